Background: an optimization exercise with open tools, aiming at small area. Do not read the settings as production practice. RTL that was checked went through simulation tests only; none was proved equivalent to the original. Runs are listed by start time; runs that overlapped did not see each other's results, and the first one shown may already differ from the original design. Some runs may be left out. An edit can pass the tests and still lose a function that they never use. For runs 2, 5 to 11, 17, 19 and 22, only the layout was checked, not whether the RTL still works. Power figures rest on the tool's default switching activity, not on a simulated workload.

==> flow/design.v <==
module lif_neuron #(
    parameter NEURON_WIDTH = 16,       
    parameter WEIGHT_WIDTH = 8,        
    parameter THRESHOLD_WIDTH = 16,    
    parameter LEAK_WIDTH = 16          
)(
    input  wire                      clk,
    input  wire                      rst,
    input  wire [THRESHOLD_WIDTH-1:0] threshold,       
    input  wire [LEAK_WIDTH-1:0]      leak_rate,       
    input  wire [7:0]                 refractory,      
    input  wire                       leaky_enable,    
    input  wire                       reset_on_spike,  
    input  wire [15:0]                input_neuron_id,  
    input  wire [WEIGHT_WIDTH-1:0]    synapse_weight,   
    input  wire                       spike_in_valid,
    output wire                       spike_in_ready,
    output reg  [15:0]                output_neuron_id,  
    output reg                        spike_out_valid,
    input  wire                       spike_out_ready,
    input  wire [15:0]                neuron_id,
    output wire [NEURON_WIDTH-1:0]    membrane_potential,
    output wire                       in_refractory,
    output wire [7:0]                 refract_counter
);
    reg signed [NEURON_WIDTH-1:0] membrane;         
    reg [7:0] refractory_counter;                    
    reg spike_pending;                               
    wire is_refractory = (refractory_counter > 0);
    wire can_integrate = spike_in_valid && spike_in_ready && !is_refractory;
    wire signed [NEURON_WIDTH-1:0] weight_extended = {
        {(NEURON_WIDTH-WEIGHT_WIDTH){synapse_weight[WEIGHT_WIDTH-1]}}, 
        synapse_weight
    };
    wire signed [NEURON_WIDTH+LEAK_WIDTH-1:0] leak_product = membrane * $signed({1'b0, leak_rate});
    wire signed [NEURON_WIDTH-1:0] leak_value = leak_product[NEURON_WIDTH+LEAK_WIDTH-1:LEAK_WIDTH];
    wire spike_condition = (membrane >= $signed(threshold)) && !is_refractory;
    assign spike_in_ready = !is_refractory && !spike_pending;
    localparam STATE_IDLE = 2'b00;
    localparam STATE_INTEGRATE = 2'b01;
    localparam STATE_SPIKE = 2'b10;
    localparam STATE_REFRACT = 2'b11;
    reg [1:0] state, next_state;
    always @(posedge clk) begin
        if (rst) begin
            state <= STATE_IDLE;
        end else begin
            state <= next_state;
        end
    end
    always @(*) begin
        next_state = state;
        case (state)
            STATE_IDLE: begin
                if (can_integrate)
                    next_state = STATE_INTEGRATE;
                else if (spike_pending)
                    next_state = STATE_SPIKE;
            end
            STATE_INTEGRATE: begin
                if (spike_condition)
                    next_state = STATE_SPIKE;
                else
                    next_state = STATE_IDLE;
            end
            STATE_SPIKE: begin
                if (spike_out_ready)
                    next_state = STATE_REFRACT;
            end
            STATE_REFRACT: begin
                if (refractory_counter == 0)
                    next_state = STATE_IDLE;
            end
        endcase
    end
    always @(posedge clk) begin
        if (rst) begin
            membrane <= 0;
            refractory_counter <= 0;
            spike_pending <= 0;
            spike_out_valid <= 0;
            output_neuron_id <= 0;
        end else begin
            case (state)
                STATE_IDLE: begin
                    if (leaky_enable && !is_refractory) begin
                        membrane <= membrane - leak_value;
                        if (membrane < leak_value)
                            membrane <= 0;
                    end
                end
                STATE_INTEGRATE: begin
                    membrane <= membrane + weight_extended;
                    if (spike_condition) begin
                        spike_pending <= 1;
                        output_neuron_id <= neuron_id;
                    end
                end
                STATE_SPIKE: begin
                    spike_out_valid <= 1;
                    if (spike_out_ready) begin
                        spike_out_valid <= 0;
                        spike_pending <= 0;
                        refractory_counter <= refractory;
                        if (reset_on_spike)
                            membrane <= 0;
                        else
                            membrane <= membrane - $signed(threshold);
                    end
                end
                STATE_REFRACT: begin
                    if (refractory_counter > 0)
                        refractory_counter <= refractory_counter - 1;
                end
            endcase
        end
    end
    assign membrane_potential = membrane;
    assign in_refractory = is_refractory;
    assign refract_counter = refractory_counter;
endmodule
==> flow/run.sh <==
#!/bin/bash
# synth_recipe.tcl (not shown) runs the flow's synth.tcl, then flattens the netlist and writes it again
# the make line also repeats each setting of config.mk as NAME=value (left out here)
make -C /OpenROAD-flow-scripts/flow DESIGN_CONFIG=/design/flow/config.mk WORK_HOME=/design/flow/orfs CLKGATE_MAP_FILE= SYNTH_SCRIPT=/design/flow/synth_recipe.tcl finish
==> flow/config.mk <==
export PLATFORM = sky130hd
export DESIGN_NAME = lif_neuron
export DESIGN_NICKNAME = lif_neuron
export VERILOG_FILES = /design/flow/design.v
export SDC_FILE = /design/flow/constraint.sdc
export NUM_CORES = 4
export LEC_CHECK = 0
export CAP_MARGIN = 20
export CORE_MARGIN = 2
export CORE_UTILIZATION = 40
export SLEW_MARGIN = 20
==> flow/constraint.sdc <==
create_clock -name core_clock -period 14.0 [get_ports {clk}]
set_input_delay 2.8000 -clock core_clock [delete_from_list [all_inputs] [get_ports {clk}]]
set_output_delay 2.8000 -clock core_clock [all_outputs]
set_load 0.01 [all_outputs]
==> results by group, run 1 <==
Worst setup path
  – Crit Path Category: in2reg
  – Critical Path End Type: register
  – Largest stage delay, worst path: 0.88 ns
  – CP most frequent cell: fa_1
  – Number of buffers and inverters on the critical path: 5
  – CP top delay family: adder cells
  – CP arrival: roughly 12 ns
  – Critical Path Source Type: input port
  – Critical Path RT: roughly 14 ns
  – Worst-path maximum fanout: 16
  – Slowest-stage cell, CP: clkdlybuf4s50_1

Routing
  – Avg WL per Cell: around 16 um
  – Residual DRC: 0
  – Via count: 10000
  – DRT Pass-1 Iters: 4
  – DR iter-0 viols: between 400 and 500
  – Final wirelength: 31.0 mm
  – Post-route ant nets: 0
  – Vias per cell: between 5 and 6

Synthesis
  – Post-synthesis cell type count: 64
  – Mean post-synth cell area: 8.50 sq um
  – Primary FF master, synth: dfxtp_1
  – YS warnings: 1
  – Mapped Area: about 12000 sq um
  – Flops & latches, synth: between 40 and 50
  – Register area share after synthesis: approximately 7.1%
  – Fraction of registers with async set/reset: 0%
  – EDFF count, synth: 0
  – Synth Instances: ~1500

GRT
  – GR Overflow Total: 0
  – Largest net degree at the start of global routing: 33
  – Vias in the first global route: between 10000 and 15000
  – Global-route wire length before repair: 51.8 mm
  – Initial antenna violation count: 1
  – Total Routing Usage GR: approximately a fifth

Floorplan
  – Num rows: 64
  – Initial core utilization: 40.6%
  – Die area: 32500 sq um
  – Core area: approximately 31000 sq um
  – Die width: about 180 um
  – Die H: between 150 and 200 um
  – IO Pins: around 130

Outcome
  – Status: finished clean

Clocking
  – Clk slew on worst S/H paths: about 0.06 ns
  – Total CTS buffers: 5
  – Skew-Pair Late Insertion Delay: between 0.2 and 0.3 ns
  – Post-CTS Resized: 0
  – H-tree depth: 2
  – # clock sinks: 44
  – Postcts setup bufs: 0
  – Clock root cell: clkbuf_16
  – CTS tree: built
  – Hold buffer count at cts: 0
  – Largest buffer count on any clock path: 2

Layout
  – Layout cells sized above 1: approximately 3.2%
  – Area grow syn2layout: 13.4%
  – Nets: roughly 2000

Run
  – Max-Cap Viols: 0

Timing
  – Setup_tns: 0 ns
  – Hold slack: between 0.4 and 0.5 ns
  – Final setup fails: 0
  – Fmax: ~0.09 GHz
  – Tcrit/Tclk final: approximately four fifths
  – Relative slew slack: roughly 31%
  – RSZ-0062 raised after global routing: false
  – Slew @ Worst Pin: between 1 and 1.5 ns
  – Fin Clk Skew: approximately 0.0086 ns
  – Max Slew Vio Count: 0
  – Minimum clock period after layout: between 10 and 15 ns
  – Hold Vio Cnt, Final: 0

Hold path
  – Hold WC Path Type: reg2reg

Placed design
  – Post-DP HPWL: between 20 and 25 mm
  – Routability cong.: 0.826
  – Port bufs: 112
-- layout make-up --
type / count / area [sq um]
timing repair buffer: 132 / 1270
inverter: 286 / 1070
tap: 396 / 495
clock buffer: 5 / 125
sequential: 44 / 881
multi-input combinational: 1078 / 10200
fill: 3048 / 16500
antenna: 1 / 2.50
clock inverter: 2 / 12.5
-- cells in the mapped netlist, types with 4 or more instances --
master    instances  area (sq um)
inv_1           284          1070
fa_1            196          3920
ha_1            166          2080
nand2_1         164           616
and2_1          113           707
nor2_1           78           293
clkbuf_1         46           173
dfxtp_1          44           881
a21oi_1          40           200
xnor2_1          38           333
o21ai_0          31           155
a211oi_1         23           173
mux2i_1          19           190
a21o_1           17           128
xor2_1           17           149
nand2b_1         16           100
nand3_1          15          75.1
o22ai_1          14          87.6
nor2b_1          12          75.1
a31oi_1          11          68.8
nor3_1           10          50.1
o21a_1            9          67.6
nand4_1           8          50.1
a22oi_1           7          52.6
o31ai_1           6          45.0
or3_1             6          37.5
o21ai_1           5          25.0
a221oi_1          4          35.0
-- worst min-delay path, stage by stage (launching register included) --
cell	delay [ns]
dfxtp_1	0.32
mux2i_1	0.06
nor2_1	0.07
-- registers in the layout (all words and copies together), names as in the netlist --
| name | cells |
|---|---|
| membrane | 16 |
| spike_out_valid | 1 |
| refractory_counter | 8 |
| output_neuron_id | 16 |
| spike_pending | 1 |
| state | 2 |
-- stage by stage --
stage	cells	util [%]	cell area [sq um]	worst slack, ns
6_report	1944	46.1	14100	2.59
5_1_grt	1943	46.1	14100	2.00
4_1_cts	1943	46.1	14100	2.56
3_5_place_dp	1936	45.6	14000	2.32
3_3_place_gp	1936	45.6	14000	2.31
2_1_floorplan	1462	-	12400	4.21
-- routing by layer --
metal / track usage, % / wire length (um)
met5: 0 / 0
met4: 3.32 / 358
met3: 3.07 / 1440
met2: 35.2 / 15900
met1: 24.6 / 13300
-- cell families (layout without fill, tap and decap cells) --
group	Yosys count	count (layout)	share of synthesized area, %
buffers and inverters	340	425	10.5
and+or+nand+nor	444	444	17.5
adders and majority gates	362	362	48.3
DFF	44	44	7.09
AOI/OAI and AO/OA	197	197	11.1
muxes	20	20	1.62
xor gates and xnor gates	55	55	3.88
other	0	1	0
-- cells in the final DEF (no fill, tap or decap), drive strengths merged, types with 5 or more instances in the layout --
master         Yosys  final
a21o              17     17
a221oi             5      5
dfxtp             44     44
clkdlybuf4s50      0    112
a31oi             11     11
mux2i             19     19
o21ai             37     37
nand2b            16     16
nor2b             12     12
nor3              12     12
o21a               9      9
nand4              8      8
inv              284    284
a22oi              7      7
or3                7      7
buf                8     20
clkbuf            46      5
o31ai              9      9
a211oi            23     23
nor2              79     79
ha               166    166
xor2              17     17
o22ai             14     14
fa               196    196
and2             113    113
a21oi             43     43
xnor2             38     38
nand2            164    164
nand3             16     16
a2111oi            5      5
-- final timing paths --
check	from	to	slack (ns)	cells past startpoint
setup reg to reg	membrane[1]	membrane[7]	5.41	30
hold / removal	output_neuron_id[6]	output_neuron_id[6]	0.49	2
setup / recovery	leak_rate[7]	membrane[7]	2.59	31
hold reg to reg	output_neuron_id[6]	output_neuron_id[6]	0.49	2
Power of run 1 is not shown: the default activity estimate is doubtful for this run.
==> inputs of run 2 (changes only) <==
==> flow/design.v (replaced) <==
module lif_neuron (
    input  wire        clk,
    input  wire        rst,
    input  wire [15:0] threshold,
    input  wire [15:0] leak_rate,
    input  wire [7:0]  refractory,
    input  wire        leaky_enable,
    input  wire        reset_on_spike,
    input  wire [15:0] input_neuron_id,
    input  wire [7:0]  synapse_weight,
    input  wire        spike_in_valid,
    output wire        spike_in_ready,
    output reg  [15:0] output_neuron_id,
    output reg         spike_out_valid,
    input  wire        spike_out_ready,
    input  wire [15:0] neuron_id,
    output wire [15:0] membrane_potential,
    output wire        in_refractory,
    output wire [7:0]  refract_counter
);
    localparam S_IDLE = 2'd0, S_INT = 2'd1, S_SPK = 2'd2, S_REF = 2'd3;
    reg  [15:0] membrane;
    reg  [7:0]  cnt;
    reg  [1:0]  state;
    wire is_ref  = |cnt;
    wire st_idle = (state == S_IDLE);
    wire st_int  = (state == S_INT);
    wire st_spk  = (state == S_SPK);
    wire st_ref  = (state == S_REF);
    wire fire = st_spk & spike_out_ready;           
    wire leak = st_idle & leaky_enable;
    wire [14:0] leak_res;
    lif_leak u_leak (.m(membrane[14:0]), .l(leak_rate), .y(leak_res));
    wire [15:0] addend = ({16{st_int}} & {{8{synapse_weight[7]}}, synapse_weight})
                       | ({16{fire}} & ~threshold);
    wire [15:0] sum = membrane + addend + {15'd0, fire};
    wire clr = rst | (leak & membrane[15]) | (fire & reset_on_spike);
    wire [15:0] m_next = clr ? 16'd0 : leak ? {1'b0, leak_res} : sum;
    wire ge = $signed(membrane) >= $signed(threshold);
    assign spike_in_ready = !is_ref && !st_spk;
    always @(posedge clk) begin
        membrane <= m_next;
        if (rst) begin
            state <= S_IDLE;
            cnt <= 8'd0;
            spike_out_valid <= 1'b0;
            output_neuron_id <= 16'd0;
        end else begin
            spike_out_valid <= st_spk & !spike_out_ready;
            if (fire)
                cnt <= refractory;
            else if (is_ref)
                cnt <= cnt - 8'd1;
            if (st_int & ge)
                output_neuron_id <= neuron_id;
            case (state)
                S_IDLE: if (spike_in_valid) state <= S_INT;
                S_INT:  state <= ge ? S_SPK : S_IDLE;
                S_SPK:  if (spike_out_ready) state <= S_REF;
                S_REF:  if (!is_ref) state <= S_IDLE;
            endcase
        end
    end
    assign membrane_potential = membrane;
    assign in_refractory = is_ref;
    assign refract_counter = cnt;
endmodule
module lif_leak (
    input  wire [14:0] m,
    input  wire [15:0] l,
    output wire [14:0] y
);
    wire pp_0_0 = ~(m[0] & l[0]);
    wire pp_0_1 = ~(m[0] & l[1]);
    wire pp_0_2 = ~(m[0] & l[2]);
    wire pp_0_3 = ~(m[0] & l[3]);
    wire pp_0_4 = ~(m[0] & l[4]);
    wire pp_0_5 = ~(m[0] & l[5]);
    wire pp_0_6 = ~(m[0] & l[6]);
    wire pp_0_7 = ~(m[0] & l[7]);
    wire pp_0_8 = ~(m[0] & l[8]);
    wire pp_0_9 = ~(m[0] & l[9]);
    wire pp_0_10 = ~(m[0] & l[10]);
    wire pp_0_11 = ~(m[0] & l[11]);
    wire pp_0_12 = ~(m[0] & l[12]);
    wire pp_0_13 = ~(m[0] & l[13]);
    wire pp_0_14 = ~(m[0] & l[14]);
    wire pp_0_15 = ~(m[0] & l[15]);
    wire pp_1_0 = ~(m[1] & l[0]);
    wire pp_1_1 = ~(m[1] & l[1]);
    wire pp_1_2 = ~(m[1] & l[2]);
    wire pp_1_3 = ~(m[1] & l[3]);
    wire pp_1_4 = ~(m[1] & l[4]);
    wire pp_1_5 = ~(m[1] & l[5]);
    wire pp_1_6 = ~(m[1] & l[6]);
    wire pp_1_7 = ~(m[1] & l[7]);
    wire pp_1_8 = ~(m[1] & l[8]);
    wire pp_1_9 = ~(m[1] & l[9]);
    wire pp_1_10 = ~(m[1] & l[10]);
    wire pp_1_11 = ~(m[1] & l[11]);
    wire pp_1_12 = ~(m[1] & l[12]);
    wire pp_1_13 = ~(m[1] & l[13]);
    wire pp_1_14 = ~(m[1] & l[14]);
    wire pp_1_15 = ~(m[1] & l[15]);
    wire pp_2_0 = ~(m[2] & l[0]);
    wire pp_2_1 = ~(m[2] & l[1]);
    wire pp_2_2 = ~(m[2] & l[2]);
    wire pp_2_3 = ~(m[2] & l[3]);
    wire pp_2_4 = ~(m[2] & l[4]);
    wire pp_2_5 = ~(m[2] & l[5]);
    wire pp_2_6 = ~(m[2] & l[6]);
    wire pp_2_7 = ~(m[2] & l[7]);
    wire pp_2_8 = ~(m[2] & l[8]);
    wire pp_2_9 = ~(m[2] & l[9]);
    wire pp_2_10 = ~(m[2] & l[10]);
    wire pp_2_11 = ~(m[2] & l[11]);
    wire pp_2_12 = ~(m[2] & l[12]);
    wire pp_2_13 = ~(m[2] & l[13]);
    wire pp_2_14 = ~(m[2] & l[14]);
    wire pp_2_15 = ~(m[2] & l[15]);
    wire pp_3_0 = ~(m[3] & l[0]);
    wire pp_3_1 = ~(m[3] & l[1]);
    wire pp_3_2 = ~(m[3] & l[2]);
    wire pp_3_3 = ~(m[3] & l[3]);
    wire pp_3_4 = ~(m[3] & l[4]);
    wire pp_3_5 = ~(m[3] & l[5]);
    wire pp_3_6 = ~(m[3] & l[6]);
    wire pp_3_7 = ~(m[3] & l[7]);
    wire pp_3_8 = ~(m[3] & l[8]);
    wire pp_3_9 = ~(m[3] & l[9]);
    wire pp_3_10 = ~(m[3] & l[10]);
    wire pp_3_11 = ~(m[3] & l[11]);
    wire pp_3_12 = ~(m[3] & l[12]);
    wire pp_3_13 = ~(m[3] & l[13]);
    wire pp_3_14 = ~(m[3] & l[14]);
    wire pp_3_15 = ~(m[3] & l[15]);
    wire pp_4_0 = ~(m[4] & l[0]);
    wire pp_4_1 = ~(m[4] & l[1]);
    wire pp_4_2 = ~(m[4] & l[2]);
    wire pp_4_3 = ~(m[4] & l[3]);
    wire pp_4_4 = ~(m[4] & l[4]);
    wire pp_4_5 = ~(m[4] & l[5]);
    wire pp_4_6 = ~(m[4] & l[6]);
    wire pp_4_7 = ~(m[4] & l[7]);
    wire pp_4_8 = ~(m[4] & l[8]);
    wire pp_4_9 = ~(m[4] & l[9]);
    wire pp_4_10 = ~(m[4] & l[10]);
    wire pp_4_11 = ~(m[4] & l[11]);
    wire pp_4_12 = ~(m[4] & l[12]);
    wire pp_4_13 = ~(m[4] & l[13]);
    wire pp_4_14 = ~(m[4] & l[14]);
    wire pp_4_15 = ~(m[4] & l[15]);
    wire pp_5_0 = ~(m[5] & l[0]);
    wire pp_5_1 = ~(m[5] & l[1]);
    wire pp_5_2 = ~(m[5] & l[2]);
    wire pp_5_3 = ~(m[5] & l[3]);
    wire pp_5_4 = ~(m[5] & l[4]);
    wire pp_5_5 = ~(m[5] & l[5]);
    wire pp_5_6 = ~(m[5] & l[6]);
    wire pp_5_7 = ~(m[5] & l[7]);
    wire pp_5_8 = ~(m[5] & l[8]);
    wire pp_5_9 = ~(m[5] & l[9]);
    wire pp_5_10 = ~(m[5] & l[10]);
    wire pp_5_11 = ~(m[5] & l[11]);
    wire pp_5_12 = ~(m[5] & l[12]);
    wire pp_5_13 = ~(m[5] & l[13]);
    wire pp_5_14 = ~(m[5] & l[14]);
    wire pp_5_15 = ~(m[5] & l[15]);
    wire pp_6_0 = ~(m[6] & l[0]);
    wire pp_6_1 = ~(m[6] & l[1]);
    wire pp_6_2 = ~(m[6] & l[2]);
    wire pp_6_3 = ~(m[6] & l[3]);
    wire pp_6_4 = ~(m[6] & l[4]);
    wire pp_6_5 = ~(m[6] & l[5]);
    wire pp_6_6 = ~(m[6] & l[6]);
    wire pp_6_7 = ~(m[6] & l[7]);
    wire pp_6_8 = ~(m[6] & l[8]);
    wire pp_6_9 = ~(m[6] & l[9]);
    wire pp_6_10 = ~(m[6] & l[10]);
    wire pp_6_11 = ~(m[6] & l[11]);
    wire pp_6_12 = ~(m[6] & l[12]);
    wire pp_6_13 = ~(m[6] & l[13]);
    wire pp_6_14 = ~(m[6] & l[14]);
    wire pp_6_15 = ~(m[6] & l[15]);
    wire pp_7_0 = ~(m[7] & l[0]);
    wire pp_7_1 = ~(m[7] & l[1]);
    wire pp_7_2 = ~(m[7] & l[2]);
    wire pp_7_3 = ~(m[7] & l[3]);
    wire pp_7_4 = ~(m[7] & l[4]);
    wire pp_7_5 = ~(m[7] & l[5]);
    wire pp_7_6 = ~(m[7] & l[6]);
    wire pp_7_7 = ~(m[7] & l[7]);
    wire pp_7_8 = ~(m[7] & l[8]);
    wire pp_7_9 = ~(m[7] & l[9]);
    wire pp_7_10 = ~(m[7] & l[10]);
    wire pp_7_11 = ~(m[7] & l[11]);
    wire pp_7_12 = ~(m[7] & l[12]);
    wire pp_7_13 = ~(m[7] & l[13]);
    wire pp_7_14 = ~(m[7] & l[14]);
    wire pp_7_15 = ~(m[7] & l[15]);
    wire pp_8_0 = ~(m[8] & l[0]);
    wire pp_8_1 = ~(m[8] & l[1]);
    wire pp_8_2 = ~(m[8] & l[2]);
    wire pp_8_3 = ~(m[8] & l[3]);
    wire pp_8_4 = ~(m[8] & l[4]);
    wire pp_8_5 = ~(m[8] & l[5]);
    wire pp_8_6 = ~(m[8] & l[6]);
    wire pp_8_7 = ~(m[8] & l[7]);
    wire pp_8_8 = ~(m[8] & l[8]);
    wire pp_8_9 = ~(m[8] & l[9]);
    wire pp_8_10 = ~(m[8] & l[10]);
    wire pp_8_11 = ~(m[8] & l[11]);
    wire pp_8_12 = ~(m[8] & l[12]);
    wire pp_8_13 = ~(m[8] & l[13]);
    wire pp_8_14 = ~(m[8] & l[14]);
    wire pp_8_15 = ~(m[8] & l[15]);
    wire pp_9_0 = ~(m[9] & l[0]);
    wire pp_9_1 = ~(m[9] & l[1]);
    wire pp_9_2 = ~(m[9] & l[2]);
    wire pp_9_3 = ~(m[9] & l[3]);
    wire pp_9_4 = ~(m[9] & l[4]);
    wire pp_9_5 = ~(m[9] & l[5]);
    wire pp_9_6 = ~(m[9] & l[6]);
    wire pp_9_7 = ~(m[9] & l[7]);
    wire pp_9_8 = ~(m[9] & l[8]);
    wire pp_9_9 = ~(m[9] & l[9]);
    wire pp_9_10 = ~(m[9] & l[10]);
    wire pp_9_11 = ~(m[9] & l[11]);
    wire pp_9_12 = ~(m[9] & l[12]);
    wire pp_9_13 = ~(m[9] & l[13]);
    wire pp_9_14 = ~(m[9] & l[14]);
    wire pp_9_15 = ~(m[9] & l[15]);
    wire pp_10_0 = ~(m[10] & l[0]);
    wire pp_10_1 = ~(m[10] & l[1]);
    wire pp_10_2 = ~(m[10] & l[2]);
    wire pp_10_3 = ~(m[10] & l[3]);
    wire pp_10_4 = ~(m[10] & l[4]);
    wire pp_10_5 = ~(m[10] & l[5]);
    wire pp_10_6 = ~(m[10] & l[6]);
    wire pp_10_7 = ~(m[10] & l[7]);
    wire pp_10_8 = ~(m[10] & l[8]);
    wire pp_10_9 = ~(m[10] & l[9]);
    wire pp_10_10 = ~(m[10] & l[10]);
    wire pp_10_11 = ~(m[10] & l[11]);
    wire pp_10_12 = ~(m[10] & l[12]);
    wire pp_10_13 = ~(m[10] & l[13]);
    wire pp_10_14 = ~(m[10] & l[14]);
    wire pp_10_15 = ~(m[10] & l[15]);
    wire pp_11_0 = ~(m[11] & l[0]);
    wire pp_11_1 = ~(m[11] & l[1]);
    wire pp_11_2 = ~(m[11] & l[2]);
    wire pp_11_3 = ~(m[11] & l[3]);
    wire pp_11_4 = ~(m[11] & l[4]);
    wire pp_11_5 = ~(m[11] & l[5]);
    wire pp_11_6 = ~(m[11] & l[6]);
    wire pp_11_7 = ~(m[11] & l[7]);
    wire pp_11_8 = ~(m[11] & l[8]);
    wire pp_11_9 = ~(m[11] & l[9]);
    wire pp_11_10 = ~(m[11] & l[10]);
    wire pp_11_11 = ~(m[11] & l[11]);
    wire pp_11_12 = ~(m[11] & l[12]);
    wire pp_11_13 = ~(m[11] & l[13]);
    wire pp_11_14 = ~(m[11] & l[14]);
    wire pp_11_15 = ~(m[11] & l[15]);
    wire pp_12_0 = ~(m[12] & l[0]);
    wire pp_12_1 = ~(m[12] & l[1]);
    wire pp_12_2 = ~(m[12] & l[2]);
    wire pp_12_3 = ~(m[12] & l[3]);
    wire pp_12_4 = ~(m[12] & l[4]);
    wire pp_12_5 = ~(m[12] & l[5]);
    wire pp_12_6 = ~(m[12] & l[6]);
    wire pp_12_7 = ~(m[12] & l[7]);
    wire pp_12_8 = ~(m[12] & l[8]);
    wire pp_12_9 = ~(m[12] & l[9]);
    wire pp_12_10 = ~(m[12] & l[10]);
    wire pp_12_11 = ~(m[12] & l[11]);
    wire pp_12_12 = ~(m[12] & l[12]);
    wire pp_12_13 = ~(m[12] & l[13]);
    wire pp_12_14 = ~(m[12] & l[14]);
    wire pp_12_15 = ~(m[12] & l[15]);
    wire pp_13_0 = ~(m[13] & l[0]);
    wire pp_13_1 = ~(m[13] & l[1]);
    wire pp_13_2 = ~(m[13] & l[2]);
    wire pp_13_3 = ~(m[13] & l[3]);
    wire pp_13_4 = ~(m[13] & l[4]);
    wire pp_13_5 = ~(m[13] & l[5]);
    wire pp_13_6 = ~(m[13] & l[6]);
    wire pp_13_7 = ~(m[13] & l[7]);
    wire pp_13_8 = ~(m[13] & l[8]);
    wire pp_13_9 = ~(m[13] & l[9]);
    wire pp_13_10 = ~(m[13] & l[10]);
    wire pp_13_11 = ~(m[13] & l[11]);
    wire pp_13_12 = ~(m[13] & l[12]);
    wire pp_13_13 = ~(m[13] & l[13]);
    wire pp_13_14 = ~(m[13] & l[14]);
    wire pp_13_15 = ~(m[13] & l[15]);
    wire pp_14_0 = ~(m[14] & l[0]);
    wire pp_14_1 = ~(m[14] & l[1]);
    wire pp_14_2 = ~(m[14] & l[2]);
    wire pp_14_3 = ~(m[14] & l[3]);
    wire pp_14_4 = ~(m[14] & l[4]);
    wire pp_14_5 = ~(m[14] & l[5]);
    wire pp_14_6 = ~(m[14] & l[6]);
    wire pp_14_7 = ~(m[14] & l[7]);
    wire pp_14_8 = ~(m[14] & l[8]);
    wire pp_14_9 = ~(m[14] & l[9]);
    wire pp_14_10 = ~(m[14] & l[10]);
    wire pp_14_11 = ~(m[14] & l[11]);
    wire pp_14_12 = ~(m[14] & l[12]);
    wire pp_14_13 = ~(m[14] & l[13]);
    wire pp_14_14 = ~(m[14] & l[14]);
    wire pp_14_15 = ~(m[14] & l[15]);
    wire hs1 = ~(pp_0_13 ^ pp_1_12);
    wire hc2 = pp_0_13 | pp_1_12;
    wire fs3, fc4;
    lif_fa u_fs3 (.a(pp_0_14), .b(pp_1_13), .c(pp_2_12), .s(fs3), .co(fc4));
    wire hs5 = ~(pp_3_11 ^ pp_4_10);
    wire hc6 = pp_3_11 | pp_4_10;
    wire fs7, fc8;
    lif_fa u_fs7 (.a(pp_0_15), .b(pp_1_14), .c(pp_2_13), .s(fs7), .co(fc8));
    wire fs9, fc10;
    lif_fa u_fs9 (.a(pp_3_12), .b(pp_4_11), .c(pp_5_10), .s(fs9), .co(fc10));
    wire fs11, fc12;
    lif_fa u_fs11 (.a(m[0]), .b(pp_1_15), .c(pp_2_14), .s(fs11), .co(fc12));
    wire fs13, fc14;
    lif_fa u_fs13 (.a(pp_3_13), .b(pp_4_12), .c(pp_5_11), .s(fs13), .co(fc14));
    wire fs15, fc16;
    lif_fa u_fs15 (.a(m[1]), .b(pp_2_15), .c(pp_3_14), .s(fs15), .co(fc16));
    wire hs17 = ~(pp_4_13 ^ pp_5_12);
    wire hc18 = pp_4_13 | pp_5_12;
    wire fs19, fc20;
    lif_fa u_fs19 (.a(m[2]), .b(pp_3_15), .c(pp_4_14), .s(fs19), .co(fc20));
    wire hs21 = ~(pp_0_9 ^ pp_1_8);
    wire hc22 = pp_0_9 | pp_1_8;
    wire fs23, fc24;
    lif_fa u_fs23 (.a(pp_0_10), .b(pp_1_9), .c(pp_2_8), .s(fs23), .co(fc24));
    wire hs25 = ~(pp_3_7 ^ pp_4_6);
    wire hc26 = pp_3_7 | pp_4_6;
    wire fs27, fc28;
    lif_fa u_fs27 (.a(pp_0_11), .b(pp_1_10), .c(pp_2_9), .s(fs27), .co(fc28));
    wire fs29, fc30;
    lif_fa u_fs29 (.a(pp_3_8), .b(pp_4_7), .c(pp_5_6), .s(fs29), .co(fc30));
    wire hs31 = ~(pp_6_5 ^ pp_7_4);
    wire hc32 = pp_6_5 | pp_7_4;
    wire fs33, fc34;
    lif_fa u_fs33 (.a(pp_0_12), .b(pp_1_11), .c(pp_2_10), .s(fs33), .co(fc34));
    wire fs35, fc36;
    lif_fa u_fs35 (.a(pp_3_9), .b(pp_4_8), .c(pp_5_7), .s(fs35), .co(fc36));
    wire fs37, fc38;
    lif_fa u_fs37 (.a(pp_6_6), .b(pp_7_5), .c(pp_8_4), .s(fs37), .co(fc38));
    wire hs39 = ~(pp_9_3 ^ pp_10_2);
    wire hc40 = pp_9_3 | pp_10_2;
    wire fs41, fc42;
    lif_fa u_fs41 (.a(pp_2_11), .b(pp_3_10), .c(pp_4_9), .s(fs41), .co(fc42));
    wire fs43, fc44;
    lif_fa u_fs43 (.a(pp_5_8), .b(pp_6_7), .c(pp_7_6), .s(fs43), .co(fc44));
    wire fs45, fc46;
    lif_fa u_fs45 (.a(pp_8_5), .b(pp_9_4), .c(pp_10_3), .s(fs45), .co(fc46));
    wire fs47, fc48;
    lif_fa u_fs47 (.a(pp_11_2), .b(pp_12_1), .c(pp_13_0), .s(fs47), .co(fc48));
    wire fs49, fc50;
    lif_fa u_fs49 (.a(pp_5_9), .b(pp_6_8), .c(pp_7_7), .s(fs49), .co(fc50));
    wire fs51, fc52;
    lif_fa u_fs51 (.a(pp_8_6), .b(pp_9_5), .c(pp_10_4), .s(fs51), .co(fc52));
    wire fs53, fc54;
    lif_fa u_fs53 (.a(pp_11_3), .b(pp_12_2), .c(pp_13_1), .s(fs53), .co(fc54));
    wire fs55, fc56;
    lif_fa u_fs55 (.a(pp_14_0), .b(hs5), .c(hc2), .s(fs55), .co(fc56));
    wire fs57, fc58;
    lif_fa u_fs57 (.a(pp_6_9), .b(pp_7_8), .c(pp_8_7), .s(fs57), .co(fc58));
    wire fs59, fc60;
    lif_fa u_fs59 (.a(pp_9_6), .b(pp_10_5), .c(pp_11_4), .s(fs59), .co(fc60));
    wire fs61, fc62;
    lif_fa u_fs61 (.a(pp_12_3), .b(pp_13_2), .c(pp_14_1), .s(fs61), .co(fc62));
    wire fs63, fc64;
    lif_fa u_fs63 (.a(hc6), .b(fs7), .c(fs9), .s(fs63), .co(fc64));
    wire fs65, fc66;
    lif_fa u_fs65 (.a(pp_6_10), .b(pp_7_9), .c(pp_8_8), .s(fs65), .co(fc66));
    wire fs67, fc68;
    lif_fa u_fs67 (.a(pp_9_7), .b(pp_10_6), .c(pp_11_5), .s(fs67), .co(fc68));
    wire fs69, fc70;
    lif_fa u_fs69 (.a(pp_12_4), .b(pp_13_3), .c(pp_14_2), .s(fs69), .co(fc70));
    wire fs71, fc72;
    lif_fa u_fs71 (.a(fs11), .b(fs13), .c(fc8), .s(fs71), .co(fc72));
    wire fs73, fc74;
    lif_fa u_fs73 (.a(pp_6_11), .b(pp_7_10), .c(pp_8_9), .s(fs73), .co(fc74));
    wire fs75, fc76;
    lif_fa u_fs75 (.a(pp_9_8), .b(pp_10_7), .c(pp_11_6), .s(fs75), .co(fc76));
    wire fs77, fc78;
    lif_fa u_fs77 (.a(pp_12_5), .b(pp_13_4), .c(pp_14_3), .s(fs77), .co(fc78));
    wire fs79, fc80;
    lif_fa u_fs79 (.a(hs17), .b(fs15), .c(fc12), .s(fs79), .co(fc80));
    wire fs81, fc82;
    lif_fa u_fs81 (.a(pp_5_13), .b(pp_6_12), .c(pp_7_11), .s(fs81), .co(fc82));
    wire fs83, fc84;
    lif_fa u_fs83 (.a(pp_8_10), .b(pp_9_9), .c(pp_10_8), .s(fs83), .co(fc84));
    wire fs85, fc86;
    lif_fa u_fs85 (.a(pp_11_7), .b(pp_12_6), .c(pp_13_5), .s(fs85), .co(fc86));
    wire fs87, fc88;
    lif_fa u_fs87 (.a(pp_14_4), .b(hc18), .c(fs19), .s(fs87), .co(fc88));
    wire fs89, fc90;
    lif_fa u_fs89 (.a(m[3]), .b(pp_4_15), .c(pp_5_14), .s(fs89), .co(fc90));
    wire fs91, fc92;
    lif_fa u_fs91 (.a(pp_6_13), .b(pp_7_12), .c(pp_8_11), .s(fs91), .co(fc92));
    wire fs93, fc94;
    lif_fa u_fs93 (.a(pp_9_10), .b(pp_10_9), .c(pp_11_8), .s(fs93), .co(fc94));
    wire fs95, fc96;
    lif_fa u_fs95 (.a(pp_12_7), .b(pp_13_6), .c(pp_14_5), .s(fs95), .co(fc96));
    wire fs97, fc98;
    lif_fa u_fs97 (.a(m[4]), .b(pp_5_15), .c(pp_6_14), .s(fs97), .co(fc98));
    wire fs99, fc100;
    lif_fa u_fs99 (.a(pp_7_13), .b(pp_8_12), .c(pp_9_11), .s(fs99), .co(fc100));
    wire fs101, fc102;
    lif_fa u_fs101 (.a(pp_10_10), .b(pp_11_9), .c(pp_12_8), .s(fs101), .co(fc102));
    wire fs103, fc104;
    lif_fa u_fs103 (.a(m[5]), .b(pp_6_15), .c(pp_7_14), .s(fs103), .co(fc104));
    wire fs105, fc106;
    lif_fa u_fs105 (.a(pp_8_13), .b(pp_9_12), .c(pp_10_11), .s(fs105), .co(fc106));
    wire fs107, fc108;
    lif_fa u_fs107 (.a(m[6]), .b(pp_7_15), .c(pp_8_14), .s(fs107), .co(fc108));
    wire hs109 = ~(pp_0_6 ^ pp_1_5);
    wire hc110 = pp_0_6 | pp_1_5;
    wire fs111, fc112;
    lif_fa u_fs111 (.a(pp_0_7), .b(pp_1_6), .c(pp_2_5), .s(fs111), .co(fc112));
    wire hs113 = ~(pp_3_4 ^ pp_4_3);
    wire hc114 = pp_3_4 | pp_4_3;
    wire fs115, fc116;
    lif_fa u_fs115 (.a(pp_0_8), .b(pp_1_7), .c(pp_2_6), .s(fs115), .co(fc116));
    wire fs117, fc118;
    lif_fa u_fs117 (.a(pp_3_5), .b(pp_4_4), .c(pp_5_3), .s(fs117), .co(fc118));
    wire hs119 = ~(pp_6_2 ^ pp_7_1);
    wire hc120 = pp_6_2 | pp_7_1;
    wire fs121, fc122;
    lif_fa u_fs121 (.a(pp_2_7), .b(pp_3_6), .c(pp_4_5), .s(fs121), .co(fc122));
    wire fs123, fc124;
    lif_fa u_fs123 (.a(pp_5_4), .b(pp_6_3), .c(pp_7_2), .s(fs123), .co(fc124));
    wire fs125, fc126;
    lif_fa u_fs125 (.a(pp_8_1), .b(pp_9_0), .c(hs21), .s(fs125), .co(fc126));
    wire fs127, fc128;
    lif_fa u_fs127 (.a(pp_5_5), .b(pp_6_4), .c(pp_7_3), .s(fs127), .co(fc128));
    wire fs129, fc130;
    lif_fa u_fs129 (.a(pp_8_2), .b(pp_9_1), .c(pp_10_0), .s(fs129), .co(fc130));
    wire fs131, fc132;
    lif_fa u_fs131 (.a(hs25), .b(hc22), .c(fs23), .s(fs131), .co(fc132));
    wire fs133, fc134;
    lif_fa u_fs133 (.a(pp_8_3), .b(pp_9_2), .c(pp_10_1), .s(fs133), .co(fc134));
    wire fs135, fc136;
    lif_fa u_fs135 (.a(pp_11_0), .b(hs31), .c(hc26), .s(fs135), .co(fc136));
    wire fs137, fc138;
    lif_fa u_fs137 (.a(fs27), .b(fs29), .c(fc24), .s(fs137), .co(fc138));
    wire fs139, fc140;
    lif_fa u_fs139 (.a(pp_11_1), .b(pp_12_0), .c(hs39), .s(fs139), .co(fc140));
    wire fs141, fc142;
    lif_fa u_fs141 (.a(hc32), .b(fs33), .c(fs35), .s(fs141), .co(fc142));
    wire fs143, fc144;
    lif_fa u_fs143 (.a(fs37), .b(fc28), .c(fc30), .s(fs143), .co(fc144));
    wire fs145, fc146;
    lif_fa u_fs145 (.a(hs1), .b(hc40), .c(fs41), .s(fs145), .co(fc146));
    wire fs147, fc148;
    lif_fa u_fs147 (.a(fs43), .b(fs45), .c(fs47), .s(fs147), .co(fc148));
    wire fs149, fc150;
    lif_fa u_fs149 (.a(fc34), .b(fc36), .c(fc38), .s(fs149), .co(fc150));
    wire fs151, fc152;
    lif_fa u_fs151 (.a(fs3), .b(fs49), .c(fs51), .s(fs151), .co(fc152));
    wire fs153, fc154;
    lif_fa u_fs153 (.a(fs53), .b(fc42), .c(fc44), .s(fs153), .co(fc154));
    wire fs155, fc156;
    lif_fa u_fs155 (.a(fc46), .b(fc48), .c(fs55), .s(fs155), .co(fc156));
    wire fs157, fc158;
    lif_fa u_fs157 (.a(fc4), .b(fs57), .c(fs59), .s(fs157), .co(fc158));
    wire fs159, fc160;
    lif_fa u_fs159 (.a(fs61), .b(fc50), .c(fc52), .s(fs159), .co(fc160));
    wire fs161, fc162;
    lif_fa u_fs161 (.a(fc54), .b(fc56), .c(fs63), .s(fs161), .co(fc162));
    wire fs163, fc164;
    lif_fa u_fs163 (.a(fc10), .b(fs65), .c(fs67), .s(fs163), .co(fc164));
    wire fs165, fc166;
    lif_fa u_fs165 (.a(fs69), .b(fc58), .c(fc60), .s(fs165), .co(fc166));
    wire fs167, fc168;
    lif_fa u_fs167 (.a(fc62), .b(fs71), .c(fc64), .s(fs167), .co(fc168));
    wire fs169, fc170;
    lif_fa u_fs169 (.a(fc14), .b(fs73), .c(fs75), .s(fs169), .co(fc170));
    wire fs171, fc172;
    lif_fa u_fs171 (.a(fs77), .b(fc66), .c(fc68), .s(fs171), .co(fc172));
    wire fs173, fc174;
    lif_fa u_fs173 (.a(fc70), .b(fs79), .c(fc72), .s(fs173), .co(fc174));
    wire fs175, fc176;
    lif_fa u_fs175 (.a(fc16), .b(fs81), .c(fs83), .s(fs175), .co(fc176));
    wire fs177, fc178;
    lif_fa u_fs177 (.a(fs85), .b(fc74), .c(fc76), .s(fs177), .co(fc178));
    wire fs179, fc180;
    lif_fa u_fs179 (.a(fc78), .b(fs87), .c(fc80), .s(fs179), .co(fc180));
    wire fs181, fc182;
    lif_fa u_fs181 (.a(fc20), .b(fs89), .c(fs91), .s(fs181), .co(fc182));
    wire fs183, fc184;
    lif_fa u_fs183 (.a(fs93), .b(fs95), .c(fc82), .s(fs183), .co(fc184));
    wire fs185, fc186;
    lif_fa u_fs185 (.a(fc84), .b(fc86), .c(fc88), .s(fs185), .co(fc186));
    wire fs187, fc188;
    lif_fa u_fs187 (.a(pp_13_7), .b(pp_14_6), .c(fs97), .s(fs187), .co(fc188));
    wire fs189, fc190;
    lif_fa u_fs189 (.a(fs99), .b(fs101), .c(fc90), .s(fs189), .co(fc190));
    wire fs191, fc192;
    lif_fa u_fs191 (.a(fc92), .b(fc94), .c(fc96), .s(fs191), .co(fc192));
    wire fs193, fc194;
    lif_fa u_fs193 (.a(pp_11_10), .b(pp_12_9), .c(pp_13_8), .s(fs193), .co(fc194));
    wire fs195, fc196;
    lif_fa u_fs195 (.a(pp_14_7), .b(fs103), .c(fs105), .s(fs195), .co(fc196));
    wire fs197, fc198;
    lif_fa u_fs197 (.a(fc98), .b(fc100), .c(fc102), .s(fs197), .co(fc198));
    wire fs199, fc200;
    lif_fa u_fs199 (.a(pp_9_13), .b(pp_10_12), .c(pp_11_11), .s(fs199), .co(fc200));
    wire fs201, fc202;
    lif_fa u_fs201 (.a(pp_12_10), .b(pp_13_9), .c(pp_14_8), .s(fs201), .co(fc202));
    wire fs203, fc204;
    lif_fa u_fs203 (.a(fs107), .b(fc104), .c(fc106), .s(fs203), .co(fc204));
    wire fs205, fc206;
    lif_fa u_fs205 (.a(m[7]), .b(pp_8_15), .c(pp_9_14), .s(fs205), .co(fc206));
    wire fs207, fc208;
    lif_fa u_fs207 (.a(pp_10_13), .b(pp_11_12), .c(pp_12_11), .s(fs207), .co(fc208));
    wire fs209, fc210;
    lif_fa u_fs209 (.a(pp_13_10), .b(pp_14_9), .c(fc108), .s(fs209), .co(fc210));
    wire fs211, fc212;
    lif_fa u_fs211 (.a(m[8]), .b(pp_9_15), .c(pp_10_14), .s(fs211), .co(fc212));
    wire fs213, fc214;
    lif_fa u_fs213 (.a(pp_11_13), .b(pp_12_12), .c(pp_13_11), .s(fs213), .co(fc214));
    wire fs215, fc216;
    lif_fa u_fs215 (.a(m[9]), .b(pp_10_15), .c(pp_11_14), .s(fs215), .co(fc216));
    wire hs217 = ~(pp_0_4 ^ pp_1_3);
    wire hc218 = pp_0_4 | pp_1_3;
    wire fs219, fc220;
    lif_fa u_fs219 (.a(pp_0_5), .b(pp_1_4), .c(pp_2_3), .s(fs219), .co(fc220));
    wire hs221 = ~(pp_3_2 ^ pp_4_1);
    wire hc222 = pp_3_2 | pp_4_1;
    wire fs223, fc224;
    lif_fa u_fs223 (.a(pp_2_4), .b(pp_3_3), .c(pp_4_2), .s(fs223), .co(fc224));
    wire fs225, fc226;
    lif_fa u_fs225 (.a(pp_5_1), .b(pp_6_0), .c(hs109), .s(fs225), .co(fc226));
    wire fs227, fc228;
    lif_fa u_fs227 (.a(pp_5_2), .b(pp_6_1), .c(pp_7_0), .s(fs227), .co(fc228));
    wire fs229, fc230;
    lif_fa u_fs229 (.a(hs113), .b(hc110), .c(fs111), .s(fs229), .co(fc230));
    wire fs231, fc232;
    lif_fa u_fs231 (.a(pp_8_0), .b(hs119), .c(hc114), .s(fs231), .co(fc232));
    wire fs233, fc234;
    lif_fa u_fs233 (.a(fs115), .b(fs117), .c(fc112), .s(fs233), .co(fc234));
    wire fs235, fc236;
    lif_fa u_fs235 (.a(hc120), .b(fs121), .c(fs123), .s(fs235), .co(fc236));
    wire fs237, fc238;
    lif_fa u_fs237 (.a(fc116), .b(fc118), .c(fs125), .s(fs237), .co(fc238));
    wire fs239, fc240;
    lif_fa u_fs239 (.a(fs127), .b(fs129), .c(fc122), .s(fs239), .co(fc240));
    wire fs241, fc242;
    lif_fa u_fs241 (.a(fc124), .b(fc126), .c(fs131), .s(fs241), .co(fc242));
    wire fs243, fc244;
    lif_fa u_fs243 (.a(fs133), .b(fc128), .c(fc130), .s(fs243), .co(fc244));
    wire fs245, fc246;
    lif_fa u_fs245 (.a(fs135), .b(fs137), .c(fc132), .s(fs245), .co(fc246));
    wire fs247, fc248;
    lif_fa u_fs247 (.a(fc134), .b(fs139), .c(fc136), .s(fs247), .co(fc248));
    wire fs249, fc250;
    lif_fa u_fs249 (.a(fs141), .b(fs143), .c(fc138), .s(fs249), .co(fc250));
    wire fs251, fc252;
    lif_fa u_fs251 (.a(fc140), .b(fs145), .c(fs147), .s(fs251), .co(fc252));
    wire fs253, fc254;
    lif_fa u_fs253 (.a(fs149), .b(fc142), .c(fc144), .s(fs253), .co(fc254));
    wire fs255, fc256;
    lif_fa u_fs255 (.a(fs151), .b(fs153), .c(fc146), .s(fs255), .co(fc256));
    wire fs257, fc258;
    lif_fa u_fs257 (.a(fc148), .b(fc150), .c(fs155), .s(fs257), .co(fc258));
    wire fs259, fc260;
    lif_fa u_fs259 (.a(fs157), .b(fs159), .c(fc152), .s(fs259), .co(fc260));
    wire fs261, fc262;
    lif_fa u_fs261 (.a(fc154), .b(fc156), .c(fs161), .s(fs261), .co(fc262));
    wire fs263, fc264;
    lif_fa u_fs263 (.a(fs163), .b(fs165), .c(fc158), .s(fs263), .co(fc264));
    wire fs265, fc266;
    lif_fa u_fs265 (.a(fc160), .b(fs167), .c(fc162), .s(fs265), .co(fc266));
    wire fs267, fc268;
    lif_fa u_fs267 (.a(fs169), .b(fs171), .c(fc164), .s(fs267), .co(fc268));
    wire fs269, fc270;
    lif_fa u_fs269 (.a(fc166), .b(fs173), .c(fc168), .s(fs269), .co(fc270));
    wire fs271, fc272;
    lif_fa u_fs271 (.a(fs175), .b(fs177), .c(fc170), .s(fs271), .co(fc272));
    wire fs273, fc274;
    lif_fa u_fs273 (.a(fc172), .b(fs179), .c(fc174), .s(fs273), .co(fc274));
    wire fs275, fc276;
    lif_fa u_fs275 (.a(fs181), .b(fs183), .c(fc176), .s(fs275), .co(fc276));
    wire fs277, fc278;
    lif_fa u_fs277 (.a(fc178), .b(fs185), .c(fc180), .s(fs277), .co(fc278));
    wire fs279, fc280;
    lif_fa u_fs279 (.a(fs187), .b(fs189), .c(fs191), .s(fs279), .co(fc280));
    wire fs281, fc282;
    lif_fa u_fs281 (.a(fc182), .b(fc184), .c(fc186), .s(fs281), .co(fc282));
    wire fs283, fc284;
    lif_fa u_fs283 (.a(fs193), .b(fs195), .c(fs197), .s(fs283), .co(fc284));
    wire fs285, fc286;
    lif_fa u_fs285 (.a(fc188), .b(fc190), .c(fc192), .s(fs285), .co(fc286));
    wire fs287, fc288;
    lif_fa u_fs287 (.a(fs199), .b(fs201), .c(fc194), .s(fs287), .co(fc288));
    wire fs289, fc290;
    lif_fa u_fs289 (.a(fs203), .b(fc196), .c(fc198), .s(fs289), .co(fc290));
    wire fs291, fc292;
    lif_fa u_fs291 (.a(fs205), .b(fs207), .c(fc200), .s(fs291), .co(fc292));
    wire fs293, fc294;
    lif_fa u_fs293 (.a(fc202), .b(fs209), .c(fc204), .s(fs293), .co(fc294));
    wire fs295, fc296;
    lif_fa u_fs295 (.a(pp_14_10), .b(fs211), .c(fs213), .s(fs295), .co(fc296));
    wire fs297, fc298;
    lif_fa u_fs297 (.a(fc206), .b(fc208), .c(fc210), .s(fs297), .co(fc298));
    wire fs299, fc300;
    lif_fa u_fs299 (.a(pp_12_13), .b(pp_13_12), .c(pp_14_11), .s(fs299), .co(fc300));
    wire fs301, fc302;
    lif_fa u_fs301 (.a(fs215), .b(fc212), .c(fc214), .s(fs301), .co(fc302));
    wire fs303, fc304;
    lif_fa u_fs303 (.a(m[10]), .b(pp_11_15), .c(pp_12_14), .s(fs303), .co(fc304));
    wire fs305, fc306;
    lif_fa u_fs305 (.a(pp_13_13), .b(pp_14_12), .c(fc216), .s(fs305), .co(fc306));
    wire fs307, fc308;
    lif_fa u_fs307 (.a(m[11]), .b(pp_12_15), .c(pp_13_14), .s(fs307), .co(fc308));
    wire hs309 = ~(pp_0_3 ^ pp_1_2);
    wire hc310 = pp_0_3 | pp_1_2;
    wire fs311, fc312;
    lif_fa u_fs311 (.a(pp_2_2), .b(pp_3_1), .c(pp_4_0), .s(fs311), .co(fc312));
    wire fs313, fc314;
    lif_fa u_fs313 (.a(pp_5_0), .b(hs221), .c(hc218), .s(fs313), .co(fc314));
    wire fs315, fc316;
    lif_fa u_fs315 (.a(hc222), .b(fs223), .c(fc220), .s(fs315), .co(fc316));
    wire fs317, fc318;
    lif_fa u_fs317 (.a(fs227), .b(fc224), .c(fc226), .s(fs317), .co(fc318));
    wire fs319, fc320;
    lif_fa u_fs319 (.a(fc228), .b(fs231), .c(fs233), .s(fs319), .co(fc320));
    wire fs321, fc322;
    lif_fa u_fs321 (.a(fc232), .b(fs235), .c(fc234), .s(fs321), .co(fc322));
    wire fs323, fc324;
    lif_fa u_fs323 (.a(fs239), .b(fc236), .c(fc238), .s(fs323), .co(fc324));
    wire fs325, fc326;
    lif_fa u_fs325 (.a(fs243), .b(fc240), .c(fs245), .s(fs325), .co(fc326));
    wire fs327, fc328;
    lif_fa u_fs327 (.a(fc244), .b(fs247), .c(fs249), .s(fs327), .co(fc328));
    wire fs329, fc330;
    lif_fa u_fs329 (.a(fc248), .b(fs251), .c(fs253), .s(fs329), .co(fc330));
    wire fs331, fc332;
    lif_fa u_fs331 (.a(fs255), .b(fc252), .c(fc254), .s(fs331), .co(fc332));
    wire fs333, fc334;
    lif_fa u_fs333 (.a(fs259), .b(fc256), .c(fc258), .s(fs333), .co(fc334));
    wire fs335, fc336;
    lif_fa u_fs335 (.a(fs263), .b(fc260), .c(fs265), .s(fs335), .co(fc336));
    wire fs337, fc338;
    lif_fa u_fs337 (.a(fs267), .b(fc264), .c(fs269), .s(fs337), .co(fc338));
    wire fs339, fc340;
    lif_fa u_fs339 (.a(fs271), .b(fc268), .c(fs273), .s(fs339), .co(fc340));
    wire fs341, fc342;
    lif_fa u_fs341 (.a(fs275), .b(fc272), .c(fs277), .s(fs341), .co(fc342));
    wire fs343, fc344;
    lif_fa u_fs343 (.a(fs279), .b(fc276), .c(fs281), .s(fs343), .co(fc344));
    wire fs345, fc346;
    lif_fa u_fs345 (.a(fs283), .b(fs285), .c(fc280), .s(fs345), .co(fc346));
    wire fs347, fc348;
    lif_fa u_fs347 (.a(fs287), .b(fs289), .c(fc284), .s(fs347), .co(fc348));
    wire fs349, fc350;
    lif_fa u_fs349 (.a(fs291), .b(fc288), .c(fs293), .s(fs349), .co(fc350));
    wire fs351, fc352;
    lif_fa u_fs351 (.a(fs295), .b(fc292), .c(fs297), .s(fs351), .co(fc352));
    wire fs353, fc354;
    lif_fa u_fs353 (.a(fs299), .b(fs301), .c(fc296), .s(fs353), .co(fc354));
    wire fs355, fc356;
    lif_fa u_fs355 (.a(fs303), .b(fc300), .c(fs305), .s(fs355), .co(fc356));
    wire fs357, fc358;
    lif_fa u_fs357 (.a(pp_14_13), .b(fs307), .c(fc304), .s(fs357), .co(fc358));
    wire fs359, fc360;
    lif_fa u_fs359 (.a(m[12]), .b(pp_13_15), .c(pp_14_14), .s(fs359), .co(fc360));
    wire hs361 = ~(pp_0_2 ^ pp_1_1);
    wire hc362 = pp_0_2 | pp_1_1;
    wire fs363, fc364;
    lif_fa u_fs363 (.a(pp_2_1), .b(pp_3_0), .c(hs309), .s(fs363), .co(fc364));
    wire fs365, fc366;
    lif_fa u_fs365 (.a(hs217), .b(hc310), .c(fs311), .s(fs365), .co(fc366));
    wire fs367, fc368;
    lif_fa u_fs367 (.a(fs219), .b(fc312), .c(fs313), .s(fs367), .co(fc368));
    wire fs369, fc370;
    lif_fa u_fs369 (.a(fs225), .b(fc314), .c(fs315), .s(fs369), .co(fc370));
    wire fs371, fc372;
    lif_fa u_fs371 (.a(fs229), .b(fc316), .c(fs317), .s(fs371), .co(fc372));
    wire fs373, fc374;
    lif_fa u_fs373 (.a(fc230), .b(fc318), .c(fs319), .s(fs373), .co(fc374));
    wire fs375, fc376;
    lif_fa u_fs375 (.a(fs237), .b(fs321), .c(fc320), .s(fs375), .co(fc376));
    wire fs377, fc378;
    lif_fa u_fs377 (.a(fs241), .b(fc322), .c(fs323), .s(fs377), .co(fc378));
    wire fs379, fc380;
    lif_fa u_fs379 (.a(fc242), .b(fc324), .c(fs325), .s(fs379), .co(fc380));
    wire fs381, fc382;
    lif_fa u_fs381 (.a(fc246), .b(fs327), .c(fc326), .s(fs381), .co(fc382));
    wire fs383, fc384;
    lif_fa u_fs383 (.a(fc250), .b(fs329), .c(fc328), .s(fs383), .co(fc384));
    wire fs385, fc386;
    lif_fa u_fs385 (.a(fs257), .b(fs331), .c(fc330), .s(fs385), .co(fc386));
    wire fs387, fc388;
    lif_fa u_fs387 (.a(fs261), .b(fc332), .c(fs333), .s(fs387), .co(fc388));
    wire fs389, fc390;
    lif_fa u_fs389 (.a(fc262), .b(fc334), .c(fs335), .s(fs389), .co(fc390));
    wire fs391, fc392;
    lif_fa u_fs391 (.a(fc266), .b(fs337), .c(fc336), .s(fs391), .co(fc392));
    wire fs393, fc394;
    lif_fa u_fs393 (.a(fc270), .b(fs339), .c(fc338), .s(fs393), .co(fc394));
    wire fs395, fc396;
    lif_fa u_fs395 (.a(fc274), .b(fs341), .c(fc340), .s(fs395), .co(fc396));
    wire fs397, fc398;
    lif_fa u_fs397 (.a(fc278), .b(fs343), .c(fc342), .s(fs397), .co(fc398));
    wire fs399, fc400;
    lif_fa u_fs399 (.a(fc282), .b(fs345), .c(fc344), .s(fs399), .co(fc400));
    wire fs401, fc402;
    lif_fa u_fs401 (.a(fc286), .b(fs347), .c(fc346), .s(fs401), .co(fc402));
    wire fs403, fc404;
    lif_fa u_fs403 (.a(fc290), .b(fs349), .c(fc348), .s(fs403), .co(fc404));
    wire fs405, fc406;
    lif_fa u_fs405 (.a(fc294), .b(fs351), .c(fc350), .s(fs405), .co(fc406));
    wire fs407, fc408;
    lif_fa u_fs407 (.a(fc298), .b(fs353), .c(fc352), .s(fs407), .co(fc408));
    wire fs409, fc410;
    lif_fa u_fs409 (.a(fc302), .b(fs355), .c(fc354), .s(fs409), .co(fc410));
    wire fs411, fc412;
    lif_fa u_fs411 (.a(fc306), .b(fs357), .c(fc356), .s(fs411), .co(fc412));
    wire fs413, fc414;
    lif_fa u_fs413 (.a(fc308), .b(fs359), .c(fc358), .s(fs413), .co(fc414));
    wire fs415, fc416;
    lif_fa u_fs415 (.a(m[13]), .b(pp_14_15), .c(fc360), .s(fs415), .co(fc416));
    wire lc417 = (pp_0_0 & 1'b1) | (pp_0_0 & 1'b1) | (1'b1 & 1'b1);
    wire lc418 = (pp_0_1 & pp_1_0) | (pp_0_1 & lc417) | (pp_1_0 & lc417);
    wire lc419 = (pp_2_0 & hs361) | (pp_2_0 & lc418) | (hs361 & lc418);
    wire lc420 = (fs363 & hc362) | (fs363 & lc419) | (hc362 & lc419);
    wire lc421 = (fs365 & fc364) | (fs365 & lc420) | (fc364 & lc420);
    wire lc422 = (fs367 & fc366) | (fs367 & lc421) | (fc366 & lc421);
    wire lc423 = (fs369 & fc368) | (fs369 & lc422) | (fc368 & lc422);
    wire lc424 = (fs371 & fc370) | (fs371 & lc423) | (fc370 & lc423);
    wire lc425 = (fs373 & fc372) | (fs373 & lc424) | (fc372 & lc424);
    wire lc426 = (fs375 & fc374) | (fs375 & lc425) | (fc374 & lc425);
    wire lc427 = (fs377 & fc376) | (fs377 & lc426) | (fc376 & lc426);
    wire lc428 = (fs379 & fc378) | (fs379 & lc427) | (fc378 & lc427);
    wire lc429 = (fs381 & fc380) | (fs381 & lc428) | (fc380 & lc428);
    wire lc430 = (fs383 & fc382) | (fs383 & lc429) | (fc382 & lc429);
    wire lc431 = (fs385 & fc384) | (fs385 & lc430) | (fc384 & lc430);
    wire lc432 = (fs387 & fc386) | (fs387 & lc431) | (fc386 & lc431);
    wire hc433, hc433s;
    lif_fa u_hc433 (.a(fs389), .b(fc388), .c(lc432), .s(hc433s), .co(hc433));
    assign y[0] = hc433s;
    wire hc434, hc434s;
    lif_fa u_hc434 (.a(fs391), .b(fc390), .c(hc433), .s(hc434s), .co(hc434));
    assign y[1] = hc434s;
    wire hc435, hc435s;
    lif_fa u_hc435 (.a(fs393), .b(fc392), .c(hc434), .s(hc435s), .co(hc435));
    assign y[2] = hc435s;
    wire hc436, hc436s;
    lif_fa u_hc436 (.a(fs395), .b(fc394), .c(hc435), .s(hc436s), .co(hc436));
    assign y[3] = hc436s;
    wire hc437, hc437s;
    lif_fa u_hc437 (.a(fs397), .b(fc396), .c(hc436), .s(hc437s), .co(hc437));
    assign y[4] = hc437s;
    wire hc438, hc438s;
    lif_fa u_hc438 (.a(fs399), .b(fc398), .c(hc437), .s(hc438s), .co(hc438));
    assign y[5] = hc438s;
    wire hc439, hc439s;
    lif_fa u_hc439 (.a(fs401), .b(fc400), .c(hc438), .s(hc439s), .co(hc439));
    assign y[6] = hc439s;
    wire hc440, hc440s;
    lif_fa u_hc440 (.a(fs403), .b(fc402), .c(hc439), .s(hc440s), .co(hc440));
    assign y[7] = hc440s;
    wire hc441, hc441s;
    lif_fa u_hc441 (.a(fs405), .b(fc404), .c(hc440), .s(hc441s), .co(hc441));
    assign y[8] = hc441s;
    wire hc442, hc442s;
    lif_fa u_hc442 (.a(fs407), .b(fc406), .c(hc441), .s(hc442s), .co(hc442));
    assign y[9] = hc442s;
    wire hc443, hc443s;
    lif_fa u_hc443 (.a(fs409), .b(fc408), .c(hc442), .s(hc443s), .co(hc443));
    assign y[10] = hc443s;
    wire hc444, hc444s;
    lif_fa u_hc444 (.a(fs411), .b(fc410), .c(hc443), .s(hc444s), .co(hc444));
    assign y[11] = hc444s;
    wire hc445, hc445s;
    lif_fa u_hc445 (.a(fs413), .b(fc412), .c(hc444), .s(hc445s), .co(hc445));
    assign y[12] = hc445s;
    wire hc446, hc446s;
    lif_fa u_hc446 (.a(fs415), .b(fc414), .c(hc445), .s(hc446s), .co(hc446));
    assign y[13] = hc446s;
    assign y[14] = (m[14] ^ fc416 ^ hc446);
endmodule
module lif_fa (
    input  wire a,
    input  wire b,
    input  wire c,
    output wire s,
    output wire co
);
    assign s = a ^ b ^ c;
    assign co = (a & b) | (a & c) | (b & c);
endmodule
--- a/flow/config.mk
+++ b/flow/config.mk
@@ -9,3 +9,5 @@
 export CORE_MARGIN = 2
 export CORE_UTILIZATION = 40
 export SLEW_MARGIN = 20
+export SYNTH_HIERARCHICAL = 1
+export SYNTH_MINIMUM_KEEP_SIZE = 0
==> run 2 against run 1 <==
  * Setup slack worse by 1.8 ns
  * Maximum frequency down 14%
  * Worst hold slack better by 0.0020 ns
  * Still clean on timing, DRC and antenna
  * Cell count down 33%
  * Synthesized cell count down 36%
  * Clock skew down 0.0013 ns
  * Utilization up 1.8 points
  * Via count down 32%
  * Sequential share of layout area up 2.0 points
  * Register-to-register slack worse by 2.3 ns
==> results by group, run 2 <==
Outcome
  – Status: finished clean

GRT
  – Largest net degree at the start of global routing: 31 (-6.1%)
  – Initial antenna violation count: 0 (-1)
  – Total Routing Usage GR: 21.8% (+2.4 points)
  – Vias in the first global route: 7670 (-27%)
  – Global-route wire length before repair: 40.3 mm (-22%)
  – GR Overflow Total: 0 (unchanged)

Worst setup path
  – Crit Path Category: in2reg
  – Slowest-stage cell, CP: clkdlybuf4s50_1
  – CP arrival: 13.44 ns (+1.84 ns)
  – CP most frequent cell: fa_1
  – Largest stage delay, worst path: 0.74 ns (-0.14 ns)
  – Worst-path maximum fanout: 7 (-9)
  – Critical Path RT: 14.22 ns (+0.03 ns)
  – Critical Path End Type: register
  – Critical Path Source Type: input port

Pwr
  – Pwr Density: 247 nW/um^2
  – Tot Pwr: roughly 2600 uW
  – VDD IR max: approximately 0.13 mV
  – Leakage power: 0.00342 uW

Routing
  – Final wirelength: 24.0 mm (-23%)
  – Avg WL per Cell: 18.4 um (+15%)
  – Via count: 6853 (-32%)
  – DR iter-0 viols: 319 (-32%)
  – Post-route ant nets: 0 (unchanged)
  – DRT Pass-1 Iters: 5 (+1)
  – Vias per cell: 5.26 (+1.9%)
  – Residual DRC: 0 (unchanged)

Layout
  – Ant. Diodes: 0 (-1)
  – Commonest non-fill, non-tap cell in the layout: nand2_1
  – Layout cells sized above 1: 5.18% (+2.0 points)
  – Fin cells: 1304 (-33%)
  – Nets: 1364 (-32%)
  – Largest regs: membrane x16, output_neuron_id x16, cnt x8
  – Most frequent cells in the layout: nand2_1 (245), fa_1 (210), clkdlybuf4s50_1 (112), inv_1 (53)
  – Area grow syn2layout: 18.4%

Floorplan
  – Core area: 21700 sq um (-29%)
  – Die H: 152 um (-16%)
  – IO Pins: 129 (unchanged)
  – Die area: 23100 sq um (-29%)
  – Num rows: 54 (-16%)
  – Initial core utilization: 40.4% (-0.20 points)
  – Die width: 152 um (-16%)

Synthesis
  – EDFF count, synth: 0 (unchanged)
  – Most frequent cell after synthesis: nand2_1
  – Synth Instances: 931 (-36%)
  – Primary FF master, synth: dfxtp_1
  – Mean post-synth cell area: 9.42 sq um (+11%)
  – Top cells by area, synth: fa_1 (48%), nand2_1 (10%), dfxtp_1 (9.8%), ha_1 (6.4%), inv_1 (2.3%)
  – Yosys top cell by area: fa_1
  – Post-synthesis cell type count: 55 (-14%)
  – Top cell type's share of synthesized area: 47.9% (+16 points)
  – Post-synth top cells: nand2_1 (245), fa_1 (210), inv_1 (53)
  – Mapped Area: 8770 sq um (-29%)
  – Fraction of registers with async set/reset: 0% (unchanged)
  – Flops & latches, synth: 43 (-2.3%)
  – Register area share after synthesis: 9.82% (+2.7 points)
  – YS warnings: 7 (+6)

Timing
  – Max Slew Vio Count: 0 (unchanged)
  – Minimum clock period after layout: 13.22 ns (+1.82 ns)
  – Setup_tns: 0 ns (unchanged)
  – Fin Clk Skew: 0.00734 ns (-0.00130 ns)
  – Setup ws final: 0.778 ns (-1.82 ns)
  – Relative slew slack: 40.7% (+9.5 points)
  – Fmax: 0.0756 GHz (-14%)
  – Slew @ Worst Pin: 0.889 ns (-0.144 ns)
  – RSZ-0062 raised after global routing: false
  – Tcrit/Tclk final: 94.4% (+13 points)
  – Final setup fails: 0 (unchanged)
  – Hold slack: 0.495 ns (+0.00205 ns)
  – Hold Vio Cnt, Final: 0 (unchanged)

Clocking
  – CTS tree: built
  – # clock sinks: 43 (-2.3%)
  – Clk slew on worst S/H paths: 0.07 ns (about the same)
  – Post-CTS Resized: 0 (unchanged)
  – Postcts setup bufs: 0 (unchanged)
  – Skew-Pair Late Insertion Delay: 0.29 ns (about the same)
  – Largest buffer count on any clock path: 2 (unchanged)
  – Clock root cell: clkbuf_16
  – Hold buffer count at cts: 0 (unchanged)
  – H-tree depth: 2 (unchanged)
  – Total CTS buffers: 5 (unchanged)

Placed design
  – Dpl ws: 0.413 ns (-1.91 ns)
  – Routability cong.: 0.889 (+7.6%)
  – Post-DP HPWL: 19.2 mm (-21%)
  – Placed Cells: 1296 (-33%)
  – Port bufs: 112 (unchanged)

Hold path
  – Hold WC Path Type: reg2reg

Run
  – Max-Cap Viols: 0 (unchanged)
-- run 2: changes by cell type after synthesis, sizes merged, moves of 12 or more --
| cell | before | now |
|---|---|---|
| nand3 | 16 | 4 |
| xor2 | 17 | 5 |
| fa | 196 | 210 |
| nor2 | 79 | 45 |
| ha | 166 | 45 |
| inv | 284 | 53 |
| and2 | 113 | 31 |
| nand2 | 164 | 245 |
| a21o | 17 | 3 |
| xnor2 | 38 | 11 |
-- run 2: per-layer routing --
metal | up-vias | global-route usage, % | part of all wire, %
met4 | 0 | 5.25 | 2.0
met5 | - | 0 | 0
met3 | 33 | 4.08 | 6.9
met1 | 3428 | 29.8 | 44
li1 | 3164 | - | -
met2 | 228 | 36.2 | 48
-- run 2: cell type report --
| type | count | area [sq um] |
|---|---|---|
| sequential | 43 | 861 |
| fill | 2058 | 11300 |
| inverter | 53 | 199 |
| tap | 280 | 350 |
| multi-input combinational | 769 | 7390 |
| clock buffer | 5 | 125 |
| timing repair buffer | 151 | 1410 |
| clock inverter | 3 | 46.3 |
-- run 2: power by group --
group | switching, uW | total [uW] | internal, uW | leakage (uW)
clock network | 54.0 | 139 | 84.9 | 0.0000804
logic | 1170 | 2210 | 1040 | 0.00299
registers | 51.9 | 206 | 154 | 0.000352
total | 1280 | 2560 | 1280 | 0.00342
-- run 2: path summary, 6_finish.rpt --
path	from	endpoint	slack [ns]	cells past startpoint
worst max-delay path	leak_rate[9]	membrane[14]	0.78	30
worst max register to register	membrane[0]	membrane[14]	3.07	29
worst min register to register	output_neuron_id[5]	output_neuron_id[5]	0.49	2
worst min-delay path	output_neuron_id[5]	output_neuron_id[5]	0.49	2
-- run 2: stage by stage --
step	area [sq um]	util, %
2_1_floorplan	8770	-
3_3_place_gp	10200	47.1
3_5_place_dp	10200	47.1
4_1_cts	10400	47.9
5_1_grt	10400	47.9
6_report	10400	47.9
-- run 2: logic make-up after synthesis --
| family | synth area share [%] |
|---|---|
| AOI/OAI and AO/OA | 8.68 |
| xor gates and xnor gates | 1.60 |
| adders and majority gates | 54.4 |
| buffers and inverters | 6.02 |
| DFF | 9.82 |
| muxes | 2.18 |
| and+or+nand+nor | 17.3 |
-- run 2: critical path, delay by kind of cell --
family,cells,cell delay [ns]
adders and majority gates,19,8.15
AOI/OAI and AO/OA,5,1.04
buffers and inverters,1,0.74
xor gates and xnor gates,2,0.32
and+or+nand+nor,3,0.37
-- run 2: modules after synthesis (local to each module, per instance) --
module,flip-flops and latches,times used
lif_fa,0,208
lif_leak,0,1
lif_neuron,43,1
==> inputs of run 3 (changes only) <==
--- a/flow/design.v
+++ b/flow/design.v
@@ -33,10 +33,27 @@
     lif_leak u_leak (.m(membrane[14:0]), .l(leak_rate), .y(leak_res));
     wire [15:0] addend = ({16{st_int}} & {{8{synapse_weight[7]}}, synapse_weight})
                        | ({16{fire}} & ~threshold);
-    wire [15:0] sum = membrane + addend + {15'd0, fire};
+    wire [15:0] sum;
+    wire [16:0] ac;
+    assign ac[0] = fire;
+    genvar gi;
+    generate
+        for (gi = 0; gi < 16; gi = gi + 1) begin : g_add
+            lif_fa u_fa (.a(membrane[gi]), .b(addend[gi]), .c(ac[gi]), .s(sum[gi]), .co(ac[gi + 1]));
+        end
+    endgenerate
     wire clr = rst | (leak & membrane[15]) | (fire & reset_on_spike);
     wire [15:0] m_next = clr ? 16'd0 : leak ? {1'b0, leak_res} : sum;
-    wire ge = $signed(membrane) >= $signed(threshold);
+    wire [16:0] gc;
+    assign gc[0] = 1'b1;
+    generate
+        for (gi = 0; gi < 16; gi = gi + 1) begin : g_cmp
+            wire ma = (gi == 15) ? ~membrane[gi] : membrane[gi];
+            wire tb = (gi == 15) ? threshold[gi] : ~threshold[gi];
+            assign gc[gi + 1] = (ma & tb) | (ma & gc[gi]) | (tb & gc[gi]);
+        end
+    endgenerate
+    wire ge = gc[16];
     assign spike_in_ready = !is_ref && !st_spk;
     always @(posedge clk) begin
         membrane <= m_next;
@@ -49,8 +66,8 @@
             spike_out_valid <= st_spk & !spike_out_ready;
             if (fire)
                 cnt <= refractory;
-            else if (is_ref)
-                cnt <= cnt - 8'd1;
+            else
+                cnt <= cnt - {7'd0, is_ref};
             if (st_int & ge)
                 output_neuron_id <= neuron_id;
             case (state)
==> run 3 against run 2 <==
  * Still clean
  * Sequential cell count did not move
  * Non-clock buffer count fell by 5
  * Via count fell by 6.9%
  * Global-route usage fell by 0.44 points
  * Sequential share of layout area rose by 0.33 points
  * Clock-buffer cell count rose by 1
  * Utilization fell by 0.39 points
  * Largest power group unchanged
==> results by group, run 3 <==
Outcome
  – Status: finished clean

Synthesis
  – Fraction of registers with async set/reset: 0% (unchanged)
  – Yosys top cell by area: fa_1
  – Post-synthesis cell type count: 54 (-1.8%)
  – YS warnings: 7 (unchanged)
  – Register area share after synthesis: 10.1% (+0.24 points)
  – Most frequent cell after synthesis: nand2_1
  – Primary FF master, synth: dfxtp_1
  – Synth Instances: 875 (-6.0%)
  – Mapped Area: 8560 sq um (-2.4%)
  – Top cell type's share of synthesized area: 52.4% (+4.4 points)
  – Flops & latches, synth: 43 (unchanged)
  – Top cells by area, synth: fa_1 (52%), nand2_1 (11%), dfxtp_1 (10%), nand2b_1 (2.9%), buf_4 (2.5%)
  – EDFF count, synth: 0 (unchanged)
  – Post-synth top cells: nand2_1 (254), fa_1 (224), clkbuf_1 (47)
  – Mean post-synth cell area: 9.78 sq um (+3.9%)

Clocking
  – Largest buffer count on any clock path: 2 (unchanged)
  – Skew-Pair Late Insertion Delay: 0.29 ns (about the same)
  – Postcts setup bufs: 0 (unchanged)
  – CTS tree: built
  – Clk slew on worst S/H paths: 0.06 ns (about the same)
  – # clock sinks: 43 (unchanged)
  – H-tree depth: 2 (unchanged)
  – Hold buffer count at cts: 0 (unchanged)
  – Post-CTS Resized: 0 (unchanged)
  – Clock root cell: clkbuf_16
  – Total CTS buffers: 5 (unchanged)

Worst setup path
  – Worst-path maximum fanout: 10 (+3)
  – Critical Path Source Type: input port
  – Crit Path Category: in2reg
  – CP most frequent cell: fa_1
  – Critical Path End Type: register
  – Setup slack, reg-to-reg: 3.07 ns (about the same)
  – Critical Path RT: 14.17 ns (-0.05 ns)
  – FF-to-FF Start: membrane[6]
  – Slowest-stage cell, CP: clkdlybuf4s50_1
  – R2R depth: 29 (unchanged)
  – FF-to-FF End: membrane[14]
  – CP arrival: 13.54 ns (+0.10 ns)
  – Largest stage delay, worst path: 0.82 ns (+0.08 ns)

Floorplan
  – Die H: 150 um (-1.2%)
  – Core area: 21000 sq um (-3.1%)
  – Initial core utilization: 40.7% (+0.29 points)
  – Die width: 150 um (-1.2%)
  – Die area: 22600 sq um (-2.3%)
  – Num rows: 53 (-1.9%)
  – IO Pins: 129 (unchanged)

Placed design
  – Post-DP HPWL: 18.0 mm (-6.2%)
  – Routability cong.: 0.837 (-5.8%)
  – Port bufs: 112 (unchanged)

Timing
  – RSZ-0062 raised after global routing: false
  – Tcrit/Tclk final: 95.5% (+1.0 points)
  – Fin Clk Skew: 0.0102 ns (+0.00285 ns)
  – Relative slew slack: 32.0% (-8.7 points)
  – Max Slew Vio Count: 0 (unchanged)
  – Setup_tns: 0 ns (unchanged)
  – Fmax: 0.0748 GHz (-1.1%)
  – Minimum clock period after layout: 13.37 ns (+0.144 ns)
  – Hold Vio Cnt, Final: 0 (unchanged)
  – Slew @ Worst Pin: 1.02 ns (+0.132 ns)
  – Final setup fails: 0 (unchanged)

GRT
  – Total Routing Usage GR: 21.4% (-0.44 points)
  – Largest net degree at the start of global routing: 45 (+45%)
  – Global-route wire length before repair: 37.4 mm (-7.1%)
  – Vias in the first global route: 6987 (-8.9%)
  – GR Overflow Total: 0 (unchanged)
  – Initial antenna violation count: 0 (unchanged)

Hold path
  – WHS Endpoint: output_neuron_id[14]
  – HP Start: output_neuron_id[14]
  – Hold WC Path Type: reg2reg
  – Hold Path Depth: 2 (unchanged)

Pwr
  – Combinational power share: 85.7% (-0.8 points)
  – Clock power share: 5.1% (-0.3 points)
  – Leakage power: 0.00296 uW (-13%)
  – Sw Share: 49.9% (about the same)
  – NetSw: 1130 uW (-12%)
  – Pint: 1130 uW (-12%)
  – Pwr Density: 226 nW/um^2 (-8.2%)
  – VDD IR max: 0.158 mV (+24%)
  – Flop pwr share: 9.2% (+1.2 points)

Run
  – Max-Cap Viols: 0 (unchanged)

Layout
  – Ant. Diodes: 0 (unchanged)
  – Layout cells sized above 1: 5.16% (-0.012 points)
  – Commonest non-fill, non-tap cell in the layout: nand2_1
  – Largest regs: membrane x16, output_neuron_id x16, cnt x8
  – Most frequent cells in the layout: nand2_1 (254), fa_1 (224), clkdlybuf4s50_1 (112), inv_1 (45), dfxtp_1 (43)
  – Fillers: 2002 (-2.7%)
  – Area grow syn2layout: 16.6%
  – Final Util: 47.5% (-0.39 points)
  – Nets: 1274 (-6.6%)

Routing
  – Avg WL per Cell: 18.8 um (+2.1%)
  – DR iter-0 viols: 330 (+3.4%)
  – Vias per cell: 5.21 (-0.83%)
  – Post-route ant nets: 0 (unchanged)
  – Residual DRC: 0 (unchanged)
  – Final wirelength: 23.0 mm (-4.2%)
  – Via count: 6379 (-6.9%)
  – DRT Pass-1 Iters: 5 (unchanged)
[run 3: routing by layer]
layer / share of wire (%) / vias to the layer above / wire length, um / GRT usage (%)
li1: - / 2854 / - / -
met1: 43 / 3325 / 9990 / 29.4
met2: 50 / 175 / 11600 / 36.9
met3: 4.2 / 25 / 967 / 2.18
met4: 1.9 / 0 / 432 / 4.29
met5: 0 / - / 0 / 0
[run 3: stage by stage]
stage | hold slack (ns) | area (sq um) | setup slack (ns) | total power [uW] | std cells
floorplan | 0.493 | 8560 | 1.64 | 2020 | 875
global placement | 0.458 | 9840 | 0.473 | 2150 | 1216
detailed placement | 0.467 | 9840 | 0.340 | 2180 | 1216
CTS | 0.480 | 9980 | 0.631 | 2300 | 1224
global route | 0.492 | 9980 | 0.0787 | 2580 | 1224
finish | 0.475 | 9980 | 0.634 | 2260 | 1224
[run 3: Yosys stat by module (local to each module, per instance)]
module / cell area [sq um] / copies in the design / flops+latches
lif_neuron: 2370 / 1 / 43
lif_leak: 1710 / 1 / 0
lif_fa: 20.0 / 224 / 0
[run 3: critical path, delay by kind of cell]
family          cells  cell delay (ns)
xor+xnor            2             0.33
simple gates        3             0.34
buf+inv             1             0.82
fa+ha+maj          19             8.18
compound gates      4             1.06
[run 3: logic make-up after synthesis]
group,synth area share (%)
adder cells (fa/ha/maj),55.1
multiplexers,1.87
AO/OA/AOI/OAI,6.39
AND/OR/NAND/NOR,18.7
buffers and inverters,7.13
flip-flops,10.1
XOR/XNOR,0.716
[run 3: how the worst max path moves through the flow]
stage	slack [ns]	end	cells after the start	from
CTS	0.63	membrane[14]	29	leak_rate[8]
detailed placement	0.34	membrane[14]	29	leak_rate[8]
floorplan	1.64	membrane[14]	29	leak_rate[8]
finish	0.63	membrane[14]	29	leak_rate[8]
global placement	0.47	membrane[14]	29	leak_rate[8]
global route	0.08	membrane[14]	29	leak_rate[8]
[run 3: area by class of cell]
type                    instances  area (sq um)  share of cell area [%]
clock inverters                 2          12.5                   0.125
well taps                     275           344                    3.45
repair buffers                146          1380                    13.8
clock buffers                   6           129                    1.29
inverters                      45           169                    1.69
flip-flops and latches         43           861                    8.63
multi-input cells             707          7090                    71.0
[run 3: power by group through the flow]
stage               clock (uW)  combinational [uW]  sequential, uW
detailed placement           0                1970             208
finish                     115                1940             207
CTS                        117                1980             206
floorplan                    0                1820             198
global placement             0                1940             208
global route               123                2250             211
==> inputs of run 4 (changes only) <==
==> flow/flow/run.sh (new file) <==
#!/bin/bash
# Standard ORFS layout (standard.sh: standard synthesis, floorplan,
# placement, CTS, routing), with one change: the buffers that buffer_ports
# puts on every input and output port are the smallest plain buffer
# (sky130_fd_sc_hd__buf_1) instead of the cell the resizer picks by default.
set -euo pipefail
cd "$(dirname "$0")/.."
bash standard.sh "BUFFER_PORTS_ARGS=-buffer_cell sky130_fd_sc_hd__buf_1" finish > make_finish.log 2>&1
==> flow/standard.sh (new file) <==
#!/bin/bash
# synth_recipe.tcl (not shown) runs the flow's synth.tcl, then flattens the netlist and writes it again
# the make line also repeats each setting of config.mk as NAME=value (left out here)
make -C /OpenROAD-flow-scripts/flow DESIGN_CONFIG=/design/flow/config.mk WORK_HOME=/design/flow/orfs CLKGATE_MAP_FILE= SYNTH_SCRIPT=/design/flow/synth_recipe.tcl "${@:-finish}"
removed: flow/run.sh
==> run 4 against run 3 <==
  * Still clean on timing, DRC and antenna
  * Area after synthesis stayed put
  * Register-to-register slack better by 0.05 ns
  * Sequential share of layout area is 0.63 points higher
  * Sequential power is 2% lower
  * Combinational power is 3% lower
  * Sequential cell count stayed put
  * Worst hold slack worse by 0.0020 ns
  * Wire length is 1.6% higher
  * Clock power is 3% higher
  * First-iteration DRC count is 12% lower
==> results by group, run 4 <==
Outcome
  – Status: finished clean

Clocking
  – H-tree depth: 2 (unchanged)
  – Skew-Pair Late Insertion Delay: 0.29 ns (about the same)
  – Hold buffer count at cts: 0 (unchanged)
  – Post-CTS Resized: 0 (unchanged)
  – Total CTS buffers: 5 (unchanged)
  – CTS tree: built
  – Clock root cell: clkbuf_16
  – # clock sinks: 43 (unchanged)
  – Postcts setup bufs: 0 (unchanged)
  – Largest buffer count on any clock path: 2 (unchanged)
  – Clk slew on worst S/H paths: 0.07 ns (about the same)

Placed design
  – Post-DP HPWL: 18.3 mm (+1.3%)
  – Dpl ws: 0.691 ns (+0.352 ns)
  – Port bufs: 112 (unchanged)
  – Placed Cells: 1218 (+0.16%)
  – Routability cong.: 0.833 (-0.48%)

Worst setup path
  – Slowest-stage cell, CP: fa_1
  – Worst-path maximum fanout: 11 (+1)
  – R2R depth: 29 (unchanged)
  – Critical Path Source Type: input port
  – CP top delay family: adder cells
  – WP depth: 29 (unchanged)
  – Crit Path Category: in2reg
  – Number of buffers and inverters on the critical path: 1 (unchanged)
  – Critical Path End Type: register
  – CP most frequent cell: fa_1
  – Largest stage delay, worst path: 0.58 ns (-0.24 ns)
  – CP arrival: 13.20 ns (-0.34 ns)
  – Setup slack, reg-to-reg: 3.12 ns (+0.05 ns)
  – FF-to-FF End: membrane[14]
  – Critical Path RT: 14.21 ns (+0.04 ns)
  – FF-to-FF Start: membrane[7]

Floorplan
  – Die width: 150 um (unchanged)
  – Core area: 21000 sq um (unchanged)
  – Num rows: 53 (unchanged)
  – IO Pins: 129 (unchanged)
  – Die H: 150 um (unchanged)
  – Initial core utilization: 40.7% (unchanged)
  – Die area: 22600 sq um (unchanged)

Pwr
  – Flop pwr share: 9.1% (about the same)
  – VDD IR max: 0.232 mV (+47%)
  – Pint: 1080 uW (-4.3%)
  – Tot Pwr: 2210 uW (-2.2%)
  – Sw Share: 51.0% (+1.1 points)
  – Combinational power share: 85.5% (-0.2 points)
  – Clock power share: 5.4% (+0.3 points)
  – Pwr Density: 238 nW/um^2 (+5.0%)
  – Leakage power: 0.00268 uW (-9.4%)
  – NetSw: 1130 uW (about the same)

Synthesis
  – Mux contribution to synthesized area: 1.87% (unchanged)
  – Post-synthesis cell type count: 54 (unchanged)
  – Post-Synth XOR/XNOR Area: 0.716% (unchanged)
  – YS warnings: 7 (unchanged)
  – Largest family of logic cells by synthesized area: adder cells
  – Post-Synth Simple-Gate Area: 18.7% (unchanged)
  – Mapped Area: 8560 sq um (unchanged)
  – Primary FF master, synth: dfxtp_1
  – Mean post-synth cell area: 9.78 sq um (unchanged)
  – Synth Area in Adders: 55.1% (unchanged)
  – Fraction of registers with async set/reset: 0% (unchanged)
  – Top cells by area, synth: fa_1 (52%), nand2_1 (11%), dfxtp_1 (10%), nand2b_1 (2.9%), buf_4 (2.5%)
  – Synth Area in Compound Gates: 6.39% (unchanged)
  – Post-synth top cells: nand2_1 (254), fa_1 (224), clkbuf_1 (47)
  – EDFF count, synth: 0 (unchanged)
  – Synth Instances: 875 (unchanged)
  – Flops & latches, synth: 43 (unchanged)
  – Yosys top cell by area: fa_1
  – Most frequent cell after synthesis: nand2_1
  – Register area share after synthesis: 10.1% (unchanged)
  – Top cell type's share of synthesized area: 52.4% (unchanged)

Routing
  – Final wirelength: 23.3 mm (+1.6%)
  – DRT Pass-1 Iters: 7 (+2)
  – Vias per cell: 5.23 (+0.29%)
  – Residual DRC: 0 (unchanged)
  – Avg WL per Cell: 19.0 um (+1.4%)
  – Via count: 6408 (+0.45%)
  – DR iter-0 viols: 291 (-12%)
  – Post-route ant nets: 0 (unchanged)

GRT
  – Largest net degree at the start of global routing: 45 (unchanged)
  – Met2 Track Usage GR: 37.9% (+1.0 points)
  – GR Util met1: 29.8% (+0.42 points)
  – GR Overflow Total: 0 (unchanged)
  – M3 GR Usage: 1.94% (-0.24 points)
  – Global-route wire length before repair: 37.4 mm (about the same)
  – Total Routing Usage GR: 21.7% (+0.34 points)
  – Gr busiest metal: met2
  – Vias in the first global route: 6942 (-0.64%)
  – Initial antenna violation count: 0 (unchanged)

Timing
  – Relative slew slack: 34.1% (+2.1 points)
  – Fin Clk Skew: 0.00762 ns (-0.00257 ns)
  – Hold Vio Cnt, Final: 0 (unchanged)
  – Slew @ Worst Pin: 0.989 ns (-0.0316 ns)
  – Setup ws final: 1.01 ns (+0.377 ns)
  – RSZ-0062 raised after global routing: false
  – Minimum clock period after layout: 12.99 ns (-0.377 ns)
  – Setup_tns: 0 ns (unchanged)
  – Max Slew Vio Count: 0 (unchanged)
  – Final setup fails: 0 (unchanged)
  – Fmax: 0.0770 GHz (+2.9%)
  – Tcrit/Tclk final: 92.8% (-2.7 points)

Hold path
  – Hold WC Path Type: reg2reg
  – Hold Path Depth: 2 (unchanged)
  – HP Start: output_neuron_id[7]
  – WHS Endpoint: output_neuron_id[7]

Layout
  – Most frequent cells in the layout: nand2_1 (254), fa_1 (224), buf_1 (112), inv_1 (45), dfxtp_1 (43)
  – Final Util: 44.2% (-3.2 points)
  – Area grow syn2layout: 8.67%
  – Fin cells: 1226 (+0.16%)
  – Layout cells sized above 1: 5.47% (+0.30 points)
  – Fillers: 2026 (+1.2%)
  – Largest regs: membrane x16, output_neuron_id x16, cnt x8
  – Nets: 1276 (+0.16%)
  – Commonest non-fill, non-tap cell in the layout: nand2_1
  – Ant. Diodes: 0 (unchanged)

Run
  – Max-Cap Viols: 0 (unchanged)
==> run 4: cell families after synthesis <==
logic type	count (synthesis)
compound gates	80
fa+ha+maj	243
mux	16
flops	43
xor+xnor	7
buf+inv	125
simple gates	361
==> run 4: power groups by stage <==
| stage | Clock [uW] | Combinational [uW] | Sequential [uW] |
|---|---|---|---|
| detailed placement | 0 | 1910 | 205 |
| finish | 119 | 1890 | 202 |
| global placement | 0 | 1860 | 204 |
| CTS | 123 | 1920 | 202 |
| floorplan | 0 | 1820 | 198 |
| global route | 127 | 2170 | 206 |
==> run 4: how the worst max path moves through the flow <==
stage	startpoint	end	slack, ns
after floorplan	leak_rate[8]	membrane[14]	1.64
after global placement	leak_rate[9]	membrane[14]	0.86
after detailed placement	leak_rate[9]	membrane[14]	0.69
after CTS	leak_rate[9]	membrane[14]	0.99
after global routing	leak_rate[9]	membrane[14]	0.58
final	leak_rate[9]	membrane[14]	1.01
==> run 4: worst register-to-register path, delay by kind of cell (launching register included) <==
family / cells / cell delay, ns
AO/OA/AOI/OAI: 4 / 1.01
XOR/XNOR: 2 / 0.36
adder cells (fa/ha/maj): 19 / 8.11
buffers and inverters: 1 / 0.32
flip-flops: 1 / 0.64
AND/OR/NAND/NOR: 3 / 0.34
==> run 4: routing by layer <==
layer  up-vias  wire length, um  share of wire, %
met1      3326            10100                43
li1       2857                -                 -
met3        24             1110               4.7
met5         -                0                 0
met4         0              337               1.4
met2       201            11800                51
==> run 4: cell type report <==
cell class / instances / area, sq um / area share, %
Clock buffer: 5 / 125 / 1.35
Clock inverter: 3 / 23.8 / 0.256
Inverter: 45 / 169 / 1.82
Multi-Input combinational cell: 707 / 7090 / 76.2
Sequential cell: 43 / 861 / 9.25
Tap cell: 275 / 344 / 3.70
Timing Repair Buffer: 148 / 691 / 7.43
==> run 4: per-module statistics from Yosys (local to each module, per instance) <==
module      cells inside  copies in the design  flip-flops and latches  cell area, sq um
lif_fa                 1                   224                       0              20.0
lif_leak             358                     1                       0              1710
lif_neuron           293                     1                      43              2370
==> run 4: metrics by stage <==
step / hold slack [ns] / area [sq um]
3_3_place_gp: 0.458 / 9150
3_5_place_dp: 0.464 / 9150
5_1_grt: 0.490 / 9300
4_1_cts: 0.478 / 9300
6_report: 0.473 / 9300
2_1_floorplan: 0.493 / 8560
==> inputs of run 5 (changes only) <==
--- a/flow/design.v
+++ b/flow/design.v
@@ -14,13 +14,13 @@
     output reg         spike_out_valid,
     input  wire        spike_out_ready,
     input  wire [15:0] neuron_id,
-    output wire [15:0] membrane_potential,
+    output reg  [15:0] membrane_potential,
     output wire        in_refractory,
-    output wire [7:0]  refract_counter
+    output reg  [7:0]  refract_counter
 );
     localparam S_IDLE = 2'd0, S_INT = 2'd1, S_SPK = 2'd2, S_REF = 2'd3;
-    reg  [15:0] membrane;
-    reg  [7:0]  cnt;
+    wire [15:0] membrane = membrane_potential;
+    wire [7:0]  cnt = refract_counter;
     reg  [1:0]  state;
     wire is_ref  = |cnt;
     wire st_idle = (state == S_IDLE);
@@ -48,26 +48,28 @@
     assign gc[0] = 1'b1;
     generate
         for (gi = 0; gi < 16; gi = gi + 1) begin : g_cmp
-            wire ma = (gi == 15) ? ~membrane[gi] : membrane[gi];
-            wire tb = (gi == 15) ? threshold[gi] : ~threshold[gi];
-            assign gc[gi + 1] = (ma & tb) | (ma & gc[gi]) | (tb & gc[gi]);
+            if (gi == 15) begin : g_top
+                assign gc[gi + 1] = (~membrane[gi] & threshold[gi]) | (~membrane[gi] & gc[gi]) | (threshold[gi] & gc[gi]);
+            end else begin : g_low
+                assign gc[gi + 1] = (membrane[gi] & ~threshold[gi]) | (membrane[gi] & gc[gi]) | (~threshold[gi] & gc[gi]);
+            end
         end
     endgenerate
     wire ge = gc[16];
     assign spike_in_ready = !is_ref && !st_spk;
     always @(posedge clk) begin
-        membrane <= m_next;
+        membrane_potential <= m_next;
         if (rst) begin
             state <= S_IDLE;
-            cnt <= 8'd0;
+            refract_counter <= 8'd0;
             spike_out_valid <= 1'b0;
             output_neuron_id <= 16'd0;
         end else begin
             spike_out_valid <= st_spk & !spike_out_ready;
             if (fire)
-                cnt <= refractory;
+                refract_counter <= refractory;
             else
-                cnt <= cnt - {7'd0, is_ref};
+                refract_counter <= cnt - {7'd0, is_ref};
             if (st_int & ge)
                 output_neuron_id <= neuron_id;
             case (state)
@@ -78,9 +80,7 @@
             endcase
         end
     end
-    assign membrane_potential = membrane;
     assign in_refractory = is_ref;
-    assign refract_counter = cnt;
 endmodule
 module lif_leak (
     input  wire [14:0] m,
@@ -759,48 +759,34 @@
     wire lc430 = (fs383 & fc382) | (fs383 & lc429) | (fc382 & lc429);
     wire lc431 = (fs385 & fc384) | (fs385 & lc430) | (fc384 & lc430);
     wire lc432 = (fs387 & fc386) | (fs387 & lc431) | (fc386 & lc431);
-    wire hc433, hc433s;
-    lif_fa u_hc433 (.a(fs389), .b(fc388), .c(lc432), .s(hc433s), .co(hc433));
-    assign y[0] = hc433s;
-    wire hc434, hc434s;
-    lif_fa u_hc434 (.a(fs391), .b(fc390), .c(hc433), .s(hc434s), .co(hc434));
-    assign y[1] = hc434s;
-    wire hc435, hc435s;
-    lif_fa u_hc435 (.a(fs393), .b(fc392), .c(hc434), .s(hc435s), .co(hc435));
-    assign y[2] = hc435s;
-    wire hc436, hc436s;
-    lif_fa u_hc436 (.a(fs395), .b(fc394), .c(hc435), .s(hc436s), .co(hc436));
-    assign y[3] = hc436s;
-    wire hc437, hc437s;
-    lif_fa u_hc437 (.a(fs397), .b(fc396), .c(hc436), .s(hc437s), .co(hc437));
-    assign y[4] = hc437s;
-    wire hc438, hc438s;
-    lif_fa u_hc438 (.a(fs399), .b(fc398), .c(hc437), .s(hc438s), .co(hc438));
-    assign y[5] = hc438s;
-    wire hc439, hc439s;
-    lif_fa u_hc439 (.a(fs401), .b(fc400), .c(hc438), .s(hc439s), .co(hc439));
-    assign y[6] = hc439s;
-    wire hc440, hc440s;
-    lif_fa u_hc440 (.a(fs403), .b(fc402), .c(hc439), .s(hc440s), .co(hc440));
-    assign y[7] = hc440s;
-    wire hc441, hc441s;
-    lif_fa u_hc441 (.a(fs405), .b(fc404), .c(hc440), .s(hc441s), .co(hc441));
-    assign y[8] = hc441s;
-    wire hc442, hc442s;
-    lif_fa u_hc442 (.a(fs407), .b(fc406), .c(hc441), .s(hc442s), .co(hc442));
-    assign y[9] = hc442s;
-    wire hc443, hc443s;
-    lif_fa u_hc443 (.a(fs409), .b(fc408), .c(hc442), .s(hc443s), .co(hc443));
-    assign y[10] = hc443s;
-    wire hc444, hc444s;
-    lif_fa u_hc444 (.a(fs411), .b(fc410), .c(hc443), .s(hc444s), .co(hc444));
-    assign y[11] = hc444s;
-    wire hc445, hc445s;
-    lif_fa u_hc445 (.a(fs413), .b(fc412), .c(hc444), .s(hc445s), .co(hc445));
-    assign y[12] = hc445s;
-    wire hc446, hc446s;
-    lif_fa u_hc446 (.a(fs415), .b(fc414), .c(hc445), .s(hc446s), .co(hc446));
-    assign y[13] = hc446s;
+    wire hc433;
+    lif_fa u_hc433 (.a(fs389), .b(fc388), .c(lc432), .s(y[0]), .co(hc433));
+    wire hc434;
+    lif_fa u_hc434 (.a(fs391), .b(fc390), .c(hc433), .s(y[1]), .co(hc434));
+    wire hc435;
+    lif_fa u_hc435 (.a(fs393), .b(fc392), .c(hc434), .s(y[2]), .co(hc435));
+    wire hc436;
+    lif_fa u_hc436 (.a(fs395), .b(fc394), .c(hc435), .s(y[3]), .co(hc436));
+    wire hc437;
+    lif_fa u_hc437 (.a(fs397), .b(fc396), .c(hc436), .s(y[4]), .co(hc437));
+    wire hc438;
+    lif_fa u_hc438 (.a(fs399), .b(fc398), .c(hc437), .s(y[5]), .co(hc438));
+    wire hc439;
+    lif_fa u_hc439 (.a(fs401), .b(fc400), .c(hc438), .s(y[6]), .co(hc439));
+    wire hc440;
+    lif_fa u_hc440 (.a(fs403), .b(fc402), .c(hc439), .s(y[7]), .co(hc440));
+    wire hc441;
+    lif_fa u_hc441 (.a(fs405), .b(fc404), .c(hc440), .s(y[8]), .co(hc441));
+    wire hc442;
+    lif_fa u_hc442 (.a(fs407), .b(fc406), .c(hc441), .s(y[9]), .co(hc442));
+    wire hc443;
+    lif_fa u_hc443 (.a(fs409), .b(fc408), .c(hc442), .s(y[10]), .co(hc443));
+    wire hc444;
+    lif_fa u_hc444 (.a(fs411), .b(fc410), .c(hc443), .s(y[11]), .co(hc444));
+    wire hc445;
+    lif_fa u_hc445 (.a(fs413), .b(fc412), .c(hc444), .s(y[12]), .co(hc445));
+    wire hc446;
+    lif_fa u_hc446 (.a(fs415), .b(fc414), .c(hc445), .s(y[13]), .co(hc446));
     assign y[14] = (m[14] ^ fc416 ^ hc446);
 endmodule
 module lif_fa (
==> run 5 against run 4 <==
  * Worst hold slack worse by 0.00079 ns
  * Area after synthesis is 2.5% lower
  * Sequential power is 2% lower
  * Largest cell class unchanged
  * Wire length is 2.7% lower
  * Still clean on timing, DRC and antenna
  * Total power is 0.23% higher
  * Cell count is 0.41% lower
  * Register-to-register slack better by 0.24 ns
  * Sequential share of layout area hardly changed
  * Setup slack better by 0.22 ns
  * Maximum frequency is 1.7% higher
  * Utilization is 1.6 points higher
  * Critical path depth stayed put
==> results by group, run 5 <==
Routing
  – Vias per cell: 5.22 (-0.11%)
  – Residual DRC: 0 (unchanged)
  – Avg WL per Cell: 18.6 um (-2.3%)
  – Final wirelength: 22.7 mm (-2.7%)
  – Via count: 6375 (-0.51%)
  – DR iter-0 viols: 298 (+2.4%)
  – Post-route ant nets: 0 (unchanged)
  – DRT Pass-1 Iters: 5 (-2)

Layout
  – Fin area: 9340 sq um (+0.36%)
  – Final Util: 45.8% (+1.6 points)
  – Ant. Diodes: 0 (unchanged)
  – Fillers: 2019 (-0.35%)
  – Most frequent cells in the layout: nand2_1 (254), fa_1 (224), buf_1 (112), inv_1 (45), dfxtp_1 (43)
  – Largest regs: membrane_potential x16, output_neuron_id x16, refract_counter x8
  – Layout cells sized above 1: 5.36% (-0.11 points)
  – Commonest non-fill, non-tap cell in the layout: nand2_1
  – Nets: 1276 (unchanged)
  – Storage cell area: 861 sq um (unchanged)
  – Area grow syn2layout: 11.9%
  – Footprint of the multi-input gates: 7090 sq um (unchanged)

Pwr
  – Pwr Density: 237 nW/um^2 (-0.13%)
  – Leakage power: 0.00271 uW (+0.92%)
  – Tot Pwr: 2210 uW (+0.23%)
  – VDD IR max: 0.199 mV (-14%)

Worst setup path
  – Critical Path Source Type: input port
  – Largest stage delay, worst path: 0.56 ns (-0.02 ns)
  – CP arrival: 12.96 ns (-0.24 ns)
  – Worst-path maximum fanout: 8 (-3)
  – R2R depth: 29 (unchanged)
  – Critical Path End Type: register
  – Critical Path RT: 14.20 ns (about the same)
  – Slowest-stage cell, CP: fa_1
  – Crit Path Category: in2reg
  – CP most frequent cell: fa_1

Synthesis
  – Largest family of logic cells by synthesized area: adder cells
  – Post-synthesis cell type count: 54 (unchanged)
  – Mux contribution to synthesized area: 1.92% (+0.049 points)
  – Yosys top cell by area: fa_1
  – Post-Synth XOR/XNOR Area: 0.735% (+0.019 points)
  – Flops & latches, synth: 43 (unchanged)
  – Synth Area in Compound Gates: 6.55% (+0.17 points)
  – Fraction of registers with async set/reset: 0% (unchanged)
  – Primary FF master, synth: dfxtp_1
  – Post-synth top cells: nand2_1 (254), fa_1 (224), clkbuf_1 (46)
  – Top cells by area, synth: fa_1 (54%), nand2_1 (11%), dfxtp_1 (10%), nand2b_1 (3.0%), ha_1 (2.4%)
  – Register area share after synthesis: 10.3% (+0.26 points)
  – Most frequent cell after synthesis: nand2_1
  – Post-Synth Simple-Gate Area: 19.2% (+0.49 points)
  – EDFF count, synth: 0 (unchanged)
  – Synth Instances: 846 (-3.3%)
  – YS warnings: 7 (unchanged)
  – Mapped Area: 8340 sq um (-2.5%)
  – Synth Area in Adders: 56.5% (+1.4 points)
  – Top cell type's share of synthesized area: 53.8% (+1.4 points)
  – Mean post-synth cell area: 9.86 sq um (+0.80%)

Timing
  – Slew @ Worst Pin: 0.984 ns (-0.00554 ns)
  – Fin Clk Skew: 0.00726 ns (-0.000361 ns)
  – Setup_tns: 0 ns (unchanged)
  – RSZ-0062 raised after global routing: false
  – Hold slack: 0.472 ns (-0.000791 ns)
  – Final setup fails: 0 (unchanged)
  – Hold Vio Cnt, Final: 0 (unchanged)
  – Relative slew slack: 34.4% (+0.37 points)
  – Fmax: 0.0783 GHz (+1.7%)
  – Tcrit/Tclk final: 91.2% (-1.6 points)
  – Max Slew Vio Count: 0 (unchanged)
  – Minimum clock period after layout: 12.77 ns (-0.222 ns)

Clocking
  – # clock sinks: 43 (unchanged)
  – Clk slew on worst S/H paths: 0.07 ns (about the same)
  – CTS tree: built
  – Post-CTS Resized: 0 (unchanged)
  – Skew-Pair Late Insertion Delay: 0.29 ns (about the same)
  – Total CTS buffers: 5 (unchanged)
  – Clock root cell: clkbuf_16
  – Hold buffer count at cts: 0 (unchanged)
  – H-tree depth: 2 (unchanged)
  – Largest buffer count on any clock path: 2 (unchanged)
  – Postcts setup bufs: 0 (unchanged)

Floorplan
  – Initial core utilization: 41.0% (+0.24 points)
  – Die H: 148 um (-1.2%)
  – IO Pins: 129 (unchanged)
  – Die width: 148 um (-1.2%)
  – Die area: 22000 sq um (-2.5%)
  – Num rows: 52 (-1.9%)
  – Core area: 20400 sq um (-3.1%)

Hold path
  – Hold WC Path Type: reg2reg
  – Hold Path Depth: 2 (unchanged)

GRT
  – GR Overflow Total: 0 (unchanged)
  – Initial antenna violation count: 0 (unchanged)
  – Vias in the first global route: 7142 (+2.9%)
  – Total Routing Usage GR: 21.8% (+0.088 points)
  – Global-route wire length before repair: 37.4 mm (+0.18%)
  – Largest net degree at the start of global routing: 45 (unchanged)

Placed design
  – Routability cong.: 0.825 (-1.0%)
  – DP Area: 9150 sq um (about the same)
  – Post-DP HPWL: 18.0 mm (-1.2%)
  – Port bufs: 112 (unchanged)

Outcome
  – Status: finished clean

Run
  – Max-Cap Viols: 0 (unchanged)
-- run 5: changes by cell type after synthesis --
cell and change:
buf_4 -29, clkbuf_1 -1, buf_1 +1
-- run 5: power by group --
part,switching (uW),leakage [uW],internal (uW)
clock network,48.6,0.0000911,102
registers,43.5,0.000352,154
logic,1010,0.00227,854
-- run 5: logic make-up (layout without fill, tap and decap cells) --
kind of cell / count (synthesis) / after routing
AND/OR/NAND/NOR: 361 / 361
adder cells (fa/ha/maj): 243 / 243
buffers and inverters: 96 / 201
AO/OA/AOI/OAI: 80 / 80
flip-flops: 43 / 43
multiplexers: 16 / 16
XOR/XNOR: 7 / 7
-- run 5: critical path, delay by kind of cell --
kind	cells	cell delay [ns]
AO/OA/AOI/OAI	4	1.01
XOR/XNOR	2	0.32
adder cells (fa/ha/maj)	19	8.08
buffers and inverters	1	0.42
AND/OR/NAND/NOR	3	0.34
-- run 5: per-stage QoR --
stage               instances  setup WS (ns)
finish                   1221           1.23
global route             1221          0.737
CTS                      1221           1.14
detailed placement       1213          0.846
global placement         1213          0.868
floorplan                 846           1.64
-- run 5: area by class of cell --
| cell class | instances | share of cell area [%] |
|---|---|---|
| Clock buffer | 6 | 1.38 |
| Clock inverter | 2 | 0.643 |
| Inverter | 45 | 1.81 |
| Multi-Input combinational cell | 707 | 75.9 |
| Sequential cell | 43 | 9.22 |
| Tap cell | 270 | 3.62 |
| Timing Repair Buffer | 148 | 7.40 |
-- run 5: path summary, 6_finish.rpt --
kind | startpoint | end | slack (ns)
hold / removal | output_neuron_id[4] | output_neuron_id[4] | 0.47
setup reg to reg | membrane_potential[8] | membrane_potential[14] | 3.36
setup / recovery | leak_rate[8] | membrane_potential[14] | 1.23
hold reg to reg | output_neuron_id[4] | output_neuron_id[4] | 0.47
-- run 5: routing by layer --
metal  share of wire, %  vias to the layer above  global-route usage (%)  routed length (um)
met4                3.2                        0                    7.29                 720
met2                 51                      173                    37.7               11500
met5                  0                        -                       0                   0
li1                   -                     2857                       -                   -
met1                 42                     3294                    29.1                9540
met3                4.1                       51                    1.90                 934
-- run 5: modules after synthesis, one instance, submodules excluded --
module / flops+latches / cell area [sq um]
lif_neuron: 43 / 2260
lif_leak: 0 / 1600
lif_fa: 0 / 20.0
==> inputs of run 6 (changes only) <==
--- a/flow/design.v
+++ b/flow/design.v
@@ -19,69 +19,112 @@
     output reg  [7:0]  refract_counter
 );
     localparam S_IDLE = 2'd0, S_INT = 2'd1, S_SPK = 2'd2, S_REF = 2'd3;
-    wire [15:0] membrane = membrane_potential;
+    reg  [1:0] state;
+    wire [15:0] m = membrane_potential;
     wire [7:0]  cnt = refract_counter;
-    reg  [1:0]  state;
     wire is_ref  = |cnt;
     wire st_idle = (state == S_IDLE);
     wire st_int  = (state == S_INT);
     wire st_spk  = (state == S_SPK);
-    wire st_ref  = (state == S_REF);
     wire fire = st_spk & spike_out_ready;           
+    wire nfire = ~fire;
     wire leak = st_idle & leaky_enable;
+    wire [16:0] gc;
+    assign gc[0] = 1'b1;
+    genvar gi;
+    generate
+        for (gi = 0; gi < 15; gi = gi + 1) begin : g_cmp
+            assign gc[gi + 1] = (m[gi] & ~threshold[gi]) | (m[gi] & gc[gi]) | (~threshold[gi] & gc[gi]);
+        end
+    endgenerate
+    assign gc[16] = (~m[15] & threshold[15]) | (~m[15] & gc[15]) | (threshold[15] & gc[15]);
+    wire ge = gc[16];
+    wire take = st_int & ge;                        
     wire [14:0] leak_res;
-    lif_leak u_leak (.m(membrane[14:0]), .l(leak_rate), .y(leak_res));
-    wire [15:0] addend = ({16{st_int}} & {{8{synapse_weight[7]}}, synapse_weight})
-                       | ({16{fire}} & ~threshold);
-    wire [15:0] sum;
+    lif_leak u_leak (.m(m[14:0]), .l(leak_rate), .y(leak_res));
+    wire [15:0] wext = {{8{synapse_weight[7]}}, synapse_weight};
+    wire [15:0] addend, sum;
     wire [16:0] ac;
     assign ac[0] = fire;
-    genvar gi;
     generate
         for (gi = 0; gi < 16; gi = gi + 1) begin : g_add
-            lif_fa u_fa (.a(membrane[gi]), .b(addend[gi]), .c(ac[gi]), .s(sum[gi]), .co(ac[gi + 1]));
+            lif_addend u_ad (.s(st_int), .w(wext[gi]), .nf(nfire), .t(threshold[gi]), .y(addend[gi]));
+            lif_fa u_fa (.a(m[gi]), .b(addend[gi]), .c(ac[gi]), .s(sum[gi]), .co(ac[gi + 1]));
         end
     endgenerate
-    wire clr = rst | (leak & membrane[15]) | (fire & reset_on_spike);
-    wire [15:0] m_next = clr ? 16'd0 : leak ? {1'b0, leak_res} : sum;
-    wire [16:0] gc;
-    assign gc[0] = 1'b1;
+    wire k_leak = leak & ~rst & ~m[15];
+    wire k_sum  = ~leak & ~rst & ~(fire & reset_on_spike);
+    wire [15:0] m_next;
     generate
-        for (gi = 0; gi < 16; gi = gi + 1) begin : g_cmp
-            if (gi == 15) begin : g_top
-                assign gc[gi + 1] = (~membrane[gi] & threshold[gi]) | (~membrane[gi] & gc[gi]) | (threshold[gi] & gc[gi]);
-            end else begin : g_low
-                assign gc[gi + 1] = (membrane[gi] & ~threshold[gi]) | (membrane[gi] & gc[gi]) | (~threshold[gi] & gc[gi]);
-            end
+        for (gi = 0; gi < 15; gi = gi + 1) begin : g_mn
+            lif_ao22 u_mn (.a(k_leak), .b(leak_res[gi]), .c(k_sum), .d(sum[gi]), .y(m_next[gi]));
         end
     endgenerate
-    wire ge = gc[16];
-    assign spike_in_ready = !is_ref && !st_spk;
+    assign m_next[15] = k_sum & sum[15];
+    wire k_id_ld = ~rst & take;
+    wire k_id_hd = ~rst & ~take;
+    wire [15:0] id_next;
+    generate
+        for (gi = 0; gi < 16; gi = gi + 1) begin : g_id
+            lif_ao22 u_id (.a(k_id_ld), .b(neuron_id[gi]), .c(k_id_hd), .d(output_neuron_id[gi]), .y(id_next[gi]));
+        end
+    endgenerate
+    wire [7:0] dec = cnt - {7'd0, is_ref};
+    wire k_c_ld = ~rst & fire;
+    wire k_c_dn = ~rst & ~fire;
+    wire [7:0] cnt_next;
+    generate
+        for (gi = 0; gi < 8; gi = gi + 1) begin : g_cn
+            lif_ao22 u_cn (.a(k_c_ld), .b(refractory[gi]), .c(k_c_dn), .d(dec[gi]), .y(cnt_next[gi]));
+        end
+    endgenerate
+    reg [1:0] state_next;
+    always @(*) begin
+        case (state)
+            S_IDLE:  state_next = spike_in_valid ? S_INT : S_IDLE;
+            S_INT:   state_next = ge ? S_SPK : S_IDLE;
+            S_SPK:   state_next = spike_out_ready ? S_REF : S_SPK;
+            default: state_next = is_ref ? S_REF : S_IDLE;
+        endcase
+    end
     always @(posedge clk) begin
         membrane_potential <= m_next;
-        if (rst) begin
-            state <= S_IDLE;
-            refract_counter <= 8'd0;
-            spike_out_valid <= 1'b0;
-            output_neuron_id <= 16'd0;
-        end else begin
-            spike_out_valid <= st_spk & !spike_out_ready;
-            if (fire)
-                refract_counter <= refractory;
-            else
-                refract_counter <= cnt - {7'd0, is_ref};
-            if (st_int & ge)
-                output_neuron_id <= neuron_id;
-            case (state)
-                S_IDLE: if (spike_in_valid) state <= S_INT;
-                S_INT:  state <= ge ? S_SPK : S_IDLE;
-                S_SPK:  if (spike_out_ready) state <= S_REF;
-                S_REF:  if (!is_ref) state <= S_IDLE;
-            endcase
-        end
+        output_neuron_id <= id_next;
+        refract_counter <= cnt_next;
+        spike_out_valid <= ~rst & st_spk & ~spike_out_ready;
+        state <= rst ? S_IDLE : state_next;
     end
+    assign spike_in_ready = ~is_ref & ~st_spk;
     assign in_refractory = is_ref;
 endmodule
+module lif_fa (
+    input  wire a,
+    input  wire b,
+    input  wire c,
+    output wire s,
+    output wire co
+);
+    assign s = a ^ b ^ c;
+    assign co = (a & b) | (a & c) | (b & c);
+endmodule
+module lif_ao22 (
+    input  wire a,
+    input  wire b,
+    input  wire c,
+    input  wire d,
+    output wire y
+);
+    assign y = (a & b) | (c & d);
+endmodule
+module lif_addend (
+    input  wire s,
+    input  wire w,
+    input  wire nf,
+    input  wire t,
+    output wire y
+);
+    assign y = (s & w) | ~(nf | t);
+endmodule
 module lif_leak (
     input  wire [14:0] m,
     input  wire [15:0] l,
@@ -789,13 +832,3 @@
     lif_fa u_hc446 (.a(fs415), .b(fc414), .c(hc445), .s(y[13]), .co(hc446));
     assign y[14] = (m[14] ^ fc416 ^ hc446);
 endmodule
-module lif_fa (
-    input  wire a,
-    input  wire b,
-    input  wire c,
-    output wire s,
-    output wire co
-);
-    assign s = a ^ b ^ c;
-    assign co = (a & b) | (a & c) | (b & c);
-endmodule
--- a/flow/config.mk
+++ b/flow/config.mk
@@ -8,6 +8,7 @@
 export CAP_MARGIN = 20
 export CORE_MARGIN = 2
 export CORE_UTILIZATION = 40
+export GPL_TIMING_DRIVEN = 0
 export SLEW_MARGIN = 20
 export SYNTH_HIERARCHICAL = 1
 export SYNTH_MINIMUM_KEEP_SIZE = 0
==> run 6 against run 5 <==
  * Cell count decreased by 5.5%
  * Worst hold slack got worse by 0.0044 ns
  * Via count fell by 3.8%
  * Synthesized cell count fell by 9.9%
  * Final area down 2.9%
  * Wire length is 1.4% lower
  * Die area fell by 2.5%
  * Clock-buffer cell count decreased by 1
  * Non-clock buffer count grew 5
  * Utilization down 0.74 points
  * Area after synthesis down 2.6%
  * Critical endpoint is now membrane_potential[14]
==> results by group, run 6 <==
Routing
  – Vias per cell: 5.31 (+1.8%)
  – Post-route ant nets: 0 (unchanged)
  – Avg WL per Cell: 19.4 um (+4.3%)
  – DR iter-0 viols: 368 (+23%)
  – DRT Pass-1 Iters: 5 (unchanged)
  – Residual DRC: 0 (unchanged)
  – Final wirelength: 22.4 mm (-1.4%)
  – Via count: 6133 (-3.8%)

Run
  – Max-Cap Viols: 0 (unchanged)

Placed design
  – Post-DP HPWL: 17.9 mm (-0.67%)
  – Routability cong.: 0.875 (+6.1%)
  – Port bufs: 111 (-0.89%)

Clocking
  – CTS tree: built
  – H-tree depth: 2 (unchanged)
  – Post-CTS Resized: 0 (unchanged)
  – Largest buffer count on any clock path: 2 (unchanged)
  – Skew-Pair Late Insertion Delay: 0.30 ns (about the same)
  – Clk slew on worst S/H paths: 0.06 ns (about the same)
  – # clock sinks: 43 (unchanged)
  – Clock root cell: clkbuf_16
  – Total CTS buffers: 5 (unchanged)
  – Hold buffer count at cts: 0 (unchanged)
  – Postcts setup bufs: 0 (unchanged)

Hold path
  – Hold WC Path Type: reg2reg
  – Hold Path Depth: 1 (-1)

Layout
  – Fillers: 1981 (-1.9%)
  – Commonest non-fill, non-tap cell in the layout: fa_1
  – Most frequent cells in the layout: fa_1 (224), nand2_1 (214), buf_1 (111), inv_1 (45), dfxtp_1 (43)
  – Area grow syn2layout: 11.6%
  – Ant. Diodes: 0 (unchanged)
  – Layout cells sized above 1: 4.75% (-0.61 points)
  – Nets: 1209 (-5.3%)
  – Largest regs: membrane_potential x16, output_neuron_id x16, refract_counter x8

Worst setup path
  – Worst-path maximum fanout: 10 (+2)
  – Crit Path Category: in2reg
  – CP arrival: 13.63 ns (+0.67 ns)
  – R2R depth: 29 (unchanged)
  – Critical Path RT: 14.19 ns (about the same)
  – Slowest-stage cell, CP: fa_1
  – CP most frequent cell: fa_1
  – Critical Path Source Type: input port
  – Critical Path End Type: register
  – Largest stage delay, worst path: 0.58 ns (+0.02 ns)

Synthesis
  – EDFF count, synth: 0 (unchanged)
  – Most frequent cell after synthesis: fa_1
  – Synth Instances: 762 (-9.9%)
  – Flops & latches, synth: 43 (unchanged)
  – Post-synth top cells: fa_1 (224), nand2_1 (214), inv_1 (45)
  – YS warnings: 7 (unchanged)
  – Fraction of registers with async set/reset: 0% (unchanged)
  – Top cell type's share of synthesized area: 55.2% (+1.4 points)
  – Register area share after synthesis: 10.6% (+0.28 points)
  – Mapped Area: 8120 sq um (-2.6%)
  – Yosys top cell by area: fa_1
  – Mean post-synth cell area: 10.7 sq um (+8.1%)
  – Post-synthesis cell type count: 52 (-3.7%)
  – Primary FF master, synth: dfxtp_1
  – Top cells by area, synth: fa_1 (55%), dfxtp_1 (11%), nand2_1 (9.9%), a22o_1 (4.3%), o2bb2ai_2 (3.0%)

Timing
  – Minimum clock period after layout: 13.44 ns (+0.673 ns)
  – Fmax: 0.0744 GHz (-5.0%)
  – Setup_tns: 0 ns (unchanged)
  – Fin Clk Skew: 0.00553 ns (-0.00173 ns)
  – Hold Vio Cnt, Final: 0 (unchanged)
  – Tcrit/Tclk final: 96.0% (+4.8 points)
  – Relative slew slack: 32.8% (-1.6 points)
  – Max Slew Vio Count: 0 (unchanged)
  – Slew @ Worst Pin: 1.01 ns (+0.0221 ns)
  – RSZ-0062 raised after global routing: false
  – Final setup fails: 0 (unchanged)

Floorplan
  – IO Pins: 129 (unchanged)
  – Die width: 147 um (-1.3%)
  – Initial core utilization: 40.4% (-0.55 points)
  – Die area: 21500 sq um (-2.5%)
  – Die H: 147 um (-1.3%)
  – Num rows: 52 (unchanged)
  – Core area: 20100 sq um (-1.3%)

GRT
  – Largest net degree at the start of global routing: 20 (-56%)
  – GR Overflow Total: 0 (unchanged)
  – Vias in the first global route: 6835 (-4.3%)
  – Initial antenna violation count: 0 (unchanged)
  – Global-route wire length before repair: 36.9 mm (-1.3%)
  – Total Routing Usage GR: 22.3% (+0.45 points)

Outcome
  – Status: finished clean
## run 6: metal layers
| metal | GRT usage [%] | up-vias | part of all wire [%] |
|---|---|---|---|
| met1 | 29.7 | 3161 | 41 |
| met4 | 5.53 | 0 | 2.1 |
| li1 | - | 2693 | - |
| met3 | 4.22 | 33 | 7.0 |
| met5 | 0 | - | 0 |
| met2 | 37.8 | 246 | 49 |
## run 6: final timing paths
| check | start | end | slack, ns |
|---|---|---|---|
| setup / recovery | leak_rate[8] | membrane_potential[14] | 0.56 |
| setup reg to reg | membrane_potential[8] | membrane_potential[14] | 2.38 |
| hold reg to reg | output_neuron_id[0] | output_neuron_id[0] | 0.47 |
| hold / removal | output_neuron_id[0] | output_neuron_id[0] | 0.47 |
## run 6: metrics by stage
stage | std cells | worst slack [ns] | util (%) | hold slack [ns] | instance area (sq um)
2_1_floorplan | 762 | 1.60 | - | 0.493 | 8120
3_3_place_gp | 1143 | 0.223 | 44.2 | 0.453 | 8880
3_5_place_dp | 1146 | 0.117 | 44.4 | 0.452 | 8920
4_1_cts | 1154 | 0.461 | 45.1 | 0.474 | 9070
5_1_grt | 1154 | 0.0950 | 45.1 | 0.491 | 9070
6_report | 1154 | 0.560 | 45.1 | 0.468 | 9070
## run 6: worst max-delay path, delay by kind of cell
family	cells	cell delay, ns
compound gates	4	1.17
fa+ha+maj	19	8.23
buf+inv	2	0.82
simple gates	2	0.33
xor+xnor	2	0.28
## run 6: final cells by class
cell class,instances,area (sq um),area share [%]
buffer,39,148,1.63
clock buffer,5,125,1.38
clock inverter,3,23.8,0.262
inverter,48,180,1.99
multi-input combinational,632,6950,76.6
sequential,43,861,9.49
tap,270,338,3.73
timing repair buffer,114,444,4.90
## run 6: per-module statistics from Yosys (local to each module, per instance)
module | cell area, sq um | copies in the design | cells inside | flip-flops and latches
lif_leak | 1600 | 1 | 344 | 0
lif_neuron | 1460 | 1 | 139 | 43
lif_fa | 20.0 | 224 | 1 | 0
lif_addend | 15.0 | 16 | 1 | 0
lif_ao22 | 8.76 | 39 | 1 | 0
## run 6: cell families (layout without fill, tap and decap cells)
family,after synthesis,after routing,share of synthesized area [%]
flip-flops,43,43,10.6
XOR/XNOR,8,8,0.862
buffers and inverters,87,209,4.04
AND/OR/NAND/NOR,281,281,15.0
adder cells (fa/ha/maj),245,245,58.3
AO/OA/AOI/OAI,98,98,11.2
Power of run 6 is not shown: the default activity estimate is doubtful for this run.
==> inputs of run 7 (changes only) <==
--- a/flow/config.mk
+++ b/flow/config.mk
@@ -8,6 +8,7 @@
 export CAP_MARGIN = 20
 export CORE_MARGIN = 2
 export CORE_UTILIZATION = 40
+export CTS_BUF_LIST = sky130_fd_sc_hd__clkbuf_8
 export GPL_TIMING_DRIVEN = 0
 export SLEW_MARGIN = 20
 export SYNTH_HIERARCHICAL = 1
==> run 7 against run 6 <==
  * Clock-buffer cell count stayed put
  * Final area shrank 0.62%
  * Sequential share of layout area rose by 0.059 points
  * Highest routed layer unchanged
  * Wire length is essentially flat
  * Worst hold slack improved by 0.0082 ns
  * Sequential cell count stayed put
  * Maximum frequency is 0.27% lower
  * Largest cell class unchanged
  * Global-route usage shrank 0.088 points
==> results by group, run 7 <==
Routing
  – DR iter-0 viols: 324 (-12%)
  – Final wirelength: 22.4 mm (about the same)
  – Via count: 6191 (+0.95%)
  – Post-route ant nets: 0 (unchanged)
  – Residual DRC: 0 (unchanged)
  – DRT Pass-1 Iters: 7 (+2)
  – Vias per cell: 5.36 (+0.95%)
  – Avg WL per Cell: 19.4 um (about the same)

Floorplan
  – Num rows: 52 (unchanged)
  – Die area: 21500 sq um (unchanged)
  – Initial core utilization: 40.4% (unchanged)
  – Die width: 147 um (unchanged)
  – Die H: 147 um (unchanged)
  – Core area: 20100 sq um (unchanged)
  – IO Pins: 129 (unchanged)

Layout
  – Most frequent cells in the layout: fa_1 (224), nand2_1 (214), buf_1 (111), inv_1 (45), dfxtp_1 (43)
  – Layout cells sized above 1: 4.75% (unchanged)
  – Fillers: 1992 (+0.56%)
  – Ant. Diodes: 0 (unchanged)
  – Commonest non-fill, non-tap cell in the layout: fa_1
  – Area grow syn2layout: 10.9%
  – Nets: 1209 (unchanged)
  – Largest regs: membrane_potential x16, output_neuron_id x16, refract_counter x8
  – Final Util: 44.8% (-0.28 points)

Clocking
  – H-tree depth: 2 (unchanged)
  – CTS tree: built
  – Clock root cell: clkbuf_8
  – Total CTS buffers: 5 (unchanged)
  – Postcts setup bufs: 0 (unchanged)
  – Largest buffer count on any clock path: 2 (unchanged)
  – Post-CTS Resized: 0 (unchanged)
  – Hold buffer count at cts: 0 (unchanged)
  – Clk slew on worst S/H paths: 0.09 ns (+0.03 ns)
  – # clock sinks: 43 (unchanged)
  – Skew-Pair Late Insertion Delay: 0.31 ns (about the same)

Placed design
  – Port bufs: 111 (unchanged)
  – Routability cong.: 0.875 (unchanged)
  – Post-DP HPWL: 17.9 mm (unchanged)

Worst setup path
  – Crit Path Category: in2reg
  – CP top delay family: adder cells
  – CP arrival: 13.68 ns (+0.05 ns)
  – Slowest-stage cell, CP: fa_1
  – Critical Path Source Type: input port
  – Number of buffers and inverters on the critical path: 2 (unchanged)
  – Critical Path RT: 14.20 ns (about the same)
  – Worst-path maximum fanout: 10 (unchanged)
  – Critical Path End Type: register
  – CP most frequent cell: fa_1
  – Largest stage delay, worst path: 0.59 ns (about the same)

Outcome
  – Status: finished clean

GRT
  – Largest net degree at the start of global routing: 20 (unchanged)
  – Initial antenna violation count: 0 (unchanged)
  – Total Routing Usage GR: 22.2% (-0.088 points)
  – GR Overflow Total: 0 (unchanged)
  – Vias in the first global route: 6834 (-0.015%)
  – Global-route wire length before repair: 36.9 mm (-0.17%)

Synthesis
  – Fraction of registers with async set/reset: 0% (unchanged)
  – Most frequent cell after synthesis: fa_1
  – Register area share after synthesis: 10.6% (unchanged)
  – Synth Instances: 762 (unchanged)
  – Post-synthesis cell type count: 52 (unchanged)
  – Top cells by area, synth: fa_1 (55%), dfxtp_1 (11%), nand2_1 (9.9%), a22o_1 (4.3%), o2bb2ai_2 (3.0%)
  – Flops & latches, synth: 43 (unchanged)
  – YS warnings: 7 (unchanged)
  – Top cell type's share of synthesized area: 55.2% (unchanged)
  – Mapped Area: 8120 sq um (unchanged)
  – Primary FF master, synth: dfxtp_1
  – Mean post-synth cell area: 10.7 sq um (unchanged)
  – Post-synth top cells: fa_1 (224), nand2_1 (214), inv_1 (45)
  – Yosys top cell by area: fa_1
  – EDFF count, synth: 0 (unchanged)

Timing
  – Relative slew slack: 32.8% (+0.038 points)
  – Max Slew Vio Count: 0 (unchanged)
  – Tcrit/Tclk final: 96.3% (+0.26 points)
  – Fmax: 0.0742 GHz (-0.27%)
  – Setup_tns: 0 ns (unchanged)
  – Fin Clk Skew: 0.00894 ns (+0.00340 ns)
  – Slew @ Worst Pin: 1.01 ns (-0.000570 ns)
  – RSZ-0062 raised after global routing: false
  – Hold Vio Cnt, Final: 0 (unchanged)
  – Minimum clock period after layout: 13.48 ns (+0.0360 ns)
  – Final setup fails: 0 (unchanged)

Hold path
  – Hold WC Path Type: reg2reg

Run
  – Max-Cap Viols: 0 (unchanged)

Pwr
  – VDD IR max: about 0.22 mV
  – Leakage power: roughly 0.0026 uW
  – Pwr Density: roughly 250 nW/um^2
  – Tot Pwr: 2300 uW
==> run 7: cell types whose count changed in the layout (fill, tap and decap cells not counted) <==
cell | before | now
clkbuf_16 | 5 | 0
clkbuf_8 | 0 | 5
==> run 7: power breakdown <==
group / internal [uW] / total [uW] / switching, uW
Sequential: 154 / 217 / 62.8
Clock: 35.7 / 84.5 / 48.8
Combinational: 932 / 1990 / 1060
==> run 7: stage by stage <==
step	setup slack [ns]	cell area [sq um]	std cells	hold slack [ns]
global placement	0.223	8880	1143	0.453
CTS	0.482	9010	1154	0.481
detailed placement	0.117	8920	1146	0.452
floorplan	1.60	8120	762	0.493
finish	0.524	9010	1154	0.476
global route	0.118	9010	1154	0.497
==> run 7: area by class of cell <==
type / instances / area, sq um / share of cell area, %
Multi-Input combinational cell: 632 / 6950 / 77.1
Tap cell: 270 / 338 / 3.75
Clock buffer: 5 / 68.8 / 0.764
Clock inverter: 3 / 23.8 / 0.264
Inverter: 48 / 180 / 2.00
Sequential cell: 43 / 861 / 9.55
Timing Repair Buffer: 114 / 444 / 4.93
Buffer: 39 / 148 / 1.64
==> run 7: per-module statistics from Yosys (local to each module, per instance) <==
module	copies in the design	cell area, sq um
lif_leak	1	1600
lif_neuron	1	1460
lif_fa	224	20.0
lif_addend	16	15.0
lif_ao22	39	8.76
==> run 7: per-layer routing <==
| metal | up-vias | part of all wire (%) | GRT usage (%) |
|---|---|---|---|
| met1 | 3178 | 41 | 29.6 |
| met5 | - | 0 | 0 |
| met3 | 34 | 7.8 | 4.19 |
| met2 | 285 | 49 | 37.7 |
| met4 | 0 | 2.1 | 5.24 |
| li1 | 2694 | - | - |
==> run 7: path summary, 6_finish.rpt <==
kind / startpoint / depth (start not counted) / slack, ns / end
max: leak_rate[11] / 29 / 0.52 / membrane_potential[14]
min: output_neuron_id[0] / 1 / 0.48 / output_neuron_id[0]
max reg2reg: membrane_potential[8] / 29 / 2.37 / membrane_potential[14]
min reg2reg: output_neuron_id[0] / 1 / 0.48 / output_neuron_id[0]
==> run 7: kinds of logic after synthesis <==
| family | Yosys count | synth area share, % |
|---|---|---|
| xor gates and xnor gates | 8 | 0.862 |
| buffers and inverters | 87 | 4.04 |
| adders and majority gates | 245 | 58.3 |
| DFF | 43 | 10.6 |
| AOI/OAI and AO/OA | 98 | 11.2 |
| and+or+nand+nor | 281 | 15.0 |
==> inputs of run 8 (changes only) <==
--- a/flow/design.v
+++ b/flow/design.v
@@ -370,12 +370,12 @@
     wire pp_14_13 = ~(m[14] & l[13]);
     wire pp_14_14 = ~(m[14] & l[14]);
     wire pp_14_15 = ~(m[14] & l[15]);
-    wire hs1 = ~(pp_0_13 ^ pp_1_12);
-    wire hc2 = pp_0_13 | pp_1_12;
+    wire hs1, hc2;
+    lif_fa u_hs1 (.a(pp_0_13), .b(pp_1_12), .c(1'b1), .s(hs1), .co(hc2));
     wire fs3, fc4;
     lif_fa u_fs3 (.a(pp_0_14), .b(pp_1_13), .c(pp_2_12), .s(fs3), .co(fc4));
-    wire hs5 = ~(pp_3_11 ^ pp_4_10);
-    wire hc6 = pp_3_11 | pp_4_10;
+    wire hs5, hc6;
+    lif_fa u_hs5 (.a(pp_3_11), .b(pp_4_10), .c(1'b1), .s(hs5), .co(hc6));
     wire fs7, fc8;
     lif_fa u_fs7 (.a(pp_0_15), .b(pp_1_14), .c(pp_2_13), .s(fs7), .co(fc8));
     wire fs9, fc10;
@@ -386,30 +386,30 @@
     lif_fa u_fs13 (.a(pp_3_13), .b(pp_4_12), .c(pp_5_11), .s(fs13), .co(fc14));
     wire fs15, fc16;
     lif_fa u_fs15 (.a(m[1]), .b(pp_2_15), .c(pp_3_14), .s(fs15), .co(fc16));
-    wire hs17 = ~(pp_4_13 ^ pp_5_12);
-    wire hc18 = pp_4_13 | pp_5_12;
+    wire hs17, hc18;
+    lif_fa u_hs17 (.a(pp_4_13), .b(pp_5_12), .c(1'b1), .s(hs17), .co(hc18));
     wire fs19, fc20;
     lif_fa u_fs19 (.a(m[2]), .b(pp_3_15), .c(pp_4_14), .s(fs19), .co(fc20));
-    wire hs21 = ~(pp_0_9 ^ pp_1_8);
-    wire hc22 = pp_0_9 | pp_1_8;
+    wire hs21, hc22;
+    lif_fa u_hs21 (.a(pp_0_9), .b(pp_1_8), .c(1'b1), .s(hs21), .co(hc22));
     wire fs23, fc24;
     lif_fa u_fs23 (.a(pp_0_10), .b(pp_1_9), .c(pp_2_8), .s(fs23), .co(fc24));
-    wire hs25 = ~(pp_3_7 ^ pp_4_6);
-    wire hc26 = pp_3_7 | pp_4_6;
+    wire hs25, hc26;
+    lif_fa u_hs25 (.a(pp_3_7), .b(pp_4_6), .c(1'b1), .s(hs25), .co(hc26));
     wire fs27, fc28;
     lif_fa u_fs27 (.a(pp_0_11), .b(pp_1_10), .c(pp_2_9), .s(fs27), .co(fc28));
     wire fs29, fc30;
     lif_fa u_fs29 (.a(pp_3_8), .b(pp_4_7), .c(pp_5_6), .s(fs29), .co(fc30));
-    wire hs31 = ~(pp_6_5 ^ pp_7_4);
-    wire hc32 = pp_6_5 | pp_7_4;
+    wire hs31, hc32;
+    lif_fa u_hs31 (.a(pp_6_5), .b(pp_7_4), .c(1'b1), .s(hs31), .co(hc32));
     wire fs33, fc34;
     lif_fa u_fs33 (.a(pp_0_12), .b(pp_1_11), .c(pp_2_10), .s(fs33), .co(fc34));
     wire fs35, fc36;
     lif_fa u_fs35 (.a(pp_3_9), .b(pp_4_8), .c(pp_5_7), .s(fs35), .co(fc36));
     wire fs37, fc38;
     lif_fa u_fs37 (.a(pp_6_6), .b(pp_7_5), .c(pp_8_4), .s(fs37), .co(fc38));
-    wire hs39 = ~(pp_9_3 ^ pp_10_2);
-    wire hc40 = pp_9_3 | pp_10_2;
+    wire hs39, hc40;
+    lif_fa u_hs39 (.a(pp_9_3), .b(pp_10_2), .c(1'b1), .s(hs39), .co(hc40));
     wire fs41, fc42;
     lif_fa u_fs41 (.a(pp_2_11), .b(pp_3_10), .c(pp_4_9), .s(fs41), .co(fc42));
     wire fs43, fc44;
@@ -478,18 +478,18 @@
     lif_fa u_fs105 (.a(pp_8_13), .b(pp_9_12), .c(pp_10_11), .s(fs105), .co(fc106));
     wire fs107, fc108;
     lif_fa u_fs107 (.a(m[6]), .b(pp_7_15), .c(pp_8_14), .s(fs107), .co(fc108));
-    wire hs109 = ~(pp_0_6 ^ pp_1_5);
-    wire hc110 = pp_0_6 | pp_1_5;
+    wire hs109, hc110;
+    lif_fa u_hs109 (.a(pp_0_6), .b(pp_1_5), .c(1'b1), .s(hs109), .co(hc110));
     wire fs111, fc112;
     lif_fa u_fs111 (.a(pp_0_7), .b(pp_1_6), .c(pp_2_5), .s(fs111), .co(fc112));
-    wire hs113 = ~(pp_3_4 ^ pp_4_3);
-    wire hc114 = pp_3_4 | pp_4_3;
+    wire hs113, hc114;
+    lif_fa u_hs113 (.a(pp_3_4), .b(pp_4_3), .c(1'b1), .s(hs113), .co(hc114));
     wire fs115, fc116;
     lif_fa u_fs115 (.a(pp_0_8), .b(pp_1_7), .c(pp_2_6), .s(fs115), .co(fc116));
     wire fs117, fc118;
     lif_fa u_fs117 (.a(pp_3_5), .b(pp_4_4), .c(pp_5_3), .s(fs117), .co(fc118));
-    wire hs119 = ~(pp_6_2 ^ pp_7_1);
-    wire hc120 = pp_6_2 | pp_7_1;
+    wire hs119, hc120;
+    lif_fa u_hs119 (.a(pp_6_2), .b(pp_7_1), .c(1'b1), .s(hs119), .co(hc120));
     wire fs121, fc122;
     lif_fa u_fs121 (.a(pp_2_7), .b(pp_3_6), .c(pp_4_5), .s(fs121), .co(fc122));
     wire fs123, fc124;
@@ -586,12 +586,12 @@
     lif_fa u_fs213 (.a(pp_11_13), .b(pp_12_12), .c(pp_13_11), .s(fs213), .co(fc214));
     wire fs215, fc216;
     lif_fa u_fs215 (.a(m[9]), .b(pp_10_15), .c(pp_11_14), .s(fs215), .co(fc216));
-    wire hs217 = ~(pp_0_4 ^ pp_1_3);
-    wire hc218 = pp_0_4 | pp_1_3;
+    wire hs217, hc218;
+    lif_fa u_hs217 (.a(pp_0_4), .b(pp_1_3), .c(1'b1), .s(hs217), .co(hc218));
     wire fs219, fc220;
     lif_fa u_fs219 (.a(pp_0_5), .b(pp_1_4), .c(pp_2_3), .s(fs219), .co(fc220));
-    wire hs221 = ~(pp_3_2 ^ pp_4_1);
-    wire hc222 = pp_3_2 | pp_4_1;
+    wire hs221, hc222;
+    lif_fa u_hs221 (.a(pp_3_2), .b(pp_4_1), .c(1'b1), .s(hs221), .co(hc222));
     wire fs223, fc224;
     lif_fa u_fs223 (.a(pp_2_4), .b(pp_3_3), .c(pp_4_2), .s(fs223), .co(fc224));
     wire fs225, fc226;
@@ -678,8 +678,8 @@
     lif_fa u_fs305 (.a(pp_13_13), .b(pp_14_12), .c(fc216), .s(fs305), .co(fc306));
     wire fs307, fc308;
     lif_fa u_fs307 (.a(m[11]), .b(pp_12_15), .c(pp_13_14), .s(fs307), .co(fc308));
-    wire hs309 = ~(pp_0_3 ^ pp_1_2);
-    wire hc310 = pp_0_3 | pp_1_2;
+    wire hs309, hc310;
+    lif_fa u_hs309 (.a(pp_0_3), .b(pp_1_2), .c(1'b1), .s(hs309), .co(hc310));
     wire fs311, fc312;
     lif_fa u_fs311 (.a(pp_2_2), .b(pp_3_1), .c(pp_4_0), .s(fs311), .co(fc312));
     wire fs313, fc314;
@@ -730,8 +730,8 @@
     lif_fa u_fs357 (.a(pp_14_13), .b(fs307), .c(fc304), .s(fs357), .co(fc358));
     wire fs359, fc360;
     lif_fa u_fs359 (.a(m[12]), .b(pp_13_15), .c(pp_14_14), .s(fs359), .co(fc360));
-    wire hs361 = ~(pp_0_2 ^ pp_1_1);
-    wire hc362 = pp_0_2 | pp_1_1;
+    wire hs361, hc362;
+    lif_fa u_hs361 (.a(pp_0_2), .b(pp_1_1), .c(1'b1), .s(hs361), .co(hc362));
     wire fs363, fc364;
     lif_fa u_fs363 (.a(pp_2_1), .b(pp_3_0), .c(hs309), .s(fs363), .co(fc364));
     wire fs365, fc366;
==> flow/flow/run.sh (replaced) <==
#!/bin/bash
# Standard ORFS layout (standard.sh: standard synthesis, floorplan,
# placement, CTS, routing) with two changes:
# - the buffers that buffer_ports puts on every input and output port are the
#   smallest plain buffer (sky130_fd_sc_hd__buf_1) instead of the cell the
#   resizer picks by default;
# - clock tree synthesis uses clkbuf_8 buffers and no dummy loads.
set -euo pipefail
cd "$(dirname "$0")/.."
bash standard.sh \
  "BUFFER_PORTS_ARGS=-buffer_cell sky130_fd_sc_hd__buf_1" \
  "CTS_ARGS=-sink_clustering_enable -repair_clock_nets -dont_use_dummy_load -buf_list sky130_fd_sc_hd__clkbuf_8" \
  finish > make_finish.log 2>&1
--- a/flow/config.mk
+++ b/flow/config.mk
@@ -8,7 +8,6 @@
 export CAP_MARGIN = 20
 export CORE_MARGIN = 2
 export CORE_UTILIZATION = 40
-export CTS_BUF_LIST = sky130_fd_sc_hd__clkbuf_8
 export GPL_TIMING_DRIVEN = 0
 export SLEW_MARGIN = 20
 export SYNTH_HIERARCHICAL = 1
==> run 8 against run 7 <==
  * Critical path type unchanged
  * Cell count fell by 1.0%
  * Die area fell by 0.52%
  * Clock-buffer cell count did not move
  * Utilization rose by 0.86 points
  * Still clean
  * Non-clock buffer count rose by 6
  * Clock skew fell by 0.0014 ns
  * Via count fell by 3.6%
  * First-iteration DRC count rose by 6.8%
==> results by group, run 8 <==
Timing
  – Fin Clk Skew: 0.00750 ns (-0.00144 ns)
  – Relative slew slack: 33.5% (+0.70 points)
  – Minimum clock period after layout: 13.31 ns (-0.166 ns)
  – Final setup fails: 0 (unchanged)
  – Setup_tns: 0 ns (unchanged)
  – RSZ-0062 raised after global routing: false
  – Slew @ Worst Pin: 0.995 ns (-0.0104 ns)
  – Hold Vio Cnt, Final: 0 (unchanged)
  – Setup ws final: 0.689 ns (+0.166 ns)
  – Fmax: 0.0751 GHz (+1.2%)
  – Tcrit/Tclk final: 95.1% (-1.2 points)
  – Max Slew Vio Count: 0 (unchanged)

Synthesis
  – Mapped Area: 8080 sq um (-0.54%)
  – Yosys top cell by area: fa_1
  – Primary FF master, synth: dfxtp_1
  – Most frequent cell after synthesis: nand2_1
  – Post-synth top cells: nand2_1 (243), fa_1 (238), clkbuf_1 (45)
  – Flops & latches, synth: 43 (unchanged)
  – YS warnings: 7 (unchanged)
  – Register area share after synthesis: 10.7% (+0.057 points)
  – EDFF count, synth: 0 (unchanged)
  – Fraction of registers with async set/reset: 0% (unchanged)
  – Synth Instances: 746 (-2.1%)
  – Mean post-synth cell area: 10.8 sq um (+1.6%)
  – Post-synthesis cell type count: 48 (-7.7%)
  – Top cells by area, synth: fa_1 (59%), nand2_1 (11%), dfxtp_1 (11%), a22o_1 (4.2%), o2bb2ai_2 (3.0%)
  – Top cell type's share of synthesized area: 59.0% (+3.8 points)

Routing
  – WL met2: 10.6 mm (-4.3%)
  – Met3 WL: 1.40 mm (-20%)
  – Avg WL per Cell: 18.6 um (-4.4%)
  – Residual DRC: 0 (unchanged)
  – Via count: 5969 (-3.6%)
  – Final wirelength: 21.2 mm (-5.4%)
  – Top Layer Used: met4
  – DR iter-0 viols: 346 (+6.8%)
  – Vias per cell: 5.23 (-2.6%)
  – Post-route ant nets: 0 (unchanged)
  – DRT met1 WL: 8.89 mm (-2.7%)
  – DRT Pass-1 Iters: 4 (-3)

Layout
  – Footprint of the multi-input gates: 7020 sq um (+1.1%)
  – Most frequent cells in the layout: nand2_1 (243), fa_1 (238), buf_1 (111), clkbuf_1 (45), dfxtp_1 (43)
  – Storage cell area: 861 sq um (unchanged)
  – Nets: 1205 (-0.33%)
  – Ant. Diodes: 0 (unchanged)
  – Commonest non-fill, non-tap cell in the layout: nand2_1
  – Fin cells: 1142 (-1.0%)
  – Fillers: 1957 (-1.8%)
  – Layout cells sized above 1: 4.10% (-0.65 points)
  – Largest regs: membrane_potential x16, output_neuron_id x16, refract_counter x8
  – Fin area: 8980 sq um (-0.36%)
  – Area grow syn2layout: 11.1%

Worst setup path
  – Crit Path Category: in2reg
  – Largest stage delay, worst path: 0.55 ns (-0.04 ns)
  – Critical Path End Type: register
  – Slowest-stage cell, CP: fa_1
  – Critical Path Source Type: input port
  – Critical Path RT: 14.20 ns (about the same)
  – CP arrival: 13.51 ns (-0.17 ns)
  – Worst-path maximum fanout: 10 (unchanged)
  – CP most frequent cell: fa_1

GRT
  – Initial antenna violation count: 0 (unchanged)
  – GR Overflow Total: 0 (unchanged)
  – Largest net degree at the start of global routing: 20 (unchanged)
  – Global-route wire length before repair: 35.7 mm (-3.1%)
  – Vias in the first global route: 6828 (-0.088%)
  – Total Routing Usage GR: 21.3% (-0.86 points)

Placed design
  – Placed Cells: 1137 (-0.79%)
  – Dpl ws: 0.356 ns (+0.239 ns)
  – DP Area: 8910 sq um (about the same)
  – Port bufs: 111 (unchanged)
  – Routability cong.: 0.851 (-2.8%)
  – Post-DP HPWL: 17.6 mm (-1.8%)

Clocking
  – Total CTS buffers: 5 (unchanged)
  – Hold buffer count at cts: 0 (unchanged)
  – Largest buffer count on any clock path: 2 (unchanged)
  – CTS tree: built
  – Post-CTS Resized: 0 (unchanged)
  – # clock sinks: 43 (unchanged)
  – Clk slew on worst S/H paths: 0.08 ns (about the same)
  – Skew-Pair Late Insertion Delay: 0.30 ns (about the same)
  – H-tree depth: 2 (unchanged)
  – Clock root cell: clkbuf_8
  – Postcts setup bufs: 0 (unchanged)

Floorplan
  – Initial core utilization: 41.1% (+0.70 points)
  – Core area: 19700 sq um (-2.2%)
  – Die area: 21400 sq um (-0.52%)
  – IO Pins: 129 (unchanged)
  – Num rows: 51 (-1.9%)
  – Die width: 146 um (-0.26%)
  – Die H: 146 um (-0.26%)

Hold path
  – Hold WC Path Type: reg2reg

Run
  – Max-Cap Viols: 0 (unchanged)

Outcome
  – Status: finished clean
==> run 8: kinds of logic after synthesis <==
group | synth area share [%]
AND/OR/NAND/NOR | 14.3
XOR/XNOR | 0.867
flip-flops | 10.7
other | 0.0464
AO/OA/AOI/OAI | 11.1
buffers and inverters | 3.17
adder cells (fa/ha/maj) | 59.9
==> run 8: worst paths after layout <==
| check | startpoint | endpoint | slack [ns] | cells after the start |
|---|---|---|---|---|
| max reg2reg | membrane_potential[5] | membrane_potential[14] | 2.60 | 29 |
| min reg2reg | output_neuron_id[4] | output_neuron_id[4] | 0.47 | 1 |
| min | output_neuron_id[4] | output_neuron_id[4] | 0.47 | 1 |
| max | leak_rate[5] | membrane_potential[14] | 0.69 | 29 |
==> run 8: Yosys stat by module, one instance, submodules excluded <==
module	flops+latches	cell area [sq um]	times used	cells
lif_leak	0	1280	1	314
lif_addend	0	15.0	16	1
lif_fa	0	20.0	238	1
lif_neuron	43	1460	1	139
lif_ao22	0	8.76	39	1
==> run 8: area by class of cell <==
class                      instances  area share [%]
buffer                            46            1.94
tap                              265            3.69
multi-input combinational        648            78.2
clock buffer                       5           0.766
timing repair buffer             113            4.86
inverter                          22           0.920
sequential                        43            9.59
==> run 8: worst max-delay path, delay by kind of cell <==
family / cells / cell delay (ns)
adders and majority gates: 19 / 8.22
AOI/OAI and AO/OA: 4 / 1.01
buffers and inverters: 2 / 0.88
and+or+nand+nor: 2 / 0.31
xor gates and xnor gates: 2 / 0.28
==> run 8: through the flow <==
stage	hold WS (ns)	util [%]
after floorplan	0.493	-
after global placement	0.451	45.2
after detailed placement	0.452	45.3
after CTS	0.476	45.7
after global routing	0.499	45.7
final	0.474	45.7
==> run 8: metal layers <==
layer  track usage, %  up-vias
li1                 -     2649
met1             29.2     3097
met2             35.7      198
met3             3.62       25
met4             5.10        0
met5                0        -
Power of run 8 is not shown: the default activity estimate is doubtful for this run.
==> inputs of run 9 (changes only) <==
==> flow/flow/run.sh (replaced) <==
#!/bin/bash
# Standard ORFS layout (standard.sh: standard synthesis, floorplan,
# placement, CTS, routing) with two changes:
# - the buffers that buffer_ports puts on every input and output port are the
#   smallest plain buffer (sky130_fd_sc_hd__buf_1) instead of the cell the
#   resizer picks by default;
# - clock tree synthesis uses small clock buffers and no dummy loads.
set -euo pipefail
cd "$(dirname "$0")/.."
bash standard.sh \
  "BUFFER_PORTS_ARGS=-buffer_cell sky130_fd_sc_hd__buf_1" \
  "CTS_ARGS=-sink_clustering_enable -repair_clock_nets -dont_use_dummy_load -buf_list sky130_fd_sc_hd__clkbuf_4 -root_buf sky130_fd_sc_hd__clkbuf_8" \
  finish > make_finish.log 2>&1
==> run 9 against run 8 <==
  * Clock-buffer cell count unchanged
  * Global-route usage did not move
  * Critical path depth unchanged
  * Still clean on timing, DRC and antenna
  * Final area unchanged
  * Setup slack unchanged
  * Worst hold slack unchanged
  * Cell count did not move
  * Via count unchanged
==> results by group, run 9 <==
Routing
  – Final wirelength: 21.2 mm (unchanged)
  – Post-route ant nets: 0 (unchanged)
  – DR iter-0 viols: 346 (unchanged)
  – DRT Pass-1 Iters: 4 (unchanged)
  – Vias per cell: 5.23 (unchanged)
  – Residual DRC: 0 (unchanged)
  – Avg WL per Cell: 18.6 um (unchanged)
  – Via count: 5969 (unchanged)

Worst setup path
  – Critical Path RT: 14.20 ns (about the same)
  – Setup crit start: leak_rate[5]
  – Largest stage delay, worst path: 0.55 ns (about the same)
  – CP arrival: 13.51 ns (about the same)
  – WP depth: 29 (unchanged)
  – Critical Path End Type: register
  – Setup slack, reg-to-reg: 2.60 ns (about the same)
  – Critical Path Source Type: input port
  – Number of buffers and inverters on the critical path: 2 (unchanged)
  – Crit Path Category: in2reg
  – R2R depth: 29 (unchanged)
  – CP top delay family: adder cells
  – Worst-path maximum fanout: 10 (unchanged)
  – FF-to-FF End: membrane_potential[14]
  – Slowest-stage cell, CP: fa_1
  – Critical path destination: membrane_potential[14]
  – FF-to-FF Start: membrane_potential[5]
  – CP most frequent cell: fa_1

Layout
  – Most frequent cells in the layout: nand2_1 (243), fa_1 (238), buf_1 (111), clkbuf_1 (45), dfxtp_1 (43)
  – Largest regs: membrane_potential x16, output_neuron_id x16, refract_counter x8
  – Area grow syn2layout: 11.1% (unchanged)
  – Commonest non-fill, non-tap cell in the layout: nand2_1
  – Nets: 1205 (unchanged)
  – Ant. Diodes: 0 (unchanged)
  – Fillers: 1957 (unchanged)
  – Layout cells sized above 1: 4.10% (unchanged)

Run
  – Max-Cap Viols: 0 (unchanged)

Floorplan
  – Die area: 21400 sq um (unchanged)
  – Core area: 19700 sq um (unchanged)
  – Initial core utilization: 41.1% (unchanged)
  – IO Pins: 129 (unchanged)
  – Num rows: 51 (unchanged)
  – Die H: 146 um (unchanged)
  – Die width: 146 um (unchanged)

Synthesis
  – YS warnings: 7 (unchanged)
  – Fraction of registers with async set/reset: 0% (unchanged)
  – Post-synthesis cell type count: 48 (unchanged)
  – Yosys top cell by area: fa_1
  – Post-synth top cells: nand2_1 (243), fa_1 (238), clkbuf_1 (45)
  – Most frequent cell after synthesis: nand2_1
  – Register area share after synthesis: 10.7% (unchanged)
  – Top cell type's share of synthesized area: 59.0% (unchanged)
  – Synth Instances: 746 (unchanged)
  – Primary FF master, synth: dfxtp_1
  – EDFF count, synth: 0 (unchanged)
  – Top cells by area, synth: fa_1 (59%), nand2_1 (11%), dfxtp_1 (11%), a22o_1 (4.2%), o2bb2ai_2 (3.0%)
  – Mapped Area: 8080 sq um (unchanged)
  – Flops & latches, synth: 43 (unchanged)
  – Mean post-synth cell area: 10.8 sq um (unchanged)

Clocking
  – Skew-Pair Late Insertion Delay: 0.30 ns (about the same)
  – Clock root cell: clkbuf_8
  – CTS tree: built
  – Postcts setup bufs: 0 (unchanged)
  – Total CTS buffers: 5 (unchanged)
  – # clock sinks: 43 (unchanged)
  – Hold buffer count at cts: 0 (unchanged)
  – H-tree depth: 2 (unchanged)
  – Largest buffer count on any clock path: 2 (unchanged)
  – Post-CTS Resized: 0 (unchanged)
  – Clk slew on worst S/H paths: 0.08 ns (about the same)

GRT
  – Largest net degree at the start of global routing: 20 (unchanged)
  – GR Util met1: 29.2% (unchanged)
  – Gr busiest metal: met2
  – M3 GR Usage: 3.62% (unchanged)
  – Initial antenna violation count: 0 (unchanged)
  – Global-route wire length before repair: 35.7 mm (unchanged)
  – Total Routing Usage GR: 21.3% (unchanged)
  – Met2 Track Usage GR: 35.7% (unchanged)
  – Vias in the first global route: 6828 (unchanged)
  – GR Overflow Total: 0 (unchanged)

Hold path
  – Hold WC Path Type: reg2reg
  – Hold Path Depth: 1 (unchanged)

Timing
  – Relative slew slack: 33.5% (unchanged)
  – Final setup fails: 0 (unchanged)
  – Setup_tns: 0 ns (unchanged)
  – Max Slew Vio Count: 0 (unchanged)
  – Minimum clock period after layout: 13.31 ns (unchanged)
  – Fmax: 0.0751 GHz (unchanged)
  – RSZ-0062 raised after global routing: false
  – Slew @ Worst Pin: 0.995 ns (unchanged)
  – Tcrit/Tclk final: 95.1% (unchanged)
  – Fin Clk Skew: 0.00750 ns (unchanged)
  – Hold Vio Cnt, Final: 0 (unchanged)

Placed design
  – Routability cong.: 0.851 (unchanged)
  – Post-DP HPWL: 17.6 mm (unchanged)
  – Port bufs: 111 (unchanged)

Outcome
  – Status: finished clean
-- run 9: cell counts in the layout (fill, tap and decap cells not counted) --
Identical to the previous run, type by type.
-- run 9: kinds of logic after synthesis --
kind of cell               after synthesis  share of synthesized area [%]
DFF                                     43                           10.7
AOI/OAI and AO/OA                       97                           11.1
xor gates and xnor gates                 8                          0.867
other                                    1                         0.0464
and+or+nand+nor                        284                           14.3
buffers and inverters                   68                           3.17
adders and majority gates              245                           59.9
-- run 9: how the worst min path moves through the flow --
stage / from / end / slack [ns]
final: output_neuron_id[4] / output_neuron_id[4] / 0.47
after global routing: output_neuron_id[2] / output_neuron_id[2] / 0.50
after CTS: output_neuron_id[2] / output_neuron_id[2] / 0.48
after detailed placement: output_neuron_id[6] / output_neuron_id[6] / 0.45
after global placement: output_neuron_id[11] / output_neuron_id[11] / 0.45
after floorplan: state[0] / state[0] / 0.49
-- run 9: final cells by class --
type                       count  area, sq um  share of cell area [%]
multi-input combinational    648         7020                    78.2
sequential                    43          861                    9.59
timing repair buffer         113          437                    4.86
tap                          265          332                    3.69
buffer                        46          174                    1.94
inverter                      22         82.6                   0.920
clock buffer                   5         68.8                   0.766
-- run 9: metal layers --
metal  vias to the layer above  share of wire (%)
met4                         0                1.5
li1                       2649                  -
met2                       198                 50
met1                      3097                 42
met3                        25                6.6
met5                         -                  0
-- run 9: modules after synthesis (local to each module, per instance) --
module	cells inside	times used	flip-flops and latches	area, sq um
lif_ao22	1	39	0	8.76
lif_leak	314	1	0	1280
lif_addend	1	16	0	15.0
lif_neuron	139	1	43	1460
lif_fa	1	238	0	20.0
-- run 9: per-stage QoR --
stage	utilization, %	cells	setup slack (ns)	hold slack, ns	area [sq um]
finish	45.7	1142	0.689	0.474	8980
global route	45.7	1142	0.278	0.499	8980
CTS	45.7	1142	0.724	0.476	8980
detailed placement	45.3	1137	0.356	0.452	8910
global placement	45.2	1135	0.401	0.451	8880
floorplan	-	759	1.54	0.493	8130
Power of run 9 is not shown: the default activity estimate is doubtful for this run.
==> inputs of run 10 (changes only) <==
==> flow/flow/run.sh (replaced) <==
#!/bin/bash
# Standard ORFS layout (standard.sh: standard synthesis, floorplan,
# placement, CTS, routing) with these changes:
# - the buffers that buffer_ports puts on every input and output port are the
#   smallest plain buffer (sky130_fd_sc_hd__buf_1) instead of the cell the
#   resizer picks by default;
# - clock tree synthesis uses small clock buffers and no dummy loads;
# - after global routing, repair_timing -recover_power downsizes gates that
#   have timing slack to spare.
set -euo pipefail
cd "$(dirname "$0")/.."
bash standard.sh \
  "BUFFER_PORTS_ARGS=-buffer_cell sky130_fd_sc_hd__buf_1" \
  "CTS_ARGS=-sink_clustering_enable -repair_clock_nets -dont_use_dummy_load -buf_list sky130_fd_sc_hd__clkbuf_8" \
  "RECOVER_POWER=100" \
  finish > make_finish.log 2>&1
==> run 10 against run 9 <==
  * Synthesized cell count stayed put
  * Register-to-register slack barely moved
  * Worst hold slack worse by 0.0013 ns
  * Largest cell class unchanged
  * Still clean
  * Critical endpoint unchanged
  * Highest routed layer unchanged
==> results by group, run 10 <==
Clocking
  – Postcts setup bufs: 0 (unchanged)
  – CTS tree: built
  – Clock root cell: clkbuf_8
  – Total CTS buffers: 5 (unchanged)
  – Hold buffer count at cts: 0 (unchanged)
  – H-tree depth: 2 (unchanged)
  – # clock sinks: 43 (unchanged)
  – Largest buffer count on any clock path: 2 (unchanged)
  – Post-CTS Resized: 0 (unchanged)
  – Clk slew on worst S/H paths: 0.08 ns (about the same)
  – Skew-Pair Late Insertion Delay: 0.30 ns (about the same)

GRT
  – Vias in the first global route: 6828 (unchanged)
  – Total Routing Usage GR: 21.3% (unchanged)
  – GR Overflow Total: 0 (unchanged)
  – Initial antenna violation count: 0 (unchanged)
  – Largest net degree at the start of global routing: 20 (unchanged)
  – Global-route wire length before repair: 35.7 mm (unchanged)

Floorplan
  – Die area: 21400 sq um (unchanged)
  – IO Pins: 129 (unchanged)
  – Initial core utilization: 41.1% (unchanged)
  – Core area: 19700 sq um (unchanged)
  – Die width: 146 um (unchanged)
  – Num rows: 51 (unchanged)
  – Die H: 146 um (unchanged)

Timing
  – Fmax: 0.0750 GHz (-0.11%)
  – Max Slew Vio Count: 0 (unchanged)
  – Hold Vio Cnt, Final: 0 (unchanged)
  – Final setup fails: 0 (unchanged)
  – Relative slew slack: 17.3% (-16 points)
  – Minimum clock period after layout: 13.33 ns (+0.0148 ns)
  – Slew @ Worst Pin: 1.23 ns (+0.234 ns)
  – Tcrit/Tclk final: 95.2% (+0.11 points)
  – RSZ-0062 raised after global routing: false
  – Setup_tns: 0 ns (unchanged)
  – Fin Clk Skew: 0.00611 ns (-0.00139 ns)

Synthesis
  – Top cells by area, synth: fa_1 (59%), nand2_1 (11%), dfxtp_1 (11%), a22o_1 (4.2%), o2bb2ai_2 (3.0%)
  – Yosys top cell by area: fa_1
  – EDFF count, synth: 0 (unchanged)
  – Synth Instances: 746 (unchanged)
  – Fraction of registers with async set/reset: 0% (unchanged)
  – Post-synthesis cell type count: 48 (unchanged)
  – Register area share after synthesis: 10.7% (unchanged)
  – Most frequent cell after synthesis: nand2_1
  – Primary FF master, synth: dfxtp_1
  – Top cell type's share of synthesized area: 59.0% (unchanged)
  – YS warnings: 7 (unchanged)
  – Mapped Area: 8080 sq um (unchanged)
  – Flops & latches, synth: 43 (unchanged)
  – Mean post-synth cell area: 10.8 sq um (unchanged)
  – Post-synth top cells: nand2_1 (243), fa_1 (238), clkbuf_1 (45)

Routing
  – Residual DRC: 0 (unchanged)
  – DR iter-0 viols: 332 (-4.0%)
  – Avg WL per Cell: 18.6 um (+0.10%)
  – Final wirelength: 21.2 mm (+0.10%)
  – DRT Pass-1 Iters: 8 (+4)
  – Post-route ant nets: 0 (unchanged)
  – Vias per cell: 5.23 (+0.10%)
  – Via count: 5975 (+0.10%)

Placed design
  – Routability cong.: 0.851 (unchanged)
  – Port bufs: 111 (unchanged)
  – Post-DP HPWL: 17.6 mm (unchanged)

Worst setup path
  – Critical Path End Type: register
  – Worst-path maximum fanout: 10 (unchanged)
  – Slowest-stage cell, CP: fa_1
  – CP most frequent cell: fa_1
  – Critical Path Source Type: input port
  – Largest stage delay, worst path: 0.55 ns (about the same)
  – Crit Path Category: in2reg
  – CP arrival: 13.52 ns (about the same)
  – Critical Path RT: 14.20 ns (about the same)

Layout
  – Nets: 1205 (unchanged)
  – Area grow syn2layout: 10.8%
  – Most frequent cells in the layout: nand2_1 (243), fa_1 (238), buf_1 (110), clkbuf_1 (47), dfxtp_1 (43)
  – Commonest non-fill, non-tap cell in the layout: nand2_1
  – Layout cells sized above 1: 3.19% (-0.91 points)
  – Ant. Diodes: 0 (unchanged)
  – Final Util: 45.6% (-0.11 points)
  – Largest regs: membrane_potential x16, output_neuron_id x16, refract_counter x8

Hold path
  – Hold WC Path Type: reg2reg

Outcome
  – Status: finished clean

Run
  – Max-Cap Viols: 0 (unchanged)
-- run 10: cell counts after synthesis --
Identical to the previous run, type by type.
-- run 10: worst paths after layout --
kind,start,endpoint,slack (ns),cells after the start
setup / recovery,leak_rate[5],membrane_potential[14],0.67,29
hold / removal,output_neuron_id[6],output_neuron_id[6],0.47,1
setup reg to reg,membrane_potential[5],membrane_potential[14],2.59,29
hold reg to reg,output_neuron_id[6],output_neuron_id[6],0.47,1
-- run 10: cells by family after synthesis --
family	after synthesis	synth area share, %
and+or+nand+nor	284	14.3
other	1	0.0464
buffers and inverters	68	3.17
AOI/OAI and AO/OA	97	11.1
adders and majority gates	245	59.9
xor gates and xnor gates	8	0.867
DFF	43	10.7
-- run 10: critical path: cells and delay by family --
family          cells  cell delay, ns
simple gates        2            0.29
compound gates      4            1.01
xor+xnor            2            0.29
buf+inv             2            0.88
fa+ha+maj          19            8.21
-- run 10: stage by stage --
stage	instances	instance area (sq um)	hold WS (ns)	setup slack (ns)
final	1142	8960	0.472	0.675
after global placement	1135	8880	0.451	0.401
after CTS	1142	8980	0.476	0.724
after global routing	1142	8960	0.499	0.291
after detailed placement	1137	8910	0.452	0.356
after floorplan	759	8130	0.493	1.54
-- run 10: layer usage --
metal / track usage, % / part of all wire [%] / up-vias
li1: - / - / 2647
met1: 29.2 / 42 / 3100
met2: 35.7 / 50 / 200
met3: 3.62 / 6.5 / 28
met4: 5.10 / 1.6 / 0
met5: 0 / 0 / -
-- run 10: final cells by class --
cell class | instances | area, sq um
flip-flops and latches | 43 | 861
well taps | 265 | 332
plain buffers | 46 | 174
multi-input cells | 648 | 7000
clock buffers | 5 | 68.8
inverters | 22 | 82.6
repair buffers | 113 | 435
fillers | 1965 | 10700
-- run 10: per-module statistics from Yosys, one instance, submodules excluded --
module | flops+latches | copies in the design | area [sq um] | cells inside
lif_ao22 | 0 | 39 | 8.76 | 1
lif_fa | 0 | 238 | 20.0 | 1
lif_addend | 0 | 16 | 15.0 | 1
lif_neuron | 43 | 1 | 1460 | 139
lif_leak | 0 | 1 | 1280 | 314
Power of run 10 is not shown: the default activity estimate is doubtful for this run.
==> inputs of run 11 (changes only) <==
--- a/flow/design.v
+++ b/flow/design.v
@@ -26,41 +26,74 @@
     wire st_idle = (state == S_IDLE);
     wire st_int  = (state == S_INT);
     wire st_spk  = (state == S_SPK);
-    wire fire = st_spk & spike_out_ready;           
-    wire nfire = ~fire;
-    wire leak = st_idle & leaky_enable;
+    wire fire  = st_spk & spike_out_ready;          
+    wire leak  = st_idle & leaky_enable;            
+    wire nleak = ~leak;
+    wire [15:0] nt = ~threshold;
     wire [16:0] gc;
     assign gc[0] = 1'b1;
     genvar gi;
     generate
         for (gi = 0; gi < 15; gi = gi + 1) begin : g_cmp
-            assign gc[gi + 1] = (m[gi] & ~threshold[gi]) | (m[gi] & gc[gi]) | (~threshold[gi] & gc[gi]);
+            assign gc[gi + 1] = (m[gi] & nt[gi]) | (m[gi] & gc[gi]) | (nt[gi] & gc[gi]);
         end
     endgenerate
     assign gc[16] = (~m[15] & threshold[15]) | (~m[15] & gc[15]) | (threshold[15] & gc[15]);
     wire ge = gc[16];
     wire take = st_int & ge;                        
-    wire [14:0] leak_res;
-    lif_leak u_leak (.m(m[14:0]), .l(leak_rate), .y(leak_res));
+    wire [14:0] xa, xb;
+    wire nc;
+    lif_leak u_leak (.m(m[14:0]), .l(leak_rate), .xa(xa), .xb(xb), .nc(nc));
     wire [15:0] wext = {{8{synapse_weight[7]}}, synapse_weight};
-    wire [15:0] addend, sum;
-    wire [16:0] ac;
-    assign ac[0] = fire;
+    wire [15:0] nx, ny, nz;
+    wire [16:0] nci;
+    lif_aoi22 u_nx0 (.a(leak), .b(xa[0]), .c(nleak), .d(m[0]), .y(nx[0]));
+    lif_aoi222 u_ny0 (.a(st_int), .b(wext[0]), .c(fire), .d(nt[0]), .e(leak), .f(xb[0]), .y(ny[0]));
+    lif_aoi22 u_nx1 (.a(leak), .b(xa[1]), .c(nleak), .d(m[1]), .y(nx[1]));
+    lif_aoi222 u_ny1 (.a(st_int), .b(wext[1]), .c(fire), .d(nt[1]), .e(leak), .f(xb[1]), .y(ny[1]));
+    lif_aoi22 u_nx2 (.a(leak), .b(xa[2]), .c(nleak), .d(m[2]), .y(nx[2]));
+    lif_aoi222 u_ny2 (.a(st_int), .b(wext[2]), .c(fire), .d(nt[2]), .e(leak), .f(xb[2]), .y(ny[2]));
+    lif_aoi22 u_nx3 (.a(leak), .b(xa[3]), .c(nleak), .d(m[3]), .y(nx[3]));
+    lif_aoi222 u_ny3 (.a(st_int), .b(wext[3]), .c(fire), .d(nt[3]), .e(leak), .f(xb[3]), .y(ny[3]));
+    lif_aoi22 u_nx4 (.a(leak), .b(xa[4]), .c(nleak), .d(m[4]), .y(nx[4]));
+    lif_aoi222 u_ny4 (.a(st_int), .b(wext[4]), .c(fire), .d(nt[4]), .e(leak), .f(xb[4]), .y(ny[4]));
+    lif_aoi22 u_nx5 (.a(leak), .b(xa[5]), .c(nleak), .d(m[5]), .y(nx[5]));
+    lif_aoi222 u_ny5 (.a(st_int), .b(wext[5]), .c(fire), .d(nt[5]), .e(leak), .f(xb[5]), .y(ny[5]));
+    lif_aoi22 u_nx6 (.a(leak), .b(xa[6]), .c(nleak), .d(m[6]), .y(nx[6]));
+    lif_aoi222 u_ny6 (.a(st_int), .b(wext[6]), .c(fire), .d(nt[6]), .e(leak), .f(xb[6]), .y(ny[6]));
+    lif_aoi22 u_nx7 (.a(leak), .b(xa[7]), .c(nleak), .d(m[7]), .y(nx[7]));
+    lif_aoi222 u_ny7 (.a(st_int), .b(wext[7]), .c(fire), .d(nt[7]), .e(leak), .f(xb[7]), .y(ny[7]));
+    lif_aoi22 u_nx8 (.a(leak), .b(xa[8]), .c(nleak), .d(m[8]), .y(nx[8]));
+    lif_aoi222 u_ny8 (.a(st_int), .b(wext[8]), .c(fire), .d(nt[8]), .e(leak), .f(xb[8]), .y(ny[8]));
+    lif_aoi22 u_nx9 (.a(leak), .b(xa[9]), .c(nleak), .d(m[9]), .y(nx[9]));
+    lif_aoi222 u_ny9 (.a(st_int), .b(wext[9]), .c(fire), .d(nt[9]), .e(leak), .f(xb[9]), .y(ny[9]));
+    lif_aoi22 u_nx10 (.a(leak), .b(xa[10]), .c(nleak), .d(m[10]), .y(nx[10]));
+    lif_aoi222 u_ny10 (.a(st_int), .b(wext[10]), .c(fire), .d(nt[10]), .e(leak), .f(xb[10]), .y(ny[10]));
+    lif_aoi22 u_nx11 (.a(leak), .b(xa[11]), .c(nleak), .d(m[11]), .y(nx[11]));
+    lif_aoi222 u_ny11 (.a(st_int), .b(wext[11]), .c(fire), .d(nt[11]), .e(leak), .f(xb[11]), .y(ny[11]));
+    lif_aoi22 u_nx12 (.a(leak), .b(xa[12]), .c(nleak), .d(m[12]), .y(nx[12]));
+    lif_aoi222 u_ny12 (.a(st_int), .b(wext[12]), .c(fire), .d(nt[12]), .e(leak), .f(xb[12]), .y(ny[12]));
+    lif_aoi22 u_nx13 (.a(leak), .b(xa[13]), .c(nleak), .d(m[13]), .y(nx[13]));
+    lif_aoi222 u_ny13 (.a(st_int), .b(wext[13]), .c(fire), .d(nt[13]), .e(leak), .f(xb[13]), .y(ny[13]));
+    lif_aoi22 u_nx14 (.a(leak), .b(m[14]), .c(nleak), .d(m[14]), .y(nx[14]));
+    lif_aoi222 u_ny14 (.a(st_int), .b(wext[14]), .c(fire), .d(nt[14]), .e(leak), .f(xb[14]), .y(ny[14]));
+    lif_inv u_nx15 (.a(m[15]), .y(nx[15]));
+    lif_aoi22 u_ny15 (.a(st_int), .b(wext[15]), .c(fire), .d(nt[15]), .y(ny[15]));
+    lif_aoi21 u_nci (.a(leak), .b(nc), .c(fire), .y(nci[0]));
     generate
         for (gi = 0; gi < 16; gi = gi + 1) begin : g_add
-            lif_addend u_ad (.s(st_int), .w(wext[gi]), .nf(nfire), .t(threshold[gi]), .y(addend[gi]));
-            lif_fa u_fa (.a(m[gi]), .b(addend[gi]), .c(ac[gi]), .s(sum[gi]), .co(ac[gi + 1]));
+            lif_fa u_fa (.a(nx[gi]), .b(ny[gi]), .c(nci[gi]), .s(nz[gi]), .co(nci[gi + 1]));
         end
     endgenerate
-    wire k_leak = leak & ~rst & ~m[15];
-    wire k_sum  = ~leak & ~rst & ~(fire & reset_on_spike);
+    wire clr = rst | (leak & m[15]) | (fire & reset_on_spike);
+    wire clr15 = clr | leak;
     wire [15:0] m_next;
     generate
         for (gi = 0; gi < 15; gi = gi + 1) begin : g_mn
-            lif_ao22 u_mn (.a(k_leak), .b(leak_res[gi]), .c(k_sum), .d(sum[gi]), .y(m_next[gi]));
+            lif_nor2 u_mn (.a(clr), .b(nz[gi]), .y(m_next[gi]));
         end
     endgenerate
-    assign m_next[15] = k_sum & sum[15];
+    lif_nor2 u_mn15 (.a(clr15), .b(nz[15]), .y(m_next[15]));
     wire k_id_ld = ~rst & take;
     wire k_id_hd = ~rst & ~take;
     wire [15:0] id_next;
@@ -97,38 +130,12 @@
     assign spike_in_ready = ~is_ref & ~st_spk;
     assign in_refractory = is_ref;
 endmodule
-module lif_fa (
-    input  wire a,
-    input  wire b,
-    input  wire c,
-    output wire s,
-    output wire co
-);
-    assign s = a ^ b ^ c;
-    assign co = (a & b) | (a & c) | (b & c);
-endmodule
-module lif_ao22 (
-    input  wire a,
-    input  wire b,
-    input  wire c,
-    input  wire d,
-    output wire y
-);
-    assign y = (a & b) | (c & d);
-endmodule
-module lif_addend (
-    input  wire s,
-    input  wire w,
-    input  wire nf,
-    input  wire t,
-    output wire y
-);
-    assign y = (s & w) | ~(nf | t);
-endmodule
 module lif_leak (
     input  wire [14:0] m,
     input  wire [15:0] l,
-    output wire [14:0] y
+    output wire [14:0] xa,
+    output wire [14:0] xb,
+    output wire        nc
 );
     wire pp_0_0 = ~(m[0] & l[0]);
     wire pp_0_1 = ~(m[0] & l[1]);
@@ -370,12 +377,12 @@
     wire pp_14_13 = ~(m[14] & l[13]);
     wire pp_14_14 = ~(m[14] & l[14]);
     wire pp_14_15 = ~(m[14] & l[15]);
-    wire hs1, hc2;
-    lif_fa u_hs1 (.a(pp_0_13), .b(pp_1_12), .c(1'b1), .s(hs1), .co(hc2));
+    wire fs1, fc2;
+    lif_fa u_fs1 (.a(pp_0_13), .b(pp_1_12), .c(1'b1), .s(fs1), .co(fc2));
     wire fs3, fc4;
     lif_fa u_fs3 (.a(pp_0_14), .b(pp_1_13), .c(pp_2_12), .s(fs3), .co(fc4));
-    wire hs5, hc6;
-    lif_fa u_hs5 (.a(pp_3_11), .b(pp_4_10), .c(1'b1), .s(hs5), .co(hc6));
+    wire fs5, fc6;
+    lif_fa u_fs5 (.a(pp_3_11), .b(pp_4_10), .c(1'b1), .s(fs5), .co(fc6));
     wire fs7, fc8;
     lif_fa u_fs7 (.a(pp_0_15), .b(pp_1_14), .c(pp_2_13), .s(fs7), .co(fc8));
     wire fs9, fc10;
@@ -386,30 +393,30 @@
     lif_fa u_fs13 (.a(pp_3_13), .b(pp_4_12), .c(pp_5_11), .s(fs13), .co(fc14));
     wire fs15, fc16;
     lif_fa u_fs15 (.a(m[1]), .b(pp_2_15), .c(pp_3_14), .s(fs15), .co(fc16));
-    wire hs17, hc18;
-    lif_fa u_hs17 (.a(pp_4_13), .b(pp_5_12), .c(1'b1), .s(hs17), .co(hc18));
+    wire fs17, fc18;
+    lif_fa u_fs17 (.a(pp_4_13), .b(pp_5_12), .c(1'b1), .s(fs17), .co(fc18));
     wire fs19, fc20;
     lif_fa u_fs19 (.a(m[2]), .b(pp_3_15), .c(pp_4_14), .s(fs19), .co(fc20));
-    wire hs21, hc22;
-    lif_fa u_hs21 (.a(pp_0_9), .b(pp_1_8), .c(1'b1), .s(hs21), .co(hc22));
+    wire fs21, fc22;
+    lif_fa u_fs21 (.a(pp_0_9), .b(pp_1_8), .c(1'b1), .s(fs21), .co(fc22));
     wire fs23, fc24;
     lif_fa u_fs23 (.a(pp_0_10), .b(pp_1_9), .c(pp_2_8), .s(fs23), .co(fc24));
-    wire hs25, hc26;
-    lif_fa u_hs25 (.a(pp_3_7), .b(pp_4_6), .c(1'b1), .s(hs25), .co(hc26));
+    wire fs25, fc26;
+    lif_fa u_fs25 (.a(pp_3_7), .b(pp_4_6), .c(1'b1), .s(fs25), .co(fc26));
     wire fs27, fc28;
     lif_fa u_fs27 (.a(pp_0_11), .b(pp_1_10), .c(pp_2_9), .s(fs27), .co(fc28));
     wire fs29, fc30;
     lif_fa u_fs29 (.a(pp_3_8), .b(pp_4_7), .c(pp_5_6), .s(fs29), .co(fc30));
-    wire hs31, hc32;
-    lif_fa u_hs31 (.a(pp_6_5), .b(pp_7_4), .c(1'b1), .s(hs31), .co(hc32));
+    wire fs31, fc32;
+    lif_fa u_fs31 (.a(pp_6_5), .b(pp_7_4), .c(1'b1), .s(fs31), .co(fc32));
     wire fs33, fc34;
     lif_fa u_fs33 (.a(pp_0_12), .b(pp_1_11), .c(pp_2_10), .s(fs33), .co(fc34));
     wire fs35, fc36;
     lif_fa u_fs35 (.a(pp_3_9), .b(pp_4_8), .c(pp_5_7), .s(fs35), .co(fc36));
     wire fs37, fc38;
     lif_fa u_fs37 (.a(pp_6_6), .b(pp_7_5), .c(pp_8_4), .s(fs37), .co(fc38));
-    wire hs39, hc40;
-    lif_fa u_hs39 (.a(pp_9_3), .b(pp_10_2), .c(1'b1), .s(hs39), .co(hc40));
+    wire fs39, fc40;
+    lif_fa u_fs39 (.a(pp_9_3), .b(pp_10_2), .c(1'b1), .s(fs39), .co(fc40));
     wire fs41, fc42;
     lif_fa u_fs41 (.a(pp_2_11), .b(pp_3_10), .c(pp_4_9), .s(fs41), .co(fc42));
     wire fs43, fc44;
@@ -425,7 +432,7 @@
     wire fs53, fc54;
     lif_fa u_fs53 (.a(pp_11_3), .b(pp_12_2), .c(pp_13_1), .s(fs53), .co(fc54));
     wire fs55, fc56;
-    lif_fa u_fs55 (.a(pp_14_0), .b(hs5), .c(hc2), .s(fs55), .co(fc56));
+    lif_fa u_fs55 (.a(pp_14_0), .b(fs3), .c(fs5), .s(fs55), .co(fc56));
     wire fs57, fc58;
     lif_fa u_fs57 (.a(pp_6_9), .b(pp_7_8), .c(pp_8_7), .s(fs57), .co(fc58));
     wire fs59, fc60;
@@ -433,7 +440,7 @@
     wire fs61, fc62;
     lif_fa u_fs61 (.a(pp_12_3), .b(pp_13_2), .c(pp_14_1), .s(fs61), .co(fc62));
     wire fs63, fc64;
-    lif_fa u_fs63 (.a(hc6), .b(fs7), .c(fs9), .s(fs63), .co(fc64));
+    lif_fa u_fs63 (.a(fs7), .b(fs9), .c(fc4), .s(fs63), .co(fc64));
     wire fs65, fc66;
     lif_fa u_fs65 (.a(pp_6_10), .b(pp_7_9), .c(pp_8_8), .s(fs65), .co(fc66));
     wire fs67, fc68;
@@ -449,7 +456,7 @@
     wire fs77, fc78;
     lif_fa u_fs77 (.a(pp_12_5), .b(pp_13_4), .c(pp_14_3), .s(fs77), .co(fc78));
     wire fs79, fc80;
-    lif_fa u_fs79 (.a(hs17), .b(fs15), .c(fc12), .s(fs79), .co(fc80));
+    lif_fa u_fs79 (.a(fs15), .b(fs17), .c(fc12), .s(fs79), .co(fc80));
     wire fs81, fc82;
     lif_fa u_fs81 (.a(pp_5_13), .b(pp_6_12), .c(pp_7_11), .s(fs81), .co(fc82));
     wire fs83, fc84;
@@ -457,7 +464,7 @@
     wire fs85, fc86;
     lif_fa u_fs85 (.a(pp_11_7), .b(pp_12_6), .c(pp_13_5), .s(fs85), .co(fc86));
     wire fs87, fc88;
-    lif_fa u_fs87 (.a(pp_14_4), .b(hc18), .c(fs19), .s(fs87), .co(fc88));
+    lif_fa u_fs87 (.a(pp_14_4), .b(fs19), .c(fc16), .s(fs87), .co(fc88));
     wire fs89, fc90;
     lif_fa u_fs89 (.a(m[3]), .b(pp_4_15), .c(pp_5_14), .s(fs89), .co(fc90));
     wire fs91, fc92;
@@ -478,60 +485,60 @@
     lif_fa u_fs105 (.a(pp_8_13), .b(pp_9_12), .c(pp_10_11), .s(fs105), .co(fc106));
     wire fs107, fc108;
     lif_fa u_fs107 (.a(m[6]), .b(pp_7_15), .c(pp_8_14), .s(fs107), .co(fc108));
-    wire hs109, hc110;
-    lif_fa u_hs109 (.a(pp_0_6), .b(pp_1_5), .c(1'b1), .s(hs109), .co(hc110));
+    wire fs109, fc110;
+    lif_fa u_fs109 (.a(pp_0_6), .b(pp_1_5), .c(1'b1), .s(fs109), .co(fc110));
     wire fs111, fc112;
     lif_fa u_fs111 (.a(pp_0_7), .b(pp_1_6), .c(pp_2_5), .s(fs111), .co(fc112));
-    wire hs113, hc114;
-    lif_fa u_hs113 (.a(pp_3_4), .b(pp_4_3), .c(1'b1), .s(hs113), .co(hc114));
+    wire fs113, fc114;
+    lif_fa u_fs113 (.a(pp_3_4), .b(pp_4_3), .c(1'b1), .s(fs113), .co(fc114));
     wire fs115, fc116;
     lif_fa u_fs115 (.a(pp_0_8), .b(pp_1_7), .c(pp_2_6), .s(fs115), .co(fc116));
     wire fs117, fc118;
     lif_fa u_fs117 (.a(pp_3_5), .b(pp_4_4), .c(pp_5_3), .s(fs117), .co(fc118));
-    wire hs119, hc120;
-    lif_fa u_hs119 (.a(pp_6_2), .b(pp_7_1), .c(1'b1), .s(hs119), .co(hc120));
+    wire fs119, fc120;
+    lif_fa u_fs119 (.a(pp_6_2), .b(pp_7_1), .c(1'b1), .s(fs119), .co(fc120));
     wire fs121, fc122;
     lif_fa u_fs121 (.a(pp_2_7), .b(pp_3_6), .c(pp_4_5), .s(fs121), .co(fc122));
     wire fs123, fc124;
     lif_fa u_fs123 (.a(pp_5_4), .b(pp_6_3), .c(pp_7_2), .s(fs123), .co(fc124));
     wire fs125, fc126;
-    lif_fa u_fs125 (.a(pp_8_1), .b(pp_9_0), .c(hs21), .s(fs125), .co(fc126));
+    lif_fa u_fs125 (.a(pp_8_1), .b(pp_9_0), .c(fs21), .s(fs125), .co(fc126));
     wire fs127, fc128;
     lif_fa u_fs127 (.a(pp_5_5), .b(pp_6_4), .c(pp_7_3), .s(fs127), .co(fc128));
     wire fs129, fc130;
     lif_fa u_fs129 (.a(pp_8_2), .b(pp_9_1), .c(pp_10_0), .s(fs129), .co(fc130));
     wire fs131, fc132;
-    lif_fa u_fs131 (.a(hs25), .b(hc22), .c(fs23), .s(fs131), .co(fc132));
+    lif_fa u_fs131 (.a(fs23), .b(fs25), .c(fc22), .s(fs131), .co(fc132));
     wire fs133, fc134;
     lif_fa u_fs133 (.a(pp_8_3), .b(pp_9_2), .c(pp_10_1), .s(fs133), .co(fc134));
     wire fs135, fc136;
-    lif_fa u_fs135 (.a(pp_11_0), .b(hs31), .c(hc26), .s(fs135), .co(fc136));
+    lif_fa u_fs135 (.a(pp_11_0), .b(fs27), .c(fs29), .s(fs135), .co(fc136));
     wire fs137, fc138;
-    lif_fa u_fs137 (.a(fs27), .b(fs29), .c(fc24), .s(fs137), .co(fc138));
+    lif_fa u_fs137 (.a(fs31), .b(fc24), .c(fc26), .s(fs137), .co(fc138));
     wire fs139, fc140;
-    lif_fa u_fs139 (.a(pp_11_1), .b(pp_12_0), .c(hs39), .s(fs139), .co(fc140));
+    lif_fa u_fs139 (.a(pp_11_1), .b(pp_12_0), .c(fs33), .s(fs139), .co(fc140));
     wire fs141, fc142;
-    lif_fa u_fs141 (.a(hc32), .b(fs33), .c(fs35), .s(fs141), .co(fc142));
+    lif_fa u_fs141 (.a(fs35), .b(fs37), .c(fs39), .s(fs141), .co(fc142));
     wire fs143, fc144;
-    lif_fa u_fs143 (.a(fs37), .b(fc28), .c(fc30), .s(fs143), .co(fc144));
+    lif_fa u_fs143 (.a(fc28), .b(fc30), .c(fc32), .s(fs143), .co(fc144));
     wire fs145, fc146;
-    lif_fa u_fs145 (.a(hs1), .b(hc40), .c(fs41), .s(fs145), .co(fc146));
+    lif_fa u_fs145 (.a(fs1), .b(fs41), .c(fs43), .s(fs145), .co(fc146));
     wire fs147, fc148;
-    lif_fa u_fs147 (.a(fs43), .b(fs45), .c(fs47), .s(fs147), .co(fc148));
+    lif_fa u_fs147 (.a(fs45), .b(fs47), .c(fc34), .s(fs147), .co(fc148));
     wire fs149, fc150;
-    lif_fa u_fs149 (.a(fc34), .b(fc36), .c(fc38), .s(fs149), .co(fc150));
+    lif_fa u_fs149 (.a(fc36), .b(fc38), .c(fc40), .s(fs149), .co(fc150));
     wire fs151, fc152;
-    lif_fa u_fs151 (.a(fs3), .b(fs49), .c(fs51), .s(fs151), .co(fc152));
+    lif_fa u_fs151 (.a(fc2), .b(fs49), .c(fs51), .s(fs151), .co(fc152));
     wire fs153, fc154;
     lif_fa u_fs153 (.a(fs53), .b(fc42), .c(fc44), .s(fs153), .co(fc154));
     wire fs155, fc156;
     lif_fa u_fs155 (.a(fc46), .b(fc48), .c(fs55), .s(fs155), .co(fc156));
     wire fs157, fc158;
-    lif_fa u_fs157 (.a(fc4), .b(fs57), .c(fs59), .s(fs157), .co(fc158));
+    lif_fa u_fs157 (.a(fc6), .b(fs57), .c(fs59), .s(fs157), .co(fc158));
     wire fs159, fc160;
     lif_fa u_fs159 (.a(fs61), .b(fc50), .c(fc52), .s(fs159), .co(fc160));
     wire fs161, fc162;
-    lif_fa u_fs161 (.a(fc54), .b(fc56), .c(fs63), .s(fs161), .co(fc162));
+    lif_fa u_fs161 (.a(fc54), .b(fs63), .c(fc56), .s(fs161), .co(fc162));
     wire fs163, fc164;
     lif_fa u_fs163 (.a(fc10), .b(fs65), .c(fs67), .s(fs163), .co(fc164));
     wire fs165, fc166;
@@ -545,7 +552,7 @@
     wire fs173, fc174;
     lif_fa u_fs173 (.a(fc70), .b(fs79), .c(fc72), .s(fs173), .co(fc174));
     wire fs175, fc176;
-    lif_fa u_fs175 (.a(fc16), .b(fs81), .c(fs83), .s(fs175), .co(fc176));
+    lif_fa u_fs175 (.a(fc18), .b(fs81), .c(fs83), .s(fs175), .co(fc176));
     wire fs177, fc178;
     lif_fa u_fs177 (.a(fs85), .b(fc74), .c(fc76), .s(fs177), .co(fc178));
     wire fs179, fc180;
@@ -586,44 +593,44 @@
     lif_fa u_fs213 (.a(pp_11_13), .b(pp_12_12), .c(pp_13_11), .s(fs213), .co(fc214));
     wire fs215, fc216;
     lif_fa u_fs215 (.a(m[9]), .b(pp_10_15), .c(pp_11_14), .s(fs215), .co(fc216));
-    wire hs217, hc218;
-    lif_fa u_hs217 (.a(pp_0_4), .b(pp_1_3), .c(1'b1), .s(hs217), .co(hc218));
+    wire fs217, fc218;
+    lif_fa u_fs217 (.a(pp_0_4), .b(pp_1_3), .c(1'b1), .s(fs217), .co(fc218));
     wire fs219, fc220;
     lif_fa u_fs219 (.a(pp_0_5), .b(pp_1_4), .c(pp_2_3), .s(fs219), .co(fc220));
-    wire hs221, hc222;
-    lif_fa u_hs221 (.a(pp_3_2), .b(pp_4_1), .c(1'b1), .s(hs221), .co(hc222));
+    wire fs221, fc222;
+    lif_fa u_fs221 (.a(pp_3_2), .b(pp_4_1), .c(1'b1), .s(fs221), .co(fc222));
     wire fs223, fc224;
     lif_fa u_fs223 (.a(pp_2_4), .b(pp_3_3), .c(pp_4_2), .s(fs223), .co(fc224));
     wire fs225, fc226;
-    lif_fa u_fs225 (.a(pp_5_1), .b(pp_6_0), .c(hs109), .s(fs225), .co(fc226));
+    lif_fa u_fs225 (.a(pp_5_1), .b(pp_6_0), .c(fs109), .s(fs225), .co(fc226));
     wire fs227, fc228;
     lif_fa u_fs227 (.a(pp_5_2), .b(pp_6_1), .c(pp_7_0), .s(fs227), .co(fc228));
     wire fs229, fc230;
-    lif_fa u_fs229 (.a(hs113), .b(hc110), .c(fs111), .s(fs229), .co(fc230));
+    lif_fa u_fs229 (.a(fs111), .b(fs113), .c(fc110), .s(fs229), .co(fc230));
     wire fs231, fc232;
-    lif_fa u_fs231 (.a(pp_8_0), .b(hs119), .c(hc114), .s(fs231), .co(fc232));
+    lif_fa u_fs231 (.a(pp_8_0), .b(fs115), .c(fs117), .s(fs231), .co(fc232));
     wire fs233, fc234;
-    lif_fa u_fs233 (.a(fs115), .b(fs117), .c(fc112), .s(fs233), .co(fc234));
+    lif_fa u_fs233 (.a(fs119), .b(fc112), .c(fc114), .s(fs233), .co(fc234));
     wire fs235, fc236;
-    lif_fa u_fs235 (.a(hc120), .b(fs121), .c(fs123), .s(fs235), .co(fc236));
+    lif_fa u_fs235 (.a(fs121), .b(fs123), .c(fc116), .s(fs235), .co(fc236));
     wire fs237, fc238;
-    lif_fa u_fs237 (.a(fc116), .b(fc118), .c(fs125), .s(fs237), .co(fc238));
+    lif_fa u_fs237 (.a(fc118), .b(fc120), .c(fs125), .s(fs237), .co(fc238));
     wire fs239, fc240;
     lif_fa u_fs239 (.a(fs127), .b(fs129), .c(fc122), .s(fs239), .co(fc240));
     wire fs241, fc242;
-    lif_fa u_fs241 (.a(fc124), .b(fc126), .c(fs131), .s(fs241), .co(fc242));
+    lif_fa u_fs241 (.a(fc124), .b(fs131), .c(fc126), .s(fs241), .co(fc242));
     wire fs243, fc244;
     lif_fa u_fs243 (.a(fs133), .b(fc128), .c(fc130), .s(fs243), .co(fc244));
     wire fs245, fc246;
     lif_fa u_fs245 (.a(fs135), .b(fs137), .c(fc132), .s(fs245), .co(fc246));
     wire fs247, fc248;
-    lif_fa u_fs247 (.a(fc134), .b(fs139), .c(fc136), .s(fs247), .co(fc248));
+    lif_fa u_fs247 (.a(fc134), .b(fs139), .c(fs141), .s(fs247), .co(fc248));
     wire fs249, fc250;
-    lif_fa u_fs249 (.a(fs141), .b(fs143), .c(fc138), .s(fs249), .co(fc250));
+    lif_fa u_fs249 (.a(fs143), .b(fc136), .c(fc138), .s(fs249), .co(fc250));
     wire fs251, fc252;
-    lif_fa u_fs251 (.a(fc140), .b(fs145), .c(fs147), .s(fs251), .co(fc252));
+    lif_fa u_fs251 (.a(fs145), .b(fs147), .c(fs149), .s(fs251), .co(fc252));
     wire fs253, fc254;
-    lif_fa u_fs253 (.a(fs149), .b(fc142), .c(fc144), .s(fs253), .co(fc254));
+    lif_fa u_fs253 (.a(fc140), .b(fc142), .c(fc144), .s(fs253), .co(fc254));
     wire fs255, fc256;
     lif_fa u_fs255 (.a(fs151), .b(fs153), .c(fc146), .s(fs255), .co(fc256));
     wire fs257, fc258;
@@ -631,7 +638,7 @@
     wire fs259, fc260;
     lif_fa u_fs259 (.a(fs157), .b(fs159), .c(fc152), .s(fs259), .co(fc260));
     wire fs261, fc262;
-    lif_fa u_fs261 (.a(fc154), .b(fc156), .c(fs161), .s(fs261), .co(fc262));
+    lif_fa u_fs261 (.a(fc154), .b(fs161), .c(fc156), .s(fs261), .co(fc262));
     wire fs263, fc264;
     lif_fa u_fs263 (.a(fs163), .b(fs165), .c(fc158), .s(fs263), .co(fc264));
     wire fs265, fc266;
@@ -678,32 +685,32 @@
     lif_fa u_fs305 (.a(pp_13_13), .b(pp_14_12), .c(fc216), .s(fs305), .co(fc306));
     wire fs307, fc308;
     lif_fa u_fs307 (.a(m[11]), .b(pp_12_15), .c(pp_13_14), .s(fs307), .co(fc308));
-    wire hs309, hc310;
-    lif_fa u_hs309 (.a(pp_0_3), .b(pp_1_2), .c(1'b1), .s(hs309), .co(hc310));
+    wire fs309, fc310;
+    lif_fa u_fs309 (.a(pp_0_3), .b(pp_1_2), .c(1'b1), .s(fs309), .co(fc310));
     wire fs311, fc312;
     lif_fa u_fs311 (.a(pp_2_2), .b(pp_3_1), .c(pp_4_0), .s(fs311), .co(fc312));
     wire fs313, fc314;
-    lif_fa u_fs313 (.a(pp_5_0), .b(hs221), .c(hc218), .s(fs313), .co(fc314));
+    lif_fa u_fs313 (.a(pp_5_0), .b(fs219), .c(fs221), .s(fs313), .co(fc314));
     wire fs315, fc316;
-    lif_fa u_fs315 (.a(hc222), .b(fs223), .c(fc220), .s(fs315), .co(fc316));
+    lif_fa u_fs315 (.a(fs223), .b(fc220), .c(fc222), .s(fs315), .co(fc316));
     wire fs317, fc318;
-    lif_fa u_fs317 (.a(fs227), .b(fc224), .c(fc226), .s(fs317), .co(fc318));
+    lif_fa u_fs317 (.a(fs227), .b(fc224), .c(fs229), .s(fs317), .co(fc318));
     wire fs319, fc320;
     lif_fa u_fs319 (.a(fc228), .b(fs231), .c(fs233), .s(fs319), .co(fc320));
     wire fs321, fc322;
-    lif_fa u_fs321 (.a(fc232), .b(fs235), .c(fc234), .s(fs321), .co(fc322));
+    lif_fa u_fs321 (.a(fs235), .b(fc232), .c(fc234), .s(fs321), .co(fc322));
     wire fs323, fc324;
-    lif_fa u_fs323 (.a(fs239), .b(fc236), .c(fc238), .s(fs323), .co(fc324));
+    lif_fa u_fs323 (.a(fs239), .b(fc236), .c(fs241), .s(fs323), .co(fc324));
     wire fs325, fc326;
     lif_fa u_fs325 (.a(fs243), .b(fc240), .c(fs245), .s(fs325), .co(fc326));
     wire fs327, fc328;
     lif_fa u_fs327 (.a(fc244), .b(fs247), .c(fs249), .s(fs327), .co(fc328));
     wire fs329, fc330;
-    lif_fa u_fs329 (.a(fc248), .b(fs251), .c(fs253), .s(fs329), .co(fc330));
+    lif_fa u_fs329 (.a(fs251), .b(fs253), .c(fc248), .s(fs329), .co(fc330));
     wire fs331, fc332;
     lif_fa u_fs331 (.a(fs255), .b(fc252), .c(fc254), .s(fs331), .co(fc332));
     wire fs333, fc334;
-    lif_fa u_fs333 (.a(fs259), .b(fc256), .c(fc258), .s(fs333), .co(fc334));
+    lif_fa u_fs333 (.a(fs259), .b(fc256), .c(fs261), .s(fs333), .co(fc334));
     wire fs335, fc336;
     lif_fa u_fs335 (.a(fs263), .b(fc260), .c(fs265), .s(fs335), .co(fc336));
     wire fs337, fc338;
@@ -730,66 +737,52 @@
     lif_fa u_fs357 (.a(pp_14_13), .b(fs307), .c(fc304), .s(fs357), .co(fc358));
     wire fs359, fc360;
     lif_fa u_fs359 (.a(m[12]), .b(pp_13_15), .c(pp_14_14), .s(fs359), .co(fc360));
-    wire hs361, hc362;
-    lif_fa u_hs361 (.a(pp_0_2), .b(pp_1_1), .c(1'b1), .s(hs361), .co(hc362));
+    wire fs361, fc362;
+    lif_fa u_fs361 (.a(pp_0_2), .b(pp_1_1), .c(1'b1), .s(fs361), .co(fc362));
     wire fs363, fc364;
-    lif_fa u_fs363 (.a(pp_2_1), .b(pp_3_0), .c(hs309), .s(fs363), .co(fc364));
+    lif_fa u_fs363 (.a(pp_2_1), .b(pp_3_0), .c(fs309), .s(fs363), .co(fc364));
     wire fs365, fc366;
-    lif_fa u_fs365 (.a(hs217), .b(hc310), .c(fs311), .s(fs365), .co(fc366));
+    lif_fa u_fs365 (.a(fs217), .b(fs311), .c(fc310), .s(fs365), .co(fc366));
     wire fs367, fc368;
-    lif_fa u_fs367 (.a(fs219), .b(fc312), .c(fs313), .s(fs367), .co(fc368));
+    lif_fa u_fs367 (.a(fc218), .b(fc312), .c(fs313), .s(fs367), .co(fc368));
     wire fs369, fc370;
-    lif_fa u_fs369 (.a(fs225), .b(fc314), .c(fs315), .s(fs369), .co(fc370));
+    lif_fa u_fs369 (.a(fs225), .b(fs315), .c(fc314), .s(fs369), .co(fc370));
     wire fs371, fc372;
-    lif_fa u_fs371 (.a(fs229), .b(fc316), .c(fs317), .s(fs371), .co(fc372));
+    lif_fa u_fs371 (.a(fc226), .b(fc316), .c(fs317), .s(fs371), .co(fc372));
     wire fs373, fc374;
-    lif_fa u_fs373 (.a(fc230), .b(fc318), .c(fs319), .s(fs373), .co(fc374));
+    lif_fa u_fs373 (.a(fc230), .b(fs319), .c(fc318), .s(fs373), .co(fc374));
     wire fs375, fc376;
     lif_fa u_fs375 (.a(fs237), .b(fs321), .c(fc320), .s(fs375), .co(fc376));
     wire fs377, fc378;
-    lif_fa u_fs377 (.a(fs241), .b(fc322), .c(fs323), .s(fs377), .co(fc378));
+    lif_fa u_fs377 (.a(fc238), .b(fc322), .c(fs323), .s(fs377), .co(fc378));
     wire fs379, fc380;
-    lif_fa u_fs379 (.a(fc242), .b(fc324), .c(fs325), .s(fs379), .co(fc380));
+    lif_fa u_fs379 (.a(fc242), .b(fs325), .c(fc324), .s(fs379), .co(fc380));
     wire fs381, fc382;
     lif_fa u_fs381 (.a(fc246), .b(fs327), .c(fc326), .s(fs381), .co(fc382));
     wire fs383, fc384;
     lif_fa u_fs383 (.a(fc250), .b(fs329), .c(fc328), .s(fs383), .co(fc384));
     wire fs385, fc386;
     lif_fa u_fs385 (.a(fs257), .b(fs331), .c(fc330), .s(fs385), .co(fc386));
-    wire fs387, fc388;
-    lif_fa u_fs387 (.a(fs261), .b(fc332), .c(fs333), .s(fs387), .co(fc388));
-    wire fs389, fc390;
-    lif_fa u_fs389 (.a(fc262), .b(fc334), .c(fs335), .s(fs389), .co(fc390));
-    wire fs391, fc392;
-    lif_fa u_fs391 (.a(fc266), .b(fs337), .c(fc336), .s(fs391), .co(fc392));
-    wire fs393, fc394;
-    lif_fa u_fs393 (.a(fc270), .b(fs339), .c(fc338), .s(fs393), .co(fc394));
-    wire fs395, fc396;
-    lif_fa u_fs395 (.a(fc274), .b(fs341), .c(fc340), .s(fs395), .co(fc396));
-    wire fs397, fc398;
-    lif_fa u_fs397 (.a(fc278), .b(fs343), .c(fc342), .s(fs397), .co(fc398));
-    wire fs399, fc400;
-    lif_fa u_fs399 (.a(fc282), .b(fs345), .c(fc344), .s(fs399), .co(fc400));
-    wire fs401, fc402;
-    lif_fa u_fs401 (.a(fc286), .b(fs347), .c(fc346), .s(fs401), .co(fc402));
-    wire fs403, fc404;
-    lif_fa u_fs403 (.a(fc290), .b(fs349), .c(fc348), .s(fs403), .co(fc404));
-    wire fs405, fc406;
-    lif_fa u_fs405 (.a(fc294), .b(fs351), .c(fc350), .s(fs405), .co(fc406));
-    wire fs407, fc408;
-    lif_fa u_fs407 (.a(fc298), .b(fs353), .c(fc352), .s(fs407), .co(fc408));
-    wire fs409, fc410;
-    lif_fa u_fs409 (.a(fc302), .b(fs355), .c(fc354), .s(fs409), .co(fc410));
-    wire fs411, fc412;
-    lif_fa u_fs411 (.a(fc306), .b(fs357), .c(fc356), .s(fs411), .co(fc412));
-    wire fs413, fc414;
-    lif_fa u_fs413 (.a(fc308), .b(fs359), .c(fc358), .s(fs413), .co(fc414));
-    wire fs415, fc416;
-    lif_fa u_fs415 (.a(m[13]), .b(pp_14_15), .c(fc360), .s(fs415), .co(fc416));
+    wire fs387;
+    lif_fa u_fs387 (.a(fc258), .b(fc332), .c(fs333), .s(fs387), .co(xb[0]));
+    lif_fa u_fs389 (.a(fc262), .b(fs335), .c(fc334), .s(xa[0]), .co(xb[1]));
+    lif_fa u_fs391 (.a(fc266), .b(fs337), .c(fc336), .s(xa[1]), .co(xb[2]));
+    lif_fa u_fs393 (.a(fc270), .b(fs339), .c(fc338), .s(xa[2]), .co(xb[3]));
+    lif_fa u_fs395 (.a(fc274), .b(fs341), .c(fc340), .s(xa[3]), .co(xb[4]));
+    lif_fa u_fs397 (.a(fc278), .b(fs343), .c(fc342), .s(xa[4]), .co(xb[5]));
+    lif_fa u_fs399 (.a(fc282), .b(fs345), .c(fc344), .s(xa[5]), .co(xb[6]));
+    lif_fa u_fs401 (.a(fc286), .b(fs347), .c(fc346), .s(xa[6]), .co(xb[7]));
+    lif_fa u_fs403 (.a(fc290), .b(fs349), .c(fc348), .s(xa[7]), .co(xb[8]));
+    lif_fa u_fs405 (.a(fc294), .b(fs351), .c(fc350), .s(xa[8]), .co(xb[9]));
+    lif_fa u_fs407 (.a(fc298), .b(fs353), .c(fc352), .s(xa[9]), .co(xb[10]));
+    lif_fa u_fs409 (.a(fc302), .b(fs355), .c(fc354), .s(xa[10]), .co(xb[11]));
+    lif_fa u_fs411 (.a(fc306), .b(fs357), .c(fc356), .s(xa[11]), .co(xb[12]));
+    lif_fa u_fs413 (.a(fc308), .b(fs359), .c(fc358), .s(xa[12]), .co(xb[13]));
+    lif_fa u_fs415 (.a(m[13]), .b(pp_14_15), .c(fc360), .s(xa[13]), .co(xb[14]));
     wire lc417 = (pp_0_0 & 1'b1) | (pp_0_0 & 1'b1) | (1'b1 & 1'b1);
     wire lc418 = (pp_0_1 & pp_1_0) | (pp_0_1 & lc417) | (pp_1_0 & lc417);
-    wire lc419 = (pp_2_0 & hs361) | (pp_2_0 & lc418) | (hs361 & lc418);
-    wire lc420 = (fs363 & hc362) | (fs363 & lc419) | (hc362 & lc419);
+    wire lc419 = (pp_2_0 & fs361) | (pp_2_0 & lc418) | (fs361 & lc418);
+    wire lc420 = (fs363 & fc362) | (fs363 & lc419) | (fc362 & lc419);
     wire lc421 = (fs365 & fc364) | (fs365 & lc420) | (fc364 & lc420);
     wire lc422 = (fs367 & fc366) | (fs367 & lc421) | (fc366 & lc421);
     wire lc423 = (fs369 & fc368) | (fs369 & lc422) | (fc368 & lc422);
@@ -802,33 +795,76 @@
     wire lc430 = (fs383 & fc382) | (fs383 & lc429) | (fc382 & lc429);
     wire lc431 = (fs385 & fc384) | (fs385 & lc430) | (fc384 & lc430);
     wire lc432 = (fs387 & fc386) | (fs387 & lc431) | (fc386 & lc431);
-    wire hc433;
-    lif_fa u_hc433 (.a(fs389), .b(fc388), .c(lc432), .s(y[0]), .co(hc433));
-    wire hc434;
-    lif_fa u_hc434 (.a(fs391), .b(fc390), .c(hc433), .s(y[1]), .co(hc434));
-    wire hc435;
-    lif_fa u_hc435 (.a(fs393), .b(fc392), .c(hc434), .s(y[2]), .co(hc435));
-    wire hc436;
-    lif_fa u_hc436 (.a(fs395), .b(fc394), .c(hc435), .s(y[3]), .co(hc436));
-    wire hc437;
-    lif_fa u_hc437 (.a(fs397), .b(fc396), .c(hc436), .s(y[4]), .co(hc437));
-    wire hc438;
-    lif_fa u_hc438 (.a(fs399), .b(fc398), .c(hc437), .s(y[5]), .co(hc438));
-    wire hc439;
-    lif_fa u_hc439 (.a(fs401), .b(fc400), .c(hc438), .s(y[6]), .co(hc439));
-    wire hc440;
-    lif_fa u_hc440 (.a(fs403), .b(fc402), .c(hc439), .s(y[7]), .co(hc440));
-    wire hc441;
-    lif_fa u_hc441 (.a(fs405), .b(fc404), .c(hc440), .s(y[8]), .co(hc441));
-    wire hc442;
-    lif_fa u_hc442 (.a(fs407), .b(fc406), .c(hc441), .s(y[9]), .co(hc442));
-    wire hc443;
-    lif_fa u_hc443 (.a(fs409), .b(fc408), .c(hc442), .s(y[10]), .co(hc443));
-    wire hc444;
-    lif_fa u_hc444 (.a(fs411), .b(fc410), .c(hc443), .s(y[11]), .co(hc444));
-    wire hc445;
-    lif_fa u_hc445 (.a(fs413), .b(fc412), .c(hc444), .s(y[12]), .co(hc445));
-    wire hc446;
-    lif_fa u_hc446 (.a(fs415), .b(fc414), .c(hc445), .s(y[13]), .co(hc446));
-    assign y[14] = (m[14] ^ fc416 ^ hc446);
+    assign nc = lc432;
+    assign xa[14] = 1'b1;   
+endmodule
+module lif_fa (
+    input  wire a,
+    input  wire b,
+    input  wire c,
+    output wire s,
+    output wire co
+);
+    assign s = a ^ b ^ c;
+    assign co = (a & b) | (a & c) | (b & c);
+endmodule
+module lif_ao22 (
+    input  wire a,
+    input  wire b,
+    input  wire c,
+    input  wire d,
+    output wire y
+);
+    assign y = (a & b) | (c & d);
+endmodule
+module lif_aoi22 (
+    input  wire a,
+    input  wire b,
+    input  wire c,
+    input  wire d,
+    output wire y
+);
+    assign y = ~((a & b) | (c & d));
+endmodule
+module lif_aoi221 (
+    input  wire a,
+    input  wire b,
+    input  wire c,
+    input  wire d,
+    input  wire e,
+    output wire y
+);
+    assign y = ~((a & b) | (c & d) | e);
+endmodule
+module lif_aoi222 (
+    input  wire a,
+    input  wire b,
+    input  wire c,
+    input  wire d,
+    input  wire e,
+    input  wire f,
+    output wire y
+);
+    assign y = ~((a & b) | (c & d) | (e & f));
+endmodule
+module lif_aoi21 (
+    input  wire a,
+    input  wire b,
+    input  wire c,
+    output wire y
+);
+    assign y = ~((a & b) | c);
+endmodule
+module lif_nor2 (
+    input  wire a,
+    input  wire b,
+    output wire y
+);
+    assign y = ~(a | b);
+endmodule
+module lif_inv (
+    input  wire a,
+    output wire y
+);
+    assign y = ~a;
 endmodule
==> flow/flow/run.sh (replaced) <==
#!/bin/bash
# Standard ORFS layout (standard.sh: standard synthesis, floorplan,
# placement, CTS, routing) with these changes:
# - after floorplan, flow/downsize.tcl sets combinational cells that synthesis
#   upsized back to drive strength 1 (repair steps size up what needs it);
# - the buffers that buffer_ports puts on every input and output port are the
#   smallest plain buffer (sky130_fd_sc_hd__buf_1) instead of the cell the
#   resizer picks by default;
# - clock tree synthesis uses clkbuf_8 buffers and no dummy loads;
# - after global routing, repair_timing -recover_power downsizes gates that
#   have timing slack to spare.
# make's whole output goes to make_finish.log; each ORFS step keeps its own
# log under orfs/logs/.
set -euo pipefail
cd "$(dirname "$0")/.."
bash standard.sh \
  "POST_FLOORPLAN_TCL=$PWD/flow/downsize.tcl" \
  "BUFFER_PORTS_ARGS=-buffer_cell sky130_fd_sc_hd__buf_1" \
  "CTS_ARGS=-sink_clustering_enable -repair_clock_nets -dont_use_dummy_load -buf_list sky130_fd_sc_hd__clkbuf_8" \
  "RECOVER_POWER=100" \
  finish > make_finish.log 2>&1
==> flow/flow/downsize.tcl (new file) <==
# Sourced by ORFS at the end of floorplan (POST_FLOORPLAN_TCL).  Synthesis
# (ABC) maps small helper modules on their own and often picks a larger drive
# strength than the layout needs; set every combinational cell that has a
# size-1 variant of the same function back to size 1.  The later repair steps
# (repair_design, repair_timing) size cells up again where timing, slew or
# capacitance need it.  Flip-flops and clock cells are left alone.
set db [ord::get_db]
set block [ord::get_db_block]
set swapped 0
foreach inst [$block getInsts] {
  set master [$inst getMaster]
  set name [$master getName]
  if {![regexp {^(sky130_fd_sc_hd__[a-z0-9]+)_([0-9]+)$} $name -> base size]} { continue }
  if {$size <= 1} { continue }
  if {[regexp {__(df|sdf|edf|dl|clk|dly|conb|tap|fill|decap|diode)} $base]} { continue }
  set small [$db findMaster ${base}_1]
  if {$small eq "NULL" || $small eq ""} { continue }
  if {[$small getWidth] >= [$master getWidth]} { continue }
  $inst swapMaster $small
  incr swapped
}
puts "downsize.tcl: $swapped cells set to drive strength 1"
==> run 11 against run 10 <==
  * Still clean on timing, DRC and antenna
  * First-iteration DRC count up 15%
  * Die area down 2.8%
  * Clock-buffer cell count unchanged
  * Clock skew up 0.0052 ns
  * Register-to-register slack worse by 0.41 ns
  * Cell count up 0.53%
  * Utilization down 0.90 points
  * Area after synthesis down 2.9%
  * Worst hold slack better by 0.0016 ns
  * Sequential share of layout area up 0.36 points
  * Critical endpoint is now membrane_potential[15]
==> results by group, run 11 <==
Routing
  – Post-route ant nets: 0 (unchanged)
  – DRT met1 WL: 9.14 mm (+2.3%)
  – Top Layer Used: met4
  – Final wirelength: 21.3 mm (+0.17%)
  – Avg WL per Cell: 18.5 um (-0.35%)
  – Residual DRC: 0 (unchanged)
  – DR iter-0 viols: 382 (+15%)
  – DRT Pass-1 Iters: 7 (-1)
  – Met3 WL: 1.35 mm (-2.0%)
  – WL met2: 10.3 mm (-2.1%)
  – Vias per cell: 5.34 (+2.1%)
  – Via count: 6133 (+2.6%)

Worst setup path
  – CP top delay family: adder cells
  – Number of buffers and inverters on the critical path: 2 (unchanged)
  – Slowest-stage cell, CP: fa_1
  – Critical Path End Type: register
  – Largest stage delay, worst path: 0.57 ns (+0.02 ns)
  – Setup slack, reg-to-reg: 2.18 ns (-0.41 ns)
  – Critical Path Source Type: input port
  – Worst-path maximum fanout: 10 (unchanged)
  – CP arrival: 13.79 ns (+0.27 ns)
  – Crit Path Category: in2reg
  – Critical Path RT: 14.19 ns (about the same)
  – CP most frequent cell: fa_1

GRT
  – Vias in the first global route: 6457 (-5.4%)
  – Largest net degree at the start of global routing: 32 (+60%)
  – GR Overflow Total: 0 (unchanged)
  – Initial antenna violation count: 0 (unchanged)
  – Global-route wire length before repair: 34.6 mm (-3.1%)
  – Total Routing Usage GR: 21.8% (+0.48 points)

Floorplan
  – Die area: 20800 sq um (-2.8%)
  – Die width: 144 um (-1.4%)
  – Die H: 144 um (-1.4%)
  – Num rows: 51 (unchanged)
  – Core area: 19300 sq um (-1.6%)
  – Initial core utilization: 40.6% (-0.53 points)
  – IO Pins: 129 (unchanged)

Clocking
  – Total CTS buffers: 5 (unchanged)
  – Clock root cell: clkbuf_8
  – CTS tree: built
  – Skew-Pair Late Insertion Delay: 0.30 ns (about the same)
  – # clock sinks: 43 (unchanged)
  – Clk slew on worst S/H paths: 0.08 ns (about the same)
  – H-tree depth: 2 (unchanged)
  – Postcts setup bufs: 0 (unchanged)
  – Largest buffer count on any clock path: 2 (unchanged)

Layout
  – Fin cells: 1148 (+0.53%)
  – Fin area: 8640 sq um (-3.6%)
  – Most frequent cells in the layout: nand2_1 (242), fa_1 (224), buf_1 (109), dfxtp_1 (43), clkbuf_1 (36)
  – Ant. Diodes: 0 (unchanged)
  – Commonest non-fill, non-tap cell in the layout: nand2_1
  – Largest regs: membrane_potential x16, output_neuron_id x16, refract_counter x8
  – Final Util: 44.7% (-0.90 points)
  – Fillers: 1935 (-1.5%)
  – Area grow syn2layout: 10.1%
  – Layout cells sized above 1: 2.60% (-0.59 points)
  – Nets: 1197 (-0.66%)

Hold path
  – Hold WC Path Type: reg2reg

Synthesis
  – YS warnings: 7 (unchanged)
  – Synth Instances: 751 (+0.67%)
  – Mapped Area: 7850 sq um (-2.9%)
  – Mean post-synth cell area: 10.4 sq um (-3.5%)

Timing
  – Hold Vio Cnt, Final: 0 (unchanged)
  – Fmax: 0.0735 GHz (-2.0%)
  – Relative slew slack: 32.7% (+15 points)
  – Minimum clock period after layout: 13.60 ns (+0.271 ns)
  – Fin Clk Skew: 0.0113 ns (+0.00520 ns)
  – Slew @ Worst Pin: 1.01 ns (-0.221 ns)
  – Max Slew Vio Count: 0 (unchanged)
  – Final setup fails: 0 (unchanged)
  – Tcrit/Tclk final: 97.1% (+1.9 points)
  – RSZ-0062 raised after global routing: false

Placed design
  – Routability cong.: 0.831 (-2.2%)
  – Post-DP HPWL: 17.3 mm (-1.7%)
  – DP Area: 8550 sq um (-4.0%)
  – Port bufs: 112 (+0.90%)
  – Placed Cells: 1143 (+0.53%)

Run
  – Max-Cap Viols: 0 (unchanged)

Outcome
  – Status: finished clean
## run 11: timing repair
item,CTS,global route
hold buffers,0,0
setup endpoints to repair,0,1
resized for setup,0,21
## run 11: worst paths after layout
check	start	cells past startpoint	end
max	leak_rate[14]	31	membrane_potential[15]
min	output_neuron_id[9]	1	output_neuron_id[9]
max reg2reg	membrane_potential[11]	31	membrane_potential[15]
min reg2reg	output_neuron_id[9]	1	output_neuron_id[9]
## run 11: layer usage
| metal | GRT usage [%] | vias up |
|---|---|---|
| met1 | 30.9 | 3178 |
| met2 | 35.8 | 233 |
| met3 | 2.62 | 28 |
| met4 | 5.62 | 0 |
| met5 | 0 | - |
| li1 | - | 2694 |
## run 11: area by class of cell
| cell class | count | area [sq um] | area share (%) |
|---|---|---|---|
| multi-input cells | 648 | 6660 | 77.1 |
| flip-flops and latches | 43 | 861 | 9.97 |
| repair buffers | 114 | 434 | 5.03 |
| well taps | 265 | 332 | 3.84 |
| plain buffers | 44 | 178 | 2.06 |
| inverters | 29 | 109 | 1.26 |
| clock buffers | 5 | 68.8 | 0.797 |
## run 11: per-stage QoR
| stage | hold WS (ns) | worst slack (ns) | setup TNS (ns) |
|---|---|---|---|
| 2_1_floorplan | 0.464 | 1.13 | 0 |
| 3_3_place_gp | 0.451 | -0.0531 | -0.0531 |
| 3_5_place_dp | 0.451 | -0.0782 | -0.0782 |
| 4_1_cts | 0.479 | 0.235 | 0 |
| 5_1_grt | 0.492 | 0.00568 | 0 |
| 6_report | 0.474 | 0.403 | 0 |
Power of run 11 is not shown: the default activity estimate is doubtful for this run.
==> inputs of run 12 (changes only) <==
--- a/flow/design.v
+++ b/flow/design.v
@@ -378,11 +378,13 @@
     wire pp_14_14 = ~(m[14] & l[14]);
     wire pp_14_15 = ~(m[14] & l[15]);
     wire fs1, fc2;
-    lif_fa u_fs1 (.a(pp_0_13), .b(pp_1_12), .c(1'b1), .s(fs1), .co(fc2));
+    lif_xnor2 u_fs1 (.a(pp_0_13), .b(pp_1_12), .y(fs1));
+    lif_or2 u_fc2 (.a(pp_0_13), .b(pp_1_12), .y(fc2));
     wire fs3, fc4;
     lif_fa u_fs3 (.a(pp_0_14), .b(pp_1_13), .c(pp_2_12), .s(fs3), .co(fc4));
     wire fs5, fc6;
-    lif_fa u_fs5 (.a(pp_3_11), .b(pp_4_10), .c(1'b1), .s(fs5), .co(fc6));
+    lif_xnor2 u_fs5 (.a(pp_3_11), .b(pp_4_10), .y(fs5));
+    lif_or2 u_fc6 (.a(pp_3_11), .b(pp_4_10), .y(fc6));
     wire fs7, fc8;
     lif_fa u_fs7 (.a(pp_0_15), .b(pp_1_14), .c(pp_2_13), .s(fs7), .co(fc8));
     wire fs9, fc10;
@@ -394,21 +396,25 @@
     wire fs15, fc16;
     lif_fa u_fs15 (.a(m[1]), .b(pp_2_15), .c(pp_3_14), .s(fs15), .co(fc16));
     wire fs17, fc18;
-    lif_fa u_fs17 (.a(pp_4_13), .b(pp_5_12), .c(1'b1), .s(fs17), .co(fc18));
+    lif_xnor2 u_fs17 (.a(pp_4_13), .b(pp_5_12), .y(fs17));
+    lif_or2 u_fc18 (.a(pp_4_13), .b(pp_5_12), .y(fc18));
     wire fs19, fc20;
     lif_fa u_fs19 (.a(m[2]), .b(pp_3_15), .c(pp_4_14), .s(fs19), .co(fc20));
     wire fs21, fc22;
-    lif_fa u_fs21 (.a(pp_0_9), .b(pp_1_8), .c(1'b1), .s(fs21), .co(fc22));
+    lif_xnor2 u_fs21 (.a(pp_0_9), .b(pp_1_8), .y(fs21));
+    lif_or2 u_fc22 (.a(pp_0_9), .b(pp_1_8), .y(fc22));
     wire fs23, fc24;
     lif_fa u_fs23 (.a(pp_0_10), .b(pp_1_9), .c(pp_2_8), .s(fs23), .co(fc24));
     wire fs25, fc26;
-    lif_fa u_fs25 (.a(pp_3_7), .b(pp_4_6), .c(1'b1), .s(fs25), .co(fc26));
+    lif_xnor2 u_fs25 (.a(pp_3_7), .b(pp_4_6), .y(fs25));
+    lif_or2 u_fc26 (.a(pp_3_7), .b(pp_4_6), .y(fc26));
     wire fs27, fc28;
     lif_fa u_fs27 (.a(pp_0_11), .b(pp_1_10), .c(pp_2_9), .s(fs27), .co(fc28));
     wire fs29, fc30;
     lif_fa u_fs29 (.a(pp_3_8), .b(pp_4_7), .c(pp_5_6), .s(fs29), .co(fc30));
     wire fs31, fc32;
-    lif_fa u_fs31 (.a(pp_6_5), .b(pp_7_4), .c(1'b1), .s(fs31), .co(fc32));
+    lif_xnor2 u_fs31 (.a(pp_6_5), .b(pp_7_4), .y(fs31));
+    lif_or2 u_fc32 (.a(pp_6_5), .b(pp_7_4), .y(fc32));
     wire fs33, fc34;
     lif_fa u_fs33 (.a(pp_0_12), .b(pp_1_11), .c(pp_2_10), .s(fs33), .co(fc34));
     wire fs35, fc36;
@@ -416,7 +422,8 @@
     wire fs37, fc38;
     lif_fa u_fs37 (.a(pp_6_6), .b(pp_7_5), .c(pp_8_4), .s(fs37), .co(fc38));
     wire fs39, fc40;
-    lif_fa u_fs39 (.a(pp_9_3), .b(pp_10_2), .c(1'b1), .s(fs39), .co(fc40));
+    lif_xnor2 u_fs39 (.a(pp_9_3), .b(pp_10_2), .y(fs39));
+    lif_or2 u_fc40 (.a(pp_9_3), .b(pp_10_2), .y(fc40));
     wire fs41, fc42;
     lif_fa u_fs41 (.a(pp_2_11), .b(pp_3_10), .c(pp_4_9), .s(fs41), .co(fc42));
     wire fs43, fc44;
@@ -432,7 +439,7 @@
     wire fs53, fc54;
     lif_fa u_fs53 (.a(pp_11_3), .b(pp_12_2), .c(pp_13_1), .s(fs53), .co(fc54));
     wire fs55, fc56;
-    lif_fa u_fs55 (.a(pp_14_0), .b(fs3), .c(fs5), .s(fs55), .co(fc56));
+    lif_fa u_fs55 (.a(pp_14_0), .b(fs5), .c(fc2), .s(fs55), .co(fc56));
     wire fs57, fc58;
     lif_fa u_fs57 (.a(pp_6_9), .b(pp_7_8), .c(pp_8_7), .s(fs57), .co(fc58));
     wire fs59, fc60;
@@ -440,7 +447,7 @@
     wire fs61, fc62;
     lif_fa u_fs61 (.a(pp_12_3), .b(pp_13_2), .c(pp_14_1), .s(fs61), .co(fc62));
     wire fs63, fc64;
-    lif_fa u_fs63 (.a(fs7), .b(fs9), .c(fc4), .s(fs63), .co(fc64));
+    lif_fa u_fs63 (.a(fc6), .b(fs7), .c(fs9), .s(fs63), .co(fc64));
     wire fs65, fc66;
     lif_fa u_fs65 (.a(pp_6_10), .b(pp_7_9), .c(pp_8_8), .s(fs65), .co(fc66));
     wire fs67, fc68;
@@ -456,7 +463,7 @@
     wire fs77, fc78;
     lif_fa u_fs77 (.a(pp_12_5), .b(pp_13_4), .c(pp_14_3), .s(fs77), .co(fc78));
     wire fs79, fc80;
-    lif_fa u_fs79 (.a(fs15), .b(fs17), .c(fc12), .s(fs79), .co(fc80));
+    lif_fa u_fs79 (.a(fs17), .b(fs15), .c(fc12), .s(fs79), .co(fc80));
     wire fs81, fc82;
     lif_fa u_fs81 (.a(pp_5_13), .b(pp_6_12), .c(pp_7_11), .s(fs81), .co(fc82));
     wire fs83, fc84;
@@ -464,7 +471,7 @@
     wire fs85, fc86;
     lif_fa u_fs85 (.a(pp_11_7), .b(pp_12_6), .c(pp_13_5), .s(fs85), .co(fc86));
     wire fs87, fc88;
-    lif_fa u_fs87 (.a(pp_14_4), .b(fs19), .c(fc16), .s(fs87), .co(fc88));
+    lif_fa u_fs87 (.a(pp_14_4), .b(fc18), .c(fs19), .s(fs87), .co(fc88));
     wire fs89, fc90;
     lif_fa u_fs89 (.a(m[3]), .b(pp_4_15), .c(pp_5_14), .s(fs89), .co(fc90));
     wire fs91, fc92;
@@ -486,17 +493,20 @@
     wire fs107, fc108;
     lif_fa u_fs107 (.a(m[6]), .b(pp_7_15), .c(pp_8_14), .s(fs107), .co(fc108));
     wire fs109, fc110;
-    lif_fa u_fs109 (.a(pp_0_6), .b(pp_1_5), .c(1'b1), .s(fs109), .co(fc110));
+    lif_xnor2 u_fs109 (.a(pp_0_6), .b(pp_1_5), .y(fs109));
+    lif_or2 u_fc110 (.a(pp_0_6), .b(pp_1_5), .y(fc110));
     wire fs111, fc112;
     lif_fa u_fs111 (.a(pp_0_7), .b(pp_1_6), .c(pp_2_5), .s(fs111), .co(fc112));
     wire fs113, fc114;
-    lif_fa u_fs113 (.a(pp_3_4), .b(pp_4_3), .c(1'b1), .s(fs113), .co(fc114));
+    lif_xnor2 u_fs113 (.a(pp_3_4), .b(pp_4_3), .y(fs113));
+    lif_or2 u_fc114 (.a(pp_3_4), .b(pp_4_3), .y(fc114));
     wire fs115, fc116;
     lif_fa u_fs115 (.a(pp_0_8), .b(pp_1_7), .c(pp_2_6), .s(fs115), .co(fc116));
     wire fs117, fc118;
     lif_fa u_fs117 (.a(pp_3_5), .b(pp_4_4), .c(pp_5_3), .s(fs117), .co(fc118));
     wire fs119, fc120;
-    lif_fa u_fs119 (.a(pp_6_2), .b(pp_7_1), .c(1'b1), .s(fs119), .co(fc120));
+    lif_xnor2 u_fs119 (.a(pp_6_2), .b(pp_7_1), .y(fs119));
+    lif_or2 u_fc120 (.a(pp_6_2), .b(pp_7_1), .y(fc120));
     wire fs121, fc122;
     lif_fa u_fs121 (.a(pp_2_7), .b(pp_3_6), .c(pp_4_5), .s(fs121), .co(fc122));
     wire fs123, fc124;
@@ -508,37 +518,37 @@
     wire fs129, fc130;
     lif_fa u_fs129 (.a(pp_8_2), .b(pp_9_1), .c(pp_10_0), .s(fs129), .co(fc130));
     wire fs131, fc132;
-    lif_fa u_fs131 (.a(fs23), .b(fs25), .c(fc22), .s(fs131), .co(fc132));
+    lif_fa u_fs131 (.a(fs25), .b(fc22), .c(fs23), .s(fs131), .co(fc132));
     wire fs133, fc134;
     lif_fa u_fs133 (.a(pp_8_3), .b(pp_9_2), .c(pp_10_1), .s(fs133), .co(fc134));
     wire fs135, fc136;
-    lif_fa u_fs135 (.a(pp_11_0), .b(fs27), .c(fs29), .s(fs135), .co(fc136));
+    lif_fa u_fs135 (.a(pp_11_0), .b(fs31), .c(fc26), .s(fs135), .co(fc136));
     wire fs137, fc138;
-    lif_fa u_fs137 (.a(fs31), .b(fc24), .c(fc26), .s(fs137), .co(fc138));
+    lif_fa u_fs137 (.a(fs27), .b(fs29), .c(fc24), .s(fs137), .co(fc138));
     wire fs139, fc140;
-    lif_fa u_fs139 (.a(pp_11_1), .b(pp_12_0), .c(fs33), .s(fs139), .co(fc140));
+    lif_fa u_fs139 (.a(pp_11_1), .b(pp_12_0), .c(fs39), .s(fs139), .co(fc140));
     wire fs141, fc142;
-    lif_fa u_fs141 (.a(fs35), .b(fs37), .c(fs39), .s(fs141), .co(fc142));
+    lif_fa u_fs141 (.a(fc32), .b(fs33), .c(fs35), .s(fs141), .co(fc142));
     wire fs143, fc144;
-    lif_fa u_fs143 (.a(fc28), .b(fc30), .c(fc32), .s(fs143), .co(fc144));
+    lif_fa u_fs143 (.a(fs37), .b(fc28), .c(fc30), .s(fs143), .co(fc144));
     wire fs145, fc146;
-    lif_fa u_fs145 (.a(fs1), .b(fs41), .c(fs43), .s(fs145), .co(fc146));
+    lif_fa u_fs145 (.a(fs1), .b(fc40), .c(fs41), .s(fs145), .co(fc146));
     wire fs147, fc148;
-    lif_fa u_fs147 (.a(fs45), .b(fs47), .c(fc34), .s(fs147), .co(fc148));
+    lif_fa u_fs147 (.a(fs43), .b(fs45), .c(fs47), .s(fs147), .co(fc148));
     wire fs149, fc150;
-    lif_fa u_fs149 (.a(fc36), .b(fc38), .c(fc40), .s(fs149), .co(fc150));
+    lif_fa u_fs149 (.a(fc34), .b(fc36), .c(fc38), .s(fs149), .co(fc150));
     wire fs151, fc152;
-    lif_fa u_fs151 (.a(fc2), .b(fs49), .c(fs51), .s(fs151), .co(fc152));
+    lif_fa u_fs151 (.a(fs3), .b(fs49), .c(fs51), .s(fs151), .co(fc152));
     wire fs153, fc154;
     lif_fa u_fs153 (.a(fs53), .b(fc42), .c(fc44), .s(fs153), .co(fc154));
     wire fs155, fc156;
     lif_fa u_fs155 (.a(fc46), .b(fc48), .c(fs55), .s(fs155), .co(fc156));
     wire fs157, fc158;
-    lif_fa u_fs157 (.a(fc6), .b(fs57), .c(fs59), .s(fs157), .co(fc158));
+    lif_fa u_fs157 (.a(fc4), .b(fs57), .c(fs59), .s(fs157), .co(fc158));
     wire fs159, fc160;
     lif_fa u_fs159 (.a(fs61), .b(fc50), .c(fc52), .s(fs159), .co(fc160));
     wire fs161, fc162;
-    lif_fa u_fs161 (.a(fc54), .b(fs63), .c(fc56), .s(fs161), .co(fc162));
+    lif_fa u_fs161 (.a(fc54), .b(fc56), .c(fs63), .s(fs161), .co(fc162));
     wire fs163, fc164;
     lif_fa u_fs163 (.a(fc10), .b(fs65), .c(fs67), .s(fs163), .co(fc164));
     wire fs165, fc166;
@@ -552,7 +562,7 @@
     wire fs173, fc174;
     lif_fa u_fs173 (.a(fc70), .b(fs79), .c(fc72), .s(fs173), .co(fc174));
     wire fs175, fc176;
-    lif_fa u_fs175 (.a(fc18), .b(fs81), .c(fs83), .s(fs175), .co(fc176));
+    lif_fa u_fs175 (.a(fc16), .b(fs81), .c(fs83), .s(fs175), .co(fc176));
     wire fs177, fc178;
     lif_fa u_fs177 (.a(fs85), .b(fc74), .c(fc76), .s(fs177), .co(fc178));
     wire fs179, fc180;
@@ -594,11 +604,13 @@
     wire fs215, fc216;
     lif_fa u_fs215 (.a(m[9]), .b(pp_10_15), .c(pp_11_14), .s(fs215), .co(fc216));
     wire fs217, fc218;
-    lif_fa u_fs217 (.a(pp_0_4), .b(pp_1_3), .c(1'b1), .s(fs217), .co(fc218));
+    lif_xnor2 u_fs217 (.a(pp_0_4), .b(pp_1_3), .y(fs217));
+    lif_or2 u_fc218 (.a(pp_0_4), .b(pp_1_3), .y(fc218));
     wire fs219, fc220;
     lif_fa u_fs219 (.a(pp_0_5), .b(pp_1_4), .c(pp_2_3), .s(fs219), .co(fc220));
     wire fs221, fc222;
-    lif_fa u_fs221 (.a(pp_3_2), .b(pp_4_1), .c(1'b1), .s(fs221), .co(fc222));
+    lif_xnor2 u_fs221 (.a(pp_3_2), .b(pp_4_1), .y(fs221));
+    lif_or2 u_fc222 (.a(pp_3_2), .b(pp_4_1), .y(fc222));
     wire fs223, fc224;
     lif_fa u_fs223 (.a(pp_2_4), .b(pp_3_3), .c(pp_4_2), .s(fs223), .co(fc224));
     wire fs225, fc226;
@@ -606,31 +618,31 @@
     wire fs227, fc228;
     lif_fa u_fs227 (.a(pp_5_2), .b(pp_6_1), .c(pp_7_0), .s(fs227), .co(fc228));
     wire fs229, fc230;
-    lif_fa u_fs229 (.a(fs111), .b(fs113), .c(fc110), .s(fs229), .co(fc230));
+    lif_fa u_fs229 (.a(fs113), .b(fc110), .c(fs111), .s(fs229), .co(fc230));
     wire fs231, fc232;
-    lif_fa u_fs231 (.a(pp_8_0), .b(fs115), .c(fs117), .s(fs231), .co(fc232));
+    lif_fa u_fs231 (.a(pp_8_0), .b(fs119), .c(fc114), .s(fs231), .co(fc232));
     wire fs233, fc234;
-    lif_fa u_fs233 (.a(fs119), .b(fc112), .c(fc114), .s(fs233), .co(fc234));
+    lif_fa u_fs233 (.a(fs115), .b(fs117), .c(fc112), .s(fs233), .co(fc234));
     wire fs235, fc236;
-    lif_fa u_fs235 (.a(fs121), .b(fs123), .c(fc116), .s(fs235), .co(fc236));
+    lif_fa u_fs235 (.a(fc120), .b(fs121), .c(fs123), .s(fs235), .co(fc236));
     wire fs237, fc238;
-    lif_fa u_fs237 (.a(fc118), .b(fc120), .c(fs125), .s(fs237), .co(fc238));
+    lif_fa u_fs237 (.a(fc116), .b(fc118), .c(fs125), .s(fs237), .co(fc238));
     wire fs239, fc240;
     lif_fa u_fs239 (.a(fs127), .b(fs129), .c(fc122), .s(fs239), .co(fc240));
     wire fs241, fc242;
-    lif_fa u_fs241 (.a(fc124), .b(fs131), .c(fc126), .s(fs241), .co(fc242));
+    lif_fa u_fs241 (.a(fc124), .b(fc126), .c(fs131), .s(fs241), .co(fc242));
     wire fs243, fc244;
     lif_fa u_fs243 (.a(fs133), .b(fc128), .c(fc130), .s(fs243), .co(fc244));
     wire fs245, fc246;
     lif_fa u_fs245 (.a(fs135), .b(fs137), .c(fc132), .s(fs245), .co(fc246));
     wire fs247, fc248;
-    lif_fa u_fs247 (.a(fc134), .b(fs139), .c(fs141), .s(fs247), .co(fc248));
+    lif_fa u_fs247 (.a(fc134), .b(fs139), .c(fc136), .s(fs247), .co(fc248));
     wire fs249, fc250;
-    lif_fa u_fs249 (.a(fs143), .b(fc136), .c(fc138), .s(fs249), .co(fc250));
+    lif_fa u_fs249 (.a(fs141), .b(fs143), .c(fc138), .s(fs249), .co(fc250));
     wire fs251, fc252;
-    lif_fa u_fs251 (.a(fs145), .b(fs147), .c(fs149), .s(fs251), .co(fc252));
+    lif_fa u_fs251 (.a(fc140), .b(fs145), .c(fs147), .s(fs251), .co(fc252));
     wire fs253, fc254;
-    lif_fa u_fs253 (.a(fc140), .b(fc142), .c(fc144), .s(fs253), .co(fc254));
+    lif_fa u_fs253 (.a(fs149), .b(fc142), .c(fc144), .s(fs253), .co(fc254));
     wire fs255, fc256;
     lif_fa u_fs255 (.a(fs151), .b(fs153), .c(fc146), .s(fs255), .co(fc256));
     wire fs257, fc258;
@@ -638,7 +650,7 @@
     wire fs259, fc260;
     lif_fa u_fs259 (.a(fs157), .b(fs159), .c(fc152), .s(fs259), .co(fc260));
     wire fs261, fc262;
-    lif_fa u_fs261 (.a(fc154), .b(fs161), .c(fc156), .s(fs261), .co(fc262));
+    lif_fa u_fs261 (.a(fc154), .b(fc156), .c(fs161), .s(fs261), .co(fc262));
     wire fs263, fc264;
     lif_fa u_fs263 (.a(fs163), .b(fs165), .c(fc158), .s(fs263), .co(fc264));
     wire fs265, fc266;
@@ -686,31 +698,32 @@
     wire fs307, fc308;
     lif_fa u_fs307 (.a(m[11]), .b(pp_12_15), .c(pp_13_14), .s(fs307), .co(fc308));
     wire fs309, fc310;
-    lif_fa u_fs309 (.a(pp_0_3), .b(pp_1_2), .c(1'b1), .s(fs309), .co(fc310));
+    lif_xnor2 u_fs309 (.a(pp_0_3), .b(pp_1_2), .y(fs309));
+    lif_or2 u_fc310 (.a(pp_0_3), .b(pp_1_2), .y(fc310));
     wire fs311, fc312;
     lif_fa u_fs311 (.a(pp_2_2), .b(pp_3_1), .c(pp_4_0), .s(fs311), .co(fc312));
     wire fs313, fc314;
-    lif_fa u_fs313 (.a(pp_5_0), .b(fs219), .c(fs221), .s(fs313), .co(fc314));
+    lif_fa u_fs313 (.a(pp_5_0), .b(fs221), .c(fc218), .s(fs313), .co(fc314));
     wire fs315, fc316;
-    lif_fa u_fs315 (.a(fs223), .b(fc220), .c(fc222), .s(fs315), .co(fc316));
+    lif_fa u_fs315 (.a(fc222), .b(fs223), .c(fc220), .s(fs315), .co(fc316));
     wire fs317, fc318;
-    lif_fa u_fs317 (.a(fs227), .b(fc224), .c(fs229), .s(fs317), .co(fc318));
+    lif_fa u_fs317 (.a(fs227), .b(fc224), .c(fc226), .s(fs317), .co(fc318));
     wire fs319, fc320;
     lif_fa u_fs319 (.a(fc228), .b(fs231), .c(fs233), .s(fs319), .co(fc320));
     wire fs321, fc322;
-    lif_fa u_fs321 (.a(fs235), .b(fc232), .c(fc234), .s(fs321), .co(fc322));
+    lif_fa u_fs321 (.a(fc232), .b(fs235), .c(fc234), .s(fs321), .co(fc322));
     wire fs323, fc324;
-    lif_fa u_fs323 (.a(fs239), .b(fc236), .c(fs241), .s(fs323), .co(fc324));
+    lif_fa u_fs323 (.a(fs239), .b(fc236), .c(fc238), .s(fs323), .co(fc324));
     wire fs325, fc326;
     lif_fa u_fs325 (.a(fs243), .b(fc240), .c(fs245), .s(fs325), .co(fc326));
     wire fs327, fc328;
     lif_fa u_fs327 (.a(fc244), .b(fs247), .c(fs249), .s(fs327), .co(fc328));
     wire fs329, fc330;
-    lif_fa u_fs329 (.a(fs251), .b(fs253), .c(fc248), .s(fs329), .co(fc330));
+    lif_fa u_fs329 (.a(fc248), .b(fs251), .c(fs253), .s(fs329), .co(fc330));
     wire fs331, fc332;
     lif_fa u_fs331 (.a(fs255), .b(fc252), .c(fc254), .s(fs331), .co(fc332));
     wire fs333, fc334;
-    lif_fa u_fs333 (.a(fs259), .b(fc256), .c(fs261), .s(fs333), .co(fc334));
+    lif_fa u_fs333 (.a(fs259), .b(fc256), .c(fc258), .s(fs333), .co(fc334));
     wire fs335, fc336;
     lif_fa u_fs335 (.a(fs263), .b(fc260), .c(fs265), .s(fs335), .co(fc336));
     wire fs337, fc338;
@@ -738,25 +751,26 @@
     wire fs359, fc360;
     lif_fa u_fs359 (.a(m[12]), .b(pp_13_15), .c(pp_14_14), .s(fs359), .co(fc360));
     wire fs361, fc362;
-    lif_fa u_fs361 (.a(pp_0_2), .b(pp_1_1), .c(1'b1), .s(fs361), .co(fc362));
+    lif_xnor2 u_fs361 (.a(pp_0_2), .b(pp_1_1), .y(fs361));
+    lif_or2 u_fc362 (.a(pp_0_2), .b(pp_1_1), .y(fc362));
     wire fs363, fc364;
     lif_fa u_fs363 (.a(pp_2_1), .b(pp_3_0), .c(fs309), .s(fs363), .co(fc364));
     wire fs365, fc366;
-    lif_fa u_fs365 (.a(fs217), .b(fs311), .c(fc310), .s(fs365), .co(fc366));
+    lif_fa u_fs365 (.a(fs217), .b(fc310), .c(fs311), .s(fs365), .co(fc366));
     wire fs367, fc368;
-    lif_fa u_fs367 (.a(fc218), .b(fc312), .c(fs313), .s(fs367), .co(fc368));
+    lif_fa u_fs367 (.a(fs219), .b(fc312), .c(fs313), .s(fs367), .co(fc368));
     wire fs369, fc370;
-    lif_fa u_fs369 (.a(fs225), .b(fs315), .c(fc314), .s(fs369), .co(fc370));
+    lif_fa u_fs369 (.a(fs225), .b(fc314), .c(fs315), .s(fs369), .co(fc370));
     wire fs371, fc372;
-    lif_fa u_fs371 (.a(fc226), .b(fc316), .c(fs317), .s(fs371), .co(fc372));
+    lif_fa u_fs371 (.a(fs229), .b(fc316), .c(fs317), .s(fs371), .co(fc372));
     wire fs373, fc374;
-    lif_fa u_fs373 (.a(fc230), .b(fs319), .c(fc318), .s(fs373), .co(fc374));
+    lif_fa u_fs373 (.a(fc230), .b(fc318), .c(fs319), .s(fs373), .co(fc374));
     wire fs375, fc376;
     lif_fa u_fs375 (.a(fs237), .b(fs321), .c(fc320), .s(fs375), .co(fc376));
     wire fs377, fc378;
-    lif_fa u_fs377 (.a(fc238), .b(fc322), .c(fs323), .s(fs377), .co(fc378));
+    lif_fa u_fs377 (.a(fs241), .b(fc322), .c(fs323), .s(fs377), .co(fc378));
     wire fs379, fc380;
-    lif_fa u_fs379 (.a(fc242), .b(fs325), .c(fc324), .s(fs379), .co(fc380));
+    lif_fa u_fs379 (.a(fc242), .b(fc324), .c(fs325), .s(fs379), .co(fc380));
     wire fs381, fc382;
     lif_fa u_fs381 (.a(fc246), .b(fs327), .c(fc326), .s(fs381), .co(fc382));
     wire fs383, fc384;
@@ -764,8 +778,8 @@
     wire fs385, fc386;
     lif_fa u_fs385 (.a(fs257), .b(fs331), .c(fc330), .s(fs385), .co(fc386));
     wire fs387;
-    lif_fa u_fs387 (.a(fc258), .b(fc332), .c(fs333), .s(fs387), .co(xb[0]));
-    lif_fa u_fs389 (.a(fc262), .b(fs335), .c(fc334), .s(xa[0]), .co(xb[1]));
+    lif_fa u_fs387 (.a(fs261), .b(fc332), .c(fs333), .s(fs387), .co(xb[0]));
+    lif_fa u_fs389 (.a(fc262), .b(fc334), .c(fs335), .s(xa[0]), .co(xb[1]));
     lif_fa u_fs391 (.a(fc266), .b(fs337), .c(fc336), .s(xa[1]), .co(xb[2]));
     lif_fa u_fs393 (.a(fc270), .b(fs339), .c(fc338), .s(xa[2]), .co(xb[3]));
     lif_fa u_fs395 (.a(fc274), .b(fs341), .c(fc340), .s(xa[3]), .co(xb[4]));
@@ -862,6 +876,20 @@
 );
     assign y = ~(a | b);
 endmodule
+module lif_xnor2 (
+    input  wire a,
+    input  wire b,
+    output wire y
+);
+    assign y = ~(a ^ b);
+endmodule
+module lif_or2 (
+    input  wire a,
+    input  wire b,
+    output wire y
+);
+    assign y = a | b;
+endmodule
 module lif_inv (
     input  wire a,
     output wire y
==> run 12 against run 11 <==
  * Worst hold slack lost 0.00058 ns
  * Sequential share of layout area grew 0.16 points
  * Maximum frequency grew 0.11%
  * Cell count shrank 0.44%
  * Final area shrank 1.6%
  * Clock skew grew 0.0058 ns
  * Area after synthesis shrank 0.94%
  * Register-to-register slack gained 0.05 ns
  * Critical path type unchanged
==> results by group, run 12 <==
Clocking
  – Clk slew on worst S/H paths: 0.07 ns (about the same)
  – Total CTS buffers: 5 (unchanged)
  – CTS tree: built
  – Skew-Pair Late Insertion Delay: 0.31 ns (about the same)
  – H-tree depth: 2 (unchanged)
  – Clock root cell: clkbuf_8
  – Largest buffer count on any clock path: 2 (unchanged)
  – # clock sinks: 43 (unchanged)

GRT
  – Global-route wire length before repair: 35.1 mm (+1.3%)
  – Total Routing Usage GR: 22.1% (+0.29 points)
  – Largest net degree at the start of global routing: 32 (unchanged)
  – Vias in the first global route: 6602 (+2.2%)
  – GR Overflow Total: 0 (unchanged)
  – Initial antenna violation count: 0 (unchanged)

Worst setup path
  – Critical Path End Type: register
  – Critical Path RT: 14.19 ns (about the same)
  – Crit Path Category: in2reg
  – CP most frequent cell: fa_1
  – CP arrival: 13.78 ns (about the same)
  – Largest stage delay, worst path: 0.59 ns (+0.02 ns)
  – Slowest-stage cell, CP: fa_1
  – Worst-path maximum fanout: 10 (unchanged)
  – Critical Path Source Type: input port

Floorplan
  – Die area: 20600 sq um (-0.91%)
  – Core area: 18900 sq um (-2.3%)
  – IO Pins: 129 (unchanged)
  – Num rows: 50 (-2.0%)
  – Die width: 143 um (-0.46%)
  – Die H: 143 um (-0.46%)
  – Initial core utilization: 41.1% (+0.56 points)

Placed design
  – Port bufs: 112 (unchanged)
  – Post-DP HPWL: 17.3 mm (about the same)
  – Routability cong.: 0.845 (+1.7%)
  – Dpl ws: 0.0510 ns (+0.129 ns)

Outcome
  – Status: finished clean

Timing
  – RSZ-0062 raised after global routing: false
  – Minimum clock period after layout: 13.58 ns (-0.0150 ns)
  – Tcrit/Tclk final: 97.0% (-0.11 points)
  – Max Slew Vio Count: 0 (unchanged)
  – Setup_tns: 0 ns (unchanged)
  – Setup ws final: 0.418 ns (+0.0150 ns)
  – Fin Clk Skew: 0.0172 ns (+0.00585 ns)
  – Relative slew slack: 18.6% (-14 points)
  – Final setup fails: 0 (unchanged)
  – Fmax: 0.0736 GHz (+0.11%)
  – Slew @ Worst Pin: 1.22 ns (+0.212 ns)
  – Hold Vio Cnt, Final: 0 (unchanged)

Synthesis
  – Mean post-synth cell area: 10.2 sq um (-2.6%)
  – Synth Instances: 764 (+1.7%)
  – Mapped Area: 7770 sq um (-0.94%)
  – YS warnings: 7 (unchanged)

Layout
  – Layout cells sized above 1: 1.81% (-0.79 points)
  – Storage cell area: 861 sq um (unchanged)
  – Footprint of the multi-input gates: 6530 sq um (-1.8%)
  – Largest regs: membrane_potential x16, output_neuron_id x16, refract_counter x8
  – Most frequent cells in the layout: nand2_1 (242), fa_1 (210), buf_1 (111), dfxtp_1 (43), clkbuf_1 (41)
  – Commonest non-fill, non-tap cell in the layout: nand2_1
  – Nets: 1183 (-1.2%)
  – Fillers: 1957 (+1.1%)
  – Ant. Diodes: 0 (unchanged)
  – Area grow syn2layout: 9.35%

Routing
  – Post-route ant nets: 0 (unchanged)
  – Residual DRC: 0 (unchanged)
  – Via count: 6133 (unchanged)
  – Avg WL per Cell: 18.6 um (+0.42%)
  – Vias per cell: 5.37 (+0.44%)
  – DRT Pass-1 Iters: 6 (-1)
  – Final wirelength: 21.3 mm (about the same)
  – DR iter-0 viols: 346 (-9.4%)

Run
  – Max-Cap Viols: 0 (unchanged)

Hold path
  – Hold WC Path Type: reg2reg
-- run 12: worst paths after layout --
check                                           start                      to  slack [ns]  cells past startpoint
worst max-delay path                     leak_rate[7]  membrane_potential[15]        0.42                     31
worst min-delay path              output_neuron_id[8]     output_neuron_id[8]        0.47                      1
worst max register to register  membrane_potential[5]  membrane_potential[15]        2.23                     31
worst min register to register    output_neuron_id[8]     output_neuron_id[8]        0.47                      1
-- run 12: cell type report --
type	count	share of cell area (%)
buffer	44	2.00
clock buffer	5	0.810
inverter	29	1.28
multi-input combinational	648	76.9
sequential	43	10.1
tap	260	3.83
timing repair buffer	114	5.09
-- run 12: routing by layer --
| layer | global-route usage (%) | share of wire, % | up-vias |
|---|---|---|---|
| met4 | 4.18 | 1.1 | 0 |
| met5 | 0 | 0 | - |
| met2 | 37.7 | 50 | 209 |
| met1 | 30.8 | 43 | 3176 |
| met3 | 2.50 | 5.6 | 19 |
| li1 | - | - | 2729 |
-- run 12: metrics by stage --
| stage | area, sq um | std cells | util [%] | hold slack, ns |
|---|---|---|---|---|
| final | 8500 | 1143 | 45.0 | 0.473 |
| after global routing | 8500 | 1143 | 45.0 | 0.498 |
| after CTS | 8490 | 1143 | 45.0 | 0.476 |
| after detailed placement | 8430 | 1138 | 44.6 | 0.451 |
| after global placement | 8400 | 1136 | 44.5 | 0.452 |
| after floorplan | 7770 | 764 | - | 0.464 |
-- run 12: critical path: cells and delay by family --
family / cells / cell delay, ns
and+or+nand+nor: 5 / 0.77
adders and majority gates: 21 / 9.14
AOI/OAI and AO/OA: 3 / 0.34
buffers and inverters: 2 / 0.71
-- run 12: timing repair --
action / CTS / global route
setup endpoints to repair: 0 / 1
hold buffers: 0 / 0
gates resized for setup: 0 / 8
buffers inserted: 0 / 0
Power of run 12 is not shown: the default activity estimate is doubtful for this run.
--- run 13: outline of the changes from run 12 ---
flow/design.v: 898 -> 1043 lines; modules unchanged: 10
  lif_neuron: edited, 132 -> 132 lines
  lif_leak: edited, 682 -> 811 lines, shown in part
  lif_ha: new, 9 lines
  lif_xor2: new, 7 lines
==> module lif_neuron, changes in run 13 <==
@@ -75,7 +75,7 @@
     lif_aoi222 u_ny12 (.a(st_int), .b(wext[12]), .c(fire), .d(nt[12]), .e(leak), .f(xb[12]), .y(ny[12]));
     lif_aoi22 u_nx13 (.a(leak), .b(xa[13]), .c(nleak), .d(m[13]), .y(nx[13]));
     lif_aoi222 u_ny13 (.a(st_int), .b(wext[13]), .c(fire), .d(nt[13]), .e(leak), .f(xb[13]), .y(ny[13]));
-    lif_aoi22 u_nx14 (.a(leak), .b(m[14]), .c(nleak), .d(m[14]), .y(nx[14]));
+    lif_aoi22 u_nx14 (.a(leak), .b(xa[14]), .c(nleak), .d(m[14]), .y(nx[14]));
     lif_aoi222 u_ny14 (.a(st_int), .b(wext[14]), .c(fire), .d(nt[14]), .e(leak), .f(xb[14]), .y(ny[14]));
     lif_inv u_nx15 (.a(m[15]), .y(nx[15]));
     lif_aoi22 u_ny15 (.a(st_int), .b(wext[15]), .c(fire), .d(nt[15]), .y(ny[15]));
==> module lif_leak as of run 13, first 47 of 811 lines <==
module lif_leak (
    input  wire [14:0] m,
    input  wire [15:0] l,
    output wire [14:0] xa,
    output wire [14:0] xb,
    output wire        nc
);
    wire b1_0 = m[0];
    wire b2_0 = m[1] & ~m[0];
    wire bs_0_0 = ~(b1_0 & l[0]);
    wire bp_0_0;
    lif_xor2 u_bp_0_0 (.a(bs_0_0), .b(m[1]), .y(bp_0_0));
    wire bs_0_1;
    lif_aoi22 u_bs_0_1 (.a(b1_0), .b(l[1]), .c(b2_0), .d(l[0]), .y(bs_0_1));
    wire bp_0_1;
    lif_xor2 u_bp_0_1 (.a(bs_0_1), .b(m[1]), .y(bp_0_1));
    wire bs_0_2;
    lif_aoi22 u_bs_0_2 (.a(b1_0), .b(l[2]), .c(b2_0), .d(l[1]), .y(bs_0_2));
    wire bp_0_2;
    lif_xor2 u_bp_0_2 (.a(bs_0_2), .b(m[1]), .y(bp_0_2));
    wire bs_0_3;
    lif_aoi22 u_bs_0_3 (.a(b1_0), .b(l[3]), .c(b2_0), .d(l[2]), .y(bs_0_3));
    wire bp_0_3;
    lif_xor2 u_bp_0_3 (.a(bs_0_3), .b(m[1]), .y(bp_0_3));
    wire bs_0_4;
    lif_aoi22 u_bs_0_4 (.a(b1_0), .b(l[4]), .c(b2_0), .d(l[3]), .y(bs_0_4));
    wire bp_0_4;
    lif_xor2 u_bp_0_4 (.a(bs_0_4), .b(m[1]), .y(bp_0_4));
    wire bs_0_5;
    lif_aoi22 u_bs_0_5 (.a(b1_0), .b(l[5]), .c(b2_0), .d(l[4]), .y(bs_0_5));
    wire bp_0_5;
    lif_xor2 u_bp_0_5 (.a(bs_0_5), .b(m[1]), .y(bp_0_5));
    wire bs_0_6;
    lif_aoi22 u_bs_0_6 (.a(b1_0), .b(l[6]), .c(b2_0), .d(l[5]), .y(bs_0_6));
    wire bp_0_6;
    lif_xor2 u_bp_0_6 (.a(bs_0_6), .b(m[1]), .y(bp_0_6));
    wire bs_0_7;
    lif_aoi22 u_bs_0_7 (.a(b1_0), .b(l[7]), .c(b2_0), .d(l[6]), .y(bs_0_7));
    wire bp_0_7;
    lif_xor2 u_bp_0_7 (.a(bs_0_7), .b(m[1]), .y(bp_0_7));
    wire bs_0_8;
    lif_aoi22 u_bs_0_8 (.a(b1_0), .b(l[8]), .c(b2_0), .d(l[7]), .y(bs_0_8));
    wire bp_0_8;
    lif_xor2 u_bp_0_8 (.a(bs_0_8), .b(m[1]), .y(bp_0_8));
    wire bs_0_9;
    lif_aoi22 u_bs_0_9 (.a(b1_0), .b(l[9]), .c(b2_0), .d(l[8]), .y(bs_0_9));
    wire bp_0_9;
==> module lif_ha as of run 13 <==
module lif_ha (
    input  wire a,
    input  wire b,
    output wire s,
    output wire co
);
    assign s = a ^ b;
    assign co = a & b;
endmodule
==> module lif_xor2 as of run 13 <==
module lif_xor2 (
    input  wire a,
    input  wire b,
    output wire y
);
    assign y = a ^ b;
endmodule
--- a/flow/flow/run.sh
+++ b/flow/flow/run.sh
@@ -7,6 +7,7 @@
 #   smallest plain buffer (sky130_fd_sc_hd__buf_1) instead of the cell the
 #   resizer picks by default;
 # - clock tree synthesis uses clkbuf_8 buffers and no dummy loads;
+# - synthesis (ABC) buffers are removed at floorplan (REMOVE_ABC_BUFFERS);
 # - after global routing, repair_timing -recover_power downsizes gates that
 #   have timing slack to spare.
 # make's whole output goes to make_finish.log; each ORFS step keeps its own
@@ -18,4 +19,5 @@
   "BUFFER_PORTS_ARGS=-buffer_cell sky130_fd_sc_hd__buf_1" \
   "CTS_ARGS=-sink_clustering_enable -repair_clock_nets -dont_use_dummy_load -buf_list sky130_fd_sc_hd__clkbuf_8" \
   "RECOVER_POWER=100" \
+  "REMOVE_ABC_BUFFERS=1" \
   finish > make_finish.log 2>&1
==> run 13 against run 12 <==
  * Now fails the layout checks on capacitance limit, slew limit
  * Clock-buffer cell count unchanged
  * Global-route usage fell by 0.69 points
  * Via count rose by 3.3%
  * Largest cell class unchanged
==> results by group, run 13 <==
Synthesis
  – Yosys top cell by area: fa_1
  – Primary FF master, synth: dfxtp_1
  – Top cell type's share of synthesized area: a little under a third
  – Most frequent cell after synthesis: a22oi_2
  – Post-synthesis cell type count: between 40 and 50
  – Post-synth top cells: a22oi_2 (136), xor2_1 (130), fa_1 (123)
  – Mean post-synth cell area: 11.2 sq um (+10%)
  – Fraction of registers with async set/reset: 0%
  – Register area share after synthesis: between 10% and 20%
  – Top cells by area, synth: fa_1 (31%), a22oi_2 (22%), xor2_1 (14%), dfxtp_1 (11%), a22o_1 (2.7%)
  – YS warnings: 7 (unchanged)
  – Mapped Area: 7900 sq um (+1.7%)
  – Synth Instances: 706 (-7.6%)
  – EDFF count, synth: 0
  – Flops & latches, synth: 43

Clocking
  – Post-CTS Resized: 0 (unchanged)
  – Skew-Pair Late Insertion Delay: 0.30 ns (about the same)
  – # clock sinks: 43 (unchanged)
  – Total CTS buffers: 5 (unchanged)
  – Clk slew on worst S/H paths: 0.08 ns (about the same)
  – H-tree depth: 2 (unchanged)
  – CTS tree: built
  – Clock root cell: clkbuf_8
  – Postcts setup bufs: 0 (unchanged)
  – Largest buffer count on any clock path: 2 (unchanged)
  – Hold buffer count at cts: 0 (unchanged)

Layout
  – Area grow syn2layout: 4.53%
  – Nets: 1052 (-11%)
  – Largest regs: membrane_potential x16, output_neuron_id x16, refract_counter x8
  – Layout cells sized above 1: 4.31% (+2.5 points)
  – Fin area: 8260 sq um (-2.8%)
  – Final Util: 42.6% (-2.4 points)
  – Most frequent cells in the layout: a22oi_1 (140), xor2_1 (124), fa_1 (123), buf_1 (110), dfxtp_1 (42)
  – Commonest non-fill, non-tap cell in the layout: a22oi_1
  – Ant. Diodes: 0 (unchanged)

Worst setup path
  – FF-to-FF Start: membrane_potential[3]
  – Number of buffers and inverters on the critical path: 1 (-1)
  – CP top delay family: adder cells
  – Critical Path End Type: register
  – Largest stage delay, worst path: 0.72 ns (+0.13 ns)
  – R2R depth: 34 (+9.7%)
  – CP arrival: 13.51 ns (-0.27 ns)
  – Worst-path maximum fanout: 16 (+6)
  – Critical Path RT: 14.20 ns (about the same)
  – Critical path destination: membrane_potential[15]
  – Critical Path Source Type: input port
  – Slowest-stage cell, CP: clkbuf_1
  – Setup crit start: leak_rate[8]
  – CP most frequent cell: fa_1
  – Setup slack, reg-to-reg: 1.32 ns (-0.91 ns)
  – Crit Path Category: in2reg
  – WP depth: 30 (-3.2%)
  – FF-to-FF End: membrane_potential[15]

Run
  – Max-Cap Viols: 2 (+2)

Floorplan
  – IO Pins: 129 (unchanged)
  – Core area: 19400 sq um (+2.7%)
  – Die area: 20900 sq um (+1.6%)
  – Die H: 145 um (+0.80%)
  – Die width: 145 um (+0.80%)
  – Num rows: 51 (+2.0%)
  – Initial core utilization: 40.7% (-0.41 points)

Timing
  – Final setup fails: 0 (unchanged)
  – Minimum clock period after layout: 13.31 ns (-0.272 ns)
  – Setup_tns: 0 ns (unchanged)
  – Fin Clk Skew: 0.0202 ns (+0.00303 ns)
  – Hold Vio Cnt, Final: 0 (unchanged)
  – Slew @ Worst Pin: 1.79 ns (+0.566 ns)
  – Fmax: 0.0751 GHz (+2.0%)
  – Tcrit/Tclk final: 95.1% (-1.9 points)
  – Max Slew Vio Count: 53 (+53)
  – Relative slew slack: -19.1% (-38 points)
  – Setup ws final: 0.690 ns (+0.272 ns)
  – RSZ-0062 raised after global routing: false

Routing
  – Vias per cell: 5.76 (+7.3%)
  – Final wirelength: 22.0 mm (+3.4%)
  – Avg WL per Cell: 20.0 um (+7.4%)
  – DR iter-0 viols: 561 (+62%)
  – Residual DRC: 0 (unchanged)
  – Via count: 6335 (+3.3%)
  – Post-route ant nets: 0 (unchanged)
  – DRT Pass-1 Iters: 5 (-1)

Outcome
  – Failing Checks: capacitance limit, slew limit
  – Status: failed layout checks

GRT
  – Largest net degree at the start of global routing: 32 (unchanged)
  – Initial antenna violation count: 0 (unchanged)
  – Vias in the first global route: 6433 (-2.6%)
  – Total Routing Usage GR: 21.4% (-0.69 points)
  – GR Overflow Total: 0 (unchanged)
  – Global-route wire length before repair: 34.9 mm (-0.47%)

Placed design
  – Dpl ws: 0.457 ns (+0.406 ns)
  – Routability cong.: 0.810 (-4.1%)
  – Port bufs: 112 (unchanged)
  – Post-DP HPWL: 16.0 mm (-7.4%)
  – DP Area: 8210 sq um (-2.5%)

Hold path
  – Hold WC Path Type: reg2reg
==> run 13: worst min path at each step <==
stage                         start              endpoint  slack, ns  cells past startpoint
3_3_place_gp    output_neuron_id[2]   output_neuron_id[2]       0.45                      1
3_5_place_dp    output_neuron_id[8]   output_neuron_id[8]       0.45                      1
6_report       output_neuron_id[10]  output_neuron_id[10]       0.47                      1
2_1_floorplan              state[0]              state[0]       0.46                      2
5_1_grt         output_neuron_id[5]   output_neuron_id[5]       0.49                      1
4_1_cts        output_neuron_id[14]  output_neuron_id[14]       0.48                      1
==> run 13: metrics by stage <==
step | std cells | hold WS, ns
finish | 1100 | 0.474
global route | 1100 | 0.494
CTS | 1100 | 0.475
detailed placement | 1095 | 0.453
global placement | 1081 | 0.452
floorplan | 704 | 0.464
==> run 13: cell type report <==
class | count | area (sq um)
clock buffer | 5 | 68.8
fill | 1953 | 11100
inverter | 40 | 150
multi-input combinational | 621 | 6240
sequential | 43 | 862
tap | 265 | 332
timing repair buffer | 126 | 603
==> run 13: modules after synthesis (local to each module, per instance) <==
module,copies in the design,flip-flops and latches
lif_fa,123,0
lif_nor2,16,0
lif_ao22,24,0
lif_aoi21,1,0
lif_aoi22,136,0
lif_or2,16,0
lif_inv,6,0
lif_xnor2,16,0
lif_leak,1,0
lif_ha,3,0
lif_neuron,1,43
lif_xor2,119,0
lif_aoi222,15,0
==> run 13: kinds of logic (layout without fill, tap and decap cells) <==
kind of cell	count (synthesis)	in the layout	synth area share [%]
adders and majority gates	135	135	32.9
DFF	43	43	10.9
buffers and inverters	42	171	2.00
and+or+nand+nor	104	104	6.60
xor gates and xnor gates	147	147	16.3
AOI/OAI and AO/OA	235	235	31.3
==> run 13: layer usage <==
| metal | part of all wire (%) | track usage, % |
|---|---|---|
| met2 | 50 | 36.2 |
| met4 | 1.0 | 3.53 |
| met5 | 0 | 0 |
| met3 | 5.4 | 2.15 |
| met1 | 44 | 30.3 |
Power of run 13 is not shown: default switching activity piles up to over one toggle a cycle in this logic, so the estimate is an artifact.
==> inputs of run 14 (changes only) <==
==> flow/design.v: back to that of run 12 <==
==> run 14 against run 13 <==
  * Clock-buffer cell count unchanged
  * Now clean on timing, DRC and antenna
  * Sequential cell count stayed put
  * Clock skew up 0.0032 ns
  * First-iteration DRC count decreased by 32%
  * Highest routed layer unchanged
  * Area after synthesis fell by 1.6%
  * Setup slack worse by 0.25 ns
  * Cell count unchanged
==> results by group, run 14 <==
Layout
  – Fin area: 8320 sq um (+0.76%)
  – Area grow syn2layout: 7.07%
  – Commonest non-fill, non-tap cell in the layout: nand2_1
  – Footprint of the multi-input gates: 6520 sq um (+4.5%)
  – Fillers: 1908 (-2.3%)
  – Layout cells sized above 1: 1.07% (-3.2 points)
  – Ant. Diodes: 0 (unchanged)
  – Nets: 1140 (+8.4%)
  – Storage cell area: 861 sq um (-0.15%)
  – Largest regs: membrane_potential x16, output_neuron_id x16, refract_counter x8
  – Most frequent cells in the layout: nand2_1 (242), fa_1 (210), buf_1 (110), dfxtp_1 (43), inv_1 (27)

Worst setup path
  – R2R depth: 30 (-12%)
  – Slowest-stage cell, CP: clkbuf_1
  – Crit Path Category: in2reg
  – Setup crit start: leak_rate[12]
  – Largest stage delay, worst path: 0.70 ns (-0.02 ns)
  – Critical path destination: membrane_potential[15]
  – CP arrival: 13.74 ns (+0.23 ns)
  – Critical Path Source Type: input port
  – FF-to-FF Start: membrane_potential[7]
  – Critical Path RT: 14.19 ns (about the same)
  – FF-to-FF End: membrane_potential[15]
  – CP most frequent cell: fa_1
  – Worst-path maximum fanout: 15 (-1)
  – Setup slack, reg-to-reg: 2.45 ns (+1.13 ns)
  – Critical Path End Type: register

Floorplan
  – Core area: 18900 sq um (-2.6%)
  – Die width: 143 um (-0.80%)
  – Initial core utilization: 41.1% (+0.41 points)
  – Die area: 20600 sq um (-1.6%)
  – IO Pins: 129 (unchanged)
  – Num rows: 50 (-2.0%)
  – Die H: 143 um (-0.80%)

Run
  – Max-Cap Viols: 0 (-2)

Clocking
  – Clock root cell: clkbuf_8
  – H-tree depth: 2 (unchanged)
  – Largest buffer count on any clock path: 2 (unchanged)
  – # clock sinks: 43 (unchanged)
  – Clk slew on worst S/H paths: 0.09 ns (about the same)
  – Skew-Pair Late Insertion Delay: 0.29 ns (about the same)
  – Post-CTS Resized: 0 (unchanged)
  – Postcts setup bufs: 0 (unchanged)
  – Hold buffer count at cts: 0 (unchanged)
  – Total CTS buffers: 5 (unchanged)
  – CTS tree: built

GRT
  – GR Overflow Total: 0 (unchanged)
  – Largest net degree at the start of global routing: 32 (unchanged)
  – Initial antenna violation count: 0 (unchanged)
  – Vias in the first global route: 6710 (+4.3%)
  – Global-route wire length before repair: 36.1 mm (+3.3%)
  – Total Routing Usage GR: 22.7% (+1.3 points)

Timing
  – RSZ-0062 raised after global routing: false
  – Tcrit/Tclk final: 96.8% (+1.8 points)
  – Fin Clk Skew: 0.0234 ns (+0.00316 ns)
  – Setup_tns: 0 ns (unchanged)
  – Minimum clock period after layout: 13.56 ns (+0.246 ns)
  – Fmax: 0.0738 GHz (-1.8%)
  – Max Slew Vio Count: 0 (-100%)
  – Slew @ Worst Pin: 1.28 ns (-0.506 ns)
  – Relative slew slack: 13.9% (+33 points)
  – Final setup fails: 0 (unchanged)
  – Hold Vio Cnt, Final: 0 (unchanged)

Outcome
  – Status: finished clean

Placed design
  – DP Area: 8250 sq um (+0.49%)
  – Port bufs: 112 (unchanged)
  – Routability cong.: 0.834 (+2.9%)
  – Post-DP HPWL: 15.6 mm (-2.5%)

Synthesis
  – Synth Instances: 764 (+8.2%)
  – Mean post-synth cell area: 10.2 sq um (-9.1%)
  – Mapped Area: 7770 sq um (-1.6%)
  – YS warnings: 7 (unchanged)

Routing
  – DR iter-0 viols: 384 (-32%)
  – Via count: 6141 (-3.1%)
  – Avg WL per Cell: 20.2 um (+1.0%)
  – Vias per cell: 5.58 (-3.1%)
  – DRT Pass-1 Iters: 9 (+4)
  – Post-route ant nets: 0 (unchanged)
  – Residual DRC: 0 (unchanged)
  – Final wirelength: 22.2 mm (+1.0%)

Hold path
  – Hold WC Path Type: reg2reg
-- run 14: worst min-delay path by stage --
stage / start / endpoint / slack (ns) / depth (start not counted)
4_1_cts: output_neuron_id[0] / output_neuron_id[0] / 0.48 / 1
2_1_floorplan: state[0] / state[0] / 0.46 / 2
6_report: output_neuron_id[4] / output_neuron_id[4] / 0.48 / 1
5_1_grt: output_neuron_id[12] / output_neuron_id[12] / 0.49 / 1
3_3_place_gp: output_neuron_id[10] / output_neuron_id[10] / 0.45 / 1
3_5_place_dp: output_neuron_id[1] / output_neuron_id[1] / 0.45 / 1
-- run 14: metrics by stage --
step,std cells,util [%],setup slack (ns),hold slack (ns)
3_5_place_dp,1094,43.7,0.125,0.451
3_3_place_gp,1092,43.6,0.134,0.451
4_1_cts,1099,44.1,0.452,0.479
5_1_grt,1100,44.0,0.0651,0.493
2_1_floorplan,720,-,1.55,0.464
6_report,1100,44.0,0.444,0.479
-- run 14: routing by layer --
metal / routed length, um / track usage (%)
met1: 9260 / 30.9
met2: 11100 / 39.0
met3: 1380 / 2.57
met4: 453 / 5.37
met5: 0 / 0
-- run 14: cell type report --
class / count / share of cell area (%)
flip-flops and latches: 43 / 10.3
well taps: 260 / 3.91
inverters: 29 / 1.31
multi-input cells: 648 / 78.4
clock buffers: 5 / 0.827
repair buffers: 115 / 5.23
-- run 14: worst max-delay path: cells and delay by family --
kind	cells	cell delay (ns)
adder cells (fa/ha/maj)	21	9.11
AND/OR/NAND/NOR	5	0.76
buffers and inverters	1	0.70
AO/OA/AOI/OAI	3	0.35
Power of run 14 is not shown: the default activity estimate is doubtful for this run.
==> inputs of run 15 (changes only) <==
==> flow/design.v: back to that of run 13 <==
--- a/flow/flow/run.sh
+++ b/flow/flow/run.sh
@@ -8,8 +8,6 @@
 #   resizer picks by default;
 # - clock tree synthesis uses clkbuf_8 buffers and no dummy loads;
 # - synthesis (ABC) buffers are removed at floorplan (REMOVE_ABC_BUFFERS);
-# - after global routing, repair_timing -recover_power downsizes gates that
-#   have timing slack to spare.
 # make's whole output goes to make_finish.log; each ORFS step keeps its own
 # log under orfs/logs/.
 set -euo pipefail
@@ -18,6 +16,5 @@
   "POST_FLOORPLAN_TCL=$PWD/flow/downsize.tcl" \
   "BUFFER_PORTS_ARGS=-buffer_cell sky130_fd_sc_hd__buf_1" \
   "CTS_ARGS=-sink_clustering_enable -repair_clock_nets -dont_use_dummy_load -buf_list sky130_fd_sc_hd__clkbuf_8" \
-  "RECOVER_POWER=100" \
   "REMOVE_ABC_BUFFERS=1" \
   finish > make_finish.log 2>&1
==> run 15 against run 14 <==
  * Still clean
  * Die area grew 1.6%
  * Utilization is 1.3 points lower
  * Clock-buffer cell count stayed put
  * Cell count unchanged
  * Clock skew fell by 0.0029 ns
  * Final area decreased by 0.47%
  * Sequential share of layout area rose by 0.15 points
  * Global-route usage is 1.3 points lower
  * First-iteration DRC count grew 50%
  * Via count rose by 3.1%
  * Maximum frequency rose by 2.1%
  * Critical path type unchanged
  * Largest cell class unchanged
  * Highest routed layer unchanged
==> results by group, run 15 <==
GRT
  – Total Routing Usage GR: 21.4% (-1.3 points)
  – GR Overflow Total: 0 (unchanged)
  – Global-route wire length before repair: 34.9 mm (-3.2%)
  – Largest net degree at the start of global routing: 32 (unchanged)
  – Vias in the first global route: 6433 (-4.1%)
  – Initial antenna violation count: 0 (unchanged)

Clocking
  – Postcts setup bufs: 0 (unchanged)
  – Clk slew on worst S/H paths: 0.08 ns (about the same)
  – CTS tree: built
  – Hold buffer count at cts: 0 (unchanged)
  – # clock sinks: 43 (unchanged)
  – Post-CTS Resized: 0 (unchanged)
  – Largest buffer count on any clock path: 2 (unchanged)
  – H-tree depth: 2 (unchanged)
  – Skew-Pair Late Insertion Delay: 0.30 ns (about the same)
  – Total CTS buffers: 5 (unchanged)
  – Clock root cell: clkbuf_8

Synthesis
  – Mapped Area: 7900 sq um (+1.7%)
  – EDFF count, synth: 0
  – Flops & latches, synth: 43
  – Fraction of registers with async set/reset: 0%
  – Synth Instances: 706 (-7.6%)
  – Top cell type's share of synthesized area: 31.2%
  – Top cells by area, synth: fa_1 (31%), a22oi_2 (22%), xor2_1 (14%), dfxtp_1 (11%), a22o_1 (2.7%)
  – Primary FF master, synth: dfxtp_1
  – Post-synthesis cell type count: 49
  – Register area share after synthesis: a little over a tenth
  – Most frequent cell after synthesis: a22oi_2
  – Mean post-synth cell area: 11.2 sq um (+10%)
  – Yosys top cell by area: fa_1
  – YS warnings: 7 (unchanged)
  – Post-synth top cells: a22oi_2 (136), xor2_1 (130), fa_1 (123)

Worst setup path
  – CP most frequent cell: fa_1
  – Setup slack, reg-to-reg: 2.32 ns (-0.13 ns)
  – Number of buffers and inverters on the critical path: 1 (unchanged)
  – FF-to-FF Start: membrane_potential[7]
  – Crit Path Category: in2reg
  – R2R depth: 31 (+3.3%)
  – Critical Path Source Type: input port
  – Critical Path RT: 14.20 ns (about the same)
  – Worst-path maximum fanout: 16 (+1)
  – CP arrival: 13.47 ns (-0.27 ns)
  – WP depth: 30 (unchanged)
  – Slowest-stage cell, CP: buf_1
  – Critical Path End Type: register
  – FF-to-FF End: membrane_potential[15]
  – CP top delay family: adder cells
  – Largest stage delay, worst path: 0.72 ns (+0.02 ns)

Layout
  – Layout cells sized above 1: 5.15% (+4.1 points)
  – Footprint of the multi-input gates: 6240 sq um (-4.3%)
  – Area grow syn2layout: 4.83%
  – Most frequent cells in the layout: a22oi_1 (140), xor2_1 (124), fa_1 (123), buf_1 (112), inv_1 (38)
  – Commonest non-fill, non-tap cell in the layout: a22oi_1
  – Storage cell area: 870 sq um (+1.0%)
  – Final Util: 42.7% (-1.3 points)
  – Ant. Diodes: 0 (unchanged)
  – Fillers: 1947 (+2.0%)
  – Nets: 1052 (-7.7%)
  – Fin area: 8280 sq um (-0.47%)
  – Largest regs: membrane_potential x16, output_neuron_id x16, refract_counter x8

Hold path
  – Hold Path Depth: 1 (unchanged)
  – HP Start: output_neuron_id[10]
  – WHS Endpoint: output_neuron_id[10]
  – Hold WC Path Type: reg2reg

Routing
  – WL met2: 10.9 mm (-2.1%)
  – DRT met1 WL: 9.76 mm (+5.4%)
  – Residual DRC: 0 (unchanged)
  – Final wirelength: 22.0 mm (-1.0%)
  – DRT Pass-1 Iters: 5 (-4)
  – Vias per cell: 5.76 (+3.1%)
  – Post-route ant nets: 0 (unchanged)
  – Avg WL per Cell: 20.0 um (-1.0%)
  – Top Layer Used: met4
  – Met3 WL: 1.09 mm (-21%)
  – DR iter-0 viols: 577 (+50%)
  – Via count: 6331 (+3.1%)

Timing
  – Fin Clk Skew: 0.0204 ns (-0.00294 ns)
  – Hold Vio Cnt, Final: 0 (unchanged)
  – Relative slew slack: 33.8% (+20 points)
  – Max Slew Vio Count: 0 (unchanged)
  – Slew @ Worst Pin: 0.993 ns (-0.287 ns)
  – RSZ-0062 raised after global routing: false
  – Final setup fails: 0 (unchanged)
  – Minimum clock period after layout: 13.28 ns (-0.279 ns)
  – Fmax: 0.0753 GHz (+2.1%)
  – Tcrit/Tclk final: 94.8% (-2.0 points)
  – Setup_tns: 0 ns (unchanged)
  – Setup ws final: 0.723 ns (+0.279 ns)

Placed design
  – Routability cong.: 0.810 (-2.8%)
  – DP Area: 8210 sq um (-0.49%)
  – Post-DP HPWL: 16.0 mm (+2.5%)
  – Port bufs: 112 (unchanged)
  – Dpl ws: 0.457 ns (+0.332 ns)

Floorplan
  – Die width: 145 um (+0.80%)
  – IO Pins: 129 (unchanged)
  – Die area: 20900 sq um (+1.6%)
  – Core area: 19400 sq um (+2.7%)
  – Initial core utilization: 40.7% (-0.41 points)
  – Die H: 145 um (+0.80%)
  – Num rows: 51 (+2.0%)

Outcome
  – Status: finished clean

Run
  – Max-Cap Viols: 0 (unchanged)
## run 15: per-stage QoR
step,std cells,hold slack [ns]
after CTS,1100,0.475
after global routing,1100,0.494
after floorplan,704,0.464
after global placement,1081,0.452
final,1100,0.474
after detailed placement,1095,0.453
## run 15: cells by family after synthesis
group | after synthesis | synth area share, %
flip-flops | 43 | 10.9
AO/OA/AOI/OAI | 235 | 31.3
AND/OR/NAND/NOR | 104 | 6.60
XOR/XNOR | 147 | 16.3
adder cells (fa/ha/maj) | 135 | 32.9
buffers and inverters | 42 | 2.00
## run 15: how the worst max path moves through the flow
stage                  start                endpoint  slack [ns]
3_3_place_gp    leak_rate[8]  membrane_potential[15]        0.39
4_1_cts         leak_rate[8]  membrane_potential[15]        0.76
5_1_grt         leak_rate[8]  membrane_potential[15]        0.34
6_report        leak_rate[8]  membrane_potential[15]        0.72
2_1_floorplan  leak_rate[14]  membrane_potential[15]        1.82
3_5_place_dp    leak_rate[8]  membrane_potential[15]        0.46
## run 15: cell type report
type / count / area share (%)
timing repair buffer: 126 / 7.48
clock buffer: 5 / 0.831
multi-input combinational: 621 / 75.4
sequential: 43 / 10.5
tap: 265 / 4.00
inverter: 40 / 1.81
## run 15: routing by layer
metal  global-route usage [%]  vias up
met2                     36.2      218
met1                     30.3     3231
met4                     3.53        0
li1                         -     2858
met3                     2.15       24
met5                        0        -
## run 15: modules after synthesis, one instance, submodules excluded, a selection
module,flip-flops and latches,cells
lif_xor2,0,1
lif_aoi222,0,1
lif_aoi21,0,1
lif_ao22,0,1
lif_nor2,0,1
lif_inv,0,1
lif_fa,0,1
lif_or2,0,1
lif_aoi22,0,1
lif_ha,0,1
Power of run 15 is left out: the tool's default activity adds up to more than one toggle a clock period on the data nets, which glitch-free logic cannot reach.
==> inputs of run 16 (changes only) <==
--- a/flow/config.mk
+++ b/flow/config.mk
@@ -5,10 +5,10 @@
 export SDC_FILE = /design/flow/constraint.sdc
 export NUM_CORES = 4
 export LEC_CHECK = 0
-export CAP_MARGIN = 20
+export CAP_MARGIN = 5
 export CORE_MARGIN = 2
 export CORE_UTILIZATION = 40
 export GPL_TIMING_DRIVEN = 0
-export SLEW_MARGIN = 20
+export SLEW_MARGIN = 5
 export SYNTH_HIERARCHICAL = 1
 export SYNTH_MINIMUM_KEEP_SIZE = 0
==> run 16 against run 15 <==
  * Area after synthesis unchanged
  * Clock-buffer cell count unchanged
  * Clock skew up 0.0041 ns
  * Synthesized cell count unchanged
  * Sequential share of layout area up 0.17 points
  * Non-clock buffer count down 7
  * Die area unchanged
  * Final area down 1.7%
  * Wire length up 0.50%
  * Cell count down 0.64%
  * Critical path depth unchanged
  * Maximum frequency down 0.35%
==> results by group, run 16 <==
GRT
  – Total Routing Usage GR: 21.5% (+0.14 points)
  – Initial antenna violation count: 0 (unchanged)
  – GR Overflow Total: 0 (unchanged)
  – Vias in the first global route: 6505 (+1.1%)
  – Largest net degree at the start of global routing: 32 (unchanged)
  – Global-route wire length before repair: 35.2 mm (+0.99%)

Routing
  – Avg WL per Cell: 20.2 um (+1.1%)
  – DR iter-0 viols: 483 (-16%)
  – DRT Pass-1 Iters: 6 (+1)
  – Vias per cell: 5.76 (about the same)
  – Residual DRC: 0 (unchanged)
  – Final wirelength: 22.1 mm (+0.50%)
  – Post-route ant nets: 0 (unchanged)
  – Via count: 6295 (-0.57%)

Timing
  – Hold Vio Cnt, Final: 0 (unchanged)
  – Tcrit/Tclk final: 95.2% (+0.33 points)
  – Fmax: 0.0751 GHz (-0.35%)
  – RSZ-0062 raised after global routing: false
  – Minimum clock period after layout: 13.32 ns (+0.0462 ns)
  – Setup_tns: 0 ns (unchanged)
  – Slew @ Worst Pin: 1.37 ns (+0.378 ns)
  – Fin Clk Skew: 0.0246 ns (+0.00415 ns)
  – Final setup fails: 0 (unchanged)
  – Relative slew slack: 8.41% (-25 points)
  – Max Slew Vio Count: 0 (unchanged)

Synthesis
  – Flops & latches, synth: 43 (unchanged)
  – Post-synthesis cell type count: 49 (unchanged)
  – EDFF count, synth: 0 (unchanged)
  – Register area share after synthesis: 10.9% (unchanged)
  – Post-Synth XOR/XNOR Area: 16.3% (unchanged)
  – Primary FF master, synth: dfxtp_1
  – Mux contribution to synthesized area: 0% (unchanged)
  – Synth Area in Adders: 32.9% (unchanged)
  – Fraction of registers with async set/reset: 0% (unchanged)
  – Top cells by area, synth: fa_1 (31%), a22oi_2 (22%), xor2_1 (14%), dfxtp_1 (11%), a22o_1 (2.7%)
  – Top cell type's share of synthesized area: 31.2% (unchanged)
  – Synth Instances: 706 (unchanged)
  – Post-Synth Simple-Gate Area: 6.60% (unchanged)
  – Mapped Area: 7900 sq um (unchanged)
  – Synth Area in Compound Gates: 31.3% (unchanged)
  – Most frequent cell after synthesis: a22oi_2
  – Largest family of logic cells by synthesized area: adder cells
  – YS warnings: 7 (unchanged)
  – Mean post-synth cell area: 11.2 sq um (unchanged)
  – Yosys top cell by area: fa_1
  – Post-synth top cells: a22oi_2 (136), xor2_1 (130), fa_1 (123)

Clocking
  – Post-CTS Resized: 0 (unchanged)
  – Hold buffer count at cts: 0 (unchanged)
  – Clk slew on worst S/H paths: 0.08 ns (about the same)
  – # clock sinks: 43 (unchanged)
  – Largest buffer count on any clock path: 2 (unchanged)
  – CTS tree: built
  – Postcts setup bufs: 0 (unchanged)
  – Skew-Pair Late Insertion Delay: 0.30 ns (about the same)
  – Clock root cell: clkbuf_8
  – Total CTS buffers: 5 (unchanged)
  – H-tree depth: 2 (unchanged)

Layout
  – Fillers: 1995 (+2.5%)
  – Most frequent cells in the layout: a22oi_1 (140), xor2_1 (125), fa_1 (123), buf_1 (112), inv_1 (38)
  – Largest regs: membrane_potential x16, output_neuron_id x16, refract_counter x8
  – Commonest non-fill, non-tap cell in the layout: a22oi_1
  – Nets: 1045 (-0.67%)
  – Area grow syn2layout: 3.04%
  – Layout cells sized above 1: 3.50% (-1.6 points)
  – Ant. Diodes: 0 (unchanged)

Floorplan
  – Num rows: 51 (unchanged)
  – Initial core utilization: 40.7% (unchanged)
  – Die width: 145 um (unchanged)
  – IO Pins: 129 (unchanged)
  – Core area: 19400 sq um (unchanged)
  – Die area: 20900 sq um (unchanged)
  – Die H: 145 um (unchanged)

Worst setup path
  – R2R depth: 30 (-3.2%)
  – CP top delay family: adder cells
  – Slowest-stage cell, CP: buf_1
  – Critical Path RT: 14.19 ns (about the same)
  – Crit Path Category: in2reg
  – Worst-path maximum fanout: 16 (unchanged)
  – Largest stage delay, worst path: 0.74 ns (+0.02 ns)
  – Number of buffers and inverters on the critical path: 1 (unchanged)
  – Critical Path End Type: register
  – WP depth: 30 (unchanged)
  – CP most frequent cell: fa_1
  – Critical Path Source Type: input port
  – CP arrival: 13.52 ns (+0.05 ns)

Placed design
  – Routability cong.: 0.810 (unchanged)
  – Port bufs: 112 (unchanged)
  – Post-DP HPWL: 15.8 mm (-1.3%)

Hold path
  – Hold Path Depth: 1 (unchanged)
  – Hold WC Path Type: reg2reg

Outcome
  – Status: finished clean

Run
  – Max-Cap Viols: 0 (unchanged)
## run 16: logic make-up (layout without fill, tap and decap cells)
kind of cell | Yosys count | in the layout
flops | 43 | 43
compound gates | 235 | 235
fa+ha+maj | 135 | 135
buf+inv | 42 | 164
xor+xnor | 147 | 147
simple gates | 104 | 104
## run 16: layout make-up
cell class / count / area, sq um / share of cell area (%)
clock buffers: 5 / 68.8 / 0.845
inverters: 40 / 150 / 1.84
multi-input cells: 621 / 6220 / 76.4
flip-flops and latches: 43 / 868 / 10.7
well taps: 265 / 332 / 4.07
repair buffers: 119 / 504 / 6.19
## run 16: Yosys stat by module (local to each module, per instance)
module	copies in the design	cells inside	flops+latches	cell area, sq um
lif_aoi22	136	1	0	12.5
lif_xor2	119	1	0	8.76
lif_nor2	16	1	0	3.75
lif_aoi222	15	1	0	10.0
lif_aoi21	1	1	0	8.76
lif_ao22	24	1	0	8.76
lif_leak	1	89	0	495
lif_ha	3	1	0	12.5
lif_fa	123	1	0	20.0
lif_or2	16	1	0	6.26
lif_xnor2	16	1	0	8.76
lif_inv	6	1	0	3.75
lif_neuron	1	142	43	1470
## run 16: stage by stage
step	std cells	setup WS (ns)	area (sq um)	hold WS [ns]	utilization, %
2_1_floorplan	704	1.82	7890	0.464	-
3_3_place_gp	1081	0.385	7920	0.452	40.8
3_5_place_dp	1088	0.418	8060	0.453	41.6
4_1_cts	1093	0.729	8130	0.474	41.9
5_1_grt	1093	0.313	8140	0.490	42.0
6_report	1093	0.677	8140	0.473	42.0
## run 16: per-layer routing
layer | global-route usage (%) | routed length [um] | up-vias
li1 | - | - | 2837
met1 | 30.2 | 9620 | 3213
met5 | 0 | 0 | -
met2 | 36.5 | 11000 | 226
met4 | 3.27 | 200 | 0
met3 | 2.68 | 1240 | 19
## run 16: final timing paths
check	slack [ns]	end	from
setup / recovery	0.68	membrane_potential[15]	leak_rate[8]
hold reg to reg	0.47	output_neuron_id[10]	output_neuron_id[10]
hold / removal	0.47	output_neuron_id[10]	output_neuron_id[10]
setup reg to reg	1.93	membrane_potential[15]	membrane_potential[1]
Power of run 16 is left out for the same reason.
--- run 17: outline of the changes from run 16 ---
flow/design.v: 1043 -> 1108 lines; modules unchanged: 13
  lif_leak: edited, 811 -> 848 lines, shown in part
  lif_benc: new, 10 lines
  lif_benc0: new, 9 lines
  lif_benc7: new, 9 lines
==> module lif_leak, changes in run 17, first 40 of 904 lines <==
@@ -5,523 +5,560 @@
     output wire [14:0] xb,
     output wire        nc
 );
-    wire b1_0 = m[0];
-    wire b2_0 = m[1] & ~m[0];
-    wire bs_0_0 = ~(b1_0 & l[0]);
+    wire b1_0_0, b2_0_0;
+    lif_benc0 u_be_0_0 (.hi(m[1]), .mid(m[0]), .one(b1_0_0), .two(b2_0_0));
+    wire bn_0_0;
+    lif_inv u_bn_0_0 (.a(m[1]), .y(bn_0_0));
+    wire bs_0_0 = ~(b1_0_0 & l[0]);
     wire bp_0_0;
-    lif_xor2 u_bp_0_0 (.a(bs_0_0), .b(m[1]), .y(bp_0_0));
+    lif_xnor2 u_bp_0_0 (.a(bs_0_0), .b(bn_0_0), .y(bp_0_0));
     wire bs_0_1;
-    lif_aoi22 u_bs_0_1 (.a(b1_0), .b(l[1]), .c(b2_0), .d(l[0]), .y(bs_0_1));
+    lif_aoi22 u_bs_0_1 (.a(b1_0_0), .b(l[1]), .c(b2_0_0), .d(l[0]), .y(bs_0_1));
     wire bp_0_1;
-    lif_xor2 u_bp_0_1 (.a(bs_0_1), .b(m[1]), .y(bp_0_1));
+    lif_xnor2 u_bp_0_1 (.a(bs_0_1), .b(bn_0_0), .y(bp_0_1));
     wire bs_0_2;
-    lif_aoi22 u_bs_0_2 (.a(b1_0), .b(l[2]), .c(b2_0), .d(l[1]), .y(bs_0_2));
+    lif_aoi22 u_bs_0_2 (.a(b1_0_0), .b(l[2]), .c(b2_0_0), .d(l[1]), .y(bs_0_2));
     wire bp_0_2;
-    lif_xor2 u_bp_0_2 (.a(bs_0_2), .b(m[1]), .y(bp_0_2));
+    lif_xnor2 u_bp_0_2 (.a(bs_0_2), .b(bn_0_0), .y(bp_0_2));
     wire bs_0_3;
-    lif_aoi22 u_bs_0_3 (.a(b1_0), .b(l[3]), .c(b2_0), .d(l[2]), .y(bs_0_3));
+    lif_aoi22 u_bs_0_3 (.a(b1_0_0), .b(l[3]), .c(b2_0_0), .d(l[2]), .y(bs_0_3));
     wire bp_0_3;
-    lif_xor2 u_bp_0_3 (.a(bs_0_3), .b(m[1]), .y(bp_0_3));
+    lif_xnor2 u_bp_0_3 (.a(bs_0_3), .b(bn_0_0), .y(bp_0_3));
     wire bs_0_4;
-    lif_aoi22 u_bs_0_4 (.a(b1_0), .b(l[4]), .c(b2_0), .d(l[3]), .y(bs_0_4));
+    lif_aoi22 u_bs_0_4 (.a(b1_0_0), .b(l[4]), .c(b2_0_0), .d(l[3]), .y(bs_0_4));
     wire bp_0_4;
-    lif_xor2 u_bp_0_4 (.a(bs_0_4), .b(m[1]), .y(bp_0_4));
+    lif_xnor2 u_bp_0_4 (.a(bs_0_4), .b(bn_0_0), .y(bp_0_4));
     wire bs_0_5;
==> module lif_benc as of run 17 <==
module lif_benc (
    input  wire hi,
    input  wire mid,
    input  wire lo,
    output wire one,
    output wire two
);
    assign one = mid ^ lo;
    assign two = (hi & ~mid & ~lo) | (~hi & mid & lo);
endmodule
==> module lif_benc0 as of run 17 <==
module lif_benc0 (
    input  wire hi,
    input  wire mid,
    output wire one,
    output wire two
);
    assign one = mid;
    assign two = hi & ~mid;
endmodule
==> module lif_benc7 as of run 17 <==
module lif_benc7 (
    input  wire mid,
    input  wire lo,
    output wire one,
    output wire two
);
    assign one = mid ^ lo;
    assign two = mid & lo;
endmodule
--- a/flow/config.mk
+++ b/flow/config.mk
@@ -5,10 +5,10 @@
 export SDC_FILE = /design/flow/constraint.sdc
 export NUM_CORES = 4
 export LEC_CHECK = 0
-export CAP_MARGIN = 5
+export CAP_MARGIN = 20
 export CORE_MARGIN = 2
 export CORE_UTILIZATION = 40
 export GPL_TIMING_DRIVEN = 0
-export SLEW_MARGIN = 5
+export SLEW_MARGIN = 20
 export SYNTH_HIERARCHICAL = 1
 export SYNTH_MINIMUM_KEEP_SIZE = 0
==> run 17 against run 16 <==
  * Critical path type unchanged
  * Worst hold slack worse by 0.0053 ns
  * Largest cell class unchanged
  * Sequential cell count stayed put
  * Sequential share of layout area is 0.22 points lower
  * Area after synthesis is 4.0% higher
  * Global-route usage is 2.1 points lower
  * First-iteration DRC count is 3.9% higher
  * Maximum frequency is 2.2% higher
  * Clock skew is 0.0088 ns higher
  * Register-to-register slack better by 0.65 ns
  * Utilization is 1.1 points lower
  * Die area is 3.9% higher
  * Synthesized cell count is 5.0% higher
==> results by group, run 17 <==
Worst setup path
  – FF-to-FF Start: membrane_potential[5]
  – Critical Path Source Type: input port
  – Worst-path maximum fanout: 16 (unchanged)
  – Critical Path End Type: register
  – Setup slack, reg-to-reg: 2.58 ns (+0.65 ns)
  – Crit Path Category: in2reg
  – Critical path destination: membrane_potential[15]
  – CP most frequent cell: fa_1
  – CP arrival: 13.23 ns (-0.29 ns)
  – Setup crit start: leak_rate[11]
  – FF-to-FF End: membrane_potential[15]
  – Critical Path RT: 14.20 ns (about the same)
  – Slowest-stage cell, CP: buf_1
  – R2R depth: 31 (+3.3%)
  – Largest stage delay, worst path: 0.65 ns (-0.09 ns)

Synthesis
  – YS warnings: 7 (unchanged)
  – Primary FF master, synth: dfxtp_1
  – Top cell type's share of synthesized area: 30.0% (-1.2 points)
  – Post-synthesis cell type count: 52 (+6.1%)
  – Register area share after synthesis: 10.5% (-0.42 points)
  – Mean post-synth cell area: 11.1 sq um (-0.91%)
  – EDFF count, synth: 0 (unchanged)
  – Mapped Area: 8220 sq um (+4.0%)
  – Flops & latches, synth: 43 (unchanged)
  – Top cells by area, synth: fa_1 (30%), a22oi_2 (21%), xnor2_1 (14%), dfxtp_1 (10%), a22o_1 (2.6%)
  – Post-synth top cells: a22oi_2 (136), xnor2_1 (136), fa_1 (123)
  – Synth Instances: 741 (+5.0%)
  – Yosys top cell by area: fa_1
  – Fraction of registers with async set/reset: 0% (unchanged)

Timing
  – Tcrit/Tclk final: 93.1% (-2.1 points)
  – RSZ-0062 raised after global routing: false
  – Final setup fails: 0 (unchanged)
  – Hold Vio Cnt, Final: 0 (unchanged)
  – Setup_tns: 0 ns (unchanged)
  – Fin Clk Skew: 0.0334 ns (+0.00885 ns)
  – Relative slew slack: 37.0% (+29 points)
  – Fmax: 0.0767 GHz (+2.2%)
  – Slew @ Worst Pin: 0.945 ns (-0.426 ns)
  – Minimum clock period after layout: 13.03 ns (-0.288 ns)
  – Hold slack: 0.468 ns (-0.00532 ns)
  – Max Slew Vio Count: 0 (unchanged)

Floorplan
  – Num rows: 52 (+2.0%)
  – Die width: 147 um (+1.9%)
  – Core area: 20200 sq um (+4.0%)
  – Die H: 147 um (+1.9%)
  – Die area: 21700 sq um (+3.9%)
  – Initial core utilization: 40.7% (about the same)
  – IO Pins: 129 (unchanged)

GRT
  – Total Routing Usage GR: 19.5% (-2.1 points)
  – Initial antenna violation count: 0 (unchanged)
  – Global-route wire length before repair: 33.7 mm (-4.5%)
  – GR Overflow Total: 0 (unchanged)
  – Largest net degree at the start of global routing: 32 (unchanged)
  – Vias in the first global route: 6250 (-3.9%)

Run
  – Max-Cap Viols: 0 (unchanged)

Clocking
  – Clock root cell: clkbuf_8
  – Postcts setup bufs: 0 (unchanged)
  – Clk slew on worst S/H paths: 0.09 ns (about the same)
  – Largest buffer count on any clock path: 2 (unchanged)
  – Total CTS buffers: 5 (unchanged)
  – # clock sinks: 43 (unchanged)
  – CTS tree: built
  – Skew-Pair Late Insertion Delay: 0.29 ns (about the same)
  – Post-CTS Resized: 0 (unchanged)
  – Hold buffer count at cts: 0 (unchanged)
  – H-tree depth: 2 (unchanged)

Layout
  – Largest regs: membrane_potential x16, output_neuron_id x16, refract_counter x8
  – Most frequent cells in the layout: a22oi_1 (138), xnor2_1 (136), fa_1 (123), buf_1 (112), inv_1 (47)
  – Area grow syn2layout: 0.244%
  – Nets: 1076 (+3.0%)
  – Final Util: 40.8% (-1.1 points)
  – Ant. Diodes: 0 (unchanged)
  – Commonest non-fill, non-tap cell in the layout: a22oi_1
  – Layout cells sized above 1: 1.40% (-2.1 points)

Routing
  – Avg WL per Cell: 18.5 um (-8.6%)
  – Residual DRC: 0 (unchanged)
  – Vias per cell: 5.67 (-1.6%)
  – Post-route ant nets: 0 (unchanged)
  – Final wirelength: 20.8 mm (-5.7%)
  – DR iter-0 viols: 502 (+3.9%)
  – Via count: 6394 (+1.6%)
  – DRT Pass-1 Iters: 6 (unchanged)

Placed design
  – Port bufs: 112 (unchanged)
  – Routability cong.: 0.824 (+1.7%)
  – Post-DP HPWL: 16.3 mm (+3.1%)

Hold path
  – Hold WC Path Type: reg2reg

Outcome
  – Status: finished clean
==> run 17: cell types whose count changed after synthesis, moves of 2 or more <==
cell,delta
xor2_1,-113
nor2b_4,+2
nand3_1,-5
nand2_1,+9
maj3_1,+3
xnor2_1,+119
o21ai_0,-7
inv_1,+9
o22ai_2,+12
a22oi_1,-2
nand2b_1,+7
buf_4,+2
==> run 17: worst min path at each step <==
stage | start | endpoint | slack [ns] | depth (start not counted)
6_report | output_neuron_id[3] | output_neuron_id[3] | 0.47 | 1
5_1_grt | output_neuron_id[4] | output_neuron_id[4] | 0.48 | 1
4_1_cts | output_neuron_id[4] | output_neuron_id[4] | 0.47 | 1
3_5_place_dp | output_neuron_id[13] | output_neuron_id[13] | 0.45 | 1
3_3_place_gp | output_neuron_id[9] | output_neuron_id[9] | 0.45 | 1
2_1_floorplan | state[0] | state[0] | 0.46 | 2
==> run 17: layout make-up <==
cell class / count / area, sq um
repair buffers: 116 / 445
well taps: 270 / 338
clock buffers: 5 / 68.8
flip-flops and latches: 43 / 861
fillers: 2072 / 11900
multi-input cells: 645 / 6340
inverters: 49 / 184
==> run 17: cell families (layout without fill, tap and decap cells) <==
| kind of cell | count (synthesis) | after routing | synth area share (%) |
|---|---|---|---|
| simple gates | 118 | 118 | 7.40 |
| buf+inv | 53 | 170 | 2.51 |
| compound gates | 235 | 235 | 31.1 |
| flops | 43 | 43 | 10.5 |
| xor+xnor | 153 | 153 | 16.3 |
| fa+ha+maj | 139 | 139 | 32.2 |
==> run 17: through the flow <==
step | setup WS (ns) | area, sq um | cells
finish | 0.965 | 8240 | 1128
global route | 0.639 | 8240 | 1128
CTS | 0.963 | 8240 | 1128
detailed placement | 0.643 | 8170 | 1123
global placement | 0.699 | 8140 | 1119
floorplan | 2.01 | 8200 | 737
==> run 17: layer usage <==
layer | vias to the layer above | routed length [um] | track usage [%]
met2 | 214 | 10300 | 32.6
met3 | 18 | 1090 | 1.83
met1 | 3221 | 9190 | 27.9
met4 | 0 | 292 | 3.27
met5 | - | 0 | 0
li1 | 2941 | - | -
==> run 17: per-module statistics from Yosys (local to each module, per instance), excerpt <==
module	times used	cells inside
lif_neuron	1	142
lif_leak	1	56
lif_fa	123	1
lif_aoi21	1	1
lif_ha	3	1
lif_aoi22	136	1
lif_aoi222	15	1
lif_nor2	16	1
lif_inv	20	1
lif_benc7	2	1
lif_benc0	2	2
lif_ao22	24	1
==> run 17: critical path, delay by kind of cell <==
family          cells  cell delay [ns]
fa+ha+maj          21             8.57
compound gates      5             0.79
buf+inv             1             0.65
xor+xnor            1             0.25
simple gates        2             0.14
Power of run 17 is left out for the same reason.
==> inputs of run 18 (changes only) <==
==> flow/design.v: back to that of run 12 <==
--- a/flow/config.mk
+++ b/flow/config.mk
@@ -5,10 +5,10 @@
 export SDC_FILE = /design/flow/constraint.sdc
 export NUM_CORES = 4
 export LEC_CHECK = 0
-export CAP_MARGIN = 20
+export CAP_MARGIN = 5
 export CORE_MARGIN = 2
 export CORE_UTILIZATION = 40
 export GPL_TIMING_DRIVEN = 0
-export SLEW_MARGIN = 20
+export SLEW_MARGIN = 5
 export SYNTH_HIERARCHICAL = 1
 export SYNTH_MINIMUM_KEEP_SIZE = 0
==> run 18 against run 17 <==
  * Cell count shrank 2.6%
  * Die area shrank 5.3%
  * Setup slack lost 0.49 ns
  * Clock skew shrank 0.013 ns
  * Highest routed layer unchanged
  * Largest cell class unchanged
  * Critical path type unchanged
  * Area after synthesis shrank 5.4%
  * Wire length grew 6.0%
  * Sequential cell count is the same
  * First-iteration DRC count shrank 8.6%
  * Global-route usage grew 3.0 points
  * Critical path depth is the same
  * Sequential share of layout area shrank 0.11 points
  * Non-clock buffer count shrank 2
==> results by group, run 18 <==
Outcome
  – Status: finished clean

Layout
  – Nets: 1139 (+5.9%)
  – Layout cells sized above 1: 1.19% (-0.21 points)
  – Footprint of the multi-input gates: 6530 sq um (+2.9%)
  – Largest regs: membrane_potential x16, output_neuron_id x16, refract_counter x8
  – Commonest non-fill, non-tap cell in the layout: nand2_1
  – Final Util: 44.1% (+3.2 points)
  – Fillers: 1890 (-8.8%)
  – Area grow syn2layout: 7.12%
  – Storage cell area: 861 sq um (unchanged)
  – Ant. Diodes: 0 (unchanged)
  – Most frequent cells in the layout: nand2_1 (242), fa_1 (210), buf_1 (112), dfxtp_1 (43)

Worst setup path
  – CP top delay family: adder cells
  – Slowest-stage cell, CP: buf_1
  – Number of buffers and inverters on the critical path: 1 (unchanged)
  – Worst-path maximum fanout: 15 (-1)
  – Largest stage delay, worst path: 0.73 ns (+0.08 ns)
  – Critical Path End Type: register
  – CP most frequent cell: fa_1
  – Critical Path Source Type: input port
  – CP arrival: 13.72 ns (+0.49 ns)
  – Critical Path RT: 14.19 ns (about the same)
  – Crit Path Category: in2reg

Clocking
  – H-tree depth: 2 (unchanged)
  – Skew-Pair Late Insertion Delay: 0.29 ns (about the same)
  – Post-CTS Resized: 0 (unchanged)
  – CTS tree: built
  – Postcts setup bufs: 0 (unchanged)
  – Clk slew on worst S/H paths: 0.08 ns (about the same)
  – Total CTS buffers: 5 (unchanged)
  – Hold buffer count at cts: 0 (unchanged)
  – # clock sinks: 43 (unchanged)
  – Largest buffer count on any clock path: 2 (unchanged)
  – Clock root cell: clkbuf_8

Routing
  – DRT Pass-1 Iters: 7 (+1)
  – DR iter-0 viols: 459 (-8.6%)
  – Avg WL per Cell: 20.1 um (+8.8%)
  – Final wirelength: 22.1 mm (+6.0%)
  – Vias per cell: 5.57 (-1.7%)
  – Post-route ant nets: 0 (unchanged)
  – Residual DRC: 0 (unchanged)
  – Via count: 6126 (-4.2%)

GRT
  – GR Overflow Total: 0 (unchanged)
  – Total Routing Usage GR: 22.4% (+3.0 points)
  – Vias in the first global route: 6562 (+5.0%)
  – Global-route wire length before repair: 35.7 mm (+6.1%)
  – Initial antenna violation count: 0 (unchanged)
  – Largest net degree at the start of global routing: 32 (unchanged)

Floorplan
  – Die H: 143 um (-2.7%)
  – Die width: 143 um (-2.7%)
  – Num rows: 50 (-3.8%)
  – Core area: 18900 sq um (-6.3%)
  – Die area: 20600 sq um (-5.3%)
  – Initial core utilization: 41.1% (+0.39 points)
  – IO Pins: 129 (unchanged)

Timing
  – Hold slack: 0.471 ns (+0.00351 ns)
  – Relative slew slack: 20.2% (-17 points)
  – Fmax: 0.0740 GHz (-3.6%)
  – Minimum clock period after layout: 13.52 ns (+0.487 ns)
  – Setup_tns: 0 ns (unchanged)
  – Max Slew Vio Count: 0 (unchanged)
  – Hold Vio Cnt, Final: 0 (unchanged)
  – RSZ-0062 raised after global routing: false
  – Tcrit/Tclk final: 96.6% (+3.5 points)
  – Final setup fails: 0 (unchanged)
  – Fin Clk Skew: 0.0201 ns (-0.0133 ns)
  – Slew @ Worst Pin: 1.19 ns (+0.247 ns)
  – Setup ws final: 0.478 ns (-0.487 ns)

Hold path
  – Hold WC Path Type: reg2reg

Synthesis
  – Mapped Area: 7770 sq um (-5.4%)
  – Synth Instances: 764 (+3.1%)
  – YS warnings: 7 (unchanged)
  – Mean post-synth cell area: 10.2 sq um (-8.3%)

Placed design
  – Dpl ws: 0.125 ns (-0.518 ns)
  – Port bufs: 112 (unchanged)
  – Post-DP HPWL: 15.7 mm (-4.1%)
  – Routability cong.: 0.834 (+1.2%)

Run
  – Max-Cap Viols: 0 (unchanged)
## run 18: cell count changes in the layout (fill, tap and decap cells not counted), sizes merged, moves of 3 or more
| cell | change |
|---|---|
| a21oi | -3 |
| a22oi | -120 |
| fa | +87 |
| ha | -5 |
| inv | -20 |
| maj3 | -4 |
| nand2 | +208 |
| nand2b | -11 |
| o2111ai | +3 |
| o22ai | -14 |
| or2 | -3 |
| xnor2 | -121 |
| xor2 | -12 |
## run 18: final cells by class
| cell class | count | share of cell area, % |
|---|---|---|
| inverter | 29 | 1.31 |
| sequential | 43 | 10.3 |
| tap | 260 | 3.91 |
| clock buffer | 5 | 0.827 |
| timing repair buffer | 114 | 5.23 |
| multi-input combinational | 648 | 78.4 |
## run 18: worst reg2reg max path, delay by kind of cell (launching register included)
| kind | cells | cell delay, ns |
|---|---|---|
| and+or+nand+nor | 5 | 0.79 |
| DFF | 1 | 1.10 |
| AOI/OAI and AO/OA | 3 | 0.35 |
| adders and majority gates | 21 | 9.12 |
## run 18: path summary, 6_finish.rpt
check,from,to,slack [ns],depth (start not counted)
max,leak_rate[12],membrane_potential[15],0.48,30
min,output_neuron_id[15],output_neuron_id[15],0.47,1
max reg2reg,membrane_potential[5],membrane_potential[15],2.56,29
min reg2reg,output_neuron_id[15],output_neuron_id[15],0.47,1
## run 18: layer usage
layer	GRT usage (%)	up-vias	part of all wire, %
li1	-	2642	-
met1	30.9	3243	43
met2	38.9	208	50
met3	2.07	33	5.1
met4	4.64	0	1.8
met5	0	-	0
## run 18: through the flow
step	std cells	instance area, sq um
6_report	1099	8330
3_5_place_dp	1094	8260
3_3_place_gp	1092	8240
2_1_floorplan	720	7610
5_1_grt	1099	8330
4_1_cts	1099	8330
Power of run 18 is not shown: the default activity estimate is doubtful for this run.
==> inputs of run 19 (changes only) <==
==> flow/design.v: back to that of run 17 <==
==> run 19 against run 18 <==
  * Highest routed layer unchanged
  * Clock-buffer cell count unchanged
  * Critical path type unchanged
  * Critical path depth unchanged
  * Final area down 1.2%
  * Still clean
  * Worst hold slack better by 0.0046 ns
==> results by group, run 19 <==
Floorplan
  – Die area: 21700 sq um (+5.6%)
  – Initial core utilization: 40.7% (-0.39 points)
  – Core area: 20200 sq um (+6.8%)
  – Num rows: 52 (+4.0%)
  – IO Pins: 129 (unchanged)
  – Die width: 147 um (+2.7%)
  – Die H: 147 um (+2.7%)

Synthesis
  – Post-synthesis cell type count: 52
  – Mean post-synth cell area: 11.1 sq um (+9.0%)
  – YS warnings: 7 (unchanged)
  – Yosys top cell by area: fa_1
  – Post-synth top cells: a22oi_2 (136), xnor2_1 (136), fa_1 (123)
  – Mapped Area: 8220 sq um (+5.7%)
  – Fraction of registers with async set/reset: 0%
  – Primary FF master, synth: dfxtp_1
  – EDFF count, synth: 0
  – Synth Instances: 741 (-3.0%)
  – Top cells by area, synth: fa_1 (30%), a22oi_2 (21%), xnor2_1 (14%), dfxtp_1 (10%), a22o_1 (2.6%)
  – Flops & latches, synth: 43
  – Top cell type's share of synthesized area: ~30%
  – Register area share after synthesis: between 10% and 20%

Placed design
  – Dpl ws: 0.665 ns (+0.540 ns)
  – Routability cong.: 0.824 (-1.1%)
  – Post-DP HPWL: 16.3 mm (+4.2%)
  – Placed Cells: 1121 (+2.5%)
  – Port bufs: 112 (unchanged)

Worst setup path
  – FF-to-FF End: membrane_potential[15]
  – FF-to-FF Start: membrane_potential[5]
  – CP most frequent cell: fa_1
  – Critical Path Source Type: input port
  – Critical Path End Type: register
  – Largest stage delay, worst path: 0.68 ns (-0.05 ns)
  – Critical Path RT: 14.20 ns (about the same)
  – Crit Path Category: in2reg
  – CP arrival: 13.20 ns (-0.52 ns)
  – Setup slack, reg-to-reg: 2.59 ns (+0.03 ns)
  – Slowest-stage cell, CP: buf_1
  – R2R depth: 31 (+6.9%)
  – Setup crit start: leak_rate[7]
  – Worst-path maximum fanout: 16 (+1)
  – Critical path destination: membrane_potential[15]

Layout
  – Most frequent cells in the layout: a22oi_1 (138), xnor2_1 (136), fa_1 (123), buf_1 (112), inv_1 (47)
  – Storage cell area: 861 sq um (unchanged)
  – Commonest non-fill, non-tap cell in the layout: a22oi_1
  – Largest regs: membrane_potential x16, output_neuron_id x16, refract_counter x8
  – Fillers: 2121 (+12%)
  – Ant. Diodes: 0 (unchanged)
  – Area grow syn2layout: 0.122%
  – Layout cells sized above 1: 1.17% (-0.024 points)
  – Fin cells: 1126 (+2.5%)
  – Nets: 1074 (-5.7%)
  – Footprint of the multi-input gates: 6340 sq um (-2.8%)

GRT
  – Largest net degree at the start of global routing: 32 (unchanged)
  – Initial antenna violation count: 0 (unchanged)
  – GR Overflow Total: 0 (unchanged)
  – Vias in the first global route: 6293 (-4.1%)
  – Total Routing Usage GR: 19.6% (-2.8 points)
  – Global-route wire length before repair: 34.0 mm (-4.7%)

Clocking
  – Total CTS buffers: 5 (unchanged)
  – Postcts setup bufs: 0 (unchanged)
  – Clock root cell: clkbuf_8
  – # clock sinks: 43 (unchanged)
  – Skew-Pair Late Insertion Delay: 0.29 ns (about the same)
  – H-tree depth: 2 (unchanged)
  – CTS tree: built
  – Hold buffer count at cts: 0 (unchanged)
  – Post-CTS Resized: 0 (unchanged)
  – Largest buffer count on any clock path: 2 (unchanged)
  – Clk slew on worst S/H paths: 0.09 ns (about the same)

Outcome
  – Status: finished clean

Timing
  – Hold Vio Cnt, Final: 0 (unchanged)
  – Slew @ Worst Pin: 1.26 ns (+0.0635 ns)
  – Hold slack: 0.476 ns (+0.00458 ns)
  – Final setup fails: 0 (unchanged)
  – Fin Clk Skew: 0.0274 ns (+0.00727 ns)
  – RSZ-0062 raised after global routing: false
  – Max Slew Vio Count: 0 (unchanged)
  – Relative slew slack: 16.0% (-4.2 points)
  – Minimum clock period after layout: 13.01 ns (-0.517 ns)
  – Tcrit/Tclk final: 92.9% (-3.7 points)
  – Setup ws final: 0.995 ns (+0.517 ns)
  – Fmax: 0.0769 GHz (+4.0%)
  – Setup_tns: 0 ns (unchanged)

Routing
  – Vias per cell: 5.65 (+1.3%)
  – DRT Pass-1 Iters: 5 (-2)
  – Final wirelength: 21.0 mm (-4.9%)
  – DR iter-0 viols: 493 (+7.4%)
  – Via count: 6360 (+3.8%)
  – Residual DRC: 0 (unchanged)
  – Post-route ant nets: 0 (unchanged)
  – Avg WL per Cell: 18.7 um (-7.1%)

Run
  – Max-Cap Viols: 0 (unchanged)

Hold path
  – Hold WC Path Type: reg2reg
run 19: area by class of cell:
type,count,area share (%)
multi-input cells,645,77.1
flip-flops and latches,43,10.5
repair buffers,114,5.29
well taps,270,4.11
inverters,49,2.24
clock buffers,5,0.836
run 19: kinds of logic (layout without fill, tap and decap cells):
kind of cell               after synthesis  in the layout  synth area share [%]
xor gates and xnor gates               153            153                  16.3
DFF                                     43             43                  10.5
adders and majority gates              139            139                  32.2
buffers and inverters                   53            168                  2.51
and+or+nand+nor                        118            118                  7.40
AOI/OAI and AO/OA                      235            235                  31.1
run 19: per-module statistics from Yosys (local to each module, per instance), excerpt:
module	cells inside	area, sq um	flops+latches
lif_neuron	142	1470	43
lif_ao22	1	8.76	0
lif_inv	1	3.75	0
lif_or2	1	6.26	0
lif_benc7	1	12.5	0
lif_aoi222	1	10.0	0
lif_aoi21	1	8.76	0
lif_leak	56	317	0
lif_ha	1	12.5	0
lif_nor2	1	3.75	0
lif_benc	4	31.3	0
lif_fa	1	20.0	0
run 19: how the worst min path moves through the flow:
stage                      endpoint  slack [ns]                 start  cells past startpoint
6_report       output_neuron_id[11]        0.48  output_neuron_id[11]                      1
5_1_grt         output_neuron_id[4]        0.49   output_neuron_id[4]                      1
4_1_cts        output_neuron_id[14]        0.48  output_neuron_id[14]                      1
3_5_place_dp    output_neuron_id[9]        0.45   output_neuron_id[9]                      1
3_3_place_gp    output_neuron_id[9]        0.45   output_neuron_id[9]                      1
2_1_floorplan              state[0]        0.46              state[0]                      2
run 19: stage by stage:
stage | area [sq um] | util [%]
after floorplan | 8200 | -
after global placement | 8140 | 40.3
after detailed placement | 8160 | 40.5
after CTS | 8230 | 40.8
after global routing | 8230 | 40.8
final | 8230 | 40.8
run 19: critical path: cells and delay by family:
family / cells / cell delay [ns]
adders and majority gates: 20 / 8.44
AOI/OAI and AO/OA: 6 / 0.86
buffers and inverters: 1 / 0.68
xor gates and xnor gates: 1 / 0.25
and+or+nand+nor: 2 / 0.13
run 19: per-layer routing:
| layer | track usage [%] | up-vias | wire length, um |
|---|---|---|---|
| li1 | - | 2930 | - |
| met1 | 28.2 | 3216 | 9500 |
| met2 | 32.9 | 198 | 10400 |
| met3 | 1.80 | 16 | 897 |
| met4 | 3.17 | 0 | 254 |
| met5 | 0 | - | 0 |
Power of run 19 is left out: the tool's default activity adds up to more than one toggle a clock period on the data nets, which glitch-free logic cannot reach.
==> inputs of run 20 (changes only) <==
==> flow/design.v: back to that of run 13 <==
--- a/flow/flow/run.sh
+++ b/flow/flow/run.sh
@@ -6,7 +6,7 @@
 # - the buffers that buffer_ports puts on every input and output port are the
 #   smallest plain buffer (sky130_fd_sc_hd__buf_1) instead of the cell the
 #   resizer picks by default;
-# - clock tree synthesis uses clkbuf_8 buffers and no dummy loads;
+# - clock tree synthesis uses clkbuf_4 and clkbuf_8 buffers and no dummy loads;
 # - synthesis (ABC) buffers are removed at floorplan (REMOVE_ABC_BUFFERS);
 # make's whole output goes to make_finish.log; each ORFS step keeps its own
 # log under orfs/logs/.
@@ -15,6 +15,6 @@
 bash standard.sh \
   "POST_FLOORPLAN_TCL=$PWD/flow/downsize.tcl" \
   "BUFFER_PORTS_ARGS=-buffer_cell sky130_fd_sc_hd__buf_1" \
-  "CTS_ARGS=-sink_clustering_enable -repair_clock_nets -dont_use_dummy_load -buf_list sky130_fd_sc_hd__clkbuf_8" \
+  "CTS_ARGS=-sink_clustering_enable -repair_clock_nets -dont_use_dummy_load -buf_list sky130_fd_sc_hd__clkbuf_4 sky130_fd_sc_hd__clkbuf_8" \
   "REMOVE_ABC_BUFFERS=1" \
   finish > make_finish.log 2>&1
==> run 20 against run 19 <==
  * The flow now stops in 4_1_cts
  * Area after synthesis decreased by 3.9%
  * Synthesized cell count shrank 4.7%
==> results by group, run 20 <==
Synthesis
  – Top cell type's share of synthesized area: 31.2% (+1.2 points)
  – Post-Synth Simple-Gate Area: 6.60% (-0.80 points)
  – Fraction of registers with async set/reset: 0% (unchanged)
  – Register area share after synthesis: 10.9% (+0.42 points)
  – Post-synthesis cell type count: 49 (-5.8%)
  – Primary FF master, synth: dfxtp_1
  – Most frequent cell after synthesis: a22oi_2
  – Mux contribution to synthesized area: 0% (unchanged)
  – Yosys top cell by area: fa_1
  – Synth Area in Adders: 32.9% (+0.75 points)
  – Flops & latches, synth: 43 (unchanged)
  – EDFF count, synth: 0 (unchanged)
  – Largest family of logic cells by synthesized area: adder cells
  – Mean post-synth cell area: 11.2 sq um (+0.91%)
  – Top cells by area, synth: fa_1 (31%), a22oi_2 (22%), xor2_1 (14%), dfxtp_1 (11%), a22o_1 (2.7%)
  – Synth Instances: 706 (-4.7%)
  – YS warnings: 7 (unchanged)
  – Mapped Area: 7900 sq um (-3.9%)
  – Post-Synth XOR/XNOR Area: 16.3% (about the same)
  – Synth Area in Compound Gates: 31.3% (+0.15 points)
  – Post-synth top cells: a22oi_2 (136), xor2_1 (130), fa_1 (123)

Floorplan
  – Initial core utilization: 40.7% (about the same)
  – Num rows: 51 (-1.9%)
  – IO Pins: 129 (unchanged)
  – Die width: 145 um (-1.9%)
  – Die H: 145 um (-1.9%)

Outcome
  – Stop stage: 4_1_cts
  – Status: did not finish
  – Stop err: [ERROR STA-0564] clock_tree_synthesis positional arguments not supported.

Placed design
  – Port bufs: 112 (unchanged)
  – Routability cong.: 0.810 (-1.7%)
  – DP Area: 8060 sq um (-1.2%)
  – Post-DP HPWL: 15.8 mm (-3.0%)
-- run 20: metrics by stage --
| step | setup WS [ns] | utilization [%] | cells | hold slack, ns |
|---|---|---|---|---|
| 2_1_floorplan | 1.82 | - | 704 | 0.464 |
| 3_3_place_gp | 0.385 | 40.8 | 1081 | 0.452 |
| 3_5_place_dp | 0.418 | 41.6 | 1088 | 0.453 |
-- run 20: kinds of logic after synthesis --
logic type | count (synthesis)
fa+ha+maj | 135
flops | 43
compound gates | 235
simple gates | 104
buf+inv | 42
xor+xnor | 147
-- run 20: Yosys stat by module, one instance, submodules excluded, a selection --
module      cells inside  times used  flops+latches  area (sq um)
lif_ao22               1          24              0          8.76
lif_aoi21              1           1              0          8.76
lif_ha                 1           3              0          12.5
lif_leak              89           1              0           495
lif_neuron           142           1             43          1470
lif_nor2               1          16              0          3.75
lif_or2                1          16              0          6.26
lif_xnor2              1          16              0          8.76
-- run 20: how the worst max path moves through the flow --
stage,startpoint,to,slack [ns],cells after the start
3_3_place_gp,leak_rate[8],membrane_potential[15],0.39,30
2_1_floorplan,leak_rate[14],membrane_potential[15],1.82,29
3_5_place_dp,leak_rate[8],membrane_potential[15],0.42,30
==> inputs of run 21 (changes only) <==
--- a/flow/flow/run.sh
+++ b/flow/flow/run.sh
@@ -6,7 +6,7 @@
 # - the buffers that buffer_ports puts on every input and output port are the
 #   smallest plain buffer (sky130_fd_sc_hd__buf_1) instead of the cell the
 #   resizer picks by default;
-# - clock tree synthesis uses clkbuf_4 and clkbuf_8 buffers and no dummy loads;
+# - clock tree synthesis uses clkbuf_8 buffers and no dummy loads;
 # - synthesis (ABC) buffers are removed at floorplan (REMOVE_ABC_BUFFERS);
 # make's whole output goes to make_finish.log; each ORFS step keeps its own
 # log under orfs/logs/.
@@ -15,6 +15,6 @@
 bash standard.sh \
   "POST_FLOORPLAN_TCL=$PWD/flow/downsize.tcl" \
   "BUFFER_PORTS_ARGS=-buffer_cell sky130_fd_sc_hd__buf_1" \
-  "CTS_ARGS=-sink_clustering_enable -repair_clock_nets -dont_use_dummy_load -buf_list sky130_fd_sc_hd__clkbuf_4 sky130_fd_sc_hd__clkbuf_8" \
+  "CTS_ARGS=-sink_clustering_enable -repair_clock_nets -dont_use_dummy_load -buf_list sky130_fd_sc_hd__clkbuf_8" \
   "REMOVE_ABC_BUFFERS=1" \
   finish > make_finish.log 2>&1
--- a/flow/config.mk
+++ b/flow/config.mk
@@ -5,10 +5,10 @@
 export SDC_FILE = /design/flow/constraint.sdc
 export NUM_CORES = 4
 export LEC_CHECK = 0
-export CAP_MARGIN = 5
+export CAP_MARGIN = 0
 export CORE_MARGIN = 2
 export CORE_UTILIZATION = 40
 export GPL_TIMING_DRIVEN = 0
-export SLEW_MARGIN = 5
+export SLEW_MARGIN = 0
 export SYNTH_HIERARCHICAL = 1
 export SYNTH_MINIMUM_KEEP_SIZE = 0
==> run 21 against run 20 <==
  * Now clean on timing, DRC and antenna
  * Synthesized cell count did not move
  * Area after synthesis stayed put
==> results by group, run 21 <==
Outcome
  – Status: finished clean

Clocking
  – Clock root cell: clkbuf_8
  – Largest buffer count on any clock path: 2
  – Skew-Pair Late Insertion Delay: 0.31 ns
  – CTS tree: built
  – # clock sinks: 43
  – H-tree depth: 2
  – Postcts setup bufs: 0
  – Clk slew on worst S/H paths: 0.09 ns
  – Hold buffer count at cts: 0
  – Total CTS buffers: 5
  – Post-CTS Resized: 0

Synthesis
  – Most frequent cell after synthesis: a22oi_2
  – Top cells by area, synth: fa_1 (31%), a22oi_2 (22%), xor2_1 (14%), dfxtp_1 (11%), a22o_1 (2.7%)
  – Top cell type's share of synthesized area: 31.2% (unchanged)
  – Mapped Area: 7900 sq um (unchanged)
  – Mean post-synth cell area: 11.2 sq um (unchanged)
  – Fraction of registers with async set/reset: 0% (unchanged)
  – Post-synthesis cell type count: 49 (unchanged)
  – Synth Instances: 706 (unchanged)
  – YS warnings: 7 (unchanged)
  – EDFF count, synth: 0 (unchanged)
  – Primary FF master, synth: dfxtp_1
  – Post-synth top cells: a22oi_2 (136), xor2_1 (130), fa_1 (123)
  – Register area share after synthesis: 10.9% (unchanged)
  – Yosys top cell by area: fa_1
  – Flops & latches, synth: 43 (unchanged)

Timing
  – Minimum clock period after layout: roughly 13 ns
  – Setup_tns: 0 ns
  – RSZ-0062 raised after global routing: false
  – Fmax: ~0.075 GHz
  – Fin Clk Skew: 0.0303 ns
  – Slew @ Worst Pin: roughly 1.3 ns
  – Tcrit/Tclk final: between 90% and 100%
  – Max Slew Vio Count: 0
  – Final setup fails: 0
  – Relative slew slack: 9.80%
  – Hold Vio Cnt, Final: 0

Worst setup path
  – Critical Path RT: ~14 ns
  – Critical Path End Type: register
  – Worst-path maximum fanout: 16
  – Critical Path Source Type: input port
  – CP arrival: 13.47 ns
  – CP most frequent cell: fa_1
  – Largest stage delay, worst path: slightly below 0.7 ns
  – Crit Path Category: in2reg
  – Slowest-stage cell, CP: buf_1

Layout
  – Fin area: just over 8000 sq um
  – Ant. Diodes: 0
  – Most frequent cells in the layout: a22oi_1 (140), xor2_1 (126), fa_1 (123), buf_1 (112), inv_1 (38)
  – Largest regs: membrane_potential x16, output_neuron_id x16, refract_counter x8
  – Commonest non-fill, non-tap cell in the layout: a22oi_1
  – Layout cells sized above 1: 3.14%
  – Area grow syn2layout: 2.77%
  – Nets: about 1000

Hold path
  – Hold WC Path Type: reg2reg

Placed design
  – Routability cong.: 0.810 (unchanged)
  – Port bufs: 112 (unchanged)
  – Post-DP HPWL: 15.8 mm (-0.36%)
  – DP Area: 8040 sq um (-0.25%)

GRT
  – Initial antenna violation count: 0
  – GR Overflow Total: 0
  – Global-route wire length before repair: about 35 mm
  – Vias in the first global route: approximately 6400
  – Total Routing Usage GR: roughly a fifth
  – Largest net degree at the start of global routing: 32

Routing
  – DR iter-0 viols: ~510
  – Residual DRC: 0
  – Final wirelength: between 20 and 25 mm
  – Avg WL per Cell: 19.9 um
  – Vias per cell: around 5.7
  – Via count: ~6300
  – DRT Pass-1 Iters: 7
  – Post-route ant nets: 0

Floorplan
  – Initial core utilization: 40.7% (unchanged)
  – Die width: 145 um (unchanged)
  – IO Pins: 129 (unchanged)
  – Core area: 19400 sq um
  – Die area: around 21000 sq um
  – Num rows: 51 (unchanged)
  – Die H: 145 um (unchanged)

Run
  – Max-Cap Viols: 0
run 21: cell counts after synthesis:
Identical to the previous run, type by type.
run 21: logic make-up after synthesis:
| logic type | share of synthesized area [%] |
|---|---|
| AOI/OAI and AO/OA | 31.3 |
| xor gates and xnor gates | 16.3 |
| adders and majority gates | 32.9 |
| buffers and inverters | 2.00 |
| DFF | 10.9 |
| and+or+nand+nor | 6.60 |
run 21: final cells by class:
cell class                 count  area [sq um]
tap                          265           332
timing repair buffer         120           503
fill                        1979         11300
sequential                    43           870
multi-input combinational    621          6200
clock buffer                   5          68.8
inverter                      40           150
run 21: worst paths after layout:
check	slack (ns)	depth (start not counted)	startpoint	endpoint
worst max-delay path	0.74	30	leak_rate[10]	membrane_potential[15]
worst min-delay path	0.47	1	output_neuron_id[9]	output_neuron_id[9]
worst max register to register	1.98	30	membrane_potential[1]	membrane_potential[15]
worst min register to register	0.47	1	output_neuron_id[9]	output_neuron_id[9]
run 21: per-layer routing:
layer | track usage, % | part of all wire [%]
met2 | 36.4 | 50
met4 | 2.81 | 1.0
met3 | 2.12 | 4.8
met5 | 0 | 0
met1 | 30.3 | 44
run 21: per-module statistics from Yosys, one instance, submodules excluded:
module	copies in the design	area (sq um)	cells
lif_inv	6	3.75	1
lif_ha	3	12.5	1
lif_nor2	16	3.75	1
lif_aoi222	15	10.0	1
lif_xnor2	16	8.76	1
lif_fa	123	20.0	1
lif_xor2	119	8.76	1
lif_ao22	24	8.76	1
lif_neuron	1	1470	142
lif_aoi21	1	8.76	1
lif_aoi22	136	12.5	1
lif_or2	16	6.26	1
lif_leak	1	495	89
run 21: through the flow:
stage	hold slack, ns	utilization [%]	setup WS [ns]	cells
floorplan	0.464	-	1.82	704
CTS	0.473	41.8	0.773	1094
detailed placement	0.455	41.5	0.447	1089
global placement	0.452	40.8	0.385	1081
global route	0.484	41.9	0.338	1094
finish	0.470	41.9	0.737	1094
run 21: critical path: cells and delay by family:
kind | cells | cell delay [ns]
AND/OR/NAND/NOR | 1 | 0.04
adder cells (fa/ha/maj) | 20 | 8.59
XOR/XNOR | 1 | 0.23
buffers and inverters | 1 | 0.68
AO/OA/AOI/OAI | 7 | 1.13
Power of run 21 is left out for the same reason.
--- run 22: outline of the changes from run 21 ---
flow/design.v: 1043 -> 1092 lines; modules unchanged: 13
  lif_leak: edited, 811 -> 832 lines, shown in part
  lif_benc: new, 10 lines
  lif_benc0: new, 9 lines
  lif_benc7: new, 9 lines
==> module lif_leak, changes in run 22, first 40 of 888 lines <==
@@ -5,523 +5,544 @@
     output wire [14:0] xb,
     output wire        nc
 );
-    wire b1_0 = m[0];
-    wire b2_0 = m[1] & ~m[0];
-    wire bs_0_0 = ~(b1_0 & l[0]);
+    wire b1_0_0, b2_0_0;
+    lif_benc0 u_be_0_0 (.hi(m[1]), .mid(m[0]), .one(b1_0_0), .two(b2_0_0));
+    wire bn_0_0;
+    lif_inv u_bn_0_0 (.a(m[1]), .y(bn_0_0));
+    wire bs_0_0 = ~(b1_0_0 & l[0]);
     wire bp_0_0;
-    lif_xor2 u_bp_0_0 (.a(bs_0_0), .b(m[1]), .y(bp_0_0));
+    lif_xnor2 u_bp_0_0 (.a(bs_0_0), .b(bn_0_0), .y(bp_0_0));
     wire bs_0_1;
-    lif_aoi22 u_bs_0_1 (.a(b1_0), .b(l[1]), .c(b2_0), .d(l[0]), .y(bs_0_1));
+    lif_aoi22 u_bs_0_1 (.a(b1_0_0), .b(l[1]), .c(b2_0_0), .d(l[0]), .y(bs_0_1));
     wire bp_0_1;
-    lif_xor2 u_bp_0_1 (.a(bs_0_1), .b(m[1]), .y(bp_0_1));
+    lif_xnor2 u_bp_0_1 (.a(bs_0_1), .b(bn_0_0), .y(bp_0_1));
     wire bs_0_2;
-    lif_aoi22 u_bs_0_2 (.a(b1_0), .b(l[2]), .c(b2_0), .d(l[1]), .y(bs_0_2));
+    lif_aoi22 u_bs_0_2 (.a(b1_0_0), .b(l[2]), .c(b2_0_0), .d(l[1]), .y(bs_0_2));
     wire bp_0_2;
-    lif_xor2 u_bp_0_2 (.a(bs_0_2), .b(m[1]), .y(bp_0_2));
+    lif_xnor2 u_bp_0_2 (.a(bs_0_2), .b(bn_0_0), .y(bp_0_2));
     wire bs_0_3;
-    lif_aoi22 u_bs_0_3 (.a(b1_0), .b(l[3]), .c(b2_0), .d(l[2]), .y(bs_0_3));
+    lif_aoi22 u_bs_0_3 (.a(b1_0_0), .b(l[3]), .c(b2_0_0), .d(l[2]), .y(bs_0_3));
     wire bp_0_3;
-    lif_xor2 u_bp_0_3 (.a(bs_0_3), .b(m[1]), .y(bp_0_3));
+    lif_xnor2 u_bp_0_3 (.a(bs_0_3), .b(bn_0_0), .y(bp_0_3));
     wire bs_0_4;
-    lif_aoi22 u_bs_0_4 (.a(b1_0), .b(l[4]), .c(b2_0), .d(l[3]), .y(bs_0_4));
+    lif_aoi22 u_bs_0_4 (.a(b1_0_0), .b(l[4]), .c(b2_0_0), .d(l[3]), .y(bs_0_4));
     wire bp_0_4;
-    lif_xor2 u_bp_0_4 (.a(bs_0_4), .b(m[1]), .y(bp_0_4));
+    lif_xnor2 u_bp_0_4 (.a(bs_0_4), .b(bn_0_0), .y(bp_0_4));
     wire bs_0_5;
==> module lif_benc as of run 22 <==
module lif_benc (
    input  wire hi,
    input  wire mid,
    input  wire lo,
    output wire one,
    output wire two
);
    assign one = mid ^ lo;
    assign two = (hi & ~mid & ~lo) | (~hi & mid & lo);
endmodule
==> module lif_benc0 as of run 22 <==
module lif_benc0 (
    input  wire hi,
    input  wire mid,
    output wire one,
    output wire two
);
    assign one = mid;
    assign two = hi & ~mid;
endmodule
==> module lif_benc7 as of run 22 <==
module lif_benc7 (
    input  wire mid,
    input  wire lo,
    output wire one,
    output wire two
);
    assign one = mid ^ lo;
    assign two = mid & lo;
endmodule
==> run 22 against run 21 <==
  * Global-route usage is 1.4 points lower
  * The layout now fails its checks (capacitance limit, slew limit)
  * Highest routed layer unchanged
  * Cell count is 0.27% higher
  * Largest cell class unchanged
  * Maximum frequency is 1.0% higher
  * Via count is 0.77% lower
  * Die area is 1.2% higher
  * Synthesized cell count is 1.1% higher
  * Non-clock buffer count is 4 lower
  * Area after synthesis is 1.2% higher
  * Final area is 0.26% lower
  * Setup slack better by 0.14 ns
  * First-iteration DRC count is 14% lower
  * Register-to-register slack better by 0.24 ns
==> results by group, run 22 <==
Placed design
  – Post-DP HPWL: 15.9 mm (+0.99%)
  – Routability cong.: 0.836 (+3.2%)
  – DP Area: 8020 sq um (-0.34%)
  – Dpl ws: 0.586 ns (+0.139 ns)
  – Port bufs: 112 (unchanged)

Synthesis
  – Register area share after synthesis: 10.8% (-0.13 points)
  – YS warnings: 7 (unchanged)
  – Yosys top cell by area: fa_1
  – Synth Instances: 714 (+1.1%)
  – Post-synth top cells: a22oi_2 (136), xnor2_1 (136), fa_1 (123)
  – Top cells by area, synth: fa_1 (31%), a22oi_2 (21%), xnor2_1 (15%), dfxtp_1 (11%), a22o_1 (2.6%)
  – Top cell type's share of synthesized area: 30.8% (-0.37 points)
  – Mapped Area: 8000 sq um (+1.2%)
  – Post-synthesis cell type count: 52 (+6.1%)
  – Flops & latches, synth: 43 (unchanged)
  – EDFF count, synth: 0 (unchanged)
  – Mean post-synth cell area: 11.2 sq um (about the same)
  – Primary FF master, synth: dfxtp_1
  – Fraction of registers with async set/reset: 0% (unchanged)

Worst setup path
  – Worst-path maximum fanout: 16 (unchanged)
  – Slowest-stage cell, CP: buf_1
  – Critical Path End Type: register
  – CP arrival: 13.32 ns (-0.15 ns)
  – CP most frequent cell: fa_1
  – Critical Path RT: 14.19 ns (-0.02 ns)
  – Crit Path Category: in2reg
  – Critical Path Source Type: input port
  – Largest stage delay, worst path: 0.67 ns (about the same)

Layout
  – Fillers: 2034 (+2.8%)
  – Final Util: 41.5% (-0.38 points)
  – Fin area: 8100 sq um (-0.26%)
  – Ant. Diodes: 0 (unchanged)
  – Footprint of the multi-input gates: 6200 sq um (about the same)
  – Largest regs: membrane_potential x16, output_neuron_id x16, refract_counter x8
  – Storage cell area: 861 sq um (-1.0%)
  – Commonest non-fill, non-tap cell in the layout: a22oi_1
  – Area grow syn2layout: 1.28%
  – Most frequent cells in the layout: a22oi_1 (138), xnor2_1 (136), fa_1 (123), buf_1 (112), inv_1 (47)
  – Layout cells sized above 1: 1.92% (-1.2 points)
  – Nets: 1049 (+0.29%)

GRT
  – GR Overflow Total: 0 (unchanged)
  – Global-route wire length before repair: 34.6 mm (-0.63%)
  – Initial antenna violation count: 0 (unchanged)
  – Largest net degree at the start of global routing: 32 (unchanged)
  – Vias in the first global route: 6419 (+0.58%)
  – Total Routing Usage GR: 20.0% (-1.4 points)

Clocking
  – Hold buffer count at cts: 0 (unchanged)
  – CTS tree: built
  – Clock root cell: clkbuf_8
  – Total CTS buffers: 5 (unchanged)
  – H-tree depth: 2 (unchanged)
  – Clk slew on worst S/H paths: 0.08 ns (about the same)
  – Skew-Pair Late Insertion Delay: 0.29 ns (-0.02 ns)
  – Postcts setup bufs: 0 (unchanged)
  – Largest buffer count on any clock path: 2 (unchanged)
  – Post-CTS Resized: 0 (unchanged)
  – # clock sinks: 43 (unchanged)

Timing
  – Hold Vio Cnt, Final: 0 (unchanged)
  – Tcrit/Tclk final: 93.8% (-0.97 points)
  – Setup_tns: 0 ns (unchanged)
  – Slew @ Worst Pin: 1.53 ns (+0.178 ns)
  – Fin Clk Skew: 0.0115 ns (-0.0188 ns)
  – Minimum clock period after layout: 13.13 ns (-0.135 ns)
  – Fmax: 0.0762 GHz (+1.0%)
  – Final setup fails: 0 (unchanged)
  – Setup ws final: 0.873 ns (+0.135 ns)
  – Relative slew slack: -2.09% (-12 points)
  – RSZ-0062 raised after global routing: false
  – Max Slew Vio Count: 17 (+17)

Routing
  – Avg WL per Cell: 19.5 um (-2.0%)
  – Via count: 6211 (-0.77%)
  – DR iter-0 viols: 442 (-14%)
  – Residual DRC: 0 (unchanged)
  – Final wirelength: 21.4 mm (-1.7%)
  – DRT Pass-1 Iters: 6 (-1)
  – Post-route ant nets: 0 (unchanged)
  – Vias per cell: 5.66 (-1.0%)

Run
  – Max-Cap Viols: 1 (+1)

Outcome
  – Failing Checks: capacitance limit, slew limit
  – Status: failed layout checks

Floorplan
  – IO Pins: 129 (unchanged)
  – Die area: 21100 sq um (+1.2%)
  – Die width: 145 um (+0.58%)
  – Core area: 19500 sq um (+0.66%)
  – Die H: 145 um (+0.58%)
  – Initial core utilization: 41.0% (+0.22 points)
  – Num rows: 51 (unchanged)

Hold path
  – Hold WC Path Type: reg2reg
-- run 22: cell types whose count changed in the layout (fill, tap and decap cells not counted), sizes merged, moves of 5 or more --
cell,delta
xor2,-119
inv,+9
xnor2,+119
o22ai,+5
nand3,-5
o21ai,-7
-- run 22: Yosys stat by module, one instance, submodules excluded, a selection --
module,flip-flops and latches,times used,area (sq um)
lif_neuron,43,1,1470
lif_benc0,0,1,21.3
lif_fa,0,123,20.0
lif_ha,0,3,12.5
lif_aoi222,0,15,10.0
lif_xnor2,0,135,8.76
lif_ao22,0,24,8.76
lif_or2,0,16,6.26
-- run 22: critical path, delay by kind of cell --
family                     cells  cell delay [ns]
adders and majority gates     21             8.64
buffers and inverters          1             0.67
AOI/OAI and AO/OA              5             0.76
and+or+nand+nor                2             0.15
xor gates and xnor gates       1             0.27
-- run 22: kinds of logic (layout without fill, tap and decap cells) --
family	Yosys count	count (layout)	share of synthesized area [%]
compound gates	229	229	31.0
fa+ha+maj	138	138	32.9
xor+xnor	147	147	16.1
flops	43	43	10.8
buf+inv	52	170	2.49
simple gates	105	105	6.68
-- run 22: worst paths after layout --
kind,startpoint,to,slack (ns),cells past startpoint
max,leak_rate[9],membrane_potential[15],0.87,30
min,output_neuron_id[14],output_neuron_id[14],0.47,1
max reg2reg,membrane_potential[3],membrane_potential[15],2.22,30
min reg2reg,output_neuron_id[14],output_neuron_id[14],0.47,1
-- run 22: metrics by stage --
stage / std cells / hold WS, ns
after floorplan: 711 / 0.464
after global placement: 1088 / 0.451
after detailed placement: 1091 / 0.451
after CTS: 1096 / 0.475
after global routing: 1097 / 0.480
final: 1097 / 0.474
-- run 22: per-layer routing --
layer  GRT usage (%)  part of all wire (%)
met4            4.51                   2.0
met1            27.1                    43
met2            34.8                    50
met3            1.88                   4.4
met5               0                     0
-- run 22: area by class of cell --
class,instances,share of cell area [%]
multi-input combinational,619,76.5
sequential,43,10.6
timing repair buffer,116,5.61
tap,265,4.09
inverter,49,2.27
clock buffer,5,0.850
Power of run 22 is left out for the same reason.
==> inputs of run 23 (changes only) <==
--- a/flow/design.v
+++ b/flow/design.v
@@ -676,291 +676,277 @@
     lif_aoi22 u_bs_7_15 (.a(b1_7_0), .b(l[15]), .c(b2_7_0), .d(l[14]), .y(bs_7_15));
     wire bs_7_16 = ~(b2_7_0 & l[15]);
     wire fs1, fc2;
-    lif_inv u_fs1 (.a(m[1]), .y(fs1));
-    assign fc2 = m[1];
+    lif_inv u_fs1 (.a(m[2]), .y(fs1));
+    assign fc2 = m[2];
     wire fs3, fc4;
-    lif_inv u_fs3 (.a(m[2]), .y(fs3));
-    assign fc4 = m[2];
+    lif_xnor2 u_fs3 (.a(bn_5_0), .b(bp_0_10), .y(fs3));
+    lif_or2 u_fc4 (.a(bn_5_0), .b(bp_0_10), .y(fc4));
     wire fs5, fc6;
-    lif_xnor2 u_fs5 (.a(bn_5_0), .b(bp_0_10), .y(fs5));
-    lif_or2 u_fc6 (.a(bn_5_0), .b(bp_0_10), .y(fc6));
+    lif_xnor2 u_fs5 (.a(bp_0_11), .b(bp_1_9), .y(fs5));
+    lif_or2 u_fc6 (.a(bp_0_11), .b(bp_1_9), .y(fc6));
     wire fs7, fc8;
-    lif_xnor2 u_fs7 (.a(bp_0_11), .b(bp_1_9), .y(fs7));
-    lif_or2 u_fc8 (.a(bp_0_11), .b(bp_1_9), .y(fc8));
+    lif_fa u_fs7 (.a(bn_6_0), .b(bp_0_12), .c(bp_1_10), .s(fs7), .co(fc8));
     wire fs9, fc10;
-    lif_fa u_fs9 (.a(bn_6_0), .b(bp_0_12), .c(bp_1_10), .s(fs9), .co(fc10));
+    lif_xnor2 u_fs9 (.a(bp_2_8), .b(bp_3_6), .y(fs9));
+    lif_or2 u_fc10 (.a(bp_2_8), .b(bp_3_6), .y(fc10));
     wire fs11, fc12;
-    lif_xnor2 u_fs11 (.a(bp_2_8), .b(bp_3_6), .y(fs11));
-    lif_or2 u_fc12 (.a(bp_2_8), .b(bp_3_6), .y(fc12));
+    lif_fa u_fs11 (.a(bp_0_13), .b(bp_1_11), .c(bp_2_9), .s(fs11), .co(fc12));
     wire fs13, fc14;
-    lif_fa u_fs13 (.a(bp_0_13), .b(bp_1_11), .c(bp_2_9), .s(fs13), .co(fc14));
+    lif_xnor2 u_fs13 (.a(bp_3_7), .b(bp_4_5), .y(fs13));
+    lif_or2 u_fc14 (.a(bp_3_7), .b(bp_4_5), .y(fc14));
     wire fs15, fc16;
-    lif_xnor2 u_fs15 (.a(bp_3_7), .b(bp_4_5), .y(fs15));
-    lif_or2 u_fc16 (.a(bp_3_7), .b(bp_4_5), .y(fc16));
+    lif_fa u_fs15 (.a(bs_7_0), .b(bp_0_14), .c(bp_1_12), .s(fs15), .co(fc16));
     wire fs17, fc18;
-    lif_fa u_fs17 (.a(bs_7_0), .b(bp_0_14), .c(bp_1_12), .s(fs17), .co(fc18));
+    lif_fa u_fs17 (.a(bp_2_10), .b(bp_3_8), .c(bp_4_6), .s(fs17), .co(fc18));
     wire fs19, fc20;
-    lif_fa u_fs19 (.a(bp_2_10), .b(bp_3_8), .c(bp_4_6), .s(fs19), .co(fc20));
+    lif_fa u_fs19 (.a(bs_7_1), .b(bp_0_15), .c(bp_1_13), .s(fs19), .co(fc20));
     wire fs21, fc22;
-    lif_fa u_fs21 (.a(bs_7_1), .b(bp_0_15), .c(bp_1_13), .s(fs21), .co(fc22));
+    lif_fa u_fs21 (.a(bp_2_11), .b(bp_3_9), .c(bp_4_7), .s(fs21), .co(fc22));
     wire fs23, fc24;
-    lif_fa u_fs23 (.a(bp_2_11), .b(bp_3_9), .c(bp_4_7), .s(fs23), .co(fc24));
+    lif_fa u_fs23 (.a(m[0]), .b(bs_7_2), .c(bp_0_16), .s(fs23), .co(fc24));
     wire fs25, fc26;
-    lif_fa u_fs25 (.a(m[0]), .b(bs_7_2), .c(bp_0_16), .s(fs25), .co(fc26));
+    lif_fa u_fs25 (.a(bp_1_14), .b(bp_2_12), .c(bp_3_10), .s(fs25), .co(fc26));
     wire fs27, fc28;
-    lif_fa u_fs27 (.a(bp_1_14), .b(bp_2_12), .c(bp_3_10), .s(fs27), .co(fc28));
+    lif_xnor2 u_fs27 (.a(bp_4_8), .b(bp_5_6), .y(fs27));
+    lif_or2 u_fc28 (.a(bp_4_8), .b(bp_5_6), .y(fc28));
     wire fs29, fc30;
-    lif_xnor2 u_fs29 (.a(bp_4_8), .b(bp_5_6), .y(fs29));
-    lif_or2 u_fc30 (.a(bp_4_8), .b(bp_5_6), .y(fc30));
+    lif_ha u_fs29 (.a(bs_7_3), .b(bp_1_15), .s(fs29), .co(fc30));
     wire fs31, fc32;
-    lif_fa u_fs31 (.a(m[1]), .b(bs_7_3), .c(fs1), .s(fs31), .co(fc32));
+    lif_fa u_fs31 (.a(bp_2_13), .b(bp_3_11), .c(bp_4_9), .s(fs31), .co(fc32));
     wire fs33, fc34;
-    lif_fa u_fs33 (.a(bp_1_15), .b(bp_2_13), .c(bp_3_11), .s(fs33), .co(fc34));
+    lif_xnor2 u_fs33 (.a(bp_5_7), .b(bp_6_5), .y(fs33));
+    lif_or2 u_fc34 (.a(bp_5_7), .b(bp_6_5), .y(fc34));
     wire fs35, fc36;
-    lif_fa u_fs35 (.a(bp_4_9), .b(bp_5_7), .c(bp_6_5), .s(fs35), .co(fc36));
+    lif_fa u_fs35 (.a(m[1]), .b(bs_7_4), .c(fs1), .s(fs35), .co(fc36));
     wire fs37, fc38;
-    lif_fa u_fs37 (.a(fc2), .b(bs_7_4), .c(fs3), .s(fs37), .co(fc38));
+    lif_fa u_fs37 (.a(bp_1_16), .b(bp_2_14), .c(bp_3_12), .s(fs37), .co(fc38));
     wire fs39, fc40;
-    lif_fa u_fs39 (.a(bp_1_16), .b(bp_2_14), .c(bp_3_12), .s(fs39), .co(fc40));
+    lif_fa u_fs39 (.a(bp_4_10), .b(bp_5_8), .c(bp_6_6), .s(fs39), .co(fc40));
     wire fs41, fc42;
-    lif_fa u_fs41 (.a(bp_4_10), .b(bp_5_8), .c(bp_6_6), .s(fs41), .co(fc42));
+    lif_fa u_fs41 (.a(fc2), .b(bs_7_5), .c(bp_2_15), .s(fs41), .co(fc42));
     wire fs43, fc44;
-    lif_fa u_fs43 (.a(m[3]), .b(m[3]), .c(fc4), .s(fs43), .co(fc44));
+    lif_fa u_fs43 (.a(bp_3_13), .b(bp_4_11), .c(bp_5_9), .s(fs43), .co(fc44));
     wire fs45, fc46;
-    lif_fa u_fs45 (.a(bs_7_5), .b(bp_2_15), .c(bp_3_13), .s(fs45), .co(fc46));
+    lif_ha u_fs45 (.a(m[4]), .b(m[3]), .s(fs45), .co(fc46));
     wire fs47, fc48;
-    lif_fa u_fs47 (.a(bp_4_11), .b(bp_5_9), .c(bp_6_7), .s(fs47), .co(fc48));
+    lif_fa u_fs47 (.a(bs_7_6), .b(bp_2_16), .c(bp_3_14), .s(fs47), .co(fc48));
     wire fs49, fc50;
-    lif_ha u_fs49 (.a(m[4]), .b(bs_7_6), .s(fs49), .co(fc50));
+    lif_xnor2 u_fs49 (.a(bp_4_12), .b(bp_5_10), .y(fs49));
+    lif_or2 u_fc50 (.a(bp_4_12), .b(bp_5_10), .y(fc50));
     wire fs51, fc52;
-    lif_fa u_fs51 (.a(bp_2_16), .b(bp_3_14), .c(bp_4_12), .s(fs51), .co(fc52));
+    lif_fa u_fs51 (.a(bs_7_7), .b(bp_3_15), .c(bp_4_13), .s(fs51), .co(fc52));
     wire fs53, fc54;
-    lif_xnor2 u_fs53 (.a(bp_5_10), .b(bp_6_8), .y(fs53));
-    lif_or2 u_fc54 (.a(bp_5_10), .b(bp_6_8), .y(fc54));
+    lif_ha u_fs53 (.a(m[6]), .b(m[5]), .s(fs53), .co(fc54));
     wire fs55, fc56;
-    lif_fa u_fs55 (.a(m[5]), .b(m[5]), .c(bs_7_7), .s(fs55), .co(fc56));
+    lif_xnor2 u_fs55 (.a(bs_7_8), .b(bp_3_16), .y(fs55));
+    lif_or2 u_fc56 (.a(bs_7_8), .b(bp_3_16), .y(fc56));
     wire fs57, fc58;
-    lif_fa u_fs57 (.a(bp_3_15), .b(bp_4_13), .c(bp_5_11), .s(fs57), .co(fc58));
+    lif_inv u_fs57 (.a(m[8]), .y(fs57));
+    assign fc58 = m[8];
     wire fs59, fc60;
-    lif_ha u_fs59 (.a(m[6]), .b(bs_7_8), .s(fs59), .co(fc60));
+    lif_xnor2 u_fs59 (.a(bn_3_0), .b(bp_0_6), .y(fs59));
+    lif_or2 u_fc60 (.a(bn_3_0), .b(bp_0_6), .y(fc60));
     wire fs61, fc62;
-    lif_xnor2 u_fs61 (.a(bp_3_16), .b(bp_4_14), .y(fs61));
-    lif_or2 u_fc62 (.a(bp_3_16), .b(bp_4_14), .y(fc62));
+    lif_xnor2 u_fs61 (.a(bp_0_7), .b(bp_1_5), .y(fs61));
+    lif_or2 u_fc62 (.a(bp_0_7), .b(bp_1_5), .y(fc62));
     wire fs63, fc64;
-    lif_fa u_fs63 (.a(m[7]), .b(m[7]), .c(bs_7_9), .s(fs63), .co(fc64));
+    lif_fa u_fs63 (.a(bn_4_0), .b(bp_0_8), .c(bp_1_6), .s(fs63), .co(fc64));
     wire fs65, fc66;
-    lif_inv u_fs65 (.a(m[8]), .y(fs65));
-    assign fc66 = m[8];
+    lif_xnor2 u_fs65 (.a(bp_2_4), .b(bp_3_2), .y(fs65));
+    lif_or2 u_fc66 (.a(bp_2_4), .b(bp_3_2), .y(fc66));
     wire fs67, fc68;
-    lif_xnor2 u_fs67 (.a(bn_3_0), .b(bp_0_6), .y(fs67));
-    lif_or2 u_fc68 (.a(bn_3_0), .b(bp_0_6), .y(fc68));
+    lif_fa u_fs67 (.a(bp_0_9), .b(bp_1_7), .c(bp_2_5), .s(fs67), .co(fc68));
     wire fs69, fc70;
-    lif_xnor2 u_fs69 (.a(bp_0_7), .b(bp_1_5), .y(fs69));
-    lif_or2 u_fc70 (.a(bp_0_7), .b(bp_1_5), .y(fc70));
+    lif_xnor2 u_fs69 (.a(bp_3_3), .b(bp_4_1), .y(fs69));
+    lif_or2 u_fc70 (.a(bp_3_3), .b(bp_4_1), .y(fc70));
     wire fs71, fc72;
-    lif_fa u_fs71 (.a(bn_4_0), .b(bp_0_8), .c(bp_1_6), .s(fs71), .co(fc72));
+    lif_fa u_fs71 (.a(bp_1_8), .b(bp_2_6), .c(bp_3_4), .s(fs71), .co(fc72));
     wire fs73, fc74;
-    lif_xnor2 u_fs73 (.a(bp_2_4), .b(bp_3_2), .y(fs73));
-    lif_or2 u_fc74 (.a(bp_2_4), .b(bp_3_2), .y(fc74));
+    lif_fa u_fs73 (.a(bp_4_2), .b(bp_5_0), .c(fs3), .s(fs73), .co(fc74));
     wire fs75, fc76;
-    lif_fa u_fs75 (.a(bp_0_9), .b(bp_1_7), .c(bp_2_5), .s(fs75), .co(fc76));
+    lif_fa u_fs75 (.a(bp_2_7), .b(bp_3_5), .c(bp_4_3), .s(fs75), .co(fc76));
     wire fs77, fc78;
-    lif_xnor2 u_fs77 (.a(bp_3_3), .b(bp_4_1), .y(fs77));
-    lif_or2 u_fc78 (.a(bp_3_3), .b(bp_4_1), .y(fc78));
+    lif_fa u_fs77 (.a(bp_5_1), .b(fs5), .c(fc4), .s(fs77), .co(fc78));
     wire fs79, fc80;
-    lif_fa u_fs79 (.a(bp_1_8), .b(bp_2_6), .c(bp_3_4), .s(fs79), .co(fc80));
+    lif_fa u_fs79 (.a(bp_4_4), .b(bp_5_2), .c(bp_6_0), .s(fs79), .co(fc80));
     wire fs81, fc82;
-    lif_fa u_fs81 (.a(bp_4_2), .b(bp_5_0), .c(fs5), .s(fs81), .co(fc82));
+    lif_fa u_fs81 (.a(fs9), .b(fc6), .c(fs7), .s(fs81), .co(fc82));
     wire fs83, fc84;
-    lif_fa u_fs83 (.a(bp_2_7), .b(bp_3_5), .c(bp_4_3), .s(fs83), .co(fc84));
+    lif_fa u_fs83 (.a(bp_5_3), .b(bp_6_1), .c(fs13), .s(fs83), .co(fc84));
     wire fs85, fc86;
-    lif_fa u_fs85 (.a(bp_5_1), .b(fs7), .c(fc6), .s(fs85), .co(fc86));
+    lif_fa u_fs85 (.a(fc10), .b(fs11), .c(fc8), .s(fs85), .co(fc86));
     wire fs87, fc88;
-    lif_fa u_fs87 (.a(bp_4_4), .b(bp_5_2), .c(bp_6_0), .s(fs87), .co(fc88));
+    lif_fa u_fs87 (.a(bp_5_4), .b(bp_6_2), .c(fc14), .s(fs87), .co(fc88));
     wire fs89, fc90;
-    lif_fa u_fs89 (.a(fs11), .b(fc8), .c(fs9), .s(fs89), .co(fc90));
+    lif_fa u_fs89 (.a(fs15), .b(fs17), .c(fc12), .s(fs89), .co(fc90));
     wire fs91, fc92;
-    lif_fa u_fs91 (.a(bp_5_3), .b(bp_6_1), .c(fs15), .s(fs91), .co(fc92));
+    lif_fa u_fs91 (.a(bp_5_5), .b(bp_6_3), .c(fs19), .s(fs91), .co(fc92));
     wire fs93, fc94;
-    lif_fa u_fs93 (.a(fc12), .b(fs13), .c(fc10), .s(fs93), .co(fc94));
+    lif_fa u_fs93 (.a(fs21), .b(fc16), .c(fc18), .s(fs93), .co(fc94));
     wire fs95, fc96;
-    lif_fa u_fs95 (.a(bp_5_4), .b(bp_6_2), .c(fc16), .s(fs95), .co(fc96));
+    lif_fa u_fs95 (.a(bp_6_4), .b(fs27), .c(fs23), .s(fs95), .co(fc96));
     wire fs97, fc98;
-    lif_fa u_fs97 (.a(fs17), .b(fs19), .c(fc14), .s(fs97), .co(fc98));
+    lif_fa u_fs97 (.a(fs25), .b(fc20), .c(fc22), .s(fs97), .co(fc98));
     wire fs99, fc100;
-    lif_fa u_fs99 (.a(bp_5_5), .b(bp_6_3), .c(fs21), .s(fs99), .co(fc100));
+    lif_fa u_fs99 (.a(fs29), .b(fs33), .c(fc28), .s(fs99), .co(fc100));
     wire fs101, fc102;
-    lif_fa u_fs101 (.a(fs23), .b(fc18), .c(fc20), .s(fs101), .co(fc102));
+    lif_fa u_fs101 (.a(fs31), .b(fc24), .c(fc26), .s(fs101), .co(fc102));
     wire fs103, fc104;
-    lif_fa u_fs103 (.a(bp_6_4), .b(fs29), .c(fs25), .s(fs103), .co(fc104));
+    lif_fa u_fs103 (.a(fs35), .b(fc30), .c(fc34), .s(fs103), .co(fc104));
     wire fs105, fc106;
-    lif_fa u_fs105 (.a(fs27), .b(fc22), .c(fc24), .s(fs105), .co(fc106));
+    lif_fa u_fs105 (.a(fs37), .b(fs39), .c(fc32), .s(fs105), .co(fc106));
     wire fs107, fc108;
-    lif_fa u_fs107 (.a(fs31), .b(fc30), .c(fs33), .s(fs107), .co(fc108));
+    lif_fa u_fs107 (.a(bp_6_7), .b(fc36), .c(fs41), .s(fs107), .co(fc108));
     wire fs109, fc110;
-    lif_fa u_fs109 (.a(fs35), .b(fc26), .c(fc28), .s(fs109), .co(fc110));
+    lif_fa u_fs109 (.a(fs43), .b(fc38), .c(fc40), .s(fs109), .co(fc110));
     wire fs111, fc112;
-    lif_fa u_fs111 (.a(fs37), .b(fc32), .c(fs39), .s(fs111), .co(fc112));
+    lif_fa u_fs111 (.a(fs45), .b(bp_6_8), .c(fs49), .s(fs111), .co(fc112));
     wire fs113, fc114;
-    lif_fa u_fs113 (.a(fs41), .b(fc34), .c(fc36), .s(fs113), .co(fc114));
+    lif_fa u_fs113 (.a(fs47), .b(fc42), .c(fc44), .s(fs113), .co(fc114));
     wire fs115, fc116;
-    lif_fa u_fs115 (.a(fs43), .b(fc38), .c(fs45), .s(fs115), .co(fc116));
+    lif_fa u_fs115 (.a(fc46), .b(bp_5_11), .c(bp_6_9), .s(fs115), .co(fc116));
     wire fs117, fc118;
-    lif_fa u_fs117 (.a(fs47), .b(fc40), .c(fc42), .s(fs117), .co(fc118));
+    lif_fa u_fs117 (.a(fc50), .b(fs51), .c(fc48), .s(fs117), .co(fc118));
     wire fs119, fc120;
-    lif_fa u_fs119 (.a(fs49), .b(fc44), .c(fs53), .s(fs119), .co(fc120));
+    lif_fa u_fs119 (.a(fs53), .b(bp_4_14), .c(bp_5_12), .s(fs119), .co(fc120));
     wire fs121, fc122;
-    lif_fa u_fs121 (.a(fs51), .b(fc46), .c(fc48), .s(fs121), .co(fc122));
+    lif_fa u_fs121 (.a(bp_6_10), .b(fs55), .c(fc52), .s(fs121), .co(fc122));
     wire fs123, fc124;
-    lif_fa u_fs123 (.a(bp_6_9), .b(fc50), .c(fs55), .s(fs123), .co(fc124));
+    lif_fa u_fs123 (.a(bs_7_9), .b(fc54), .c(bp_4_15), .s(fs123), .co(fc124));
     wire fs125, fc126;
-    lif_fa u_fs125 (.a(fc54), .b(fs57), .c(fc52), .s(fs125), .co(fc126));
+    lif_fa u_fs125 (.a(bp_5_13), .b(bp_6_11), .c(fc56), .s(fs125), .co(fc126));
     wire fs127, fc128;
-    lif_fa u_fs127 (.a(bp_5_12), .b(bp_6_10), .c(fs59), .s(fs127), .co(fc128));
+    lif_fa u_fs127 (.a(m[7]), .b(bs_7_10), .c(fs57), .s(fs127), .co(fc128));
     wire fs129, fc130;
-    lif_fa u_fs129 (.a(fs61), .b(fc56), .c(fc58), .s(fs129), .co(fc130));
+    lif_fa u_fs129 (.a(bp_4_16), .b(bp_5_14), .c(bp_6_12), .s(fs129), .co(fc130));
     wire fs131, fc132;
-    lif_fa u_fs131 (.a(bp_4_15), .b(bp_5_13), .c(bp_6_11), .s(fs131), .co(fc132));
+    lif_fa u_fs131 (.a(fc58), .b(bs_7_11), .c(bp_5_15), .s(fs131), .co(fc132));
     wire fs133, fc134;
-    lif_fa u_fs133 (.a(fc60), .b(fs63), .c(fc62), .s(fs133), .co(fc134));
+    lif_ha u_fs133 (.a(m[10]), .b(m[9]), .s(fs133), .co(fc134));
     wire fs135, fc136;
-    lif_fa u_fs135 (.a(bs_7_10), .b(fs65), .c(bp_4_16), .s(fs135), .co(fc136));
+    lif_xnor2 u_fs135 (.a(bs_7_12), .b(bp_5_16), .y(fs135));
+    lif_or2 u_fc136 (.a(bs_7_12), .b(bp_5_16), .y(fc136));
     wire fs137, fc138;
-    lif_fa u_fs137 (.a(bp_5_14), .b(bp_6_12), .c(fc64), .s(fs137), .co(fc138));
+    lif_inv u_fs137 (.a(m[12]), .y(fs137));
+    assign fc138 = m[12];
     wire fs139, fc140;
-    lif_fa u_fs139 (.a(m[9]), .b(m[9]), .c(fc66), .s(fs139), .co(fc140));
+    lif_xnor2 u_fs139 (.a(bn_2_0), .b(bp_0_4), .y(fs139));
+    lif_or2 u_fc140 (.a(bn_2_0), .b(bp_0_4), .y(fc140));
     wire fs141, fc142;
-    lif_fa u_fs141 (.a(bs_7_11), .b(bp_5_15), .c(bp_6_13), .s(fs141), .co(fc142));
+    lif_xnor2 u_fs141 (.a(bp_0_5), .b(bp_1_3), .y(fs141));
+    lif_or2 u_fc142 (.a(bp_0_5), .b(bp_1_3), .y(fc142));
     wire fs143, fc144;
-    lif_ha u_fs143 (.a(m[10]), .b(bs_7_12), .s(fs143), .co(fc144));
+    lif_fa u_fs143 (.a(bp_1_4), .b(bp_2_2), .c(bp_3_0), .s(fs143), .co(fc144));
     wire fs145, fc146;
-    lif_xnor2 u_fs145 (.a(bp_5_16), .b(bp_6_14), .y(fs145));
-    lif_or2 u_fc146 (.a(bp_5_16), .b(bp_6_14), .y(fc146));
+    lif_fa u_fs145 (.a(bp_2_3), .b(bp_3_1), .c(fs61), .s(fs145), .co(fc146));
     wire fs147, fc148;
-    lif_fa u_fs147 (.a(m[11]), .b(m[11]), .c(bs_7_13), .s(fs147), .co(fc148));
+    lif_fa u_fs147 (.a(bp_4_0), .b(fs65), .c(fc62), .s(fs147), .co(fc148));
     wire fs149, fc150;
-    lif_inv u_fs149 (.a(m[12]), .y(fs149));
-    assign fc150 = m[12];
+    lif_fa u_fs149 (.a(fs69), .b(fc66), .c(fs67), .s(fs149), .co(fc150));
     wire fs151, fc152;
-    lif_xnor2 u_fs151 (.a(bn_2_0), .b(bp_0_4), .y(fs151));
-    lif_or2 u_fc152 (.a(bn_2_0), .b(bp_0_4), .y(fc152));
+    lif_fa u_fs151 (.a(fc70), .b(fs71), .c(fc68), .s(fs151), .co(fc152));
     wire fs153, fc154;
-    lif_xnor2 u_fs153 (.a(bp_0_5), .b(bp_1_3), .y(fs153));
-    lif_or2 u_fc154 (.a(bp_0_5), .b(bp_1_3), .y(fc154));
+    lif_fa u_fs153 (.a(fs75), .b(fc72), .c(fs77), .s(fs153), .co(fc154));
     wire fs155, fc156;
-    lif_fa u_fs155 (.a(bp_1_4), .b(bp_2_2), .c(bp_3_0), .s(fs155), .co(fc156));
+    lif_fa u_fs155 (.a(fs79), .b(fc76), .c(fc78), .s(fs155), .co(fc156));
     wire fs157, fc158;
-    lif_fa u_fs157 (.a(bp_2_3), .b(bp_3_1), .c(fs69), .s(fs157), .co(fc158));
+    lif_fa u_fs157 (.a(fc80), .b(fs83), .c(fs85), .s(fs157), .co(fc158));
     wire fs159, fc160;
-    lif_fa u_fs159 (.a(bp_4_0), .b(fs73), .c(fc70), .s(fs159), .co(fc160));
+    lif_fa u_fs159 (.a(fs87), .b(fc84), .c(fs89), .s(fs159), .co(fc160));
     wire fs161, fc162;
-    lif_fa u_fs161 (.a(fs77), .b(fc74), .c(fs75), .s(fs161), .co(fc162));
+    lif_fa u_fs161 (.a(fc88), .b(fs91), .c(fs93), .s(fs161), .co(fc162));
     wire fs163, fc164;
-    lif_fa u_fs163 (.a(fc78), .b(fs79), .c(fc76), .s(fs163), .co(fc164));
+    lif_fa u_fs163 (.a(fs95), .b(fs97), .c(fc92), .s(fs163), .co(fc164));
     wire fs165, fc166;
-    lif_fa u_fs165 (.a(fs83), .b(fc80), .c(fs85), .s(fs165), .co(fc166));
+    lif_fa u_fs165 (.a(fs99), .b(fs101), .c(fc96), .s(fs165), .co(fc166));
     wire fs167, fc168;
-    lif_fa u_fs167 (.a(fs87), .b(fc84), .c(fc86), .s(fs167), .co(fc168));
+    lif_fa u_fs167 (.a(fs103), .b(fc100), .c(fs105), .s(fs167), .co(fc168));
     wire fs169, fc170;
-    lif_fa u_fs169 (.a(fc88), .b(fs91), .c(fs93), .s(fs169), .co(fc170));
+    lif_fa u_fs169 (.a(fc104), .b(fs107), .c(fs109), .s(fs169), .co(fc170));
     wire fs171, fc172;
-    lif_fa u_fs171 (.a(fs95), .b(fc92), .c(fs97), .s(fs171), .co(fc172));
+    lif_fa u_fs171 (.a(fs111), .b(fs113), .c(fc108), .s(fs171), .co(fc172));
     wire fs173, fc174;
-    lif_fa u_fs173 (.a(fc96), .b(fs99), .c(fs101), .s(fs173), .co(fc174));
+    lif_fa u_fs173 (.a(fs115), .b(fc112), .c(fs117), .s(fs173), .co(fc174));
     wire fs175, fc176;
-    lif_fa u_fs175 (.a(fs103), .b(fs105), .c(fc100), .s(fs175), .co(fc176));
+    lif_fa u_fs175 (.a(fs119), .b(fc116), .c(fs121), .s(fs175), .co(fc176));
     wire fs177, fc178;
-    lif_fa u_fs177 (.a(fs107), .b(fs109), .c(fc104), .s(fs177), .co(fc178));
+    lif_fa u_fs177 (.a(fs123), .b(fc120), .c(fs125), .s(fs177), .co(fc178));
     wire fs179, fc180;
-    lif_fa u_fs179 (.a(fs111), .b(fs113), .c(fc108), .s(fs179), .co(fc180));
+    lif_fa u_fs179 (.a(fs127), .b(fs129), .c(fc124), .s(fs179), .co(fc180));
     wire fs181, fc182;
-    lif_fa u_fs181 (.a(fs115), .b(fs117), .c(fc112), .s(fs181), .co(fc182));
+    lif_fa u_fs181 (.a(bp_6_13), .b(fc128), .c(fs131), .s(fs181), .co(fc182));
     wire fs183, fc184;
-    lif_fa u_fs183 (.a(fs119), .b(fs121), .c(fc116), .s(fs183), .co(fc184));
+    lif_fa u_fs183 (.a(fs133), .b(bp_6_14), .c(fs135), .s(fs183), .co(fc184));
     wire fs185, fc186;
-    lif_fa u_fs185 (.a(fs123), .b(fc120), .c(fs125), .s(fs185), .co(fc186));
+    lif_fa u_fs185 (.a(bs_7_13), .b(fc134), .c(bp_6_15), .s(fs185), .co(fc186));
     wire fs187, fc188;
-    lif_fa u_fs187 (.a(fs127), .b(fc124), .c(fs129), .s(fs187), .co(fc188));
+    lif_fa u_fs187 (.a(m[11]), .b(bs_7_14), .c(fs137), .s(fs187), .co(fc188));
     wire fs189, fc190;
-    lif_fa u_fs189 (.a(fs131), .b(fc128), .c(fs133), .s(fs189), .co(fc190));
+    lif_inv u_fs189 (.a(m[14]), .y(fs189));
+    assign fc190 = m[14];
     wire fs191, fc192;
-    lif_fa u_fs191 (.a(fs135), .b(fc132), .c(fs137), .s(fs191), .co(fc192));
+    lif_xnor2 u_fs191 (.a(bn_1_0), .b(bp_0_2), .y(fs191));
+    lif_or2 u_fc192 (.a(bn_1_0), .b(bp_0_2), .y(fc192));
     wire fs193, fc194;
-    lif_fa u_fs193 (.a(fs139), .b(fs141), .c(fc136), .s(fs193), .co(fc194));
+    lif_xnor2 u_fs193 (.a(bp_0_3), .b(bp_1_1), .y(fs193));
+    lif_or2 u_fc194 (.a(bp_0_3), .b(bp_1_1), .y(fc194));
     wire fs195, fc196;
-    lif_fa u_fs195 (.a(fs143), .b(fc140), .c(fs145), .s(fs195), .co(fc196));
+    lif_fa u_fs195 (.a(bp_1_2), .b(bp_2_0), .c(fs139), .s(fs195), .co(fc196));
     wire fs197, fc198;
-    lif_fa u_fs197 (.a(bp_6_15), .b(fc144), .c(fs147), .s(fs197), .co(fc198));
+    lif_fa u_fs197 (.a(bp_2_1), .b(fs141), .c(fc140), .s(fs197), .co(fc198));
     wire fs199, fc200;
-    lif_fa u_fs199 (.a(bs_7_14), .b(fs149), .c(bp_6_16), .s(fs199), .co(fc200));
+    lif_fa u_fs199 (.a(fs59), .b(fc142), .c(fs143), .s(fs199), .co(fc200));
     wire fs201, fc202;
-    lif_fa u_fs201 (.a(m[13]), .b(m[13]), .c(fc150), .s(fs201), .co(fc202));
+    lif_fa u_fs201 (.a(fc60), .b(fc144), .c(fs145), .s(fs201), .co(fc202));
     wire fs203, fc204;
-    lif_inv u_fs203 (.a(m[14]), .y(fs203));
-    assign fc204 = m[14];
+    lif_fa u_fs203 (.a(fs63), .b(fs147), .c(fc146), .s(fs203), .co(fc204));
     wire fs205, fc206;
-    lif_xnor2 u_fs205 (.a(bn_1_0), .b(bp_0_2), .y(fs205));
-    lif_or2 u_fc206 (.a(bn_1_0), .b(bp_0_2), .y(fc206));
+    lif_fa u_fs205 (.a(fc64), .b(fc148), .c(fs149), .s(fs205), .co(fc206));
     wire fs207, fc208;
-    lif_xnor2 u_fs207 (.a(bp_0_3), .b(bp_1_1), .y(fs207));
-    lif_or2 u_fc208 (.a(bp_0_3), .b(bp_1_1), .y(fc208));
+    lif_fa u_fs207 (.a(fs73), .b(fs151), .c(fc150), .s(fs207), .co(fc208));
     wire fs209, fc210;
-    lif_fa u_fs209 (.a(bp_1_2), .b(bp_2_0), .c(fs151), .s(fs209), .co(fc210));
+    lif_fa u_fs209 (.a(fc74), .b(fc152), .c(fs153), .s(fs209), .co(fc210));
     wire fs211, fc212;
-    lif_fa u_fs211 (.a(bp_2_1), .b(fs153), .c(fc152), .s(fs211), .co(fc212));
+    lif_fa u_fs211 (.a(fs81), .b(fs155), .c(fc154), .s(fs211), .co(fc212));
     wire fs213, fc214;
-    lif_fa u_fs213 (.a(fs67), .b(fc154), .c(fs155), .s(fs213), .co(fc214));
+    lif_fa u_fs213 (.a(fc82), .b(fc156), .c(fs157), .s(fs213), .co(fc214));
     wire fs215, fc216;
-    lif_fa u_fs215 (.a(fc68), .b(fc156), .c(fs157), .s(fs215), .co(fc216));
-    wire fs217, fc218;
-    lif_fa u_fs217 (.a(fs71), .b(fs159), .c(fc158), .s(fs217), .co(fc218));
-    wire fs219, fc220;
-    lif_fa u_fs219 (.a(fc72), .b(fc160), .c(fs161), .s(fs219), .co(fc220));
-    wire fs221, fc222;
-    lif_fa u_fs221 (.a(fs81), .b(fs163), .c(fc162), .s(fs221), .co(fc222));
-    wire fs223, fc224;
-    lif_fa u_fs223 (.a(fc82), .b(fc164), .c(fs165), .s(fs223), .co(fc224));
-    wire fs225, fc226;
-    lif_fa u_fs225 (.a(fs89), .b(fs167), .c(fc166), .s(fs225), .co(fc226));
-    wire fs227, fc228;
-    lif_fa u_fs227 (.a(fc90), .b(fc168), .c(fs169), .s(fs227), .co(fc228));
-    wire fs229, fc230;
-    lif_fa u_fs229 (.a(fc94), .b(fs171), .c(fc170), .s(fs229), .co(fc230));
-    wire fs231;
-    lif_fa u_fs231 (.a(fc98), .b(fs173), .c(fc172), .s(fs231), .co(xb[0]));
-    lif_fa u_fs233 (.a(fc102), .b(fs175), .c(fc174), .s(xa[0]), .co(xb[1]));
-    lif_fa u_fs235 (.a(fc106), .b(fs177), .c(fc176), .s(xa[1]), .co(xb[2]));
-    lif_fa u_fs237 (.a(fc110), .b(fs179), .c(fc178), .s(xa[2]), .co(xb[3]));
-    lif_fa u_fs239 (.a(fc114), .b(fs181), .c(fc180), .s(xa[3]), .co(xb[4]));
-    lif_fa u_fs241 (.a(fc118), .b(fs183), .c(fc182), .s(xa[4]), .co(xb[5]));
-    lif_fa u_fs243 (.a(fc122), .b(fs185), .c(fc184), .s(xa[5]), .co(xb[6]));
-    lif_fa u_fs245 (.a(fc126), .b(fs187), .c(fc186), .s(xa[6]), .co(xb[7]));
-    lif_fa u_fs247 (.a(fc130), .b(fs189), .c(fc188), .s(xa[7]), .co(xb[8]));
-    lif_fa u_fs249 (.a(fc134), .b(fs191), .c(fc190), .s(xa[8]), .co(xb[9]));
-    lif_fa u_fs251 (.a(fc138), .b(fs193), .c(fc192), .s(xa[9]), .co(xb[10]));
-    lif_fa u_fs253 (.a(fc142), .b(fs195), .c(fc194), .s(xa[10]), .co(xb[11]));
-    lif_fa u_fs255 (.a(fc146), .b(fs197), .c(fc196), .s(xa[11]), .co(xb[12]));
-    lif_fa u_fs257 (.a(fc148), .b(fs199), .c(fc198), .s(xa[12]), .co(xb[13]));
-    lif_fa u_fs259 (.a(bs_7_15), .b(fs201), .c(fc200), .s(xa[13]), .co(xb[14]));
-    wire fc262;
-    lif_fa u_fs261 (.a(bs_7_16), .b(fs203), .c(fc202), .s(xa[14]), .co(fc262));
-    wire lc263 = (bn_0_0 & bp_0_0) | (bn_0_0 & 1'b1) | (bp_0_0 & 1'b1);
-    wire lc264 = (bp_0_1 & 1'b1) | (bp_0_1 & lc263) | (1'b1 & lc263);
-    wire lc265 = (bp_1_0 & fs205) | (bp_1_0 & lc264) | (fs205 & lc264);
-    wire lc266 = (fs207 & fc206) | (fs207 & lc265) | (fc206 & lc265);
-    wire lc267 = (fs209 & fc208) | (fs209 & lc266) | (fc208 & lc266);
-    wire lc268 = (fs211 & fc210) | (fs211 & lc267) | (fc210 & lc267);
-    wire lc269 = (fs213 & fc212) | (fs213 & lc268) | (fc212 & lc268);
-    wire lc270 = (fs215 & fc214) | (fs215 & lc269) | (fc214 & lc269);
-    wire lc271 = (fs217 & fc216) | (fs217 & lc270) | (fc216 & lc270);
-    wire lc272 = (fs219 & fc218) | (fs219 & lc271) | (fc218 & lc271);
-    wire lc273 = (fs221 & fc220) | (fs221 & lc272) | (fc220 & lc272);
-    wire lc274 = (fs223 & fc222) | (fs223 & lc273) | (fc222 & lc273);
-    wire lc275 = (fs225 & fc224) | (fs225 & lc274) | (fc224 & lc274);
-    wire lc276 = (fs227 & fc226) | (fs227 & lc275) | (fc226 & lc275);
-    wire lc277 = (fs229 & fc228) | (fs229 & lc276) | (fc228 & lc276);
-    wire lc278 = (fs231 & fc230) | (fs231 & lc277) | (fc230 & lc277);
-    assign nc = lc278;
+    lif_fa u_fs215 (.a(fc86), .b(fs159), .c(fc158), .s(fs215), .co(fc216));
+    wire fs217;
+    lif_fa u_fs217 (.a(fc90), .b(fs161), .c(fc160), .s(fs217), .co(xb[0]));
+    lif_fa u_fs219 (.a(fc94), .b(fs163), .c(fc162), .s(xa[0]), .co(xb[1]));
+    lif_fa u_fs221 (.a(fc98), .b(fs165), .c(fc164), .s(xa[1]), .co(xb[2]));
+    lif_fa u_fs223 (.a(fc102), .b(fs167), .c(fc166), .s(xa[2]), .co(xb[3]));
+    lif_fa u_fs225 (.a(fc106), .b(fs169), .c(fc168), .s(xa[3]), .co(xb[4]));
+    lif_fa u_fs227 (.a(fc110), .b(fs171), .c(fc170), .s(xa[4]), .co(xb[5]));
+    lif_fa u_fs229 (.a(fc114), .b(fs173), .c(fc172), .s(xa[5]), .co(xb[6]));
+    lif_fa u_fs231 (.a(fc118), .b(fs175), .c(fc174), .s(xa[6]), .co(xb[7]));
+    lif_fa u_fs233 (.a(fc122), .b(fs177), .c(fc176), .s(xa[7]), .co(xb[8]));
+    lif_fa u_fs235 (.a(fc126), .b(fs179), .c(fc178), .s(xa[8]), .co(xb[9]));
+    lif_fa u_fs237 (.a(fc130), .b(fs181), .c(fc180), .s(xa[9]), .co(xb[10]));
+    lif_fa u_fs239 (.a(fc132), .b(fs183), .c(fc182), .s(xa[10]), .co(xb[11]));
+    lif_fa u_fs241 (.a(fc136), .b(fs185), .c(fc184), .s(xa[11]), .co(xb[12]));
+    lif_fa u_fs243 (.a(bp_6_16), .b(fs187), .c(fc186), .s(xa[12]), .co(xb[13]));
+    lif_fa u_fs245 (.a(fc138), .b(bs_7_15), .c(fc188), .s(xa[13]), .co(xb[14]));
+    wire fc248;
+    lif_fa u_fs247 (.a(m[13]), .b(bs_7_16), .c(fs189), .s(xa[14]), .co(fc248));
+    wire lc249 = (bn_0_0 & bp_0_0) | (bn_0_0 & 1'b1) | (bp_0_0 & 1'b1);
+    wire lc250 = (bp_0_1 & 1'b1) | (bp_0_1 & lc249) | (1'b1 & lc249);
+    wire lc251 = (bp_1_0 & fs191) | (bp_1_0 & lc250) | (fs191 & lc250);
+    wire lc252 = (fs193 & fc192) | (fs193 & lc251) | (fc192 & lc251);
+    wire lc253 = (fs195 & fc194) | (fs195 & lc252) | (fc194 & lc252);
+    wire lc254 = (fs197 & fc196) | (fs197 & lc253) | (fc196 & lc253);
+    wire lc255 = (fs199 & fc198) | (fs199 & lc254) | (fc198 & lc254);
+    wire lc256 = (fs201 & fc200) | (fs201 & lc255) | (fc200 & lc255);
+    wire lc257 = (fs203 & fc202) | (fs203 & lc256) | (fc202 & lc256);
+    wire lc258 = (fs205 & fc204) | (fs205 & lc257) | (fc204 & lc257);
+    wire lc259 = (fs207 & fc206) | (fs207 & lc258) | (fc206 & lc258);
+    wire lc260 = (fs209 & fc208) | (fs209 & lc259) | (fc208 & lc259);
+    wire lc261 = (fs211 & fc210) | (fs211 & lc260) | (fc210 & lc260);
+    wire lc262 = (fs213 & fc212) | (fs213 & lc261) | (fc212 & lc261);
+    wire lc263 = (fs215 & fc214) | (fs215 & lc262) | (fc214 & lc262);
+    wire lc264 = (fs217 & fc216) | (fs217 & lc263) | (fc216 & lc263);
+    assign nc = lc264;
 endmodule
 module lif_fa (
     input  wire a,
--- a/flow/config.mk
+++ b/flow/config.mk
@@ -5,10 +5,10 @@
 export SDC_FILE = /design/flow/constraint.sdc
 export NUM_CORES = 4
 export LEC_CHECK = 0
-export CAP_MARGIN = 0
+export CAP_MARGIN = 10
 export CORE_MARGIN = 2
 export CORE_UTILIZATION = 40
 export GPL_TIMING_DRIVEN = 0
-export SLEW_MARGIN = 0
+export SLEW_MARGIN = 10
 export SYNTH_HIERARCHICAL = 1
 export SYNTH_MINIMUM_KEEP_SIZE = 0
==> run 23 against run 22 <==
  * The run now finishes clean
  * Critical path depth stayed put
  * Wire length is 0.66% higher
  * Critical endpoint unchanged
  * Clock-buffer cell count stayed put
  * Maximum frequency is 0.19% higher
  * Area after synthesis is 1.7% lower
  * Largest cell class unchanged
  * Worst hold slack better by 0.0014 ns
  * Setup slack better by 0.024 ns
  * Via count is 0.47% lower
  * Register-to-register slack better by 0.16 ns
==> results by group, run 23 <==
Outcome
  – Status: finished clean

Worst setup path
  – FF-to-FF End: membrane_potential[15]
  – Setup slack, reg-to-reg: 2.38 ns (+0.16 ns)
  – FF-to-FF Start: membrane_potential[1]
  – Critical Path End Type: register
  – Crit Path Category: in2reg
  – CP most frequent cell: fa_1
  – Critical Path RT: 14.19 ns (about the same)
  – Slowest-stage cell, CP: buf_1
  – Largest stage delay, worst path: 0.66 ns (about the same)
  – CP arrival: 13.29 ns (-0.03 ns)
  – Critical Path Source Type: input port
  – Worst-path maximum fanout: 16 (unchanged)
  – R2R depth: 30 (unchanged)

Synthesis
  – Flops & latches, synth: 43 (unchanged)
  – EDFF count, synth: 0 (unchanged)
  – Top cell type's share of synthesized area: 29.3% (-1.5 points)
  – Post-synth top cells: xnor2_1 (137), a22oi_2 (136), fa_1 (115)
  – Most frequent cell after synthesis: xnor2_1
  – Yosys top cell by area: fa_1
  – Primary FF master, synth: dfxtp_1
  – Top cells by area, synth: fa_1 (29%), a22oi_2 (22%), xnor2_1 (15%), dfxtp_1 (11%), a22o_1 (2.7%)
  – Post-synthesis cell type count: 52 (unchanged)
  – YS warnings: 7 (unchanged)
  – Mapped Area: 7860 sq um (-1.7%)
  – Register area share after synthesis: 11.0% (+0.19 points)
  – Synth Instances: 708 (-0.84%)
  – Mean post-synth cell area: 11.1 sq um (-0.87%)
  – Fraction of registers with async set/reset: 0% (unchanged)

Routing
  – DR iter-0 viols: 427 (-3.4%)
  – Residual DRC: 0 (unchanged)
  – DRT Pass-1 Iters: 5 (-1)
  – Via count: 6182 (-0.47%)
  – Avg WL per Cell: 19.7 um (+1.3%)
  – Vias per cell: 5.67 (+0.17%)
  – Post-route ant nets: 0 (unchanged)
  – Final wirelength: 21.5 mm (+0.66%)

Timing
  – Fin Clk Skew: 0.00909 ns (-0.00243 ns)
  – Slew @ Worst Pin: 1.25 ns (-0.277 ns)
  – Hold Vio Cnt, Final: 0 (unchanged)
  – Setup_tns: 0 ns (unchanged)
  – Max Slew Vio Count: 0 (-17)
  – RSZ-0062 raised after global routing: false
  – Minimum clock period after layout: 13.10 ns (-0.0245 ns)
  – Tcrit/Tclk final: 93.6% (-0.17 points)
  – Relative slew slack: 16.6% (+19 points)
  – Fmax: 0.0763 GHz (+0.19%)
  – Final setup fails: 0 (unchanged)

Clocking
  – CTS tree: built
  – Largest buffer count on any clock path: 2 (unchanged)
  – Skew-Pair Late Insertion Delay: 0.29 ns (about the same)
  – Post-CTS Resized: 0 (unchanged)
  – Postcts setup bufs: 0 (unchanged)
  – Total CTS buffers: 5 (unchanged)
  – Hold buffer count at cts: 0 (unchanged)
  – H-tree depth: 2 (unchanged)
  – Clk slew on worst S/H paths: 0.08 ns (about the same)
  – Clock root cell: clkbuf_8
  – # clock sinks: 43 (unchanged)

GRT
  – Vias in the first global route: 6265 (-2.4%)
  – Largest net degree at the start of global routing: 32 (unchanged)
  – Global-route wire length before repair: 34.0 mm (-1.8%)
  – GR Overflow Total: 0 (unchanged)
  – Total Routing Usage GR: 20.6% (+0.67 points)
  – Initial antenna violation count: 0 (unchanged)

Floorplan
  – Die width: 144 um (-0.83%)
  – IO Pins: 129 (unchanged)
  – Initial core utilization: 40.5% (-0.43 points)
  – Core area: 19400 sq um (-0.65%)
  – Die area: 20800 sq um (-1.7%)
  – Num rows: 51 (unchanged)
  – Die H: 144 um (-0.83%)

Hold path
  – HP Start: output_neuron_id[12]
  – Hold Path Depth: 1 (unchanged)
  – WHS Endpoint: output_neuron_id[12]
  – Hold WC Path Type: reg2reg

Layout
  – Area grow syn2layout: 1.85%
  – Ant. Diodes: 0 (unchanged)
  – Layout cells sized above 1: 2.79% (+0.86 points)
  – Footprint of the multi-input gates: 6120 sq um (-1.3%)
  – Nets: 1035 (-1.3%)
  – Storage cell area: 861 sq um (unchanged)
  – Fillers: 2008 (-1.3%)
  – Most frequent cells in the layout: a22oi_1 (138), xnor2_1 (137), fa_1 (115), buf_1 (112), inv_1 (46)
  – Commonest non-fill, non-tap cell in the layout: a22oi_1
  – Largest regs: membrane_potential x16, output_neuron_id x16, refract_counter x8

Placed design
  – Port bufs: 112 (unchanged)
  – Routability cong.: 0.860 (+2.8%)
  – Post-DP HPWL: 15.7 mm (-1.5%)

Run
  – Max-Cap Viols: 0 (-1)
-- run 23: per-module statistics from Yosys (local to each module, per instance), excerpt --
module	flops+latches	copies in the design	cell area, sq um
lif_aoi22	0	136	12.5
lif_ao22	0	24	8.76
lif_aoi222	0	15	10.0
lif_ha	0	4	12.5
lif_leak	0	1	317
lif_nor2	0	16	3.75
lif_benc0	0	1	21.3
-- run 23: through the flow --
step	setup slack, ns	util, %	area (sq um)	cells	hold slack (ns)
after floorplan	2.01	-	7850	705	0.464
after detailed placement	0.538	40.9	7930	1085	0.451
after global routing	0.503	41.3	8010	1090	0.482
after global placement	0.605	40.3	7830	1082	0.451
final	0.897	41.3	8010	1090	0.475
after CTS	0.882	41.2	8000	1090	0.473
-- run 23: worst max path at each step --
stage | cells after the start | end | startpoint
after floorplan | 29 | membrane_potential[15] | leak_rate[11]
after global placement | 30 | membrane_potential[15] | leak_rate[7]
after detailed placement | 30 | membrane_potential[15] | leak_rate[11]
after CTS | 30 | membrane_potential[15] | leak_rate[11]
after global routing | 30 | membrane_potential[15] | leak_rate[13]
final | 30 | membrane_potential[15] | leak_rate[11]
-- run 23: layer usage --
metal  vias to the layer above  track usage (%)  routed length, um  part of all wire, %
li1                       2821                -                  -                    -
met1                      3093             29.2               9270                   43
met2                       246             35.0              10700                   50
met3                        22             1.62               1260                  5.8
met4                         0             3.88                289                  1.3
met5                         -                0                  0                    0
-- run 23: layout make-up --
| type | count | area share [%] |
|---|---|---|
| flip-flops and latches | 43 | 10.8 |
| well taps | 265 | 4.14 |
| multi-input cells | 614 | 76.4 |
| inverters | 48 | 2.25 |
| clock buffers | 5 | 0.860 |
| repair buffers | 115 | 5.58 |
-- run 23: logic make-up after synthesis --
logic type / count (synthesis) / synth area share [%]
flip-flops: 43 / 11.0
XOR/XNOR: 148 / 16.5
adder cells (fa/ha/maj): 131 / 31.6
buffers and inverters: 51 / 2.48
AO/OA/AOI/OAI: 229 / 31.6
AND/OR/NAND/NOR: 106 / 6.88
-- run 23: worst max-delay path: cells and delay by family --
kind	cells	cell delay, ns
AO/OA/AOI/OAI	6	0.85
adder cells (fa/ha/maj)	20	8.61
XOR/XNOR	1	0.21
AND/OR/NAND/NOR	2	0.13
buffers and inverters	1	0.66
Power of run 23 is left out for the same reason.
==> inputs of run 24 (changes only) <==
--- a/flow/config.mk
+++ b/flow/config.mk
@@ -5,10 +5,10 @@
 export SDC_FILE = /design/flow/constraint.sdc
 export NUM_CORES = 4
 export LEC_CHECK = 0
-export CAP_MARGIN = 10
+export CAP_MARGIN = 5
 export CORE_MARGIN = 2
 export CORE_UTILIZATION = 40
 export GPL_TIMING_DRIVEN = 0
-export SLEW_MARGIN = 10
+export SLEW_MARGIN = 5
 export SYNTH_HIERARCHICAL = 1
 export SYNTH_MINIMUM_KEEP_SIZE = 0
==> run 24 against run 23 <==
  * Clock-buffer cell count is the same
  * Die area is the same
  * Setup slack gained 0.011 ns
  * Global-route usage shrank 0.11 points
  * Register-to-register slack lost 0.12 ns
  * Synthesized cell count is the same
  * Still clean
==> results by group, run 24 <==
Synthesis
  – Mapped Area: 7860 sq um (unchanged)
  – Fraction of registers with async set/reset: 0% (unchanged)
  – Post-synth top cells: xnor2_1 (137), a22oi_2 (136), fa_1 (115)
  – Register area share after synthesis: 11.0% (unchanged)
  – Mean post-synth cell area: 11.1 sq um (unchanged)
  – Post-synthesis cell type count: 52 (unchanged)
  – Most frequent cell after synthesis: xnor2_1
  – Top cells by area, synth: fa_1 (29%), a22oi_2 (22%), xnor2_1 (15%), dfxtp_1 (11%), a22o_1 (2.7%)
  – Synth Instances: 708 (unchanged)
  – Top cell type's share of synthesized area: 29.3% (unchanged)
  – Primary FF master, synth: dfxtp_1
  – Yosys top cell by area: fa_1
  – YS warnings: 7 (unchanged)
  – Flops & latches, synth: 43 (unchanged)
  – EDFF count, synth: 0 (unchanged)

Worst setup path
  – Setup slack, reg-to-reg: 2.26 ns (-0.12 ns)
  – FF-to-FF End: membrane_potential[15]
  – Setup crit start: leak_rate[11]
  – Critical Path RT: 14.19 ns (about the same)
  – Slowest-stage cell, CP: buf_1
  – CP most frequent cell: fa_1
  – R2R depth: 31 (+3.3%)
  – Largest stage delay, worst path: 0.67 ns (about the same)
  – CP top delay family: adder cells
  – Worst-path maximum fanout: 16 (unchanged)
  – WP depth: 30 (unchanged)
  – Crit Path Category: in2reg
  – Number of buffers and inverters on the critical path: 1 (unchanged)
  – FF-to-FF Start: membrane_potential[7]
  – CP arrival: 13.29 ns (about the same)
  – Critical Path End Type: register
  – Critical Path Source Type: input port

Layout
  – Nets: 1035 (unchanged)
  – Fin area: 7990 sq um (-0.16%)
  – Most frequent cells in the layout: a22oi_1 (138), xnor2_1 (137), fa_1 (115), buf_1 (112), inv_1 (46)
  – Layout cells sized above 1: 2.42% (-0.36 points)
  – Ant. Diodes: 0 (unchanged)
  – Commonest non-fill, non-tap cell in the layout: a22oi_1
  – Area grow syn2layout: 1.69%
  – Largest regs: membrane_potential x16, output_neuron_id x16, refract_counter x8

Clocking
  – Largest buffer count on any clock path: 2 (unchanged)
  – # clock sinks: 43 (unchanged)
  – Clock root cell: clkbuf_8
  – CTS tree: built
  – Hold buffer count at cts: 0 (unchanged)
  – Total CTS buffers: 5 (unchanged)
  – Post-CTS Resized: 0 (unchanged)
  – Clk slew on worst S/H paths: 0.08 ns (about the same)
  – H-tree depth: 2 (unchanged)
  – Postcts setup bufs: 0 (unchanged)
  – Skew-Pair Late Insertion Delay: 0.29 ns (about the same)

Floorplan
  – Die area: 20800 sq um (unchanged)
  – Initial core utilization: 40.5% (unchanged)
  – Core area: 19400 sq um (unchanged)
  – Die H: 144 um (unchanged)
  – Num rows: 51 (unchanged)
  – IO Pins: 129 (unchanged)
  – Die width: 144 um (unchanged)

Hold path
  – Hold WC Path Type: reg2reg
  – Hold Path Depth: 1 (unchanged)
  – WHS Endpoint: output_neuron_id[0]
  – HP Start: output_neuron_id[0]

Routing
  – Residual DRC: 0 (unchanged)
  – Vias per cell: 5.77 (+1.7%)
  – Via count: 6287 (+1.7%)
  – Final wirelength: 21.6 mm (+0.33%)
  – Avg WL per Cell: 19.8 um (+0.33%)
  – DR iter-0 viols: 499 (+17%)
  – Post-route ant nets: 0 (unchanged)
  – DRT Pass-1 Iters: 7 (+2)

Timing
  – Hold Vio Cnt, Final: 0 (unchanged)
  – Fmax: 0.0764 GHz (about the same)
  – Max Slew Vio Count: 0 (unchanged)
  – Fin Clk Skew: 0.0171 ns (+0.00798 ns)
  – Final setup fails: 0 (unchanged)
  – Minimum clock period after layout: 13.09 ns (-0.0109 ns)
  – RSZ-0062 raised after global routing: false
  – Slew @ Worst Pin: 1.33 ns (+0.0834 ns)
  – Tcrit/Tclk final: 93.5% (about the same)
  – Relative slew slack: 10.9% (-5.7 points)
  – Setup_tns: 0 ns (unchanged)
  – Setup ws final: 0.908 ns (+0.0109 ns)

Outcome
  – Status: finished clean

GRT
  – Global-route wire length before repair: 33.7 mm (-0.71%)
  – Largest net degree at the start of global routing: 32 (unchanged)
  – Vias in the first global route: 6143 (-1.9%)
  – Total Routing Usage GR: 20.5% (-0.11 points)
  – Initial antenna violation count: 0 (unchanged)
  – GR Overflow Total: 0 (unchanged)

Placed design
  – Routability cong.: 0.860 (unchanged)
  – Dpl ws: 0.553 ns (+0.0156 ns)
  – Post-DP HPWL: 15.7 mm (+0.15%)
  – Port bufs: 112 (unchanged)
  – DP Area: 7920 sq um (-0.14%)

Run
  – Max-Cap Viols: 0 (unchanged)
## run 24: worst reg2reg max path: cells and delay by family, from the launching register on
family	cells	cell delay, ns
DFF	1	0.73
adders and majority gates	20	8.57
AOI/OAI and AO/OA	7	1.82
and+or+nand+nor	3	0.25
xor gates and xnor gates	1	0.28
## run 24: worst max-delay path by stage
stage / end / slack, ns
2_1_floorplan: membrane_potential[15] / 2.01
3_3_place_gp: membrane_potential[15] / 0.61
3_5_place_dp: membrane_potential[15] / 0.55
4_1_cts: membrane_potential[15] / 0.87
5_1_grt: membrane_potential[15] / 0.49
6_report: membrane_potential[15] / 0.91
## run 24: cell families (layout without fill, tap and decap cells)
family,Yosys count,after routing,synth area share (%)
xor+xnor,148,148,16.5
simple gates,106,106,6.88
flops,43,43,11.0
compound gates,229,229,31.6
fa+ha+maj,131,131,31.6
buf+inv,51,168,2.48
## run 24: layout make-up
| class | count | area (sq um) |
|---|---|---|
| fill | 1977 | 11400 |
| multi-input combinational | 614 | 6100 |
| clock buffer | 5 | 68.8 |
| timing repair buffer | 115 | 450 |
| inverter | 48 | 180 |
| tap | 265 | 332 |
| sequential | 43 | 861 |
## run 24: metal layers
metal  vias up  routed length, um  GRT usage, %
met1      3177               9200          29.1
met2       259              10600          34.4
li1       2823                  -             -
met5         -                  0             0
met4         0                420          4.80
met3        28               1310          1.56
## run 24: Yosys stat by module, one instance, submodules excluded, excerpt
module	times used	flops+latches	area, sq um
lif_leak	1	0	317
lif_aoi21	1	0	8.76
lif_fa	115	0	20.0
lif_ao22	24	0	8.76
lif_neuron	1	43	1470
lif_ha	4	0	12.5
## run 24: metrics by stage
stage / hold slack [ns] / std cells / utilization, %
after detailed placement: 0.453 / 1085 / 40.8
after floorplan: 0.464 / 705 / -
after global placement: 0.451 / 1082 / 40.3
final: 0.476 / 1090 / 41.2
after CTS: 0.478 / 1090 / 41.2
after global routing: 0.487 / 1090 / 41.2
Power of run 24 is left out for the same reason.
==> inputs of run 25 (changes only) <==
--- a/flow/design.v
+++ b/flow/design.v
@@ -35,7 +35,7 @@
     genvar gi;
     generate
         for (gi = 0; gi < 15; gi = gi + 1) begin : g_cmp
-            assign gc[gi + 1] = (m[gi] & nt[gi]) | (m[gi] & gc[gi]) | (nt[gi] & gc[gi]);
+            lif_maj u_cmp (.a(m[gi]), .b(nt[gi]), .c(gc[gi]), .y(gc[gi + 1]));
         end
     endgenerate
     assign gc[16] = (~m[15] & threshold[15]) | (~m[15] & gc[15]) | (threshold[15] & gc[15]);
@@ -958,6 +958,14 @@
     assign s = a ^ b ^ c;
     assign co = (a & b) | (a & c) | (b & c);
 endmodule
+module lif_maj (
+    input  wire a,
+    input  wire b,
+    input  wire c,
+    output wire y
+);
+    assign y = (a & b) | (a & c) | (b & c);
+endmodule
 module lif_ao22 (
     input  wire a,
     input  wire b,
==> run 25 against run 24 <==
  * Still clean on timing, DRC and antenna
  * Wire length decreased by 2.4%
  * Worst hold slack got worse by 0.0024 ns
  * Non-clock buffer count increased by 1
  * Clock skew decreased by 0.0049 ns
  * Critical path depth unchanged
  * Setup slack got worse by 0.079 ns
  * Critical endpoint unchanged
  * Highest routed layer unchanged
==> results by group, run 25 <==
Synthesis
  – Yosys top cell by area: fa_1
  – Top cell type's share of synthesized area: 29.5% (+0.20 points)
  – Mapped Area: 7810 sq um (-0.68%)
  – Post-synth top cells: xnor2_1 (138), a22oi_2 (136), fa_1 (115)
  – Synth Instances: 690 (-2.5%)
  – Primary FF master, synth: dfxtp_1
  – EDFF count, synth: 0 (unchanged)
  – Top cells by area, synth: fa_1 (29%), a22oi_2 (22%), xnor2_1 (15%), dfxtp_1 (11%), a22o_1 (2.7%)
  – Fraction of registers with async set/reset: 0% (unchanged)
  – Mean post-synth cell area: 11.3 sq um (+1.9%)
  – Register area share after synthesis: 11.0% (+0.075 points)
  – Flops & latches, synth: 43 (unchanged)
  – YS warnings: 7 (unchanged)
  – Most frequent cell after synthesis: xnor2_1
  – Post-synthesis cell type count: 46 (-12%)

Clocking
  – Postcts setup bufs: 0 (unchanged)
  – Largest buffer count on any clock path: 2 (unchanged)
  – Total CTS buffers: 5 (unchanged)
  – Clk slew on worst S/H paths: 0.08 ns (about the same)
  – Hold buffer count at cts: 0 (unchanged)
  – # clock sinks: 43 (unchanged)
  – Skew-Pair Late Insertion Delay: 0.29 ns (about the same)
  – H-tree depth: 2 (unchanged)
  – Post-CTS Resized: 0 (unchanged)
  – Clock root cell: clkbuf_8
  – CTS tree: built

Floorplan
  – Die area: 20600 sq um (-0.66%)
  – Die H: 144 um (-0.33%)
  – Num rows: 51 (unchanged)
  – Initial core utilization: 40.4% (-0.14 points)
  – Core area: 19300 sq um (-0.33%)
  – IO Pins: 129 (unchanged)
  – Die width: 144 um (-0.33%)

Routing
  – Vias per cell: 5.68 (-1.5%)
  – Avg WL per Cell: 19.6 um (-0.81%)
  – Post-route ant nets: 0 (unchanged)
  – DRT Pass-1 Iters: 10 (+3)
  – Via count: 6099 (-3.0%)
  – Residual DRC: 0 (unchanged)
  – DR iter-0 viols: 527 (+5.6%)
  – Final wirelength: 21.1 mm (-2.4%)

Worst setup path
  – FF-to-FF End: membrane_potential[15]
  – Slowest-stage cell, CP: buf_1
  – Critical Path End Type: register
  – Critical path destination: membrane_potential[15]
  – Crit Path Category: in2reg
  – CP arrival: 13.35 ns (+0.06 ns)
  – Setup crit start: leak_rate[15]
  – FF-to-FF Start: membrane_potential[7]
  – CP most frequent cell: fa_1
  – Worst-path maximum fanout: 16 (unchanged)
  – R2R depth: 31 (unchanged)
  – Largest stage delay, worst path: 0.71 ns (+0.04 ns)
  – Critical Path Source Type: input port
  – Critical Path RT: 14.18 ns (about the same)
  – Setup slack, reg-to-reg: 2.56 ns (+0.30 ns)

Outcome
  – Status: finished clean

Run
  – Max-Cap Viols: 0 (unchanged)

Layout
  – Largest regs: membrane_potential x16, output_neuron_id x16, refract_counter x8
  – Layout cells sized above 1: 3.09% (+0.67 points)
  – Commonest non-fill, non-tap cell in the layout: xnor2_1
  – Area grow syn2layout: 2.07%
  – Ant. Diodes: 0 (unchanged)
  – Nets: 1019 (-1.5%)
  – Most frequent cells in the layout: xnor2_1 (138), a22oi_1 (137), fa_1 (115), buf_1 (112)
  – Fillers: 1964 (-0.66%)

Timing
  – Max Slew Vio Count: 0 (unchanged)
  – Setup_tns: 0 ns (unchanged)
  – Fmax: 0.0759 GHz (-0.60%)
  – Relative slew slack: 19.1% (+8.3 points)
  – Hold Vio Cnt, Final: 0 (unchanged)
  – RSZ-0062 raised after global routing: false
  – Slew @ Worst Pin: 1.21 ns (-0.119 ns)
  – Final setup fails: 0 (unchanged)
  – Minimum clock period after layout: 13.17 ns (+0.0791 ns)
  – Tcrit/Tclk final: 94.1% (+0.56 points)
  – Fin Clk Skew: 0.0121 ns (-0.00492 ns)

Placed design
  – Port bufs: 112 (unchanged)
  – Routability cong.: 0.823 (-4.3%)
  – Post-DP HPWL: 15.4 mm (-2.0%)

GRT
  – GR Overflow Total: 0 (unchanged)
  – Initial antenna violation count: 0 (unchanged)
  – Total Routing Usage GR: 20.7% (+0.12 points)
  – Global-route wire length before repair: 33.6 mm (-0.45%)
  – Largest net degree at the start of global routing: 33 (+3.1%)
  – Vias in the first global route: 6111 (-0.52%)

Hold path
  – Hold Path Depth: 1 (unchanged)
  – Hold WC Path Type: reg2reg
-- run 25: cell types whose count changed after synthesis, moves of 2 or more --
cell,change
maj3_1,-2
nand2_1,-2
a221oi_1,-2
nand2b_1,-3
or3_1,-2
inv_1,-3
maj3_2,+12
o221ai_1,-2
nor2_1,-2
a21oi_1,-3
o21ai_0,-4
-- run 25: layer usage --
metal / wire, um / part of all wire, % / track usage, %
met1: 8960 / 43 / 29.0
met2: 10600 / 50 / 35.2
met3: 1270 / 6.0 / 2.07
met4: 214 / 1.0 / 3.46
met5: 0 / 0 / 0
-- run 25: worst min path at each step --
stage | startpoint | to
2_1_floorplan | state[0] | spike_out_valid
3_3_place_gp | output_neuron_id[1] | output_neuron_id[1]
3_5_place_dp | output_neuron_id[13] | output_neuron_id[13]
4_1_cts | output_neuron_id[1] | output_neuron_id[1]
5_1_grt | output_neuron_id[8] | output_neuron_id[8]
6_report | output_neuron_id[13] | output_neuron_id[13]
-- run 25: critical path: cells and delay by family --
kind	cells	cell delay [ns]
buffers and inverters	1	0.71
adders and majority gates	20	8.62
AOI/OAI and AO/OA	6	0.81
and+or+nand+nor	2	0.15
xor gates and xnor gates	1	0.27
-- run 25: area by class of cell --
cell class	instances	area, sq um	area share, %
Inverter	43	161	2.03
Tap cell	265	332	4.16
Timing Repair Buffer	116	462	5.79
Clock buffer	5	68.8	0.864
Sequential cell	43	861	10.8
Multi-Input combinational cell	601	6080	76.4
-- run 25: modules after synthesis (local to each module, per instance), excerpt --
module / cells inside / cell area [sq um]
lif_aoi222: 1 / 10.0
lif_benc: 4 / 31.3
lif_benc7: 1 / 12.5
lif_fa: 1 / 20.0
lif_maj: 1 / 11.3
lif_neuron: 109 / 1250
lif_nor2: 1 / 3.75
lif_or2: 1 / 6.26
lif_xnor2: 1 / 8.76
-- run 25: kinds of logic after synthesis --
family | Yosys count | share of synthesized area, %
xor+xnor | 148 | 16.6
other cells | 1 | 0.0480
flops | 43 | 11.0
buf+inv | 46 | 2.26
simple gates | 96 | 6.24
mux | 1 | 0.144
fa+ha+maj | 142 | 33.5
compound gates | 213 | 30.2
-- run 25: through the flow --
step / utilization [%] / worst slack (ns) / cells / hold WS (ns) / area [sq um]
final: 41.2 / 0.829 / 1073 / 0.474 / 7970
after global routing: 41.2 / 0.306 / 1073 / 0.496 / 7970
after CTS: 41.0 / 0.751 / 1073 / 0.476 / 7920
after detailed placement: 40.6 / 0.426 / 1068 / 0.454 / 7850
after global placement: 40.2 / 0.555 / 1064 / 0.452 / 7780
after floorplan: - / 2.00 / 687 / 0.469 / 7790
Power of run 25 is left out for the same reason.
==> inputs of run 26 (changes only) <==
--- a/flow/config.mk
+++ b/flow/config.mk
@@ -7,7 +7,7 @@
 export LEC_CHECK = 0
 export CAP_MARGIN = 5
 export CORE_MARGIN = 2
-export CORE_UTILIZATION = 40
+export CORE_UTILIZATION = 55
 export GPL_TIMING_DRIVEN = 0
 export SLEW_MARGIN = 5
 export SYNTH_HIERARCHICAL = 1
==> run 26 against run 25 <==
  * Still clean
  * Non-clock buffer count is 2 lower
  * Clock-buffer cell count stayed put
  * Sequential cell count stayed put
  * Register-to-register slack worse by 0.32 ns
  * Area after synthesis stayed put
  * First-iteration DRC count is 1.3% lower
  * Synthesized cell count stayed put
  * Critical path depth stayed put
  * Utilization is 15 points higher
  * Maximum frequency is 0.18% lower
  * Via count is 0.62% higher
  * Setup slack worse by 0.024 ns
  * Critical path type unchanged
  * Highest routed layer unchanged
==> results by group, run 26 <==
Worst setup path
  – FF-to-FF End: membrane_potential[15]
  – Crit Path Category: in2reg
  – Slowest-stage cell, CP: buf_1
  – Setup crit start: leak_rate[9]
  – Critical Path RT: 14.22 ns (+0.04 ns)
  – FF-to-FF Start: membrane_potential[3]
  – Setup slack, reg-to-reg: 2.24 ns (-0.32 ns)
  – CP arrival: 13.41 ns (+0.06 ns)
  – Critical Path End Type: register
  – Worst-path maximum fanout: 16 (unchanged)
  – CP top delay family: adder cells
  – Number of buffers and inverters on the critical path: 1 (unchanged)
  – R2R depth: 30 (-3.2%)
  – Critical Path Source Type: input port
  – Largest stage delay, worst path: 0.67 ns (-0.04 ns)
  – CP most frequent cell: fa_1
  – Critical path destination: membrane_potential[15]
  – WP depth: 30 (unchanged)

Timing
  – Hold Vio Cnt, Final: 0 (unchanged)
  – Setup_tns: 0 ns (unchanged)
  – Max Slew Vio Count: 0 (unchanged)
  – Final setup fails: 0 (unchanged)
  – Relative slew slack: 9.89% (-9.2 points)
  – Slew @ Worst Pin: 1.35 ns (+0.134 ns)
  – Tcrit/Tclk final: 94.3% (+0.17 points)
  – RSZ-0062 raised after global routing: false
  – Fmax: 0.0758 GHz (-0.18%)
  – Fin Clk Skew: 0.0285 ns (+0.0164 ns)
  – Minimum clock period after layout: 13.20 ns (+0.0239 ns)

Layout
  – Largest regs: membrane_potential x16, output_neuron_id x16, refract_counter x8
  – Nets: 1017 (-0.20%)
  – Most frequent cells in the layout: xnor2_1 (138), a22oi_1 (137), fa_1 (115), buf_1 (112)
  – Ant. Diodes: 0 (unchanged)
  – Layout cells sized above 1: 2.61% (-0.49 points)
  – Area grow syn2layout: 0.224%
  – Commonest non-fill, non-tap cell in the layout: xnor2_1

Synthesis
  – Synth Instances: 690 (unchanged)
  – Mean post-synth cell area: 11.3 sq um (unchanged)
  – EDFF count, synth: 0 (unchanged)
  – Yosys top cell by area: fa_1
  – YS warnings: 7 (unchanged)
  – Top cells by area, synth: fa_1 (29%), a22oi_2 (22%), xnor2_1 (15%), dfxtp_1 (11%), a22o_1 (2.7%)
  – Post-synth top cells: xnor2_1 (138), a22oi_2 (136), fa_1 (115)
  – Register area share after synthesis: 11.0% (unchanged)
  – Flops & latches, synth: 43 (unchanged)
  – Fraction of registers with async set/reset: 0% (unchanged)
  – Post-synthesis cell type count: 46 (unchanged)
  – Primary FF master, synth: dfxtp_1
  – Mapped Area: 7810 sq um (unchanged)
  – Top cell type's share of synthesized area: 29.5% (unchanged)
  – Most frequent cell after synthesis: xnor2_1

GRT
  – Largest net degree at the start of global routing: 33 (unchanged)
  – Initial antenna violation count: 0 (unchanged)
  – Vias in the first global route: 6356 (+4.0%)
  – GR Overflow Total: 0 (unchanged)
  – Global-route wire length before repair: 32.5 mm (-3.3%)
  – Total Routing Usage GR: 27.5% (+6.9 points)

Hold path
  – Hold Path Depth: 1 (unchanged)
  – Hold WC Path Type: reg2reg

Floorplan
  – Core area: 13900 sq um (-28%)
  – Die H: 123 um (-14%)
  – Initial core utilization: 56.2% (+16 points)
  – IO Pins: 129 (unchanged)
  – Die area: 15200 sq um (-27%)
  – Num rows: 43 (-16%)
  – Die width: 123 um (-14%)

Clocking
  – Clk slew on worst S/H paths: 0.09 ns (about the same)
  – H-tree depth: 2 (unchanged)
  – Hold buffer count at cts: 0 (unchanged)
  – Post-CTS Resized: 0 (unchanged)
  – # clock sinks: 43 (unchanged)
  – Postcts setup bufs: 0 (unchanged)
  – Largest buffer count on any clock path: 2 (unchanged)
  – Clock root cell: clkbuf_8
  – Total CTS buffers: 5 (unchanged)
  – Skew-Pair Late Insertion Delay: 0.32 ns (+0.03 ns)
  – CTS tree: built

Routing
  – Final wirelength: 20.8 mm (-1.5%)
  – Via count: 6137 (+0.62%)
  – DRT Pass-1 Iters: 8 (-2)
  – Avg WL per Cell: 21.1 um (+7.2%)
  – Post-route ant nets: 0 (unchanged)
  – Residual DRC: 0 (unchanged)
  – DR iter-0 viols: 520 (-1.3%)
  – Vias per cell: 6.22 (+9.5%)

Run
  – Max-Cap Viols: 0 (unchanged)

Placed design
  – Routability cong.: 0.870 (+5.8%)
  – Port bufs: 112 (unchanged)
  – Post-DP HPWL: 15.2 mm (-1.2%)

Outcome
  – Status: finished clean
-- run 26: Yosys stat by module (local to each module, per instance), a selection --
module | copies in the design | cell area, sq um
lif_ao22 | 24 | 8.76
lif_leak | 1 | 317
lif_aoi22 | 136 | 12.5
lif_neuron | 1 | 1250
lif_aoi222 | 15 | 10.0
lif_xnor2 | 136 | 8.76
lif_benc0 | 1 | 21.3
lif_maj | 15 | 11.3
lif_benc | 6 | 31.3
lif_or2 | 17 | 6.26
lif_fa | 115 | 20.0
lif_benc7 | 1 | 12.5
lif_aoi21 | 1 | 8.76
lif_inv | 19 | 3.75
-- run 26: worst min path at each step --
stage / from / to / slack, ns
after CTS: output_neuron_id[2] / output_neuron_id[2] / 0.48
after detailed placement: output_neuron_id[2] / output_neuron_id[2] / 0.46
after global placement: output_neuron_id[4] / output_neuron_id[4] / 0.45
final: output_neuron_id[7] / output_neuron_id[7] / 0.48
after floorplan: state[0] / spike_out_valid / 0.47
after global routing: output_neuron_id[10] / output_neuron_id[10] / 0.50
-- run 26: cell type report --
cell class / instances / area, sq um
Inverter: 43 / 161
Fill cell: 1294 / 6060
Clock buffer: 5 / 68.8
Tap cell: 180 / 225
Timing Repair Buffer: 114 / 439
Sequential cell: 43 / 861
Multi-Input combinational cell: 601 / 6070
-- run 26: layer usage --
| layer | wire length (um) | track usage [%] | part of all wire [%] | vias to the layer above |
|---|---|---|---|---|
| met5 | 0 | 0 | 0 | - |
| met4 | 443 | 8.81 | 2.1 | 0 |
| met1 | 8790 | 36.4 | 42 | 3118 |
| met3 | 1100 | 3.51 | 5.3 | 32 |
| li1 | - | - | - | 2746 |
| met2 | 10400 | 46.8 | 50 | 241 |
-- run 26: logic make-up after synthesis --
kind of cell / Yosys count / share of synthesized area, %
buffers and inverters: 46 / 2.26
XOR/XNOR: 148 / 16.6
AO/OA/AOI/OAI: 213 / 30.2
AND/OR/NAND/NOR: 96 / 6.24
multiplexers: 1 / 0.144
other: 1 / 0.0480
flip-flops: 43 / 11.0
adder cells (fa/ha/maj): 142 / 33.5
-- run 26: through the flow --
| stage | setup WS, ns | area, sq um | cells | hold slack, ns | utilization, % |
|---|---|---|---|---|---|
| 2_1_floorplan | 2.00 | 7790 | 687 | 0.469 | - |
| 3_3_place_gp | 0.617 | 7670 | 979 | 0.452 | 55.3 |
| 3_5_place_dp | 0.568 | 7690 | 980 | 0.456 | 55.4 |
| 4_1_cts | 0.895 | 7760 | 985 | 0.476 | 55.9 |
| 5_1_grt | 0.411 | 7820 | 986 | 0.497 | 56.4 |
| 6_report | 0.805 | 7820 | 986 | 0.479 | 56.4 |
Power of run 26 is left out for the same reason.
==> inputs of run 27 (changes only) <==
--- a/flow/config.mk
+++ b/flow/config.mk
@@ -9,6 +9,7 @@
 export CORE_MARGIN = 2
 export CORE_UTILIZATION = 55
 export GPL_TIMING_DRIVEN = 0
+export PLACE_DENSITY = 0.75
 export SLEW_MARGIN = 5
 export SYNTH_HIERARCHICAL = 1
 export SYNTH_MINIMUM_KEEP_SIZE = 0
==> run 27 against run 26 <==
  * Non-clock buffer count did not move
  * Critical endpoint unchanged
  * Worst hold slack got worse by 0.0064 ns
  * Via count fell by 0.73%
  * Final area fell by 0.42%
==> results by group, run 27 <==
Placed design
  – Routability cong.: 0.846 (-2.8%)
  – Post-DP HPWL: 14.5 mm (-5.0%)
  – Port bufs: 112 (unchanged)

Layout
  – Nets: 1017 (unchanged)
  – Layout cells sized above 1: 1.86% (-0.74 points)
  – Most frequent cells in the layout: xnor2_1 (138), a22oi_1 (137), fa_1 (115), buf_1 (112)
  – Commonest non-fill, non-tap cell in the layout: xnor2_1
  – Largest regs: membrane_potential x16, output_neuron_id x16, refract_counter x8
  – Area grow syn2layout: -0.192%
  – Ant. Diodes: 0 (unchanged)

Timing
  – Relative slew slack: 9.29% (-0.60 points)
  – Final setup fails: 0 (unchanged)
  – Fin Clk Skew: 0.0143 ns (-0.0142 ns)
  – Slew @ Worst Pin: 1.36 ns (+0.00895 ns)
  – Hold Vio Cnt, Final: 0 (unchanged)
  – RSZ-0062 raised after global routing: false
  – Setup_tns: 0 ns (unchanged)
  – Minimum clock period after layout: 13.02 ns (-0.177 ns)
  – Tcrit/Tclk final: 93.0% (-1.3 points)
  – Max Slew Vio Count: 0 (unchanged)
  – Fmax: 0.0768 GHz (+1.4%)

Synthesis
  – Primary FF master, synth: dfxtp_1
  – YS warnings: 7 (unchanged)
  – Most frequent cell after synthesis: xnor2_1
  – Synth Instances: 690 (unchanged)
  – EDFF count, synth: 0 (unchanged)
  – Flops & latches, synth: 43 (unchanged)
  – Top cells by area, synth: fa_1 (29%), a22oi_2 (22%), xnor2_1 (15%), dfxtp_1 (11%), a22o_1 (2.7%)
  – Yosys top cell by area: fa_1
  – Mean post-synth cell area: 11.3 sq um (unchanged)
  – Fraction of registers with async set/reset: 0% (unchanged)
  – Register area share after synthesis: 11.0% (unchanged)
  – Post-synthesis cell type count: 46 (unchanged)
  – Top cell type's share of synthesized area: 29.5% (unchanged)
  – Mapped Area: 7810 sq um (unchanged)
  – Post-synth top cells: xnor2_1 (138), a22oi_2 (136), fa_1 (115)

Clocking
  – Skew-Pair Late Insertion Delay: 0.29 ns (-0.03 ns)
  – Clk slew on worst S/H paths: 0.08 ns (about the same)
  – CTS tree: built
  – Total CTS buffers: 5 (unchanged)
  – Hold buffer count at cts: 0 (unchanged)
  – Largest buffer count on any clock path: 2 (unchanged)
  – H-tree depth: 2 (unchanged)
  – Postcts setup bufs: 0 (unchanged)
  – # clock sinks: 43 (unchanged)
  – Post-CTS Resized: 0 (unchanged)
  – Clock root cell: clkbuf_8

Routing
  – Via count: 6092 (-0.73%)
  – Residual DRC: 0 (unchanged)
  – Post-route ant nets: 0 (unchanged)
  – DR iter-0 viols: 535 (+2.9%)
  – Vias per cell: 6.18 (-0.73%)
  – Avg WL per Cell: 19.6 um (-6.8%)
  – Final wirelength: 19.4 mm (-6.8%)
  – DRT Pass-1 Iters: 8 (unchanged)

GRT
  – Total Routing Usage GR: 26.0% (-1.5 points)
  – Largest net degree at the start of global routing: 33 (unchanged)
  – Global-route wire length before repair: 31.0 mm (-4.6%)
  – Initial antenna violation count: 0 (unchanged)
  – Vias in the first global route: 6057 (-4.7%)
  – GR Overflow Total: 0 (unchanged)

Worst setup path
  – Slowest-stage cell, CP: buf_1
  – Worst-path maximum fanout: 16 (unchanged)
  – Critical Path Source Type: input port
  – Largest stage delay, worst path: 0.67 ns (about the same)
  – CP arrival: 13.22 ns (-0.19 ns)
  – CP most frequent cell: fa_1
  – CP top delay family: adder cells
  – Critical Path RT: 14.20 ns (-0.02 ns)
  – R2R depth: 31 (+3.3%)
  – Number of buffers and inverters on the critical path: 1 (unchanged)
  – Critical Path End Type: register
  – WP depth: 30 (unchanged)
  – Crit Path Category: in2reg

Floorplan
  – Num rows: 43 (unchanged)
  – Die H: 123 um (unchanged)
  – Core area: 13900 sq um (unchanged)
  – Die area: 15200 sq um (unchanged)
  – Initial core utilization: 56.2% (unchanged)
  – Die width: 123 um (unchanged)
  – IO Pins: 129 (unchanged)

Run
  – Max-Cap Viols: 0 (unchanged)

Outcome
  – Status: finished clean

Hold path
  – Hold Path Depth: 1 (unchanged)
  – Hold WC Path Type: reg2reg
-- run 27: cell counts after synthesis --
Identical to the previous run, type by type.
-- run 27: final cells by class --
class	instances	area [sq um]
Clock buffer	5	68.8
Fill cell	1292	6090
Inverter	43	161
Multi-Input combinational cell	601	6040
Sequential cell	43	861
Tap cell	180	225
Timing Repair Buffer	114	439
-- run 27: path summary, 6_finish.rpt --
path                    startpoint                      to  slack [ns]
max                  leak_rate[13]  membrane_potential[15]        0.98
min reg2reg   output_neuron_id[14]    output_neuron_id[14]        0.47
min           output_neuron_id[14]    output_neuron_id[14]        0.47
max reg2reg  membrane_potential[1]  membrane_potential[15]        2.40
-- run 27: routing by layer --
layer  up-vias  global-route usage [%]  wire [um]
met5         -                       0          0
met4         0                    8.45        465
met3        37                    3.51       1390
met2       298                    43.5       9780
met1      3006                    35.0       7710
li1       2751                       -          -
-- run 27: per-module statistics from Yosys, one instance, submodules excluded, a selection --
module | cells inside | copies in the design | cell area [sq um] | flops+latches
lif_neuron | 109 | 1 | 1250 | 43
lif_leak | 56 | 1 | 317 | 0
lif_benc | 4 | 6 | 31.3 | 0
lif_benc0 | 2 | 1 | 21.3 | 0
lif_fa | 1 | 115 | 20.0 | 0
lif_benc7 | 1 | 1 | 12.5 | 0
lif_ha | 1 | 4 | 12.5 | 0
lif_aoi22 | 1 | 136 | 12.5 | 0
lif_maj | 1 | 15 | 11.3 | 0
lif_ao22 | 1 | 24 | 8.76 | 0
lif_aoi21 | 1 | 1 | 8.76 | 0
lif_xnor2 | 1 | 136 | 8.76 | 0
lif_or2 | 1 | 17 | 6.26 | 0
lif_inv | 1 | 19 | 3.75 | 0
-- run 27: cells by family (layout without fill, tap and decap cells) --
kind of cell / Yosys count / in the layout / share of synthesized area [%]
adders and majority gates: 142 / 142 / 33.5
and+or+nand+nor: 96 / 96 / 6.24
AOI/OAI and AO/OA: 213 / 213 / 30.2
DFF: 43 / 43 / 11.0
xor gates and xnor gates: 148 / 148 / 16.6
buffers and inverters: 46 / 162 / 2.26
muxes: 1 / 1 / 0.144
other: 1 / 1 / 0.0480
-- run 27: through the flow --
step / hold WS, ns / area (sq um) / cells / utilization (%) / setup WS (ns)
finish: 0.473 / 7790 / 986 / 56.1 / 0.982
global route: 0.495 / 7790 / 986 / 56.1 / 0.469
CTS: 0.473 / 7780 / 985 / 56.0 / 0.945
detailed placement: 0.455 / 7710 / 980 / 55.5 / 0.615
global placement: 0.452 / 7670 / 979 / 55.3 / 0.674
floorplan: 0.469 / 7790 / 687 / - / 2.00
Power of run 27 is left out for the same reason.
==> inputs of run 28 (changes only) <==
--- a/flow/config.mk
+++ b/flow/config.mk
@@ -7,9 +7,9 @@
 export LEC_CHECK = 0
 export CAP_MARGIN = 5
 export CORE_MARGIN = 2
-export CORE_UTILIZATION = 55
+export CORE_UTILIZATION = 65
 export GPL_TIMING_DRIVEN = 0
-export PLACE_DENSITY = 0.75
+export PLACE_DENSITY = 0.85
 export SLEW_MARGIN = 5
 export SYNTH_HIERARCHICAL = 1
 export SYNTH_MINIMUM_KEEP_SIZE = 0
==> run 28 against run 27 <==
  * The layout now fails its checks (capacitance limit, slew limit)
  * Utilization up 9.3 points
  * Critical path depth unchanged
  * Non-clock buffer count down 1
  * Sequential share of layout area about the same
  * Synthesized cell count unchanged
  * Critical endpoint unchanged
==> results by group, run 28 <==
Floorplan
  – Die width: 114 um (-7.8%)
  – Die H: 114 um (-7.8%)
  – Die area: 12900 sq um (-15%)
  – Initial core utilization: 65.8% (+9.6 points)
  – IO Pins: 129 (unchanged)
  – Core area: 11900 sq um (-15%)
  – Num rows: 40 (-7.0%)

Layout
  – Layout cells sized above 1: 2.11% (+0.25 points)
  – Commonest non-fill, non-tap cell in the layout: xnor2_1
  – Most frequent cells in the layout: xnor2_1 (138), a22oi_1 (137), fa_1 (115), buf_1 (112)
  – Largest regs: membrane_potential x16, output_neuron_id x16, refract_counter x8
  – Ant. Diodes: 0 (unchanged)
  – Fin cells: 952 (-3.4%)
  – Nets: 1016 (-0.098%)
  – Area grow syn2layout: -0.609%
  – Fillers: 946 (-27%)

Outcome
  – Failing Checks: capacitance limit, slew limit
  – Status: failed layout checks

Timing
  – Relative slew slack: -0.107% (-9.4 points)
  – Tcrit/Tclk final: 94.2% (+1.2 points)
  – Fmax: 0.0758 GHz (-1.3%)
  – Setup_tns: 0 ns (unchanged)
  – RSZ-0062 raised after global routing: false
  – Fin Clk Skew: 0.0131 ns (-0.00115 ns)
  – Slew @ Worst Pin: 1.50 ns (+0.141 ns)
  – Minimum clock period after layout: 13.18 ns (+0.167 ns)
  – Final setup fails: 0 (unchanged)
  – Max Slew Vio Count: 1 (+1)
  – Hold Vio Cnt, Final: 0 (unchanged)

Routing
  – DRT Pass-1 Iters: 9 (+1)
  – Post-route ant nets: 0 (unchanged)
  – Final wirelength: 19.5 mm (+0.89%)
  – Via count: 6241 (+2.4%)
  – Vias per cell: 6.56 (+6.1%)
  – DR iter-0 viols: 681 (+27%)
  – Avg WL per Cell: 20.5 um (+4.5%)
  – Residual DRC: 0 (unchanged)

Worst setup path
  – CP top delay family: adder cells
  – Worst-path maximum fanout: 16 (unchanged)
  – Critical Path RT: 14.19 ns (about the same)
  – Largest stage delay, worst path: 0.66 ns (about the same)
  – Crit Path Category: in2reg
  – R2R depth: 30 (-3.2%)
  – Slowest-stage cell, CP: buf_1
  – WP depth: 30 (unchanged)
  – CP most frequent cell: fa_1
  – CP arrival: 13.38 ns (+0.16 ns)
  – Critical Path End Type: register
  – Critical Path Source Type: input port
  – Number of buffers and inverters on the critical path: 1 (unchanged)

Synthesis
  – Most frequent cell after synthesis: xnor2_1
  – Post-synth top cells: xnor2_1 (138), a22oi_2 (136), fa_1 (115)
  – Largest family of logic cells by synthesized area: adder cells
  – Fraction of registers with async set/reset: 0% (unchanged)
  – Top cells by area, synth: fa_1 (29%), a22oi_2 (22%), xnor2_1 (15%), dfxtp_1 (11%), a22o_1 (2.7%)
  – Post-synthesis cell type count: 46 (unchanged)
  – Yosys top cell by area: fa_1
  – Synth Area in Adders: 33.5% (unchanged)
  – Primary FF master, synth: dfxtp_1
  – Mux contribution to synthesized area: 0.144% (unchanged)
  – Mean post-synth cell area: 11.3 sq um (unchanged)
  – YS warnings: 7 (unchanged)
  – Post-Synth XOR/XNOR Area: 16.6% (unchanged)
  – EDFF count, synth: 0 (unchanged)
  – Synth Area in Compound Gates: 30.2% (unchanged)
  – Post-Synth Simple-Gate Area: 6.23% (unchanged)
  – Mapped Area: 7810 sq um (unchanged)
  – Synth Instances: 690 (unchanged)
  – Register area share after synthesis: 11.0% (unchanged)
  – Top cell type's share of synthesized area: 29.5% (unchanged)
  – Flops & latches, synth: 43 (unchanged)

Clocking
  – Hold buffer count at cts: 0 (unchanged)
  – # clock sinks: 43 (unchanged)
  – Total CTS buffers: 5 (unchanged)
  – Postcts setup bufs: 0 (unchanged)
  – H-tree depth: 2 (unchanged)
  – Post-CTS Resized: 0 (unchanged)
  – Skew-Pair Late Insertion Delay: 0.30 ns (about the same)
  – Clk slew on worst S/H paths: 0.08 ns (about the same)
  – Clock root cell: clkbuf_8
  – Largest buffer count on any clock path: 2 (unchanged)
  – CTS tree: built

GRT
  – Vias in the first global route: 6528 (+7.8%)
  – Global-route wire length before repair: 31.9 mm (+2.8%)
  – Largest net degree at the start of global routing: 33 (unchanged)
  – Total Routing Usage GR: 30.8% (+4.8 points)
  – GR Overflow Total: 0 (unchanged)
  – Initial antenna violation count: 0 (unchanged)

Hold path
  – Hold Path Depth: 1 (unchanged)
  – Hold WC Path Type: reg2reg

Placed design
  – Routability cong.: 0.899 (+6.3%)
  – Post-DP HPWL: 14.3 mm (-1.2%)
  – Placed Cells: 947 (-3.4%)
  – Port bufs: 112 (unchanged)

Run
  – Max-Cap Viols: 1 (+1)
-- run 28: changes by cell type in the layout (fill, tap and decap cells not counted), sizes merged --
cell | previous run | this run
buf | 114 | 113
-- run 28: path summary, 6_finish.rpt --
kind	startpoint	end	slack (ns)
worst min-delay path	output_neuron_id[15]	output_neuron_id[15]	0.47
worst max register to register	membrane_potential[1]	membrane_potential[15]	2.12
worst max-delay path	leak_rate[11]	membrane_potential[15]	0.82
worst min register to register	output_neuron_id[15]	output_neuron_id[15]	0.47
-- run 28: Yosys stat by module (local to each module, per instance) --
| module | flops+latches | copies in the design | cell area, sq um |
|---|---|---|---|
| lif_maj | 0 | 15 | 11.3 |
| lif_or2 | 0 | 17 | 6.26 |
| lif_leak | 0 | 1 | 317 |
| lif_fa | 0 | 115 | 20.0 |
| lif_ha | 0 | 4 | 12.5 |
| lif_aoi222 | 0 | 15 | 10.0 |
| lif_aoi22 | 0 | 136 | 12.5 |
| lif_neuron | 43 | 1 | 1250 |
| lif_benc | 0 | 6 | 31.3 |
| lif_aoi21 | 0 | 1 | 8.76 |
| lif_benc7 | 0 | 1 | 12.5 |
| lif_nor2 | 0 | 16 | 3.75 |
| lif_benc0 | 0 | 1 | 21.3 |
| lif_inv | 0 | 19 | 3.75 |
| lif_xnor2 | 0 | 136 | 8.76 |
| lif_ao22 | 0 | 24 | 8.76 |
-- run 28: logic make-up after synthesis --
family          Yosys count
xor+xnor                148
compound gates          213
buf+inv                  46
mux                       1
fa+ha+maj               142
flops                    43
simple gates             96
other cells               1
-- run 28: metal layers --
metal,vias to the layer above,GRT usage [%],part of all wire (%)
met1,3122,39.7,39
met5,-,0,0
met2,333,52.2,50
met4,0,12.0,2.6
li1,2744,-,-
met3,42,5.15,7.8
-- run 28: per-stage QoR --
stage	utilization, %	hold WS (ns)	setup WS [ns]	area, sq um
after floorplan	-	0.469	2.00	7790
after global placement	64.3	0.451	0.652	7630
after detailed placement	64.4	0.454	0.538	7640
after CTS	65.0	0.477	0.840	7710
after global routing	65.4	0.485	0.445	7760
final	65.4	0.472	0.815	7760
-- run 28: area by class of cell --
type / instances / area [sq um] / area share, %
Clock buffer: 5 / 68.8 / 0.887
Inverter: 43 / 161 / 2.08
Timing Repair Buffer: 113 / 432 / 5.56
Tap cell: 147 / 184 / 2.37
Multi-Input combinational cell: 601 / 6050 / 78.0
Sequential cell: 43 / 861 / 11.1
Power of run 28 is left out for the same reason.
==> inputs of run 29 (changes only) <==
--- a/flow/config.mk
+++ b/flow/config.mk
@@ -7,9 +7,9 @@
 export LEC_CHECK = 0
 export CAP_MARGIN = 5
 export CORE_MARGIN = 2
-export CORE_UTILIZATION = 65
+export CORE_UTILIZATION = 55
 export GPL_TIMING_DRIVEN = 0
-export PLACE_DENSITY = 0.85
+export PLACE_DENSITY = 0.9
 export SLEW_MARGIN = 5
 export SYNTH_HIERARCHICAL = 1
 export SYNTH_MINIMUM_KEEP_SIZE = 0
==> run 29 against run 28 <==
  * Now clean on timing, DRC and antenna
  * Critical path depth did not move
  * Via count rose by 2.9%
  * First-iteration DRC count rose by 16%
  * Maximum frequency about the same
  * Final area rose by 0.79%
  * Highest routed layer unchanged
  * Clock skew fell by 0.0015 ns
  * Setup slack improved by 0.0040 ns
  * Die area is 18% higher
  * Sequential share of layout area is 0.087 points lower
  * Global-route usage down 4.0 points
==> results by group, run 29 <==
Placed design
  – Post-DP HPWL: 14.8 mm (+3.7%)
  – Routability cong.: 0.909 (+1.1%)
  – Port bufs: 112 (unchanged)

Routing
  – Avg WL per Cell: 20.3 um (-1.1%)
  – Residual DRC: 0 (unchanged)
  – Vias per cell: 6.50 (-0.86%)
  – Final wirelength: 20.0 mm (+2.6%)
  – DR iter-0 viols: 793 (+16%)
  – DRT Pass-1 Iters: 9 (unchanged)
  – Via count: 6421 (+2.9%)
  – Post-route ant nets: 0 (unchanged)

Synthesis
  – EDFF count, synth: 0 (unchanged)
  – Post-synthesis cell type count: 46 (unchanged)
  – Flops & latches, synth: 43 (unchanged)
  – Register area share after synthesis: 11.0% (unchanged)
  – Synth Instances: 690 (unchanged)
  – Post-synth top cells: xnor2_1 (138), a22oi_2 (136), fa_1 (115)
  – Primary FF master, synth: dfxtp_1
  – Mapped Area: 7810 sq um (unchanged)
  – Top cells by area, synth: fa_1 (29%), a22oi_2 (22%), xnor2_1 (15%), dfxtp_1 (11%), a22o_1 (2.7%)
  – Fraction of registers with async set/reset: 0% (unchanged)
  – Yosys top cell by area: fa_1
  – Most frequent cell after synthesis: xnor2_1
  – Mean post-synth cell area: 11.3 sq um (unchanged)
  – Top cell type's share of synthesized area: 29.5% (unchanged)
  – YS warnings: 7 (unchanged)

Worst setup path
  – Critical Path Source Type: input port
  – CP arrival: 13.37 ns (about the same)
  – Critical Path End Type: register
  – Worst-path maximum fanout: 16 (unchanged)
  – Slowest-stage cell, CP: buf_1
  – Crit Path Category: in2reg
  – Setup crit start: leak_rate[13]
  – Critical Path RT: 14.18 ns (about the same)
  – CP most frequent cell: fa_1
  – Largest stage delay, worst path: 0.68 ns (+0.02 ns)
  – FF-to-FF Start: membrane_potential[3]
  – Setup slack, reg-to-reg: 2.23 ns (+0.11 ns)
  – FF-to-FF End: membrane_potential[15]
  – R2R depth: 30 (unchanged)

Timing
  – Fmax: 0.0759 GHz (about the same)
  – Minimum clock period after layout: 13.18 ns (-0.00400 ns)
  – Fin Clk Skew: 0.0116 ns (-0.00154 ns)
  – Tcrit/Tclk final: 94.1% (about the same)
  – RSZ-0062 raised after global routing: false
  – Setup_tns: 0 ns (unchanged)
  – Relative slew slack: 10.7% (+11 points)
  – Slew @ Worst Pin: 1.34 ns (-0.161 ns)
  – Max Slew Vio Count: 0 (-1)
  – Hold Vio Cnt, Final: 0 (unchanged)
  – Final setup fails: 0 (unchanged)

Layout
  – Most frequent cells in the layout: xnor2_1 (138), a22oi_1 (137), fa_1 (115), buf_1 (112)
  – Nets: 1019 (+0.30%)
  – Largest regs: membrane_potential x16, output_neuron_id x16, refract_counter x8
  – Fillers: 1201 (+27%)
  – Commonest non-fill, non-tap cell in the layout: xnor2_1
  – Area grow syn2layout: 0.176%
  – Layout cells sized above 1: 2.35% (+0.24 points)
  – Ant. Diodes: 0 (unchanged)

Clocking
  – Largest buffer count on any clock path: 2 (unchanged)
  – Postcts setup bufs: 0 (unchanged)
  – Skew-Pair Late Insertion Delay: 0.29 ns (about the same)
  – Clock root cell: clkbuf_8
  – Hold buffer count at cts: 0 (unchanged)
  – # clock sinks: 43 (unchanged)
  – Clk slew on worst S/H paths: 0.08 ns (about the same)
  – Post-CTS Resized: 0 (unchanged)
  – H-tree depth: 2 (unchanged)
  – CTS tree: built
  – Total CTS buffers: 5 (unchanged)

GRT
  – Vias in the first global route: 6699 (+2.6%)
  – Largest net degree at the start of global routing: 33 (unchanged)
  – Initial antenna violation count: 0 (unchanged)
  – Global-route wire length before repair: 32.4 mm (+1.8%)
  – GR Overflow Total: 0 (unchanged)
  – Total Routing Usage GR: 26.8% (-4.0 points)

Floorplan
  – Die width: 123 um (+8.4%)
  – IO Pins: 129 (unchanged)
  – Die H: 123 um (+8.4%)
  – Core area: 13900 sq um (+17%)
  – Die area: 15200 sq um (+18%)
  – Initial core utilization: 56.2% (-9.6 points)
  – Num rows: 43 (+7.5%)

Run
  – Max-Cap Viols: 0 (-1)

Hold path
  – HP Start: output_neuron_id[4]
  – Hold WC Path Type: reg2reg
  – WHS Endpoint: output_neuron_id[4]
  – Hold Path Depth: 1 (unchanged)

Outcome
  – Status: finished clean
## run 29: cell counts after synthesis
Identical to the previous run, type by type.
## run 29: kinds of logic (layout without fill, tap and decap cells)
| logic type | Yosys count | count (layout) | synth area share, % |
|---|---|---|---|
| AO/OA/AOI/OAI | 213 | 213 | 30.2 |
| XOR/XNOR | 148 | 148 | 16.6 |
| adder cells (fa/ha/maj) | 142 | 142 | 33.5 |
| buffers and inverters | 46 | 164 | 2.26 |
| flip-flops | 43 | 43 | 11.0 |
| multiplexers | 1 | 1 | 0.144 |
| other | 1 | 1 | 0.0480 |
| AND/OR/NAND/NOR | 96 | 96 | 6.24 |
## run 29: Yosys stat by module, one instance, submodules excluded, excerpt
module,cell area [sq um],cells,flops+latches
lif_neuron,1250,109,43
lif_leak,317,56,0
lif_benc,31.3,4,0
lif_benc0,21.3,2,0
lif_benc7,12.5,1,0
lif_ha,12.5,1,0
lif_aoi22,12.5,1,0
lif_maj,11.3,1,0
lif_aoi222,10.0,1,0
lif_xnor2,8.76,1,0
lif_ao22,8.76,1,0
lif_or2,6.26,1,0
lif_inv,3.75,1,0
## run 29: critical path, delay by kind of cell
family / cells / cell delay, ns
and+or+nand+nor: 2 / 0.13
AOI/OAI and AO/OA: 6 / 0.80
adders and majority gates: 20 / 8.63
xor gates and xnor gates: 1 / 0.29
buffers and inverters: 1 / 0.68
## run 29: area by class of cell
| cell class | count | area [sq um] | share of cell area [%] |
|---|---|---|---|
| Clock buffer | 5 | 68.8 | 0.880 |
| Sequential cell | 43 | 861 | 11.0 |
| Timing Repair Buffer | 116 | 458 | 5.86 |
| Multi-Input combinational cell | 601 | 6050 | 77.3 |
| Inverter | 43 | 161 | 2.06 |
| Tap cell | 180 | 225 | 2.88 |
## run 29: worst max-delay path by stage
stage	to	slack [ns]	cells past startpoint
2_1_floorplan	membrane_potential[15]	2.00	29
3_3_place_gp	membrane_potential[15]	0.73	30
3_5_place_dp	membrane_potential[15]	0.55	30
4_1_cts	membrane_potential[15]	0.85	30
5_1_grt	membrane_potential[15]	0.52	30
6_report	membrane_potential[15]	0.82	30
## run 29: routing by layer
metal,vias up,GRT usage (%),wire (um)
li1,2751,-,-
met1,3181,33.4,7330
met2,425,46.4,10300
met3,64,3.69,1770
met4,0,11.3,659
met5,-,0,0
## run 29: through the flow
stage	hold slack, ns	setup slack, ns	area, sq um	cells	utilization [%]
6_report	0.477	0.819	7820	988	56.3
3_3_place_gp	0.451	0.725	7670	979	55.3
2_1_floorplan	0.469	2.00	7790	687	-
5_1_grt	0.491	0.521	7820	988	56.3
4_1_cts	0.474	0.848	7770	987	56.0
3_5_place_dp	0.455	0.550	7710	982	55.5
Power of run 29 is left out for the same reason.
==> inputs of run 30 (changes only) <==
--- a/flow/design.v
+++ b/flow/design.v
@@ -932,21 +932,33 @@
     lif_fa u_fs247 (.a(m[13]), .b(bs_7_16), .c(fs189), .s(xa[14]), .co(fc248));
     wire lc249 = (bn_0_0 & bp_0_0) | (bn_0_0 & 1'b1) | (bp_0_0 & 1'b1);
     wire lc250 = (bp_0_1 & 1'b1) | (bp_0_1 & lc249) | (1'b1 & lc249);
-    wire lc251 = (bp_1_0 & fs191) | (bp_1_0 & lc250) | (fs191 & lc250);
-    wire lc252 = (fs193 & fc192) | (fs193 & lc251) | (fc192 & lc251);
-    wire lc253 = (fs195 & fc194) | (fs195 & lc252) | (fc194 & lc252);
-    wire lc254 = (fs197 & fc196) | (fs197 & lc253) | (fc196 & lc253);
-    wire lc255 = (fs199 & fc198) | (fs199 & lc254) | (fc198 & lc254);
-    wire lc256 = (fs201 & fc200) | (fs201 & lc255) | (fc200 & lc255);
-    wire lc257 = (fs203 & fc202) | (fs203 & lc256) | (fc202 & lc256);
-    wire lc258 = (fs205 & fc204) | (fs205 & lc257) | (fc204 & lc257);
-    wire lc259 = (fs207 & fc206) | (fs207 & lc258) | (fc206 & lc258);
-    wire lc260 = (fs209 & fc208) | (fs209 & lc259) | (fc208 & lc259);
-    wire lc261 = (fs211 & fc210) | (fs211 & lc260) | (fc210 & lc260);
-    wire lc262 = (fs213 & fc212) | (fs213 & lc261) | (fc212 & lc261);
-    wire lc263 = (fs215 & fc214) | (fs215 & lc262) | (fc214 & lc262);
-    wire lc264 = (fs217 & fc216) | (fs217 & lc263) | (fc216 & lc263);
-    assign nc = lc264;
+    wire lc251;
+    lif_maj u_lc2 (.a(bp_1_0), .b(fs191), .c(lc250), .y(lc251));
+    wire lc252;
+    lif_maj u_lc3 (.a(fs193), .b(fc192), .c(lc251), .y(lc252));
+    wire lc253;
+    lif_maj u_lc4 (.a(fs195), .b(fc194), .c(lc252), .y(lc253));
+    wire lc254;
+    lif_maj u_lc5 (.a(fs197), .b(fc196), .c(lc253), .y(lc254));
+    wire lc255;
+    lif_maj u_lc6 (.a(fs199), .b(fc198), .c(lc254), .y(lc255));
+    wire lc256;
+    lif_maj u_lc7 (.a(fs201), .b(fc200), .c(lc255), .y(lc256));
+    wire lc257;
+    lif_maj u_lc8 (.a(fs203), .b(fc202), .c(lc256), .y(lc257));
+    wire lc258;
+    lif_maj u_lc9 (.a(fs205), .b(fc204), .c(lc257), .y(lc258));
+    wire lc259;
+    lif_maj u_lc10 (.a(fs207), .b(fc206), .c(lc258), .y(lc259));
+    wire lc260;
+    lif_maj u_lc11 (.a(fs209), .b(fc208), .c(lc259), .y(lc260));
+    wire lc261;
+    lif_maj u_lc12 (.a(fs211), .b(fc210), .c(lc260), .y(lc261));
+    wire lc262;
+    lif_maj u_lc13 (.a(fs213), .b(fc212), .c(lc261), .y(lc262));
+    wire lc263;
+    lif_maj u_lc14 (.a(fs215), .b(fc214), .c(lc262), .y(lc263));
+    lif_maj u_lc15 (.a(fs217), .b(fc216), .c(lc263), .y(nc));
 endmodule
 module lif_fa (
     input  wire a,
--- a/flow/config.mk
+++ b/flow/config.mk
@@ -9,7 +9,7 @@
 export CORE_MARGIN = 2
 export CORE_UTILIZATION = 55
 export GPL_TIMING_DRIVEN = 0
-export PLACE_DENSITY = 0.9
+export PLACE_DENSITY = 0.75
 export SLEW_MARGIN = 5
 export SYNTH_HIERARCHICAL = 1
 export SYNTH_MINIMUM_KEEP_SIZE = 0
==> run 30 against run 29 <==
  * Critical path depth grew 5
  * Clock-buffer cell count is the same
  * Still clean
  * Worst hold slack lost 0.0075 ns
  * Sequential share of layout area grew 0.12 points
  * Clock skew grew 0.014 ns
  * First-iteration DRC count shrank 27%
  * Critical path type unchanged
  * Via count shrank 8.4%
  * Synthesized cell count shrank 3.3%
  * Register-to-register slack gained 0.07 ns
  * Sequential cell count is the same
==> results by group, run 30 <==
Timing
  – Final setup fails: 0 (unchanged)
  – Setup_tns: 0 ns (unchanged)
  – Fmax: 0.0754 GHz (-0.65%)
  – Fin Clk Skew: 0.0254 ns (+0.0138 ns)
  – Slew @ Worst Pin: 1.20 ns (-0.136 ns)
  – Hold Vio Cnt, Final: 0 (unchanged)
  – Minimum clock period after layout: 13.27 ns (+0.0858 ns)
  – Relative slew slack: 20.1% (+9.4 points)
  – Max Slew Vio Count: 0 (unchanged)
  – RSZ-0062 raised after global routing: false
  – Tcrit/Tclk final: 94.8% (+0.61 points)

Synthesis
  – Register area share after synthesis: 11.1% (+0.12 points)
  – Mean post-synth cell area: 11.6 sq um (+2.4%)
  – Flops & latches, synth: 43 (unchanged)
  – Most frequent cell after synthesis: xnor2_1
  – Post-synthesis cell type count: 37 (-20%)
  – Synth Instances: 667 (-3.3%)
  – Mapped Area: 7720 sq um (-1.1%)
  – YS warnings: 7 (unchanged)
  – Yosys top cell by area: fa_1
  – Primary FF master, synth: dfxtp_1
  – Top cell type's share of synthesized area: 29.8% (+0.32 points)
  – EDFF count, synth: 0 (unchanged)
  – Fraction of registers with async set/reset: 0% (unchanged)
  – Top cells by area, synth: fa_1 (30%), a22oi_2 (22%), xnor2_1 (16%), dfxtp_1 (11%), maj3_2 (4.2%)
  – Post-synth top cells: xnor2_1 (138), a22oi_2 (136), fa_1 (115)

Worst setup path
  – Critical Path End Type: register
  – FF-to-FF End: membrane_potential[15]
  – Critical Path Source Type: input port
  – Slowest-stage cell, CP: buf_1
  – FF-to-FF Start: membrane_potential[3]
  – Critical Path RT: 14.22 ns (+0.04 ns)
  – Crit Path Category: in2reg
  – CP most frequent cell: fa_1
  – R2R depth: 32 (+6.7%)
  – Worst-path maximum fanout: 16 (unchanged)
  – Setup slack, reg-to-reg: 2.30 ns (+0.07 ns)
  – Largest stage delay, worst path: 0.65 ns (-0.03 ns)
  – CP arrival: 13.48 ns (+0.11 ns)

Clocking
  – Skew-Pair Late Insertion Delay: 0.31 ns (+0.02 ns)
  – Hold buffer count at cts: 0 (unchanged)
  – H-tree depth: 2 (unchanged)
  – Total CTS buffers: 5 (unchanged)
  – Largest buffer count on any clock path: 2 (unchanged)
  – CTS tree: built
  – Clock root cell: clkbuf_8
  – Clk slew on worst S/H paths: 0.09 ns (about the same)
  – Postcts setup bufs: 0 (unchanged)
  – Post-CTS Resized: 0 (unchanged)
  – # clock sinks: 43 (unchanged)

Layout
  – Most frequent cells in the layout: xnor2_1 (138), a22oi_1 (136), fa_1 (115), buf_1 (112), dfxtp_1 (43)
  – Nets: 996 (-2.3%)
  – Storage cell area: 861 sq um (unchanged)
  – Footprint of the multi-input gates: 5970 sq um (-1.2%)
  – Layout cells sized above 1: 2.55% (+0.20 points)
  – Area grow syn2layout: 0.178% (about the same)
  – Ant. Diodes: 0 (unchanged)
  – Commonest non-fill, non-tap cell in the layout: xnor2_1
  – Fillers: 1258 (+4.7%)
  – Largest regs: membrane_potential x16, output_neuron_id x16, refract_counter x8

Floorplan
  – Initial core utilization: 56.1% (-0.16 points)
  – Die width: 123 um (-0.51%)
  – Num rows: 43 (unchanged)
  – Die area: 15000 sq um (-1.0%)
  – Die H: 123 um (-0.51%)
  – Core area: 13800 sq um (-0.78%)
  – IO Pins: 129 (unchanged)

Routing
  – DRT Pass-1 Iters: 8 (-1)
  – Residual DRC: 0 (unchanged)
  – Final wirelength: 18.8 mm (-6.3%)
  – DR iter-0 viols: 582 (-27%)
  – Avg WL per Cell: 19.5 um (-4.1%)
  – Via count: 5884 (-8.4%)
  – Post-route ant nets: 0 (unchanged)
  – Vias per cell: 6.10 (-6.2%)

Hold path
  – WHS Endpoint: output_neuron_id[9]
  – HP Start: output_neuron_id[9]
  – Hold Path Depth: 1 (unchanged)
  – Hold WC Path Type: reg2reg

GRT
  – Global-route wire length before repair: 30.0 mm (-7.5%)
  – Vias in the first global route: 5959 (-11%)
  – Initial antenna violation count: 0 (unchanged)
  – GR Overflow Total: 0 (unchanged)
  – Largest net degree at the start of global routing: 33 (unchanged)
  – Total Routing Usage GR: 25.6% (-1.2 points)

Run
  – Max-Cap Viols: 0 (unchanged)

Placed design
  – Routability cong.: 0.861 (-5.3%)
  – Port bufs: 112 (unchanged)
  – Post-DP HPWL: 14.0 mm (-5.5%)

Outcome
  – Status: finished clean
-- run 30: cell count changes in the layout (fill, tap and decap cells not counted), sizes merged, moves of 2 or more --
cell	delta
a31oi	-2
maj3	+10
o21ai	-2
or2	-2
nor2	-5
o22ai	-5
a21oi	-6
-- run 30: per-layer routing --
metal  vias up  share of wire [%]  global-route usage [%]
met3        17                6.7                    4.32
met4         0                1.1                    5.82
met2       230                 51                    43.5
li1       2649                  -                       -
met1      2988                 42                    34.2
met5         -                  0                       0
-- run 30: kinds of logic after synthesis --
family / after synthesis / synth area share [%]
buffers and inverters: 45 / 2.27
DFF: 43 / 11.1
AOI/OAI and AO/OA: 191 / 28.6
other: 1 / 0.0486
muxes: 1 / 0.146
adders and majority gates: 152 / 35.3
xor gates and xnor gates: 148 / 16.8
and+or+nand+nor: 86 / 5.70
-- run 30: per-module statistics from Yosys (local to each module, per instance), a selection --
module	flops+latches	area, sq um
lif_neuron	43	1250
lif_leak	0	76.3
lif_benc0	0	21.3
lif_fa	0	20.0
lif_benc7	0	12.5
lif_nor2	0	3.75
-- run 30: worst max-delay path: cells and delay by family --
family | cells | cell delay (ns)
compound gates | 2 | 0.34
xor+xnor | 2 | 0.39
fa+ha+maj | 29 | 9.25
buf+inv | 1 | 0.65
simple gates | 1 | 0.04
-- run 30: how the worst max path moves through the flow --
stage	startpoint	endpoint	slack, ns	cells after the start
after floorplan	leak_rate[4]	membrane_potential[15]	1.74	34
after global placement	leak_rate[5]	membrane_potential[15]	0.53	33
after detailed placement	leak_rate[2]	membrane_potential[15]	0.44	33
after CTS	leak_rate[4]	membrane_potential[15]	0.75	35
after global routing	leak_rate[4]	membrane_potential[15]	0.35	35
final	leak_rate[4]	membrane_potential[15]	0.73	35
-- run 30: per-stage QoR --
stage / std cells / hold slack (ns) / area (sq um) / util (%) / setup WS (ns)
global placement: 956 / 0.451 / 7580 / 55.0 / 0.531
detailed placement: 960 / 0.455 / 7610 / 55.3 / 0.435
global route: 965 / 0.485 / 7740 / 56.2 / 0.348
finish: 965 / 0.469 / 7740 / 56.2 / 0.733
floorplan: 664 / 0.469 / 7710 / - / 1.74
CTS: 965 / 0.474 / 7680 / 55.8 / 0.754
-- run 30: area by class of cell --
| cell class | instances | share of cell area (%) |
|---|---|---|
| sequential | 43 | 11.1 |
| clock buffer | 5 | 0.889 |
| tap | 180 | 2.91 |
| timing repair buffer | 116 | 5.87 |
| multi-input combinational | 579 | 77.2 |
| inverter | 42 | 2.04 |
Power of run 30 is left out for the same reason.
==> inputs of run 31 (changes only) <==
--- a/flow/config.mk
+++ b/flow/config.mk
@@ -5,11 +5,11 @@
 export SDC_FILE = /design/flow/constraint.sdc
 export NUM_CORES = 4
 export LEC_CHECK = 0
-export CAP_MARGIN = 5
+export CAP_MARGIN = 2
 export CORE_MARGIN = 2
 export CORE_UTILIZATION = 55
 export GPL_TIMING_DRIVEN = 0
 export PLACE_DENSITY = 0.75
-export SLEW_MARGIN = 5
+export SLEW_MARGIN = 2
 export SYNTH_HIERARCHICAL = 1
 export SYNTH_MINIMUM_KEEP_SIZE = 0
==> run 31 against run 30 <==
  * Register-to-register slack worse by 0.06 ns
  * Wire length decreased by 0.46%
  * Synthesized cell count did not move
  * Maximum frequency is essentially flat
==> results by group, run 31 <==
Routing
  – Vias per cell: 6.18 (+1.3%)
  – Final wirelength: 18.7 mm (-0.46%)
  – Via count: 5954 (+1.2%)
  – Post-route ant nets: 0 (unchanged)
  – Residual DRC: 0 (unchanged)
  – Avg WL per Cell: 19.4 um (-0.36%)
  – DR iter-0 viols: 586 (+0.69%)
  – DRT Pass-1 Iters: 7 (-1)

Timing
  – Slew @ Worst Pin: 1.29 ns (+0.0875 ns)
  – Minimum clock period after layout: 13.27 ns (-0.00160 ns)
  – Relative slew slack: 14.0% (-6.1 points)
  – Fin Clk Skew: 0.0236 ns (-0.00180 ns)
  – Tcrit/Tclk final: 94.8% (about the same)
  – Hold slack: 0.473 ns (+0.00353 ns)
  – RSZ-0062 raised after global routing: false
  – Setup_tns: 0 ns (unchanged)
  – Fmax: 0.0754 GHz (about the same)
  – Hold Vio Cnt, Final: 0 (unchanged)
  – Final setup fails: 0 (unchanged)
  – Max Slew Vio Count: 0 (unchanged)

Synthesis
  – Primary FF master, synth: dfxtp_1
  – Flops & latches, synth: 43 (unchanged)
  – Synth Instances: 667 (unchanged)
  – Top cell type's share of synthesized area: 29.8% (unchanged)
  – Post-synth top cells: xnor2_1 (138), a22oi_2 (136), fa_1 (115)
  – Fraction of registers with async set/reset: 0% (unchanged)
  – Mapped Area: 7720 sq um (unchanged)
  – YS warnings: 7 (unchanged)
  – Mean post-synth cell area: 11.6 sq um (unchanged)
  – Most frequent cell after synthesis: xnor2_1
  – Register area share after synthesis: 11.1% (unchanged)
  – Post-synthesis cell type count: 37 (unchanged)
  – Top cells by area, synth: fa_1 (30%), a22oi_2 (22%), xnor2_1 (16%), dfxtp_1 (11%), maj3_2 (4.2%)
  – Yosys top cell by area: fa_1
  – EDFF count, synth: 0 (unchanged)

GRT
  – Initial antenna violation count: 0 (unchanged)
  – Global-route wire length before repair: 29.7 mm (-0.97%)
  – Largest net degree at the start of global routing: 33 (unchanged)
  – GR Overflow Total: 0 (unchanged)
  – Vias in the first global route: 5999 (+0.67%)
  – Total Routing Usage GR: 25.2% (-0.35 points)

Worst setup path
  – Number of buffers and inverters on the critical path: 1 (unchanged)
  – Critical Path End Type: register
  – Critical Path RT: 14.22 ns (about the same)
  – Largest stage delay, worst path: 0.63 ns (-0.02 ns)
  – Crit Path Category: in2reg
  – CP arrival: 13.48 ns (about the same)
  – Worst-path maximum fanout: 16 (unchanged)
  – Slowest-stage cell, CP: buf_1
  – CP top delay family: adder cells
  – CP most frequent cell: fa_1
  – Critical Path Source Type: input port

Layout
  – Fin cells: 964 (-0.10%)
  – Layout cells sized above 1: 2.30% (-0.25 points)
  – Area grow syn2layout: 0.0486%
  – Most frequent cells in the layout: xnor2_1 (138), a22oi_1 (136), fa_1 (115), buf_1 (112), dfxtp_1 (43)
  – Ant. Diodes: 0 (unchanged)
  – Fillers: 1268 (+0.79%)
  – Largest regs: membrane_potential x16, output_neuron_id x16, refract_counter x8
  – Footprint of the multi-input gates: 5960 sq um (-0.17%)
  – Commonest non-fill, non-tap cell in the layout: xnor2_1
  – Nets: 995 (-0.10%)
  – Storage cell area: 861 sq um (unchanged)

Run
  – Max-Cap Viols: 0 (unchanged)

Clocking
  – CTS tree: built
  – Hold buffer count at cts: 0 (unchanged)
  – Post-CTS Resized: 0 (unchanged)
  – Total CTS buffers: 5 (unchanged)
  – Clock root cell: clkbuf_8
  – Skew-Pair Late Insertion Delay: 0.32 ns (about the same)
  – # clock sinks: 43 (unchanged)
  – Clk slew on worst S/H paths: 0.09 ns (about the same)
  – Postcts setup bufs: 0 (unchanged)
  – H-tree depth: 2 (unchanged)
  – Largest buffer count on any clock path: 2 (unchanged)

Placed design
  – Placed Cells: 957 (-0.31%)
  – Post-DP HPWL: 13.9 mm (-0.42%)
  – Routability cong.: 0.861 (unchanged)
  – Port bufs: 112 (unchanged)

Floorplan
  – Die area: 15000 sq um (unchanged)
  – Die H: 123 um (unchanged)
  – Core area: 13800 sq um (unchanged)
  – Initial core utilization: 56.1% (unchanged)
  – Num rows: 43 (unchanged)
  – Die width: 123 um (unchanged)
  – IO Pins: 129 (unchanged)

Hold path
  – Hold WC Path Type: reg2reg

Outcome
  – Status: finished clean
run 31: cell counts after synthesis:
No cell type changed its count.
run 31: cell type report:
cell class                 count  share of cell area [%]
sequential                    43                    11.1
timing repair buffer         115                    5.88
tap                          180                    2.91
clock buffer                   5                   0.891
inverter                      42                    2.04
multi-input combinational    579                    77.1
run 31: worst paths after layout:
path / end / depth (start not counted) / slack (ns) / startpoint
worst min register to register: output_neuron_id[9] / 1 / 0.47 / output_neuron_id[9]
worst max register to register: membrane_potential[15] / 33 / 2.24 / membrane_potential[3]
worst max-delay path: membrane_potential[15] / 33 / 0.73 / leak_rate[5]
worst min-delay path: output_neuron_id[9] / 1 / 0.47 / output_neuron_id[9]
run 31: modules after synthesis (local to each module, per instance):
module	times used	area (sq um)	cells inside	flip-flops and latches
lif_benc7	1	12.5	1	0
lif_ao22	24	8.76	1	0
lif_inv	19	3.75	1	0
lif_benc0	1	21.3	2	0
lif_xnor2	136	8.76	1	0
lif_benc	6	31.3	4	0
lif_ha	4	12.5	1	0
lif_or2	17	6.26	1	0
lif_nor2	16	3.75	1	0
lif_fa	115	20.0	1	0
lif_leak	1	76.3	19	0
lif_neuron	1	1250	109	43
lif_aoi222	15	10.0	1	0
lif_maj	29	11.3	1	0
lif_aoi22	136	12.5	1	0
lif_aoi21	1	8.76	1	0
run 31: cells by family after synthesis:
| group | after synthesis | synth area share [%] |
|---|---|---|
| compound gates | 191 | 28.6 |
| buf+inv | 45 | 2.27 |
| flops | 43 | 11.1 |
| other cells | 1 | 0.0486 |
| simple gates | 86 | 5.70 |
| fa+ha+maj | 152 | 35.3 |
| mux | 1 | 0.146 |
| xor+xnor | 148 | 16.8 |
run 31: worst register-to-register path, delay by kind of cell, from the launching register on:
family	cells	cell delay (ns)
AO/OA/AOI/OAI	2	0.36
XOR/XNOR	2	1.29
adder cells (fa/ha/maj)	28	9.38
flip-flops	1	0.63
AND/OR/NAND/NOR	1	0.04
run 31: layer usage:
| metal | share of wire, % | track usage [%] | vias to the layer above |
|---|---|---|---|
| met5 | 0 | 0 | - |
| met4 | 1.8 | 6.61 | 0 |
| met3 | 7.0 | 3.90 | 28 |
| li1 | - | - | 2652 |
| met1 | 41 | 33.0 | 3030 |
| met2 | 50 | 43.6 | 244 |
run 31: metrics by stage:
step	setup WS, ns	instance area [sq um]	util (%)
5_1_grt	0.363	7730	56.1
4_1_cts	0.756	7660	55.6
6_report	0.735	7730	56.1
3_3_place_gp	0.531	7580	55.0
3_5_place_dp	0.452	7590	55.1
2_1_floorplan	1.74	7710	-
Power of run 31 is left out for the same reason.
==> inputs of run 32 (changes only) <==
==> flow/config.mk (replaced) <==
export PLATFORM = sky130hd
export DESIGN_NAME = lif_neuron
export DESIGN_NICKNAME = lif_neuron
export VERILOG_FILES = /design/flow/design.v
export SDC_FILE = /design/flow/constraint.sdc
export NUM_CORES = 4
export LEC_CHECK = 0
export CAP_MARGIN = 5
export CORE_MARGIN = 2
export CORE_UTILIZATION = 50
export GPL_TIMING_DRIVEN = 0
export PLACE_DENSITY = 0.8
export SLEW_MARGIN = 5
export SYNTH_HIERARCHICAL = 1
export SYNTH_MINIMUM_KEEP_SIZE = 0
==> run 32 against run 31 <==
  * First-iteration DRC count down 1.0%
  * Clock skew down 0.0045 ns
  * Critical endpoint unchanged
  * Clock-buffer cell count unchanged
==> results by group, run 32 <==
Floorplan
  – Die area: 16500 sq um (+9.7%)
  – Die H: 128 um (+4.7%)
  – IO Pins: 129 (unchanged)
  – Initial core utilization: 51.0% (-5.1 points)
  – Num rows: 45 (+4.7%)
  – Die width: 128 um (+4.7%)
  – Core area: 15100 sq um (+10%)

Synthesis
  – Most frequent cell after synthesis: xnor2_1
  – Yosys top cell by area: fa_1
  – Flops & latches, synth: 43 (unchanged)
  – Mean post-synth cell area: 11.6 sq um (unchanged)
  – Primary FF master, synth: dfxtp_1
  – Fraction of registers with async set/reset: 0% (unchanged)
  – Post-synth top cells: xnor2_1 (138), a22oi_2 (136), fa_1 (115)
  – Register area share after synthesis: 11.1% (unchanged)
  – Top cells by area, synth: fa_1 (30%), a22oi_2 (22%), xnor2_1 (16%), dfxtp_1 (11%), maj3_2 (4.2%)
  – EDFF count, synth: 0 (unchanged)
  – Synth Instances: 667 (unchanged)
  – Post-synthesis cell type count: 37 (unchanged)
  – YS warnings: 7 (unchanged)
  – Top cell type's share of synthesized area: 29.8% (unchanged)
  – Mapped Area: 7720 sq um (unchanged)

Routing
  – Residual DRC: 0 (unchanged)
  – WL met2: 9.64 mm (+2.4%)
  – Vias per cell: 6.22 (+0.77%)
  – Via count: 6037 (+1.4%)
  – Final wirelength: 19.1 mm (+2.4%)
  – Avg WL per Cell: 19.7 um (+1.8%)
  – Post-route ant nets: 0 (unchanged)
  – Top Layer Used: met4
  – Met3 WL: 1.51 mm (+15%)
  – DRT Pass-1 Iters: 6 (-1)
  – DR iter-0 viols: 580 (-1.0%)
  – DRT met1 WL: 7.56 mm (-0.89%)

GRT
  – Largest net degree at the start of global routing: 33 (unchanged)
  – Initial antenna violation count: 0 (unchanged)
  – Global-route wire length before repair: 30.9 mm (+4.0%)
  – Vias in the first global route: 6238 (+4.0%)
  – GR Overflow Total: 0 (unchanged)
  – Total Routing Usage GR: 23.4% (-1.8 points)

Layout
  – Fin cells: 970 (+0.62%)
  – Layout cells sized above 1: 2.56% (+0.26 points)
  – Most frequent cells in the layout: xnor2_1 (138), a22oi_1 (136), fa_1 (115), buf_1 (112), dfxtp_1 (43)
  – Ant. Diodes: 0 (unchanged)
  – Area grow syn2layout: 0.275%
  – Fin area: 7740 sq um (+0.23%)
  – Largest regs: membrane_potential x16, output_neuron_id x16, refract_counter x8
  – Nets: 993 (-0.20%)
  – Commonest non-fill, non-tap cell in the layout: xnor2_1
  – Fillers: 1372 (+8.2%)

Worst setup path
  – Slowest-stage cell, CP: buf_1
  – Critical Path End Type: register
  – Worst-path maximum fanout: 16 (unchanged)
  – Crit Path Category: in2reg
  – Largest stage delay, worst path: 0.66 ns (+0.03 ns)
  – Critical Path Source Type: input port
  – Critical Path RT: 14.20 ns (-0.02 ns)
  – CP arrival: 13.34 ns (-0.14 ns)
  – CP most frequent cell: fa_1

Hold path
  – Hold WC Path Type: reg2reg

Timing
  – Setup_tns: 0 ns (unchanged)
  – Tcrit/Tclk final: 93.9% (-0.89 points)
  – Hold slack: 0.466 ns (-0.00695 ns)
  – Final setup fails: 0 (unchanged)
  – Max Slew Vio Count: 0 (unchanged)
  – RSZ-0062 raised after global routing: false
  – Fin Clk Skew: 0.0191 ns (-0.00451 ns)
  – Relative slew slack: 14.5% (+0.52 points)
  – Hold Vio Cnt, Final: 0 (unchanged)
  – Minimum clock period after layout: 13.14 ns (-0.124 ns)
  – Fmax: 0.0761 GHz (+0.95%)
  – Slew @ Worst Pin: 1.28 ns (-0.00606 ns)

Clocking
  – H-tree depth: 2 (unchanged)
  – Hold buffer count at cts: 0 (unchanged)
  – Post-CTS Resized: 0 (unchanged)
  – Skew-Pair Late Insertion Delay: 0.30 ns (-0.02 ns)
  – # clock sinks: 43 (unchanged)
  – Clock root cell: clkbuf_8
  – CTS tree: built
  – Postcts setup bufs: 0 (unchanged)
  – Clk slew on worst S/H paths: 0.08 ns (about the same)
  – Total CTS buffers: 5 (unchanged)
  – Largest buffer count on any clock path: 2 (unchanged)

Placed design
  – Port bufs: 112 (unchanged)
  – Routability cong.: 0.879 (+2.1%)
  – DP Area: 7600 sq um (+0.16%)
  – Placed Cells: 965 (+0.84%)
  – Post-DP HPWL: 13.8 mm (-0.89%)

Outcome
  – Status: finished clean

Run
  – Max-Cap Viols: 0 (unchanged)
## run 32: cell families after synthesis
kind of cell    synth area share [%]
fa+ha+maj                       35.3
mux                            0.146
flops                           11.1
compound gates                  28.6
xor+xnor                        16.8
simple gates                    5.70
other cells                   0.0486
buf+inv                         2.27
## run 32: layout make-up
type | instances | area [sq um] | area share, %
clock buffers | 5 | 68.8 | 0.889
inverters | 42 | 158 | 2.04
multi-input cells | 579 | 5990 | 77.4
flip-flops and latches | 43 | 861 | 11.1
well taps | 188 | 235 | 3.04
repair buffers | 113 | 428 | 5.53
## run 32: worst max-delay path, delay by kind of cell
family	cells	cell delay, ns
adder cells (fa/ha/maj)	27	9.04
buffers and inverters	1	0.66
XOR/XNOR	2	0.46
AO/OA/AOI/OAI	2	0.33
AND/OR/NAND/NOR	1	0.04
## run 32: metal layers
metal | GRT usage [%] | up-vias
met3 | 3.55 | 36
li1 | - | 2642
met1 | 30.3 | 3054
met2 | 40.3 | 305
met5 | 0 | -
met4 | 7.63 | 0
## run 32: stage by stage
step                      util (%)  setup WS, ns
after floorplan                  -          1.74
after global placement        50.1         0.658
after detailed placement      50.2         0.569
after CTS                     50.6         0.868
after global routing          51.1         0.391
final                         51.1         0.859
## run 32: final timing paths
kind / end / from / cells after the start / slack [ns]
worst max-delay path: membrane_potential[15] / leak_rate[7] / 33 / 0.86
worst min-delay path: output_neuron_id[3] / output_neuron_id[3] / 1 / 0.47
worst max register to register: membrane_potential[15] / membrane_potential[0] / 35 / 2.34
worst min register to register: output_neuron_id[3] / output_neuron_id[3] / 1 / 0.47
## run 32: per-module statistics from Yosys, one instance, submodules excluded, a selection
module     cell area, sq um  times used  flops+latches  cells inside
lif_benc7              12.5           1              0             1
lif_benc               31.3           6              0             4
lif_xnor2              8.76         136              0             1
lif_ha                 12.5           4              0             1
lif_nor2               3.75          16              0             1
lif_maj                11.3          29              0             1
lif_benc0              21.3           1              0             2
Power of run 32 is left out for the same reason.
==> inputs of run 33 (changes only) <==
--- a/flow/design.v
+++ b/flow/design.v
@@ -32,9 +32,10 @@
     wire [15:0] nt = ~threshold;
     wire [16:0] gc;
     assign gc[0] = 1'b1;
+    assign gc[1] = m[0] | nt[0];                   
     genvar gi;
     generate
-        for (gi = 0; gi < 15; gi = gi + 1) begin : g_cmp
+        for (gi = 1; gi < 15; gi = gi + 1) begin : g_cmp
             lif_maj u_cmp (.a(m[gi]), .b(nt[gi]), .c(gc[gi]), .y(gc[gi + 1]));
         end
     endgenerate
--- a/flow/config.mk
+++ b/flow/config.mk
@@ -7,9 +7,9 @@
 export LEC_CHECK = 0
 export CAP_MARGIN = 5
 export CORE_MARGIN = 2
-export CORE_UTILIZATION = 50
+export CORE_UTILIZATION = 55
 export GPL_TIMING_DRIVEN = 0
-export PLACE_DENSITY = 0.8
+export PLACE_DENSITY = 0.75
 export SLEW_MARGIN = 5
 export SYNTH_HIERARCHICAL = 1
 export SYNTH_MINIMUM_KEEP_SIZE = 0
==> run 33 against run 32 <==
  * Clock skew fell by 0.011 ns
  * Sequential cell count did not move
  * Clock-buffer cell count did not move
  * Largest cell class unchanged
  * Sequential share of layout area barely moved
  * Worst hold slack improved by 0.0043 ns
  * Maximum frequency fell by 1.1%
  * First-iteration DRC count fell by 7.1%
  * Setup slack got worse by 0.15 ns
  * Register-to-register slack got worse by 0.06 ns
  * Area after synthesis fell by 0.11%
==> results by group, run 33 <==
GRT
  – Global-route wire length before repair: 30.0 mm (-2.9%)
  – Total Routing Usage GR: 25.4% (+2.0 points)
  – GR Overflow Total: 0 (unchanged)
  – Largest net degree at the start of global routing: 33 (unchanged)
  – Initial antenna violation count: 0 (unchanged)
  – Vias in the first global route: 5937 (-4.8%)

Synthesis
  – Flops & latches, synth: 43 (unchanged)
  – Post-Synth Simple-Gate Area: 5.79% (+0.088 points)
  – Post-synth top cells: xnor2_1 (138), a22oi_2 (136), fa_1 (115)
  – EDFF count, synth: 0 (unchanged)
  – Most frequent cell after synthesis: xnor2_1
  – Post-synthesis cell type count: 36 (-2.7%)
  – Synth Area in Adders: 35.2% (-0.11 points)
  – Mapped Area: 7710 sq um (-0.11%)
  – Register area share after synthesis: 11.2% (+0.013 points)
  – Synth Instances: 666 (-0.15%)
  – Fraction of registers with async set/reset: 0% (unchanged)
  – Top cells by area, synth: fa_1 (30%), a22oi_2 (22%), xnor2_1 (16%), dfxtp_1 (11%), maj3_2 (4.1%)
  – Synth Area in Compound Gates: 28.6% (+0.032 points)
  – Mean post-synth cell area: 11.6 sq um (about the same)
  – Top cell type's share of synthesized area: 29.8% (+0.034 points)
  – Primary FF master, synth: dfxtp_1
  – Mux contribution to synthesized area: 0.146% (+0.00017 points)
  – Yosys top cell by area: fa_1
  – Post-Synth XOR/XNOR Area: 16.8% (+0.019 points)
  – YS warnings: 7 (unchanged)
  – Largest family of logic cells by synthesized area: adder cells

Timing
  – RSZ-0062 raised after global routing: false
  – Tcrit/Tclk final: 94.9% (+1.1 points)
  – Fmax: 0.0752 GHz (-1.1%)
  – Hold Vio Cnt, Final: 0 (unchanged)
  – Slew @ Worst Pin: 1.25 ns (-0.0279 ns)
  – Setup_tns: 0 ns (unchanged)
  – Relative slew slack: 16.5% (+2.0 points)
  – Max Slew Vio Count: 0 (unchanged)
  – Final setup fails: 0 (unchanged)
  – Fin Clk Skew: 0.00847 ns (-0.0106 ns)
  – Setup ws final: 0.710 ns (-0.149 ns)
  – Hold slack: 0.470 ns (+0.00431 ns)
  – Minimum clock period after layout: 13.29 ns (+0.149 ns)

Clocking
  – Clk slew on worst S/H paths: 0.08 ns (about the same)
  – Total CTS buffers: 5 (unchanged)
  – Largest buffer count on any clock path: 2 (unchanged)
  – # clock sinks: 43 (unchanged)
  – Post-CTS Resized: 0 (unchanged)
  – H-tree depth: 2 (unchanged)
  – CTS tree: built
  – Hold buffer count at cts: 0 (unchanged)
  – Postcts setup bufs: 0 (unchanged)
  – Clock root cell: clkbuf_8
  – Skew-Pair Late Insertion Delay: 0.30 ns (about the same)

Placed design
  – Post-DP HPWL: 13.9 mm (+0.62%)
  – Dpl ws: 0.434 ns (-0.135 ns)
  – DP Area: 7590 sq um (-0.18%)
  – Port bufs: 112 (unchanged)
  – Routability cong.: 0.864 (-1.7%)

Layout
  – Largest regs: membrane_potential x16, output_neuron_id x16, refract_counter x8
  – Nets: 992 (-0.10%)
  – Commonest non-fill, non-tap cell in the layout: xnor2_1
  – Fin area: 7720 sq um (-0.32%)
  – Most frequent cells in the layout: xnor2_1 (138), a22oi_1 (136), fa_1 (115), buf_1 (112), dfxtp_1 (43)
  – Ant. Diodes: 0 (unchanged)
  – Layout cells sized above 1: 2.43% (-0.12 points)
  – Area grow syn2layout: 0.0648%

Routing
  – Post-route ant nets: 0 (unchanged)
  – Avg WL per Cell: 19.7 um (-0.33%)
  – DRT Pass-1 Iters: 9 (+3)
  – Residual DRC: 0 (unchanged)
  – Via count: 5981 (-0.93%)
  – Final wirelength: 18.9 mm (-1.3%)
  – Vias per cell: 6.22 (about the same)
  – DR iter-0 viols: 539 (-7.1%)

Worst setup path
  – Worst-path maximum fanout: 16 (unchanged)
  – Critical path destination: membrane_potential[15]
  – Setup slack, reg-to-reg: 2.28 ns (-0.06 ns)
  – Critical Path RT: 14.20 ns (about the same)
  – Slowest-stage cell, CP: buf_1
  – FF-to-FF End: membrane_potential[15]
  – Critical Path End Type: register
  – FF-to-FF Start: membrane_potential[3]
  – Setup crit start: leak_rate[4]
  – CP most frequent cell: fa_1
  – CP arrival: 13.49 ns (+0.15 ns)
  – R2R depth: 34 (-2.9%)
  – Largest stage delay, worst path: 0.64 ns (-0.02 ns)
  – Critical Path Source Type: input port
  – Crit Path Category: in2reg

Floorplan
  – Die width: 122 um (-4.6%)
  – Initial core utilization: 56.0% (+5.0 points)
  – IO Pins: 129 (unchanged)
  – Core area: 13800 sq um (-9.1%)
  – Num rows: 43 (-4.4%)
  – Die H: 122 um (-4.6%)
  – Die area: 15000 sq um (-8.9%)

Hold path
  – Hold Path Depth: 1 (unchanged)
  – Hold WC Path Type: reg2reg

Outcome
  – Status: finished clean

Run
  – Max-Cap Viols: 0 (unchanged)
## run 33: worst min-delay path by stage
stage                    startpoint                   end  slack (ns)
3_5_place_dp   output_neuron_id[15]  output_neuron_id[15]        0.45
2_1_floorplan              state[0]       spike_out_valid        0.47
4_1_cts         output_neuron_id[4]   output_neuron_id[4]        0.47
5_1_grt         output_neuron_id[3]   output_neuron_id[3]        0.49
6_report       output_neuron_id[10]  output_neuron_id[10]        0.47
3_3_place_gp    output_neuron_id[4]   output_neuron_id[4]        0.45
## run 33: layer usage
| layer | share of wire, % | track usage (%) | wire [um] |
|---|---|---|---|
| met5 | 0 | 0 | 0 |
| met4 | 2.5 | 7.90 | 465 |
| met3 | 6.9 | 3.25 | 1310 |
| met2 | 49 | 42.6 | 9340 |
| met1 | 41 | 34.4 | 7780 |
## run 33: cells by family after synthesis
family,after synthesis
AO/OA/AOI/OAI,191
AND/OR/NAND/NOR,87
adder cells (fa/ha/maj),151
buffers and inverters,45
XOR/XNOR,148
flip-flops,43
multiplexers,1
## run 33: area by class of cell
class / count / area (sq um)
sequential: 43 / 861
multi-input combinational: 578 / 5980
inverter: 42 / 158
timing repair buffer: 113 / 432
tap: 180 / 225
clock buffer: 5 / 68.8
fill: 1267 / 6050
## run 33: critical path: cells and delay by family
family	cells	cell delay [ns]
AND/OR/NAND/NOR	1	0.05
adder cells (fa/ha/maj)	29	9.20
XOR/XNOR	2	0.45
buffers and inverters	1	0.64
AO/OA/AOI/OAI	2	0.34
## run 33: per-stage QoR
stage,utilization (%),std cells
after floorplan,-,663
after global placement,55.0,955
after detailed placement,55.1,956
after CTS,55.6,961
after global routing,56.1,961
final,56.1,961
## run 33: Yosys stat by module, one instance, submodules excluded, excerpt
module,flip-flops and latches,cells inside,cell area (sq um),copies in the design
lif_xnor2,0,1,8.76,136
lif_aoi22,0,1,12.5,136
lif_ha,0,1,12.5,4
lif_aoi222,0,1,10.0,15
lif_benc0,0,2,21.3,1
lif_benc7,0,1,12.5,1
Power of run 33 is left out for the same reason.

[afterwards: timing with drivers on the ports]
How much do the figures lean on ideal ports? The routed layouts below were timed once more, with nothing changed but the port constraints. Step 1 (the two cells are an assumption about what drives the block):
set clk [get_ports {clk}]
set_driving_cell -lib_cell sky130_fd_sc_hd__clkbuf_16 $clk
set_driving_cell -lib_cell sky130_fd_sc_hd__buf_2 [delete_from_list [all_inputs] $clk]
Step 2, shift: input delay + t, output delay - t, t = (earliest + latest rising clock arrival at the registers) / 2. This alone moves slack from input paths to output paths. Three values: ideal, step 1, step 2; two values: the first two.
| run | t, ns | slack for setup (ns) | worst setup path at the end |
|---|---|---|---|
| run 1 | 0.322 | 2.593 / 2.606 / 2.284 | input to register |
| run 2 | 0.328 | 0.778 / 0.779 / 0.451 | input to register |
| run 3 | 0.310 | 0.634 / 0.637 / 0.327 | input to register |
| run 4 | 0.320 | 1.011 / 1.009 / 0.689 | input to register |
| run 5 | 0.311 | 1.233 / 1.227 / 0.915 | input to register |
| run 6 | 0.332 | 0.560 / 0.574 / 0.242 | input to register |
| run 7 | 0.337 | 0.524 / 0.534 / 0.198 | input to register |
| run 8 | 0.331 | 0.689 / 0.699 / 0.368 | input to register |
| run 9 | 0.331 | 0.689 / 0.699 / 0.368 | input to register |
| run 10 | 0.329 | 0.675 / 0.684 / 0.356 | input to register |
| run 11 | 0.329 | 0.403 / 0.409 / 0.080 | input to register |
| run 12 | 0.331 | 0.418 / 0.428 / 0.097 | input to register |
| run 13 | 0.326 | 0.690 / 0.694 / 0.368 | input to register |
| run 14 | 0.302 | 0.444 / 0.443 / 0.141 | input to register |
| run 15 | 0.326 | 0.723 / 0.727 / 0.401 | input to register |
| run 16 | 0.322 | 0.677 / 0.681 / 0.359 | input to register |
| run 17 | 0.311 | 0.965 / 0.962 / 0.651 | input to register |
| run 18 | 0.307 | 0.478 / 0.476 / 0.169 | input to register |
| run 19 | 0.312 | 0.995 / 0.998 / 0.686 | input to register |
| run 21 | 0.321 | 0.737 / 0.720 / 0.399 | input to register |
| run 22 | 0.308 | 0.873 / 0.870 / 0.562 | input to register |
| run 23 | 0.310 | 0.897 / 0.895 / 0.585 | input to register |
| run 24 | 0.310 | 0.908 / 0.908 / 0.598 | input to register |
| run 25 | 0.315 | 0.829 / 0.831 / 0.516 | input to register |
| run 26 | 0.347 | 0.805 / 0.814 / 0.468 | input to register |
| run 27 | 0.320 | 0.982 / 0.987 / 0.667 | input to register |
| run 28 | 0.325 | 0.815 / 0.821 / 0.496 | input to register |
| run 29 | 0.308 | 0.819 / 0.816 / 0.507 | input to register |
| run 30 | 0.338 | 0.733 / 0.742 / 0.404 | input to register |
| run 31 | 0.340 | 0.735 / 0.743 / 0.403 | input to register |
| run 32 | 0.318 | 0.859 / 0.846 / 0.528 | input to register |
| run 33 | 0.335 | 0.710 / 0.717 / 0.382 | input to register |
The setup slack of run 21, which loses most, moves by -0.017 ns with the drivers and by -0.338 ns with both steps.
